From an optimization exercise on the open Yosys and OpenROAD flow, aimed at small area and a short achievable clock period; shortcuts taken in it are not production practice.
RTL that was checked went through simulation tests only; none was proved equivalent to the original.
The runs stand in the order in which they began. Some may have run side by side, so a run need not build on the results above it, and the first need not be the original design.
Some runs may be left out. An edit can pass the tests and still lose a function that they never use.
For runs 3, 4, 11, 14, 15, 22, 23, 30, 34, 35, 38 to 42 and 44, only the layout was checked, not whether the RTL still works.
Power is estimated from default activity; no workload was simulated.

**flow/run.sh**
```bash
#!/bin/bash
# synth_recipe.tcl (not shown) runs the flow's synth.tcl, then flattens the netlist and writes it again
# the make line also repeats each setting of config.mk as NAME=value (left out here)
make -C /OpenROAD-flow-scripts/flow DESIGN_CONFIG=/design/flow/config.mk WORK_HOME=/design/flow/orfs CLKGATE_MAP_FILE= SYNTH_SCRIPT=/design/flow/synth_recipe.tcl finish
```
**flow/config.mk**
```make
export PLATFORM = sky130hd
export DESIGN_NAME = mult_top
export DESIGN_NICKNAME = mult_top
export VERILOG_FILES = /design/flow/design.v
export SDC_FILE = /design/flow/constraint.sdc
export NUM_CORES = 4
export LEC_CHECK = 0
export CAP_MARGIN = 20
export CORE_MARGIN = 2
export CORE_UTILIZATION = 40
export SLEW_MARGIN = 20
```
**flow/constraint.sdc**
```tcl
create_clock -name core_clock -period 5.0 [get_ports {clk}]
set_input_delay 1.0000 -clock core_clock [delete_from_list [all_inputs] [get_ports {clk}]]
set_output_delay 1.0000 -clock core_clock [all_outputs]
set_load 0.01 [all_outputs]
```
**flow/design.v**
```verilog
module LOBOq2_10bit_1C_v2(
    input [15:0] x,
    input [15:0] y,
    output [31:0] p
    );
wire [16:0] pp_rad4_0;
wire [16:0] pp_rad4_1;
wire [16:0] pp_rad4_2;
wire [2:0] sign_factor;
rad4_gen rad4_gen1( 
	.x1(x[15:9]), .y(y),
	.pp_rad4_0(pp_rad4_0),
	.pp_rad4_1(pp_rad4_1),
	.pp_rad4_2(pp_rad4_2),
	.sign_factor(sign_factor));
wire [12:0] PP_oa;
wire [24:0] PP_ob;
rad1024_gen_LOBO rad1024_gen_v1( 
  .x2(x[9:0]),.y(y),
  .PP_oa(PP_oa),
  .PP_ob(PP_ob));
pp_tree_red_v2 wallace_tree_quant(
	.pp_rad4_0(pp_rad4_0),
	.pp_rad4_1(pp_rad4_1),
	.pp_rad4_2(pp_rad4_2),
	.PP_oa(PP_oa),
        .PP_ob(PP_ob),
        .sign_factor(sign_factor),
	.p(p));
endmodule 
module code(one,two,sign,y2,y1,y0);  
	input y2,y1,y0;                     
	output one,two,sign;                
	wire [1:0]k;                        
	xor x1(one,y0,y1);                  
	xor x2(k[1],y2,y1);                 
	not n1(k[0],one);                   
	and a1(two,k[0],k[1]);              
	assign sign=y2;                     
endmodule        
module rad4_gen( x1,y,pp_rad4_0,pp_rad4_1,pp_rad4_2,sign_factor);
    input [15:0] y;
    input [6:0] x1;
    output [16:0] pp_rad4_0;
    output [16:0] pp_rad4_1;
    output [16:0] pp_rad4_2;
    output [2:0] sign_factor;
    wire [2:0] one,two,sign;
    code code0(one[0],two[0],sign[0],x1[2],x1[1], x1[0]);
    code code1(one[1],two[1],sign[1],x1[4],x1[3], x1[2]);
    code code2(one[2],two[2],sign[2],x1[6],x1[5], x1[4]);
    wire [16:0] tmp1_pp; 
    assign tmp1_pp = {y[15],y};  
    wire [17:0] out1;
    assign out1[0] = sign[0];
    genvar i;
    generate
        for ( i = 0; i < 17; i = i+1 )
            begin : pp_rad4_first 
            product pp_pr(tmp1_pp[i],out1[i],one[0],two[0],sign[0],pp_rad4_0[i],out1[i+1]);
            end
    endgenerate
    wire[17:0] out2;
    assign out2[0] = sign[1];
    genvar i2;
    generate
        for ( i2 = 0; i2 < 17; i2 = i2+1 )
            begin : pp_second 
            product pp_pr(tmp1_pp[i2],out2[i2],one[1],two[1],sign[1],pp_rad4_1[i2],out2[i2+1]);
            end
    endgenerate
    wire [17:0] out3;
    assign out3[0] = sign[2];
    genvar i3;
    generate
        for ( i3 = 0; i3 < 17; i3 = i3+1 )
            begin : pp_third 
            product pp_pr(tmp1_pp[i3],out3[i3],one[2],two[2],sign[2],pp_rad4_2[i3],out3[i3+1]);
            end
    endgenerate
    genvar i_sign;
    generate
        for ( i_sign = 0; i_sign < 3; i_sign = i_sign+1 )
            begin : sgn_fac
            sgn_gen sgn_genXX(one[i_sign],two[i_sign],sign[i_sign],sign_factor[i_sign]);
            end
    endgenerate
endmodule
module product(x1,x0,one,two,sign,p,i);
	input x1,x0,sign,one,two;
	output p,i;
	wire [1:0] k;
	xor xo1(i,x1,sign);
	and a1(k[1],i,one);
	and a0(k[0],x0,two);
	or o1(p,k[1],k[0]);
endmodule
module sgn_gen(one,two,sign,sign_factor);
	input sign,one,two;
	output sign_factor;
	wire k;
	or o1(k,one,two);
	and a1(sign_factor,sign,k);
endmodule
module rad1024_gen_LOBO(x2,y,PP_oa,PP_ob);
input [15:0] y;
input [9:0] x2;
output [12:0] PP_oa;
output [24:0] PP_ob;
wire [9:0] abs_x2;
wire [4:0] k_x2;
wire [2:0] k_x_enc;
wire zero_x2;
sec_complement_w10 x0_abs_gen
		(
            .data_in(x2), 
            .sign(x2[9]),
            .data_out(abs_x2) 
        );
LOD10_quant lod_x_2(abs_x2,zero_x2,k_x2);
PriorityEncoder_5 enc_kx(
            .data_i(k_x2),
            .code_o(k_x_enc));
wire [3:0] k_y;
wire [1:0] k_y_enc;
wire [15:0] y_abs;
wire zero_y;
sec_complement_w16 y_abs_gen 
		(
            .data_in(y), 
            .sign(y[15]),
            .data_out(y_abs) 
        );	
LOD16_quant lod_y(y_abs[15:12],zero_y,k_y);
PriorityEncoder_4 enc_ky(
            .data_i(k_y),
            .code_o(k_y_enc));
wire [9:0] x20;  
assign x20[9:6] =  abs_x2[9:6] & (~(k_x2[4:1]));
assign x20[5:1] =  abs_x2[5:1];
assign x20[0] =  abs_x2[0] & (~(k_x2[0]));
wire prod_sign;
wire [9:0] tmp_out0;
wire [15:0] tmp_out1;
wire [9:0] x20_signed;
wire [15:0] y_signed;
assign prod_sign = x2[9] ^ y[15];
sec_complement_w10 x20_sign_gen 
		(
            .data_in(x20), 
            .sign(prod_sign),
            .data_out(tmp_out0) 
        );
sec_complement_w16 y_sign_gen 
		(
            .data_in(y_abs), 
            .sign(prod_sign),
            .data_out(tmp_out1) 
        );
assign y_signed = (!zero_x2 ) ? tmp_out1 : 16'b0;			
assign x20_signed = (!zero_y) ? tmp_out0 : 10'b0;
Barrel27L_10_quant gen_P0b(
	     .shift_i(k_x_enc),
             .data_i(y_signed),
             .data_o(PP_ob));
Barrel13L_16 gen_P0a(
            .data_i(x20_signed),
            .shift_i(k_y_enc),
            .data_o(PP_oa));
endmodule 
module LOD16_quant(
    input [3:0] data_i,
    output zero_o,
    output [3:0] data_o
    );
	 wire zdet;
	 assign zdet = data_i[3] | data_i[2] | data_i[1] | data_i[0];
	 assign zero_o = ~zdet;
	 LOD4 lod4_1 (
		.data_i(data_i), 
		.data_o(data_o)
	 );
endmodule
module LOD10_quant(
    input [9:0] data_i,
    output zero_o,
    output [4:0] data_o
    );
     wire zdet;
     wire [4:0] tmp_in;	 
    assign tmp_in[3:1] = data_i[8:6];
    assign tmp_in[0] = |data_i[5:0];
    assign zdet = data_i[9] | tmp_in[3] | tmp_in[2] | tmp_in[1] | tmp_in[0];
    assign zero_o = ~( zdet);
    LOD4 lod4_1 (
        .data_i(tmp_in[3:0]), 
        .data_o(data_o[3:0])
    );
  assign	data_o[4] = data_i[9];
endmodule
module LOD3(
    input [2:0] data_i,
    output [2:0] data_o
    );
	 wire mux0;
	 wire mux1;
	 assign mux1 = (data_i[2]==1) ? 1'b0 : 1'b1;
	 assign mux0 = (data_i[1]==1) ? 1'b0 : mux1;
	 assign data_o[2] = data_i[2];
	 assign data_o[1] =(mux1 & data_i[1]);
	 assign data_o[0] =(mux0 & data_i[0]);
endmodule
module LOD4(
    input [3:0] data_i,
    output [3:0] data_o
    );
	 wire mux0;
	 wire mux1;
	 wire mux2;
	 assign mux2 = (data_i[3]==1) ? 1'b0 : 1'b1;
	 assign mux1 = (data_i[2]==1) ? 1'b0 : mux2;
	 assign mux0 = (data_i[1]==1) ? 1'b0 : mux1;
	 assign data_o[3] = data_i[3];
	 assign data_o[2] =(mux2 & data_i[2]);
	 assign data_o[1] =(mux1 & data_i[1]);
	 assign data_o[0] =(mux0 & data_i[0]);
endmodule
module LOD2(
    input [1:0] data_i,
    output [1:0] data_o
    );
	 assign data_o[1] =(data_i[1]);
	 assign data_o[0] =(~data_i[1] & data_i[0]);
endmodule
module Muxes2in1Array2(
    input [1:0] data_i,
    input select_i,
    output [1:0] data_o
    );
	assign data_o[1] = select_i ? data_i[1] : 1'b0;
	assign data_o[0] = select_i ? data_i[0] : 1'b0;
endmodule
module Muxes2in1Array4(
    input [3:0] data_i,
    input select_i,
    output [3:0] data_o
    );
	assign data_o[3] = select_i ? data_i[3] : 1'b0;
	assign data_o[2] = select_i ? data_i[2] : 1'b0;
	assign data_o[1] = select_i ? data_i[1] : 1'b0;
	assign data_o[0] = select_i ? data_i[0] : 1'b0;
endmodule
module PriorityEncoder_4(
    input [3:0] data_i,
    output reg [1:0] code_o
    );
	always @*
		case (data_i)
	     4'b0001 : code_o = 2'b00;
         4'b0010 : code_o = 2'b01;
         4'b0100 : code_o = 2'b10;
		 default  : code_o = 2'b11;
		endcase		
endmodule
module PriorityEncoder_5(
    input [4:0] data_i,
    output reg [2:0] code_o
    );
	always @*
	case (data_i)
	 5'b00001 : code_o = 3'b000;
         5'b00010 : code_o = 3'b001;
         5'b00100 : code_o = 3'b010;
         5'b01000 : code_o = 3'b011;
	  default  : code_o = 3'b100;
		endcase		
endmodule
module Barrel13L_16(
    input [9:0] data_i,
    input [1:0] shift_i,
    output reg [12:0] data_o
    );
	wire [12:0] tmp;
    assign tmp = {{3{data_i[9]}},data_i};
   always @*
      case (shift_i)
         2'b00: data_o = tmp;
         2'b01: data_o = tmp << 1;
         2'b10: data_o = tmp << 2;
         default: data_o = tmp << 3;
      endcase
endmodule
module Barrel27L_10_quant(
    input [15:0] data_i,
    input [2:0] shift_i,
    output reg [24:0] data_o
    );
	wire [24:0] tmp;
   assign tmp = {{9{data_i[15]}},data_i};
   always @*
      case (shift_i)
         3'b000: data_o = tmp;
         3'b001: data_o = tmp << 6;
         3'b010: data_o = tmp << 7;
         3'b011: data_o = tmp << 8;
         default: data_o = tmp << 9;
      endcase
endmodule
module pp_tree_red_v2(pp_rad4_0,pp_rad4_1,pp_rad4_2,PP_oa,PP_ob,sign_factor,p);
input [16:0] pp_rad4_0;
input [16:0] pp_rad4_1;
input [16:0] pp_rad4_2;
input [12:0] PP_oa;
input [24:0] PP_ob;
input [2:0] sign_factor;
output [31:0] p;
wire [4:0] E_MSB;
not n1(E_MSB[0],PP_ob[24]);
not n2(E_MSB[1],PP_oa[12]);
not n3(E_MSB[2],pp_rad4_0[16]);
not n4(E_MSB[3],pp_rad4_1[16]);
not n5(E_MSB[4],pp_rad4_2[16]);
wire [15:0] sum00_FA;
wire [15:0] carry00_FA;
wire [15:0] tmp001_FA;
wire [15:0] tmp002_FA;
wire [15:0] tmp003_FA;
assign tmp001_FA = {E_MSB[0],PP_ob[24:10]};
assign tmp002_FA = {E_MSB[1],PP_oa, 2'b0};
assign tmp003_FA = {pp_rad4_0[15:0]};
genvar i001;
generate
	for (i001 = 0; i001 < 16; i001 = i001 + 1)
		begin : pp_fad00
		FAd pp_fad(tmp001_FA[i001],tmp002_FA[i001], tmp003_FA[i001], carry00_FA[i001],sum00_FA[i001]);
		end
endgenerate
wire sum00_HA;
wire carry00_HA;
assign sum00_HA = ~pp_rad4_0[16];
assign carry00_HA = pp_rad4_0[16];
wire sum01_FA;
wire carry01_FA;
wire [16:0] sum01_HA;
wire [16:0] carry01_HA;
wire [16:0] tmp011_HA;
wire [16:0] tmp012_HA;
assign tmp011_HA = {1'b1,E_MSB[3],pp_rad4_1[16:3],pp_rad4_1[0]};
assign tmp012_HA = {pp_rad4_2[16:1],sign_factor[1]};
genvar i010;
generate
	for (i010 = 0; i010 < 17; i010 = i010 + 1)
		begin : pp_had01
		HAd pp_had(tmp011_HA[i010],tmp012_HA[i010],carry01_HA[i010],sum01_HA[i010]);
		end
endgenerate
FAd pp_fad010(pp_rad4_1[2],pp_rad4_2[0],sign_factor[2],carry01_FA,sum01_FA);
wire [16:0] sum10_FA;
wire [16:0] carry10_FA;
wire[16:0] tmp100;
wire[16:0] tmp101;
wire[16:0] tmp102;
assign tmp100 = {1'b1,E_MSB[2],sum00_HA,sum00_FA[15:2]};
assign tmp101 = {sum01_HA[14],carry00_HA,carry00_FA[15:1]};
assign tmp102 = {carry01_HA[13],sum01_HA[13:1],sum01_FA,pp_rad4_1[1],sum01_HA[0]};
genvar i11;
generate
	for(i11 = 0; i11 < 17; i11 = i11 +1 )
		begin : pp_fad10
		FAd pp_fad(tmp100[i11],tmp101[i11],tmp102[i11],carry10_FA[i11],sum10_FA[i11]);
		end
endgenerate
wire [2:0] tmp100_HA;
wire [2:0] tmp101_HA;
wire [2:0] sum10_HA;
wire [2:0] carry10_HA;
assign tmp100_HA = {E_MSB[4],sum01_HA[16:15]};
assign tmp101_HA = {carry01_HA[16:14]};
genvar i12;
generate
	for (i12 = 0; i12 < 3; i12 = i12 + 1)
		begin : pp_had10000
		HAd pp_had(tmp100_HA[i12],tmp101_HA[i12],carry10_HA[i12],sum10_HA[i12]);
		end
endgenerate
wire [13:0] sum20_FA;
wire [13:0] carry20_FA;
wire [4:0] sum20_HA;
wire [4:0] carry20_HA; 
wire[4:0] tmp200_HA;
wire[4:0] tmp201_HA;
assign tmp200_HA = {sum10_HA,sum10_FA[16],sum10_FA[2]};
assign tmp201_HA = {carry10_HA[1:0],carry10_FA[16:15],carry10_FA[1]};
genvar i20;
generate
	for(i20 = 0; i20 < 5; i20 = i20 +1 )
		begin : pp_had20 
		HAd pp_had(tmp200_HA[i20],tmp201_HA[i20],carry20_HA[i20],sum20_HA[i20]);
		end
endgenerate
wire[13:0] tmp200_FA;
wire[13:0] tmp201_FA;
wire[13:0] tmp202_FA;
assign tmp200_FA = {sum10_FA[15:3],sum10_FA[1]};
assign tmp201_FA = {carry10_FA[14:2],carry10_FA[0]};
assign tmp202_FA = {carry01_HA[12:1],carry01_FA,carry01_HA[0]};
genvar i21;
generate
	for(i21 = 0; i21 < 14; i21 = i21 +1 )
		begin : pp_fad20
		FAd pp_fad(tmp200_FA[i21],tmp201_FA[i21],tmp202_FA[i21],carry20_FA[i21],sum20_FA[i21]);
		end
endgenerate
wire [31:0] tmp_ADD1;
wire [31:0] tmp_ADD2;
assign tmp_ADD1 = {sum20_HA[4:1],sum20_FA[13:1],sum20_HA[0],sum20_FA[0],sum10_FA[0],sum00_FA[1:0],10'b0};
assign tmp_ADD2 = {carry20_HA[3:1],carry20_FA[13:1],carry20_HA[0],carry20_FA[0],1'b0,1'b0,carry00_FA[0],sign_factor[0],PP_ob[9:0]};
assign p = tmp_ADD1 + tmp_ADD2;
endmodule 
module HAd(a,b,c,s);
	input a,b;
	output c,s;
	xor x1(s,a,b);
	and a1(c,a,b);
endmodule
module FAd(a,b,c,cy,sm);
	input a,b,c;
	output cy,sm;
	wire x,y,z;
	xor x1(x,a,b);
	xor x2(sm,x,c);
	and a1(y,a,b);
	and a2(z,x,c);
	or o1(cy,y,z);
endmodule
module sec_complement_w10
  (
   input [9:0] data_in,
   input sign,
   output [9:0] data_out
   );
  genvar  ii;
  generate
    for (ii=0; ii<10; ii=ii+1) 
      begin: pc
	   assign data_out[ii] = data_in[ii] ^ (sign);
      end
  endgenerate
endmodule  
module sec_complement_w16
  (
   input [15:0] data_in,
   input sign,
   output [15:0] data_out
   );
  genvar  ii;
  generate
    for (ii=0; ii<16; ii=ii+1) 
      begin: pc
 	 assign data_out[ii] = data_in[ii] ^ (sign);
      end
  endgenerate
endmodule  
module mult_top(
    input clk,
    input  [15:0] x,
    input  [15:0] y,
    output reg [31:0] p_out
    );
    wire [31:0] P_vec;
    reg [15:0] X_vec;
    reg [15:0] Y_vec;
    LOBOq2_10bit_1C_v2 mult(X_vec,Y_vec,P_vec); 
    always @(posedge clk) 
    begin
        p_out <= P_vec;
        X_vec <= x;
        Y_vec <= y;
    end
endmodule 
```
==> results_dict.tcl, run 1 <==
set metrics [dict create \
    synth_edf_count 0 \
    status "timing/DRC/antenna clean" \
    yosysSeqAreaShare_pct 19.0 \
    die_area_mm2 0.0179 \
    skew_ps 7.58 \
    synth_top_area_cell "dfxtp_1" \
    root_buffer "clkbuf_16" \
    worstSetupPathType "flop to flop" \
    dieHeight_um 134 \
    drive_above_1_share_pct 18.5 \
    clk_latency_ps 350 \
    crit_required_ps 5220 \
    htree_levels 3 \
    drv_cap 0 \
    rsz0062_at_grt "true" \
    fin_ws_ps 174 \
    grt.total_usage_pct 21.1 \
    final_area_mm2 0.00876 \
    yosysWarnings 5 \
    crit_path_top_delay_cell "or4_4" \
    std_cell_rows 47 \
    ys.flop_type "dfxtp_1" \
    wirelength_um 18800 \
    worstPathMaxFanout 3 \
    period_share_pct 96.5 \
    fmax_mhz 207 \
    layout.nets 1050 \
    port_buffers 64 \
    holdCritPathClass "flop to flop" \
    r2r_cells 19 \
    async_flop_share_pct 0 \
    clockBufferDepth 2 \
    cp_num_buf_inv 4 \
    overflow 0 \
    firstDrtPassIters 6 \
    io_pins 65 \
    synth_cell_types 69 \
    r2r-start "X_vec[9]" \
    p_per_area_mw_per_mm2 575 \
    arrival_ps 5050 \
    p_total_mw 5.04 \
    grt_pass1_wl_um 29700 \
    dpl.hpwl_um 14200 \
    cts.sink_count 64 \
    relSlewSlack_pct 58.8 \
    cp_num_cells 19 \
    hold_viol 0 \
    globalplace.congestion 0.856 \
    synth_top_cell_area_share_pct 19.0 \
    drc 0 \
    worstPathCellList "or4_4 > o21ai_4 > nand2_2 > and2_4 > a211oi_2 > a21oi_2 > fa_1 > inv_1 > fa_1 > inv_1 > fa_2 > ha_4 > nand4b_1 > a2111oi_4 > buf_4 > o2111ai_4 > a21boi_1 > buf_4 > o311ai_0" \
    crit_start "X_vec[9]" \
    synthesis.nets 952 \
    finalMaxSlewViolations 0 \
    crit_path_end_kind "flop" \
    postSynthAreaPerCell_um2 8.11 \
    cts_tree "done" \
    die_w_um 134 \
    wl_per_cell_um 16.3 \
    clk_pin_slew_ps 60 \
    netlist_area_mm2 0.00673 \
    crit_end "p_out[28]" \
    slowest_delay_ps 540 \
    syn_inst 830 \
    syn2layout_area_growth_pct 30.1 \
    synth_seq_cells 64 \
    startpoint_type "flop" \
    reg2reg_to "p_out[28]" \
    core_area_mm2 0.0165 \
    place_ws_ps -220 \
    holdBufCountCts 0 \
    tightestPinTransition_ps 613 \
    tns_ps 0 \
    final_antenna_net_count 0 \
    antenna-diode-count 0 \
    r2r_slack_ps 170 \
    grt_start_max_net_pins 34 \
    leakage_nw 3.71 \
    synthTopCellsByArea "dfxtp_1, fa_1, ha_1, xor2_1, xnor2_1" \
    cp_top_family "adder cells" \
    route.vias.total 6337 \
    vias_per_cell 5.50 \
    max-vdd-ir-drop_mv 0.341 \
    antenna_found_initial 0 \
    start_util_pct 40.7 \
    cts_buffers 9 \
    first_global_vias 5706 \
    drt_iter0_drc 492 \
    finalSetupViolCount 0 \
    place_area_mm2 0.00811 \
    layout_min_cycle_time_ps 4830 \
    post-route-util_pct 53.0 \
]
[how the worst min path moves through the flow]
| stage | startpoint | end | slack, ps | depth (start not counted) |
|---|---|---|---|---|
| final | Y_vec[9] | p_out[9] | 630 | 2 |
| after global routing | Y_vec[9] | p_out[9] | 670 | 2 |
| after CTS | Y_vec[9] | p_out[9] | 630 | 2 |
| after detailed placement | Y_vec[9] | p_out[9] | 620 | 2 |
| after global placement | Y_vec[9] | p_out[9] | 620 | 2 |
| after floorplan | X_vec[10] | p_out[10] | 660 | 3 |
[worst register-to-register path, cell delays in order, from the launching register on]
cell	delay, ps
dfxtp_2	320
or4_4	540
o21ai_4	190
nand2_2	90
and2_4	170
a211oi_2	200
a21oi_2	60
fa_1	530
inv_1	50
fa_1	530
inv_1	60
fa_2	350
ha_4	280
nand4b_1	180
a2111oi_4	410
buf_4	180
o2111ai_4	130
a21boi_1	180
buf_4	130
o311ai_0	110
[cell usage after synthesis, drive strengths merged, types with 5 or more instances]
cell,count
nand2,52
a31oi,8
o22ai,12
o221ai,11
nand2b,6
a222oi,5
xor2,41
buf,22
o31ai,8
a2111oi,7
a211oi,16
nor3,8
ha,43
nand3,9
dfxtp,64
a221o,10
xnor2,38
inv,72
a22oi,31
o21ai,60
clkbuf,57
a221oi,8
a21oi,45
nor2b,9
fa,46
nor2,69
a21o,7
[layout by cell type, fill, tap and decap left out, types with 7 or more instances in the layout]
cell type	count
dfxtp_1	62
nor2_1	65
ha_1	37
nand3_1	8
a31oi_1	8
nor2b_1	9
a221oi_1	8
a211oi_1	14
o22ai_1	12
clkbuf_16	10
nand2_1	49
inv_1	71
xor2_1	40
a21oi_2	7
o31ai_1	7
buf_4	99
o21ai_0	56
clkdlybuf4s50_1	64
fa_1	43
o221ai_1	11
a21oi_1	37
xnor2_1	38
a221o_1	10
a22oi_1	31
[registers in the layout (all words and copies together) (netlist names)]
signal,count
Y_vec,16
p_out,32
X_vec,16
[cells by family (layout without fill, tap and decap cells)]
family	count (synthesis)	count (layout)	share of synthesized area [%]
and+or+nand+nor	179	179	12.2
muxes	5	5	0.762
DFF	64	64	19.0
buffers and inverters	152	255	8.79
xor gates and xnor gates	79	79	10.3
adders and majority gates	90	90	21.8
AOI/OAI and AO/OA	261	261	27.1
[where the power goes]
part	internal, mW	leakage, nW	total [mW]	switching (mW)
Combinational	1.82	3.02	3.63	1.81
Clock	0.451	0.155	0.704	0.253
Sequential	0.659	0.538	0.706	0.0466
Total	2.93	3.71	5.04	2.11
[timing repair]
action,in CTS,in global routing
cloned,0,1
gates resized for setup,7,50
buffers inserted,0,0
endpoints found under the setup margin,9,10
pin swaps,0,27
[final cells by class]
class                      instances  area (µm²)
inverter                          73         274
tap                              220         275
sequential                        64        1280
timing repair buffer             166        1450
multi-input combinational        614        5140
clock buffer                      10         239
fill                            1549        7770
clock inverter                     6        92.6
[through the flow]
stage	cells	hold WS, ps
floorplan	830	664
global placement	1136	619
detailed placement	1136	618
CTS	1152	628
global route	1153	674
finish	1153	631
[routing by layer]
| layer | part of all wire [%] | global-route usage [%] | vias to the layer above |
|---|---|---|---|
| li1 | - | - | 3129 |
| met1 | 46 | 28.7 | 3020 |
| met2 | 47 | 33.5 | 167 |
| met3 | 4.7 | 4.07 | 21 |
| met4 | 1.9 | 7.09 | 0 |
| met5 | 0 | 0 | - |
==> run 2: changes to the inputs <==
==> flow/design.v (replaced) <==
module mult_top(
    input clk,
    input  [15:0] x,
    input  [15:0] y,
    output [31:0] p_out
    );
    wire [2:0] on0, tw0, ng0;
    genvar g;
    generate for (g = 0; g < 3; g = g + 1) begin : benc
        wire b2 = x[11+2*g], b1 = x[10+2*g], b0 = x[9+2*g];
        assign on0[g] = b1 ^ b0;
        assign tw0[g] = (b2 ^ b1) & ~(b1 ^ b0);
        assign ng0[g] = b2 & ~(b1 & b0);
    end endgenerate
    wire sx0 = x[9];
    wire [9:0] ax = x[9:0] ^ {10{sx0}};
    wire t3 = ax[8], t2 = ax[7], t1 = ax[6], t0 = |ax[5:0];
    wire h80 = t3, h70 = ~t3 & t2, h60 = ~t3 & ~t2 & t1, h00 = ~t3 & ~t2 & ~t1 & t0;
    wire [8:0] x20 = {ax[8] & ~h80, ax[7] & ~h70, ax[6] & ~h60, ax[5:1], ax[0] & ~h00};
    wire ps = x[9] ^ y[15];
    wire [15:0] ya = y ^ {16{y[15]}};
    wire zy = ~(ya[14] | ya[13] | ya[12]);
    wire [9:0] xs = zy ? 10'd0 : ({1'b0, x20} ^ {10{ps}});
    wire [12:0] oa0 = ya[14] ? {xs[9], xs, 2'b0} : ya[13] ? {{2{xs[9]}}, xs, 1'b0} : {{3{xs[9]}}, xs};
    reg [15:0] y1; reg [2:0] on, tw, ng; reg sx, h8, h7, h6, h0; reg [12:0] oa1;
    always @(posedge clk) begin
        y1 <= y; on <= on0; tw <= tw0; ng <= ng0;
        sx <= sx0; h8 <= h80; h7 <= h70; h6 <= h60; h0 <= h00;
        oa1 <= oa0;
    end
    wire b0_0 = ((y1[0]^ng[0])&on[0])|(ng[0]&tw[0]);
    wire b0_1 = ((y1[1]^ng[0])&on[0])|((y1[0]^ng[0])&tw[0]);
    wire b0_2 = ((y1[2]^ng[0])&on[0])|((y1[1]^ng[0])&tw[0]);
    wire b0_3 = ((y1[3]^ng[0])&on[0])|((y1[2]^ng[0])&tw[0]);
    wire b0_4 = ((y1[4]^ng[0])&on[0])|((y1[3]^ng[0])&tw[0]);
    wire b0_5 = ((y1[5]^ng[0])&on[0])|((y1[4]^ng[0])&tw[0]);
    wire b0_6 = ((y1[6]^ng[0])&on[0])|((y1[5]^ng[0])&tw[0]);
    wire b0_7 = ((y1[7]^ng[0])&on[0])|((y1[6]^ng[0])&tw[0]);
    wire b0_8 = ((y1[8]^ng[0])&on[0])|((y1[7]^ng[0])&tw[0]);
    wire b0_9 = ((y1[9]^ng[0])&on[0])|((y1[8]^ng[0])&tw[0]);
    wire b0_10 = ((y1[10]^ng[0])&on[0])|((y1[9]^ng[0])&tw[0]);
    wire b0_11 = ((y1[11]^ng[0])&on[0])|((y1[10]^ng[0])&tw[0]);
    wire b0_12 = ((y1[12]^ng[0])&on[0])|((y1[11]^ng[0])&tw[0]);
    wire b0_13 = ((y1[13]^ng[0])&on[0])|((y1[12]^ng[0])&tw[0]);
    wire b0_14 = ((y1[14]^ng[0])&on[0])|((y1[13]^ng[0])&tw[0]);
    wire b0_15 = ((y1[15]^ng[0])&on[0])|((y1[14]^ng[0])&tw[0]);
    wire b0_16 = ~((y1[15]^ng[0])&(on[0]|tw[0]));
    wire b1_0 = ((y1[0]^ng[1])&on[1])|(ng[1]&tw[1]);
    wire b1_1 = ((y1[1]^ng[1])&on[1])|((y1[0]^ng[1])&tw[1]);
    wire b1_2 = ((y1[2]^ng[1])&on[1])|((y1[1]^ng[1])&tw[1]);
    wire b1_3 = ((y1[3]^ng[1])&on[1])|((y1[2]^ng[1])&tw[1]);
    wire b1_4 = ((y1[4]^ng[1])&on[1])|((y1[3]^ng[1])&tw[1]);
    wire b1_5 = ((y1[5]^ng[1])&on[1])|((y1[4]^ng[1])&tw[1]);
    wire b1_6 = ((y1[6]^ng[1])&on[1])|((y1[5]^ng[1])&tw[1]);
    wire b1_7 = ((y1[7]^ng[1])&on[1])|((y1[6]^ng[1])&tw[1]);
    wire b1_8 = ((y1[8]^ng[1])&on[1])|((y1[7]^ng[1])&tw[1]);
    wire b1_9 = ((y1[9]^ng[1])&on[1])|((y1[8]^ng[1])&tw[1]);
    wire b1_10 = ((y1[10]^ng[1])&on[1])|((y1[9]^ng[1])&tw[1]);
    wire b1_11 = ((y1[11]^ng[1])&on[1])|((y1[10]^ng[1])&tw[1]);
    wire b1_12 = ((y1[12]^ng[1])&on[1])|((y1[11]^ng[1])&tw[1]);
    wire b1_13 = ((y1[13]^ng[1])&on[1])|((y1[12]^ng[1])&tw[1]);
    wire b1_14 = ((y1[14]^ng[1])&on[1])|((y1[13]^ng[1])&tw[1]);
    wire b1_15 = ((y1[15]^ng[1])&on[1])|((y1[14]^ng[1])&tw[1]);
    wire b1_16 = ~((y1[15]^ng[1])&(on[1]|tw[1]));
    wire b2_0 = ((y1[0]^ng[2])&on[2])|(ng[2]&tw[2]);
    wire b2_1 = ((y1[1]^ng[2])&on[2])|((y1[0]^ng[2])&tw[2]);
    wire b2_2 = ((y1[2]^ng[2])&on[2])|((y1[1]^ng[2])&tw[2]);
    wire b2_3 = ((y1[3]^ng[2])&on[2])|((y1[2]^ng[2])&tw[2]);
    wire b2_4 = ((y1[4]^ng[2])&on[2])|((y1[3]^ng[2])&tw[2]);
    wire b2_5 = ((y1[5]^ng[2])&on[2])|((y1[4]^ng[2])&tw[2]);
    wire b2_6 = ((y1[6]^ng[2])&on[2])|((y1[5]^ng[2])&tw[2]);
    wire b2_7 = ((y1[7]^ng[2])&on[2])|((y1[6]^ng[2])&tw[2]);
    wire b2_8 = ((y1[8]^ng[2])&on[2])|((y1[7]^ng[2])&tw[2]);
    wire b2_9 = ((y1[9]^ng[2])&on[2])|((y1[8]^ng[2])&tw[2]);
    wire b2_10 = ((y1[10]^ng[2])&on[2])|((y1[9]^ng[2])&tw[2]);
    wire b2_11 = ((y1[11]^ng[2])&on[2])|((y1[10]^ng[2])&tw[2]);
    wire b2_12 = ((y1[12]^ng[2])&on[2])|((y1[11]^ng[2])&tw[2]);
    wire b2_13 = ((y1[13]^ng[2])&on[2])|((y1[12]^ng[2])&tw[2]);
    wire b2_14 = ((y1[14]^ng[2])&on[2])|((y1[13]^ng[2])&tw[2]);
    wire b2_15 = ((y1[15]^ng[2])&on[2])|((y1[14]^ng[2])&tw[2]);
    wire b2_16 = ~((y1[15]^ng[2])&(on[2]|tw[2]));
    wire [15:0] ys = y1 ^ {16{sx}};
    wire [24:0] ob = ({25{h0}} & {{9{ys[15]}},ys}) | ({25{h6}} & {{3{ys[15]}},ys,6'b0}) | ({25{h7}} & {{2{ys[15]}},ys,7'b0}) | ({25{h8}} & {ys[15],ys,8'b0});
    wire ob24n = ~ob[24];
    wire oa12n = ~oa1[12];
    wire q1 = b0_2^b1_0;
    wire q2 = b0_2&b1_0;
    wire q3 = b0_3^b1_1;
    wire q4 = b0_3&b1_1;
    wire q5 = b0_4^b1_2^b2_0;
    wire q6 = (b0_4&b1_2)|(b0_4&b2_0)|(b1_2&b2_0);
    wire q7 = ng[2]^ob[14];
    wire q8 = ng[2]&ob[14];
    wire q9 = b0_5^b1_3^b2_1;
    wire q10 = (b0_5&b1_3)|(b0_5&b2_1)|(b1_3&b2_1);
    wire q11 = ob[15]^oa1[3];
    wire q12 = ob[15]&oa1[3];
    wire q13 = b0_6^b1_4^b2_2;
    wire q14 = (b0_6&b1_4)|(b0_6&b2_2)|(b1_4&b2_2);
    wire q15 = ob[16]^oa1[4];
    wire q16 = ob[16]&oa1[4];
    wire q17 = b0_7^b1_5^b2_3;
    wire q18 = (b0_7&b1_5)|(b0_7&b2_3)|(b1_5&b2_3);
    wire q19 = ob[17]^oa1[5];
    wire q20 = ob[17]&oa1[5];
    wire q21 = b0_8^b1_6^b2_4;
    wire q22 = (b0_8&b1_6)|(b0_8&b2_4)|(b1_6&b2_4);
    wire q23 = ob[18]^oa1[6];
    wire q24 = ob[18]&oa1[6];
    wire q25 = b0_9^b1_7^b2_5;
    wire q26 = (b0_9&b1_7)|(b0_9&b2_5)|(b1_7&b2_5);
    wire q27 = ob[19]^oa1[7];
    wire q28 = ob[19]&oa1[7];
    wire q29 = b0_10^b1_8^b2_6;
    wire q30 = (b0_10&b1_8)|(b0_10&b2_6)|(b1_8&b2_6);
    wire q31 = ob[20]^oa1[8];
    wire q32 = ob[20]&oa1[8];
    wire q33 = b0_11^b1_9^b2_7;
    wire q34 = (b0_11&b1_9)|(b0_11&b2_7)|(b1_9&b2_7);
    wire q35 = ob[21]^oa1[9];
    wire q36 = ob[21]&oa1[9];
    wire q37 = b0_12^b1_10^b2_8;
    wire q38 = (b0_12&b1_10)|(b0_12&b2_8)|(b1_10&b2_8);
    wire q39 = ob[22]^oa1[10];
    wire q40 = ob[22]&oa1[10];
    wire q41 = b0_13^b1_11^b2_9;
    wire q42 = (b0_13&b1_11)|(b0_13&b2_9)|(b1_11&b2_9);
    wire q43 = ob[23]^oa1[11];
    wire q44 = ob[23]&oa1[11];
    wire q45 = b0_14^b1_12^b2_10;
    wire q46 = (b0_14&b1_12)|(b0_14&b2_10)|(b1_12&b2_10);
    wire q47 = ob24n^oa12n;
    wire q48 = ob24n&oa12n;
    wire q49 = b0_15^b1_13^b2_11;
    wire q50 = (b0_15&b1_13)|(b0_15&b2_11)|(b1_13&b2_11);
    wire q51 = q1^ng[1];
    wire q52 = q1&ng[1];
    wire q53 = q3^ob[13]^oa1[1];
    wire q54 = (q3&ob[13])|(q3&oa1[1])|(ob[13]&oa1[1]);
    wire q55 = q5^q7^oa1[2];
    wire q56 = (q5&q7)|(q5&oa1[2])|(q7&oa1[2]);
    wire q57 = q9^q11^q6;
    wire q58 = (q9&q11)|(q9&q6)|(q11&q6);
    wire q59 = q13^q15^q10;
    wire q60 = (q13&q15)|(q13&q10)|(q15&q10);
    wire q61 = q17^q19^q14;
    wire q62 = (q17&q19)|(q17&q14)|(q19&q14);
    wire q63 = q21^q23^q18;
    wire q64 = (q21&q23)|(q21&q18)|(q23&q18);
    wire q65 = q25^q27^q22;
    wire q66 = (q25&q27)|(q25&q22)|(q27&q22);
    wire q67 = q29^q31^q26;
    wire q68 = (q29&q31)|(q29&q26)|(q31&q26);
    wire q69 = q33^q35^q30;
    wire q70 = (q33&q35)|(q33&q30)|(q35&q30);
    wire q71 = q37^q39^q34;
    wire q72 = (q37&q39)|(q37&q34)|(q39&q34);
    wire q73 = q41^q43^q38;
    wire q74 = (q41&q43)|(q41&q38)|(q43&q38);
    wire q75 = q45^q47^q42;
    wire q76 = (q45&q47)|(q45&q42)|(q47&q42);
    wire q77 = q49^1'b1^q46;
    wire q78 = (q49&1'b1)|(q49&q46)|(1'b1&q46);
    wire q79 = b0_16^b1_14^b2_12;
    wire q80 = (b0_16&b1_14)|(b0_16&b2_12)|(b1_14&b2_12);
    wire q81 = b1_15^b2_13;
    wire q82 = b1_15&b2_13;
    wire q83 = b0_0^ng[0];
    wire q84 = b0_0&ng[0];
    wire q85 = b0_1^ob[11];
    wire q86 = b0_1&ob[11];
    wire q87 = q51^ob[12]^oa1[0];
    wire q88 = (q51&ob[12])|(q51&oa1[0])|(ob[12]&oa1[0]);
    wire q89 = q53^q2^q52;
    wire q90 = (q53&q2)|(q53&q52)|(q2&q52);
    wire q91 = q55^q4^q54;
    wire q92 = (q55&q4)|(q55&q54)|(q4&q54);
    wire q93 = q57^q8^q56;
    wire q94 = (q57&q8)|(q57&q56)|(q8&q56);
    wire q95 = q59^q12^q58;
    wire q96 = (q59&q12)|(q59&q58)|(q12&q58);
    wire q97 = q61^q16^q60;
    wire q98 = (q61&q16)|(q61&q60)|(q16&q60);
    wire q99 = q63^q20^q62;
    wire q100 = (q63&q20)|(q63&q62)|(q20&q62);
    wire q101 = q65^q24^q64;
    wire q102 = (q65&q24)|(q65&q64)|(q24&q64);
    wire q103 = q67^q28^q66;
    wire q104 = (q67&q28)|(q67&q66)|(q28&q66);
    wire q105 = q69^q32^q68;
    wire q106 = (q69&q32)|(q69&q68)|(q32&q68);
    wire q107 = q71^q36^q70;
    wire q108 = (q71&q36)|(q71&q70)|(q36&q70);
    wire q109 = q73^q40^q72;
    wire q110 = (q73&q40)|(q73&q72)|(q40&q72);
    wire q111 = q75^q44^q74;
    wire q112 = (q75&q44)|(q75&q74)|(q44&q74);
    wire q113 = q77^q48^q76;
    wire q114 = (q77&q48)|(q77&q76)|(q48&q76);
    wire q115 = q79^q50^q78;
    wire q116 = (q79&q50)|(q79&q78)|(q50&q78);
    wire q117 = q81^1'b1^q80;
    wire q118 = (q81&1'b1)|(q81&q80)|(1'b1&q80);
    wire q119 = b1_16^b2_14^q82;
    wire q120 = (b1_16&b2_14)|(b1_16&q82)|(b2_14&q82);
    wire q121 = b2_15^1'b1;
    wire q122 = b2_15&1'b1;
    wire [31:0] ra = {1'b1,b2_16,q121,q119,q117,q115,q113,q111,q109,q107,q105,q103,q101,q99,q97,q95,q93,q91,q89,q87,q85,q83,ob[9],ob[8],ob[7],ob[6],ob[5],ob[4],ob[3],ob[2],ob[1],ob[0]};
    wire [31:0] rb = {1'b0,q122,q120,q118,q116,q114,q112,q110,q108,q106,q104,q102,q100,q98,q96,q94,q92,q90,q88,q86,q84,ob[10],1'b0,1'b0,1'b0,1'b0,1'b0,1'b0,1'b0,1'b0,1'b0,1'b0};
    wire [12:0] lo = ra[11:0] + rb[11:0];
    wire [19:0] hi = ra[31:12] + rb[31:12];
    reg [11:0] r2lo; reg [19:0] r2hi; reg r2c;
    always @(posedge clk) begin r2lo <= lo[11:0]; r2hi <= hi; r2c <= lo[12]; end
    assign p_out = {r2hi + {19'b0, r2c}, r2lo};
endmodule
==> run 2 against run 1 <==
  * First-iteration DRC count grew 1.8%
  * Routed wire length shrank 21%
  * Critical path depth fell by 7
  * Clock skew grew 1.7 ps
  * Combinational power is 12% lower
  * Fmax rose by 8.3%
  * Sequential share of layout area up 5.2 points
  * Still clean
  * Synthesized area decreased by 4.6%
  * Worst hold slack improved by 82 ps
  * Die area shrank 4.4%
  * Synthesized cell count fell by 13%
  * Clock-buffer cell count shrank 1
==> results_dict.tcl, run 2 <==
set metrics [dict create \
    cts_buffers 9 \
    drt_iter0_drc 501 \
    final_common_cell "xor2_1" \
    cp_common_cell "fa_1" \
    drive_above_1_share_pct 4.99 \
    dieHeight_um 131 \
    hold_path_startpoint "h0" \
    port_buffers 64 \
    core_area_mm2 0.0158 \
    antenna_found_initial 0 \
    first_global_vias 4984 \
    crit_required_ps 5250 \
    skew_ps 9.28 \
    start_util_pct 40.7 \
    syn2layout_area_growth_pct 16.3 \
    rsz0062_at_grt "false" \
    layout_common_cells "xor2_1, dfxtp_1, inv_1" \
    synth_top_cell_area_share_pct 23.1 \
    cts.sink_count 74 \
    clk_latency_ps 350 \
    arrival_ps 4710 \
    ys.flop_type "dfxtp_1" \
    p_total_mw 4.74 \
    dpl.hpwl_um 12100 \
    synth.most_common_cell "xor2_1" \
    synthTopCellsByArea "dfxtp_1, fa_1, xor2_1, ha_1, a22oi_1" \
    synth_top_area_cell "dfxtp_1" \
    hold_viol 0 \
    finalSetupViolCount 0 \
    cts_tree "done" \
    hold_depth 2 \
    cts_resized 0 \
    worstSetupPathType "flop to flop" \
    route.vias.total 5311 \
    cp_num_cells 12 \
    finalMaxSlewViolations 0 \
    relSlewSlack_pct 35.0 \
    tightestPinTransition_ps 972 \
    final_antenna_net_count 0 \
    antenna-diode-count 0 \
    cp_top_family "compound AO/OA/AOI/OAI gates" \
    synth_edf_count 0 \
    r2r_slack_ps 540 \
    die_w_um 131 \
    synth_seq_cells 74 \
    synthesis.nets 845 \
    yosysWarnings 1 \
    startpoint_type "flop" \
    slowest_delay_ps 650 \
    crit_path_end_kind "flop" \
    fmax_mhz 224 \
    clockBufferDepth 2 \
    reg2reg_to "r2hi[19]" \
    period_share_pct 89.1 \
    netlist_area_mm2 0.00642 \
    syn_inst 726 \
    p_per_area_mw_per_mm2 634 \
    root_buffer "clkbuf_16" \
    grt_start_max_net_pins 29 \
    wirelength_um 15000 \
    cts_setup_buffers 0 \
    crit_path_top_delay_cell "dfxtp_1" \
    cp_num_buf_inv 2 \
    worstPathMaxFanout 12 \
    globalplace.congestion 0.903 \
    std_cell_rows 46 \
    holdWs_ps 713 \
    status "timing/DRC/antenna clean" \
    grt_pass1_wl_um 24800 \
    fill_cells 1548 \
    io_pins 65 \
    holdBufCountCts 0 \
    dp_cells 961 \
    synthTopCellsByCount "xor2_1, dfxtp_1, inv_1" \
    vias_per_cell 5.44 \
    leakage_nw 3.21 \
    min_to "r2lo[2]" \
    die_area_mm2 0.0171 \
    async_flop_share_pct 0 \
    max-vdd-ir-drop_mv 0.265 \
    wl_per_cell_um 15.3 \
    max_flop_register "r2hi" \
    clk_pin_slew_ps 60 \
    firstDrtPassIters 6 \
    holdCritPathClass "flop to flop" \
    postSynthAreaPerCell_um2 8.85 \
    htree_levels 3 \
    worstPathCellList "buf_4 > xor2_1 > a221oi_1 > fa_1 > fa_1 > inv_1 > ha_1 > a21oi_1 > o211ai_2 > a311oi_4 > o21ai_2 > a221oi_2" \
    post-route-util_pct 47.4 \
    drv_cap 0 \
    synth_cell_types 63 \
    tns_ps 0 \
    layout_min_cycle_time_ps 4460 \
    final_cells 977 \
    overflow 0 \
    r2r_cells 12 \
    largest_register_ffs 20 \
    r2r-start "sx" \
    grt.total_usage_pct 18.4 \
    yosysSeqAreaShare_pct 23.1 \
    top_regs "r2hi (20), y1 (16), r2lo (12)" \
    drc 0 \
    layout.nets 875 \
]
run 2: cell types whose count changed in the layout (fill, tap and decap cells not counted), sizes merged, moves of 8 or more:
cell    before  now
buf        101    5
nor2        69   24
o21ai       60   25
xor2        41   75
a22o         2   19
nand3        9   26
a21oi       45   29
a22oi       31   45
a211oi      16    3
dfxtp       64   74
nand2       52   43
a221o       10    2
o221ai      11    3
run 2: stage by stage:
step	setup slack [ps]	cell area, µm²
after floorplan	885	6420
after global placement	732	7160
after detailed placement	628	7160
after CTS	606	7470
after global routing	250	7470
final	543	7470
run 2: worst max path at each step:
| stage | start | end | slack [ps] |
|---|---|---|---|
| finish | sx | r2hi[19] | 540 |
| global route | sx | r2hi[19] | 250 |
| CTS | sx | r2hi[15] | 610 |
| detailed placement | sx | r2hi[15] | 630 |
| global placement | sx | r2hi[19] | 730 |
| floorplan | ng[0] | r2hi[19] | 890 |
run 2: area by class of cell:
cell class	count	area [µm²]	share of cell area [%]
well taps	216	270	3.62
multi-input cells	529	4460	59.7
clock buffers	9	225	3.02
clock inverters	7	81.3	1.09
repair buffers	69	678	9.08
inverters	73	274	3.67
flip-flops and latches	74	1480	19.8
run 2: cell families after synthesis:
family          share of synthesized area, %
simple gates                            11.5
mux                                    0.507
fa+ha+maj                               21.9
buf+inv                                 7.52
compound gates                          21.0
flops                                   23.1
xor+xnor                                14.6
run 2: tightest hold or removal path: cells and delay by family (launching register included):
kind          cells  cell delay (ps)
flops             1              330
buf+inv           1              200
simple gates      1              150
run 2: power breakdown:
group	switching (mW)	internal, mW	total, mW
registers	0.136	0.761	0.897
clock network	0.260	0.394	0.654
logic	1.77	1.42	3.19
total	2.17	2.57	4.74
run 2: per-layer routing:
layer | vias up | global-route usage, % | share of wire, %
met5 | - | 0 | 0
met4 | 0 | 8.26 | 3.0
met3 | 42 | 2.28 | 4.7
met2 | 214 | 30.3 | 47
met1 | 2477 | 24.2 | 45
li1 | 2578 | - | -
==> run 3: changes to the inputs <==
--- a/flow/design.v
+++ b/flow/design.v
@@ -10,12 +10,12 @@
         wire b2 = x[11+2*g], b1 = x[10+2*g], b0 = x[9+2*g];
         assign on0[g] = b1 ^ b0;
         assign tw0[g] = (b2 ^ b1) & ~(b1 ^ b0);
-        assign ng0[g] = b2 & ~(b1 & b0);
+        assign ng0[g] = b2 & ~(b1 & b0);           
     end endgenerate
     wire sx0 = x[9];
     wire [9:0] ax = x[9:0] ^ {10{sx0}};
-    wire t3 = ax[8], t2 = ax[7], t1 = ax[6], t0 = |ax[5:0];
-    wire h80 = t3, h70 = ~t3 & t2, h60 = ~t3 & ~t2 & t1, h00 = ~t3 & ~t2 & ~t1 & t0;
+    wire l3 = ax[8], l2 = ax[7], l1 = ax[6], l0 = |ax[5:0];
+    wire h80 = l3, h70 = ~l3 & l2, h60 = ~l3 & ~l2 & l1, h00 = ~l3 & ~l2 & ~l1 & l0;
     wire [8:0] x20 = {ax[8] & ~h80, ax[7] & ~h70, ax[6] & ~h60, ax[5:1], ax[0] & ~h00};
     wire ps = x[9] ^ y[15];
     wire [15:0] ya = y ^ {16{y[15]}};
@@ -25,59 +25,58 @@
     reg [15:0] y1; reg [2:0] on, tw, ng; reg sx, h8, h7, h6, h0; reg [12:0] oa1;
     always @(posedge clk) begin
         y1 <= y; on <= on0; tw <= tw0; ng <= ng0;
-        sx <= sx0; h8 <= h80; h7 <= h70; h6 <= h60; h0 <= h00;
-        oa1 <= oa0;
+        sx <= sx0; h8 <= h80; h7 <= h70; h6 <= h60; h0 <= h00; oa1 <= oa0;
     end
-    wire b0_0 = ((y1[0]^ng[0])&on[0])|(ng[0]&tw[0]);
-    wire b0_1 = ((y1[1]^ng[0])&on[0])|((y1[0]^ng[0])&tw[0]);
-    wire b0_2 = ((y1[2]^ng[0])&on[0])|((y1[1]^ng[0])&tw[0]);
-    wire b0_3 = ((y1[3]^ng[0])&on[0])|((y1[2]^ng[0])&tw[0]);
-    wire b0_4 = ((y1[4]^ng[0])&on[0])|((y1[3]^ng[0])&tw[0]);
-    wire b0_5 = ((y1[5]^ng[0])&on[0])|((y1[4]^ng[0])&tw[0]);
-    wire b0_6 = ((y1[6]^ng[0])&on[0])|((y1[5]^ng[0])&tw[0]);
-    wire b0_7 = ((y1[7]^ng[0])&on[0])|((y1[6]^ng[0])&tw[0]);
-    wire b0_8 = ((y1[8]^ng[0])&on[0])|((y1[7]^ng[0])&tw[0]);
-    wire b0_9 = ((y1[9]^ng[0])&on[0])|((y1[8]^ng[0])&tw[0]);
-    wire b0_10 = ((y1[10]^ng[0])&on[0])|((y1[9]^ng[0])&tw[0]);
-    wire b0_11 = ((y1[11]^ng[0])&on[0])|((y1[10]^ng[0])&tw[0]);
-    wire b0_12 = ((y1[12]^ng[0])&on[0])|((y1[11]^ng[0])&tw[0]);
-    wire b0_13 = ((y1[13]^ng[0])&on[0])|((y1[12]^ng[0])&tw[0]);
-    wire b0_14 = ((y1[14]^ng[0])&on[0])|((y1[13]^ng[0])&tw[0]);
-    wire b0_15 = ((y1[15]^ng[0])&on[0])|((y1[14]^ng[0])&tw[0]);
+    wire b0_0 = (y1[0]&on[0])^ng[0];
+    wire b0_1 = ((y1[1]&on[0])|(y1[0]&tw[0]))^ng[0];
+    wire b0_2 = ((y1[2]&on[0])|(y1[1]&tw[0]))^ng[0];
+    wire b0_3 = ((y1[3]&on[0])|(y1[2]&tw[0]))^ng[0];
+    wire b0_4 = ((y1[4]&on[0])|(y1[3]&tw[0]))^ng[0];
+    wire b0_5 = ((y1[5]&on[0])|(y1[4]&tw[0]))^ng[0];
+    wire b0_6 = ((y1[6]&on[0])|(y1[5]&tw[0]))^ng[0];
+    wire b0_7 = ((y1[7]&on[0])|(y1[6]&tw[0]))^ng[0];
+    wire b0_8 = ((y1[8]&on[0])|(y1[7]&tw[0]))^ng[0];
+    wire b0_9 = ((y1[9]&on[0])|(y1[8]&tw[0]))^ng[0];
+    wire b0_10 = ((y1[10]&on[0])|(y1[9]&tw[0]))^ng[0];
+    wire b0_11 = ((y1[11]&on[0])|(y1[10]&tw[0]))^ng[0];
+    wire b0_12 = ((y1[12]&on[0])|(y1[11]&tw[0]))^ng[0];
+    wire b0_13 = ((y1[13]&on[0])|(y1[12]&tw[0]))^ng[0];
+    wire b0_14 = ((y1[14]&on[0])|(y1[13]&tw[0]))^ng[0];
+    wire b0_15 = ((y1[15]&on[0])|(y1[14]&tw[0]))^ng[0];
     wire b0_16 = ~((y1[15]^ng[0])&(on[0]|tw[0]));
-    wire b1_0 = ((y1[0]^ng[1])&on[1])|(ng[1]&tw[1]);
-    wire b1_1 = ((y1[1]^ng[1])&on[1])|((y1[0]^ng[1])&tw[1]);
-    wire b1_2 = ((y1[2]^ng[1])&on[1])|((y1[1]^ng[1])&tw[1]);
-    wire b1_3 = ((y1[3]^ng[1])&on[1])|((y1[2]^ng[1])&tw[1]);
-    wire b1_4 = ((y1[4]^ng[1])&on[1])|((y1[3]^ng[1])&tw[1]);
-    wire b1_5 = ((y1[5]^ng[1])&on[1])|((y1[4]^ng[1])&tw[1]);
-    wire b1_6 = ((y1[6]^ng[1])&on[1])|((y1[5]^ng[1])&tw[1]);
-    wire b1_7 = ((y1[7]^ng[1])&on[1])|((y1[6]^ng[1])&tw[1]);
-    wire b1_8 = ((y1[8]^ng[1])&on[1])|((y1[7]^ng[1])&tw[1]);
-    wire b1_9 = ((y1[9]^ng[1])&on[1])|((y1[8]^ng[1])&tw[1]);
-    wire b1_10 = ((y1[10]^ng[1])&on[1])|((y1[9]^ng[1])&tw[1]);
-    wire b1_11 = ((y1[11]^ng[1])&on[1])|((y1[10]^ng[1])&tw[1]);
-    wire b1_12 = ((y1[12]^ng[1])&on[1])|((y1[11]^ng[1])&tw[1]);
-    wire b1_13 = ((y1[13]^ng[1])&on[1])|((y1[12]^ng[1])&tw[1]);
-    wire b1_14 = ((y1[14]^ng[1])&on[1])|((y1[13]^ng[1])&tw[1]);
-    wire b1_15 = ((y1[15]^ng[1])&on[1])|((y1[14]^ng[1])&tw[1]);
+    wire b1_0 = (y1[0]&on[1])^ng[1];
+    wire b1_1 = ((y1[1]&on[1])|(y1[0]&tw[1]))^ng[1];
+    wire b1_2 = ((y1[2]&on[1])|(y1[1]&tw[1]))^ng[1];
+    wire b1_3 = ((y1[3]&on[1])|(y1[2]&tw[1]))^ng[1];
+    wire b1_4 = ((y1[4]&on[1])|(y1[3]&tw[1]))^ng[1];
+    wire b1_5 = ((y1[5]&on[1])|(y1[4]&tw[1]))^ng[1];
+    wire b1_6 = ((y1[6]&on[1])|(y1[5]&tw[1]))^ng[1];
+    wire b1_7 = ((y1[7]&on[1])|(y1[6]&tw[1]))^ng[1];
+    wire b1_8 = ((y1[8]&on[1])|(y1[7]&tw[1]))^ng[1];
+    wire b1_9 = ((y1[9]&on[1])|(y1[8]&tw[1]))^ng[1];
+    wire b1_10 = ((y1[10]&on[1])|(y1[9]&tw[1]))^ng[1];
+    wire b1_11 = ((y1[11]&on[1])|(y1[10]&tw[1]))^ng[1];
+    wire b1_12 = ((y1[12]&on[1])|(y1[11]&tw[1]))^ng[1];
+    wire b1_13 = ((y1[13]&on[1])|(y1[12]&tw[1]))^ng[1];
+    wire b1_14 = ((y1[14]&on[1])|(y1[13]&tw[1]))^ng[1];
+    wire b1_15 = ((y1[15]&on[1])|(y1[14]&tw[1]))^ng[1];
     wire b1_16 = ~((y1[15]^ng[1])&(on[1]|tw[1]));
-    wire b2_0 = ((y1[0]^ng[2])&on[2])|(ng[2]&tw[2]);
-    wire b2_1 = ((y1[1]^ng[2])&on[2])|((y1[0]^ng[2])&tw[2]);
-    wire b2_2 = ((y1[2]^ng[2])&on[2])|((y1[1]^ng[2])&tw[2]);
-    wire b2_3 = ((y1[3]^ng[2])&on[2])|((y1[2]^ng[2])&tw[2]);
-    wire b2_4 = ((y1[4]^ng[2])&on[2])|((y1[3]^ng[2])&tw[2]);
-    wire b2_5 = ((y1[5]^ng[2])&on[2])|((y1[4]^ng[2])&tw[2]);
-    wire b2_6 = ((y1[6]^ng[2])&on[2])|((y1[5]^ng[2])&tw[2]);
-    wire b2_7 = ((y1[7]^ng[2])&on[2])|((y1[6]^ng[2])&tw[2]);
-    wire b2_8 = ((y1[8]^ng[2])&on[2])|((y1[7]^ng[2])&tw[2]);
-    wire b2_9 = ((y1[9]^ng[2])&on[2])|((y1[8]^ng[2])&tw[2]);
-    wire b2_10 = ((y1[10]^ng[2])&on[2])|((y1[9]^ng[2])&tw[2]);
-    wire b2_11 = ((y1[11]^ng[2])&on[2])|((y1[10]^ng[2])&tw[2]);
-    wire b2_12 = ((y1[12]^ng[2])&on[2])|((y1[11]^ng[2])&tw[2]);
-    wire b2_13 = ((y1[13]^ng[2])&on[2])|((y1[12]^ng[2])&tw[2]);
-    wire b2_14 = ((y1[14]^ng[2])&on[2])|((y1[13]^ng[2])&tw[2]);
-    wire b2_15 = ((y1[15]^ng[2])&on[2])|((y1[14]^ng[2])&tw[2]);
+    wire b2_0 = (y1[0]&on[2])^ng[2];
+    wire b2_1 = ((y1[1]&on[2])|(y1[0]&tw[2]))^ng[2];
+    wire b2_2 = ((y1[2]&on[2])|(y1[1]&tw[2]))^ng[2];
+    wire b2_3 = ((y1[3]&on[2])|(y1[2]&tw[2]))^ng[2];
+    wire b2_4 = ((y1[4]&on[2])|(y1[3]&tw[2]))^ng[2];
+    wire b2_5 = ((y1[5]&on[2])|(y1[4]&tw[2]))^ng[2];
+    wire b2_6 = ((y1[6]&on[2])|(y1[5]&tw[2]))^ng[2];
+    wire b2_7 = ((y1[7]&on[2])|(y1[6]&tw[2]))^ng[2];
+    wire b2_8 = ((y1[8]&on[2])|(y1[7]&tw[2]))^ng[2];
+    wire b2_9 = ((y1[9]&on[2])|(y1[8]&tw[2]))^ng[2];
+    wire b2_10 = ((y1[10]&on[2])|(y1[9]&tw[2]))^ng[2];
+    wire b2_11 = ((y1[11]&on[2])|(y1[10]&tw[2]))^ng[2];
+    wire b2_12 = ((y1[12]&on[2])|(y1[11]&tw[2]))^ng[2];
+    wire b2_13 = ((y1[13]&on[2])|(y1[12]&tw[2]))^ng[2];
+    wire b2_14 = ((y1[14]&on[2])|(y1[13]&tw[2]))^ng[2];
+    wire b2_15 = ((y1[15]&on[2])|(y1[14]&tw[2]))^ng[2];
     wire b2_16 = ~((y1[15]^ng[2])&(on[2]|tw[2]));
     wire [15:0] ys = y1 ^ {16{sx}};
     wire [24:0] ob = ({25{h0}} & {{9{ys[15]}},ys}) | ({25{h6}} & {{3{ys[15]}},ys,6'b0}) | ({25{h7}} & {{2{ys[15]}},ys,7'b0}) | ({25{h8}} & {ys[15],ys,8'b0});
@@ -207,9 +206,13 @@
     wire q122 = b2_15&1'b1;
     wire [31:0] ra = {1'b1,b2_16,q121,q119,q117,q115,q113,q111,q109,q107,q105,q103,q101,q99,q97,q95,q93,q91,q89,q87,q85,q83,ob[9],ob[8],ob[7],ob[6],ob[5],ob[4],ob[3],ob[2],ob[1],ob[0]};
     wire [31:0] rb = {1'b0,q122,q120,q118,q116,q114,q112,q110,q108,q106,q104,q102,q100,q98,q96,q94,q92,q90,q88,q86,q84,ob[10],1'b0,1'b0,1'b0,1'b0,1'b0,1'b0,1'b0,1'b0,1'b0,1'b0};
-    wire [12:0] lo = ra[11:0] + rb[11:0];
-    wire [19:0] hi = ra[31:12] + rb[31:12];
-    reg [11:0] r2lo; reg [19:0] r2hi; reg r2c;
-    always @(posedge clk) begin r2lo <= lo[11:0]; r2hi <= hi; r2c <= lo[12]; end
-    assign p_out = {r2hi + {19'b0, r2c}, r2lo};
+    wire [16:0] lo = ra[15:0] + rb[15:0];
+    wire [7:0] mid = ra[23:16] + rb[23:16];
+    reg [15:0] r2lo; reg [7:0] r2mid; reg r2c; reg [7:0] r2a, r2b;
+    always @(posedge clk) begin
+        r2lo <= lo[15:0]; r2mid <= mid; r2c <= lo[16]; r2a <= ra[31:24]; r2b <= rb[31:24];
+    end
+    wire [8:0] m3 = r2mid + {{7{1'b0}}, r2c};
+    wire [7:0] h3 = r2a + r2b + m3[8];
+    assign p_out = {h3, m3[7:0], r2lo};
 endmodule
==> flow/flow/run.sh (new file) <==
#!/bin/bash
# The standard layout; the only change is the port buffer cell (buf_1 instead of the default).
set -euo pipefail
export BUFFER_PORTS_ARGS="-buffer_cell sky130_fd_sc_hd__buf_1"
bash standard.sh > standard.log 2>&1
==> flow/standard.sh (new file) <==
#!/bin/bash
# synth_recipe.tcl (not shown) runs the flow's synth.tcl, then flattens the netlist and writes it again
# the make line also repeats each setting of config.mk as NAME=value (left out here)
make -C /OpenROAD-flow-scripts/flow DESIGN_CONFIG=/design/flow/config.mk WORK_HOME=/design/flow/orfs CLKGATE_MAP_FILE= SYNTH_SCRIPT=/design/flow/synth_recipe.tcl "${@:-finish}"
--- a/flow/config.mk
+++ b/flow/config.mk
@@ -8,4 +8,5 @@
 export CAP_MARGIN = 20
 export CORE_MARGIN = 2
 export CORE_UTILIZATION = 40
+export SETUP_SLACK_MARGIN = 1.5
 export SLEW_MARGIN = 20
removed: flow/run.sh
==> run 3 against run 2 <==
  * Cell area rose by 4.0%
  * Clock power rose by 2%
  * Synthesized cell count fell by 7.9%
  * Clock skew rose by 1.1 ps
  * Non-clock buffer count rose by 59
  * Routed wire length rose by 10%
  * Worst hold slack got worse by 120 ps
  * Sequential share of layout area rose by 1.9 points
  * Fmax rose by 19%
  * Utilization rose by 3.5 points
  * Flip-flop and latch count rose by 6
==> results_dict.tcl, run 3 <==
set metrics [dict create \
    status "timing/DRC/antenna clean" \
    die_w_um 129 \
    drt_iter0_drc 466 \
    cp_common_cell "inv_2" \
    max-vdd-ir-drop_mv 0.368 \
    synth_top_cell_area_share_pct 25.5 \
    period_share_pct 75.0 \
    crit_path_top_delay_cell "fa_1" \
    dp_cells 887 \
    start_util_pct 41.2 \
    cts.sink_count 80 \
    antenna-diode-count 0 \
    multi_input_area_mm2 0.00446 \
    crit_path_end_kind "flop" \
    final_common_cell "buf_1" \
    finalMaxSlewViolations 0 \
    hold_viol 0 \
    synthTopCellsByArea "dfxtp_1, fa_1, ha_1, xor2_1, a22oi_1" \
    final_antenna_net_count 0 \
    async_flop_share_pct 0 \
    cts_tree "done" \
    synth_cell_types 60 \
    synth_top_area_cell "dfxtp_1" \
    top_regs "r2lo (16), y1 (16), oa1 (11)" \
    fin_ws_ps 1250 \
    wl_per_cell_um 17.2 \
    syn2layout_area_growth_pct 23.5 \
    relSlewSlack_pct 33.5 \
    antenna_found_initial 0 \
    port_buffers 64 \
    clk_latency_ps 350 \
    drv_cap 0 \
    leakage_nw 3.24 \
    layout.nets 864 \
    p_per_area_mw_per_mm2 602 \
    htree_levels 3 \
    final_area_mm2 0.00777 \
    worstSetupPathType "flop to flop" \
    overflow 0 \
    holdWs_ps 596 \
    tns_ps 0 \
    dieHeight_um 129 \
    grt_pass1_wl_um 26100 \
    skew_ps 10.4 \
    worstPathCellList "a22oi_2 > xor2_2 > fa_1 > inv_2 > fa_1 > inv_2 > fa_2 > inv_2 > ha_4 > inv_2 > fa_2 > nor2b_2 > o21ai_2 > a21boi_2 > or4_4 > nand3_2" \
    holdCritPathClass "flop to flop" \
    startpoint_type "flop" \
    yosysWarnings 1 \
    slowest_delay_ps 570 \
    grtUsageMet2_pct 33.1 \
    wirelength_um 16500 \
    drc 0 \
    finalSetupViolCount 0 \
    synthTopCellsByCount "dfxtp_1, inv_1, a22oi_1" \
    grt_start_max_net_pins 29 \
    place_ws_ps 882 \
    synth_edf_count 0 \
    worstPathMaxFanout 6 \
    grt_use_met1_pct 26.1 \
    layout_min_cycle_time_ps 3750 \
    postSynthAreaPerCell_um2 9.40 \
    final_cells 958 \
    arrival_ps 4050 \
    core_area_mm2 0.0153 \
    fmax_mhz 267 \
    clk_pin_slew_ps 60 \
    crit_required_ps 5290 \
    io_pins 65 \
    layout_common_cells "buf_1, inv_1, buf_4" \
    first_global_vias 5136 \
    gr-usage-met3_pct 3.01 \
    ys.flop_type "dfxtp_1" \
    firstDrtPassIters 6 \
    cts_buffers 9 \
    synthesis.nets 790 \
    dpl.hpwl_um 11600 \
    tightestPinTransition_ps 997 \
    cp_top_family "adder cells" \
    cp_num_buf_inv 4 \
    globalplace.congestion 0.914 \
    vias_per_cell 5.44 \
    synth_seq_cells 80 \
    drive_above_1_share_pct 27.4 \
    clockBufferDepth 2 \
    std_cell_rows 45 \
    netlist_area_mm2 0.00629 \
    die_area_mm2 0.0167 \
    root_buffer "clkbuf_16" \
    seq_area_mm2 0.00169 \
    route.vias.total 5216 \
    synth.most_common_cell "dfxtp_1" \
    place_area_mm2 0.00658 \
    fill_cells 1436 \
    rsz0062_at_grt "true" \
    grt.busiest_layer "met2" \
    grt.total_usage_pct 20.4 \
    yosysSeqAreaShare_pct 25.5 \
    syn_inst 669 \
]
## run 3: cell types whose count changed in the layout (fill, tap and decap cells not counted), sizes merged, moves of 8 or more
cell / previous run / this run
a21oi: 29 / 16
a22oi: 45 / 53
nand2b: 11 / 3
buf: 5 / 127
clkdlybuf4s50: 64 / 0
xor2: 75 / 51
a22o: 19 / 1
o22ai: 9 / 0
o221a: 2 / 12
nand3: 26 / 13
a221oi: 9 / 18
nand2: 43 / 23
xnor2: 32 / 40
## run 3: what timing repair did
item	in CTS	in global routing
setup buffers	45	10
cloned	0	1
setup endpoints to repair	15	10
pin swaps	39	28
hold buffers	0	0
resized for setup	101	30
## run 3: layer usage
metal / part of all wire (%) / routed length (µm)
met4: 3.6 / 596
met3: 5.5 / 906
met5: 0 / 0
met2: 48 / 7930
met1: 43 / 7100
## run 3: logic make-up (layout without fill, tap and decap cells)
| group | after synthesis | in the layout | synth area share, % |
|---|---|---|---|
| flip-flops | 80 | 80 | 25.5 |
| XOR/XNOR | 91 | 91 | 12.7 |
| AND/OR/NAND/NOR | 91 | 91 | 7.42 |
| AO/OA/AOI/OAI | 176 | 176 | 21.6 |
| multiplexers | 3 | 3 | 0.497 |
| buffers and inverters | 139 | 217 | 9.29 |
| adder cells (fa/ha/maj) | 89 | 89 | 23.1 |
## run 3: cell type report
type	instances	area share [%]
clock buffer	10	3.08
clock inverter	5	0.822
inverter	74	3.61
multi-input combinational	450	57.5
sequential	80	21.7
tap	211	3.40
timing repair buffer	128	9.89
## run 3: final timing paths
| path | start | end | slack, ps | cells after the start |
|---|---|---|---|---|
| setup / recovery | y1[6] | r2mid[6] | 1250 | 16 |
| hold / removal | tw[2] | r2a[6] | 600 | 1 |
| setup reg to reg | y1[6] | r2mid[6] | 1250 | 16 |
| hold reg to reg | tw[2] | r2a[6] | 600 | 1 |
## run 3: where the power goes
part           internal [mW]  leakage [nW]  switching, mW
logic                   1.52          2.41           1.54
clock network          0.401         0.146          0.268
registers              0.820         0.682          0.125
total                   2.74          3.24           1.94
## run 3: through the flow
| step | power (mW) | util (%) |
|---|---|---|
| after global routing | 5.11 | 50.9 |
| final | 4.67 | 50.9 |
| after global placement | 3.33 | 43.1 |
| after CTS | 4.47 | 49.4 |
| after floorplan | 2.86 | - |
| after detailed placement | 3.41 | 43.1 |
==> run 4: changes to the inputs <==
==> flow/run.sh (new file) <==
#!/bin/bash
# synth_recipe.tcl (not shown) runs the flow's synth.tcl, then flattens the netlist and writes it again
# the make line also repeats each setting of config.mk as NAME=value (left out here)
make -C /OpenROAD-flow-scripts/flow DESIGN_CONFIG=/design/flow/config.mk WORK_HOME=/design/flow/orfs CLKGATE_MAP_FILE= SYNTH_SCRIPT=/design/flow/synth_recipe.tcl finish
removed: flow/flow/run.sh
removed: flow/standard.sh
==> run 4 against run 3 <==
  * Via count is essentially flat
  * Flip-flop and latch count stayed put
  * Fmax increased by 0.24%
  * First-iteration DRC count is 7.5% lower
  * Clock skew down 2.3 ps
  * Die area did not move
  * Utilization grew 2.4 points
  * Final cell count increased by 0.21%
==> results_dict.tcl, run 4 <==
set metrics [dict create \
    clk_pin_slew_ps 60 \
    hold_viol 0 \
    p_total_mw 5.03 \
    dpl.hpwl_um 11500 \
    cts.sink_count 80 \
    drt_iter0_drc 431 \
    tns_ps 0 \
    seq_area_mm2 0.00169 \
    clk_latency_ps 350 \
    die_w_um 129 \
    tightestPinTransition_ps 983 \
    slowest_delay_ps 480 \
    holdCritPathClass "flop to flop" \
    max-vdd-ir-drop_mv 0.410 \
    antenna-diode-count 0 \
    syn2layout_area_growth_pct 29.2 \
    finalSetupViolCount 0 \
    syn_inst 669 \
    final_common_cell "inv_1" \
    top_regs "r2lo (16), y1 (16), oa1 (11)" \
    std_cell_rows 45 \
    vias_per_cell 5.43 \
    crit_path_end_kind "flop" \
    period_share_pct 74.8 \
    worstSetupPathType "flop to flop" \
    root_buffer "clkbuf_16" \
    drive_above_1_share_pct 28.0 \
    skew_ps 8.06 \
    holdBufCountCts 0 \
    status "timing/DRC/antenna clean" \
    synth_edf_count 0 \
    grt_start_max_net_pins 29 \
    drc 0 \
    grt.total_usage_pct 20.2 \
    dieHeight_um 129 \
    multi_input_area_mm2 0.00445 \
    p_comb_share_pct 68.7 \
    crit_required_ps 5290 \
    antenna_found_initial 0 \
    rsz0062_at_grt "true" \
    relSlewSlack_pct 34.3 \
    grt_pass1_wl_um 26300 \
    synth_top_cell_area_share_pct 25.5 \
    intPower_mw 3.02 \
    leakage_nw 3.40 \
    switchingPower_mw 2.01 \
    fill_cells 1397 \
    wl_per_cell_um 17.0 \
    yosysWarnings 1 \
    startpoint_type "flop" \
    drv_cap 0 \
    p_clk_share_pct 12.7 \
    layout_min_cycle_time_ps 3740 \
    route.vias.total 5212 \
    synth_top_area_cell "dfxtp_1" \
    htree_levels 3 \
    netlist_area_mm2 0.00629 \
    worstPathCellList "a221o_1 > a221o_1 > ha_1 > fa_1 > inv_1 > fa_1 > inv_1 > ha_2 > inv_2 > fa_2 > nor2b_4 > o21ai_2 > a21boi_2 > or4_1 > nand3_1" \
    synthesis.nets 790 \
    ys.flop_type "dfxtp_1" \
    layout_common_cells "inv_1, clkdlybuf4s50_1, buf_4" \
    crit_path_top_delay_cell "fa_1" \
    io_pins 65 \
    async_flop_share_pct 0 \
    wirelength_um 16400 \
    core_area_mm2 0.0153 \
    globalplace.congestion 0.885 \
    synth.most_common_cell "dfxtp_1" \
    overflow 0 \
    p_per_area_mw_per_mm2 619 \
    swShare_pct 40.1 \
    clockBufferDepth 2 \
    first_global_vias 5228 \
    arrival_ps 4030 \
    die_area_mm2 0.0167 \
    synthTopCellsByCount "dfxtp_1, inv_1, a22oi_1" \
    finalMaxSlewViolations 0 \
    worstPathMaxFanout 4 \
    cts_tree "done" \
    pwr-share-seq_pct 18.7 \
    synth_seq_cells 80 \
    final_antenna_net_count 0 \
    firstDrtPassIters 5 \
    port_buffers 64 \
    yosysSeqAreaShare_pct 25.5 \
    cts_buffers 9 \
    fmax_mhz 267 \
    start_util_pct 41.2 \
    synth_cell_types 60 \
    layout.nets 865 \
    synthTopCellsByArea "dfxtp_1, fa_1, ha_1, xor2_1, a22oi_1" \
    postSynthAreaPerCell_um2 9.40 \
]
run 4: cells by family after synthesis:
group / count (synthesis) / share of synthesized area (%)
XOR/XNOR: 91 / 12.7
AND/OR/NAND/NOR: 91 / 7.42
flip-flops: 80 / 25.5
multiplexers: 3 / 0.497
buffers and inverters: 139 / 9.29
adder cells (fa/ha/maj): 89 / 23.1
AO/OA/AOI/OAI: 176 / 21.6
run 4: per-stage QoR:
stage                     cell area (µm²)  cells  worst slack, ps  hold slack (ps)  utilization (%)
final                                8130    960             1260              637             53.3
after global routing                 8130    960             1120              642             53.3
after CTS                            7860    947             1280              631             51.5
after detailed placement             6970    886              724              723             45.7
after global placement               6970    886              865              728             45.7
after floorplan                      6370    669             1260              567                -
run 4: final timing paths:
kind                            start        to  slack (ps)  depth (start not counted)
worst max-delay path               h7  r2mid[6]        1260                         15
worst min-delay path               h0   r2lo[0]         640                          1
worst max register to register     h7  r2mid[6]        1260                         15
worst min register to register     h0   r2lo[0]         640                          1
run 4: worst max-delay path: cells and delay by family, from the launching register on:
kind | cells | cell delay, ps
adder cells (fa/ha/maj) | 5 | 1650
AO/OA/AOI/OAI | 4 | 930
AND/OR/NAND/NOR | 3 | 580
flip-flops | 1 | 370
buffers and inverters | 3 | 150
run 4: repair_timing:
item / in CTS / in global routing
setup buffers: 45 / 13
pin swaps: 40 / 49
setup endpoints to repair: 18 / 11
gates resized for setup: 99 / 49
gates cloned: 0 / 0
run 4: area by class of cell:
class                      count  share of cell area (%)
clock buffer                  10                    2.94
clock inverter                 6                   0.631
inverter                      74                    3.48
multi-input combinational    450                    54.8
sequential                    80                    20.8
tap                          211                    3.25
timing repair buffer         129                    14.1
run 4: per-layer routing:
layer | share of wire [%] | track usage (%)
met1 | 42 | 25.3
met2 | 49 | 33.7
met3 | 5.8 | 3.84
met4 | 3.7 | 9.46
met5 | 0 | 0
run 4: power groups by stage:
stage	clock network (mW)	logic [mW]	registers [mW]
floorplan	0	1.96	0.900
global placement	0	2.59	0.955
detailed placement	0	2.67	0.961
CTS	0.654	3.12	0.935
global route	0.684	3.87	0.956
finish	0.636	3.45	0.938
--- run 5: outline of the changes from run 4 ---
flow/design.v: 218 -> 218 lines; modules unchanged: 0
  mult_top: edited, 218 -> 218 lines, shown in part
==> module mult_top as of run 5, first 40 of 218 lines <==
module mult_top(
    input clk,
    input  [15:0] x,
    input  [15:0] y,
    output [31:0] p_out
    );
    wire [2:0] on0, tw0, ng0;
    genvar g;
    generate for (g = 0; g < 3; g = g + 1) begin : benc
        wire b2 = x[11+2*g], b1 = x[10+2*g], b0 = x[9+2*g];
        assign on0[g] = b1 ^ b0;
        assign tw0[g] = (b2 ^ b1) & ~(b1 ^ b0);
        assign ng0[g] = b2 & ~(b1 & b0);           
    end endgenerate
    wire sx0 = x[9];
    wire [9:0] ax = x[9:0] ^ {10{sx0}};
    wire l3 = ax[8], l2 = ax[7], l1 = ax[6], l0 = |ax[5:0];
    wire h80 = l3, h70 = ~l3 & l2, h60 = ~l3 & ~l2 & l1, h00 = ~l3 & ~l2 & ~l1 & l0;
    wire [8:0] x20 = {ax[8] & ~h80, ax[7] & ~h70, ax[6] & ~h60, ax[5:1], ax[0] & ~h00};
    wire ps = x[9] ^ y[15];
    wire [15:0] ya = y ^ {16{y[15]}};
    wire zy = ~(ya[14] | ya[13] | ya[12]);
    wire [9:0] xs = zy ? 10'd0 : ({1'b0, x20} ^ {10{ps}});
    wire [12:0] oa0 = ya[14] ? {xs[9], xs, 2'b0} : ya[13] ? {{2{xs[9]}}, xs, 1'b0} : {{3{xs[9]}}, xs};
    reg [15:0] y1; reg [2:0] on, tw, ng; reg sx, h8, h7, h6, h0; reg [12:0] oa1;
    always @(posedge clk) begin
        y1 <= y; on <= on0; tw <= tw0; ng <= ng0;
        sx <= sx0; h8 <= h80; h7 <= h70; h6 <= h60; h0 <= h00; oa1 <= oa0;
    end
    wire b0_0 = (y1[0]&on[0])^ng[0];
    wire b0_1 = ((y1[1]&on[0])|(y1[0]&tw[0]))^ng[0];
    wire b0_2 = ((y1[2]&on[0])|(y1[1]&tw[0]))^ng[0];
    wire b0_3 = ((y1[3]&on[0])|(y1[2]&tw[0]))^ng[0];
    wire b0_4 = ((y1[4]&on[0])|(y1[3]&tw[0]))^ng[0];
    wire b0_5 = ((y1[5]&on[0])|(y1[4]&tw[0]))^ng[0];
    wire b0_6 = ((y1[6]&on[0])|(y1[5]&tw[0]))^ng[0];
    wire b0_7 = ((y1[7]&on[0])|(y1[6]&tw[0]))^ng[0];
    wire b0_8 = ((y1[8]&on[0])|(y1[7]&tw[0]))^ng[0];
    wire b0_9 = ((y1[9]&on[0])|(y1[8]&tw[0]))^ng[0];
    wire b0_10 = ((y1[10]&on[0])|(y1[9]&tw[0]))^ng[0];
removed: flow/run.sh
==> flow/flow/run.sh (new file) <==
#!/bin/bash
# The standard layout; the only change is the port buffer cell (buf_1 instead of the default).
set -euo pipefail
export BUFFER_PORTS_ARGS="-buffer_cell sky130_fd_sc_hd__buf_1"
bash standard.sh > standard.log 2>&1
==> flow/standard.sh (new file) <==
#!/bin/bash
# synth_recipe.tcl (not shown) runs the flow's synth.tcl, then flattens the netlist and writes it again
# the make line also repeats each setting of config.mk as NAME=value (left out here)
make -C /OpenROAD-flow-scripts/flow DESIGN_CONFIG=/design/flow/config.mk WORK_HOME=/design/flow/orfs CLKGATE_MAP_FILE= SYNTH_SCRIPT=/design/flow/synth_recipe.tcl "${@:-finish}"
--- a/flow/config.mk
+++ b/flow/config.mk
@@ -8,5 +8,5 @@
 export CAP_MARGIN = 20
 export CORE_MARGIN = 2
 export CORE_UTILIZATION = 40
-export SETUP_SLACK_MARGIN = 1.5
+export SETUP_SLACK_MARGIN = 2.0
 export SLEW_MARGIN = 20
==> run 5 against run 4 <==
  * Clock skew increased by 2.1 ps
  * Still clean
  * Power decreased by 6.5%
  * Largest cell class unchanged
  * Fmax decreased by 0.48%
  * Critical endpoint is now p_out[26]
  * Worst setup slack got worse by 18 ps
  * Die area decreased by 4.8%
  * Sequential share of layout area increased by 1.7 points
  * Routed wire length decreased by 18%
  * Combinational power decreased by 12%
  * Sequential power increased by 4.2%
  * Critical path type is now flop to primary output
==> results_dict.tcl, run 5 <==
set metrics [dict create \
    hold_path_startpoint "y1[15]" \
    holdCritPathClass "flop to flop" \
    fill_cells 1340 \
    grt.total_usage_pct 17.7 \
    layout_min_cycle_time_ps 3760 \
    post-route-util_pct 50.2 \
    final_cells 879 \
    period_share_pct 75.2 \
    clockBufferDepth 2 \
    start_util_pct 41.0 \
    arrival_ps 2760 \
    holdBufCountCts 0 \
    netlist_area_mm2 0.00598 \
    status "timing/DRC/antenna clean" \
    top_regs "r2lo (16), y1 (16), oa1 (11)" \
    globalplace.congestion 0.989 \
    route.vias.total 4632 \
    cts_tree "done" \
    overflow 0 \
    synth_edf_count 0 \
    cts_buffers 9 \
    io_pins 65 \
    syn_inst 641 \
    layout_common_cells "dfxtp_1, a22oi_1, buf_1" \
    tightestPinTransition_ps 923 \
    clk_pin_slew_ps 60 \
    firstDrtPassIters 5 \
    synth_cell_types 48 \
    fmax_mhz 266 \
    synth_seq_cells 81 \
    die_w_um 126 \
    synth.most_common_cell "dfxtp_1" \
    crit_required_ps 4000 \
    wirelength_um 13400 \
    dp_cells 838 \
    tns_ps 0 \
    clk_latency_ps 350 \
    grt_start_max_net_pins 24 \
    final_antenna_net_count 0 \
    rsz0062_at_grt "true" \
    wl_per_cell_um 15.2 \
    std_cell_rows 44 \
    r2r_cells 13 \
    root_buffer "clkbuf_16" \
    crit_path_end_kind "primary output" \
    drv_cap 0 \
    final_common_cell "dfxtp_1" \
    pwr-share-seq_pct 20.8 \
    htree_levels 3 \
    finalSetupViolCount 0 \
    synthTopCellsByArea "dfxtp_1, fa_1, ha_1, xnor2_1, a22oi_1" \
    yosysSeqAreaShare_pct 27.1 \
    postSynthAreaPerCell_um2 9.33 \
    first_global_vias 4702 \
    leakage_nw 3.01 \
    dpl.hpwl_um 10200 \
    p_clk_share_pct 14.6 \
    hold_viol 0 \
    p_per_area_mw_per_mm2 641 \
    die_area_mm2 0.0159 \
    drt_iter0_drc 235 \
    layout.nets 812 \
    r2r-start "y1[4]" \
    synth_top_area_cell "dfxtp_1" \
    switchingPower_mw 1.84 \
    worstPathMaxFanout 4 \
    core_area_mm2 0.0146 \
    max-vdd-ir-drop_mv 0.318 \
    vias_per_cell 5.27 \
    dieHeight_um 126 \
    worstSetupPathType "flop to primary output" \
    ys.flop_type "dfxtp_1" \
    port_buffers 64 \
    min_to "r2a[6]" \
    skew_ps 10.2 \
    intPower_mw 2.86 \
    reg2reg_to "r2mc" \
    relSlewSlack_pct 38.5 \
    r2r_slack_ps 1360 \
    cts.sink_count 81 \
    antenna-diode-count 0 \
    holdWs_ps 595 \
    synthTopCellsByCount "dfxtp_1, a22oi_1, inv_1" \
    synthesis.nets 762 \
    hold_depth 2 \
    antenna_found_initial 0 \
    drc 0 \
    async_flop_share_pct 0 \
    grt_pass1_wl_um 22700 \
    p_comb_share_pct 64.6 \
    finalMaxSlewViolations 0 \
    synth_top_cell_area_share_pct 27.1 \
    syn2layout_area_growth_pct 22.6 \
    yosysWarnings 1 \
    swShare_pct 39.1 \
    startpoint_type "flop" \
    drive_above_1_share_pct 21.9 \
]
[run 5: layout make-up]
cell class | instances | area [µm²] | share of cell area, %
multi-input combinational | 447 | 4380 | 59.8
sequential | 81 | 1650 | 22.5
timing repair buffer | 93 | 534 | 7.29
clock buffer | 11 | 233 | 3.17
tap | 184 | 230 | 3.14
inverter | 59 | 221 | 3.02
clock inverter | 4 | 76.3 | 1.04
[run 5: critical path: stages, from the launching register on]
cell	delay, ps
dfxtp_2	330
ha_4	170
ha_4	160
nand3_4	70
o21bai_4	70
fa_2	350
fa_2	360
buf_4	150
buf_6	100
buf_6	100
buf_6	100
buf_6	100
buf_6	100
xor2_1	120
buf_2	140
[run 5: power groups by stage]
stage / sequential (mW) / combinational [mW] / clock (mW)
finish: 0.977 / 3.04 / 0.685
global route: 0.996 / 3.43 / 0.725
CTS: 0.975 / 2.88 / 0.702
detailed placement: 0.983 / 2.45 / 0
global placement: 0.977 / 2.42 / 0
floorplan: 0.923 / 2.00 / 0
[run 5: logic make-up after synthesis]
family | share of synthesized area, %
AND/OR/NAND/NOR | 9.54
multiplexers | 0.670
buffers and inverters | 7.68
AO/OA/AOI/OAI | 16.8
flip-flops | 27.1
adder cells (fa/ha/maj) | 24.4
XOR/XNOR | 13.8
[run 5: worst max path at each step]
stage	startpoint	end	cells past startpoint	slack, ps
CTS	r2c	p_out[30]	12	1100
floorplan	sx	r2mid[6]	15	1600
detailed placement	tw[0]	r2mid[6]	13	1240
global placement	sx	r2mid[6]	16	1340
finish	r2mid[0]	p_out[26]	14	1240
global route	r2mid[0]	p_out[30]	12	1130
[run 5: repair_timing]
action / in CTS / in global routing
cloned: 0 / 0
hold endpoints to repair: 0 / 0
resized for setup: 78 / 29
setup buffers: 19 / 7
setup endpoints to repair: 19 / 19
pin swaps: 36 / 33
[run 5: routing by layer]
metal	vias to the layer above	track usage (%)	part of all wire [%]
met5	-	0	0
met3	21	3.10	4.0
li1	2261	-	-
met1	2238	22.2	44
met2	112	30.4	50
met4	0	6.40	1.7
[run 5: through the flow]
step | cell area, µm² | total power [mW] | setup WS [ps]
6_report | 7330 | 4.70 | 1240
5_1_grt | 7330 | 5.15 | 1130
4_1_cts | 7150 | 4.55 | 1100
3_5_place_dp | 6410 | 3.43 | 1240
3_3_place_gp | 6410 | 3.40 | 1340
2_1_floorplan | 6210 | 2.93 | 1600
==> run 6: changes to the inputs <==
--- a/flow/config.mk
+++ b/flow/config.mk
@@ -8,5 +8,5 @@
 export CAP_MARGIN = 20
 export CORE_MARGIN = 2
 export CORE_UTILIZATION = 40
-export SETUP_SLACK_MARGIN = 2.0
+export SETUP_SLACK_MARGIN = 1.0
 export SLEW_MARGIN = 20
==> run 6 against run 5 <==
  * Sequential power down 2%
  * Global-route usage down 0.93 points
  * Combinational power down 28%
  * Critical path depth down 2
  * Synthesized cell count unchanged
  * Still clean
==> results_dict.tcl, run 6 <==
set metrics [dict create \
    synth.most_common_cell "dfxtp_1" \
    root_buffer "clkbuf_16" \
    synthesis.nets 762 \
    reg2reg_to "r2mid[6]" \
    slowest_delay_ps 360 \
    yosysSeqAreaShare_pct 27.1 \
    synth_top_area_cell "dfxtp_1" \
    skew_ps 9.16 \
    io_pins 65 \
    final_common_cell "dfxtp_1" \
    layout_min_cycle_time_ps 3840 \
    rsz0062_at_grt "true" \
    layout.nets 789 \
    worstPathMaxFanout 4 \
    top_regs "r2lo (16), y1 (16), oa1 (11)" \
    synth_top_cell_area_share_pct 27.1 \
    leakage_nw 2.82 \
    synth_seq_cells 81 \
    crit_path_end_kind "primary output" \
    p_per_area_mw_per_mm2 576 \
    route.vias.total 4486 \
    first_global_vias 4463 \
    r2r_slack_ps 1170 \
    core_area_mm2 0.0146 \
    firstDrtPassIters 5 \
    synthTopCellsByCount "dfxtp_1, a22oi_1, inv_1" \
    status "timing/DRC/antenna clean" \
    max-vdd-ir-drop_mv 0.201 \
    hold_viol 0 \
    synthTopCellsByArea "dfxtp_1, fa_1, ha_1, xnor2_1, a22oi_1" \
    arrival_ps 2840 \
    synth_edf_count 0 \
    ys.flop_type "dfxtp_1" \
    drt_iter0_drc 223 \
    worstPathCellList "ha_1 > ha_2 > nand3_2 > o21bai_2 > fa_2 > fa_2 > a21o_1 > a21oi_2 > o21bai_1 > a21oi_2 > xnor2_1 > buf_2" \
    hold_path_startpoint "h0" \
    clk_latency_ps 350 \
    holdBufCountCts 0 \
    finalSetupViolCount 0 \
    cp_num_cells 12 \
    clk_pin_slew_ps 60 \
    tns_ps 0 \
    cts.sink_count 81 \
    startpoint_type "flop" \
    grt_start_max_net_pins 24 \
    dpl.hpwl_um 10200 \
    clockBufferDepth 2 \
    crit_end "p_out[30]" \
    crit_required_ps 4000 \
    netlist_area_mm2 0.00598 \
    wl_per_cell_um 14.9 \
    wirelength_um 12800 \
    crit_start "r2mid[0]" \
    die_area_mm2 0.0159 \
    holdCritPathClass "flop to flop" \
    async_flop_share_pct 0 \
    htree_levels 3 \
    overflow 0 \
    grt.total_usage_pct 16.7 \
    globalplace.congestion 0.847 \
    finalMaxSlewViolations 0 \
    drive_above_1_share_pct 8.17 \
    final_antenna_net_count 0 \
    antenna_found_initial 0 \
    vias_per_cell 5.23 \
    place_area_mm2 0.00625 \
    synth_cell_types 48 \
    cp_num_buf_inv 1 \
    relSlewSlack_pct 37.1 \
    cts_buffers 9 \
    cp_top_family "adder cells" \
    cts_tree "done" \
    port_buffers 64 \
    start_util_pct 41.0 \
    r2r-start "y1[10]" \
    period_share_pct 76.9 \
    crit_path_top_delay_cell "fa_2" \
    r2r_cells 14 \
    yosysWarnings 1 \
    grt_pass1_wl_um 21700 \
    tightestPinTransition_ps 943 \
    dieHeight_um 126 \
    syn_inst 641 \
    std_cell_rows 44 \
    syn2layout_area_growth_pct 10.9 \
    layout_common_cells "dfxtp_1, a22oi_1, buf_1" \
    worstSetupPathType "flop to primary output" \
    drv_cap 0 \
    final_area_mm2 0.00663 \
    postSynthAreaPerCell_um2 9.33 \
    antenna-diode-count 0 \
    die_w_um 126 \
    fmax_mhz 260 \
    drc 0 \
]
-- run 6: cell counts after synthesis --
Identical to the previous run, type by type.
-- run 6: worst min-delay path by stage --
stage,endpoint,slack (ps),depth (start not counted)
6_report,r2lo[4],610,1
4_1_cts,y1[4],730,1
3_5_place_dp,r2a[6],720,2
5_1_grt,r2lo[2],640,1
3_3_place_gp,r2lo[2],720,1
2_1_floorplan,r2lo[10],570,2
-- run 6: cell type report --
cell class	instances	area (µm²)
Fill cell	1448	7960
Multi-Input combinational cell	447	3940
Clock buffer	9	225
Sequential cell	81	1640
Inverter	59	221
Tap cell	184	230
Clock inverter	7	83.8
Timing Repair Buffer	70	287
-- run 6: kinds of logic (layout without fill, tap and decap cells) --
logic type | Yosys count | after routing | synth area share (%)
AND/OR/NAND/NOR | 119 | 119 | 9.54
buffers and inverters | 113 | 145 | 7.68
adder cells (fa/ha/maj) | 89 | 89 | 24.4
AO/OA/AOI/OAI | 141 | 141 | 16.8
multiplexers | 4 | 4 | 0.670
XOR/XNOR | 94 | 94 | 13.8
flip-flops | 81 | 81 | 27.1
-- run 6: timing repair --
action,CTS,global route
setup endpoints to repair,3,8
pin swaps,0,1
gates resized for setup,3,22
setup buffers,0,1
endpoints found under the hold margin,0,0
-- run 6: through the flow --
step,instances,power [mW],utilization [%],hold WS (ps),setup slack (ps)
final,857,3.82,45.5,612,1160
after global placement,840,3.10,42.8,718,989
after CTS,856,3.87,45.0,730,842
after detailed placement,840,3.17,42.8,723,827
after global routing,857,4.24,45.5,636,991
after floorplan,641,2.68,-,572,1320
-- run 6: metal layers --
metal / global-route usage (%) / vias up / share of wire, %
li1: - / 2211 / -
met3: 3.31 / 15 / 4.6
met1: 21.2 / 2158 / 45
met4: 4.98 / 0 / 1.5
met2: 28.8 / 102 / 48
met5: 0 / - / 0
-- run 6: power breakdown --
part	internal, mW	switching, mW
combinational	1.02	1.17
sequential	0.834	0.127
clock	0.396	0.281
==> run 7: changes to the inputs <==
--- a/flow/config.mk
+++ b/flow/config.mk
@@ -8,5 +8,5 @@
 export CAP_MARGIN = 20
 export CORE_MARGIN = 2
 export CORE_UTILIZATION = 40
-export SETUP_SLACK_MARGIN = 1.0
+export SETUP_SLACK_MARGIN = 0
 export SLEW_MARGIN = 20
==> run 7 against run 6 <==
  * Still clean on timing, DRC and antenna
  * Sequential share of layout area barely moved
  * Flip-flop and latch count did not move
  * Clock power barely moved
  * Non-clock buffer count fell by 1
  * Synthesized area did not move
  * Utilization fell by 0.51 points
  * Final cell count fell by 0.12%
  * Worst hold slack improved by 120 ps
  * First-iteration DRC count fell by 8.5%
  * Synthesized cell count did not move
  * Critical path type is now flop to flop
  * Largest cell class unchanged
  * Largest power group unchanged
==> results_dict.tcl, run 7 <==
set metrics [dict create \
    status "timing/DRC/antenna clean" \
    std_cell_rows 44 \
    finalSetupViolCount 0 \
    drv_cap 0 \
    vias_per_cell 5.24 \
    ys.flop_type "dfxtp_1" \
    synth_edf_count 0 \
    fin_ws_ps 815 \
    grt_start_max_net_pins 24 \
    synth.most_common_cell "dfxtp_1" \
    dieHeight_um 126 \
    syn2layout_area_growth_pct 9.69 \
    fmax_mhz 239 \
    place_ws_ps 827 \
    first_global_vias 4463 \
    crit_required_ps 5230 \
    max-vdd-ir-drop_mv 0.200 \
    final_common_cell "dfxtp_1" \
    overflow 0 \
    yosysWarnings 1 \
    layout_min_cycle_time_ps 4180 \
    cts_setup_buffers 0 \
    clk_latency_ps 350 \
    route.vias.total 4484 \
    drive_above_1_share_pct 4.46 \
    cts.sink_count 81 \
    root_buffer "clkbuf_16" \
    yosysSeqAreaShare_pct 27.1 \
    cts_buffers 9 \
    die_area_mm2 0.0159 \
    synthesis.nets 762 \
    tightestPinTransition_ps 938 \
    drc 0 \
    fill_cells 1453 \
    async_flop_share_pct 0 \
    period_share_pct 83.7 \
    io_pins 65 \
    switchingPower_mw 1.56 \
    holdCritPathClass "flop to flop" \
    wl_per_cell_um 14.8 \
    synthTopCellsByCount "dfxtp_1, a22oi_1, inv_1" \
    startpoint_type "flop" \
    port_buffers 64 \
    netlist_area_mm2 0.00598 \
    clockBufferDepth 2 \
    p_clk_share_pct 17.8 \
    grt.total_usage_pct 16.7 \
    hold_viol 0 \
    die_w_um 126 \
    p_per_area_mw_per_mm2 578 \
    grt_pass1_wl_um 21700 \
    synth_cell_types 48 \
    worstPathMaxFanout 13 \
    dpl.hpwl_um 10200 \
    rsz0062_at_grt "false" \
    pwr-share-seq_pct 25.2 \
    swShare_pct 41.1 \
    top_regs "r2lo (16), y1 (16), oa1 (11)" \
    final_antenna_net_count 0 \
    core_area_mm2 0.0146 \
    syn_inst 641 \
    holdBufCountCts 0 \
    postSynthAreaPerCell_um2 9.33 \
    skew_ps 8.75 \
    synth_top_cell_area_share_pct 27.1 \
    synth_seq_cells 81 \
    p_comb_share_pct 56.9 \
    htree_levels 3 \
    wirelength_um 12700 \
    firstDrtPassIters 5 \
    synth_top_area_cell "dfxtp_1" \
    drt_iter0_drc 204 \
    antenna-diode-count 0 \
    tns_ps 0 \
    crit_path_end_kind "flop" \
    relSlewSlack_pct 37.5 \
    layout_common_cells "dfxtp_1, a22oi_1, buf_1" \
    intPower_mw 2.23 \
    start_util_pct 41.0 \
    cts_tree "done" \
    worstSetupPathType "flop to flop" \
    cts_resized 0 \
    layout.nets 788 \
    finalMaxSlewViolations 0 \
    arrival_ps 4410 \
    antenna_found_initial 0 \
    clk_pin_slew_ps 60 \
    globalplace.congestion 0.847 \
    synthTopCellsByArea "dfxtp_1, fa_1, ha_1, xnor2_1, a22oi_1" \
    leakage_nw 2.81 \
]
[run 7: cell families (layout without fill, tap and decap cells)]
| group | Yosys count | count (layout) | share of synthesized area (%) |
|---|---|---|---|
| and+or+nand+nor | 119 | 119 | 9.54 |
| muxes | 4 | 4 | 0.670 |
| DFF | 81 | 81 | 27.1 |
| xor gates and xnor gates | 94 | 94 | 13.8 |
| AOI/OAI and AO/OA | 141 | 141 | 16.8 |
| buffers and inverters | 113 | 144 | 7.68 |
| adders and majority gates | 89 | 89 | 24.4 |
[run 7: routing by layer]
metal  vias to the layer above  global-route usage [%]  routed length [µm]
li1                       2212                       -                   -
met1                      2146                    21.2                5780
met2                       113                    28.8                6130
met3                        13                    3.31                 604
met4                         0                    4.98                 178
met5                         -                       0                   0
[run 7: power by group through the flow]
stage | clock, mW | combinational [mW] | sequential, mW
4_1_cts | 0.695 | 2.21 | 0.958
3_3_place_gp | 0 | 2.13 | 0.968
5_1_grt | 0.719 | 2.52 | 0.979
3_5_place_dp | 0 | 2.19 | 0.972
2_1_floorplan | 0 | 1.76 | 0.918
6_report | 0.676 | 2.16 | 0.957
[run 7: final timing paths]
| check | from | end | slack [ps] | cells past startpoint |
|---|---|---|---|---|
| worst max-delay path | sx | r2mid[6] | 820 | 16 |
| worst min-delay path | h0 | r2lo[4] | 730 | 1 |
| worst max register to register | sx | r2mid[6] | 820 | 16 |
| worst min register to register | h0 | r2lo[4] | 730 | 1 |
[run 7: area by class of cell]
| class | count | area, µm² | area share (%) |
|---|---|---|---|
| clock buffer | 9 | 225 | 3.43 |
| clock inverter | 7 | 83.8 | 1.28 |
| multi-input combinational | 447 | 3900 | 59.4 |
| tap | 184 | 230 | 3.51 |
| timing repair buffer | 69 | 278 | 4.24 |
| inverter | 59 | 221 | 3.38 |
| sequential | 81 | 1620 | 24.7 |
[run 7: through the flow]
stage	utilization, %	power (mW)	cell area (µm²)	hold WS, ps	cells
6_report	44.9	3.79	6560	730	856
5_1_grt	44.9	4.21	6560	729	856
3_3_place_gp	42.8	3.10	6250	718	840
2_1_floorplan	-	2.68	5980	572	641
3_5_place_dp	42.8	3.17	6250	723	840
4_1_cts	44.9	3.86	6560	730	856
[run 7: critical path, stage by stage (launching register included)]
cell and delay (ps):
dfxtp_1 730, xor2_1 250, a22oi_1 250, nand2_1 100, fa_1 380, inv_1 90, fa_1 440, fa_1 430
inv_1 60, ha_1 160, inv_1 50, fa_1 390, nor2b_1 170, o21ai_1 100, a21oi_1 220, a211oi_1 90
xnor2_1 140
==> run 8: changes to the inputs <==
--- a/flow/config.mk
+++ b/flow/config.mk
@@ -8,5 +8,5 @@
 export CAP_MARGIN = 20
 export CORE_MARGIN = 2
 export CORE_UTILIZATION = 40
-export SETUP_SLACK_MARGIN = 0
+export SETUP_SLACK_MARGIN = 0.5
 export SLEW_MARGIN = 20
==> run 8 against run 7 <==
  * Critical path depth unchanged
  * Flip-flop and latch count unchanged
  * Utilization unchanged
  * Via count unchanged
  * Worst hold slack unchanged
  * Clock power about the same
  * Cell area unchanged
  * Final cell count unchanged
  * First-iteration DRC count unchanged
==> results_dict.tcl, run 8 <==
set metrics [dict create \
    synth_top_family_by_area "adder cells" \
    rsz0062_at_grt "false" \
    synth_edf_count 0 \
    dpl.hpwl_um 10200 \
    startpoint_type "flop" \
    r2r_cells 16 \
    intPower_mw 2.23 \
    cts_setup_buffers 0 \
    pwr-share-seq_pct 25.2 \
    drive_above_1_share_pct 4.46 \
    final_antenna_net_count 0 \
    synth_fa_ha_area_share_pct 24.4 \
    syn_inst 641 \
    synthesis.nets 762 \
    period_share_pct 83.7 \
    layout_min_cycle_time_ps 4180 \
    port_buffers 64 \
    p_comb_share_pct 56.9 \
    synth_seq_cells 81 \
    fill_cells 1453 \
    layout_common_cells "dfxtp_1, a22oi_1, buf_1" \
    clockBufferDepth 2 \
    first_global_vias 4463 \
    vias_per_cell 5.24 \
    yosysWarnings 1 \
    antenna-diode-count 0 \
    synth-compound-area-share_pct 16.8 \
    worstPathMaxFanout 13 \
    drv_cap 0 \
    p_clk_share_pct 17.8 \
    p_total_mw 3.79 \
    io_pins 65 \
    drc 0 \
    swShare_pct 41.1 \
    start_util_pct 41.0 \
    leakage_nw 2.81 \
    cts_resized 0 \
    async_flop_share_pct 0 \
    antenna_found_initial 0 \
    cts_tree "done" \
    relSlewSlack_pct 37.5 \
    synth.most_common_cell "dfxtp_1" \
    p_per_area_mw_per_mm2 578 \
    root_buffer "clkbuf_16" \
    cts.sink_count 81 \
    finalMaxSlewViolations 0 \
    firstDrtPassIters 5 \
    final_common_cell "dfxtp_1" \
    wl_per_cell_um 14.8 \
    synthTopCellsByArea "dfxtp_1, fa_1, ha_1, xnor2_1, a22oi_1" \
    tns_ps 0 \
    wirelength_um 12700 \
    fmax_mhz 239 \
    grt_pass1_wl_um 21700 \
    worstSetupPathType "flop to flop" \
    hold_viol 0 \
    tightestPinTransition_ps 938 \
    status "timing/DRC/antenna clean" \
    synth_cell_types 48 \
    hold_depth 1 \
    grt_start_max_net_pins 24 \
    layout.nets 788 \
    die_w_um 126 \
    finalSetupViolCount 0 \
    holdCritPathClass "flop to flop" \
    holdWs_ps 730 \
    syn2layout_area_growth_pct 9.69 \
    yosysSeqAreaShare_pct 27.1 \
    yosys.area_share.simple_pct 9.54 \
    arrival_ps 4410 \
    top_regs "r2lo (16), y1 (16), oa1 (11)" \
    synth_mux_area_share_pct 0.670 \
    core_area_mm2 0.0146 \
    route.vias.total 4484 \
    synth_top_cell_area_share_pct 27.1 \
    clk_pin_slew_ps 60 \
    crit_required_ps 5230 \
    globalplace.congestion 0.847 \
    holdBufCountCts 0 \
    cts_buffers 9 \
    ys.flop_type "dfxtp_1" \
    std_cell_rows 44 \
    postSynthAreaPerCell_um2 9.33 \
    overflow 0 \
    max-vdd-ir-drop_mv 0.200 \
    drt_iter0_drc 204 \
    dieHeight_um 126 \
    grt.total_usage_pct 16.7 \
    crit_path_end_kind "flop" \
    netlist_area_mm2 0.00598 \
    die_area_mm2 0.0159 \
    synthTopCellsByCount "dfxtp_1, a22oi_1, inv_1" \
    htree_levels 3 \
    clk_latency_ps 350 \
    skew_ps 8.75 \
    synthXorXnorAreaFrac_pct 13.8 \
    switchingPower_mw 1.56 \
    synth_top_area_cell "dfxtp_1" \
]
## run 8: stage by stage
| stage | area (µm²) | util (%) | cells | setup slack [ps] |
|---|---|---|---|---|
| 2_1_floorplan | 5980 | - | 641 | 1320 |
| 3_3_place_gp | 6250 | 42.8 | 840 | 989 |
| 3_5_place_dp | 6250 | 42.8 | 840 | 827 |
| 4_1_cts | 6560 | 44.9 | 856 | 764 |
| 5_1_grt | 6560 | 44.9 | 856 | 590 |
| 6_report | 6560 | 44.9 | 856 | 815 |
## run 8: path summary, 6_finish.rpt
| kind | startpoint | endpoint | slack [ps] |
|---|---|---|---|
| worst max-delay path | sx | r2mid[6] | 820 |
| worst min-delay path | h0 | r2lo[4] | 730 |
| worst max register to register | sx | r2mid[6] | 820 |
| worst min register to register | h0 | r2lo[4] | 730 |
## run 8: final cells by class
cell class	instances	area [µm²]	area share [%]
Tap cell	184	230	3.51
Timing Repair Buffer	69	278	4.24
Inverter	59	221	3.38
Clock inverter	7	83.8	1.28
Multi-Input combinational cell	447	3900	59.4
Clock buffer	9	225	3.43
Sequential cell	81	1620	24.7
## run 8: logic make-up (layout without fill, tap and decap cells)
| logic type | Yosys count | count (layout) |
|---|---|---|
| buffers and inverters | 113 | 144 |
| and+or+nand+nor | 119 | 119 |
| DFF | 81 | 81 |
| xor gates and xnor gates | 94 | 94 |
| AOI/OAI and AO/OA | 141 | 141 |
| muxes | 4 | 4 |
| adders and majority gates | 89 | 89 |
## run 8: metal layers
layer	vias to the layer above	part of all wire (%)	wire, µm	track usage (%)
met2	113	48	6130	28.8
li1	2212	-	-	-
met1	2146	46	5780	21.2
met5	-	0	0	0
met3	13	4.8	604	3.31
met4	0	1.4	178	4.98
## run 8: power groups by stage
stage          logic [mW]  clock network (mW)  registers (mW)
5_1_grt              2.52               0.719           0.979
3_3_place_gp         2.13                   0           0.968
4_1_cts              2.21               0.695           0.958
3_5_place_dp         2.19                   0           0.972
6_report             2.16               0.676           0.957
2_1_floorplan        1.76                   0           0.918
## run 8: critical path, stage by stage (launching register included)
cell,delay (ps)
dfxtp_1,730
xor2_1,250
a22oi_1,250
nand2_1,100
fa_1,380
inv_1,90
fa_1,440
fa_1,430
inv_1,60
ha_1,160
inv_1,50
fa_1,390
nor2b_1,170
o21ai_1,100
a21oi_1,220
a211oi_1,90
xnor2_1,140
==> run 9: changes to the inputs <==
--- a/flow/config.mk
+++ b/flow/config.mk
@@ -8,5 +8,6 @@
 export CAP_MARGIN = 20
 export CORE_MARGIN = 2
 export CORE_UTILIZATION = 40
-export SETUP_SLACK_MARGIN = 0.5
+export CTS_BUF_LIST = sky130_fd_sc_hd__clkbuf_4 sky130_fd_sc_hd__clkbuf_8
+export SETUP_SLACK_MARGIN = 1.0
 export SLEW_MARGIN = 20
==> run 9 against run 8 <==
  * Worst setup slack improved by 310 ps
  * Critical path depth shrank 4
  * Clock-buffer cell count stayed put
  * Global-route usage hardly changed
  * Utilization is 0.10 points lower
  * Routed wire length grew 0.44%
  * Worst hold slack got worse by 120 ps
  * Via count unchanged
  * Combinational power hardly changed
  * Synthesized cell count did not move
  * Register-to-register slack improved by 380 ps
  * Largest cell class unchanged
  * Largest power group unchanged
==> results_dict.tcl, run 9 <==
set metrics [dict create \
    status "timing/DRC/antenna clean" \
    synth_cell_types 48 \
    syn_inst 641 \
    clk_pin_slew_ps 90 \
    cts_tree "done" \
    fmax_mhz 258 \
    final_antenna_net_count 0 \
    dpl.hpwl_um 10200 \
    skew_ps 15.0 \
    grt.total_usage_pct 16.7 \
    final_common_cell "dfxtp_1" \
    layout_common_cells "dfxtp_1, a22oi_1, buf_1" \
    drt_iter0_drc 253 \
    grt_pass1_wl_um 21500 \
    firstDrtPassIters 7 \
    grtUsageMet2_pct 28.4 \
    holdBufCountCts 0 \
    place_area_mm2 0.00625 \
    synth_top_cell_area_share_pct 27.1 \
    wl_per_cell_um 14.9 \
    core_area_mm2 0.0146 \
    tightestPinTransition_ps 950 \
    synthTopCellsByArea "dfxtp_1, fa_1, ha_1, xnor2_1, a22oi_1" \
    drv_cap 0 \
    synthTopCellsByCount "dfxtp_1, a22oi_1, inv_1" \
    port_buffers 64 \
    synth_edf_count 0 \
    layout.nets 790 \
    die_area_mm2 0.0159 \
    gr-usage-met3_pct 3.82 \
    period_share_pct 77.6 \
    htree_levels 3 \
    hold_viol 0 \
    p_total_mw 3.66 \
    grt.busiest_layer "met2" \
    root_buffer "clkbuf_8" \
    arrival_ps 2880 \
    yosysSeqAreaShare_pct 27.1 \
    final_area_mm2 0.00654 \
    cts_buffers 9 \
    netlist_area_mm2 0.00598 \
    synth.most_common_cell "dfxtp_1" \
    postSynthAreaPerCell_um2 9.33 \
    drc 0 \
    wirelength_um 12800 \
    clockBufferDepth 2 \
    hold_depth 1 \
    overflow 0 \
    async_flop_share_pct 0 \
    std_cell_rows 44 \
    finalMaxSlewViolations 0 \
    io_pins 65 \
    max-vdd-ir-drop_mv 0.218 \
    worstPathMaxFanout 4 \
    first_global_vias 4437 \
    dieHeight_um 126 \
    synth_seq_cells 81 \
    tns_ps 0 \
    antenna-diode-count 0 \
    start_util_pct 41.0 \
    synthesis.nets 762 \
    route.vias.total 4484 \
    worstSetupPathType "flop to primary output" \
    drive_above_1_share_pct 8.61 \
    leakage_nw 2.78 \
    grt_use_met1_pct 21.2 \
    synth_top_area_cell "dfxtp_1" \
    layout_min_cycle_time_ps 3880 \
    vias_per_cell 5.23 \
    ys.flop_type "dfxtp_1" \
    grt_start_max_net_pins 24 \
    final_cells 858 \
    antenna_found_initial 0 \
    holdCritPathClass "flop to flop" \
    rsz0062_at_grt "true" \
    cts.sink_count 81 \
    relSlewSlack_pct 36.7 \
    dp_cells 840 \
    clk_latency_ps 380 \
    startpoint_type "flop" \
    p_per_area_mw_per_mm2 559 \
    globalplace.congestion 0.847 \
    yosysWarnings 1 \
    r2r_cells 14 \
    finalSetupViolCount 0 \
    crit_path_end_kind "primary output" \
    crit_required_ps 4000 \
    syn2layout_area_growth_pct 9.44 \
    top_regs "r2lo (16), y1 (16), oa1 (11)" \
    die_w_um 126 \
]
run 9: cell count changes in the layout (fill, tap and decap cells not counted), moves of 2 or more:
cell	change
clkbuf_8	+9
fa_2	+2
buf_4	+2
dfxtp_2	+13
xor2_1	-3
fa_1	-2
a21oi_2	+3
dfxtp_1	-14
a21oi_1	-3
xor2_2	+3
clkbuf_16	-9
run 9: cell type report:
type,instances,area [µm²]
timing repair buffer,71,294
clock inverter,7,83.8
clock buffer,9,124
multi-input combinational,447,3950
tap,184,230
inverter,59,221
fill,1456,8050
sequential,81,1640
run 9: critical path: stages (launching register included):
cell and delay (ps):
dfxtp_1 310, ha_1 240, ha_2 220, nand3_2 90, o21bai_2 90, fa_2 360, fa_2 360, a21o_1 180
a21oi_2 170, o21bai_1 90, a21oi_2 140, xnor2_1 120, buf_2 140
run 9: cell families after synthesis:
group	after synthesis	synth area share, %
multiplexers	4	0.670
XOR/XNOR	94	13.8
AND/OR/NAND/NOR	119	9.54
adder cells (fa/ha/maj)	89	24.4
buffers and inverters	113	7.68
AO/OA/AOI/OAI	141	16.8
flip-flops	81	27.1
run 9: final timing paths:
check	startpoint	endpoint	slack, ps
worst min-delay path	h0	r2lo[4]	610
worst min register to register	h0	r2lo[4]	610
worst max register to register	sx	r2mid[6]	1200
worst max-delay path	r2mid[0]	p_out[30]	1120
run 9: layer usage:
metal  up-vias  wire length (µm)  part of all wire, %
li1       2213                 -                    -
met1      2163              5880                   46
met2        96              6200                   49
met3        12               502                  3.9
met4         0               176                  1.4
met5         -                 0                    0
run 9: per-stage QoR:
step / setup WS, ps / hold slack, ps / utilization, %
2_1_floorplan: 1320 / 572 / -
3_3_place_gp: 989 / 718 / 42.8
3_5_place_dp: 827 / 723 / 42.8
4_1_cts: 852 / 687 / 44.3
5_1_grt: 936 / 638 / 44.8
6_report: 1120 / 615 / 44.8
run 9: timing repair:
action	in CTS	in global routing
pin swaps	0	2
setup endpoints to repair	4	8
buffers inserted	0	2
gates resized for setup	4	23
run 9: power by group:
group          switching (mW)  leakage, nW  total, mW  internal [mW]
Combinational            1.17         1.99       2.19           1.02
Clock                   0.263        0.103      0.503          0.240
Sequential              0.126        0.682      0.959          0.833
Total                    1.56         2.78       3.66           2.09
==> run 10: changes to the inputs <==
--- a/flow/config.mk
+++ b/flow/config.mk
@@ -7,7 +7,6 @@
 export LEC_CHECK = 0
 export CAP_MARGIN = 20
 export CORE_MARGIN = 2
-export CORE_UTILIZATION = 40
-export CTS_BUF_LIST = sky130_fd_sc_hd__clkbuf_4 sky130_fd_sc_hd__clkbuf_8
+export CORE_UTILIZATION = 60
 export SETUP_SLACK_MARGIN = 1.0
 export SLEW_MARGIN = 20
==> run 10 against run 9 <==
  * Routed wire length is 2.2% higher
  * Cell area is 0.27% lower
  * Still clean
  * Global-route usage is 8.9 points higher
  * Die area is 32% lower
  * Fmax is 1.0% higher
==> results_dict.tcl, run 10 <==
set metrics [dict create \
    netlist_area_mm2 0.00598 \
    route.vias.total 4589 \
    hold_depth 1 \
    yosysWarnings 1 \
    yosysSeqAreaShare_pct 27.1 \
    period_share_pct 76.8 \
    layout_common_cells "dfxtp_1, a22oi_1, buf_1" \
    grt.total_usage_pct 25.6 \
    crit_start "r2mid[0]" \
    leakage_nw 2.79 \
    std_cell_rows 36 \
    cp_num_buf_inv 1 \
    layout.nets 789 \
    overflow 0 \
    layout_min_cycle_time_ps 3840 \
    core_area_mm2 0.00973 \
    antenna_found_initial 0 \
    crit_required_ps 4000 \
    grtUsageMet2_pct 43.3 \
    grt_use_met1_pct 33.4 \
    p_per_area_mw_per_mm2 583 \
    skew_ps 10.6 \
    clk_pin_slew_ps 80 \
    vias_per_cell 5.69 \
    synth_edf_count 0 \
    synthTopCellsByArea "dfxtp_1, fa_1, ha_1, xnor2_1, a22oi_1" \
    synth_top_cell_area_share_pct 27.1 \
    tns_ps 0 \
    slowest_delay_ps 390 \
    finalSetupViolCount 0 \
    first_global_vias 4522 \
    synth_cell_types 48 \
    grt_start_max_net_pins 24 \
    place_area_mm2 0.00618 \
    crit_end "p_out[30]" \
    drc 0 \
    drive_above_1_share_pct 9.21 \
    cts_buffers 9 \
    syn2layout_area_growth_pct 9.15 \
    worstPathMaxFanout 4 \
    io_pins 65 \
    arrival_ps 2840 \
    final_common_cell "dfxtp_1" \
    fill_cells 815 \
    synthTopCellsByCount "dfxtp_1, a22oi_1, inv_1" \
    die_w_um 104 \
    postSynthAreaPerCell_um2 9.33 \
    hold_viol 0 \
    fmax_mhz 261 \
    die_area_mm2 0.0108 \
    cp_top_family "adder cells" \
    firstDrtPassIters 5 \
    reg2reg_to "r2mid[6]" \
    dieHeight_um 104 \
    tightestPinTransition_ps 892 \
    worstPathCellList "ha_2 > ha_2 > nand3_2 > o21bai_2 > fa_2 > fa_2 > a21o_1 > a21oi_2 > o21bai_1 > a21oi_1 > xnor2_1 > buf_2" \
    ys.flop_type "dfxtp_1" \
    final_area_mm2 0.00653 \
    clockBufferDepth 2 \
    startpoint_type "flop" \
    max-vdd-ir-drop_mv 0.455 \
    status "timing/DRC/antenna clean" \
    synth_seq_cells 81 \
    top_regs "r2lo (16), y1 (16), oa1 (11)" \
    grt_pass1_wl_um 22200 \
    cts.sink_count 81 \
    final_antenna_net_count 0 \
    holdCritPathClass "flop to flop" \
    clk_latency_ps 370 \
    synthesis.nets 762 \
    crit_path_end_kind "primary output" \
    grt.busiest_layer "met2" \
    crit_path_top_delay_cell "fa_2" \
    r2r-start "y1[11]" \
    synth_top_area_cell "dfxtp_1" \
    finalMaxSlewViolations 0 \
    wl_per_cell_um 16.2 \
    dpl.hpwl_um 9960 \
    htree_levels 3 \
    root_buffer "clkbuf_8" \
    wirelength_um 13000 \
    syn_inst 641 \
    cp_num_cells 12 \
    rsz0062_at_grt "false" \
    gr-usage-met3_pct 4.91 \
    drv_cap 0 \
    cts_tree "done" \
    r2r_slack_ps 1210 \
    globalplace.congestion 0.878 \
    async_flop_share_pct 0 \
    start_util_pct 61.4 \
    p_total_mw 3.80 \
    antenna-diode-count 0 \
    synth.most_common_cell "dfxtp_1" \
    r2r_cells 13 \
    port_buffers 64 \
    relSlewSlack_pct 40.5 \
    worstSetupPathType "flop to primary output" \
    holdBufCountCts 0 \
    drt_iter0_drc 325 \
]
-- run 10: how the worst min path moves through the flow --
stage,from,to,slack (ps)
2_1_floorplan,ng[0],r2lo[10],570
3_3_place_gp,tw[2],r2a[6],730
3_5_place_dp,y1[15],r2a[6],720
4_1_cts,y[0],y1[0],700
5_1_grt,h0,r2lo[1],640
6_report,h0,r2lo[1],620
-- run 10: report_power, final --
group | switching [mW] | leakage [nW] | total (mW) | internal, mW
Sequential | 0.134 | 0.682 | 0.968 | 0.834
Clock | 0.248 | 0.119 | 0.595 | 0.347
Combinational | 1.19 | 1.99 | 2.24 | 1.04
Total | 1.58 | 2.79 | 3.80 | 2.22
-- run 10: cell families after synthesis --
kind of cell | count (synthesis) | share of synthesized area [%]
compound gates | 141 | 16.8
simple gates | 119 | 9.54
buf+inv | 113 | 7.68
xor+xnor | 94 | 13.8
fa+ha+maj | 89 | 24.4
flops | 81 | 27.1
mux | 4 | 0.670
-- run 10: final cells by class --
cell class,instances,area (µm²),share of cell area (%)
well taps,133,166,2.55
multi-input cells,447,3950,60.6
repair buffers,70,287,4.39
clock buffers,10,138,2.11
inverters,59,221,3.39
flip-flops and latches,81,1650,25.2
clock inverters,6,114,1.74
-- run 10: per-stage QoR --
stage / cells / setup WS, ps / utilization [%] / hold slack, ps
2_1_floorplan: 641 / 1320 / - / 572
3_3_place_gp: 788 / 1060 / 63.5 / 726
3_5_place_dp: 788 / 931 / 63.5 / 716
4_1_cts: 804 / 937 / 66.2 / 700
5_1_grt: 806 / 1010 / 67.1 / 642
6_report: 806 / 1160 / 67.1 / 616
-- run 10: what timing repair did --
item                       in CTS  in global routing
setup buffers                   0                  2
gates resized for setup         5                 28
setup endpoints to repair       3                  6
pin swaps                       0                  6
gates cloned                    0                  0
-- run 10: routing by layer --
| layer | wire [µm] | part of all wire [%] |
|---|---|---|
| met1 | 5620 | 43 |
| met2 | 6500 | 50 |
| met3 | 687 | 5.3 |
| met4 | 228 | 1.7 |
| met5 | 0 | 0 |
==> run 11: changes to the inputs <==
--- a/flow/design.v
+++ b/flow/design.v
@@ -212,7 +212,8 @@
     always @(posedge clk) begin
         r2lo <= lo[15:0]; r2mid <= mid[7:0]; r2c <= lo[16]; r2a <= ra[31:24]; r2b <= rb[31:24]; r2mc <= mid[8];
     end
-    wire [8:0] m3 = r2mid + {{7{1'b0}}, r2c};
-    wire [7:0] h3 = r2a + r2b + (m3[8] | r2mc);    
-    assign p_out = {h3, m3[7:0], r2lo};
+    wire c24 = r2mc | (r2c & (&r2mid));
+    wire [8:0] m3 = {r2mid, 1'b1} + {{8{1'b0}}, r2c};
+    wire [8:0] h3 = {r2a, 1'b1} + {r2b, c24};
+    assign p_out = {h3[8:1], m3[8:1], r2lo};
 endmodule
==> run 11 against run 10 <==
  * Non-clock buffer count increased by 10
  * Clock skew is 1.4 ps higher
  * Final cell count increased by 2.9%
  * Sequential power is essentially flat
  * Synthesized area is 1.9% higher
  * Utilization up 1.3 points
  * Combinational power grew 13%
  * Via count up 5.1%
  * Power rose by 4.9%
  * Flip-flop and latch count did not move
  * Clock power down 16%
  * Routed wire length up 9.0%
  * Largest cell class unchanged
==> results_dict.tcl, run 11 <==
set metrics [dict create \
    status "timing/DRC/antenna clean" \
    p_total_mw 3.99 \
    firstDrtPassIters 5 \
    antenna_found_initial 0 \
    cts_tree "done" \
    antenna-diode-count 0 \
    netlist_area_mm2 0.00609 \
    leakage_nw 2.87 \
    crit_start "sx" \
    drc 0 \
    hold_path_startpoint "y1[15]" \
    synth.most_common_cell "dfxtp_1" \
    die_area_mm2 0.0110 \
    layout_common_cells "dfxtp_1, buf_1, a22oi_1" \
    syn2layout_area_growth_pct 10.3 \
    finalSetupViolCount 0 \
    core_area_mm2 0.00982 \
    startpoint_type "flop" \
    synth_seq_cells 81 \
    synth_top_area_cell "dfxtp_1" \
    port_buffers 64 \
    synthesis.nets 774 \
    r2r_cells 14 \
    place_ws_ps 499 \
    dieHeight_um 105 \
    finalMaxSlewViolations 0 \
    overflow 0 \
    layout_min_cycle_time_ps 3940 \
    holdCritPathClass "flop to flop" \
    route.vias.total 4825 \
    io_pins 65 \
    skew_ps 12.0 \
    slowest_delay_ps 420 \
    min_to "r2a[6]" \
    cts.sink_count 81 \
    yosysWarnings 1 \
    clockBufferDepth 2 \
    globalplace.congestion 0.921 \
    final_antenna_net_count 0 \
    yosysSeqAreaShare_pct 26.6 \
    grt_start_max_net_pins 30 \
    first_global_vias 4687 \
    p_per_area_mw_per_mm2 594 \
    syn_inst 654 \
    vias_per_cell 5.82 \
    crit_required_ps 5250 \
    hold_depth 2 \
    max-vdd-ir-drop_mv 0.389 \
    rsz0062_at_grt "true" \
    wirelength_um 14200 \
    synth_cell_types 54 \
    tightestPinTransition_ps 777 \
    top_regs "r2lo (16), y1 (16), oa1 (11)" \
    synthTopCellsByCount "dfxtp_1, a22oi_1, inv_1" \
    htree_levels 3 \
    worstPathMaxFanout 6 \
    fin_ws_ps 1060 \
    tns_ps 0 \
    std_cell_rows 36 \
    post-route-util_pct 68.4 \
    fmax_mhz 254 \
    drive_above_1_share_pct 9.48 \
    start_util_pct 62.0 \
    synth_top_cell_area_share_pct 26.6 \
    crit_path_top_delay_cell "fa_2" \
    worstPathCellList "buf_2 > buf_4 > xor2_2 > a22oi_1 > nand2_1 > fa_2 > fa_2 > fa_1 > ha_2 > fa_2 > a21o_1 > a21oi_2 > o21ai_0 > o41a_1" \
    r2r-start "sx" \
    clk_pin_slew_ps 90 \
    layout.nets 811 \
    r2r_slack_ps 1060 \
    final_common_cell "dfxtp_1" \
    clk_latency_ps 370 \
    postSynthAreaPerCell_um2 9.31 \
    cts_buffers 9 \
    worstSetupPathType "flop to flop" \
    cp_common_cell "fa_2" \
    period_share_pct 78.7 \
    relSlewSlack_pct 48.2 \
    reg2reg_to "r2mc" \
    hold_viol 0 \
    grt.total_usage_pct 26.6 \
    dpl.hpwl_um 11200 \
    synthTopCellsByArea "dfxtp_1, fa_1, ha_1, a22oi_1, xnor2_1" \
    drt_iter0_drc 496 \
    grt_pass1_wl_um 23100 \
    crit_path_end_kind "flop" \
    synth_edf_count 0 \
    drv_cap 0 \
    arrival_ps 4190 \
    ys.flop_type "dfxtp_1" \
    wl_per_cell_um 17.1 \
    holdBufCountCts 0 \
    die_w_um 105 \
    async_flop_share_pct 0 \
    root_buffer "clkbuf_8" \
]
-- run 11: layout make-up --
| class | count | area [µm²] |
|---|---|---|
| multi-input combinational | 463 | 4140 |
| fill | 841 | 3100 |
| sequential | 81 | 1640 |
| timing repair buffer | 80 | 358 |
| inverter | 56 | 210 |
| tap | 133 | 166 |
| clock buffer | 9 | 124 |
| clock inverter | 7 | 82.6 |
-- run 11: how the worst max path moves through the flow --
| stage | end |
|---|---|
| floorplan | r2mc |
| global placement | r2mc |
| detailed placement | r2mc |
| CTS | r2mc |
| global route | r2mc |
| finish | r2mc |
-- run 11: repair_timing --
action,CTS,global route
gates resized for setup,12,15
setup endpoints to repair,4,3
setup buffers,4,4
pin swaps,0,4
-- run 11: logic make-up after synthesis --
| family | Yosys count | share of synthesized area [%] |
|---|---|---|
| simple gates | 131 | 10.8 |
| compound gates | 146 | 17.6 |
| buf+inv | 110 | 7.15 |
| xor+xnor | 96 | 13.8 |
| mux | 2 | 0.349 |
| flops | 81 | 26.6 |
| fa+ha+maj | 88 | 23.6 |
-- run 11: metrics by stage --
step / cells / hold WS (ps) / instance area (µm²)
2_1_floorplan: 654 / 564 / 6090
3_3_place_gp: 805 / 685 / 6330
3_5_place_dp: 805 / 671 / 6330
4_1_cts: 825 / 635 / 6610
5_1_grt: 829 / 619 / 6720
6_report: 829 / 583 / 6720
-- run 11: worst max-delay path, delay by kind of cell, from the launching register on --
kind / cells / cell delay [ps]
xor+xnor: 1 / 170
buf+inv: 2 / 350
flops: 1 / 390
fa+ha+maj: 5 / 1740
simple gates: 1 / 150
compound gates: 5 / 1010
-- run 11: power by group --
group	switching (mW)	leakage [nW]	internal, mW
clock network	0.259	0.0988	0.239
registers	0.136	0.682	0.834
logic	1.39	2.09	1.13
-- run 11: layer usage --
layer | global-route usage [%] | wire [µm]
met3 | 4.18 | 667
met4 | 8.67 | 239
met2 | 46.2 | 7250
met5 | 0 | 0
met1 | 33.9 | 6050
==> run 12: changes to the inputs <==
--- a/flow/design.v
+++ b/flow/design.v
@@ -212,8 +212,7 @@
     always @(posedge clk) begin
         r2lo <= lo[15:0]; r2mid <= mid[7:0]; r2c <= lo[16]; r2a <= ra[31:24]; r2b <= rb[31:24]; r2mc <= mid[8];
     end
-    wire c24 = r2mc | (r2c & (&r2mid));
-    wire [8:0] m3 = {r2mid, 1'b1} + {{8{1'b0}}, r2c};
-    wire [8:0] h3 = {r2a, 1'b1} + {r2b, c24};
-    assign p_out = {h3[8:1], m3[8:1], r2lo};
+    wire [8:0] m3 = r2mid + {{7{1'b0}}, r2c};
+    wire [7:0] h3 = r2a + r2b + (m3[8] | r2mc);    
+    assign p_out = {h3, m3[7:0], r2lo};
 endmodule
--- a/flow/config.mk
+++ b/flow/config.mk
@@ -8,5 +8,6 @@
 export CAP_MARGIN = 20
 export CORE_MARGIN = 2
 export CORE_UTILIZATION = 60
+export CTS_BUF_LIST = sky130_fd_sc_hd__clkbuf_4 sky130_fd_sc_hd__clkbuf_8
 export SETUP_SLACK_MARGIN = 1.0
 export SLEW_MARGIN = 20
==> run 12 against run 11 <==
  * Still clean
  * Clock power is 19% higher
  * Via count decreased by 4.9%
  * Utilization is 1.3 points lower
  * Die area shrank 1.8%
  * Largest power group unchanged
==> results_dict.tcl, run 12 <==
set metrics [dict create \
    p_total_mw 3.80 \
    startpoint_type "flop" \
    overflow 0 \
    io_pins 65 \
    skew_ps 10.6 \
    synth.most_common_cell "dfxtp_1" \
    layout.nets 789 \
    hold_depth 1 \
    root_buffer "clkbuf_8" \
    drv_cap 0 \
    port_buffers 64 \
    syn_inst 641 \
    worstSetupPathType "flop to primary output" \
    vias_per_cell 5.69 \
    clockBufferDepth 2 \
    slowest_delay_ps 390 \
    layout_common_cells "dfxtp_1, a22oi_1, buf_1" \
    hold_path_startpoint "h0" \
    netlist_area_mm2 0.00598 \
    status "timing/DRC/antenna clean" \
    fin_ws_ps 1160 \
    clk_pin_slew_ps 80 \
    core_area_mm2 0.00973 \
    dieHeight_um 104 \
    drc 0 \
    drt_iter0_drc 325 \
    fmax_mhz 261 \
    syn2layout_area_growth_pct 9.15 \
    wl_per_cell_um 16.2 \
    p_per_area_mw_per_mm2 583 \
    hold_viol 0 \
    dpl.hpwl_um 9960 \
    die_area_mm2 0.0108 \
    leakage_nw 2.79 \
    rsz0062_at_grt "false" \
    cts_tree "done" \
    holdCritPathClass "flop to flop" \
    synth_cell_types 48 \
    crit_path_top_delay_cell "fa_2" \
    synthTopCellsByCount "dfxtp_1, a22oi_1, inv_1" \
    arrival_ps 2840 \
    crit_path_end_kind "primary output" \
    r2r_cells 13 \
    first_global_vias 4522 \
    antenna_found_initial 0 \
    synthTopCellsByArea "dfxtp_1, fa_1, ha_1, xnor2_1, a22oi_1" \
    holdBufCountCts 0 \
    globalplace.congestion 0.878 \
    yosysSeqAreaShare_pct 27.1 \
    reg2reg_to "r2mid[6]" \
    finalMaxSlewViolations 0 \
    ys.flop_type "dfxtp_1" \
    post-route-util_pct 67.1 \
    postSynthAreaPerCell_um2 9.33 \
    synthesis.nets 762 \
    period_share_pct 76.8 \
    relSlewSlack_pct 40.5 \
    synth_top_area_cell "dfxtp_1" \
    cts_buffers 9 \
    firstDrtPassIters 5 \
    yosysWarnings 1 \
    r2r_slack_ps 1210 \
    min_to "r2lo[1]" \
    wirelength_um 13000 \
    tns_ps 0 \
    synth_edf_count 0 \
    grt_start_max_net_pins 24 \
    final_common_cell "dfxtp_1" \
    grt_pass1_wl_um 22200 \
    place_ws_ps 931 \
    synth_top_cell_area_share_pct 27.1 \
    die_w_um 104 \
    route.vias.total 4589 \
    finalSetupViolCount 0 \
    worstPathCellList "ha_2 > ha_2 > nand3_2 > o21bai_2 > fa_2 > fa_2 > a21o_1 > a21oi_2 > o21bai_1 > a21oi_1 > xnor2_1 > buf_2" \
    htree_levels 3 \
    worstPathMaxFanout 4 \
    synth_seq_cells 81 \
    grt.total_usage_pct 25.6 \
    antenna-diode-count 0 \
    std_cell_rows 36 \
    max-vdd-ir-drop_mv 0.455 \
    crit_required_ps 4000 \
    top_regs "r2lo (16), y1 (16), oa1 (11)" \
    holdWs_ps 616 \
    r2r-start "y1[11]" \
    layout_min_cycle_time_ps 3840 \
    async_flop_share_pct 0 \
    drive_above_1_share_pct 9.21 \
    clk_latency_ps 370 \
    tightestPinTransition_ps 892 \
    cts.sink_count 81 \
    final_antenna_net_count 0 \
    start_util_pct 61.4 \
]
run 12: per-stage QoR:
| stage | instance area [µm²] | instances |
|---|---|---|
| global route | 6530 | 806 |
| global placement | 6180 | 788 |
| finish | 6530 | 806 |
| detailed placement | 6180 | 788 |
| floorplan | 5980 | 641 |
| CTS | 6440 | 804 |
run 12: cell families (layout without fill, tap and decap cells):
| kind of cell | after synthesis | in the layout | synth area share (%) |
|---|---|---|---|
| adders and majority gates | 89 | 89 | 24.4 |
| AOI/OAI and AO/OA | 141 | 141 | 16.8 |
| DFF | 81 | 81 | 27.1 |
| and+or+nand+nor | 119 | 119 | 9.54 |
| buffers and inverters | 113 | 145 | 7.68 |
| muxes | 4 | 4 | 0.670 |
| xor gates and xnor gates | 94 | 94 | 13.8 |
run 12: timing repair:
item	4_1_cts	5_1_grt
gates cloned	0	0
setup buffers	0	2
resized for setup	5	28
pin swaps	0	6
hold endpoints to repair	0	0
setup endpoints to repair	3	6
run 12: layout make-up:
cell class | instances | area (µm²)
Tap cell | 133 | 166
Timing Repair Buffer | 70 | 287
Fill cell | 815 | 3200
Clock inverter | 6 | 114
Inverter | 59 | 221
Clock buffer | 10 | 138
Multi-Input combinational cell | 447 | 3950
Sequential cell | 81 | 1650
run 12: per-layer routing:
| metal | global-route usage [%] | part of all wire [%] | vias to the layer above | wire length, µm |
|---|---|---|---|---|
| li1 | - | - | 2213 | - |
| met1 | 33.4 | 43 | 2199 | 5620 |
| met2 | 43.3 | 50 | 151 | 6500 |
| met3 | 4.91 | 5.3 | 26 | 687 |
| met4 | 7.92 | 1.7 | 0 | 228 |
| met5 | 0 | 0 | - | 0 |
run 12: worst max-delay path: cells and delay by family (launching register included):
kind            cells  cell delay (ps)
xor+xnor            1              130
flops               1              310
fa+ha+maj           4             1150
buf+inv             1              140
simple gates        1               80
compound gates      5              650
run 12: worst max path at each step:
| stage | from | end | depth (start not counted) |
|---|---|---|---|
| floorplan | tw[0] | r2mid[6] | 15 |
| detailed placement | sx | r2mid[6] | 14 |
| finish | r2mid[0] | p_out[30] | 12 |
| global route | sx | r2mc | 17 |
| global placement | sx | r2mid[6] | 16 |
| CTS | r2mid[0] | p_out[30] | 12 |
run 12: power by group:
group	switching [mW]	internal, mW	total, mW
combinational	1.19	1.04	2.24
clock	0.248	0.347	0.595
sequential	0.134	0.834	0.968
==> run 13: changes to the inputs <==
--- a/flow/config.mk
+++ b/flow/config.mk
@@ -5,6 +5,7 @@
 export SDC_FILE = /design/flow/constraint.sdc
 export NUM_CORES = 4
 export LEC_CHECK = 0
+export ABC_AREA = 1
 export CAP_MARGIN = 20
 export CORE_MARGIN = 2
 export CORE_UTILIZATION = 60
==> run 13 against run 12 <==
  * Still clean on timing, DRC and antenna
  * Clock power shrank 14%
  * Sequential power is 2.8% lower
  * Flip-flop and latch count is the same
  * Clock skew is 8.2 ps higher
  * Final cell count increased by 11%
  * Global-route usage is 1.3 points higher
  * Synthesized area is 1.7% lower
  * Highest routed layer unchanged
==> results_dict.tcl, run 13 <==
set metrics [dict create \
    status "timing/DRC/antenna clean" \
    firstDrtPassIters 5 \
    holdBufCountCts 0 \
    yosys.area_share.simple_pct 12.6 \
    crit_required_ps 4000 \
    wirelength_um 13500 \
    syn_inst 690 \
    core_area_mm2 0.00964 \
    wl_per_cell_um 15.1 \
    max-vdd-ir-drop_mv 0.514 \
    skew_ps 18.7 \
    port_buffers 64 \
    clk_latency_ps 360 \
    grt_start_max_net_pins 17 \
    p_per_area_mw_per_mm2 604 \
    final_common_cell "inv_1" \
    fmax_mhz 254 \
    cts.sink_count 81 \
    syn2layout_area_growth_pct 11.4 \
    holdCritPathClass "flop to flop" \
    postSynthAreaPerCell_um2 8.52 \
    post-route-util_pct 67.9 \
    synth_top_family_by_area "adder cells" \
    overflow 0 \
    clk_pin_slew_ps 90 \
    grt.total_usage_pct 26.9 \
    tns_ps 0 \
    ys.flop_type "dfxtp_1" \
    dpl.hpwl_um 10800 \
    synth_seq_cells 81 \
    die_w_um 103 \
    synth_mux_area_share_pct 0 \
    dieHeight_um 103 \
    p_total_mw 3.95 \
    grt_pass1_wl_um 21600 \
    drt_iter0_drc 275 \
    synth-compound-area-share_pct 11.8 \
    route.vias.total 4765 \
    synth_top_cell_area_share_pct 27.6 \
    holdWs_ps 504 \
    top_regs "r2lo (16), y1 (16), oa1 (11)" \
    arrival_ps 2940 \
    clockBufferDepth 2 \
    drv_cap 0 \
    netlist_area_mm2 0.00588 \
    htree_levels 3 \
    synthTopCellsByCount "inv_1, nand2_1, dfxtp_1" \
    layout_common_cells "inv_1, nand2_1, dfxtp_1" \
    finalSetupViolCount 0 \
    leakage_nw 3.16 \
    rsz0062_at_grt "true" \
    cts_buffers 9 \
    antenna-diode-count 0 \
    worstPathMaxFanout 2 \
    synth_top_area_cell "dfxtp_1" \
    io_pins 65 \
    die_area_mm2 0.0106 \
    worstSetupPathType "flop to primary output" \
    async_flop_share_pct 0 \
    yosysWarnings 1 \
    yosysSeqAreaShare_pct 27.6 \
    final_antenna_net_count 0 \
    start_util_pct 61.0 \
    layout_min_cycle_time_ps 3940 \
    relSlewSlack_pct 30.3 \
    hold_viol 0 \
    vias_per_cell 5.34 \
    drive_above_1_share_pct 8.30 \
    synthTopCellsByArea "dfxtp_1, fa_1, xor2_1, ha_1, inv_1" \
    antenna_found_initial 0 \
    crit_path_end_kind "primary output" \
    synth_edf_count 0 \
    synthesis.nets 811 \
    synthXorXnorAreaFrac_pct 14.1 \
    tightestPinTransition_ps 1050 \
    period_share_pct 78.7 \
    layout.nets 875 \
    synth_fa_ha_area_share_pct 24.6 \
    drc 0 \
    root_buffer "clkbuf_8" \
    globalplace.congestion 0.928 \
    startpoint_type "flop" \
    first_global_vias 4540 \
    finalMaxSlewViolations 0 \
    synth.most_common_cell "inv_1" \
    std_cell_rows 36 \
    synth_cell_types 37 \
    cts_tree "done" \
]
run 13: report_power, final:
part / switching (mW) / total [mW] / internal, mW
registers: 0.0945 / 0.941 / 0.847
logic: 1.45 / 2.50 / 1.05
clock network: 0.261 / 0.512 / 0.251
run 13: cell families after synthesis:
logic type	count (synthesis)
AO/OA/AOI/OAI	112
XOR/XNOR	89
adder cells (fa/ha/maj)	88
buffers and inverters	141
flip-flops	81
AND/OR/NAND/NOR	179
run 13: through the flow:
step	worst slack [ps]	instance area, µm²	std cells
6_report	1060	6550	892
5_1_grt	865	6550	892
4_1_cts	942	6450	890
3_5_place_dp	955	6240	874
3_3_place_gp	1040	6240	874
2_1_floorplan	1350	5880	690
run 13: area by class of cell:
class                           count  area [µm²]
Clock buffer                       10         138
Inverter                          124         483
Sequential cell                    81        1630
Tap cell                          133         166
Clock inverter                      6        72.6
Timing Repair Buffer               70         287
Multi-Input combinational cell    468        3770
Fill cell                         804        3090
run 13: critical path, cell delays in order (launching register included):
cell and delay [ps]:
dfxtp_1 340, ha_4 170, ha_4 170, nand3_4 60, nor2_2 40, a41o_1 280, fa_2 390, fa_2 390
nand3_2 70, nand2_2 60, a21oi_2 140, nor2_1 60, nor2_1 120, xnor2_1 130, buf_2 150
run 13: final timing paths:
kind         cells past startpoint  slack (ps)     start         to
min                              1         500     tw[2]     r2a[6]
min reg2reg                      1         500     tw[2]     r2a[6]
max reg2reg                     15        1160     on[0]   r2mid[6]
max                             14        1060  r2mid[0]  p_out[30]
run 13: timing repair:
item                       in CTS  in global routing
cloned                          0                  0
setup endpoints to repair       2                  6
resized for setup               3                 19
pin swaps                       0                 10
setup buffers                   0                  2
run 13: per-layer routing:
layer / routed length (µm) / track usage [%] / up-vias
li1: - / - / 2343
met1: 5630 / 34.3 / 2188
met2: 6500 / 44.3 / 196
met3: 888 / 5.76 / 38
met4: 433 / 11.7 / 0
met5: 0 / 0 / -
==> run 14: changes to the inputs <==
--- a/flow/design.v
+++ b/flow/design.v
@@ -206,13 +206,12 @@
     wire q122 = 1'b1&b2_15;
     wire [31:0] ra = {1'b1,b2_16,q121,q119,q117,q115,q113,q111,q109,q107,q105,q103,q101,q99,q97,q95,q93,q91,q89,q87,q85,q83,ob[9],ob[8],ob[7],ob[6],ob[5],ob[4],ob[3],ob[2],ob[1],ob[0]};
     wire [31:0] rb = {1'b0,q122,q120,q118,q116,q114,q112,q110,q108,q106,q104,q102,q100,q98,q96,q94,q92,q90,q88,q86,q84,b0_0,1'b0,1'b0,1'b0,1'b0,1'b0,1'b0,1'b0,1'b0,1'b0,1'b0};
-    wire [16:0] lo = ra[15:0] + rb[15:0];
-    wire [8:0] mid = ra[23:16] + rb[23:16];
-    reg [15:0] r2lo; reg [7:0] r2mid; reg r2c; reg [7:0] r2a, r2b; reg r2mc;
+    wire [20:0] lo = ra[19:0] + rb[19:0];
+    wire [12:0] mid = ra[31:20] + rb[31:20];
+    reg [19:0] r2lo; reg [11:0] r2mid; reg r2c;
     always @(posedge clk) begin
-        r2lo <= lo[15:0]; r2mid <= mid[7:0]; r2c <= lo[16]; r2a <= ra[31:24]; r2b <= rb[31:24]; r2mc <= mid[8];
+        r2lo <= lo[19:0]; r2mid <= mid[11:0]; r2c <= lo[20];
     end
-    wire [8:0] m3 = r2mid + {{7{1'b0}}, r2c};
-    wire [7:0] h3 = r2a + r2b + (m3[8] | r2mc);    
-    assign p_out = {h3, m3[7:0], r2lo};
+    wire [12:0] m3 = {r2mid, 1'b1} + {{12{1'b0}}, r2c};
+    assign p_out = {m3[12:1], r2lo};
 endmodule
==> flow/config.mk (replaced) <==
export PLATFORM = sky130hd
export DESIGN_NAME = mult_top
export DESIGN_NICKNAME = mult_top
export VERILOG_FILES = /design/flow/design.v
export SDC_FILE = /design/flow/constraint.sdc
export NUM_CORES = 4
export LEC_CHECK = 0
export CAP_MARGIN = 20
export CORE_MARGIN = 2
export CORE_UTILIZATION = 60
export SETUP_SLACK_MARGIN = 1.0
export SLEW_MARGIN = 20
==> run 14 against run 13 <==
  * Power is 11% higher
  * Critical path depth is 1 lower
  * Flip-flop and latch count is 7 lower
  * Synthesized area is 4.8% higher
  * Still clean
==> results_dict.tcl, run 14 <==
set metrics [dict create \
    final_common_cell "a22oi_1" \
    layout_min_cycle_time_ps 3840 \
    final_antenna_net_count 0 \
    synth_cell_types 61 \
    status "timing/DRC/antenna clean" \
    grt_start_max_net_pins 29 \
    netlist_area_mm2 0.00616 \
    holdWs_ps 627 \
    drc 0 \
    r2r_slack_ps 1160 \
    p_clk_share_pct 13.1 \
    crit_path_end_kind "flop" \
    antenna_found_initial 0 \
    core_area_mm2 0.00986 \
    tightestPinTransition_ps 857 \
    syn2layout_area_growth_pct 9.31 \
    syn_inst 679 \
    vias_per_cell 5.74 \
    grt.total_usage_pct 24.9 \
    first_global_vias 4677 \
    p_comb_share_pct 66.3 \
    crit_required_ps 5260 \
    holdBufCountCts 0 \
    clk_latency_ps 370 \
    hold_viol 0 \
    antenna-diode-count 0 \
    drt_iter0_drc 300 \
    ys.flop_type "dfxtp_1" \
    cts_buffers 9 \
    wl_per_cell_um 15.7 \
    firstDrtPassIters 6 \
    final_area_mm2 0.00673 \
    start_util_pct 62.4 \
    max-vdd-ir-drop_mv 0.472 \
    globalplace.congestion 0.953 \
    synth_seq_cells 74 \
    route.vias.total 4854 \
    largest_register_ffs 20 \
    relSlewSlack_pct 42.8 \
    skew_ps 14.5 \
    post-route-util_pct 68.2 \
    worstSetupPathType "flop to flop" \
    max_flop_register "r2lo" \
    root_buffer "clkbuf_8" \
    top_regs "r2lo (20), y1 (16), r2mid (12)" \
    yosysWarnings 1 \
    synth_edf_count 0 \
    dpl.hpwl_um 10300 \
    port_buffers 64 \
    drv_cap 0 \
    yosysSeqAreaShare_pct 24.1 \
    overflow 0 \
    period_share_pct 76.8 \
    arrival_ps 4100 \
    synthesis.nets 798 \
    swShare_pct 44.7 \
    synthTopCellsByArea "dfxtp_1, fa_1, ha_1, a22oi_1, xnor2_1" \
    grt_pass1_wl_um 22100 \
    dieHeight_um 105 \
    io_pins 65 \
    rsz0062_at_grt "false" \
    p_total_mw 4.37 \
    layout.nets 826 \
    cts_tree "done" \
    fmax_mhz 260 \
    finalMaxSlewViolations 0 \
    synthTopCellsByCount "dfxtp_1, a22oi_1, inv_1" \
    worstPathMaxFanout 7 \
    wirelength_um 13300 \
    tns_ps 0 \
    synth_top_area_cell "dfxtp_1" \
    startpoint_type "flop" \
    htree_levels 3 \
    pwr-share-seq_pct 20.5 \
    drive_above_1_share_pct 8.43 \
    synth.most_common_cell "dfxtp_1" \
    place_area_mm2 0.00634 \
    synth_top_cell_area_share_pct 24.1 \
    clk_pin_slew_ps 80 \
    p_per_area_mw_per_mm2 650 \
    std_cell_rows 36 \
    cts.sink_count 74 \
    fill_cells 827 \
    leakage_nw 2.83 \
    die_area_mm2 0.0111 \
    holdCritPathClass "flop to flop" \
    layout_common_cells "a22oi_1, dfxtp_1, buf_1" \
    async_flop_share_pct 0 \
    finalSetupViolCount 0 \
    switchingPower_mw 1.95 \
    clockBufferDepth 2 \
    intPower_mw 2.42 \
    die_w_um 105 \
    postSynthAreaPerCell_um2 9.07 \
]
[run 14: final cells by class]
| class | count | area (µm²) | share of cell area [%] |
|---|---|---|---|
| Clock buffer | 12 | 155 | 2.30 |
| Clock inverter | 4 | 97.6 | 1.45 |
| Inverter | 59 | 221 | 3.29 |
| Multi-Input combinational cell | 489 | 4260 | 63.3 |
| Sequential cell | 74 | 1500 | 22.3 |
| Tap cell | 133 | 166 | 2.47 |
| Timing Repair Buffer | 74 | 329 | 4.89 |
[run 14: what timing repair did]
item | CTS | global route
setup endpoints to repair | 7 | 8
buffers inserted | 0 | 3
gates resized for setup | 9 | 20
pin swaps | 2 | 3
[run 14: through the flow]
step,cells,setup slack [ps]
finish,845,1160
global route,845,936
CTS,842,1010
detailed placement,826,568
global placement,826,739
floorplan,679,1110
[run 14: cells by family (layout without fill, tap and decap cells)]
| family | Yosys count | count (layout) | share of synthesized area, % |
|---|---|---|---|
| simple gates | 142 | 142 | 11.8 |
| mux | 5 | 5 | 0.813 |
| fa+ha+maj | 87 | 87 | 23.0 |
| compound gates | 157 | 157 | 18.3 |
| flops | 74 | 74 | 24.1 |
| buf+inv | 116 | 149 | 8.11 |
| xor+xnor | 98 | 98 | 13.9 |
[run 14: final timing paths]
| check | startpoint | to | cells past startpoint |
|---|---|---|---|
| worst min-delay path | h0 | r2lo[3] | 1 |
| worst max-delay path | y1[12] | r2mid[10] | 13 |
| worst max register to register | y1[12] | r2mid[10] | 13 |
| worst min register to register | h0 | r2lo[3] | 1 |
[run 14: worst max-delay path, stage by stage, from the launching register on]
cell and delay [ps]:
dfxtp_1 520, xor2_2 260, nand2_1 70, and3_1 200, fa_2 370, fa_1 450, fa_1 490, inv_1 40
ha_2 190, fa_2 420, a211oi_2 280, o211a_1 230, nor3_1 70, nand3b_1 150
[run 14: power by group through the flow]
| stage | Sequential (mW) | Combinational [mW] | Clock, mW |
|---|---|---|---|
| 2_1_floorplan | 0.868 | 2.29 | 0 |
| 6_report | 0.898 | 2.90 | 0.573 |
| 3_3_place_gp | 0.902 | 2.74 | 0 |
| 4_1_cts | 0.893 | 2.88 | 0.585 |
| 5_1_grt | 0.912 | 3.30 | 0.610 |
| 3_5_place_dp | 0.905 | 2.84 | 0 |
[run 14: routing by layer]
metal  up-vias  share of wire [%]  track usage (%)
met4         0                1.9             8.76
met3        20                4.5             4.45
met5         -                  0                0
met2       129                 48             41.2
met1      2329                 46             32.7
li1       2376                  -                -
==> run 15: changes to the inputs <==
--- a/flow/design.v
+++ b/flow/design.v
@@ -206,12 +206,14 @@
     wire q122 = 1'b1&b2_15;
     wire [31:0] ra = {1'b1,b2_16,q121,q119,q117,q115,q113,q111,q109,q107,q105,q103,q101,q99,q97,q95,q93,q91,q89,q87,q85,q83,ob[9],ob[8],ob[7],ob[6],ob[5],ob[4],ob[3],ob[2],ob[1],ob[0]};
     wire [31:0] rb = {1'b0,q122,q120,q118,q116,q114,q112,q110,q108,q106,q104,q102,q100,q98,q96,q94,q92,q90,q88,q86,q84,b0_0,1'b0,1'b0,1'b0,1'b0,1'b0,1'b0,1'b0,1'b0,1'b0,1'b0};
-    wire [20:0] lo = ra[19:0] + rb[19:0];
-    wire [12:0] mid = ra[31:20] + rb[31:20];
-    reg [19:0] r2lo; reg [11:0] r2mid; reg r2c;
+    wire [14:0] lo = ra[13:0] + rb[13:0];
+    wire [10:0] mid = ra[23:14] + rb[23:14];
+    reg [13:0] r2lo; reg [9:0] r2mid; reg r2c; reg [7:0] r2a, r2b; reg r2mc;
     always @(posedge clk) begin
-        r2lo <= lo[19:0]; r2mid <= mid[11:0]; r2c <= lo[20];
+        r2lo <= lo[13:0]; r2mid <= mid[9:0]; r2c <= lo[14]; r2a <= ra[31:24]; r2b <= rb[31:24]; r2mc <= mid[10];
     end
-    wire [12:0] m3 = {r2mid, 1'b1} + {{12{1'b0}}, r2c};
-    assign p_out = {m3[12:1], r2lo};
+    wire c24 = r2mc | (r2c & (&r2mid));
+    wire [10:0] m3 = {r2mid, 1'b1} + {{10{1'b0}}, r2c};
+    wire [8:0] h3 = {r2a, 1'b1} + {r2b, c24};
+    assign p_out = {h3[8:1], m3[10:1], r2lo};
 endmodule
==> run 15 against run 14 <==
  * Still clean
  * Final cell count shrank 3.9%
  * Sequential power rose by 8.1%
  * Global-route usage is 0.44 points lower
  * Fmax decreased by 0.37%
  * Critical endpoint is now r2mid[9]
==> results_dict.tcl, run 15 <==
set metrics [dict create \
    intPower_mw 2.32 \
    p_comb_share_pct 62.4 \
    final_common_cell "a22oi_1" \
    port_buffers 64 \
    arrival_ps 4160 \
    tightestPinTransition_ps 926 \
    antenna_found_initial 0 \
    dp_cells 789 \
    postSynthAreaPerCell_um2 9.37 \
    start_util_pct 61.6 \
    fill_cells 793 \
    layout_common_cells "a22oi_1, dfxtp_1, buf_1" \
    synth_edf_count 0 \
    switchingPower_mw 1.71 \
    overflow 0 \
    skew_ps 13.5 \
    p_clk_share_pct 13.4 \
    tns_ps 0 \
    synthesis.nets 760 \
    layout_min_cycle_time_ps 3850 \
    clockBufferDepth 2 \
    cts_buffers 9 \
    rsz0062_at_grt "false" \
    synth_top_area_cell "dfxtp_1" \
    worstPathMaxFanout 6 \
    final_antenna_net_count 0 \
    finalSetupViolCount 0 \
    firstDrtPassIters 8 \
    drv_cap 0 \
    wirelength_um 12600 \
    hold_depth 1 \
    multi_input_area_mm2 0.00416 \
    synthTopCellsByArea "dfxtp_1, fa_1, ha_1, a22oi_1, xnor2_1" \
    first_global_vias 4556 \
    clk_latency_ps 370 \
    cts.sink_count 81 \
    yosysWarnings 1 \
    fmax_mhz 260 \
    status "timing/DRC/antenna clean" \
    vias_per_cell 5.71 \
    syn_inst 640 \
    synth_cell_types 55 \
    leakage_nw 2.86 \
    io_pins 65 \
    period_share_pct 77.1 \
    grt_start_max_net_pins 26 \
    final_cells 812 \
    startpoint_type "flop" \
    dieHeight_um 104 \
    relSlewSlack_pct 38.2 \
    async_flop_share_pct 0 \
    cts_tree "done" \
    max-vdd-ir-drop_mv 0.433 \
    wl_per_cell_um 15.5 \
    min_to "r2lo[4]" \
    globalplace.congestion 0.911 \
    netlist_area_mm2 0.00600 \
    r2r_slack_ps 1150 \
    worstSetupPathType "flop to flop" \
    crit_required_ps 5300 \
    pwr-share-seq_pct 24.1 \
    reg2reg_to "r2mid[9]" \
    grt_pass1_wl_um 21200 \
    layout.nets 794 \
    fin_ws_ps 1150 \
    core_area_mm2 0.00973 \
    hold_path_startpoint "h0" \
    std_cell_rows 36 \
    syn2layout_area_growth_pct 12.7 \
    seq_area_mm2 0.00165 \
    top_regs "y1 (16), r2lo (14), oa1 (11)" \
    place_ws_ps 671 \
    p_per_area_mw_per_mm2 596 \
    route.vias.total 4640 \
    root_buffer "clkbuf_8" \
    die_area_mm2 0.0108 \
    finalMaxSlewViolations 0 \
    antenna-diode-count 0 \
    synth_seq_cells 81 \
    holdCritPathClass "flop to flop" \
    ys.flop_type "dfxtp_1" \
    drc 0 \
    htree_levels 3 \
    drt_iter0_drc 243 \
    hold_viol 0 \
    max_flop_register "y1" \
    synth_top_cell_area_share_pct 27.0 \
    swShare_pct 42.3 \
    grt.total_usage_pct 24.4 \
    r2r-start "sx" \
    die_w_um 104 \
    clk_pin_slew_ps 90 \
    crit_path_end_kind "flop" \
    largest_register_ffs 16 \
    yosysSeqAreaShare_pct 27.0 \
    synth.most_common_cell "dfxtp_1" \
    dpl.hpwl_um 9560 \
    synthTopCellsByCount "dfxtp_1, a22oi_1, inv_1" \
    drive_above_1_share_pct 11.8 \
    p_total_mw 4.03 \
    r2r_cells 14 \
]
## run 15: changes by cell type after synthesis, moves of 4 or more
cell	previous run	this run
buf_2	29	7
clkbuf_1	23	43
nand3_1	16	6
o21ai_1	10	1
nor2_1	30	22
o21ai_0	14	22
dfxtp_1	74	81
inv_1	58	52
nor2b_1	10	15
xnor2_1	56	51
nand3b_1	5	1
## run 15: repair_timing
item,CTS,global route
pin swaps,0,9
resized for setup,15,37
hold buffers,0,0
setup buffers,0,7
setup endpoints to repair,5,6
## run 15: worst max path at each step
stage | startpoint | to | slack [ps] | depth (start not counted)
finish | sx | r2mid[9] | 1150 | 14
global route | sx | r2mid[9] | 980 | 14
CTS | sx | r2mid[9] | 1020 | 15
detailed placement | sx | r2mc | 670 | 15
global placement | sx | r2mc | 760 | 15
floorplan | ng[0] | r2mc | 1120 | 17
## run 15: worst max-delay path, cell delays in order, from the launching register on
cell and delay, ps:
dfxtp_4 440, buf_12 170, xor2_4 210, nand2_1 80, and3_1 220, fa_1 380, inv_1 90, fa_1 430
fa_1 560, ha_4 220, o21a_1 210, a2111oi_4 360, o21bai_1 110, a21oi_1 170, xnor2_1 130
## run 15: layout make-up
class                           count  area share [%]
Multi-Input combinational cell    453            61.5
Timing Repair Buffer               77            5.42
Clock buffer                        9            1.83
Inverter                           52            2.89
Tap cell                          133            2.46
Sequential cell                    81            24.3
Clock inverter                      7            1.52
## run 15: logic make-up (layout without fill, tap and decap cells)
logic type / after synthesis / after routing / synth area share [%]
XOR/XNOR: 96 / 96 / 14.0
AND/OR/NAND/NOR: 119 / 119 / 9.91
buffers and inverters: 106 / 145 / 6.97
multiplexers: 4 / 4 / 0.668
AO/OA/AOI/OAI: 146 / 146 / 17.4
flip-flops: 81 / 81 / 27.0
adder cells (fa/ha/maj): 88 / 88 / 24.0
## run 15: routing by layer
layer	track usage, %	wire (µm)	up-vias
li1	-	-	2232
met1	30.4	5320	2221
met2	41.2	6250	156
met3	5.95	667	31
met4	9.36	391	0
met5	0	0	-
## run 15: power by group through the flow
| stage | clock network (mW) | registers (mW) | logic (mW) |
|---|---|---|---|
| after floorplan | 0 | 0.923 | 1.89 |
| after global placement | 0 | 0.974 | 2.29 |
| after detailed placement | 0 | 0.980 | 2.32 |
| after CTS | 0.554 | 0.966 | 2.36 |
| after global routing | 0.583 | 0.992 | 2.84 |
| final | 0.541 | 0.971 | 2.51 |
## run 15: through the flow
stage | utilization [%] | area [µm²] | hold slack (ps)
after global routing | 69.5 | 6760 | 630
final | 69.5 | 6760 | 610
after CTS | 66.9 | 6510 | 659
after floorplan | - | 6000 | 564
after detailed placement | 64.0 | 6230 | 718
after global placement | 64.0 | 6230 | 698
==> run 16: changes to the inputs <==
--- a/flow/design.v
+++ b/flow/design.v
@@ -206,14 +206,13 @@
     wire q122 = 1'b1&b2_15;
     wire [31:0] ra = {1'b1,b2_16,q121,q119,q117,q115,q113,q111,q109,q107,q105,q103,q101,q99,q97,q95,q93,q91,q89,q87,q85,q83,ob[9],ob[8],ob[7],ob[6],ob[5],ob[4],ob[3],ob[2],ob[1],ob[0]};
     wire [31:0] rb = {1'b0,q122,q120,q118,q116,q114,q112,q110,q108,q106,q104,q102,q100,q98,q96,q94,q92,q90,q88,q86,q84,b0_0,1'b0,1'b0,1'b0,1'b0,1'b0,1'b0,1'b0,1'b0,1'b0,1'b0};
-    wire [14:0] lo = ra[13:0] + rb[13:0];
-    wire [10:0] mid = ra[23:14] + rb[23:14];
-    reg [13:0] r2lo; reg [9:0] r2mid; reg r2c; reg [7:0] r2a, r2b; reg r2mc;
+    wire [16:0] lo = ra[15:0] + rb[15:0];
+    wire [8:0] mid = ra[23:16] + rb[23:16];
+    reg [15:0] r2lo; reg [7:0] r2mid; reg r2c; reg [7:0] r2a, r2b; reg r2mc;
     always @(posedge clk) begin
-        r2lo <= lo[13:0]; r2mid <= mid[9:0]; r2c <= lo[14]; r2a <= ra[31:24]; r2b <= rb[31:24]; r2mc <= mid[10];
+        r2lo <= lo[15:0]; r2mid <= mid[7:0]; r2c <= lo[16]; r2a <= ra[31:24]; r2b <= rb[31:24]; r2mc <= mid[8];
     end
-    wire c24 = r2mc | (r2c & (&r2mid));
-    wire [10:0] m3 = {r2mid, 1'b1} + {{10{1'b0}}, r2c};
-    wire [8:0] h3 = {r2a, 1'b1} + {r2b, c24};
-    assign p_out = {h3[8:1], m3[10:1], r2lo};
+    wire [8:0] m3 = r2mid + {{7{1'b0}}, r2c};
+    wire [7:0] h3 = r2a + r2b + (m3[8] | r2mc);    
+    assign p_out = {h3, m3[7:0], r2lo};
 endmodule
--- a/flow/config.mk
+++ b/flow/config.mk
@@ -8,5 +8,5 @@
 export CAP_MARGIN = 20
 export CORE_MARGIN = 2
 export CORE_UTILIZATION = 60
-export SETUP_SLACK_MARGIN = 1.0
+export SETUP_SLACK_MARGIN = 1.3
 export SLEW_MARGIN = 20
==> run 16 against run 15 <==
  * Still clean
  * Utilization grew 1.0 points
  * Routed wire length grew 4.7%
  * Synthesized cell count grew 0.16%
  * Power grew 0.63%
  * Highest routed layer unchanged
==> results_dict.tcl, run 16 <==
set metrics [dict create \
    drv_cap 0 \
    finalSetupViolCount 0 \
    final_antenna_net_count 0 \
    holdCritPathClass "flop to flop" \
    port_buffers 64 \
    postSynthAreaPerCell_um2 9.33 \
    holdBufCountCts 0 \
    period_share_pct 74.6 \
    p_per_area_mw_per_mm2 591 \
    leakage_nw 2.90 \
    hold_viol 0 \
    wl_per_cell_um 16.1 \
    synthesis.nets 762 \
    seq_area_mm2 0.00166 \
    fin_ws_ps 1270 \
    place_ws_ps 931 \
    arrival_ps 2730 \
    synth_edf_count 0 \
    synth_seq_cells 81 \
    io_pins 65 \
    yosysWarnings 1 \
    firstDrtPassIters 6 \
    synthTopCellsByCount "dfxtp_1, a22oi_1, inv_1" \
    first_global_vias 4585 \
    fmax_mhz 268 \
    yosys.area_share.simple_pct 9.54 \
    synth_top_cell_area_share_pct 27.1 \
    top_regs "r2lo (16), y1 (16), oa1 (11)" \
    grt_start_max_net_pins 24 \
    cts_buffers 9 \
    dieHeight_um 104 \
    start_util_pct 61.4 \
    synthXorXnorAreaFrac_pct 13.8 \
    grt.total_usage_pct 25.9 \
    multi_input_area_mm2 0.00414 \
    core_area_mm2 0.00973 \
    synth-compound-area-share_pct 16.8 \
    netlist_area_mm2 0.00598 \
    globalplace.congestion 0.878 \
    synth_top_family_by_area "adder cells" \
    finalMaxSlewViolations 0 \
    async_flop_share_pct 0 \
    relSlewSlack_pct 39.2 \
    worstPathMaxFanout 2 \
    die_area_mm2 0.0108 \
    startpoint_type "flop" \
    fill_cells 772 \
    r2r_slack_ps 1380 \
    overflow 0 \
    status "timing/DRC/antenna clean" \
    ys.flop_type "dfxtp_1" \
    synth_cell_types 48 \
    root_buffer "clkbuf_8" \
    skew_ps 13.4 \
    layout.nets 803 \
    clk_pin_slew_ps 80 \
    final_common_cell "a22oi_1" \
    max-vdd-ir-drop_mv 0.478 \
    drive_above_1_share_pct 15.7 \
    grt_pass1_wl_um 22400 \
    route.vias.total 4649 \
    std_cell_rows 36 \
    synth_top_area_cell "dfxtp_1" \
    yosysSeqAreaShare_pct 27.1 \
    rsz0062_at_grt "true" \
    syn2layout_area_growth_pct 14.7 \
    worstSetupPathType "flop to primary output" \
    syn_inst 641 \
    synthTopCellsByArea "dfxtp_1, fa_1, ha_1, xnor2_1, a22oi_1" \
    drt_iter0_drc 304 \
    clk_latency_ps 370 \
    wirelength_um 13200 \
    die_w_um 104 \
    layout_common_cells "a22oi_1, buf_1, dfxtp_1" \
    dpl.hpwl_um 9960 \
    htree_levels 3 \
    drc 0 \
    tns_ps 0 \
    synth_fa_ha_area_share_pct 24.4 \
    crit_path_end_kind "primary output" \
    cts_tree "done" \
    tightestPinTransition_ps 912 \
    crit_required_ps 4000 \
    layout_min_cycle_time_ps 3730 \
    clockBufferDepth 2 \
    vias_per_cell 5.67 \
    cts.sink_count 81 \
    synth_mux_area_share_pct 0.670 \
    synth.most_common_cell "dfxtp_1" \
    antenna-diode-count 0 \
    antenna_found_initial 0 \
]
## run 16: cell count changes after synthesis, moves of 5 or more
cell / previous run / this run
xnor2_1: 51 / 57
nor3_1: 4 / 9
buf_2: 7 / 12
nand3_1: 6 / 11
inv_1: 52 / 59
xor2_1: 45 / 37
clkbuf_1: 43 / 38
nor2b_1: 15 / 8
## run 16: final timing paths
check | startpoint | to | cells after the start
max | r2mid[0] | p_out[30] | 12
min | y1[15] | r2a[6] | 2
max reg2reg | sx | r2mc | 14
min reg2reg | y1[15] | r2a[6] | 2
## run 16: power by group
part | leakage [nW] | switching [mW] | internal (mW)
Combinational | 2.09 | 1.27 | 1.20
Sequential | 0.684 | 0.144 | 0.836
Clock | 0.119 | 0.248 | 0.347
## run 16: cell families after synthesis
logic type,Yosys count
AOI/OAI and AO/OA,141
xor gates and xnor gates,94
adders and majority gates,89
buffers and inverters,113
DFF,81
muxes,4
and+or+nand+nor,119
## run 16: critical path, stage by stage, from the launching register on
cell,delay (ps)
dfxtp_2,330
ha_4,170
ha_4,160
nand3_4,70
o21bai_4,70
fa_2,370
fa_2,360
a21o_1,170
a21oi_2,150
o21bai_1,80
a21oi_1,180
xnor2_1,130
buf_2,140
## run 16: metal layers
metal  part of all wire [%]  GRT usage (%)
met5                      0              0
met4                    1.3           7.92
met2                     51           44.1
met1                     42           33.5
met3                    5.8           4.91
## run 16: timing repair
action | 4_1_cts | 5_1_grt
buffers inserted | 9 | 7
endpoints found under the setup margin | 10 | 9
endpoints found under the hold margin | 0 | 0
resized for setup | 48 | 34
pin swaps | 11 | 19
## run 16: stage by stage
stage	power [mW]	utilization, %	cells	hold slack (ps)	cell area [µm²]
detailed placement	3.18	63.5	788	716	6180
global route	4.45	70.5	820	649	6860
finish	4.05	70.5	820	611	6860
floorplan	2.68	-	641	572	5980
global placement	3.09	63.5	788	726	6180
CTS	3.92	68.5	813	616	6660
## run 16: layout make-up
type                       instances  area share [%]
tap                              133            2.43
clock buffer                      10            2.01
sequential                        81            24.2
multi-input combinational        447            60.4
clock inverter                     6            1.66
timing repair buffer              84            6.10
inverter                          59            3.23
==> run 17: changes to the inputs <==
--- a/flow/config.mk
+++ b/flow/config.mk
@@ -7,6 +7,6 @@
 export LEC_CHECK = 0
 export CAP_MARGIN = 20
 export CORE_MARGIN = 2
-export CORE_UTILIZATION = 60
-export SETUP_SLACK_MARGIN = 1.3
+export CORE_UTILIZATION = 75
+export SETUP_SLACK_MARGIN = 1.0
 export SLEW_MARGIN = 20
==> run 17 against run 16 <==
  * Still clean on timing, DRC and antenna
  * Sequential power fell by 1%
  * Clock skew rose by 3.7 ps
  * Cell area fell by 6.1%
  * Clock power fell by 13%
  * Die area fell by 19%
  * Combinational power fell by 4%
  * Final cell count fell by 5.5%
  * Worst setup slack got worse by 140 ps
  * Routed wire length rose by 4.1%
  * Flip-flop and latch count did not move
  * First-iteration DRC count rose by 57%
  * Register-to-register slack got worse by 220 ps
==> results_dict.tcl, run 17 <==
set metrics [dict create \
    die_w_um 93.3 \
    p_comb_share_pct 61.6 \
    synth_seq_cells 81 \
    synthesis.nets 762 \
    synth_top_area_cell "dfxtp_1" \
    r2r-start "sx" \
    dieHeight_um 93.3 \
    hold_viol 0 \
    grt.total_usage_pct 33.8 \
    fmax_mhz 259 \
    globalplace.congestion 0.989 \
    top_regs "r2lo (16), y1 (16), oa1 (11)" \
    hold_depth 1 \
    slowest_delay_ps 370 \
    die_area_mm2 0.00870 \
    layout_min_cycle_time_ps 3870 \
    ys.flop_type "dfxtp_1" \
    worstSetupPathType "flop to primary output" \
    synth_edf_count 0 \
    swShare_pct 44.2 \
    dpl.hpwl_um 9960 \
    std_cell_rows 32 \
    cts_buffers 9 \
    leakage_nw 2.78 \
    postSynthAreaPerCell_um2 9.33 \
    p_clk_share_pct 13.3 \
    crit_required_ps 4000 \
    rsz0062_at_grt "true" \
    dp_cells 758 \
    core_area_mm2 0.00773 \
    async_flop_share_pct 0 \
    tns_ps 0 \
    synth_top_cell_area_share_pct 27.1 \
    cts_tree "done" \
    drc 0 \
    firstDrtPassIters 8 \
    antenna-diode-count 0 \
    p_per_area_mw_per_mm2 601 \
    relSlewSlack_pct 40.3 \
    drive_above_1_share_pct 8.77 \
    min_to "r2lo[3]" \
    clk_pin_slew_ps 90 \
    worstPathCellList "ha_2 > ha_2 > nand3_1 > o21bai_1 > fa_2 > fa_2 > a21o_1 > a21oi_2 > o21bai_1 > a21oi_2 > xnor2_1 > buf_2" \
    start_util_pct 77.4 \
    tightestPinTransition_ps 895 \
    vias_per_cell 6.21 \
    crit_path_end_kind "primary output" \
    holdCritPathClass "flop to flop" \
    reg2reg_to "r2mc" \
    skew_ps 17.1 \
    finalSetupViolCount 0 \
    synthTopCellsByCount "dfxtp_1, a22oi_1, inv_1" \
    intPower_mw 2.16 \
    drt_iter0_drc 476 \
    r2r_slack_ps 1160 \
    fill_cells 484 \
    final_antenna_net_count 0 \
    pwr-share-seq_pct 25.0 \
    clockBufferDepth 2 \
    layout.nets 789 \
    status "timing/DRC/antenna clean" \
    clk_latency_ps 380 \
    hold_path_startpoint "h0" \
    syn_inst 641 \
    port_buffers 64 \
    grt_start_max_net_pins 24 \
    yosysWarnings 1 \
    startpoint_type "flop" \
    final_common_cell "dfxtp_1" \
    htree_levels 3 \
    grt_pass1_wl_um 22900 \
    netlist_area_mm2 0.00598 \
    period_share_pct 77.3 \
    overflow 0 \
    wirelength_um 13800 \
    yosysSeqAreaShare_pct 27.1 \
    io_pins 65 \
    crit_path_top_delay_cell "fa_2" \
    root_buffer "clkbuf_8" \
    antenna_found_initial 0 \
    syn2layout_area_growth_pct 7.70 \
    first_global_vias 4959 \
    max-vdd-ir-drop_mv 0.462 \
    synth_cell_types 48 \
    layout_common_cells "dfxtp_1, a22oi_1, buf_1" \
    final_cells 775 \
    r2r_cells 17 \
    route.vias.total 4815 \
    cts.sink_count 81 \
    synth.most_common_cell "dfxtp_1" \
    wl_per_cell_um 17.8 \
    switchingPower_mw 1.71 \
    finalMaxSlewViolations 0 \
    arrival_ps 2870 \
    worstPathMaxFanout 4 \
    drv_cap 0 \
    synthTopCellsByArea "dfxtp_1, fa_1, ha_1, xnor2_1, a22oi_1" \
]
-- run 17: changes by cell type in the layout (fill, tap and decap cells not counted), sizes merged --
cell,before,now
buf,83,70
bufinv,3,1
clkinv,0,2
clkinvlp,2,0
inv,60,62
clkbuf,11,10
-- run 17: worst max-delay path, delay by kind of cell, from the launching register on --
kind	cells	cell delay [ps]
AO/OA/AOI/OAI	5	680
flip-flops	1	320
buffers and inverters	1	140
XOR/XNOR	1	120
adder cells (fa/ha/maj)	4	1110
AND/OR/NAND/NOR	1	100
-- run 17: per-stage QoR --
| stage | power, mW | setup WS [ps] | area [µm²] | hold slack [ps] | util, % |
|---|---|---|---|---|---|
| 2_1_floorplan | 2.68 | 1320 | 5980 | 572 | - |
| 3_3_place_gp | 3.06 | 1110 | 6150 | 707 | 79.5 |
| 3_5_place_dp | 3.20 | 924 | 6150 | 717 | 79.5 |
| 4_1_cts | 3.79 | 930 | 6360 | 703 | 82.4 |
| 5_1_grt | 4.20 | 965 | 6440 | 639 | 83.3 |
| 6_report | 3.87 | 1130 | 6440 | 610 | 83.3 |
-- run 17: routing by layer --
metal	wire length [µm]	share of wire, %	vias up	GRT usage (%)
met1	5260	38	2263	40.3
met4	589	4.3	0	18.8
met5	0	0	-	0
met3	1050	7.6	59	6.20
li1	-	-	2215	-
met2	6860	50	278	57.6
-- run 17: cells by family after synthesis --
family	Yosys count	synth area share, %
muxes	4	0.670
and+or+nand+nor	119	9.54
buffers and inverters	113	7.68
adders and majority gates	89	24.4
AOI/OAI and AO/OA	141	16.8
xor gates and xnor gates	94	13.8
DFF	81	27.1
-- run 17: how the worst max path moves through the flow --
stage | endpoint | depth (start not counted) | from | slack [ps]
detailed placement | r2mid[6] | 16 | sx | 920
global route | r2mc | 17 | sx | 960
CTS | p_out[30] | 12 | r2c | 930
finish | p_out[30] | 12 | r2c | 1130
global placement | r2mid[6] | 16 | sx | 1110
floorplan | r2mid[6] | 15 | tw[0] | 1320
-- run 17: cell type report --
class | count | area (µm²) | area share (%)
Inverter | 59 | 221 | 3.44
Multi-Input combinational cell | 447 | 3950 | 61.3
Clock buffer | 10 | 138 | 2.14
Clock inverter | 6 | 72.6 | 1.13
Timing Repair Buffer | 70 | 287 | 4.45
Tap cell | 102 | 128 | 1.98
Sequential cell | 81 | 1640 | 25.5
-- run 17: repair_timing --
item,CTS,global route
resized for setup,4,27
pin swaps,0,4
buffers inserted,0,1
hold buffers,0,0
setup endpoints to repair,5,5
-- run 17: power groups by stage --
stage	clock, mW	combinational (mW)	sequential (mW)
finish	0.516	2.39	0.968
global route	0.544	2.67	0.984
CTS	0.522	2.30	0.964
detailed placement	0	2.22	0.978
global placement	0	2.10	0.967
floorplan	0	1.76	0.918
==> run 18: changes to the inputs <==
--- a/flow/config.mk
+++ b/flow/config.mk
@@ -7,6 +7,9 @@
 export LEC_CHECK = 0
 export CAP_MARGIN = 20
 export CORE_MARGIN = 2
-export CORE_UTILIZATION = 75
+export CORE_UTILIZATION = 60
+export CTS_BUF_LIST = sky130_fd_sc_hd__clkbuf_8
+export CTS_CLUSTER_DIAMETER = 150
+export CTS_CLUSTER_SIZE = 40
 export SETUP_SLACK_MARGIN = 1.0
 export SLEW_MARGIN = 20
==> run 18 against run 17 <==
  * Critical path type unchanged
  * Die area rose by 24%
  * Clock skew fell by 6.5 ps
  * Largest power group unchanged
  * Still clean
  * Utilization fell by 16 points
==> results_dict.tcl, run 18 <==
set metrics [dict create \
    status "timing/DRC/antenna clean" \
    p_per_area_mw_per_mm2 583 \
    layout_common_cells "dfxtp_1, a22oi_1, buf_1" \
    synth_edf_count 0 \
    cts.sink_count 81 \
    clockBufferDepth 2 \
    synth_top_cell_area_share_pct 27.1 \
    leakage_nw 2.79 \
    multi_input_area_mm2 0.00395 \
    r2r-start "y1[11]" \
    globalplace.congestion 0.878 \
    antenna-diode-count 0 \
    worstPathCellList "ha_2 > ha_2 > nand3_2 > o21bai_2 > fa_2 > fa_2 > a21o_1 > a21oi_2 > o21bai_1 > a21oi_1 > xnor2_1 > buf_2" \
    die_area_mm2 0.0108 \
    cp_num_cells 12 \
    worstSetupPathType "flop to primary output" \
    layout.nets 789 \
    io_pins 65 \
    slowest_delay_ps 390 \
    skew_ps 10.6 \
    route.vias.total 4589 \
    port_buffers 64 \
    dieHeight_um 104 \
    cts_buffers 9 \
    firstDrtPassIters 5 \
    tightestPinTransition_ps 892 \
    crit_path_end_kind "primary output" \
    post-route-util_pct 67.1 \
    postSynthAreaPerCell_um2 9.33 \
    worstPathMaxFanout 4 \
    top_regs "r2lo (16), y1 (16), oa1 (11)" \
    syn2layout_area_growth_pct 9.15 \
    overflow 0 \
    synthTopCellsByArea "dfxtp_1, fa_1, ha_1, xnor2_1, a22oi_1" \
    htree_levels 3 \
    ys.flop_type "dfxtp_1" \
    cts_tree "done" \
    synth_cell_types 48 \
    vias_per_cell 5.69 \
    netlist_area_mm2 0.00598 \
    synth_top_area_cell "dfxtp_1" \
    clk_pin_slew_ps 80 \
    yosysWarnings 1 \
    core_area_mm2 0.00973 \
    tns_ps 0 \
    synthesis.nets 762 \
    antenna_found_initial 0 \
    std_cell_rows 36 \
    rsz0062_at_grt "false" \
    finalMaxSlewViolations 0 \
    p_total_mw 3.80 \
    fill_cells 815 \
    grt_start_max_net_pins 24 \
    layout_min_cycle_time_ps 3840 \
    wirelength_um 13000 \
    period_share_pct 76.8 \
    cp_top_family "adder cells" \
    root_buffer "clkbuf_8" \
    reg2reg_to "r2mid[6]" \
    grt_pass1_wl_um 22200 \
    drv_cap 0 \
    holdCritPathClass "flop to flop" \
    syn_inst 641 \
    r2r_cells 13 \
    die_w_um 104 \
    place_ws_ps 931 \
    hold_viol 0 \
    holdBufCountCts 0 \
    crit_required_ps 4000 \
    synthTopCellsByCount "dfxtp_1, a22oi_1, inv_1" \
    fmax_mhz 261 \
    crit_path_top_delay_cell "fa_2" \
    drc 0 \
    hold_path_startpoint "h0" \
    finalSetupViolCount 0 \
    synth_seq_cells 81 \
    hold_depth 1 \
    drt_iter0_drc 325 \
    wl_per_cell_um 16.2 \
    min_to "r2lo[1]" \
    relSlewSlack_pct 40.5 \
    cp_num_buf_inv 1 \
    clk_latency_ps 370 \
    seq_area_mm2 0.00165 \
    startpoint_type "flop" \
    start_util_pct 61.4 \
    arrival_ps 2840 \
    dpl.hpwl_um 9960 \
    fin_ws_ps 1160 \
    holdWs_ps 616 \
    drive_above_1_share_pct 9.21 \
    max-vdd-ir-drop_mv 0.455 \
    final_common_cell "dfxtp_1" \
    r2r_slack_ps 1210 \
    yosysSeqAreaShare_pct 27.1 \
    async_flop_share_pct 0 \
    final_antenna_net_count 0 \
    grt.total_usage_pct 25.6 \
    synth.most_common_cell "dfxtp_1" \
    first_global_vias 4522 \
]
[run 18: cells by family after synthesis]
group / Yosys count / share of synthesized area, %
buffers and inverters: 113 / 7.68
multiplexers: 4 / 0.670
AO/OA/AOI/OAI: 141 / 16.8
flip-flops: 81 / 27.1
adder cells (fa/ha/maj): 89 / 24.4
AND/OR/NAND/NOR: 119 / 9.54
XOR/XNOR: 94 / 13.8
[run 18: repair_timing]
action	4_1_cts	5_1_grt
setup buffers	0	2
endpoints found under the hold margin	0	0
setup endpoints to repair	3	6
pin swaps	0	6
resized for setup	5	28
[run 18: metrics by stage]
step,cell area (µm²),std cells
after floorplan,5980,641
after detailed placement,6180,788
final,6530,806
after CTS,6440,804
after global placement,6180,788
after global routing,6530,806
[run 18: worst max-delay path by stage]
stage / slack [ps] / start / end
after floorplan: 1320 / tw[0] / r2mid[6]
after global placement: 1060 / sx / r2mid[6]
after detailed placement: 930 / sx / r2mid[6]
after CTS: 940 / r2mid[0] / p_out[30]
after global routing: 1010 / sx / r2mc
final: 1160 / r2mid[0] / p_out[30]
[run 18: where the power goes]
group / switching (mW) / internal [mW] / total, mW
clock: 0.248 / 0.347 / 0.595
sequential: 0.134 / 0.834 / 0.968
combinational: 1.19 / 1.04 / 2.24
[run 18: worst reg2reg max path: cells and delay by family (launching register included)]
| family | cells | cell delay [ps] |
|---|---|---|
| AO/OA/AOI/OAI | 4 | 670 |
| XOR/XNOR | 2 | 540 |
| adder cells (fa/ha/maj) | 4 | 1600 |
| buffers and inverters | 1 | 80 |
| flip-flops | 1 | 450 |
| AND/OR/NAND/NOR | 2 | 390 |
[run 18: cell type report]
type | count | share of cell area [%]
multi-input cells | 447 | 60.6
repair buffers | 70 | 4.39
inverters | 59 | 3.39
clock buffers | 10 | 2.11
well taps | 133 | 2.55
flip-flops and latches | 81 | 25.2
clock inverters | 6 | 1.74
[run 18: metal layers]
metal	routed length, µm	vias to the layer above	track usage (%)	part of all wire [%]
met5	0	-	0	0
met3	687	26	4.91	5.3
met4	228	0	7.92	1.7
met1	5620	2199	33.4	43
li1	-	2213	-	-
met2	6500	151	43.3	50
==> run 19: changes to the inputs <==
--- a/flow/design.v
+++ b/flow/design.v
@@ -207,12 +207,10 @@
     wire [31:0] ra = {1'b1,b2_16,q121,q119,q117,q115,q113,q111,q109,q107,q105,q103,q101,q99,q97,q95,q93,q91,q89,q87,q85,q83,ob[9],ob[8],ob[7],ob[6],ob[5],ob[4],ob[3],ob[2],ob[1],ob[0]};
     wire [31:0] rb = {1'b0,q122,q120,q118,q116,q114,q112,q110,q108,q106,q104,q102,q100,q98,q96,q94,q92,q90,q88,q86,q84,b0_0,1'b0,1'b0,1'b0,1'b0,1'b0,1'b0,1'b0,1'b0,1'b0,1'b0};
     wire [16:0] lo = ra[15:0] + rb[15:0];
-    wire [8:0] mid = ra[23:16] + rb[23:16];
-    reg [15:0] r2lo; reg [7:0] r2mid; reg r2c; reg [7:0] r2a, r2b; reg r2mc;
+    reg [15:0] r2lo; reg r2c; reg [15:0] r2a, r2b;
     always @(posedge clk) begin
-        r2lo <= lo[15:0]; r2mid <= mid[7:0]; r2c <= lo[16]; r2a <= ra[31:24]; r2b <= rb[31:24]; r2mc <= mid[8];
+        r2lo <= lo[15:0]; r2c <= lo[16]; r2a <= ra[31:16]; r2b <= rb[31:16];
     end
-    wire [8:0] m3 = r2mid + {{7{1'b0}}, r2c};
-    wire [7:0] h3 = r2a + r2b + (m3[8] | r2mc);    
-    assign p_out = {h3, m3[7:0], r2lo};
+    wire [16:0] h3 = {r2a, 1'b1} + {r2b, r2c};
+    assign p_out = {h3[16:1], r2lo};
 endmodule
--- a/flow/config.mk
+++ b/flow/config.mk
@@ -8,8 +8,5 @@
 export CAP_MARGIN = 20
 export CORE_MARGIN = 2
 export CORE_UTILIZATION = 60
-export CTS_BUF_LIST = sky130_fd_sc_hd__clkbuf_8
-export CTS_CLUSTER_DIAMETER = 150
-export CTS_CLUSTER_SIZE = 40
-export SETUP_SLACK_MARGIN = 1.0
+export SETUP_SLACK_MARGIN = 1.3
 export SLEW_MARGIN = 20
==> run 19 against run 18 <==
  * Critical endpoint is now p_out[29]
  * Critical path type unchanged
  * Clock skew up 1.9 ps
  * Flip-flop and latch count is 7 higher
  * Largest power group unchanged
  * Combinational power decreased by 8%
==> results_dict.tcl, run 19 <==
set metrics [dict create \
    dpl.hpwl_um 10600 \
    std_cell_rows 37 \
    layout_min_cycle_time_ps 3510 \
    port_buffers 64 \
    cp_num_buf_inv 2 \
    final_cells 829 \
    firstDrtPassIters 5 \
    max-vdd-ir-drop_mv 0.464 \
    cts.sink_count 88 \
    synth_top_cell_area_share_pct 28.0 \
    io_pins 65 \
    drv_cap 0 \
    clk_latency_ps 370 \
    worstPathCellList "inv_1 > fa_1 > nor2b_1 > o21bai_1 > a21oi_1 > o221ai_1 > a21oi_1 > a31oi_1 > buf_1" \
    cts_buffers 9 \
    finalSetupViolCount 0 \
    synth_seq_cells 88 \
    cts_tree "done" \
    synth_top_area_cell "dfxtp_1" \
    worstSetupPathType "flop to primary output" \
    syn_inst 668 \
    wirelength_um 14100 \
    p_per_area_mw_per_mm2 533 \
    leakage_nw 2.78 \
    synth_cell_types 48 \
    antenna_found_initial 0 \
    root_buffer "clkbuf_8" \
    antenna-diode-count 0 \
    postSynthAreaPerCell_um2 9.43 \
    hold_viol 0 \
    period_share_pct 70.3 \
    final_antenna_net_count 0 \
    arrival_ps 2510 \
    cp_common_cell "a21oi_1" \
    layout_common_cells "dfxtp_1, buf_1, inv_1" \
    tns_ps 0 \
    synthesis.nets 786 \
    syn2layout_area_growth_pct 6.74 \
    worstPathMaxFanout 3 \
    grt.total_usage_pct 25.7 \
    relSlewSlack_pct 28.1 \
    drive_above_1_share_pct 6.06 \
    route.vias.total 4953 \
    grt_pass1_wl_um 22900 \
    clockBufferDepth 2 \
    cp_top_family "compound AO/OA/AOI/OAI gates" \
    synthTopCellsByArea "dfxtp_1, fa_1, ha_1, xnor2_1, a22oi_1" \
    startpoint_type "flop" \
    rsz0062_at_grt "false" \
    crit_path_end_kind "primary output" \
    slowest_delay_ps 460 \
    netlist_area_mm2 0.00630 \
    yosysWarnings 1 \
    async_flop_share_pct 0 \
    holdWs_ps 704 \
    vias_per_cell 5.97 \
    synth_edf_count 0 \
    holdCritPathClass "flop to flop" \
    finalMaxSlewViolations 0 \
    core_area_mm2 0.0103 \
    yosysSeqAreaShare_pct 28.0 \
    first_global_vias 4635 \
    status "timing/DRC/antenna clean" \
    fmax_mhz 285 \
    top_regs "r2lo (16), y1 (16)" \
    htree_levels 3 \
    synth.most_common_cell "dfxtp_1" \
    die_w_um 106 \
    layout.nets 806 \
    skew_ps 12.4 \
    globalplace.congestion 0.886 \
    grt_start_max_net_pins 35 \
    die_area_mm2 0.0113 \
    clk_pin_slew_ps 90 \
    tightestPinTransition_ps 1080 \
    crit_required_ps 4000 \
    dp_cells 813 \
    overflow 0 \
    drt_iter0_drc 340 \
    final_common_cell "dfxtp_1" \
    ys.flop_type "dfxtp_1" \
    drc 0 \
    dieHeight_um 106 \
    synthTopCellsByCount "dfxtp_1, inv_1, a22oi_1" \
    wl_per_cell_um 17.0 \
    crit_path_top_delay_cell "fa_1" \
    start_util_pct 61.3 \
]
## run 19: what timing repair did
item                                    CTS  global route
buffers inserted                          0             0
gates resized for setup                   0             3
endpoints found under the setup margin    0             2
hold buffers                              0             0
## run 19: where the power goes
part / leakage, nW / switching (mW) / total [mW] / internal, mW
registers: 0.740 / 0.122 / 1.02 / 0.894
logic: 1.94 / 1.15 / 2.05 / 0.902
clock network: 0.101 / 0.259 / 0.510 / 0.251
## run 19: per-stage QoR
| step | worst slack, ps | instance area (µm²) | power (mW) | utilization (%) |
|---|---|---|---|---|
| floorplan | 1880 | 6300 | 2.56 | - |
| global placement | 1500 | 6500 | 3.02 | 63.3 |
| detailed placement | 1320 | 6500 | 3.09 | 63.3 |
| CTS | 1330 | 6720 | 3.60 | 65.4 |
| global route | 1330 | 6720 | 3.93 | 65.4 |
| finish | 1490 | 6720 | 3.58 | 65.4 |
## run 19: worst paths after layout
check | cells past startpoint | startpoint | endpoint | slack, ps
hold reg to reg | 1 | h7 | r2lo[7] | 700
setup reg to reg | 11 | h6 | r2c | 1550
setup / recovery | 9 | r2c | p_out[29] | 1490
hold / removal | 1 | h7 | r2lo[7] | 700
## run 19: logic make-up after synthesis
family	share of synthesized area, %
compound gates	22.2
xor+xnor	12.8
fa+ha+maj	22.3
buf+inv	7.43
flops	28.0
mux	0.477
simple gates	6.78
## run 19: layer usage
layer | share of wire (%) | track usage, %
met1 | 44 | 32.7
met2 | 48 | 43.6
met5 | 0 | 0
met3 | 5.6 | 4.66
met4 | 2.9 | 9.55
## run 19: layout make-up
cell class / count / area [µm²]
clock buffer: 10 / 138
clock inverter: 6 / 73.8
fill: 885 / 3560
inverter: 61 / 229
multi-input combinational: 459 / 4070
sequential: 88 / 1770
tap: 136 / 170
timing repair buffer: 69 / 278
==> run 20: changes to the inputs <==
--- a/flow/config.mk
+++ b/flow/config.mk
@@ -8,5 +8,5 @@
 export CAP_MARGIN = 20
 export CORE_MARGIN = 2
 export CORE_UTILIZATION = 60
-export SETUP_SLACK_MARGIN = 1.3
+export SETUP_SLACK_MARGIN = 1.9
 export SLEW_MARGIN = 20
==> run 20 against run 19 <==
  * First-iteration DRC count decreased by 4.1%
  * Worst hold slack got worse by 100 ps
  * Still clean
  * Synthesized cell count unchanged
  * Non-clock buffer count increased by 23
  * Routed wire length increased by 7.9%
  * Power increased by 19%
  * Critical path type unchanged
  * Fmax increased by 7.6%
  * Clock skew decreased by 5.4 ps
  * Sequential power about the same
  * Final cell count increased by 2.8%
  * Flip-flop and latch count unchanged
==> results_dict.tcl, run 20 <==
set metrics [dict create \
    arrival_ps 2270 \
    r2r-start "h7" \
    worstSetupPathType "flop to primary output" \
    die_area_mm2 0.0113 \
    finalMaxSlewViolations 0 \
    crit_required_ps 4000 \
    die_w_um 106 \
    clk_pin_slew_ps 90 \
    skew_ps 6.99 \
    dieHeight_um 106 \
    yosysSeqAreaShare_pct 28.0 \
    yosysWarnings 1 \
    worstPathMaxFanout 2 \
    async_flop_share_pct 0 \
    layout_common_cells "inv_1, a22oi_1, dfxtp_1, buf_1, xnor2_1" \
    fmax_mhz 306 \
    netlist_area_mm2 0.00630 \
    max-vdd-ir-drop_mv 0.546 \
    syn2layout_area_growth_pct 14.9 \
    synth_seq_cells 88 \
    leakage_nw 2.97 \
    synth_edf_count 0 \
    layout_min_cycle_time_ps 3270 \
    synth_cell_types 48 \
    start_util_pct 61.3 \
    grt_start_max_net_pins 24 \
    clockBufferDepth 2 \
    period_share_pct 65.3 \
    vias_per_cell 5.93 \
    finalSetupViolCount 0 \
    drt_iter0_drc 326 \
    globalplace.congestion 0.867 \
    reg2reg_to "r2a[1]" \
    htree_levels 3 \
    dpl.hpwl_um 10800 \
    first_global_vias 4815 \
    wl_per_cell_um 17.9 \
    syn_inst 668 \
    tns_ps 0 \
    p_total_mw 4.24 \
    cts_tree "done" \
    synth_top_area_cell "dfxtp_1" \
    hold_path_startpoint "h0" \
    synth_top_cell_area_share_pct 28.0 \
    synthTopCellsByArea "dfxtp_1, fa_1, ha_1, xnor2_1, a22oi_1" \
    std_cell_rows 37 \
    min_to "r2lo[3]" \
    clk_latency_ps 370 \
    hold_depth 1 \
    antenna_found_initial 0 \
    layout.nets 829 \
    drive_above_1_share_pct 19.6 \
    core_area_mm2 0.0103 \
    cts_buffers 9 \
    top_regs "r2lo (16), y1 (16)" \
    cts.sink_count 88 \
    final_antenna_net_count 0 \
    route.vias.total 5053 \
    r2r_cells 8 \
    overflow 0 \
    final_common_cell "inv_1" \
    wirelength_um 15200 \
    postSynthAreaPerCell_um2 9.43 \
    rsz0062_at_grt "true" \
    drc 0 \
    port_buffers 64 \
    grt.total_usage_pct 27.0 \
    status "timing/DRC/antenna clean" \
    synthesis.nets 786 \
    antenna-diode-count 0 \
    p_per_area_mw_per_mm2 586 \
    hold_viol 0 \
    startpoint_type "flop" \
    crit_path_end_kind "primary output" \
    drv_cap 0 \
    grt_pass1_wl_um 23800 \
    r2r_slack_ps 2060 \
    synthTopCellsByCount "dfxtp_1, inv_1, a22oi_1" \
    fill_cells 774 \
    firstDrtPassIters 5 \
    relSlewSlack_pct 39.7 \
    tightestPinTransition_ps 904 \
    io_pins 65 \
    ys.flop_type "dfxtp_1" \
    synth.most_common_cell "dfxtp_1" \
    holdCritPathClass "flop to flop" \
    root_buffer "clkbuf_8" \
]
run 20: timing repair:
action                     in CTS  in global routing
setup endpoints to repair      26                 13
setup buffers                  14                  9
resized for setup              57                 50
hold buffers                    0                  0
pin swaps                      22                 22
run 20: stage by stage:
stage | hold WS [ps] | cells | setup slack, ps | util, % | area [µm²]
final | 601 | 852 | 1730 | 70.4 | 7240
after global routing | 620 | 852 | 1650 | 70.4 | 7240
after CTS | 628 | 843 | 1790 | 68.5 | 7040
after detailed placement | 707 | 813 | 1430 | 63.3 | 6500
after global placement | 702 | 813 | 1480 | 63.3 | 6500
after floorplan | 570 | 668 | 1910 | - | 6300
run 20: cell type report:
| cell class | instances | area (µm²) | area share (%) |
|---|---|---|---|
| inverter | 61 | 236 | 3.27 |
| clock buffer | 10 | 128 | 1.76 |
| sequential | 88 | 1830 | 25.3 |
| multi-input combinational | 459 | 4280 | 59.1 |
| clock inverter | 6 | 115 | 1.59 |
| tap | 136 | 170 | 2.35 |
| timing repair buffer | 92 | 483 | 6.67 |
run 20: worst max path at each step:
stage,start,end,slack (ps),cells past startpoint
floorplan,on[1],r2c,1910,14
global placement,h6,r2c,1480,11
detailed placement,h6,r2c,1430,11
CTS,r2b[1],p_out[28],1790,8
global route,r2c,p_out[19],1650,12
finish,r2c,p_out[19],1730,12
run 20: kinds of logic (layout without fill, tap and decap cells):
| logic type | after synthesis | after routing | synth area share [%] |
|---|---|---|---|
| compound gates | 190 | 190 | 22.2 |
| xor+xnor | 92 | 92 | 12.8 |
| mux | 3 | 3 | 0.477 |
| fa+ha+maj | 86 | 86 | 22.3 |
| flops | 88 | 88 | 28.0 |
| buf+inv | 121 | 169 | 7.43 |
| simple gates | 88 | 88 | 6.78 |
run 20: worst max-delay path, stage by stage (launching register included):
cell     delay [ps]
dfxtp_2         360
inv_2            40
fa_2            410
nor2b_4         170
buf_6           110
buf_6            80
buf_6            80
buf_6            90
nor2_4           30
nor2_2          110
nor2_1           60
xnor2_1         180
buf_2           160
run 20: power breakdown:
part / total (mW) / internal [mW] / switching (mW)
sequential: 1.05 / 0.906 / 0.142
combinational: 2.60 / 1.24 / 1.36
clock: 0.594 / 0.336 / 0.258
run 20: routing by layer:
| layer | track usage (%) | share of wire, % | wire length (µm) |
|---|---|---|---|
| met1 | 34.1 | 43 | 6540 |
| met4 | 11.7 | 2.7 | 418 |
| met2 | 45.7 | 49 | 7500 |
| met3 | 4.48 | 5.0 | 767 |
| met5 | 0 | 0 | 0 |
==> run 21: changes to the inputs <==
--- a/flow/config.mk
+++ b/flow/config.mk
@@ -8,5 +8,5 @@
 export CAP_MARGIN = 20
 export CORE_MARGIN = 2
 export CORE_UTILIZATION = 60
-export SETUP_SLACK_MARGIN = 1.9
+export SETUP_SLACK_MARGIN = 2.2
 export SLEW_MARGIN = 20
==> run 21 against run 20 <==
  * Critical path depth is 1 higher
  * Cell area is 6.1% higher
  * Synthesized cell count stayed put
  * First-iteration DRC count is 16% higher
  * Routed wire length is 3.8% higher
  * Clock skew is 3.7 ps higher
  * Synthesized area stayed put
  * Via count is 2.3% higher
  * Die area stayed put
  * Clock power is 16% lower
  * Sequential share of layout area is 1.1 points lower
  * Critical endpoint unchanged
  * Highest routed layer unchanged
==> results_dict.tcl, run 21 <==
set metrics [dict create \
    first_global_vias 5023 \
    synthTopCellsByArea "dfxtp_1, fa_1, ha_1, xnor2_1, a22oi_1" \
    fill_cells 745 \
    crit_path_end_kind "primary output" \
    crit_required_ps 4000 \
    dpl.hpwl_um 10700 \
    grt_pass1_wl_um 24800 \
    netlist_area_mm2 0.00630 \
    route.vias.total 5171 \
    rsz0062_at_grt "true" \
    layout_common_cells "inv_1, xnor2_1, a22oi_1, buf_1, dfxtp_1" \
    place_area_mm2 0.00654 \
    synthesis.nets 786 \
    holdCritPathClass "flop to flop" \
    yosys.area_share.simple_pct 6.78 \
    drc 0 \
    period_share_pct 68.5 \
    overflow 0 \
    synth-compound-area-share_pct 22.2 \
    final_area_mm2 0.00768 \
    clk_latency_ps 370 \
    synthTopCellsByCount "dfxtp_1, inv_1, a22oi_1" \
    async_flop_share_pct 0 \
    wl_per_cell_um 18.0 \
    synth_mux_area_share_pct 0.477 \
    seq_area_mm2 0.00185 \
    grt.total_usage_pct 27.7 \
    htree_levels 3 \
    firstDrtPassIters 6 \
    antenna-diode-count 0 \
    max-vdd-ir-drop_mv 0.523 \
    wirelength_um 15800 \
    synth_fa_ha_area_share_pct 22.3 \
    core_area_mm2 0.0103 \
    syn2layout_area_growth_pct 21.9 \
    io_pins 65 \
    synth_top_area_cell "dfxtp_1" \
    worstSetupPathType "flop to primary output" \
    top_regs "r2lo (16), y1 (16)" \
    multi_input_area_mm2 0.00451 \
    relSlewSlack_pct 41.1 \
    holdWs_ps 607 \
    vias_per_cell 5.90 \
    cts_tree "done" \
    std_cell_rows 37 \
    postSynthAreaPerCell_um2 9.43 \
    status "timing/DRC/antenna clean" \
    finalSetupViolCount 0 \
    drv_cap 0 \
    layout.nets 854 \
    tightestPinTransition_ps 883 \
    syn_inst 668 \
    cts.sink_count 88 \
    tns_ps 0 \
    layout_min_cycle_time_ps 3430 \
    synth_top_family_by_area "adder cells" \
    fmax_mhz 292 \
    die_area_mm2 0.0113 \
    hold_viol 0 \
    drt_iter0_drc 378 \
    synth_cell_types 48 \
    grt_start_max_net_pins 35 \
    cts_buffers 9 \
    synth_edf_count 0 \
    yosysSeqAreaShare_pct 28.0 \
    start_util_pct 61.3 \
    arrival_ps 2430 \
    leakage_nw 3.12 \
    synthXorXnorAreaFrac_pct 12.8 \
    dieHeight_um 106 \
    port_buffers 64 \
    worstPathMaxFanout 2 \
    die_w_um 106 \
    clk_pin_slew_ps 90 \
    skew_ps 10.7 \
    post-route-util_pct 74.7 \
    final_common_cell "inv_1" \
    final_antenna_net_count 0 \
    ys.flop_type "dfxtp_1" \
    synth_seq_cells 88 \
    synth_top_cell_area_share_pct 28.0 \
    startpoint_type "flop" \
    antenna_found_initial 0 \
    clockBufferDepth 2 \
    synth.most_common_cell "dfxtp_1" \
    globalplace.congestion 0.828 \
    drive_above_1_share_pct 27.9 \
    yosysWarnings 1 \
    finalMaxSlewViolations 0 \
    root_buffer "clkbuf_8" \
    p_per_area_mw_per_mm2 571 \
]
[run 21: cell types whose count changed in the layout (fill, tap and decap cells not counted), moves of 4 or more]
cell     delta
a21oi_1     -4
dfxtp_1     -5
a22oi_2     +5
inv_2       +4
buf_6      +10
o21ai_0     -4
buf_4      +14
dfxtp_4     +7
xor2_1      -8
a22oi_1     -5
ha_4        +6
xor2_2      +7
[run 21: final timing paths]
kind	start	endpoint	slack (ps)	cells past startpoint
hold / removal	h0	r2lo[1]	610	1
setup reg to reg	sx	r2c	2080	11
setup / recovery	r2b[0]	p_out[19]	1570	13
hold reg to reg	h0	r2lo[1]	610	1
[run 21: timing repair]
action	CTS	global route
setup buffers	26	25
gates cloned	0	0
pin swaps	36	40
hold buffers	0	0
resized for setup	98	59
setup endpoints to repair	42	23
[run 21: per-layer routing]
layer	global-route usage, %	up-vias	routed length (µm)
li1	-	2454	-
met1	35.9	2528	6840
met2	47.0	169	8080
met3	4.60	20	657
met4	9.28	0	241
met5	0	-	0
[run 21: cells by family (layout without fill, tap and decap cells)]
kind of cell | count (synthesis) | in the layout
multiplexers | 3 | 3
XOR/XNOR | 92 | 92
buffers and inverters | 121 | 194
flip-flops | 88 | 88
AO/OA/AOI/OAI | 190 | 190
AND/OR/NAND/NOR | 88 | 88
adder cells (fa/ha/maj) | 86 | 86
[run 21: worst max-delay path, cell delays in order (launching register included)]
cell and delay (ps):
dfxtp_2 380, inv_2 50, fa_2 420, nor2b_4 160
buf_6 110, buf_6 80, buf_6 80, buf_6 80
buf_6 80, nor2_2 20, nor2_1 110, nor2_1 80
xnor2_1 220, buf_2 180
[run 21: where the power goes]
part	total (mW)	switching [mW]	leakage [nW]	internal (mW)
logic	2.83	1.43	2.27	1.40
registers	1.05	0.146	0.747	0.905
clock network	0.496	0.261	0.100	0.235
total	4.38	1.84	3.12	2.54
[run 21: final cells by class]
class / count / share of cell area, %
clock buffers: 9 / 1.61
clock inverters: 7 / 1.01
inverters: 61 / 3.03
multi-input cells: 459 / 58.8
flip-flops and latches: 88 / 24.1
well taps: 136 / 2.22
repair buffers: 117 / 9.23
[run 21: through the flow]
| stage | setup slack (ps) | cells | power, mW |
|---|---|---|---|
| detailed placement | 1340 | 810 | 3.12 |
| global route | 1500 | 877 | 4.71 |
| CTS | 1780 | 852 | 3.99 |
| global placement | 1410 | 810 | 3.04 |
| floorplan | 2200 | 668 | 2.60 |
| finish | 1570 | 877 | 4.38 |
==> run 22: changes to the inputs <==
--- a/flow/design.v
+++ b/flow/design.v
@@ -206,11 +206,11 @@
     wire q122 = 1'b1&b2_15;
     wire [31:0] ra = {1'b1,b2_16,q121,q119,q117,q115,q113,q111,q109,q107,q105,q103,q101,q99,q97,q95,q93,q91,q89,q87,q85,q83,ob[9],ob[8],ob[7],ob[6],ob[5],ob[4],ob[3],ob[2],ob[1],ob[0]};
     wire [31:0] rb = {1'b0,q122,q120,q118,q116,q114,q112,q110,q108,q106,q104,q102,q100,q98,q96,q94,q92,q90,q88,q86,q84,b0_0,1'b0,1'b0,1'b0,1'b0,1'b0,1'b0,1'b0,1'b0,1'b0,1'b0};
-    wire [16:0] lo = ra[15:0] + rb[15:0];
-    reg [15:0] r2lo; reg r2c; reg [15:0] r2a, r2b;
+    wire [14:0] lo = ra[13:0] + rb[13:0];
+    reg [13:0] r2lo; reg r2c; reg [17:0] r2a, r2b;
     always @(posedge clk) begin
-        r2lo <= lo[15:0]; r2c <= lo[16]; r2a <= ra[31:16]; r2b <= rb[31:16];
+        r2lo <= lo[13:0]; r2c <= lo[14]; r2a <= ra[31:14]; r2b <= rb[31:14];
     end
-    wire [16:0] h3 = {r2a, 1'b1} + {r2b, r2c};
-    assign p_out = {h3[16:1], r2lo};
+    wire [18:0] h3 = {r2a, 1'b1} + {r2b, r2c};
+    assign p_out = {h3[18:1], r2lo};
 endmodule
--- a/flow/config.mk
+++ b/flow/config.mk
@@ -8,5 +8,5 @@
 export CAP_MARGIN = 20
 export CORE_MARGIN = 2
 export CORE_UTILIZATION = 60
-export SETUP_SLACK_MARGIN = 2.2
+export SETUP_SLACK_MARGIN = 1.9
 export SLEW_MARGIN = 20
==> run 22 against run 21 <==
  * Still clean
  * Clock skew hardly changed
  * Worst setup slack better by 140 ps
  * Clock-buffer cell count stayed put
  * Power is 1.7% lower
  * Via count is 3.8% higher
  * Routed wire length is 0.85% lower
  * Final cell count is 4.1% higher
  * Cell area is 3.1% lower
  * Worst hold slack better by 77 ps
  * Synthesized area is 5.5% higher
  * First-iteration DRC count is 25% higher
  * Flip-flop and latch count is 2 higher
  * Critical path type unchanged
==> results_dict.tcl, run 22 <==
set metrics [dict create \
    status "timing/DRC/antenna clean" \
    leakage_nw 3.08 \
    layout_min_cycle_time_ps 3290 \
    skew_ps 10.8 \
    cts_buffers 9 \
    grt_start_max_net_pins 49 \
    cts_tree "done" \
    crit_start "r2b[0]" \
    firstDrtPassIters 5 \
    crit_path_top_delay_cell "fa_2" \
    first_global_vias 4871 \
    holdBufCountCts 0 \
    io_pins 65 \
    port_buffers 64 \
    drv_cap 0 \
    crit_path_end_kind "primary output" \
    final_cells 913 \
    synth.most_common_cell "dfxtp_1" \
    fill_cells 876 \
    antenna-diode-count 0 \
    clk_pin_slew_ps 90 \
    dieHeight_um 109 \
    startpoint_type "flop" \
    ys.flop_type "dfxtp_1" \
    tightestPinTransition_ps 1040 \
    hold_path_startpoint "h6" \
    worstPathMaxFanout 2 \
    finalMaxSlewViolations 0 \
    route.vias.total 5366 \
    final_antenna_net_count 0 \
    core_area_mm2 0.0108 \
    slowest_delay_ps 380 \
    syn2layout_area_growth_pct 12.0 \
    synthTopCellsByArea "dfxtp_1, fa_1, ha_1, xnor2_1, a22oi_1" \
    std_cell_rows 38 \
    rsz0062_at_grt "true" \
    wl_per_cell_um 17.2 \
    drive_above_1_share_pct 13.8 \
    wirelength_um 15700 \
    antenna_found_initial 0 \
    drt_iter0_drc 473 \
    worstPathCellList "inv_2 > fa_2 > nand2b_4 > a211oi_4 > buf_4 > o211ai_1 > mux2i_1 > nand2_1 > buf_2" \
    synthesis.nets 853 \
    period_share_pct 65.8 \
    holdCritPathClass "flop to flop" \
    clockBufferDepth 2 \
    die_w_um 109 \
    fmax_mhz 304 \
    drc 0 \
    syn_inst 736 \
    synth_cell_types 56 \
    dp_cells 876 \
    r2r-start "h8" \
    layout_common_cells "inv_1, dfxtp_1, xnor2_1" \
    crit_required_ps 4000 \
    max-vdd-ir-drop_mv 0.519 \
    overflow 0 \
    p_per_area_mw_per_mm2 579 \
    postSynthAreaPerCell_um2 9.02 \
    arrival_ps 2290 \
    yosysWarnings 1 \
    htree_levels 3 \
    cts.sink_count 90 \
    clk_latency_ps 370 \
    yosysSeqAreaShare_pct 27.1 \
    globalplace.congestion 0.860 \
    grt.total_usage_pct 26.9 \
    final_common_cell "inv_1" \
    synth_edf_count 0 \
    synth_top_area_cell "dfxtp_1" \
    start_util_pct 61.3 \
    relSlewSlack_pct 30.7 \
    hold_depth 1 \
    die_area_mm2 0.0119 \
    tns_ps 0 \
    synth_seq_cells 90 \
    vias_per_cell 5.88 \
    hold_viol 0 \
    layout.nets 885 \
    grt_pass1_wl_um 24500 \
    top_regs "r2a (17), r2b (17), y1 (16)" \
    worstSetupPathType "flop to primary output" \
    dpl.hpwl_um 11400 \
    finalSetupViolCount 0 \
    netlist_area_mm2 0.00664 \
    r2r_cells 9 \
    async_flop_share_pct 0 \
    synthTopCellsByCount "dfxtp_1, inv_1, xnor2_1" \
    synth_top_cell_area_share_pct 27.1 \
    root_buffer "clkbuf_8" \
]
## run 22: changes by cell type in the layout (fill, tap and decap cells not counted), moves of 11 or more
cell	delta
buf_4	-16
buf_6	-15
dfxtp_1	+28
dfxtp_2	-12
dfxtp_4	-14
inv_1	+27
o21ai_0	+11
## run 22: worst max-delay path: cells and delay by family, from the launching register on
kind / cells / cell delay (ps)
buf+inv: 3 / 330
mux: 1 / 200
simple gates: 2 / 220
flops: 1 / 350
fa+ha+maj: 1 / 380
compound gates: 2 / 430
## run 22: cell families (layout without fill, tap and decap cells)
logic type	after synthesis	after routing	synth area share [%]
AO/OA/AOI/OAI	206	206	22.6
AND/OR/NAND/NOR	111	111	8.37
XOR/XNOR	91	91	12.0
multiplexers	2	2	0.302
flip-flops	90	90	27.1
adder cells (fa/ha/maj)	86	86	20.9
buffers and inverters	150	187	8.71
## run 22: what timing repair did
item                                    CTS  global route
endpoints found under the setup margin   23            23
pin swaps                                15             7
gates resized for setup                  39            21
buffers inserted                         11            10
gates cloned                              0             0
## run 22: through the flow
stage,power [mW],cell area (µm²),hold WS [ps],utilization (%),setup slack [ps]
global placement,3.21,6810,735,62.8,1740
global route,4.71,7440,696,68.6,1590
CTS,4.19,7290,693,67.3,1670
detailed placement,3.27,6810,757,62.8,1690
floorplan,2.72,6640,576,-,2160
finish,4.31,7440,685,68.6,1710
## run 22: path summary, 6_finish.rpt
path / slack, ps / endpoint
setup / recovery: 1710 / p_out[29]
hold / removal: 680 / r2lo[6]
setup reg to reg: 2020 / r2a[7]
hold reg to reg: 680 / r2lo[6]
## run 22: area by class of cell
| cell class | instances | area (µm²) | share of cell area (%) |
|---|---|---|---|
| well taps | 140 | 175 | 2.36 |
| flip-flops and latches | 90 | 1820 | 24.5 |
| clock inverters | 7 | 124 | 1.67 |
| repair buffers | 86 | 439 | 5.91 |
| multi-input cells | 496 | 4420 | 59.5 |
| inverters | 85 | 327 | 4.39 |
| clock buffers | 9 | 124 | 1.67 |
## run 22: per-layer routing
layer	global-route usage [%]	up-vias	part of all wire (%)
met3	3.95	36	4.3
met4	10.9	0	2.6
met1	34.3	2533	44
met5	0	-	0
li1	-	2614	-
met2	45.7	183	49
## run 22: where the power goes
| part | leakage (nW) | internal (mW) | total (mW) | switching (mW) |
|---|---|---|---|---|
| Sequential | 0.759 | 0.925 | 1.10 | 0.175 |
| Clock | 0.126 | 0.337 | 0.598 | 0.261 |
| Combinational | 2.20 | 1.21 | 2.61 | 1.40 |
==> run 23: changes to the inputs <==
--- a/flow/config.mk
+++ b/flow/config.mk
@@ -8,5 +8,5 @@
 export CAP_MARGIN = 20
 export CORE_MARGIN = 2
 export CORE_UTILIZATION = 60
-export SETUP_SLACK_MARGIN = 1.9
+export SETUP_SLACK_MARGIN = 1.6
 export SLEW_MARGIN = 20
==> run 23 against run 22 <==
  * Via count decreased by 1.8%
  * Clock-buffer cell count is the same
  * Sequential share of layout area up 0.88 points
  * Register-to-register slack got worse by 90 ps
  * Worst hold slack better by 23 ps
  * Combinational power down 12%
  * Final cell count decreased by 2.0%
  * Non-clock buffer count down 18
  * Synthesized cell count did not move
  * Fmax is 0.58% lower
==> results_dict.tcl, run 23 <==
set metrics [dict create \
    holdWs_ps 707 \
    arrival_ps 2310 \
    htree_levels 3 \
    synth_top_area_cell "dfxtp_1" \
    clockBufferDepth 2 \
    yosysWarnings 1 \
    dieHeight_um 109 \
    fin_ws_ps 1690 \
    antenna-diode-count 0 \
    port_buffers 64 \
    post-route-util_pct 65.8 \
    place_ws_ps 1690 \
    root_buffer "clkbuf_8" \
    fmax_mhz 302 \
    firstDrtPassIters 5 \
    layout.nets 867 \
    io_pins 65 \
    skew_ps 10.9 \
    synthTopCellsByCount "dfxtp_1, inv_1, xnor2_1" \
    syn_inst 736 \
    synth_top_cell_area_share_pct 27.1 \
    hold_viol 0 \
    ys.flop_type "dfxtp_1" \
    startpoint_type "flop" \
    p_total_mw 3.95 \
    vias_per_cell 5.89 \
    netlist_area_mm2 0.00664 \
    layout_common_cells "inv_1, dfxtp_1, buf_1" \
    r2r_cells 8 \
    period_share_pct 66.1 \
    status "timing/DRC/antenna clean" \
    std_cell_rows 38 \
    start_util_pct 61.3 \
    worstSetupPathType "flop to primary output" \
    synth_cell_types 56 \
    relSlewSlack_pct 30.7 \
    cts.sink_count 90 \
    drc 0 \
    max-vdd-ir-drop_mv 0.457 \
    final_antenna_net_count 0 \
    cts_buffers 9 \
    drive_above_1_share_pct 7.55 \
    layout_min_cycle_time_ps 3310 \
    tightestPinTransition_ps 1040 \
    tns_ps 0 \
    synth.most_common_cell "dfxtp_1" \
    crit_required_ps 4000 \
    grt_pass1_wl_um 24000 \
    worstPathMaxFanout 3 \
    clk_latency_ps 370 \
    hold_depth 1 \
    finalMaxSlewViolations 0 \
    clk_pin_slew_ps 90 \
    yosysSeqAreaShare_pct 27.1 \
    rsz0062_at_grt "true" \
    top_regs "r2a (17), r2b (17), y1 (16)" \
    overflow 0 \
    synthTopCellsByArea "dfxtp_1, fa_1, ha_1, xnor2_1, a22oi_1" \
    finalSetupViolCount 0 \
    die_w_um 109 \
    wl_per_cell_um 16.8 \
    wirelength_um 15000 \
    drt_iter0_drc 383 \
    synthesis.nets 853 \
    die_area_mm2 0.0119 \
    globalplace.congestion 0.860 \
    synth_edf_count 0 \
    cts_tree "done" \
    dpl.hpwl_um 11400 \
    first_global_vias 4822 \
    synth_seq_cells 90 \
    async_flop_share_pct 0 \
    grt.total_usage_pct 26.3 \
    leakage_nw 2.97 \
    antenna_found_initial 0 \
    route.vias.total 5270 \
    syn2layout_area_growth_pct 7.35 \
    drv_cap 0 \
    holdCritPathClass "flop to flop" \
    crit_path_end_kind "primary output" \
    core_area_mm2 0.0108 \
    postSynthAreaPerCell_um2 9.02 \
    grt_start_max_net_pins 49 \
    p_per_area_mw_per_mm2 554 \
]
run 23: through the flow:
| step | cells | instance area (µm²) |
|---|---|---|
| floorplan | 736 | 6640 |
| global placement | 876 | 6810 |
| detailed placement | 876 | 6810 |
| CTS | 894 | 7100 |
| global route | 895 | 7130 |
| finish | 895 | 7130 |
run 23: critical path, stage by stage, from the launching register on:
cell and delay, ps:
dfxtp_2 350, inv_2 40, fa_2 390, nand2b_4 170
a211oi_4 270, buf_4 160, o211ai_1 160, mux2i_1 200
nand2_1 60, buf_2 130
run 23: logic make-up (layout without fill, tap and decap cells):
logic type	Yosys count	count (layout)	synth area share, %
buf+inv	150	169	8.71
mux	2	2	0.302
compound gates	206	206	22.6
fa+ha+maj	86	86	20.9
xor+xnor	91	91	12.0
simple gates	111	111	8.37
flops	90	90	27.1
run 23: layout make-up:
type / instances / area (µm²)
multi-input combinational: 496 / 4300
clock buffer: 9 / 124
sequential: 90 / 1810
timing repair buffer: 68 / 274
tap: 140 / 175
fill: 924 / 3710
inverter: 85 / 319
clock inverter: 7 / 124
run 23: repair_timing:
item / 4_1_cts / 5_1_grt
pin swaps: 3 / 4
buffers inserted: 2 / 1
endpoints found under the setup margin: 5 / 19
gates resized for setup: 8 / 14
hold buffers: 0 / 0
run 23: metal layers:
metal | global-route usage (%) | routed length (µm) | up-vias
met5 | 0 | 0 | -
met1 | 33.4 | 6590 | 2477
li1 | - | - | 2579
met3 | 3.95 | 695 | 36
met4 | 11.1 | 406 | 0
met2 | 44.6 | 7340 | 178
run 23: path summary, 6_finish.rpt:
kind	start	end	slack [ps]
max	r2b[0]	p_out[29]	1690
min	h6	r2lo[6]	710
min reg2reg	h6	r2lo[6]	710
max reg2reg	h7	r2a[1]	1930
run 23: report_power, final:
group	switching [mW]	internal, mW	leakage [nW]
sequential	0.146	0.919	0.758
clock	0.261	0.337	0.126
combinational	1.31	0.980	2.08
total	1.72	2.24	2.97
==> run 24: changes to the inputs <==
--- a/flow/design.v
+++ b/flow/design.v
@@ -206,11 +206,11 @@
     wire q122 = 1'b1&b2_15;
     wire [31:0] ra = {1'b1,b2_16,q121,q119,q117,q115,q113,q111,q109,q107,q105,q103,q101,q99,q97,q95,q93,q91,q89,q87,q85,q83,ob[9],ob[8],ob[7],ob[6],ob[5],ob[4],ob[3],ob[2],ob[1],ob[0]};
     wire [31:0] rb = {1'b0,q122,q120,q118,q116,q114,q112,q110,q108,q106,q104,q102,q100,q98,q96,q94,q92,q90,q88,q86,q84,b0_0,1'b0,1'b0,1'b0,1'b0,1'b0,1'b0,1'b0,1'b0,1'b0,1'b0};
-    wire [14:0] lo = ra[13:0] + rb[13:0];
-    reg [13:0] r2lo; reg r2c; reg [17:0] r2a, r2b;
+    wire [16:0] lo = ra[15:0] + rb[15:0];
+    reg [15:0] r2lo; reg r2c; reg [15:0] r2a, r2b;
     always @(posedge clk) begin
-        r2lo <= lo[13:0]; r2c <= lo[14]; r2a <= ra[31:14]; r2b <= rb[31:14];
+        r2lo <= lo[15:0]; r2c <= lo[16]; r2a <= ra[31:16]; r2b <= rb[31:16];
     end
-    wire [18:0] h3 = {r2a, 1'b1} + {r2b, r2c};
-    assign p_out = {h3[18:1], r2lo};
+    wire [16:0] h3 = {r2a, 1'b1} + {r2b, r2c};
+    assign p_out = {h3[16:1], r2lo};
 endmodule
==> run 24 against run 23 <==
  * Still clean
  * Clock-buffer cell count grew 1
  * Cell area is 3.5% lower
  * Die area fell by 5.0%
  * Sequential share of layout area grew 0.42 points
  * Power down 5.5%
  * Via count down 6.0%
  * Synthesized area shrank 5.2%
  * Global-route usage fell by 0.56 points
  * Highest routed layer unchanged
==> results_dict.tcl, run 24 <==
set metrics [dict create \
    status "timing/DRC/antenna clean" \
    io_pins 65 \
    wirelength_um 14300 \
    drt_iter0_drc 334 \
    port_buffers 64 \
    synth_mux_area_share_pct 0.477 \
    yosysWarnings 1 \
    root_buffer "clkbuf_8" \
    final_area_mm2 0.00688 \
    min_to "r2lo[3]" \
    layout.nets 812 \
    grt_pass1_wl_um 22900 \
    finalSetupViolCount 0 \
    period_share_pct 66.7 \
    grt.total_usage_pct 25.7 \
    seq_area_mm2 0.00178 \
    firstDrtPassIters 5 \
    layout_common_cells "dfxtp_1, buf_1, inv_1" \
    multi_input_area_mm2 0.00416 \
    synth_top_area_cell "dfxtp_1" \
    async_flop_share_pct 0 \
    globalplace.congestion 0.886 \
    p_per_area_mw_per_mm2 543 \
    antenna-diode-count 0 \
    dp_cells 813 \
    syn_inst 668 \
    tightestPinTransition_ps 882 \
    dieHeight_um 106 \
    yosys.area_share.simple_pct 6.78 \
    crit_required_ps 4000 \
    finalMaxSlewViolations 0 \
    synth_top_cell_area_share_pct 28.0 \
    yosysSeqAreaShare_pct 28.0 \
    r2r_cells 9 \
    synth_cell_types 48 \
    std_cell_rows 37 \
    r2r_slack_ps 1760 \
    relSlewSlack_pct 41.2 \
    synth_fa_ha_area_share_pct 22.3 \
    dpl.hpwl_um 10600 \
    netlist_area_mm2 0.00630 \
    p_total_mw 3.73 \
    overflow 0 \
    grt_start_max_net_pins 35 \
    drv_cap 0 \
    synth_edf_count 0 \
    clockBufferDepth 2 \
    syn2layout_area_growth_pct 9.22 \
    synthTopCellsByCount "dfxtp_1, inv_1, a22oi_1" \
    cts_tree "done" \
    synthTopCellsByArea "dfxtp_1, fa_1, ha_1, xnor2_1, a22oi_1" \
    holdCritPathClass "flop to flop" \
    place_ws_ps 1320 \
    hold_path_startpoint "h0" \
    die_w_um 106 \
    max-vdd-ir-drop_mv 0.489 \
    crit_path_end_kind "primary output" \
    first_global_vias 4632 \
    worstSetupPathType "flop to primary output" \
    place_area_mm2 0.00650 \
    layout_min_cycle_time_ps 3330 \
    final_cells 835 \
    drive_above_1_share_pct 9.44 \
    synth.most_common_cell "dfxtp_1" \
    cts_buffers 9 \
    holdBufCountCts 0 \
    leakage_nw 2.82 \
    route.vias.total 4956 \
    core_area_mm2 0.0103 \
    cts.sink_count 88 \
    ys.flop_type "dfxtp_1" \
    rsz0062_at_grt "true" \
    die_area_mm2 0.0113 \
    r2r-start "y1[2]" \
    drc 0 \
    htree_levels 3 \
    vias_per_cell 5.94 \
    startpoint_type "flop" \
    synth_seq_cells 88 \
    tns_ps 0 \
    antenna_found_initial 0 \
    synth-compound-area-share_pct 22.2 \
    clk_pin_slew_ps 90 \
    skew_ps 12.7 \
    synth_top_family_by_area "adder cells" \
    worstPathMaxFanout 3 \
    synthXorXnorAreaFrac_pct 12.8 \
    wl_per_cell_um 17.1 \
    hold_depth 1 \
    clk_latency_ps 370 \
    reg2reg_to "r2c" \
    final_common_cell "dfxtp_1" \
    fin_ws_ps 1670 \
    fill_cells 865 \
    fmax_mhz 300 \
    start_util_pct 61.3 \
    postSynthAreaPerCell_um2 9.43 \
    synthesis.nets 786 \
    final_antenna_net_count 0 \
    top_regs "r2lo (16), y1 (16)" \
    hold_viol 0 \
    arrival_ps 2330 \
]
run 24: changes by cell type after synthesis, sizes merged, moves of 6 or more:
cell    before  now
a31oi        8    2
inv         85   61
o21ai       38   32
clkbuf      52   46
o22ai        3    9
run 24: repair_timing:
| item | CTS | global route |
|---|---|---|
| gates resized for setup | 6 | 21 |
| endpoints found under the setup margin | 5 | 7 |
| gates cloned | 0 | 0 |
| setup buffers | 0 | 6 |
| pin swaps | 1 | 4 |
run 24: worst max path at each step:
stage	slack (ps)	to	from
detailed placement	1320	r2c	h7
finish	1670	p_out[27]	r2c
CTS	1610	p_out[29]	r2c
global placement	1500	r2c	h6
floorplan	1880	r2c	ng[0]
global route	1550	p_out[27]	r2c
run 24: kinds of logic after synthesis:
group                    after synthesis
AO/OA/AOI/OAI                        190
XOR/XNOR                              92
adder cells (fa/ha/maj)               86
buffers and inverters                121
flip-flops                            88
multiplexers                           3
AND/OR/NAND/NOR                       88
run 24: final cells by class:
cell class              count  area share, %
multi-input cells         459           60.5
clock inverters             6           1.07
well taps                 136           2.47
flip-flops and latches     88           25.8
clock buffers              10           2.00
repair buffers             75           4.75
inverters                  61           3.38
run 24: metal layers:
metal | global-route usage [%] | routed length [µm] | share of wire [%]
met1 | 32.8 | 6250 | 44
met5 | 0 | 0 | 0
met2 | 43.7 | 6810 | 48
met4 | 9.55 | 386 | 2.7
met3 | 4.66 | 805 | 5.6
run 24: per-stage QoR:
stage,util (%),hold slack [ps]
final,66.9,641
after global routing,66.9,668
after CTS,65.4,699
after detailed placement,63.3,717
after global placement,63.3,703
after floorplan,-,570
run 24: where the power goes:
part / internal (mW) / total [mW] / switching [mW]
clock: 0.251 / 0.510 / 0.259
sequential: 0.894 / 1.03 / 0.135
combinational: 0.988 / 2.19 / 1.21
total: 2.13 / 3.73 / 1.60
run 24: critical path, cell delays in order, from the launching register on:
cell and delay (ps):
dfxtp_1 360, inv_1 70, fa_1 470, nor2b_2 180, o21bai_2 100, a21oi_2 240
buf_4 150, o41ai_2 70, xnor2_1 170, clkbuf_2 160
==> run 25: changes to the inputs <==
--- a/flow/config.mk
+++ b/flow/config.mk
@@ -8,5 +8,6 @@
 export CAP_MARGIN = 20
 export CORE_MARGIN = 2
 export CORE_UTILIZATION = 60
+export PLACE_DENSITY = 0.8
 export SETUP_SLACK_MARGIN = 1.6
 export SLEW_MARGIN = 20
==> run 25 against run 24 <==
  * Still clean
  * Power up 1.6%
  * Die area unchanged
  * Utilization up 0.49 points
  * Clock-buffer cell count did not move
  * Routed wire length up 1.9%
  * Critical endpoint is now p_out[28]
==> results_dict.tcl, run 25 <==
set metrics [dict create \
    route.vias.total 5036 \
    holdCritPathClass "flop to flop" \
    dpl.hpwl_um 10800 \
    synth_seq_cells 88 \
    die_w_um 106 \
    topRoutingLayerUsed "met4" \
    cts_buffers 9 \
    layout_common_cells "dfxtp_1, buf_1, inv_1" \
    leakage_nw 2.84 \
    drc 0 \
    std_cell_rows 37 \
    grt_pass1_wl_um 23800 \
    synth.most_common_cell "dfxtp_1" \
    netlist_area_mm2 0.00630 \
    htree_levels 3 \
    dr_wl_met2_um 7300 \
    synth_edf_count 0 \
    drive_above_1_share_pct 10.4 \
    antenna_found_initial 0 \
    root_buffer "clkbuf_8" \
    worstSetupPathType "flop to primary output" \
    max-vdd-ir-drop_mv 0.431 \
    r2r_slack_ps 1760 \
    skew_ps 9.55 \
    tns_ps 0 \
    dieHeight_um 106 \
    fmax_mhz 305 \
    yosysWarnings 1 \
    crit_end "p_out[28]" \
    clk_latency_ps 370 \
    fill_cells 819 \
    overflow 0 \
    wirelength_um 14500 \
    port_buffers 64 \
    die_area_mm2 0.0113 \
    crit_required_ps 4000 \
    dp_cells 812 \
    wl_met1_um 6100 \
    cts.sink_count 88 \
    start_util_pct 61.3 \
    final_area_mm2 0.00693 \
    layout.nets 815 \
    core_area_mm2 0.0103 \
    synthesis.nets 786 \
    final_cells 838 \
    tightestPinTransition_ps 868 \
    layout_min_cycle_time_ps 3280 \
    reg2reg_to "r2c" \
    cts_tree "done" \
    synth_cell_types 48 \
    yosysSeqAreaShare_pct 28.0 \
    rsz0062_at_grt "true" \
    firstDrtPassIters 6 \
    crit_path_end_kind "primary output" \
    r2r-start "sx" \
    drv_cap 0 \
    slowest_delay_ps 370 \
    postSynthAreaPerCell_um2 9.43 \
    io_pins 65 \
    final_antenna_net_count 0 \
    crit_path_top_delay_cell "ha_2" \
    synth_top_cell_area_share_pct 28.0 \
    hold_viol 0 \
    clockBufferDepth 2 \
    final_common_cell "dfxtp_1" \
    synth_top_area_cell "dfxtp_1" \
    finalMaxSlewViolations 0 \
    finalSetupViolCount 0 \
    grt.total_usage_pct 26.4 \
    worstPathCellList "ha_2 > nand3_1 > a21o_1 > a311oi_4 > nor3_1 > o21bai_1 > xor2_1 > buf_1" \
    syn_inst 668 \
    synthTopCellsByCount "dfxtp_1, inv_1, a22oi_1" \
    startpoint_type "flop" \
    arrival_ps 2280 \
    drt_iter0_drc 491 \
    place_area_mm2 0.00650 \
    synthTopCellsByArea "dfxtp_1, fa_1, ha_1, xnor2_1, a22oi_1" \
    clk_pin_slew_ps 90 \
    async_flop_share_pct 0 \
    grt_start_max_net_pins 47 \
    vias_per_cell 6.01 \
    p_per_area_mw_per_mm2 547 \
    relSlewSlack_pct 42.1 \
    r2r_cells 12 \
    antenna-diode-count 0 \
    first_global_vias 4828 \
    period_share_pct 65.6 \
    worstPathMaxFanout 3 \
    status "timing/DRC/antenna clean" \
    top_regs "r2lo (16), y1 (16)" \
    globalplace.congestion 0.889 \
    ys.flop_type "dfxtp_1" \
    wl_met3_um 877 \
    crit_start "r2b[4]" \
    wl_per_cell_um 17.3 \
    syn2layout_area_growth_pct 10.0 \
]
run 25: cell counts after synthesis:
Identical to the previous run, type by type.
run 25: worst min-delay path by stage:
stage               to    from  depth (start not counted)
3_3_place_gp   r2a[14]  y1[15]                          2
3_5_place_dp   r2a[14]  y1[15]                          2
4_1_cts        r2a[14]  y1[15]                          2
6_report       r2lo[1]      h0                          1
5_1_grt        r2lo[3]      h0                          1
2_1_floorplan  r2lo[7]   y1[1]                          2
run 25: timing repair:
action	CTS	global route
pin swaps	1	4
endpoints found under the setup margin	4	10
gates resized for setup	3	30
setup buffers	1	9
endpoints found under the hold margin	0	0
hold buffers	0	0
run 25: worst max-delay path: cells and delay by family, from the launching register on:
kind | cells | cell delay [ps]
and+or+nand+nor | 2 | 170
xor gates and xnor gates | 1 | 190
adders and majority gates | 1 | 370
DFF | 1 | 310
buffers and inverters | 1 | 170
AOI/OAI and AO/OA | 3 | 710
run 25: metal layers:
metal	up-vias	GRT usage (%)
li1	2387	-
met1	2425	33.9
met2	199	46.4
met3	25	4.54
met4	0	6.68
met5	-	0
run 25: kinds of logic after synthesis:
family	Yosys count	synth area share, %
AO/OA/AOI/OAI	190	22.2
buffers and inverters	121	7.43
XOR/XNOR	92	12.8
AND/OR/NAND/NOR	88	6.78
flip-flops	88	28.0
adder cells (fa/ha/maj)	86	22.3
multiplexers	3	0.477
run 25: layout make-up:
| class | instances | area, µm² | area share [%] |
|---|---|---|---|
| timing repair buffer | 78 | 354 | 5.11 |
| inverter | 61 | 236 | 3.41 |
| clock buffer | 10 | 138 | 1.99 |
| sequential | 88 | 1780 | 25.7 |
| clock inverter | 6 | 90.1 | 1.30 |
| multi-input combinational | 459 | 4160 | 60.0 |
| tap | 136 | 170 | 2.46 |
run 25: through the flow:
| stage | hold slack [ps] | total power [mW] | util, % | worst slack, ps |
|---|---|---|---|---|
| 6_report | 636 | 3.79 | 67.4 | 1720 |
| 5_1_grt | 656 | 4.13 | 67.4 | 1580 |
| 4_1_cts | 712 | 3.65 | 65.6 | 1620 |
| 3_5_place_dp | 688 | 3.09 | 63.2 | 1420 |
| 3_3_place_gp | 687 | 2.99 | 63.2 | 1570 |
| 2_1_floorplan | 570 | 2.56 | - | 1880 |
run 25: report_power, final:
part / internal, mW / switching [mW]
logic: 0.983 / 1.22
registers: 0.896 / 0.130
clock network: 0.298 / 0.261
==> run 26: changes to the inputs <==
--- a/flow/config.mk
+++ b/flow/config.mk
@@ -8,6 +8,5 @@
 export CAP_MARGIN = 20
 export CORE_MARGIN = 2
 export CORE_UTILIZATION = 60
-export PLACE_DENSITY = 0.8
-export SETUP_SLACK_MARGIN = 1.6
+export SETUP_SLACK_MARGIN = 1.45
 export SLEW_MARGIN = 20
==> run 26 against run 25 <==
  * Power decreased by 5.5%
  * Worst setup slack got worse by 110 ps
  * Fmax decreased by 3.4%
  * Worst hold slack improved by 8.3 ps
  * Synthesized area unchanged
  * Clock power decreased by 8.6%
  * Still clean
  * Clock-buffer cell count unchanged
  * Sequential share of layout area increased by 0.50 points
==> results_dict.tcl, run 26 <==
set metrics [dict create \
    dieHeight_um 106 \
    fill_cells 881 \
    period_share_pct 67.9 \
    crit_path_top_delay_cell "fa_1" \
    leakage_nw 2.79 \
    synth.most_common_cell "dfxtp_1" \
    finalMaxSlewViolations 0 \
    synthTopCellsByArea "dfxtp_1, fa_1, ha_1, xnor2_1, a22oi_1" \
    cts_buffers 9 \
    tightestPinTransition_ps 871 \
    fin_ws_ps 1600 \
    core_area_mm2 0.0103 \
    holdBufCountCts 0 \
    top_regs "r2lo (16), y1 (16)" \
    crit_path_end_kind "primary output" \
    arrival_ps 2400 \
    status "timing/DRC/antenna clean" \
    layout_common_cells "dfxtp_1, buf_1, inv_1" \
    syn2layout_area_growth_pct 7.45 \
    worstSetupPathType "flop to primary output" \
    worstPathCellList "inv_1 > fa_1 > nor2b_1 > o21bai_1 > a21oi_2 > o221ai_1 > a21oi_1 > a31oi_1 > buf_1" \
    die_area_mm2 0.0113 \
    wl_per_cell_um 16.9 \
    max-vdd-ir-drop_mv 0.465 \
    crit_required_ps 4000 \
    rsz0062_at_grt "false" \
    skew_ps 12.8 \
    p_per_area_mw_per_mm2 530 \
    grt_pass1_wl_um 22900 \
    drv_cap 0 \
    slowest_delay_ps 460 \
    overflow 0 \
    vias_per_cell 5.91 \
    synth_top_cell_area_share_pct 28.0 \
    post-route-util_pct 65.8 \
    place_ws_ps 1320 \
    grt.total_usage_pct 25.7 \
    drc 0 \
    first_global_vias 4633 \
    globalplace.congestion 0.886 \
    holdCritPathClass "flop to flop" \
    clk_latency_ps 370 \
    synthesis.nets 786 \
    dp_cells 813 \
    io_pins 65 \
    grt_start_max_net_pins 35 \
    firstDrtPassIters 5 \
    ys.flop_type "dfxtp_1" \
    fmax_mhz 294 \
    synth_seq_cells 88 \
    relSlewSlack_pct 41.9 \
    die_w_um 106 \
    root_buffer "clkbuf_8" \
    synth_edf_count 0 \
    dpl.hpwl_um 10600 \
    std_cell_rows 37 \
    htree_levels 3 \
    startpoint_type "flop" \
    worstPathMaxFanout 3 \
    antenna-diode-count 0 \
    yosysWarnings 1 \
    hold_viol 0 \
    final_common_cell "dfxtp_1" \
    layout.nets 810 \
    cts.sink_count 88 \
    final_cells 833 \
    p_total_mw 3.59 \
    drt_iter0_drc 344 \
    clk_pin_slew_ps 90 \
    synth_cell_types 48 \
    syn_inst 668 \
    wirelength_um 14100 \
    clockBufferDepth 2 \
    start_util_pct 61.3 \
    async_flop_share_pct 0 \
    netlist_area_mm2 0.00630 \
    tns_ps 0 \
    layout_min_cycle_time_ps 3400 \
    synth_top_area_cell "dfxtp_1" \
    finalSetupViolCount 0 \
    final_antenna_net_count 0 \
    yosysSeqAreaShare_pct 28.0 \
    drive_above_1_share_pct 7.17 \
    synthTopCellsByCount "dfxtp_1, inv_1, a22oi_1" \
    route.vias.total 4922 \
    cts_tree "done" \
    antenna_found_initial 0 \
    postSynthAreaPerCell_um2 9.43 \
    port_buffers 64 \
]
run 26: where the power goes:
part	switching [mW]	internal [mW]	leakage, nW
clock	0.260	0.251	0.101
sequential	0.121	0.894	0.741
combinational	1.15	0.904	1.95
total	1.54	2.05	2.79
run 26: path summary, 6_finish.rpt:
kind         from        end  slack [ps]  cells after the start
max           r2c  p_out[29]        1600                      9
min            h0    r2lo[3]         640                      1
max reg2reg    h7        r2c        1710                     11
min reg2reg    h0    r2lo[3]         640                      1
run 26: cell families (layout without fill, tap and decap cells):
family	count (synthesis)	after routing	share of synthesized area, %
compound gates	190	190	22.2
mux	3	3	0.477
flops	88	88	28.0
buf+inv	121	150	7.43
simple gates	88	88	6.78
xor+xnor	92	92	12.8
fa+ha+maj	86	86	22.3
run 26: what timing repair did:
item,4_1_cts,5_1_grt
pin swaps,0,1
setup buffers,0,4
resized for setup,2,7
setup endpoints to repair,2,5
run 26: metrics by stage:
step	instance area, µm²	hold WS (ps)
global route	6770	668
CTS	6720	699
detailed placement	6500	717
global placement	6500	703
finish	6770	644
floorplan	6300	570
run 26: worst max-delay path: cells and delay by family (launching register included):
family,cells,cell delay [ps]
flops,1,350
compound gates,5,830
simple gates,1,180
buf+inv,2,200
fa+ha+maj,1,460
run 26: layout make-up:
| cell class | instances | area, µm² | share of cell area, % |
|---|---|---|---|
| Tap cell | 136 | 170 | 2.52 |
| Clock inverter | 6 | 73.8 | 1.09 |
| Timing Repair Buffer | 73 | 308 | 4.55 |
| Multi-Input combinational cell | 459 | 4070 | 60.2 |
| Clock buffer | 10 | 138 | 2.03 |
| Sequential cell | 88 | 1770 | 26.2 |
| Inverter | 61 | 233 | 3.44 |
run 26: per-layer routing:
metal / track usage, % / up-vias / wire [µm]
met5: 0 / - / 0
met4: 9.55 / 0 / 424
met3: 4.66 / 33 / 767
met2: 43.7 / 184 / 6670
met1: 32.8 / 2332 / 6210
li1: - / 2373 / -
==> run 27: changes to the inputs <==
--- a/flow/config.mk
+++ b/flow/config.mk
@@ -8,5 +8,5 @@
 export CAP_MARGIN = 20
 export CORE_MARGIN = 2
 export CORE_UTILIZATION = 60
-export SETUP_SLACK_MARGIN = 1.45
+export SETUP_SLACK_MARGIN = 1.75
 export SLEW_MARGIN = 20
==> run 27 against run 26 <==
  * Via count grew 0.83%
  * First-iteration DRC count down 0.29%
  * Clock skew up 1.4 ps
  * Worst hold slack worse by 1.4 ps
  * Worst setup slack better by 170 ps
  * Synthesized cell count unchanged
  * Critical path depth fell by 1
  * Power is 10% higher
  * Critical path type unchanged
  * Largest cell class unchanged
  * Largest power group unchanged
==> results_dict.tcl, run 27 <==
set metrics [dict create \
    htree_levels 3 \
    max-vdd-ir-drop_mv 0.502 \
    wl_per_cell_um 17.5 \
    skew_ps 14.2 \
    synth_top_cell_area_share_pct 28.0 \
    synth_edf_count 0 \
    synth-compound-area-share_pct 22.2 \
    synth_top_area_cell "dfxtp_1" \
    status "timing/DRC/antenna clean" \
    final_common_cell "dfxtp_1" \
    ys.flop_type "dfxtp_1" \
    drc 0 \
    yosysWarnings 1 \
    worstSetupPathType "flop to primary output" \
    synthXorXnorAreaFrac_pct 12.8 \
    io_pins 65 \
    firstDrtPassIters 5 \
    cts.sink_count 88 \
    period_share_pct 64.5 \
    route.vias.total 4963 \
    syn2layout_area_growth_pct 11.6 \
    dieHeight_um 106 \
    syn_inst 668 \
    synth_cell_types 48 \
    rsz0062_at_grt "true" \
    die_area_mm2 0.0113 \
    dpl.hpwl_um 10600 \
    drive_above_1_share_pct 14.7 \
    p_per_area_mw_per_mm2 563 \
    finalSetupViolCount 0 \
    grt.total_usage_pct 26.2 \
    antenna-diode-count 0 \
    core_area_mm2 0.0103 \
    hold_viol 0 \
    start_util_pct 61.3 \
    p_total_mw 3.95 \
    holdCritPathClass "flop to flop" \
    die_w_um 106 \
    final_antenna_net_count 0 \
    finalMaxSlewViolations 0 \
    worstPathMaxFanout 4 \
    crit_required_ps 4000 \
    synthTopCellsByCount "dfxtp_1, inv_1, a22oi_1" \
    vias_per_cell 5.92 \
    synth_seq_cells 88 \
    drt_iter0_drc 343 \
    cts_buffers 9 \
    clk_latency_ps 380 \
    first_global_vias 4677 \
    synth_top_family_by_area "adder cells" \
    synthesis.nets 786 \
    arrival_ps 2230 \
    grt_start_max_net_pins 35 \
    cts_tree "done" \
    leakage_nw 2.86 \
    final_area_mm2 0.00702 \
    antenna_found_initial 0 \
    synth.most_common_cell "dfxtp_1" \
    synth_mux_area_share_pct 0.477 \
    tns_ps 0 \
    layout_common_cells "dfxtp_1, inv_1, buf_1" \
    relSlewSlack_pct 42.3 \
    postSynthAreaPerCell_um2 9.43 \
    async_flop_share_pct 0 \
    drv_cap 0 \
    place_area_mm2 0.00650 \
    overflow 0 \
    globalplace.congestion 0.886 \
    port_buffers 64 \
    synth_fa_ha_area_share_pct 22.3 \
    crit_path_end_kind "primary output" \
    clk_pin_slew_ps 90 \
    clockBufferDepth 2 \
    std_cell_rows 37 \
    layout.nets 816 \
    top_regs "r2lo (16), y1 (16)" \
    grt_pass1_wl_um 23200 \
    netlist_area_mm2 0.00630 \
    root_buffer "clkbuf_8" \
    tightestPinTransition_ps 866 \
    fmax_mhz 310 \
    synthTopCellsByArea "dfxtp_1, fa_1, ha_1, xnor2_1, a22oi_1" \
    layout_min_cycle_time_ps 3230 \
    yosysSeqAreaShare_pct 28.0 \
    wirelength_um 14700 \
    yosys.area_share.simple_pct 6.78 \
    startpoint_type "flop" \
]
run 27: layer usage:
metal	track usage, %	part of all wire (%)
met5	0	0
met1	33.2	44
met2	44.7	48
met4	9.65	2.9
met3	4.66	5.0
run 27: report_power, final:
part	internal (mW)	switching (mW)	leakage, nW	total, mW
clock	0.251	0.261	0.101	0.512
combinational	1.09	1.31	2.01	2.40
sequential	0.903	0.139	0.742	1.04
run 27: path summary, 6_finish.rpt:
| check | from | endpoint | slack [ps] | cells past startpoint |
|---|---|---|---|---|
| hold reg to reg | h0 | r2lo[3] | 640 | 1 |
| setup / recovery | r2a[3] | p_out[24] | 1770 | 8 |
| setup reg to reg | h6 | r2c | 1860 | 10 |
| hold / removal | h0 | r2lo[3] | 640 | 1 |
run 27: cell type report:
type                            count  area [µm²]
Clock buffer                       10         138
Tap cell                          136         170
Multi-Input combinational cell    459        4250
Clock inverter                      6        73.8
Inverter                           61         236
Sequential cell                    88        1800
Timing Repair Buffer               79         360
Fill cell                         830        3250
run 27: cells by family after synthesis:
family          Yosys count
compound gates          190
buf+inv                 121
xor+xnor                 92
flops                    88
fa+ha+maj                86
mux                       3
simple gates             88
run 27: metrics by stage:
stage / utilization [%] / cells / setup WS, ps / hold slack (ps)
5_1_grt: 68.3 / 839 / 1700 / 667
3_3_place_gp: 63.3 / 813 / 1500 / 703
2_1_floorplan: - / 668 / 1880 / 570
3_5_place_dp: 63.3 / 813 / 1320 / 717
4_1_cts: 66.4 / 832 / 1730 / 632
6_report: 68.3 / 839 / 1770 / 643
run 27: repair_timing:
action | 4_1_cts | 5_1_grt
pin swaps | 5 | 11
gates resized for setup | 20 | 48
hold buffers | 0 | 0
buffers inserted | 3 | 7
endpoints found under the setup margin | 21 | 11
run 27: worst max-delay path: stages, from the launching register on:
cell       delay [ps]
dfxtp_2           340
ha_4              260
a21o_1            190
a21oi_4           250
nand2_2           120
a2111oi_4         320
nor3_2             90
xor2_1            140
buf_2             140
==> run 28: changes to the inputs <==
--- a/flow/config.mk
+++ b/flow/config.mk
@@ -7,6 +7,7 @@
 export LEC_CHECK = 0
 export CAP_MARGIN = 20
 export CORE_MARGIN = 2
-export CORE_UTILIZATION = 60
+export CORE_UTILIZATION = 70
+export PLACE_DENSITY = 0.8
 export SETUP_SLACK_MARGIN = 1.75
 export SLEW_MARGIN = 20
==> run 28 against run 27 <==
  * Critical endpoint is now p_out[28]
  * Still clean
  * Critical path type unchanged
  * Combinational power barely moved
  * Clock-buffer cell count unchanged
  * Critical path depth is the same
  * Utilization rose by 12 points
  * Largest cell class unchanged
  * Die area fell by 14%
  * Clock power increased by 18%
  * Worst setup slack got worse by 56 ps
  * Cell area grew 0.18%
==> results_dict.tcl, run 28 <==
set metrics [dict create \
    ys.flop_type "dfxtp_1" \
    leakage_nw 2.89 \
    layout_min_cycle_time_ps 3280 \
    fin_ws_ps 1720 \
    vias_per_cell 6.36 \
    antenna-diode-count 0 \
    grt_pass1_wl_um 24100 \
    synth.most_common_cell "dfxtp_1" \
    layout.nets 819 \
    layout_common_cells "dfxtp_1, inv_1, buf_1" \
    crit_required_ps 4000 \
    r2r_cells 9 \
    std_cell_rows 34 \
    die_area_mm2 0.00977 \
    status "timing/DRC/antenna clean" \
    clk_pin_slew_ps 80 \
    clk_latency_ps 350 \
    holdCritPathClass "flop to flop" \
    rsz0062_at_grt "true" \
    crit_path_end_kind "primary output" \
    route.vias.total 5181 \
    place_area_mm2 0.00646 \
    clockBufferDepth 2 \
    drv_cap 0 \
    grt.total_usage_pct 30.8 \
    antenna_found_initial 0 \
    swShare_pct 42.8 \
    yosysWarnings 1 \
    syn2layout_area_growth_pct 11.8 \
    cts.sink_count 88 \
    synth_top_area_cell "dfxtp_1" \
    globalplace.congestion 0.959 \
    fmax_mhz 305 \
    hold_depth 1 \
    grt_start_max_net_pins 35 \
    syn_inst 668 \
    async_flop_share_pct 0 \
    final_common_cell "dfxtp_1" \
    postSynthAreaPerCell_um2 9.43 \
    worstPathMaxFanout 4 \
    cts_buffers 9 \
    yosysSeqAreaShare_pct 28.0 \
    drc 0 \
    drive_above_1_share_pct 14.2 \
    start_util_pct 72.2 \
    wl_per_cell_um 19.4 \
    hold_viol 0 \
    tns_ps 0 \
    post-route-util_pct 80.7 \
    holdBufCountCts 0 \
    synthTopCellsByArea "dfxtp_1, fa_1, ha_1, xnor2_1, a22oi_1" \
    skew_ps 16.0 \
    relSlewSlack_pct 43.8 \
    synthesis.nets 786 \
    final_antenna_net_count 0 \
    final_area_mm2 0.00704 \
    die_w_um 98.8 \
    p_per_area_mw_per_mm2 576 \
    synth_edf_count 0 \
    port_buffers 64 \
    arrival_ps 2280 \
    startpoint_type "flop" \
    core_area_mm2 0.00872 \
    io_pins 65 \
    synth_cell_types 48 \
    cts_tree "done" \
    firstDrtPassIters 5 \
    wirelength_um 15800 \
    worstSetupPathType "flop to primary output" \
    overflow 0 \
    drt_iter0_drc 371 \
    finalMaxSlewViolations 0 \
    synth_seq_cells 88 \
    top_regs "r2lo (16), y1 (16)" \
    period_share_pct 65.7 \
    p_clk_share_pct 14.8 \
    root_buffer "clkbuf_8" \
    max-vdd-ir-drop_mv 0.332 \
    finalSetupViolCount 0 \
    synthTopCellsByCount "dfxtp_1, inv_1, a22oi_1" \
    tightestPinTransition_ps 843 \
    intPower_mw 2.32 \
    place_ws_ps 1430 \
    dieHeight_um 98.8 \
    htree_levels 3 \
    first_global_vias 4933 \
    synth_top_cell_area_share_pct 28.0 \
    p_comb_share_pct 59.1 \
    dpl.hpwl_um 11100 \
    pwr-share-seq_pct 26.0 \
    switchingPower_mw 1.73 \
    netlist_area_mm2 0.00630 \
]
[run 28: cell families (layout without fill, tap and decap cells)]
logic type	after synthesis	after routing	share of synthesized area, %
compound gates	190	190	22.2
xor+xnor	92	92	12.8
fa+ha+maj	86	86	22.3
buf+inv	121	159	7.43
flops	88	88	28.0
mux	3	3	0.477
simple gates	88	88	6.78
[run 28: metrics by stage]
stage               hold WS [ps]  cells  power, mW
floorplan                    570    668       2.56
global placement             706    784       2.99
detailed placement           722    784       3.11
CTS                          721    805       3.85
global route                 654    814       4.35
finish                       640    814       4.06
[run 28: layout make-up]
class,count,area [µm²]
fill,541,1680
timing repair buffer,81,383
inverter,61,236
sequential,88,1800
multi-input combinational,459,4230
clock buffer,10,138
clock inverter,6,115
timing repair inverter,1,5.00
tap,108,135
[run 28: power by group through the flow]
| stage | Sequential (mW) | Clock (mW) | Combinational [mW] |
|---|---|---|---|
| finish | 1.06 | 0.602 | 2.40 |
| global route | 1.07 | 0.640 | 2.64 |
| CTS | 1.03 | 0.609 | 2.21 |
| detailed placement | 1.04 | 0 | 2.08 |
| global placement | 1.03 | 0 | 1.96 |
| floorplan | 0.971 | 0 | 1.58 |
[run 28: path summary, 6_finish.rpt]
path / from / end / slack [ps]
max: r2b[3] / p_out[28] / 1720
min: h0 / r2lo[1] / 640
max reg2reg: y1[2] / r2c / 1780
min reg2reg: h0 / r2lo[1] / 640
[run 28: critical path: stages (launching register included)]
cell	delay, ps
dfxtp_2	340
ha_4	290
nand3_1	100
a21o_1	220
a311oi_4	370
nor3_2	70
o21bai_1	190
xor2_1	190
buf_2	160
[run 28: repair_timing]
action | CTS | global route
endpoints found under the setup margin | 18 | 11
cloned | 0 | 1
gates resized for setup | 24 | 35
setup buffers | 5 | 8
pin swaps | 4 | 7
endpoints found under the hold margin | 0 | 0
[run 28: metal layers]
metal,share of wire [%],global-route usage [%],routed length [µm]
met3,6.0,5.04,953
met1,39,37.9,6230
met2,52,54.9,8220
met4,2.6,10.3,405
met5,0,0,0
==> run 29: changes to the inputs <==
==> flow/config.mk (replaced) <==
export PLATFORM = sky130hd
export DESIGN_NAME = mult_top
export DESIGN_NICKNAME = mult_top
export VERILOG_FILES = /design/flow/design.v
export SDC_FILE = /design/flow/constraint.sdc
export NUM_CORES = 4
export LEC_CHECK = 0
export CAP_MARGIN = 0
export CORE_MARGIN = 2
export CORE_UTILIZATION = 60
export PLACE_DENSITY = 0.8
export SETUP_SLACK_MARGIN = 1.75
export SLEW_MARGIN = 0
==> run 29 against run 28 <==
  * Synthesized cell count unchanged
  * Cell area is 0.52% lower
  * Global-route usage down 4.1 points
  * Clock power shrank 7.5%
  * Worst hold slack lost 4.0 ps
  * Highest routed layer unchanged
  * Critical endpoint unchanged
  * Critical path depth is the same
==> results_dict.tcl, run 29 <==
set metrics [dict create \
    status "timing/DRC/antenna clean" \
    vias_per_cell 5.98 \
    synth_top_cell_area_share_pct 28.0 \
    period_share_pct 65.9 \
    finalMaxSlewViolations 0 \
    grt_pass1_wl_um 24000 \
    core_area_mm2 0.0103 \
    relSlewSlack_pct 40.6 \
    top_regs "r2lo (16), y1 (16)" \
    die_area_mm2 0.0113 \
    cts_tree "done" \
    max-vdd-ir-drop_mv 0.443 \
    synthesis.nets 786 \
    synth_top_area_cell "dfxtp_1" \
    wirelength_um 14700 \
    grt_use_met1_pct 33.8 \
    syn_inst 668 \
    leakage_nw 2.86 \
    clk_latency_ps 360 \
    crit_required_ps 4000 \
    first_global_vias 4844 \
    antenna-diode-count 0 \
    yosysSeqAreaShare_pct 28.0 \
    yosysWarnings 1 \
    holdCritPathClass "flop to flop" \
    grt_start_max_net_pins 47 \
    std_cell_rows 37 \
    netlist_area_mm2 0.00630 \
    syn2layout_area_growth_pct 11.2 \
    grtUsageMet2_pct 47.9 \
    io_pins 65 \
    worstSetupPathType "flop to primary output" \
    drive_above_1_share_pct 13.4 \
    dieHeight_um 106 \
    layout_min_cycle_time_ps 3300 \
    root_buffer "clkbuf_8" \
    start_util_pct 61.3 \
    tns_ps 0 \
    fmax_mhz 303 \
    p_per_area_mw_per_mm2 558 \
    rsz0062_at_grt "true" \
    worstPathMaxFanout 4 \
    final_common_cell "dfxtp_1" \
    cts_buffers 9 \
    fill_cells 806 \
    synth_edf_count 0 \
    synth_seq_cells 88 \
    cts.sink_count 88 \
    dpl.hpwl_um 10800 \
    gr-usage-met3_pct 4.29 \
    post-route-util_pct 68.1 \
    layout.nets 812 \
    synthTopCellsByCount "dfxtp_1, inv_1, a22oi_1" \
    layout_common_cells "dfxtp_1, inv_1, buf_1" \
    dp_cells 812 \
    postSynthAreaPerCell_um2 9.43 \
    grt.total_usage_pct 26.7 \
    globalplace.congestion 0.889 \
    ys.flop_type "dfxtp_1" \
    drt_iter0_drc 438 \
    final_cells 835 \
    holdBufCountCts 0 \
    firstDrtPassIters 5 \
    drv_cap 0 \
    hold_viol 0 \
    arrival_ps 2300 \
    port_buffers 64 \
    final_antenna_net_count 0 \
    synth.most_common_cell "dfxtp_1" \
    route.vias.total 4991 \
    htree_levels 3 \
    drc 0 \
    overflow 0 \
    antenna_found_initial 0 \
    skew_ps 9.45 \
    synthTopCellsByArea "dfxtp_1, fa_1, ha_1, xnor2_1, a22oi_1" \
    wl_per_cell_um 17.6 \
    startpoint_type "flop" \
    finalSetupViolCount 0 \
    async_flop_share_pct 0 \
    tightestPinTransition_ps 891 \
    clockBufferDepth 2 \
    synth_cell_types 48 \
    grt.busiest_layer "met2" \
    die_w_um 106 \
    crit_path_end_kind "primary output" \
    clk_pin_slew_ps 90 \
]
run 29: cell counts after synthesis:
Identical to the previous run, type by type.
run 29: final timing paths:
| kind | cells after the start | end | startpoint | slack [ps] |
|---|---|---|---|---|
| worst min-delay path | 1 | r2lo[3] | h0 | 640 |
| worst max-delay path | 8 | p_out[28] | r2a[1] | 1700 |
| worst max register to register | 10 | r2c | y1[5] | 1810 |
| worst min register to register | 1 | r2lo[3] | h0 | 640 |
run 29: final cells by class:
| class | instances | area, µm² | area share [%] |
|---|---|---|---|
| multi-input cells | 459 | 4230 | 60.4 |
| flip-flops and latches | 88 | 1790 | 25.6 |
| repair buffers | 75 | 348 | 4.97 |
| inverters | 61 | 236 | 3.38 |
| well taps | 136 | 170 | 2.43 |
| clock buffers | 10 | 138 | 1.97 |
| clock inverters | 6 | 90.1 | 1.29 |
run 29: layer usage:
metal  vias to the layer above  routed length (µm)  share of wire, %
met5                         -                   0                 0
met4                         0                 221               1.5
met3                        26                 794               5.4
met2                       203                7390                50
met1                      2385                6250                43
li1                       2377                   -                 -
run 29: worst max-delay path, stage by stage, from the launching register on:
cell	delay (ps)
dfxtp_2	340
ha_4	290
nand3_2	80
a21o_1	220
a311oi_4	360
nor3_1	90
o21bai_1	220
xor2_1	180
buf_2	150
run 29: per-stage QoR:
step	power (mW)	setup slack, ps	hold slack [ps]	cell area, µm²
global route	4.24	1650	656	7000
finish	3.91	1700	636	7000
global placement	2.99	1570	687	6500
detailed placement	3.09	1420	688	6500
CTS	3.77	1710	712	6850
floorplan	2.56	1880	570	6300
run 29: timing repair:
| item | in CTS | in global routing |
|---|---|---|
| endpoints found under the hold margin | 0 | 0 |
| pin swaps | 5 | 13 |
| endpoints found under the setup margin | 10 | 11 |
| gates resized for setup | 21 | 42 |
| setup buffers | 4 | 3 |
| gates cloned | 0 | 0 |
run 29: report_power, final:
| part | internal (mW) | switching (mW) | total (mW) | leakage, nW |
|---|---|---|---|---|
| Combinational | 1.06 | 1.25 | 2.31 | 2.00 |
| Clock | 0.298 | 0.259 | 0.557 | 0.113 |
| Sequential | 0.903 | 0.143 | 1.05 | 0.742 |
| Total | 2.26 | 1.65 | 3.91 | 2.86 |
run 29: logic make-up after synthesis:
| logic type | count (synthesis) | synth area share (%) |
|---|---|---|
| xor+xnor | 92 | 12.8 |
| flops | 88 | 28.0 |
| mux | 3 | 0.477 |
| fa+ha+maj | 86 | 22.3 |
| simple gates | 88 | 6.78 |
| buf+inv | 121 | 7.43 |
| compound gates | 190 | 22.2 |
==> run 30: changes to the inputs <==
--- a/flow/design.v
+++ b/flow/design.v
@@ -206,11 +206,33 @@
     wire q122 = 1'b1&b2_15;
     wire [31:0] ra = {1'b1,b2_16,q121,q119,q117,q115,q113,q111,q109,q107,q105,q103,q101,q99,q97,q95,q93,q91,q89,q87,q85,q83,ob[9],ob[8],ob[7],ob[6],ob[5],ob[4],ob[3],ob[2],ob[1],ob[0]};
     wire [31:0] rb = {1'b0,q122,q120,q118,q116,q114,q112,q110,q108,q106,q104,q102,q100,q98,q96,q94,q92,q90,q88,q86,q84,b0_0,1'b0,1'b0,1'b0,1'b0,1'b0,1'b0,1'b0,1'b0,1'b0,1'b0};
-    wire [16:0] lo = ra[15:0] + rb[15:0];
-    reg [15:0] r2lo; reg r2c; reg [15:0] r2a, r2b;
+    wire [12:0] lo = ra[11:0] + rb[11:0];
+    wire [19:0] gg = ra[31:12] & rb[31:12];    
+    wire [19:0] pp = ra[31:12] ^ rb[31:12];    
+    reg [11:0] r2lo; reg r2c; reg [19:0] r2g, r2p;
     always @(posedge clk) begin
-        r2lo <= lo[15:0]; r2c <= lo[16]; r2a <= ra[31:16]; r2b <= rb[31:16];
+        r2lo <= lo[11:0]; r2c <= lo[12]; r2g <= gg; r2p <= pp;
     end
-    wire [16:0] h3 = {r2a, 1'b1} + {r2b, r2c};
-    assign p_out = {h3[16:1], r2lo};
+    wire [19:0] cy;
+    ks20 pfx(.g({r2g[18:0], r2c}), .p({r2p[18:0], 1'b0}), .c(cy));
+    assign p_out = {r2p ^ cy, r2lo};
 endmodule
+module ks20(input [19:0] g, input [19:0] p, output [19:0] c);
+    wire [19:0] gl [0:5];
+    wire [19:0] pl [0:5];
+    assign gl[0] = g;
+    assign pl[0] = p;
+    genvar l, i;
+    generate for (l = 0; l < 5; l = l + 1) begin : lv
+        for (i = 0; i < 20; i = i + 1) begin : bt
+            if (i >= (1 << l)) begin : op
+                assign gl[l+1][i] = gl[l][i] | (pl[l][i] & gl[l][i - (1 << l)]);
+                assign pl[l+1][i] = pl[l][i] & pl[l][i - (1 << l)];
+            end else begin : pass
+                assign gl[l+1][i] = gl[l][i];
+                assign pl[l+1][i] = pl[l][i];
+            end
+        end
+    end endgenerate
+    assign c = gl[5];
+endmodule
==> flow/config.mk (replaced) <==
export PLATFORM = sky130hd
export DESIGN_NAME = mult_top
export DESIGN_NICKNAME = mult_top
export VERILOG_FILES = /design/flow/design.v
export SDC_FILE = /design/flow/constraint.sdc
export NUM_CORES = 4
export LEC_CHECK = 0
export CAP_MARGIN = 20
export CORE_MARGIN = 2
export CORE_UTILIZATION = 60
export SETUP_SLACK_MARGIN = 1.75
export SLEW_MARGIN = 20
==> run 30 against run 29 <==
  * Fmax is 2.1% higher
  * Utilization is 1.4 points lower
  * Critical path depth stayed put
  * Critical path type unchanged
  * Critical endpoint is now p_out[30]
==> results_dict.tcl, run 30 <==
set metrics [dict create \
    dpl.hpwl_um 10800 \
    synth_top_area_cell "dfxtp_1" \
    crit_path_end_kind "primary output" \
    relSlewSlack_pct 33.0 \
    synth_top_cell_area_share_pct 28.9 \
    core_area_mm2 0.0103 \
    clk_pin_slew_ps 100 \
    drv_cap 0 \
    tns_ps 0 \
    rsz0062_at_grt "true" \
    fmax_mhz 310 \
    wl_per_cell_um 16.3 \
    holdCritPathClass "input pin to flop" \
    worstPathMaxFanout 2 \
    htree_levels 3 \
    fin_ws_ps 1770 \
    dieHeight_um 107 \
    arrival_ps 2230 \
    layout_common_cells "dfxtp_1, inv_1, a22oi_1" \
    slowest_delay_ps 350 \
    cp_num_buf_inv 2 \
    synth.most_common_cell "dfxtp_1" \
    final_common_cell "dfxtp_1" \
    status "timing/DRC/antenna clean" \
    p_total_mw 3.53 \
    grt.total_usage_pct 25.5 \
    max-vdd-ir-drop_mv 0.296 \
    place_ws_ps 1470 \
    syn_inst 695 \
    synthesis.nets 812 \
    antenna_found_initial 0 \
    io_pins 65 \
    leakage_nw 2.92 \
    start_util_pct 61.7 \
    crit_required_ps 4000 \
    cts_tree "done" \
    clockBufferDepth 2 \
    antenna-diode-count 0 \
    yosysSeqAreaShare_pct 28.9 \
    finalMaxSlewViolations 0 \
    r2r-start "y1[7]" \
    worstSetupPathType "flop to primary output" \
    synthTopCellsByCount "dfxtp_1, inv_1, a22oi_1" \
    route.vias.total 4950 \
    synth_cell_types 54 \
    vias_per_cell 5.75 \
    postSynthAreaPerCell_um2 9.16 \
    die_area_mm2 0.0115 \
    cp_num_cells 8 \
    async_flop_share_pct 0 \
    tightestPinTransition_ps 1000 \
    hold_depth 1 \
    holdWs_ps 711 \
    top_regs "r2g (19), r2p (19), y1 (16)" \
    wirelength_um 14000 \
    worstPathCellList "buf_4 > a211oi_2 > o211ai_1 > a21boi_1 > nand2b_1 > o31ai_2 > xnor2_1 > clkbuf_2" \
    startpoint_type "flop" \
    drc 0 \
    crit_path_top_delay_cell "dfxtp_2" \
    p_per_area_mw_per_mm2 513 \
    die_w_um 107 \
    synth_seq_cells 92 \
    netlist_area_mm2 0.00637 \
    synth_edf_count 0 \
    skew_ps 14.1 \
    drive_above_1_share_pct 7.59 \
    grt_pass1_wl_um 23200 \
    globalplace.congestion 0.913 \
    cts_buffers 9 \
    synthTopCellsByArea "dfxtp_1, fa_1, ha_1, a22oi_1, xnor2_1" \
    firstDrtPassIters 5 \
    period_share_pct 64.6 \
    grt_start_max_net_pins 30 \
    crit_start "r2c" \
    first_global_vias 4745 \
    r2r_cells 8 \
    layout.nets 837 \
    syn2layout_area_growth_pct 8.12 \
    yosysWarnings 2 \
    hold_path_startpoint "y[5]" \
    finalSetupViolCount 0 \
    cts.sink_count 92 \
    port_buffers 64 \
    clk_latency_ps 370 \
    final_antenna_net_count 0 \
    post-route-util_pct 66.7 \
    overflow 0 \
    std_cell_rows 37 \
    root_buffer "clkbuf_8" \
    layout_min_cycle_time_ps 3230 \
    ys.flop_type "dfxtp_1" \
    cp_top_family "compound AO/OA/AOI/OAI gates" \
    hold_viol 0 \
    drt_iter0_drc 364 \
]
run 30: path summary, 6_finish.rpt:
check,to,slack [ps]
worst max register to register,r2p[4],1900
worst max-delay path,p_out[30],1770
worst min register to register,r2lo[8],770
worst min-delay path,y1[5],710
run 30: worst reg2reg max path: stages, from the launching register on:
cell and delay, ps:
dfxtp_1 530, xor2_1 380, a22oi_1 140, and3_1 260, fa_1 410, inv_1 100
fa_1 440, fa_1 460, ha_1 290
run 30: layout make-up:
cell class	instances	area [µm²]
Clock inverter	7	83.8
Inverter	65	244
Timing Repair Buffer	73	317
Sequential cell	92	1850
Multi-Input combinational cell	479	4090
Tap cell	136	170
Clock buffer	9	124
Fill cell	875	3440
run 30: logic make-up (layout without fill, tap and decap cells):
kind of cell / Yosys count / in the layout / share of synthesized area [%]
flops: 92 / 92 / 28.9
buf+inv: 124 / 154 / 7.45
mux: 5 / 5 / 0.786
compound gates: 179 / 179 / 19.6
simple gates: 120 / 120 / 9.08
fa+ha+maj: 85 / 85 / 21.7
xor+xnor: 90 / 90 / 12.4
run 30: layer usage:
metal / GRT usage (%) / wire length (µm) / vias up
met5: 0 / 0 / -
met1: 32.8 / 6410 / 2346
met4: 9.74 / 365 / 0
li1: - / - / 2417
met3: 3.89 / 623 / 27
met2: 43.4 / 6640 / 160
run 30: power by group:
group	leakage (nW)	internal [mW]	switching [mW]
Clock	0.108	0.241	0.279
Sequential	0.772	0.942	0.271
Combinational	2.04	0.842	0.957
Total	2.92	2.03	1.51
run 30: metrics by stage:
step | instances | area, µm²
finish | 861 | 6880
global route | 861 | 6880
CTS | 859 | 6830
detailed placement | 837 | 6550
global placement | 837 | 6550
floorplan | 695 | 6370
run 30: timing repair:
| item | in CTS | in global routing |
|---|---|---|
| setup endpoints to repair | 29 | 31 |
| buffers inserted | 6 | 2 |
| hold buffers | 0 | 0 |
| gates resized for setup | 9 | 15 |
| pin swaps | 8 | 4 |
==> run 31: changes to the inputs <==
--- a/flow/design.v
+++ b/flow/design.v
@@ -206,25 +206,25 @@
     wire q122 = 1'b1&b2_15;
     wire [31:0] ra = {1'b1,b2_16,q121,q119,q117,q115,q113,q111,q109,q107,q105,q103,q101,q99,q97,q95,q93,q91,q89,q87,q85,q83,ob[9],ob[8],ob[7],ob[6],ob[5],ob[4],ob[3],ob[2],ob[1],ob[0]};
     wire [31:0] rb = {1'b0,q122,q120,q118,q116,q114,q112,q110,q108,q106,q104,q102,q100,q98,q96,q94,q92,q90,q88,q86,q84,b0_0,1'b0,1'b0,1'b0,1'b0,1'b0,1'b0,1'b0,1'b0,1'b0,1'b0};
-    wire [12:0] lo = ra[11:0] + rb[11:0];
-    wire [19:0] gg = ra[31:12] & rb[31:12];    
-    wire [19:0] pp = ra[31:12] ^ rb[31:12];    
-    reg [11:0] r2lo; reg r2c; reg [19:0] r2g, r2p;
+    wire [14:0] lo = ra[13:0] + rb[13:0];
+    wire [17:0] gg = ra[31:14] & rb[31:14];    
+    wire [17:0] pp = ra[31:14] ^ rb[31:14];    
+    reg [13:0] r2lo; reg r2c; reg [17:0] r2g, r2p;
     always @(posedge clk) begin
-        r2lo <= lo[11:0]; r2c <= lo[12]; r2g <= gg; r2p <= pp;
+        r2lo <= lo[13:0]; r2c <= lo[14]; r2g <= gg; r2p <= pp;
     end
-    wire [19:0] cy;
-    ks20 pfx(.g({r2g[18:0], r2c}), .p({r2p[18:0], 1'b0}), .c(cy));
+    wire [17:0] cy;
+    ks18 pfx(.g({r2g[16:0], r2c}), .p({r2p[16:0], 1'b0}), .c(cy));
     assign p_out = {r2p ^ cy, r2lo};
 endmodule
-module ks20(input [19:0] g, input [19:0] p, output [19:0] c);
-    wire [19:0] gl [0:5];
-    wire [19:0] pl [0:5];
+module ks18(input [17:0] g, input [17:0] p, output [17:0] c);
+    wire [17:0] gl [0:5];
+    wire [17:0] pl [0:5];
     assign gl[0] = g;
     assign pl[0] = p;
     genvar l, i;
     generate for (l = 0; l < 5; l = l + 1) begin : lv
-        for (i = 0; i < 20; i = i + 1) begin : bt
+        for (i = 0; i < 18; i = i + 1) begin : bt
             if (i >= (1 << l)) begin : op
                 assign gl[l+1][i] = gl[l][i] | (pl[l][i] & gl[l][i - (1 << l)]);
                 assign pl[l+1][i] = pl[l][i] & pl[l][i - (1 << l)];
--- a/flow/config.mk
+++ b/flow/config.mk
@@ -8,5 +8,5 @@
 export CAP_MARGIN = 20
 export CORE_MARGIN = 2
 export CORE_UTILIZATION = 60
-export SETUP_SLACK_MARGIN = 1.75
+export SETUP_SLACK_MARGIN = 1.6
 export SLEW_MARGIN = 20
==> run 31 against run 30 <==
  * Utilization down 1.0 points
  * Combinational power decreased by 9%
  * Sequential share of layout area is essentially flat
  * Synthesized area decreased by 1.3%
==> results_dict.tcl, run 31 <==
set metrics [dict create \
    status "timing/DRC/antenna clean" \
    hold_path_startpoint "y[2]" \
    synth_edf_count 0 \
    dieHeight_um 106 \
    tightestPinTransition_ps 1060 \
    wl_per_cell_um 16.9 \
    grt_start_max_net_pins 35 \
    wirelength_um 14100 \
    antenna_found_initial 0 \
    yosysSeqAreaShare_pct 28.7 \
    synth_top_cell_area_share_pct 28.7 \
    fin_ws_ps 1760 \
    die_area_mm2 0.0113 \
    layout_common_cells "dfxtp_1, buf_1, inv_1" \
    skew_ps 11.4 \
    htree_levels 3 \
    cts_tree "done" \
    place_ws_ps 1390 \
    clk_latency_ps 370 \
    firstDrtPassIters 5 \
    r2r-start "y1[8]" \
    cts_buffers 9 \
    leakage_nw 2.88 \
    p_per_area_mw_per_mm2 495 \
    tns_ps 0 \
    clk_pin_slew_ps 90 \
    finalSetupViolCount 0 \
    worstSetupPathType "flop to primary output" \
    r2r_cells 10 \
    io_pins 65 \
    std_cell_rows 37 \
    ys.flop_type "dfxtp_1" \
    grt_pass1_wl_um 23100 \
    grt.total_usage_pct 25.9 \
    synthTopCellsByCount "dfxtp_1, inv_1, a22oi_1" \
    vias_per_cell 5.78 \
    crit_path_end_kind "primary output" \
    synthesis.nets 788 \
    fmax_mhz 309 \
    overflow 0 \
    layout_min_cycle_time_ps 3240 \
    worstPathMaxFanout 3 \
    die_w_um 106 \
    dpl.hpwl_um 11000 \
    holdCritPathClass "input pin to flop" \
    layout.nets 810 \
    min_to "y1[2]" \
    final_common_cell "dfxtp_1" \
    clockBufferDepth 2 \
    finalMaxSlewViolations 0 \
    fill_cells 874 \
    drive_above_1_share_pct 5.02 \
    syn2layout_area_growth_pct 6.83 \
    startpoint_type "flop" \
    relSlewSlack_pct 29.3 \
    rsz0062_at_grt "false" \
    core_area_mm2 0.0102 \
    syn_inst 670 \
    synth_seq_cells 90 \
    yosysWarnings 2 \
    period_share_pct 64.7 \
    globalplace.congestion 0.884 \
    max-vdd-ir-drop_mv 0.273 \
    port_buffers 64 \
    hold_depth 1 \
    drv_cap 0 \
    reg2reg_to "r2p[1]" \
    cts.sink_count 90 \
    root_buffer "clkbuf_8" \
    r2r_slack_ps 1850 \
    synth_top_area_cell "dfxtp_1" \
    postSynthAreaPerCell_um2 9.38 \
    synthTopCellsByArea "dfxtp_1, fa_1, ha_1, a22oi_1, xnor2_1" \
    route.vias.total 4818 \
    crit_required_ps 4000 \
    final_antenna_net_count 0 \
    async_flop_share_pct 0 \
    netlist_area_mm2 0.00628 \
    synth.most_common_cell "dfxtp_1" \
    hold_viol 0 \
    first_global_vias 4715 \
    drt_iter0_drc 379 \
    arrival_ps 2240 \
    antenna-diode-count 0 \
    drc 0 \
    top_regs "r2g (17), r2p (17), y1 (16)" \
    start_util_pct 61.4 \
    synth_cell_types 60 \
]
run 31: cell families after synthesis:
logic type / Yosys count / share of synthesized area, %
xor gates and xnor gates: 90 / 12.5
muxes: 4 / 0.637
adders and majority gates: 86 / 22.2
AOI/OAI and AO/OA: 172 / 20.1
DFF: 90 / 28.7
and+or+nand+nor: 110 / 8.56
buffers and inverters: 118 / 7.27
run 31: timing repair:
item / CTS / global route
endpoints found under the setup margin: 20 / 3
pin swaps: 0 / 2
buffers inserted: 0 / 1
resized for setup: 2 / 3
hold buffers: 0 / 0
run 31: worst max-delay path by stage:
| stage | start | end | slack [ps] | cells after the start |
|---|---|---|---|---|
| floorplan | sx | r2p[9] | 1980 | 11 |
| global placement | sx | r2p[1] | 1460 | 10 |
| detailed placement | sx | r2p[1] | 1390 | 10 |
| CTS | ng[2] | r2p[1] | 1640 | 8 |
| global route | r2c | p_out[31] | 1600 | 7 |
| finish | r2c | p_out[31] | 1760 | 7 |
run 31: cell type report:
cell class | count | area, µm² | area share [%]
clock buffers | 10 | 138 | 2.05
clock inverters | 6 | 71.3 | 1.06
inverters | 63 | 236 | 3.52
multi-input cells | 462 | 4040 | 60.1
flip-flops and latches | 90 | 1810 | 26.9
well taps | 136 | 170 | 2.53
repair buffers | 66 | 255 | 3.80
run 31: per-stage QoR:
step                      util (%)  area, µm²  hold slack [ps]  std cells  power, mW
after floorplan                  -       6280              564        670       2.36
after global placement        63.4       6480              776        816       2.75
after detailed placement      63.4       6480              761        816       2.83
after CTS                     65.5       6700              704        832       3.35
after global routing          65.6       6710              706        833       3.65
final                         65.6       6710              713        833       3.32
run 31: report_power, final:
part	switching (mW)	leakage (nW)	total (mW)	internal, mW
combinational	0.890	2.03	1.64	0.749
clock	0.264	0.0999	0.514	0.250
sequential	0.249	0.755	1.17	0.919
run 31: metal layers:
metal,vias up,part of all wire (%),track usage [%]
li1,2350,-,-
met1,2306,44,33.1
met2,135,49,44.9
met3,27,4.3,2.64
met4,0,2.7,10.5
met5,-,0,0
run 31: worst max-delay path, stage by stage (launching register included):
cell	delay (ps)
dfxtp_1	340
ha_1	220
o211ai_1	250
a21oi_2	130
o2111ai_2	290
nand3b_1	160
a221oi_1	290
buf_1	180
==> run 32: changes to the inputs <==
--- a/flow/config.mk
+++ b/flow/config.mk
@@ -8,5 +8,5 @@
 export CAP_MARGIN = 20
 export CORE_MARGIN = 2
 export CORE_UTILIZATION = 60
-export SETUP_SLACK_MARGIN = 1.6
+export SETUP_SLACK_MARGIN = 2.0
 export SLEW_MARGIN = 20
==> run 32 against run 31 <==
  * Flip-flop and latch count unchanged
  * Clock power decreased by 5.6%
  * Utilization increased by 2.5 points
  * Synthesized area unchanged
  * Worst hold slack got worse by 52 ps
  * Still clean on timing, DRC and antenna
  * Highest routed layer unchanged
  * Fmax increased by 3.0%
  * Register-to-register slack improved by 230 ps
  * Power increased by 3.1%
  * Sequential power about the same
==> results_dict.tcl, run 32 <==
set metrics [dict create \
    yosysWarnings 2 \
    synth_seq_cells 90 \
    r2r_slack_ps 2080 \
    synth.most_common_cell "dfxtp_1" \
    leakage_nw 2.98 \
    drt_iter0_drc 381 \
    clk_latency_ps 370 \
    final_common_cell "dfxtp_1" \
    drive_above_1_share_pct 14.0 \
    tightestPinTransition_ps 896 \
    r2r_cells 8 \
    io_pins 65 \
    status "timing/DRC/antenna clean" \
    antenna-diode-count 0 \
    root_buffer "clkbuf_8" \
    synthTopCellsByCount "dfxtp_1, inv_1, a22oi_1" \
    final_antenna_net_count 0 \
    synth_top_area_cell "dfxtp_1" \
    wirelength_um 14400 \
    p_comb_share_pct 51.0 \
    holdBufCountCts 0 \
    syn_inst 670 \
    switchingPower_mw 1.46 \
    port_buffers 64 \
    p_per_area_mw_per_mm2 491 \
    final_area_mm2 0.00697 \
    crit_path_end_kind "primary output" \
    drc 0 \
    crit_required_ps 4000 \
    overflow 0 \
    drv_cap 0 \
    hold_viol 0 \
    wl_per_cell_um 17.1 \
    vias_per_cell 5.76 \
    dpl.hpwl_um 10900 \
    p_clk_share_pct 14.2 \
    finalMaxSlewViolations 0 \
    seq_area_mm2 0.00185 \
    htree_levels 3 \
    cts.sink_count 90 \
    max-vdd-ir-drop_mv 0.273 \
    worstPathMaxFanout 3 \
    intPower_mw 1.96 \
    core_area_mm2 0.0102 \
    swShare_pct 42.6 \
    std_cell_rows 37 \
    grt.total_usage_pct 26.3 \
    postSynthAreaPerCell_um2 9.38 \
    crit_start "r2p[0]" \
    clockBufferDepth 2 \
    clk_pin_slew_ps 100 \
    arrival_ps 2140 \
    hold_depth 1 \
    min_to "r2lo[3]" \
    layout.nets 818 \
    synth_cell_types 60 \
    layout_common_cells "dfxtp_1, inv_1, a22oi_1" \
    rsz0062_at_grt "true" \
    period_share_pct 62.9 \
    ys.flop_type "dfxtp_1" \
    startpoint_type "flop" \
    antenna_found_initial 0 \
    finalSetupViolCount 0 \
    r2r-start "y1[12]" \
    synthesis.nets 788 \
    synth_top_cell_area_share_pct 28.7 \
    synthTopCellsByArea "dfxtp_1, fa_1, ha_1, a22oi_1, xnor2_1" \
    layout_min_cycle_time_ps 3140 \
    fmax_mhz 318 \
    globalplace.congestion 0.907 \
    firstDrtPassIters 5 \
    die_w_um 106 \
    netlist_area_mm2 0.00628 \
    start_util_pct 61.4 \
    dieHeight_um 106 \
    fill_cells 834 \
    cts_buffers 9 \
    pwr-share-seq_pct 34.9 \
    reg2reg_to "r2p[5]" \
    multi_input_area_mm2 0.00418 \
    syn2layout_area_growth_pct 10.9 \
    first_global_vias 4751 \
    hold_path_startpoint "h0" \
    die_area_mm2 0.0113 \
    place_area_mm2 0.00648 \
    synth_edf_count 0 \
    grt_pass1_wl_um 23200 \
    grt_start_max_net_pins 35 \
    relSlewSlack_pct 40.2 \
    async_flop_share_pct 0 \
    tns_ps 0 \
    cts_tree "done" \
    skew_ps 10.0 \
    route.vias.total 4844 \
    holdCritPathClass "flop to flop" \
    worstSetupPathType "flop to primary output" \
    top_regs "r2g (17), r2p (17), y1 (16)" \
    yosysSeqAreaShare_pct 28.7 \
]
run 32: critical path: stages, from the launching register on:
cell and delay (ps):
dfxtp_2 350, ha_4 150, o211ai_1 240, a21oi_2 120, o2111ai_2 290, nand3b_1 170
buf_4 170, xor2_1 130, buf_2 150
run 32: stage by stage:
step                      utilization (%)  cells  total power [mW]  setup WS (ps)  hold slack (ps)
final                                68.1    841              3.42           1860              661
after CTS                            66.5    838              3.39           1840              695
after global routing                 68.1    841              3.77           1740              679
after global placement               63.4    816              2.76           1590              769
after detailed placement             63.4    816              2.83           1480              764
after floorplan                         -    670              2.36           2050              564
run 32: layer usage:
layer	up-vias	track usage (%)	routed length [µm]
met5	-	0	0
met4	0	8.55	320
met3	20	5.82	725
met2	156	44.9	7050
met1	2309	32.9	6280
li1	2359	-	-
run 32: repair_timing:
action | CTS | global route
endpoints found under the hold margin | 0 | 0
resized for setup | 32 | 41
setup buffers | 6 | 3
pin swaps | 7 | 8
endpoints found under the setup margin | 39 | 35
run 32: cell families after synthesis:
kind of cell / share of synthesized area, %
AOI/OAI and AO/OA: 20.1
xor gates and xnor gates: 12.5
adders and majority gates: 22.2
buffers and inverters: 7.27
DFF: 28.7
muxes: 0.637
and+or+nand+nor: 8.56
run 32: worst max-delay path by stage:
stage	endpoint	slack [ps]	cells past startpoint
finish	p_out[27]	1860	8
global route	p_out[27]	1740	8
CTS	p_out[31]	1840	7
detailed placement	r2p[1]	1480	10
global placement	r2p[2]	1590	8
floorplan	r2p[9]	2050	11
run 32: power by group through the flow:
stage | Sequential [mW] | Clock, mW | Combinational [mW]
2_1_floorplan | 1.07 | 0 | 1.29
3_3_place_gp | 1.17 | 0 | 1.59
3_5_place_dp | 1.18 | 0 | 1.65
4_1_cts | 1.17 | 0.494 | 1.73
5_1_grt | 1.22 | 0.529 | 2.02
6_report | 1.19 | 0.485 | 1.74
run 32: area by class of cell:
type	count	share of cell area, %
Multi-Input combinational cell	462	60.0
Timing Repair Buffer	74	4.86
Clock buffer	10	1.97
Inverter	63	3.45
Sequential cell	90	26.5
Tap cell	136	2.44
Clock inverter	6	0.808
==> run 33: changes to the inputs <==
--- a/flow/config.mk
+++ b/flow/config.mk
@@ -8,5 +8,5 @@
 export CAP_MARGIN = 20
 export CORE_MARGIN = 2
 export CORE_UTILIZATION = 60
-export SETUP_SLACK_MARGIN = 2.0
+export SETUP_SLACK_MARGIN = 1.75
 export SLEW_MARGIN = 20
==> run 33 against run 32 <==
  * Sequential power hardly changed
  * Clock skew is 0.90 ps lower
  * Clock-buffer cell count stayed put
  * Utilization is 2.0 points lower
  * Largest power group unchanged
  * Synthesized cell count stayed put
  * Clock power is 5.8% higher
  * Still clean
  * Register-to-register slack worse by 150 ps
  * Flip-flop and latch count stayed put
  * Highest routed layer unchanged
  * Power is 1.8% lower
==> results_dict.tcl, run 33 <==
set metrics [dict create \
    synth_seq_cells 90 \
    place_area_mm2 0.00648 \
    hold_depth 1 \
    leakage_nw 2.92 \
    worstSetupPathType "flop to primary output" \
    worstPathMaxFanout 3 \
    vias_per_cell 5.82 \
    fmax_mhz 318 \
    std_cell_rows 37 \
    wl_per_cell_um 16.9 \
    die_w_um 106 \
    rsz0062_at_grt "true" \
    final_cells 838 \
    drt_iter0_drc 461 \
    finalMaxSlewViolations 0 \
    crit_path_end_kind "primary output" \
    switchingPower_mw 1.42 \
    swShare_pct 42.1 \
    syn_inst 670 \
    yosysSeqAreaShare_pct 28.7 \
    synth_top_cell_area_share_pct 28.7 \
    relSlewSlack_pct 28.7 \
    grt_start_max_net_pins 35 \
    synth_cell_types 60 \
    htree_levels 3 \
    async_flop_share_pct 0 \
    r2r_slack_ps 1930 \
    grt.total_usage_pct 26.0 \
    synth_top_area_cell "dfxtp_1" \
    final_common_cell "dfxtp_1" \
    status "timing/DRC/antenna clean" \
    io_pins 65 \
    min_to "y1[2]" \
    top_regs "r2g (17), r2p (17), y1 (16)" \
    ys.flop_type "dfxtp_1" \
    synthTopCellsByArea "dfxtp_1, fa_1, ha_1, a22oi_1, xnor2_1" \
    grt_pass1_wl_um 23200 \
    max-vdd-ir-drop_mv 0.320 \
    startpoint_type "flop" \
    reg2reg_to "r2p[6]" \
    holdCritPathClass "input pin to flop" \
    clockBufferDepth 2 \
    p_per_area_mw_per_mm2 497 \
    hold_path_startpoint "y[2]" \
    tightestPinTransition_ps 1070 \
    antenna-diode-count 0 \
    dp_cells 816 \
    synthTopCellsByCount "dfxtp_1, inv_1, a22oi_1" \
    drc 0 \
    route.vias.total 4875 \
    holdWs_ps 714 \
    pwr-share-seq_pct 34.8 \
    wirelength_um 14200 \
    r2r-start "sx" \
    first_global_vias 4720 \
    clk_latency_ps 370 \
    yosysWarnings 2 \
    r2r_cells 8 \
    synth_edf_count 0 \
    start_util_pct 61.4 \
    final_area_mm2 0.00677 \
    post-route-util_pct 66.2 \
    clk_pin_slew_ps 90 \
    overflow 0 \
    antenna_found_initial 0 \
    holdBufCountCts 0 \
    layout_common_cells "dfxtp_1, inv_1, buf_1" \
    layout_min_cycle_time_ps 3140 \
    arrival_ps 2140 \
    dpl.hpwl_um 11000 \
    skew_ps 9.15 \
    period_share_pct 62.8 \
    crit_required_ps 4000 \
    port_buffers 64 \
    final_antenna_net_count 0 \
    layout.nets 815 \
    slowest_delay_ps 340 \
    firstDrtPassIters 6 \
    postSynthAreaPerCell_um2 9.38 \
    cts_buffers 9 \
    intPower_mw 1.95 \
    core_area_mm2 0.0102 \
    syn2layout_area_growth_pct 7.70 \
    cts.sink_count 90 \
    tns_ps 0 \
    dieHeight_um 106 \
    drive_above_1_share_pct 6.98 \
    fill_cells 869 \
    synthesis.nets 788 \
    p_comb_share_pct 50.0 \
    drv_cap 0 \
    cts_tree "done" \
    root_buffer "clkbuf_8" \
    finalSetupViolCount 0 \
    crit_path_top_delay_cell "dfxtp_2" \
    netlist_area_mm2 0.00628 \
    cp_num_buf_inv 2 \
    worstPathCellList "ha_2 > o211ai_1 > a21oi_2 > o2111ai_2 > buf_4 > a31o_2 > a31oi_1 > buf_2" \
    cp_top_family "compound AO/OA/AOI/OAI gates" \
    globalplace.congestion 0.884 \
    die_area_mm2 0.0113 \
    p_clk_share_pct 15.3 \
    synth.most_common_cell "dfxtp_1" \
    hold_viol 0 \
]
[run 33: worst max-delay path by stage]
stage | from | end | slack (ps) | cells after the start
global route | r2c | p_out[19] | 1730 | 9
global placement | sx | r2p[1] | 1460 | 10
CTS | r2c | p_out[31] | 1760 | 7
finish | r2p[0] | p_out[29] | 1860 | 8
floorplan | sx | r2p[9] | 1980 | 11
detailed placement | sx | r2p[1] | 1390 | 10
[run 33: layer usage]
layer	vias to the layer above	wire length (µm)	GRT usage, %
li1	2364	-	-
met1	2351	6210	33.1
met2	137	7020	45.1
met3	23	613	2.64
met4	0	335	10.5
met5	-	0	0
[run 33: layout make-up]
cell class                 instances  area (µm²)  area share [%]
multi-input combinational        462        4050            59.8
sequential                        90        1810            26.8
timing repair buffer              71         297            4.38
inverter                          63         236            3.49
tap                              136         170            2.51
clock buffer                      10         138            2.03
clock inverter                     6        71.3            1.05
[run 33: through the flow]
step	setup WS, ps	power (mW)
2_1_floorplan	1980	2.36
3_3_place_gp	1460	2.75
3_5_place_dp	1390	2.83
4_1_cts	1760	3.35
5_1_grt	1730	3.69
6_report	1860	3.36
[run 33: cell families after synthesis]
family | share of synthesized area, %
xor+xnor | 12.5
simple gates | 8.56
mux | 0.637
compound gates | 20.1
flops | 28.7
buf+inv | 7.27
fa+ha+maj | 22.2
[run 33: power by group through the flow]
stage / Combinational (mW) / Sequential (mW) / Clock, mW
6_report: 1.68 / 1.17 / 0.513
5_1_grt: 1.94 / 1.20 / 0.555
4_1_cts: 1.67 / 1.16 / 0.527
3_5_place_dp: 1.65 / 1.18 / 0
3_3_place_gp: 1.58 / 1.17 / 0
2_1_floorplan: 1.29 / 1.07 / 0
[run 33: repair_timing]
action / CTS / global route
setup endpoints to repair: 31 / 18
setup buffers: 1 / 5
pin swaps: 2 / 7
resized for setup: 4 / 12
==> run 34: changes to the inputs <==
--- a/flow/design.v
+++ b/flow/design.v
@@ -225,9 +225,9 @@
     genvar l, i;
     generate for (l = 0; l < 5; l = l + 1) begin : lv
         for (i = 0; i < 18; i = i + 1) begin : bt
-            if (i >= (1 << l)) begin : op
-                assign gl[l+1][i] = gl[l][i] | (pl[l][i] & gl[l][i - (1 << l)]);
-                assign pl[l+1][i] = pl[l][i] & pl[l][i - (1 << l)];
+            if ((i >> l) & 1) begin : op
+                assign gl[l+1][i] = gl[l][i] | (pl[l][i] & gl[l][((i >> l) << l) - 1]);
+                assign pl[l+1][i] = pl[l][i] & pl[l][((i >> l) << l) - 1];
             end else begin : pass
                 assign gl[l+1][i] = gl[l][i];
                 assign pl[l+1][i] = pl[l][i];
==> run 34 against run 33 <==
  * Clock skew up 8.1 ps
  * Highest routed layer unchanged
  * Still clean
  * Synthesized area shrank 2.6%
  * Utilization rose by 2.5 points
  * Final cell count decreased by 3.2%
  * Clock power fell by 2%
==> results_dict.tcl, run 34 <==
set metrics [dict create \
    status "timing/DRC/antenna clean" \
    die_w_um 105 \
    cts.sink_count 90 \
    top_regs "r2g (17), r2p (17), y1 (16)" \
    r2r_slack_ps 1910 \
    skew_ps 17.3 \
    holdCritPathClass "input pin to flop" \
    hold_viol 0 \
    htree_levels 3 \
    drv_cap 0 \
    finalMaxSlewViolations 0 \
    root_buffer "clkbuf_8" \
    firstDrtPassIters 5 \
    clk_pin_slew_ps 100 \
    grt.total_usage_pct 26.9 \
    worstPathMaxFanout 6 \
    multi_input_area_mm2 0.00400 \
    clk_latency_ps 370 \
    cts_buffers 9 \
    p_per_area_mw_per_mm2 492 \
    crit_path_end_kind "primary output" \
    start_util_pct 62.4 \
    holdBufCountCts 0 \
    cts_tree "done" \
    yosysWarnings 2 \
    layout_min_cycle_time_ps 3440 \
    syn2layout_area_growth_pct 10.1 \
    grt_start_max_net_pins 35 \
    yosysSeqAreaShare_pct 29.4 \
    fill_cells 806 \
    wl_per_cell_um 17.8 \
    std_cell_rows 36 \
    antenna-diode-count 0 \
    relSlewSlack_pct 31.4 \
    core_area_mm2 0.00982 \
    postSynthAreaPerCell_um2 9.49 \
    layout.nets 796 \
    io_pins 65 \
    syn_inst 645 \
    drc 0 \
    synthTopCellsByArea "dfxtp_1, fa_1, ha_1, a22oi_1, xnor2_1" \
    first_global_vias 4670 \
    final_antenna_net_count 0 \
    overflow 0 \
    max-vdd-ir-drop_mv 0.283 \
    die_area_mm2 0.0110 \
    port_buffers 64 \
    place_ws_ps 1500 \
    startpoint_type "flop" \
    async_flop_share_pct 0 \
    synth_top_area_cell "dfxtp_1" \
    rsz0062_at_grt "true" \
    synth_cell_types 60 \
    route.vias.total 4770 \
    fin_ws_ps 1560 \
    layout_common_cells "dfxtp_1, inv_1, a22oi_1" \
    drive_above_1_share_pct 9.00 \
    final_common_cell "dfxtp_1" \
    arrival_ps 2440 \
    ys.flop_type "dfxtp_1" \
    crit_required_ps 4000 \
    fmax_mhz 291 \
    drt_iter0_drc 388 \
    synthesis.nets 767 \
    wirelength_um 14400 \
    p_total_mw 3.32 \
    globalplace.congestion 0.880 \
    tightestPinTransition_ps 1030 \
    tns_ps 0 \
    seq_area_mm2 0.00181 \
    dpl.hpwl_um 10500 \
    synth_edf_count 0 \
    netlist_area_mm2 0.00612 \
    grt_pass1_wl_um 23300 \
    post-route-util_pct 68.7 \
    period_share_pct 68.7 \
    synth.most_common_cell "dfxtp_1" \
    leakage_nw 2.92 \
    synth_seq_cells 90 \
    holdWs_ps 712 \
    finalSetupViolCount 0 \
    clockBufferDepth 2 \
    dieHeight_um 105 \
    synth_top_cell_area_share_pct 29.4 \
    vias_per_cell 5.88 \
    antenna_found_initial 0 \
    synthTopCellsByCount "dfxtp_1, inv_1, a22oi_1" \
    worstSetupPathType "flop to primary output" \
]
run 34: cell count changes after synthesis, sizes merged, moves of 3 or more:
cell and change:
nand3 -3, nand2 -8, o21ai -7, a21o -9, ha +4, a21oi -3
xor2 -6, inv +3, nor3 +7
run 34: per-layer routing:
metal	vias up	routed length [µm]	global-route usage [%]
met1	2282	6300	34.7
li1	2263	-	-
met4	0	450	11.0
met2	190	6790	44.3
met3	35	865	4.93
met5	-	0	0
run 34: timing repair:
action                     CTS  global route
gates resized for setup     16            25
setup endpoints to repair   31            22
pin swaps                    9             5
buffers inserted             5             1
run 34: metrics by stage:
| stage | cell area, µm² | instances |
|---|---|---|
| 6_report | 6740 | 811 |
| 3_5_place_dp | 6340 | 790 |
| 3_3_place_gp | 6340 | 790 |
| 5_1_grt | 6740 | 811 |
| 4_1_cts | 6630 | 810 |
| 2_1_floorplan | 6120 | 645 |
run 34: final cells by class:
cell class,count,share of cell area [%]
clock inverter,6,1.08
sequential,90,26.9
timing repair buffer,72,4.77
inverter,66,3.67
clock buffer,9,1.84
multi-input combinational,435,59.3
tap,133,2.47
run 34: worst paths after layout:
check,from,to,cells after the start
min reg2reg,h0,r2lo[3],1
max,r2p[9],p_out[30],10
min,y[9],y1[9],1
max reg2reg,y1[8],r2p[2],8
run 34: critical path: stages, from the launching register on:
cell,delay [ps]
dfxtp_1,380
and4_1,270
a31o_1,270
nor3_1,160
a21oi_1,90
buf_4,160
or2_4,260
ha_4,160
nor2_2,90
xnor2_1,110
buf_2,140
run 34: power breakdown:
| group | internal, mW | leakage, nW | switching [mW] |
|---|---|---|---|
| clock | 0.236 | 0.102 | 0.267 |
| combinational | 0.795 | 2.06 | 0.894 |
| sequential | 0.918 | 0.754 | 0.210 |
| total | 1.95 | 2.92 | 1.37 |
run 34: cells by family (layout without fill, tap and decap cells):
kind of cell,count (synthesis),count (layout),share of synthesized area (%)
XOR/XNOR,84,84,12.0
AO/OA/AOI/OAI,151,151,18.2
multiplexers,3,3,0.511
adder cells (fa/ha/maj),90,90,23.6
flip-flops,90,90,29.4
buffers and inverters,120,153,7.46
AND/OR/NAND/NOR,107,107,8.77
==> run 35: changes to the inputs <==
--- a/flow/design.v
+++ b/flow/design.v
@@ -24,10 +24,10 @@
     wire [12:0] oa0 = ya[14] ? {xs[9], xs, 2'b0} : ya[13] ? {{2{xs[9]}}, xs, 1'b0} : {{3{xs[9]}}, xs};
     reg [15:0] y1; reg [2:0] on, tw, ng; reg sx, h8, h7, h6, h0; reg [12:0] oa1;
     always @(posedge clk) begin
-        y1 <= y; on <= on0; tw <= tw0; ng <= ng0;
+        y1 <= y ^ {16{sx0}}; on <= on0; tw <= tw0; ng <= ng0 ^ ({3{sx0}} & (on0 | tw0));
         sx <= sx0; h8 <= h80; h7 <= h70; h6 <= h60; h0 <= h00; oa1 <= oa0;
     end
-    wire b0_0 = (y1[0]&on[0])^ng[0];
+    wire b0_0 = ((y1[0]&on[0])|(sx&tw[0]))^ng[0];
     wire b0_1 = ((y1[1]&on[0])|(y1[0]&tw[0]))^ng[0];
     wire b0_2 = ((y1[2]&on[0])|(y1[1]&tw[0]))^ng[0];
     wire b0_3 = ((y1[3]&on[0])|(y1[2]&tw[0]))^ng[0];
@@ -44,7 +44,7 @@
     wire b0_14 = ((y1[14]&on[0])|(y1[13]&tw[0]))^ng[0];
     wire b0_15 = ((y1[15]&on[0])|(y1[14]&tw[0]))^ng[0];
     wire b0_16 = ~((y1[15]^ng[0])&(on[0]|tw[0]));
-    wire b1_0 = (y1[0]&on[1])^ng[1];
+    wire b1_0 = ((y1[0]&on[1])|(sx&tw[1]))^ng[1];
     wire b1_1 = ((y1[1]&on[1])|(y1[0]&tw[1]))^ng[1];
     wire b1_2 = ((y1[2]&on[1])|(y1[1]&tw[1]))^ng[1];
     wire b1_3 = ((y1[3]&on[1])|(y1[2]&tw[1]))^ng[1];
@@ -61,7 +61,7 @@
     wire b1_14 = ((y1[14]&on[1])|(y1[13]&tw[1]))^ng[1];
     wire b1_15 = ((y1[15]&on[1])|(y1[14]&tw[1]))^ng[1];
     wire b1_16 = ~((y1[15]^ng[1])&(on[1]|tw[1]));
-    wire b2_0 = (y1[0]&on[2])^ng[2];
+    wire b2_0 = ((y1[0]&on[2])|(sx&tw[2]))^ng[2];
     wire b2_1 = ((y1[1]&on[2])|(y1[0]&tw[2]))^ng[2];
     wire b2_2 = ((y1[2]&on[2])|(y1[1]&tw[2]))^ng[2];
     wire b2_3 = ((y1[3]&on[2])|(y1[2]&tw[2]))^ng[2];
@@ -78,16 +78,17 @@
     wire b2_14 = ((y1[14]&on[2])|(y1[13]&tw[2]))^ng[2];
     wire b2_15 = ((y1[15]&on[2])|(y1[14]&tw[2]))^ng[2];
     wire b2_16 = ~((y1[15]^ng[2])&(on[2]|tw[2]));
-    wire [15:0] ys = y1 ^ {16{sx}};
+    wire [2:0] sf = ng ^ ({3{sx}} & (on | tw));
+    wire [15:0] ys = y1;
     wire [24:0] ob = ({25{h0}} & {{9{ys[15]}},ys}) | ({25{h6}} & {{3{ys[15]}},ys,6'b0}) | ({25{h7}} & {{2{ys[15]}},ys,7'b0}) | ({25{h8}} & {ys[15],ys,8'b0});
     wire ob24n = ~ob[24];
     wire oa12n = ~oa1[12];
-    wire q1 = ng[1]^oa1[0];
-    wire q2 = ng[1]&oa1[0];
+    wire q1 = sf[1]^oa1[0];
+    wire q2 = sf[1]&oa1[0];
     wire q3 = oa1[1]^ob[13];
     wire q4 = oa1[1]&ob[13];
-    wire q5 = ng[2]^oa1[2]^ob[14];
-    wire q6 = (ng[2]&oa1[2])|(ng[2]&ob[14])|(oa1[2]&ob[14]);
+    wire q5 = sf[2]^oa1[2]^ob[14];
+    wire q6 = (sf[2]&oa1[2])|(sf[2]&ob[14])|(oa1[2]&ob[14]);
     wire q7 = b0_4^b1_2;
     wire q8 = b0_4&b1_2;
     wire q9 = oa1[3]^ob[15]^b0_5;
@@ -164,8 +165,8 @@
     wire q80 = (b0_16&b1_14)|(b0_16&b2_12)|(b1_14&b2_12);
     wire q81 = 1'b1^b1_15;
     wire q82 = 1'b1&b1_15;
-    wire q83 = ng[0]^ob[10];
-    wire q84 = ng[0]&ob[10];
+    wire q83 = sf[0]^ob[10];
+    wire q84 = sf[0]&ob[10];
     wire q85 = ob[11]^b0_1;
     wire q86 = ob[11]&b0_1;
     wire q87 = b0_2^b1_0^q51;
@@ -225,9 +226,9 @@
     genvar l, i;
     generate for (l = 0; l < 5; l = l + 1) begin : lv
         for (i = 0; i < 18; i = i + 1) begin : bt
-            if ((i >> l) & 1) begin : op
-                assign gl[l+1][i] = gl[l][i] | (pl[l][i] & gl[l][((i >> l) << l) - 1]);
-                assign pl[l+1][i] = pl[l][i] & pl[l][((i >> l) << l) - 1];
+            if (i >= (1 << l)) begin : op
+                assign gl[l+1][i] = gl[l][i] | (pl[l][i] & gl[l][i - (1 << l)]);
+                assign pl[l+1][i] = pl[l][i] & pl[l][i - (1 << l)];
             end else begin : pass
                 assign gl[l+1][i] = gl[l][i];
                 assign pl[l+1][i] = pl[l][i];
==> run 35 against run 34 <==
  * Sequential share of layout area down 1.1 points
  * Critical path type unchanged
  * First-iteration DRC count up 49%
  * Clock skew up 3.2 ps
  * Critical path depth down 3
  * Cell area up 3.8%
  * Utilization down 3.5 points
  * Synthesized cell count up 12%
==> results_dict.tcl, run 35 <==
set metrics [dict create \
    vias_per_cell 5.80 \
    die_w_um 109 \
    worstSetupPathType "flop to primary output" \
    antenna-diode-count 0 \
    clockBufferDepth 2 \
    yosysWarnings 2 \
    slowest_delay_ps 360 \
    antenna_found_initial 0 \
    cts_tree "done" \
    crit_path_end_kind "primary output" \
    postSynthAreaPerCell_um2 9.05 \
    cp_top_family "compound AO/OA/AOI/OAI gates" \
    period_share_pct 63.4 \
    crit_required_ps 4000 \
    dieHeight_um 109 \
    synth_top_area_cell "dfxtp_1" \
    drv_cap 0 \
    holdCritPathClass "flop to flop" \
    tightestPinTransition_ps 1070 \
    tns_ps 0 \
    cts.sink_count 90 \
    port_buffers 64 \
    startpoint_type "flop" \
    synthTopCellsByArea "dfxtp_1, fa_1, ha_1, a22oi_1, xor2_1" \
    worstPathCellList "ha_4 > o211ai_1 > a21oi_2 > o2111ai_2 > nand3b_1 > a211oi_2 > clkbuf_2" \
    synth.most_common_cell "dfxtp_1" \
    drive_above_1_share_pct 5.76 \
    netlist_area_mm2 0.00656 \
    max-vdd-ir-drop_mv 0.366 \
    synthesis.nets 843 \
    syn_inst 725 \
    clk_latency_ps 380 \
    die_area_mm2 0.0118 \
    start_util_pct 61.0 \
    final_common_cell "dfxtp_1" \
    clk_pin_slew_ps 100 \
    synth_edf_count 0 \
    place_area_mm2 0.00674 \
    yosysSeqAreaShare_pct 27.5 \
    layout_min_cycle_time_ps 3170 \
    synth_cell_types 62 \
    cts_buffers 9 \
    io_pins 65 \
    async_flop_share_pct 0 \
    cp_num_buf_inv 1 \
    firstDrtPassIters 7 \
    fmax_mhz 316 \
    std_cell_rows 38 \
    p_per_area_mw_per_mm2 545 \
    layout.nets 860 \
    globalplace.congestion 0.842 \
    root_buffer "clkbuf_8" \
    wl_per_cell_um 15.9 \
    dpl.hpwl_um 10700 \
    first_global_vias 4804 \
    skew_ps 20.4 \
    final_antenna_net_count 0 \
    wirelength_um 14100 \
    grt_pass1_wl_um 23100 \
    synthTopCellsByCount "dfxtp_1, inv_1, a22oi_1" \
    holdBufCountCts 0 \
    relSlewSlack_pct 28.2 \
    finalSetupViolCount 0 \
    arrival_ps 2170 \
    overflow 0 \
    synth_top_cell_area_share_pct 27.5 \
    syn2layout_area_growth_pct 6.73 \
    htree_levels 3 \
    crit_path_top_delay_cell "dfxtp_2" \
    finalMaxSlewViolations 0 \
    leakage_nw 3.03 \
    route.vias.total 5147 \
    status "timing/DRC/antenna clean" \
    core_area_mm2 0.0107 \
    top_regs "r2g (17), r2p (17), y1 (16)" \
    rsz0062_at_grt "true" \
    drc 0 \
    synth_seq_cells 90 \
    hold_viol 0 \
    final_area_mm2 0.00700 \
    layout_common_cells "dfxtp_1, inv_1, a22oi_1" \
    grt.total_usage_pct 25.2 \
    worstPathMaxFanout 3 \
    grt_start_max_net_pins 39 \
    drt_iter0_drc 577 \
    ys.flop_type "dfxtp_1" \
]
run 35: cell types whose count changed after synthesis, moves of 6 or more:
| cell | before | now |
|---|---|---|
| buf_2 | 5 | 19 |
| a21oi_1 | 20 | 31 |
| a22oi_1 | 58 | 69 |
| inv_1 | 65 | 76 |
| clkbuf_1 | 46 | 36 |
| xor2_1 | 37 | 47 |
| a21o_1 | 3 | 11 |
| o21ai_0 | 8 | 15 |
| nand2_1 | 29 | 35 |
| nor2_1 | 23 | 29 |
run 35: cells by family after synthesis:
family	Yosys count	share of synthesized area [%]
compound gates	187	20.3
simple gates	128	9.71
flops	90	27.5
fa+ha+maj	85	21.1
buf+inv	138	8.28
xor+xnor	92	12.3
mux	5	0.782
run 35: stage by stage:
step	total power [mW]	hold WS [ps]	worst slack, ps	instances	utilization (%)
floorplan	2.74	651	2110	725	-
global placement	3.19	641	1900	870	62.7
detailed placement	3.29	639	1870	870	62.7
finish	3.81	674	1830	887	65.1
global route	4.28	702	1710	887	65.1
CTS	3.83	659	1760	886	64.8
run 35: cell type report:
| class | count | area, µm² |
|---|---|---|
| clock buffers | 10 | 138 |
| clock inverters | 6 | 80.1 |
| fillers | 918 | 3740 |
| inverters | 77 | 289 |
| multi-input cells | 497 | 4240 |
| flip-flops and latches | 90 | 1810 |
| well taps | 140 | 175 |
| repair buffers | 67 | 269 |
run 35: worst paths after layout:
check | end | cells past startpoint | start | slack [ps]
min | r2lo[5] | 1 | y1[5] | 670
max | p_out[31] | 7 | r2p[0] | 1830
max reg2reg | r2c | 9 | ng[1] | 1880
min reg2reg | r2lo[5] | 1 | y1[5] | 670
run 35: layer usage:
metal / vias to the layer above / GRT usage, % / share of wire (%)
met3: 22 / 4.40 / 5.3
met1: 2442 / 33.9 / 45
met4: 0 / 9.89 / 2.3
met5: - / 0 / 0
met2: 167 / 40.4 / 47
li1: 2516 / - / -
run 35: repair_timing:
action,4_1_cts,5_1_grt
gates cloned,0,0
setup buffers,0,1
setup endpoints to repair,3,6
resized for setup,1,13
pin swaps,1,7
run 35: power breakdown:
part           total, mW  internal [mW]  switching [mW]
logic               2.04          0.943            1.10
clock network      0.532          0.254           0.278
registers           1.24          0.951           0.286
total               3.81           2.15            1.66
run 35: worst register-to-register path, delay by kind of cell (launching register included):
| kind | cells | cell delay [ps] |
|---|---|---|
| adders and majority gates | 4 | 1360 |
| DFF | 1 | 1040 |
| AOI/OAI and AO/OA | 2 | 350 |
| xor gates and xnor gates | 1 | 170 |
| buffers and inverters | 2 | 90 |
==> run 36: changes to the inputs <==
==> flow/design.v: back to that of run 31 <==
--- a/flow/config.mk
+++ b/flow/config.mk
@@ -8,5 +8,6 @@
 export CAP_MARGIN = 20
 export CORE_MARGIN = 2
 export CORE_UTILIZATION = 60
+export PLACE_DENSITY = 0.8
 export SETUP_SLACK_MARGIN = 1.75
 export SLEW_MARGIN = 20
==> run 36 against run 35 <==
  * Flip-flop and latch count stayed put
  * Still clean
  * Power down 9.7%
  * Register-to-register slack worse by 40 ps
  * Critical endpoint is now r2p[10]
  * Clock power up 6.0%
  * Die area decreased by 4.0%
  * Sequential share of layout area grew 0.92 points
  * Worst hold slack improved by 44 ps
  * Worst setup slack better by 9.7 ps
  * Clock skew is 14 ps lower
  * Final cell count is 6.0% lower
  * Synthesized cell count decreased by 7.6%
==> results_dict.tcl, run 36 <==
set metrics [dict create \
    syn2layout_area_growth_pct 7.68 \
    synth_cell_types 60 \
    fmax_mhz 317 \
    std_cell_rows 37 \
    cts_buffers 9 \
    root_buffer "clkbuf_8" \
    globalplace.congestion 0.957 \
    synth_edf_count 0 \
    first_global_vias 4842 \
    core_area_mm2 0.0102 \
    drc 0 \
    drt_iter0_drc 389 \
    period_share_pct 63.2 \
    final_antenna_net_count 0 \
    cts.sink_count 90 \
    holdCritPathClass "input pin to flop" \
    grt_start_max_net_pins 35 \
    hold_depth 1 \
    overflow 0 \
    slowest_delay_ps 1070 \
    clk_pin_slew_ps 90 \
    p_per_area_mw_per_mm2 509 \
    synth_top_area_cell "dfxtp_1" \
    grt_pass1_wl_um 23300 \
    async_flop_share_pct 0 \
    dpl.hpwl_um 10900 \
    worstPathCellList "xnor2_1 > ha_1 > fa_1 > inv_1 > fa_1 > inv_1 > ha_1" \
    arrival_ps 3420 \
    crit_path_end_kind "flop" \
    tns_ps 0 \
    layout_min_cycle_time_ps 3160 \
    final_common_cell "dfxtp_1" \
    r2r_cells 7 \
    synth_seq_cells 90 \
    relSlewSlack_pct 24.6 \
    synth_top_cell_area_share_pct 28.7 \
    antenna_found_initial 0 \
    cts_tree "done" \
    start_util_pct 61.4 \
    dieHeight_um 106 \
    die_area_mm2 0.0113 \
    place_area_mm2 0.00649 \
    htree_levels 3 \
    drv_cap 0 \
    hold_viol 0 \
    yosysSeqAreaShare_pct 28.7 \
    synthesis.nets 788 \
    antenna-diode-count 0 \
    firstDrtPassIters 6 \
    r2r_slack_ps 1840 \
    port_buffers 64 \
    yosysWarnings 2 \
    synthTopCellsByCount "dfxtp_1, inv_1, a22oi_1" \
    status "timing/DRC/antenna clean" \
    layout.nets 811 \
    rsz0062_at_grt "true" \
    io_pins 65 \
    grt.total_usage_pct 26.1 \
    route.vias.total 4993 \
    leakage_nw 2.91 \
    netlist_area_mm2 0.00628 \
    tightestPinTransition_ps 1130 \
    drive_above_1_share_pct 5.87 \
    vias_per_cell 5.99 \
    ys.flop_type "dfxtp_1" \
    holdBufCountCts 0 \
    wl_per_cell_um 17.3 \
    wirelength_um 14400 \
    layout_common_cells "dfxtp_1, inv_1, buf_1" \
    clockBufferDepth 2 \
    synthTopCellsByArea "dfxtp_1, fa_1, ha_1, a22oi_1, xnor2_1" \
    synth.most_common_cell "dfxtp_1" \
    skew_ps 6.60 \
    worstSetupPathType "flop to flop" \
    worstPathMaxFanout 18 \
    max-vdd-ir-drop_mv 0.275 \
    final_area_mm2 0.00677 \
    die_w_um 106 \
    finalMaxSlewViolations 0 \
    clk_latency_ps 370 \
    crit_path_top_delay_cell "dfxtp_1" \
    postSynthAreaPerCell_um2 9.38 \
    startpoint_type "flop" \
    crit_required_ps 5260 \
    syn_inst 670 \
    finalSetupViolCount 0 \
    top_regs "r2g (17), r2p (17), y1 (16)" \
]
[run 36: cell types whose count changed in the layout (fill, tap and decap cells not counted), sizes merged, moves of 4 or more]
cell    change
a221o       +4
a22oi      -11
xor2        -4
nor2        -8
o21a        -4
a21oi       -8
o221a       +4
inv        -14
clkbuf      -4
and3        -4
a221oi      +6
a211oi      -5
[run 36: worst max-delay path: cells and delay by family, from the launching register on]
| family | cells | cell delay, ps |
|---|---|---|
| DFF | 1 | 1070 |
| buffers and inverters | 2 | 100 |
| xor gates and xnor gates | 1 | 200 |
| adders and majority gates | 4 | 1660 |
[run 36: cell families after synthesis]
group	after synthesis	share of synthesized area, %
AO/OA/AOI/OAI	172	20.1
buffers and inverters	118	7.27
AND/OR/NAND/NOR	110	8.56
XOR/XNOR	90	12.5
flip-flops	90	28.7
adder cells (fa/ha/maj)	86	22.2
multiplexers	4	0.637
[run 36: repair_timing]
action / 4_1_cts / 5_1_grt
buffers inserted: 0 / 1
resized for setup: 4 / 8
setup endpoints to repair: 28 / 20
pin swaps: 1 / 6
[run 36: worst paths after layout]
| path | end | from |
|---|---|---|
| setup / recovery | r2p[10] | ng[1] |
| hold / removal | y1[3] | y[3] |
| setup reg to reg | r2p[10] | ng[1] |
| hold reg to reg | r2lo[9] | sx |
[run 36: report_power, final]
group	internal, mW	total, mW	switching [mW]
combinational	0.779	1.70	0.924
sequential	0.921	1.18	0.255
clock	0.293	0.564	0.271
[run 36: through the flow]
step           cells  hold WS [ps]  utilization, %  worst slack (ps)  total power [mW]
2_1_floorplan    670           564               -              1980              2.36
3_3_place_gp     817           764            63.4              1600              2.74
3_5_place_dp     817           750            63.4              1510              2.87
4_1_cts          833           706            65.8              1760              3.45
5_1_grt          834           705            66.1              1700              3.78
6_report         834           718            66.1              1840              3.44
[run 36: area by class of cell]
| class | count | area, µm² |
|---|---|---|
| repair buffers | 67 | 265 |
| flip-flops and latches | 90 | 1810 |
| well taps | 136 | 170 |
| clock buffers | 9 | 124 |
| inverters | 63 | 236 |
| clock inverters | 7 | 109 |
| fillers | 861 | 3460 |
| multi-input cells | 462 | 4060 |
[run 36: per-layer routing]
metal | GRT usage (%) | routed length, µm | part of all wire, % | vias up
met2 | 44.8 | 7070 | 49 | 186
met5 | 0 | 0 | 0 | -
met4 | 10.5 | 463 | 3.2 | 0
li1 | - | - | - | 2356
met3 | 4.29 | 770 | 5.3 | 31
met1 | 32.8 | 6100 | 42 | 2420
==> run 37: changes to the inputs <==
--- a/flow/config.mk
+++ b/flow/config.mk
@@ -8,6 +8,5 @@
 export CAP_MARGIN = 20
 export CORE_MARGIN = 2
 export CORE_UTILIZATION = 60
-export PLACE_DENSITY = 0.8
-export SETUP_SLACK_MARGIN = 1.75
+export SETUP_SLACK_MARGIN = 1.85
 export SLEW_MARGIN = 20
==> run 37 against run 36 <==
  * Non-clock buffer count is 4 higher
  * Worst setup slack improved by 5.5 ps
  * Die area unchanged
  * Routed wire length is 0.51% lower
  * Sequential power barely moved
  * Synthesized cell count unchanged
  * Critical endpoint is now p_out[27]
  * First-iteration DRC count is 15% higher
  * Worst hold slack got worse by 63 ps
==> results_dict.tcl, run 37 <==
set metrics [dict create \
    max-vdd-ir-drop_mv 0.281 \
    clockBufferDepth 2 \
    rsz0062_at_grt "true" \
    cts_buffers 9 \
    status "timing/DRC/antenna clean" \
    synth.most_common_cell "dfxtp_1" \
    antenna_found_initial 0 \
    yosys.area_share.simple_pct 8.56 \
    synth_cell_types 60 \
    tightestPinTransition_ps 937 \
    route.vias.total 4901 \
    netlist_area_mm2 0.00628 \
    hold_depth 1 \
    fill_cells 874 \
    top_regs "r2g (17), r2p (17), y1 (16)" \
    drt_iter0_drc 448 \
    synth_top_area_cell "dfxtp_1" \
    die_area_mm2 0.0113 \
    holdCritPathClass "flop to flop" \
    holdWs_ps 654 \
    port_buffers 64 \
    start_util_pct 61.4 \
    synth_fa_ha_area_share_pct 22.2 \
    hold_viol 0 \
    synth_seq_cells 90 \
    drive_above_1_share_pct 8.55 \
    final_cells 838 \
    layout_min_cycle_time_ps 3150 \
    worstPathMaxFanout 3 \
    period_share_pct 63.1 \
    synth-compound-area-share_pct 20.1 \
    yosysWarnings 2 \
    ys.flop_type "dfxtp_1" \
    synthesis.nets 788 \
    std_cell_rows 37 \
    synthTopCellsByArea "dfxtp_1, fa_1, ha_1, a22oi_1, xnor2_1" \
    synthXorXnorAreaFrac_pct 12.5 \
    dp_cells 816 \
    worstPathCellList "ha_4 > o211ai_1 > a21oi_2 > o2111ai_2 > nand3b_1 > buf_4 > xor2_1 > buf_2" \
    arrival_ps 2150 \
    wirelength_um 14300 \
    p_per_area_mw_per_mm2 498 \
    die_w_um 106 \
    slowest_delay_ps 350 \
    drv_cap 0 \
    overflow 0 \
    seq_area_mm2 0.00182 \
    cts.sink_count 90 \
    cts_tree "done" \
    vias_per_cell 5.85 \
    first_global_vias 4759 \
    synth_top_family_by_area "adder cells" \
    synthTopCellsByCount "dfxtp_1, inv_1, a22oi_1" \
    firstDrtPassIters 5 \
    io_pins 65 \
    final_antenna_net_count 0 \
    reg2reg_to "r2p[5]" \
    drc 0 \
    fmax_mhz 317 \
    syn_inst 670 \
    async_flop_share_pct 0 \
    globalplace.congestion 0.884 \
    r2r_slack_ps 1960 \
    synth_top_cell_area_share_pct 28.7 \
    antenna-diode-count 0 \
    layout_common_cells "dfxtp_1, inv_1, buf_1" \
    final_common_cell "dfxtp_1" \
    postSynthAreaPerCell_um2 9.38 \
    cp_num_buf_inv 2 \
    grt_start_max_net_pins 35 \
    worstSetupPathType "flop to primary output" \
    yosysSeqAreaShare_pct 28.7 \
    dpl.hpwl_um 11000 \
    layout.nets 815 \
    synth_edf_count 0 \
    cp_top_family "compound AO/OA/AOI/OAI gates" \
    crit_path_end_kind "primary output" \
    grt.total_usage_pct 26.1 \
    clk_pin_slew_ps 90 \
    r2r-start "y1[12]" \
    leakage_nw 2.93 \
    multi_input_area_mm2 0.00407 \
    skew_ps 12.1 \
    min_to "r2lo[2]" \
    grt_pass1_wl_um 23300 \
    finalSetupViolCount 0 \
    finalMaxSlewViolations 0 \
    synth_mux_area_share_pct 0.637 \
    tns_ps 0 \
    htree_levels 3 \
    hold_path_startpoint "h0" \
    wl_per_cell_um 17.1 \
    root_buffer "clkbuf_8" \
    crit_required_ps 4000 \
    r2r_cells 8 \
    startpoint_type "flop" \
    relSlewSlack_pct 37.5 \
    crit_path_top_delay_cell "dfxtp_2" \
    dieHeight_um 106 \
    syn2layout_area_growth_pct 8.32 \
    core_area_mm2 0.0102 \
    clk_latency_ps 370 \
]
[run 37: area by class of cell]
class	count	share of cell area, %
multi-input combinational	462	59.8
sequential	90	26.7
timing repair buffer	71	4.37
inverter	63	3.47
tap	136	2.50
clock buffer	10	2.02
clock inverter	6	1.05
[run 37: power breakdown]
group / total [mW] / switching [mW] / internal (mW)
Combinational: 1.69 / 0.909 / 0.784
Sequential: 1.18 / 0.254 / 0.925
Clock: 0.517 / 0.268 / 0.250
Total: 3.39 / 1.43 / 1.96
[run 37: worst max path at each step]
stage | start | endpoint | slack (ps) | cells past startpoint
final | r2p[0] | p_out[27] | 1850 | 8
after global routing | r2p[0] | p_out[27] | 1790 | 8
after CTS | r2c | p_out[31] | 1840 | 7
after detailed placement | sx | r2p[1] | 1390 | 10
after global placement | sx | r2p[1] | 1460 | 10
after floorplan | sx | r2p[9] | 1980 | 11
[run 37: timing repair]
action                                  CTS  global route
endpoints found under the setup margin   34            19
pin swaps                                 6             7
hold buffers                              0             0
endpoints found under the hold margin     0             0
cloned                                    0             0
setup buffers                             4             2
resized for setup                        13            14
[run 37: layer usage]
layer / up-vias / wire length [µm] / GRT usage (%)
met4: 0 / 369 / 10.5
met2: 161 / 7060 / 45.3
met5: - / 0 / 0
li1: 2360 / - / -
met3: 28 / 636 / 2.64
met1: 2352 / 6260 / 33.3
[run 37: stage by stage]
step / utilization [%] / power [mW] / cell area, µm² / setup WS [ps]
floorplan: - / 2.36 / 6280 / 1980
global placement: 63.4 / 2.75 / 6480 / 1460
detailed placement: 63.4 / 2.83 / 6480 / 1390
CTS: 66.1 / 3.39 / 6760 / 1840
global route: 66.5 / 3.72 / 6810 / 1790
finish: 66.5 / 3.39 / 6810 / 1850
[run 37: cells by family after synthesis]
kind of cell,after synthesis
flops,90
xor+xnor,90
mux,4
buf+inv,118
simple gates,110
compound gates,172
fa+ha+maj,86
==> run 38: changes to the inputs <==
--- a/flow/design.v
+++ b/flow/design.v
@@ -84,118 +84,118 @@
     wire oa12n = ~oa1[12];
     wire q1 = ng[1]^oa1[0];
     wire q2 = ng[1]&oa1[0];
-    wire q3 = oa1[1]^ob[13];
-    wire q4 = oa1[1]&ob[13];
-    wire q5 = ng[2]^oa1[2]^ob[14];
-    wire q6 = (ng[2]&oa1[2])|(ng[2]&ob[14])|(oa1[2]&ob[14]);
-    wire q7 = b0_4^b1_2;
-    wire q8 = b0_4&b1_2;
-    wire q9 = oa1[3]^ob[15]^b0_5;
-    wire q10 = (oa1[3]&ob[15])|(oa1[3]&b0_5)|(ob[15]&b0_5);
-    wire q11 = b1_3^b2_1;
-    wire q12 = b1_3&b2_1;
-    wire q13 = oa1[4]^ob[16]^b0_6;
-    wire q14 = (oa1[4]&ob[16])|(oa1[4]&b0_6)|(ob[16]&b0_6);
-    wire q15 = b1_4^b2_2;
-    wire q16 = b1_4&b2_2;
-    wire q17 = oa1[5]^ob[17]^b0_7;
-    wire q18 = (oa1[5]&ob[17])|(oa1[5]&b0_7)|(ob[17]&b0_7);
-    wire q19 = b1_5^b2_3;
-    wire q20 = b1_5&b2_3;
-    wire q21 = oa1[6]^ob[18]^b0_8;
-    wire q22 = (oa1[6]&ob[18])|(oa1[6]&b0_8)|(ob[18]&b0_8);
-    wire q23 = b1_6^b2_4;
-    wire q24 = b1_6&b2_4;
-    wire q25 = oa1[7]^ob[19]^b0_9;
-    wire q26 = (oa1[7]&ob[19])|(oa1[7]&b0_9)|(ob[19]&b0_9);
-    wire q27 = b1_7^b2_5;
-    wire q28 = b1_7&b2_5;
-    wire q29 = oa1[8]^ob[20]^b0_10;
-    wire q30 = (oa1[8]&ob[20])|(oa1[8]&b0_10)|(ob[20]&b0_10);
-    wire q31 = b1_8^b2_6;
-    wire q32 = b1_8&b2_6;
-    wire q33 = oa1[9]^ob[21]^b0_11;
-    wire q34 = (oa1[9]&ob[21])|(oa1[9]&b0_11)|(ob[21]&b0_11);
-    wire q35 = b1_9^b2_7;
-    wire q36 = b1_9&b2_7;
-    wire q37 = oa1[10]^ob[22]^b0_12;
-    wire q38 = (oa1[10]&ob[22])|(oa1[10]&b0_12)|(ob[22]&b0_12);
-    wire q39 = b1_10^b2_8;
-    wire q40 = b1_10&b2_8;
-    wire q41 = oa1[11]^ob[23]^b0_13;
-    wire q42 = (oa1[11]&ob[23])|(oa1[11]&b0_13)|(ob[23]&b0_13);
-    wire q43 = b1_11^b2_9;
-    wire q44 = b1_11&b2_9;
-    wire q45 = oa12n^ob24n^b0_14;
-    wire q46 = (oa12n&ob24n)|(oa12n&b0_14)|(ob24n&b0_14);
-    wire q47 = b1_12^b2_10;
-    wire q48 = b1_12&b2_10;
+    wire q3 = oa1[1]^b0_3;
+    wire q4 = oa1[1]&b0_3;
+    wire q5 = ng[2]^oa1[2]^b0_4;
+    wire q6 = (ng[2]&oa1[2])|(ng[2]&b0_4)|(oa1[2]&b0_4);
+    wire q7 = b1_2^b2_0;
+    wire q8 = b1_2&b2_0;
+    wire q9 = oa1[3]^b0_5^b1_3;
+    wire q10 = (oa1[3]&b0_5)|(oa1[3]&b1_3)|(b0_5&b1_3);
+    wire q11 = b2_1^ob[15];
+    wire q12 = b2_1&ob[15];
+    wire q13 = oa1[4]^b0_6^b1_4;
+    wire q14 = (oa1[4]&b0_6)|(oa1[4]&b1_4)|(b0_6&b1_4);
+    wire q15 = b2_2^ob[16];
+    wire q16 = b2_2&ob[16];
+    wire q17 = oa1[5]^b0_7^b1_5;
+    wire q18 = (oa1[5]&b0_7)|(oa1[5]&b1_5)|(b0_7&b1_5);
+    wire q19 = b2_3^ob[17];
+    wire q20 = b2_3&ob[17];
+    wire q21 = oa1[6]^b0_8^b1_6;
+    wire q22 = (oa1[6]&b0_8)|(oa1[6]&b1_6)|(b0_8&b1_6);
+    wire q23 = b2_4^ob[18];
+    wire q24 = b2_4&ob[18];
+    wire q25 = oa1[7]^b0_9^b1_7;
+    wire q26 = (oa1[7]&b0_9)|(oa1[7]&b1_7)|(b0_9&b1_7);
+    wire q27 = b2_5^ob[19];
+    wire q28 = b2_5&ob[19];
+    wire q29 = oa1[8]^b0_10^b1_8;
+    wire q30 = (oa1[8]&b0_10)|(oa1[8]&b1_8)|(b0_10&b1_8);
+    wire q31 = b2_6^ob[20];
+    wire q32 = b2_6&ob[20];
+    wire q33 = oa1[9]^b0_11^b1_9;
+    wire q34 = (oa1[9]&b0_11)|(oa1[9]&b1_9)|(b0_11&b1_9);
+    wire q35 = b2_7^ob[21];
+    wire q36 = b2_7&ob[21];
+    wire q37 = oa1[10]^b0_12^b1_10;
+    wire q38 = (oa1[10]&b0_12)|(oa1[10]&b1_10)|(b0_12&b1_10);
+    wire q39 = b2_8^ob[22];
+    wire q40 = b2_8&ob[22];
+    wire q41 = oa1[11]^b0_13^b1_11;
+    wire q42 = (oa1[11]&b0_13)|(oa1[11]&b1_11)|(b0_13&b1_11);
+    wire q43 = b2_9^ob[23];
+    wire q44 = b2_9&ob[23];
+    wire q45 = oa12n^b0_14^b1_12;
+    wire q46 = (oa12n&b0_14)|(oa12n&b1_12)|(b0_14&b1_12);
+    wire q47 = b2_10^ob24n;
+    wire q48 = b2_10&ob24n;
     wire q49 = 1'b1^b0_15^b1_13;
     wire q50 = (1'b1&b0_15)|(1'b1&b1_13)|(b0_15&b1_13);
-    wire q51 = q1^ob[12];
-    wire q52 = q1&ob[12];
-    wire q53 = q2^b0_3^b1_1;
-    wire q54 = (q2&b0_3)|(q2&b1_1)|(b0_3&b1_1);
-    wire q55 = b2_0^q4^q7;
-    wire q56 = (b2_0&q4)|(b2_0&q7)|(q4&q7);
-    wire q57 = q8^q11^q6;
-    wire q58 = (q8&q11)|(q8&q6)|(q11&q6);
-    wire q59 = q12^q15^q10;
-    wire q60 = (q12&q15)|(q12&q10)|(q15&q10);
-    wire q61 = q16^q19^q14;
-    wire q62 = (q16&q19)|(q16&q14)|(q19&q14);
-    wire q63 = q20^q23^q18;
-    wire q64 = (q20&q23)|(q20&q18)|(q23&q18);
-    wire q65 = q24^q27^q22;
-    wire q66 = (q24&q27)|(q24&q22)|(q27&q22);
-    wire q67 = q28^q31^q26;
-    wire q68 = (q28&q31)|(q28&q26)|(q31&q26);
-    wire q69 = q32^q35^q30;
-    wire q70 = (q32&q35)|(q32&q30)|(q35&q30);
-    wire q71 = q36^q39^q34;
-    wire q72 = (q36&q39)|(q36&q34)|(q39&q34);
-    wire q73 = q40^q43^q38;
-    wire q74 = (q40&q43)|(q40&q38)|(q43&q38);
-    wire q75 = q44^q47^q42;
-    wire q76 = (q44&q47)|(q44&q42)|(q47&q42);
-    wire q77 = b2_11^q48^q46;
-    wire q78 = (b2_11&q48)|(b2_11&q46)|(q48&q46);
+    wire q51 = q1^b0_2;
+    wire q52 = q1&b0_2;
+    wire q53 = q2^b1_1^ob[13];
+    wire q54 = (q2&b1_1)|(q2&ob[13])|(b1_1&ob[13]);
+    wire q55 = ob[14]^q4^q7;
+    wire q56 = (ob[14]&q4)|(ob[14]&q7)|(q4&q7);
+    wire q57 = q8^q6^q9;
+    wire q58 = (q8&q6)|(q8&q9)|(q6&q9);
+    wire q59 = q10^q13^q12;
+    wire q60 = (q10&q13)|(q10&q12)|(q13&q12);
+    wire q61 = q14^q17^q16;
+    wire q62 = (q14&q17)|(q14&q16)|(q17&q16);
+    wire q63 = q18^q21^q20;
+    wire q64 = (q18&q21)|(q18&q20)|(q21&q20);
+    wire q65 = q22^q25^q24;
+    wire q66 = (q22&q25)|(q22&q24)|(q25&q24);
+    wire q67 = q26^q29^q28;
+    wire q68 = (q26&q29)|(q26&q28)|(q29&q28);
+    wire q69 = q30^q33^q32;
+    wire q70 = (q30&q33)|(q30&q32)|(q33&q32);
+    wire q71 = q34^q37^q36;
+    wire q72 = (q34&q37)|(q34&q36)|(q37&q36);
+    wire q73 = q38^q41^q40;
+    wire q74 = (q38&q41)|(q38&q40)|(q41&q40);
+    wire q75 = q42^q45^q44;
+    wire q76 = (q42&q45)|(q42&q44)|(q45&q44);
+    wire q77 = b2_11^q46^q49;
+    wire q78 = (b2_11&q46)|(b2_11&q49)|(q46&q49);
     wire q79 = b0_16^b1_14^b2_12;
     wire q80 = (b0_16&b1_14)|(b0_16&b2_12)|(b1_14&b2_12);
     wire q81 = 1'b1^b1_15;
     wire q82 = 1'b1&b1_15;
-    wire q83 = ng[0]^ob[10];
-    wire q84 = ng[0]&ob[10];
-    wire q85 = ob[11]^b0_1;
-    wire q86 = ob[11]&b0_1;
-    wire q87 = b0_2^b1_0^q51;
-    wire q88 = (b0_2&b1_0)|(b0_2&q51)|(b1_0&q51);
+    wire q83 = ng[0]^b0_0;
+    wire q84 = ng[0]&b0_0;
+    wire q85 = b0_1^ob[11];
+    wire q86 = b0_1&ob[11];
+    wire q87 = b1_0^ob[12]^q51;
+    wire q88 = (b1_0&ob[12])|(b1_0&q51)|(ob[12]&q51);
     wire q89 = q52^q3^q53;
     wire q90 = (q52&q3)|(q52&q53)|(q3&q53);
     wire q91 = q5^q54^q55;
     wire q92 = (q5&q54)|(q5&q55)|(q54&q55);
-    wire q93 = q9^q56^q57;
-    wire q94 = (q9&q56)|(q9&q57)|(q56&q57);
-    wire q95 = q13^q58^q59;
-    wire q96 = (q13&q58)|(q13&q59)|(q58&q59);
-    wire q97 = q17^q60^q61;
-    wire q98 = (q17&q60)|(q17&q61)|(q60&q61);
-    wire q99 = q21^q62^q63;
-    wire q100 = (q21&q62)|(q21&q63)|(q62&q63);
-    wire q101 = q25^q64^q65;
-    wire q102 = (q25&q64)|(q25&q65)|(q64&q65);
-    wire q103 = q29^q66^q67;
-    wire q104 = (q29&q66)|(q29&q67)|(q66&q67);
-    wire q105 = q33^q68^q69;
-    wire q106 = (q33&q68)|(q33&q69)|(q68&q69);
-    wire q107 = q37^q70^q71;
-    wire q108 = (q37&q70)|(q37&q71)|(q70&q71);
-    wire q109 = q41^q72^q73;
-    wire q110 = (q41&q72)|(q41&q73)|(q72&q73);
-    wire q111 = q45^q74^q75;
-    wire q112 = (q45&q74)|(q45&q75)|(q74&q75);
-    wire q113 = q49^q76^q77;
-    wire q114 = (q49&q76)|(q49&q77)|(q76&q77);
+    wire q93 = q11^q56^q57;
+    wire q94 = (q11&q56)|(q11&q57)|(q56&q57);
+    wire q95 = q15^q58^q59;
+    wire q96 = (q15&q58)|(q15&q59)|(q58&q59);
+    wire q97 = q19^q60^q61;
+    wire q98 = (q19&q60)|(q19&q61)|(q60&q61);
+    wire q99 = q23^q62^q63;
+    wire q100 = (q23&q62)|(q23&q63)|(q62&q63);
+    wire q101 = q27^q64^q65;
+    wire q102 = (q27&q64)|(q27&q65)|(q64&q65);
+    wire q103 = q31^q66^q67;
+    wire q104 = (q31&q66)|(q31&q67)|(q66&q67);
+    wire q105 = q35^q68^q69;
+    wire q106 = (q35&q68)|(q35&q69)|(q68&q69);
+    wire q107 = q39^q70^q71;
+    wire q108 = (q39&q70)|(q39&q71)|(q70&q71);
+    wire q109 = q43^q72^q73;
+    wire q110 = (q43&q72)|(q43&q73)|(q72&q73);
+    wire q111 = q47^q74^q75;
+    wire q112 = (q47&q74)|(q47&q75)|(q74&q75);
+    wire q113 = q48^q77^q76;
+    wire q114 = (q48&q77)|(q48&q76)|(q77&q76);
     wire q115 = q50^q79^q78;
     wire q116 = (q50&q79)|(q50&q78)|(q79&q78);
     wire q117 = b2_13^q81^q80;
@@ -205,7 +205,7 @@
     wire q121 = 1'b1^b2_15;
     wire q122 = 1'b1&b2_15;
     wire [31:0] ra = {1'b1,b2_16,q121,q119,q117,q115,q113,q111,q109,q107,q105,q103,q101,q99,q97,q95,q93,q91,q89,q87,q85,q83,ob[9],ob[8],ob[7],ob[6],ob[5],ob[4],ob[3],ob[2],ob[1],ob[0]};
-    wire [31:0] rb = {1'b0,q122,q120,q118,q116,q114,q112,q110,q108,q106,q104,q102,q100,q98,q96,q94,q92,q90,q88,q86,q84,b0_0,1'b0,1'b0,1'b0,1'b0,1'b0,1'b0,1'b0,1'b0,1'b0,1'b0};
+    wire [31:0] rb = {1'b0,q122,q120,q118,q116,q114,q112,q110,q108,q106,q104,q102,q100,q98,q96,q94,q92,q90,q88,q86,q84,ob[10],1'b0,1'b0,1'b0,1'b0,1'b0,1'b0,1'b0,1'b0,1'b0,1'b0};
     wire [14:0] lo = ra[13:0] + rb[13:0];
     wire [17:0] gg = ra[31:14] & rb[31:14];    
     wire [17:0] pp = ra[31:14] ^ rb[31:14];    
--- a/flow/config.mk
+++ b/flow/config.mk
@@ -8,5 +8,5 @@
 export CAP_MARGIN = 20
 export CORE_MARGIN = 2
 export CORE_UTILIZATION = 60
-export SETUP_SLACK_MARGIN = 1.85
+export SETUP_SLACK_MARGIN = 1.75
 export SLEW_MARGIN = 20
==> run 38 against run 37 <==
  * Highest routed layer unchanged
  * Power rose by 1.3%
  * Global-route usage fell by 0.57 points
  * Die area rose by 3.7%
  * Via count rose by 6.0%
  * Synthesized area rose by 3.8%
  * Flip-flop and latch count did not move
  * Routed wire length rose by 2.7%
  * Worst setup slack got worse by 52 ps
==> results_dict.tcl, run 38 <==
set metrics [dict create \
    startpoint_type "flop" \
    drt_iter0_drc 463 \
    tightestPinTransition_ps 953 \
    period_share_pct 64.1 \
    wl_per_cell_um 17.1 \
    synth_top_cell_area_share_pct 27.6 \
    vias_per_cell 6.02 \
    p_per_area_mw_per_mm2 492 \
    p_total_mw 3.43 \
    synthTopCellsByCount "dfxtp_1, inv_1, xnor2_1" \
    synth_top_area_cell "dfxtp_1" \
    crit_path_end_kind "primary output" \
    synth_edf_count 0 \
    dieHeight_um 108 \
    die_area_mm2 0.0117 \
    wirelength_um 14700 \
    finalMaxSlewViolations 0 \
    htree_levels 3 \
    antenna_found_initial 0 \
    clk_pin_slew_ps 100 \
    status "timing/DRC/antenna clean" \
    synth_cell_types 59 \
    r2r_slack_ps 1920 \
    rsz0062_at_grt "true" \
    synthTopCellsByArea "dfxtp_1, fa_1, ha_1, xnor2_1, a22oi_1" \
    layout.nets 836 \
    async_flop_share_pct 0 \
    grt_pass1_wl_um 23200 \
    route.vias.total 5196 \
    tns_ps 0 \
    final_antenna_net_count 0 \
    grt_start_max_net_pins 35 \
    synth_seq_cells 90 \
    synth.most_common_cell "dfxtp_1" \
    seq_area_mm2 0.00182 \
    ys.flop_type "dfxtp_1" \
    drv_cap 0 \
    hold_viol 0 \
    fmax_mhz 312 \
    worstPathMaxFanout 3 \
    cts.sink_count 90 \
    cts_tree "done" \
    yosysSeqAreaShare_pct 27.6 \
    std_cell_rows 38 \
    clockBufferDepth 2 \
    yosysWarnings 2 \
    crit_required_ps 4000 \
    netlist_area_mm2 0.00652 \
    root_buffer "clkbuf_8" \
    layout_common_cells "inv_1, dfxtp_1, buf_1" \
    antenna-diode-count 0 \
    globalplace.congestion 0.907 \
    cts_buffers 9 \
    layout_min_cycle_time_ps 3210 \
    grt.total_usage_pct 25.5 \
    firstDrtPassIters 5 \
    worstSetupPathType "flop to primary output" \
    dpl.hpwl_um 11400 \
    syn2layout_area_growth_pct 6.90 \
    post-route-util_pct 64.9 \
    core_area_mm2 0.0107 \
    top_regs "r2g (17), r2p (17), y1 (16)" \
    start_util_pct 60.7 \
    clk_latency_ps 370 \
    syn_inst 700 \
    dp_cells 845 \
    first_global_vias 4679 \
    drive_above_1_share_pct 7.61 \
    max-vdd-ir-drop_mv 0.365 \
    postSynthAreaPerCell_um2 9.32 \
    die_w_um 108 \
    holdCritPathClass "input pin to flop" \
    multi_input_area_mm2 0.00418 \
    final_cells 863 \
    finalSetupViolCount 0 \
    arrival_ps 2210 \
    place_area_mm2 0.00671 \
    leakage_nw 2.97 \
    holdBufCountCts 0 \
    fill_cells 916 \
    synthesis.nets 818 \
    drc 0 \
    overflow 0 \
    relSlewSlack_pct 36.4 \
    skew_ps 15.3 \
    port_buffers 64 \
    io_pins 65 \
    final_area_mm2 0.00697 \
]
==> run 38: final cells by class <==
type                    count  share of cell area (%)
multi-input cells         466                    59.9
flip-flops and latches     90                    26.0
inverters                  82                    4.41
repair buffers             69                    4.02
well taps                 140                    2.51
clock buffers              10                    1.97
clock inverters             6                    1.09
==> run 38: through the flow <==
stage	hold WS, ps	setup slack, ps
6_report	711	1790
5_1_grt	697	1690
2_1_floorplan	562	1960
3_3_place_gp	762	1630
4_1_cts	700	1740
3_5_place_dp	777	1590
==> run 38: layer usage <==
| layer | vias to the layer above | GRT usage, % | share of wire (%) |
|---|---|---|---|
| met5 | - | 0 | 0 |
| met4 | 0 | 7.23 | 1.7 |
| met3 | 18 | 4.28 | 4.9 |
| met2 | 179 | 44.4 | 49 |
| met1 | 2522 | 32.8 | 44 |
| li1 | 2477 | - | - |
==> run 38: kinds of logic after synthesis <==
family / Yosys count / share of synthesized area (%)
flops: 90 / 27.6
buf+inv: 144 / 8.55
mux: 4 / 0.614
compound gates: 198 / 23.1
fa+ha+maj: 86 / 21.4
simple gates: 88 / 6.64
xor+xnor: 90 / 12.1
==> run 38: repair_timing <==
item                                    in CTS  in global routing
buffers inserted                             1                  1
pin swaps                                    3                  6
gates resized for setup                      6                 11
endpoints found under the setup margin      19                 15
endpoints found under the hold margin        0                  0
==> run 38: worst paths after layout <==
| kind | startpoint | end | cells after the start |
|---|---|---|---|
| max | r2c | p_out[27] | 8 |
| min | y[3] | y1[3] | 1 |
| max reg2reg | y1[9] | r2p[5] | 8 |
| min reg2reg | h6 | r2lo[9] | 2 |
==> run 38: worst max-delay path: stages (launching register included) <==
cell and delay, ps:
dfxtp_2 350, ha_1 220, o211ai_1 260, a21oi_2 120, o2111ai_2 260, nand3b_1 160, buf_4 170, xor2_1 120
buf_1 180
==> run 38: report_power, final <==
part           total, mW  switching, mW  internal (mW)
clock              0.526          0.272          0.254
sequential          1.18          0.258          0.923
combinational       1.73          0.945          0.782
total               3.43           1.47           1.96
==> run 39: changes to the inputs <==
==> flow/design.v (replaced) <==
module mult_top(
    input clk,
    input  [15:0] x,
    input  [15:0] y,
    output [31:0] p_out
    );
    wire [2:0] on0, tw0, ng0;
    genvar g;
    generate for (g = 0; g < 3; g = g + 1) begin : benc
        wire b2 = x[11+2*g], b1 = x[10+2*g], b0 = x[9+2*g];
        assign on0[g] = b1 ^ b0;
        assign tw0[g] = (b2 ^ b1) & ~(b1 ^ b0);
        assign ng0[g] = b2 & ~(b1 & b0);           
    end endgenerate
    wire sx0 = x[9];
    wire [9:0] ax = x[9:0] ^ {10{sx0}};
    wire l3 = ax[8], l2 = ax[7], l1 = ax[6], l0 = |ax[5:0];
    wire h80 = l3, h70 = ~l3 & l2, h60 = ~l3 & ~l2 & l1, h00 = ~l3 & ~l2 & ~l1 & l0;
    wire [8:0] x20 = {ax[8] & ~h80, ax[7] & ~h70, ax[6] & ~h60, ax[5:1], ax[0] & ~h00};
    wire ps = x[9] ^ y[15];
    wire [15:0] ya = y ^ {16{y[15]}};
    wire zy = ~(ya[14] | ya[13] | ya[12]);
    wire [9:0] xs = zy ? 10'd0 : ({1'b0, x20} ^ {10{ps}});
    wire [12:0] oa0 = ya[14] ? {xs[9], xs, 2'b0} : ya[13] ? {{2{xs[9]}}, xs, 1'b0} : {{3{xs[9]}}, xs};
    reg [15:0] y1; reg [2:0] on, tw, ng; reg sx, h8, h7, h6, h0; reg [12:0] oa1;
    always @(posedge clk) begin
        y1 <= y; on <= on0; tw <= tw0; ng <= ng0;
        sx <= sx0; h8 <= h80; h7 <= h70; h6 <= h60; h0 <= h00; oa1 <= oa0;
    end
    wire b0_0 = (y1[0]&on[0])^ng[0];
    wire b0_1 = ((y1[1]&on[0])|(y1[0]&tw[0]))^ng[0];
    wire b0_2 = ((y1[2]&on[0])|(y1[1]&tw[0]))^ng[0];
    wire b0_3 = ((y1[3]&on[0])|(y1[2]&tw[0]))^ng[0];
    wire b0_4 = ((y1[4]&on[0])|(y1[3]&tw[0]))^ng[0];
    wire b0_5 = ((y1[5]&on[0])|(y1[4]&tw[0]))^ng[0];
    wire b0_6 = ((y1[6]&on[0])|(y1[5]&tw[0]))^ng[0];
    wire b0_7 = ((y1[7]&on[0])|(y1[6]&tw[0]))^ng[0];
    wire b0_8 = ((y1[8]&on[0])|(y1[7]&tw[0]))^ng[0];
    wire b0_9 = ((y1[9]&on[0])|(y1[8]&tw[0]))^ng[0];
    wire b0_10 = ((y1[10]&on[0])|(y1[9]&tw[0]))^ng[0];
    wire b0_11 = ((y1[11]&on[0])|(y1[10]&tw[0]))^ng[0];
    wire b0_12 = ((y1[12]&on[0])|(y1[11]&tw[0]))^ng[0];
    wire b0_13 = ((y1[13]&on[0])|(y1[12]&tw[0]))^ng[0];
    wire b0_14 = ((y1[14]&on[0])|(y1[13]&tw[0]))^ng[0];
    wire b0_15 = ((y1[15]&on[0])|(y1[14]&tw[0]))^ng[0];
    wire b0_16 = ~((y1[15]^ng[0])&(on[0]|tw[0]));
    wire b1_0 = (y1[0]&on[1])^ng[1];
    wire b1_1 = ((y1[1]&on[1])|(y1[0]&tw[1]))^ng[1];
    wire b1_2 = ((y1[2]&on[1])|(y1[1]&tw[1]))^ng[1];
    wire b1_3 = ((y1[3]&on[1])|(y1[2]&tw[1]))^ng[1];
    wire b1_4 = ((y1[4]&on[1])|(y1[3]&tw[1]))^ng[1];
    wire b1_5 = ((y1[5]&on[1])|(y1[4]&tw[1]))^ng[1];
    wire b1_6 = ((y1[6]&on[1])|(y1[5]&tw[1]))^ng[1];
    wire b1_7 = ((y1[7]&on[1])|(y1[6]&tw[1]))^ng[1];
    wire b1_8 = ((y1[8]&on[1])|(y1[7]&tw[1]))^ng[1];
    wire b1_9 = ((y1[9]&on[1])|(y1[8]&tw[1]))^ng[1];
    wire b1_10 = ((y1[10]&on[1])|(y1[9]&tw[1]))^ng[1];
    wire b1_11 = ((y1[11]&on[1])|(y1[10]&tw[1]))^ng[1];
    wire b1_12 = ((y1[12]&on[1])|(y1[11]&tw[1]))^ng[1];
    wire b1_13 = ((y1[13]&on[1])|(y1[12]&tw[1]))^ng[1];
    wire b1_14 = ((y1[14]&on[1])|(y1[13]&tw[1]))^ng[1];
    wire b1_15 = ((y1[15]&on[1])|(y1[14]&tw[1]))^ng[1];
    wire b1_16 = ~((y1[15]^ng[1])&(on[1]|tw[1]));
    wire b2_0 = (y1[0]&on[2])^ng[2];
    wire b2_1 = ((y1[1]&on[2])|(y1[0]&tw[2]))^ng[2];
    wire b2_2 = ((y1[2]&on[2])|(y1[1]&tw[2]))^ng[2];
    wire b2_3 = ((y1[3]&on[2])|(y1[2]&tw[2]))^ng[2];
    wire b2_4 = ((y1[4]&on[2])|(y1[3]&tw[2]))^ng[2];
    wire b2_5 = ((y1[5]&on[2])|(y1[4]&tw[2]))^ng[2];
    wire b2_6 = ((y1[6]&on[2])|(y1[5]&tw[2]))^ng[2];
    wire b2_7 = ((y1[7]&on[2])|(y1[6]&tw[2]))^ng[2];
    wire b2_8 = ((y1[8]&on[2])|(y1[7]&tw[2]))^ng[2];
    wire b2_9 = ((y1[9]&on[2])|(y1[8]&tw[2]))^ng[2];
    wire b2_10 = ((y1[10]&on[2])|(y1[9]&tw[2]))^ng[2];
    wire b2_11 = ((y1[11]&on[2])|(y1[10]&tw[2]))^ng[2];
    wire b2_12 = ((y1[12]&on[2])|(y1[11]&tw[2]))^ng[2];
    wire b2_13 = ((y1[13]&on[2])|(y1[12]&tw[2]))^ng[2];
    wire b2_14 = ((y1[14]&on[2])|(y1[13]&tw[2]))^ng[2];
    wire b2_15 = ((y1[15]&on[2])|(y1[14]&tw[2]))^ng[2];
    wire b2_16 = ~((y1[15]^ng[2])&(on[2]|tw[2]));
    wire [15:0] ys = y1 ^ {16{sx}};
    wire [24:0] ob = ({25{h0}} & {{9{ys[15]}},ys}) | ({25{h6}} & {{3{ys[15]}},ys,6'b0}) | ({25{h7}} & {{2{ys[15]}},ys,7'b0}) | ({25{h8}} & {ys[15],ys,8'b0});
    wire ob24n = ~ob[24];
    wire oa12n = ~oa1[12];
    wire q1 = ng[1]^oa1[0];
    wire q2 = ng[1]&oa1[0];
    wire q3 = oa1[1]^ob[13];
    wire q4 = oa1[1]&ob[13];
    wire q5 = ng[2]^oa1[2]^ob[14];
    wire q6 = (ng[2]&oa1[2])|(ng[2]&ob[14])|(oa1[2]&ob[14]);
    wire q7 = b0_4^b1_2;
    wire q8 = b0_4&b1_2;
    wire q9 = oa1[3]^ob[15]^b0_5;
    wire q10 = (oa1[3]&ob[15])|(oa1[3]&b0_5)|(ob[15]&b0_5);
    wire q11 = b1_3^b2_1;
    wire q12 = b1_3&b2_1;
    wire q13 = oa1[4]^ob[16]^b0_6;
    wire q14 = (oa1[4]&ob[16])|(oa1[4]&b0_6)|(ob[16]&b0_6);
    wire q15 = b1_4^b2_2;
    wire q16 = b1_4&b2_2;
    wire q17 = oa1[5]^ob[17]^b0_7;
    wire q18 = (oa1[5]&ob[17])|(oa1[5]&b0_7)|(ob[17]&b0_7);
    wire q19 = b1_5^b2_3;
    wire q20 = b1_5&b2_3;
    wire q21 = oa1[6]^ob[18]^b0_8;
    wire q22 = (oa1[6]&ob[18])|(oa1[6]&b0_8)|(ob[18]&b0_8);
    wire q23 = b1_6^b2_4;
    wire q24 = b1_6&b2_4;
    wire q25 = oa1[7]^ob[19]^b0_9;
    wire q26 = (oa1[7]&ob[19])|(oa1[7]&b0_9)|(ob[19]&b0_9);
    wire q27 = b1_7^b2_5;
    wire q28 = b1_7&b2_5;
    wire q29 = oa1[8]^ob[20]^b0_10;
    wire q30 = (oa1[8]&ob[20])|(oa1[8]&b0_10)|(ob[20]&b0_10);
    wire q31 = b1_8^b2_6;
    wire q32 = b1_8&b2_6;
    wire q33 = oa1[9]^ob[21]^b0_11;
    wire q34 = (oa1[9]&ob[21])|(oa1[9]&b0_11)|(ob[21]&b0_11);
    wire q35 = b1_9^b2_7;
    wire q36 = b1_9&b2_7;
    wire q37 = oa1[10]^ob[22]^b0_12;
    wire q38 = (oa1[10]&ob[22])|(oa1[10]&b0_12)|(ob[22]&b0_12);
    wire q39 = b1_10^b2_8;
    wire q40 = b1_10&b2_8;
    wire q41 = oa1[11]^ob[23]^b0_13;
    wire q42 = (oa1[11]&ob[23])|(oa1[11]&b0_13)|(ob[23]&b0_13);
    wire q43 = b1_11^b2_9;
    wire q44 = b1_11&b2_9;
    wire q45 = oa12n^ob24n^b0_14;
    wire q46 = (oa12n&ob24n)|(oa12n&b0_14)|(ob24n&b0_14);
    wire q47 = b1_12^b2_10;
    wire q48 = b1_12&b2_10;
    wire q49 = 1'b1^b0_15^b1_13;
    wire q50 = (1'b1&b0_15)|(1'b1&b1_13)|(b0_15&b1_13);
    wire q51 = q1^ob[12];
    wire q52 = q1&ob[12];
    wire q53 = q2^b0_3^b1_1;
    wire q54 = (q2&b0_3)|(q2&b1_1)|(b0_3&b1_1);
    wire q55 = b2_0^q4^q7;
    wire q56 = (b2_0&q4)|(b2_0&q7)|(q4&q7);
    wire q57 = q8^q11^q6;
    wire q58 = (q8&q11)|(q8&q6)|(q11&q6);
    wire q59 = q12^q15^q10;
    wire q60 = (q12&q15)|(q12&q10)|(q15&q10);
    wire q61 = q16^q19^q14;
    wire q62 = (q16&q19)|(q16&q14)|(q19&q14);
    wire q63 = q20^q23^q18;
    wire q64 = (q20&q23)|(q20&q18)|(q23&q18);
    wire q65 = q24^q27^q22;
    wire q66 = (q24&q27)|(q24&q22)|(q27&q22);
    wire q67 = q28^q31^q26;
    wire q68 = (q28&q31)|(q28&q26)|(q31&q26);
    wire q69 = q32^q35^q30;
    wire q70 = (q32&q35)|(q32&q30)|(q35&q30);
    wire q71 = q36^q39^q34;
    wire q72 = (q36&q39)|(q36&q34)|(q39&q34);
    wire q73 = q40^q43^q38;
    wire q74 = (q40&q43)|(q40&q38)|(q43&q38);
    wire q75 = q44^q47^q42;
    wire q76 = (q44&q47)|(q44&q42)|(q47&q42);
    wire q77 = b2_11^q48^q46;
    wire q78 = (b2_11&q48)|(b2_11&q46)|(q48&q46);
    wire q79 = b0_16^b1_14^b2_12;
    wire q80 = (b0_16&b1_14)|(b0_16&b2_12)|(b1_14&b2_12);
    wire q81 = 1'b1^b1_15;
    wire q82 = 1'b1&b1_15;
    wire q83 = ng[0]^ob[10];
    wire q84 = ng[0]&ob[10];
    wire q85 = ob[11]^b0_1;
    wire q86 = ob[11]&b0_1;
    wire q87 = b0_2^b1_0^q51;
    wire q88 = (b0_2&b1_0)|(b0_2&q51)|(b1_0&q51);
    wire q89 = q52^q3^q53;
    wire q90 = (q52&q3)|(q52&q53)|(q3&q53);
    wire q91 = q5^q54^q55;
    wire q92 = (q5&q54)|(q5&q55)|(q54&q55);
    wire q93 = q9^q56^q57;
    wire q94 = (q9&q56)|(q9&q57)|(q56&q57);
    wire q95 = q13^q58^q59;
    wire q96 = (q13&q58)|(q13&q59)|(q58&q59);
    wire q97 = q17^q60^q61;
    wire q98 = (q17&q60)|(q17&q61)|(q60&q61);
    wire q99 = q21^q62^q63;
    wire q100 = (q21&q62)|(q21&q63)|(q62&q63);
    wire q101 = q25^q64^q65;
    wire q102 = (q25&q64)|(q25&q65)|(q64&q65);
    wire q103 = q29^q66^q67;
    wire q104 = (q29&q66)|(q29&q67)|(q66&q67);
    wire q105 = q33^q68^q69;
    wire q106 = (q33&q68)|(q33&q69)|(q68&q69);
    wire q107 = q37^q70^q71;
    wire q108 = (q37&q70)|(q37&q71)|(q70&q71);
    wire q109 = q41^q72^q73;
    wire q110 = (q41&q72)|(q41&q73)|(q72&q73);
    wire q111 = q45^q74^q75;
    wire q112 = (q45&q74)|(q45&q75)|(q74&q75);
    wire q113 = q49^q76^q77;
    wire q114 = (q49&q76)|(q49&q77)|(q76&q77);
    wire q115 = q50^q79^q78;
    wire q116 = (q50&q79)|(q50&q78)|(q79&q78);
    wire q117 = b2_13^q81^q80;
    wire q118 = (b2_13&q81)|(b2_13&q80)|(q81&q80);
    wire q119 = b1_16^b2_14^q82;
    wire q120 = (b1_16&b2_14)|(b1_16&q82)|(b2_14&q82);
    wire q121 = 1'b1^b2_15;
    wire q122 = 1'b1&b2_15;
    wire [31:0] ra = {1'b1,b2_16,q121,q119,q117,q115,q113,q111,q109,q107,q105,q103,q101,q99,q97,q95,q93,q91,q89,q87,q85,q83,ob[9],ob[8],ob[7],ob[6],ob[5],ob[4],ob[3],ob[2],ob[1],ob[0]};
    wire [31:0] rb = {1'b0,q122,q120,q118,q116,q114,q112,q110,q108,q106,q104,q102,q100,q98,q96,q94,q92,q90,q88,q86,q84,b0_0,1'b0,1'b0,1'b0,1'b0,1'b0,1'b0,1'b0,1'b0,1'b0,1'b0};
    wire [16:0] lo = ra[15:0] + rb[15:0];
    wire [15:0] gg = ra[31:16] & rb[31:16];    
    wire [15:0] pp = ra[31:16] ^ rb[31:16];    
    reg [15:0] r2lo; reg r2c; reg [15:0] r2g, r2p;
    always @(posedge clk) begin
        r2lo <= lo[15:0]; r2c <= lo[16]; r2g <= gg; r2p <= pp;
    end
    wire [15:0] cy;
    ks16 pfx(.g({r2g[14:0], r2c}), .p({r2p[14:0], 1'b0}), .c(cy));
    assign p_out = {r2p ^ cy, r2lo};
endmodule
module ks16(input [15:0] g, input [15:0] p, output [15:0] c);
    wire [15:0] gl [0:4];
    wire [15:0] pl [0:4];
    assign gl[0] = g;
    assign pl[0] = p;
    genvar l, i;
    generate for (l = 0; l < 4; l = l + 1) begin : lv
        for (i = 0; i < 16; i = i + 1) begin : bt
            if (i >= (1 << l)) begin : op
                assign gl[l+1][i] = gl[l][i] | (pl[l][i] & gl[l][i - (1 << l)]);
                assign pl[l+1][i] = pl[l][i] & pl[l][i - (1 << l)];
            end else begin : pass
                assign gl[l+1][i] = gl[l][i];
                assign pl[l+1][i] = pl[l][i];
            end
        end
    end endgenerate
    assign c = gl[4];
endmodule
==> run 39 against run 38 <==
  * Critical path type is now flop to flop
  * Synthesized cell count is 0.71% higher
  * Highest routed layer unchanged
  * Global-route usage rose by 1.6 points
  * Largest power group unchanged
  * Still clean
  * Flip-flop and latch count shrank 2
==> results_dict.tcl, run 39 <==
set metrics [dict create \
    die_area_mm2 0.0116 \
    final_cells 875 \
    finalMaxSlewViolations 0 \
    hold_viol 0 \
    r2r-start "h8" \
    ys.flop_type "dfxtp_1" \
    fmax_mhz 320 \
    globalplace.congestion 0.975 \
    yosysSeqAreaShare_pct 27.3 \
    holdBufCountCts 0 \
    crit_path_top_delay_cell "fa_1" \
    p_clk_share_pct 14.2 \
    antenna_found_initial 0 \
    post-route-util_pct 67.1 \
    netlist_area_mm2 0.00645 \
    io_pins 65 \
    worstPathCellList "buf_4 > a221o_1 > a221o_1 > fa_2 > fa_1 > inv_1 > fa_1 > inv_1 > ha_1" \
    finalSetupViolCount 0 \
    place_ws_ps 1150 \
    seq_area_mm2 0.00180 \
    std_cell_rows 37 \
    start_util_pct 62.2 \
    cp_top_family "adder cells" \
    leakage_nw 2.99 \
    layout_min_cycle_time_ps 3120 \
    synthesis.nets 823 \
    route.vias.total 5162 \
    cts.sink_count 88 \
    grt_pass1_wl_um 24500 \
    p_per_area_mw_per_mm2 471 \
    worstSetupPathType "flop to flop" \
    holdCritPathClass "flop to flop" \
    worstPathMaxFanout 14 \
    firstDrtPassIters 5 \
    p_total_mw 3.28 \
    grt.total_usage_pct 27.1 \
    status "timing/DRC/antenna clean" \
    crit_path_end_kind "flop" \
    period_share_pct 62.5 \
    synth_seq_cells 88 \
    p_comb_share_pct 51.8 \
    arrival_ps 3390 \
    top_regs "r2lo (16), y1 (16)" \
    layout.nets 852 \
    dieHeight_um 108 \
    relSlewSlack_pct 40.6 \
    layout_common_cells "inv_1, buf_1, dfxtp_1" \
    root_buffer "clkbuf_8" \
    switchingPower_mw 1.42 \
    grt_start_max_net_pins 32 \
    holdWs_ps 649 \
    synthTopCellsByCount "dfxtp_1, inv_1, a22oi_1" \
    synth_edf_count 0 \
    synth_top_area_cell "dfxtp_1" \
    clk_pin_slew_ps 100 \
    yosysWarnings 2 \
    syn2layout_area_growth_pct 7.89 \
    clk_latency_ps 380 \
    final_area_mm2 0.00696 \
    die_w_um 108 \
    overflow 0 \
    slowest_delay_ps 490 \
    multi_input_area_mm2 0.00412 \
    drive_above_1_share_pct 11.8 \
    htree_levels 3 \
    tns_ps 0 \
    antenna-diode-count 0 \
    synth_cell_types 55 \
    clockBufferDepth 2 \
    pwr-share-seq_pct 34.1 \
    vias_per_cell 5.90 \
    wirelength_um 14700 \
    syn_inst 705 \
    swShare_pct 43.5 \
    first_global_vias 5038 \
    postSynthAreaPerCell_um2 9.15 \
    synthTopCellsByArea "dfxtp_1, fa_1, ha_1, xnor2_1, a22oi_1" \
    hold_path_startpoint "h0" \
    skew_ps 15.9 \
    final_common_cell "inv_1" \
    cts_buffers 9 \
    synth.most_common_cell "dfxtp_1" \
    async_flop_share_pct 0 \
    cp_num_buf_inv 3 \
    fill_cells 890 \
    drt_iter0_drc 426 \
    synth_top_cell_area_share_pct 27.3 \
    dp_cells 844 \
    wl_per_cell_um 16.8 \
    rsz0062_at_grt "true" \
    crit_start "h8" \
    crit_required_ps 5260 \
    tightestPinTransition_ps 891 \
    final_antenna_net_count 0 \
    dpl.hpwl_um 11100 \
    max-vdd-ir-drop_mv 0.345 \
    port_buffers 64 \
    startpoint_type "flop" \
    drc 0 \
    fin_ws_ps 1880 \
    place_area_mm2 0.00661 \
    cts_tree "done" \
    intPower_mw 1.85 \
    core_area_mm2 0.0104 \
    drv_cap 0 \
]
-- run 39: cell types whose count changed in the layout (fill, tap and decap cells not counted), sizes merged, moves of 4 or more --
cell | before | now
o21ai | 28 | 46
buf | 69 | 79
xnor2 | 57 | 50
a221o | 13 | 7
a21o | 12 | 8
nand2 | 24 | 28
nor3 | 3 | 7
-- run 39: final timing paths --
path / to / slack (ps) / depth (start not counted)
worst max-delay path: r2p[2] / 1880 / 9
worst min-delay path: r2lo[2] / 650 / 2
worst max register to register: r2p[2] / 1880 / 9
worst min register to register: r2lo[2] / 650 / 2
-- run 39: cell type report --
cell class	count	share of cell area [%]
Inverter	83	4.55
Sequential cell	88	25.9
Clock buffer	9	1.78
Multi-Input combinational cell	472	59.2
Tap cell	136	2.44
Clock inverter	7	0.917
Timing Repair Buffer	80	5.19
-- run 39: cells by family after synthesis --
kind of cell	synth area share (%)
AOI/OAI and AO/OA	23.3
buffers and inverters	8.92
and+or+nand+nor	6.65
DFF	27.3
adders and majority gates	21.7
xor gates and xnor gates	11.5
muxes	0.640
-- run 39: per-layer routing --
layer | up-vias | routed length (µm) | GRT usage (%)
met2 | 168 | 7260 | 46.1
met5 | - | 0 | 0
met3 | 19 | 922 | 5.39
met1 | 2487 | 6290 | 34.5
li1 | 2488 | - | -
met4 | 0 | 245 | 8.61
-- run 39: power groups by stage --
stage          Combinational, mW  Clock (mW)  Sequential [mW]
2_1_floorplan               1.33           0             1.03
3_3_place_gp                1.62           0             1.13
3_5_place_dp                1.69           0             1.13
4_1_cts                     1.70       0.476             1.11
5_1_grt                     1.99       0.511             1.14
6_report                    1.70       0.464             1.12
-- run 39: worst register-to-register path, delay by kind of cell (launching register included) --
family	cells	cell delay, ps
buffers and inverters	3	270
adder cells (fa/ha/maj)	4	1610
AO/OA/AOI/OAI	2	740
flip-flops	1	370
-- run 39: what timing repair did --
| item | in CTS | in global routing |
|---|---|---|
| setup buffers | 4 | 11 |
| gates resized for setup | 17 | 18 |
| endpoints found under the setup margin | 27 | 10 |
==> run 40: changes to the inputs <==
--- a/flow/design.v
+++ b/flow/design.v
@@ -206,33 +206,110 @@
     wire q122 = 1'b1&b2_15;
     wire [31:0] ra = {1'b1,b2_16,q121,q119,q117,q115,q113,q111,q109,q107,q105,q103,q101,q99,q97,q95,q93,q91,q89,q87,q85,q83,ob[9],ob[8],ob[7],ob[6],ob[5],ob[4],ob[3],ob[2],ob[1],ob[0]};
     wire [31:0] rb = {1'b0,q122,q120,q118,q116,q114,q112,q110,q108,q106,q104,q102,q100,q98,q96,q94,q92,q90,q88,q86,q84,b0_0,1'b0,1'b0,1'b0,1'b0,1'b0,1'b0,1'b0,1'b0,1'b0,1'b0};
-    wire [16:0] lo = ra[15:0] + rb[15:0];
-    wire [15:0] gg = ra[31:16] & rb[31:16];    
-    wire [15:0] pp = ra[31:16] ^ rb[31:16];    
-    reg [15:0] r2lo; reg r2c; reg [15:0] r2g, r2p;
+    wire [14:0] lo = ra[13:0] + rb[13:0];
+    wire [17:0] gg = ra[31:14] & rb[31:14];    
+    wire [17:0] pp = ra[31:14] ^ rb[31:14];    
+    reg [13:0] r2lo; reg r2c; reg [17:0] r2g, r2p;
     always @(posedge clk) begin
-        r2lo <= lo[15:0]; r2c <= lo[16]; r2g <= gg; r2p <= pp;
+        r2lo <= lo[13:0]; r2c <= lo[14]; r2g <= gg; r2p <= pp;
     end
-    wire [15:0] cy;
-    ks16 pfx(.g({r2g[14:0], r2c}), .p({r2p[14:0], 1'b0}), .c(cy));
+    wire [17:0] cy;
+    ks18 pfx(.g({r2g[16:0], r2c}), .p({r2p[16:0], 1'b0}), .c(cy));
     assign p_out = {r2p ^ cy, r2lo};
 endmodule
-module ks16(input [15:0] g, input [15:0] p, output [15:0] c);
-    wire [15:0] gl [0:4];
-    wire [15:0] pl [0:4];
-    assign gl[0] = g;
-    assign pl[0] = p;
-    genvar l, i;
-    generate for (l = 0; l < 4; l = l + 1) begin : lv
-        for (i = 0; i < 16; i = i + 1) begin : bt
-            if (i >= (1 << l)) begin : op
-                assign gl[l+1][i] = gl[l][i] | (pl[l][i] & gl[l][i - (1 << l)]);
-                assign pl[l+1][i] = pl[l][i] & pl[l][i - (1 << l)];
-            end else begin : pass
-                assign gl[l+1][i] = gl[l][i];
-                assign pl[l+1][i] = pl[l][i];
-            end
-        end
-    end endgenerate
-    assign c = gl[4];
+module ks18(input [17:0] g, input [17:0] p, output [17:0] c);
+    wire hg1 = g[1] | (p[1] & g[0]);
+    wire hp1 = p[1] & p[0];
+    wire hg2 = g[3] | (p[3] & g[2]);
+    wire hp2 = p[3] & p[2];
+    wire hg3 = g[5] | (p[5] & g[4]);
+    wire hp3 = p[5] & p[4];
+    wire hg4 = g[7] | (p[7] & g[6]);
+    wire hp4 = p[7] & p[6];
+    wire hg5 = g[9] | (p[9] & g[8]);
+    wire hp5 = p[9] & p[8];
+    wire hg6 = g[11] | (p[11] & g[10]);
+    wire hp6 = p[11] & p[10];
+    wire hg7 = g[13] | (p[13] & g[12]);
+    wire hp7 = p[13] & p[12];
+    wire hg8 = g[15] | (p[15] & g[14]);
+    wire hp8 = p[15] & p[14];
+    wire hg9 = g[17] | (p[17] & g[16]);
+    wire hp9 = p[17] & p[16];
+    wire hg10 = hg2 | (hp2 & hg1);
+    wire hp10 = hp2 & hp1;
+    wire hg11 = hg3 | (hp3 & hg2);
+    wire hp11 = hp3 & hp2;
+    wire hg12 = hg4 | (hp4 & hg3);
+    wire hp12 = hp4 & hp3;
+    wire hg13 = hg5 | (hp5 & hg4);
+    wire hp13 = hp5 & hp4;
+    wire hg14 = hg6 | (hp6 & hg5);
+    wire hp14 = hp6 & hp5;
+    wire hg15 = hg7 | (hp7 & hg6);
+    wire hp15 = hp7 & hp6;
+    wire hg16 = hg8 | (hp8 & hg7);
+    wire hp16 = hp8 & hp7;
+    wire hg17 = hg9 | (hp9 & hg8);
+    wire hp17 = hp9 & hp8;
+    wire hg18 = hg11 | (hp11 & hg1);
+    wire hp18 = hp11 & hp1;
+    wire hg19 = hg12 | (hp12 & hg10);
+    wire hp19 = hp12 & hp10;
+    wire hg20 = hg13 | (hp13 & hg11);
+    wire hp20 = hp13 & hp11;
+    wire hg21 = hg14 | (hp14 & hg12);
+    wire hp21 = hp14 & hp12;
+    wire hg22 = hg15 | (hp15 & hg13);
+    wire hp22 = hp15 & hp13;
+    wire hg23 = hg16 | (hp16 & hg14);
+    wire hp23 = hp16 & hp14;
+    wire hg24 = hg17 | (hp17 & hg15);
+    wire hp24 = hp17 & hp15;
+    wire hg25 = hg20 | (hp20 & hg1);
+    wire hp25 = hp20 & hp1;
+    wire hg26 = hg21 | (hp21 & hg10);
+    wire hp26 = hp21 & hp10;
+    wire hg27 = hg22 | (hp22 & hg18);
+    wire hp27 = hp22 & hp18;
+    wire hg28 = hg23 | (hp23 & hg19);
+    wire hp28 = hp23 & hp19;
+    wire hg29 = hg24 | (hp24 & hg20);
+    wire hp29 = hp24 & hp20;
+    wire hg30 = hg29 | (hp29 & hg1);
+    wire hp30 = hp29 & hp1;
+    wire hg31 = g[2] | (p[2] & hg1);
+    wire hp31 = p[2] & hp1;
+    wire hg32 = g[4] | (p[4] & hg10);
+    wire hp32 = p[4] & hp10;
+    wire hg33 = g[6] | (p[6] & hg18);
+    wire hp33 = p[6] & hp18;
+    wire hg34 = g[8] | (p[8] & hg19);
+    wire hp34 = p[8] & hp19;
+    wire hg35 = g[10] | (p[10] & hg25);
+    wire hp35 = p[10] & hp25;
+    wire hg36 = g[12] | (p[12] & hg26);
+    wire hp36 = p[12] & hp26;
+    wire hg37 = g[14] | (p[14] & hg27);
+    wire hp37 = p[14] & hp27;
+    wire hg38 = g[16] | (p[16] & hg28);
+    wire hp38 = p[16] & hp28;
+    assign c[0] = g[0];
+    assign c[1] = hg1;
+    assign c[2] = hg31;
+    assign c[3] = hg10;
+    assign c[4] = hg32;
+    assign c[5] = hg18;
+    assign c[6] = hg33;
+    assign c[7] = hg19;
+    assign c[8] = hg34;
+    assign c[9] = hg25;
+    assign c[10] = hg35;
+    assign c[11] = hg26;
+    assign c[12] = hg36;
+    assign c[13] = hg27;
+    assign c[14] = hg37;
+    assign c[15] = hg28;
+    assign c[16] = hg38;
+    assign c[17] = hg30;
 endmodule
==> run 40 against run 39 <==
  * Critical path depth grew 1
  * Sequential share of layout area rose by 1.7 points
  * Register-to-register slack hardly changed
  * Critical endpoint is now p_out[22]
  * Routed wire length fell by 10%
==> results_dict.tcl, run 40 <==
set metrics [dict create \
    io_pins 65 \
    drc 0 \
    status "timing/DRC/antenna clean" \
    synth_mux_area_share_pct 0.185 \
    globalplace.congestion 0.887 \
    period_share_pct 65.6 \
    postSynthAreaPerCell_um2 9.55 \
    multi_input_area_mm2 0.00387 \
    async_flop_share_pct 0 \
    top_regs "r2g (17), r2p (17), y1 (16)" \
    dieHeight_um 105 \
    syn_inst 636 \
    final_common_cell "dfxtp_1" \
    clk_pin_slew_ps 90 \
    synthTopCellsByArea "dfxtp_1, fa_1, ha_1, xnor2_1, a22oi_1" \
    leakage_nw 2.84 \
    startpoint_type "flop" \
    switchingPower_mw 1.28 \
    crit_required_ps 4000 \
    synth_top_area_cell "dfxtp_1" \
    synthesis.nets 762 \
    synth.most_common_cell "dfxtp_1" \
    die_w_um 105 \
    swShare_pct 40.3 \
    final_antenna_net_count 0 \
    die_area_mm2 0.0109 \
    cts.sink_count 90 \
    antenna-diode-count 0 \
    synth_fa_ha_area_share_pct 24.6 \
    synth_seq_cells 90 \
    synth_top_family_by_area "adder cells" \
    std_cell_rows 36 \
    ys.flop_type "dfxtp_1" \
    p_clk_share_pct 15.9 \
    hold_viol 0 \
    crit_path_end_kind "primary output" \
    drive_above_1_share_pct 8.58 \
    holdCritPathClass "input pin to flop" \
    relSlewSlack_pct 40.1 \
    holdBufCountCts 0 \
    drt_iter0_drc 229 \
    layout.nets 785 \
    antenna_found_initial 0 \
    netlist_area_mm2 0.00608 \
    clk_latency_ps 370 \
    dpl.hpwl_um 10100 \
    synth_cell_types 52 \
    yosys.area_share.simple_pct 7.91 \
    r2r_cells 9 \
    synth-compound-area-share_pct 17.3 \
    synth_top_cell_area_share_pct 29.7 \
    core_area_mm2 0.00982 \
    synthXorXnorAreaFrac_pct 12.3 \
    hold_path_startpoint "y[5]" \
    pwr-share-seq_pct 34.6 \
    cts_buffers 9 \
    wirelength_um 13200 \
    reg2reg_to "r2p[9]" \
    rsz0062_at_grt "true" \
    root_buffer "clkbuf_8" \
    overflow 0 \
    min_to "y1[5]" \
    cts_tree "done" \
    fill_cells 854 \
    grt_pass1_wl_um 21600 \
    finalSetupViolCount 0 \
    seq_area_mm2 0.00182 \
    layout_min_cycle_time_ps 3280 \
    skew_ps 10.3 \
    port_buffers 64 \
    syn2layout_area_growth_pct 8.15 \
    yosysWarnings 1 \
    first_global_vias 4404 \
    clockBufferDepth 2 \
    wl_per_cell_um 16.6 \
    intPower_mw 1.90 \
    route.vias.total 4606 \
    synthTopCellsByCount "dfxtp_1, inv_1, a22oi_1" \
    max-vdd-ir-drop_mv 0.275 \
    finalMaxSlewViolations 0 \
    yosysSeqAreaShare_pct 29.7 \
    hold_depth 1 \
    r2r-start "sx" \
    final_cells 797 \
    vias_per_cell 5.78 \
    tns_ps 0 \
    worstPathMaxFanout 4 \
    drv_cap 0 \
    tightestPinTransition_ps 899 \
    r2r_slack_ps 1880 \
    firstDrtPassIters 7 \
    grt.total_usage_pct 24.8 \
    worstSetupPathType "flop to primary output" \
    post-route-util_pct 66.9 \
    fmax_mhz 305 \
    grt_start_max_net_pins 31 \
    synth_edf_count 0 \
    dp_cells 779 \
    p_per_area_mw_per_mm2 485 \
    layout_common_cells "dfxtp_1, inv_1, buf_1" \
    arrival_ps 2280 \
    p_comb_share_pct 49.5 \
    htree_levels 3 \
    start_util_pct 61.9 \
]
[run 40: changes by cell type after synthesis, moves of 5 or more]
cell and change:
buf_2 -6, o21ai_1 -8, a221oi_1 -7, inv_1 -19
o21ai_0 -22, ha_1 +8, a21oi_1 -9, nor2_1 +5
o221a_2 -12, a31oi_1 +5, o22ai_1 +5
[run 40: area by class of cell]
| type | count | area share, % |
|---|---|---|
| multi-input cells | 426 | 58.8 |
| clock buffers | 10 | 2.09 |
| well taps | 133 | 2.53 |
| flip-flops and latches | 90 | 27.6 |
| clock inverters | 6 | 1.09 |
| repair buffers | 67 | 4.11 |
| inverters | 65 | 3.71 |
[run 40: cells by family (layout without fill, tap and decap cells)]
family | count (synthesis) | after routing
xor gates and xnor gates | 85 | 85
muxes | 1 | 1
AOI/OAI and AO/OA | 146 | 146
DFF | 90 | 90
buffers and inverters | 120 | 148
adders and majority gates | 94 | 94
and+or+nand+nor | 100 | 100
[run 40: repair_timing]
item / CTS / global route
endpoints found under the setup margin: 39 / 14
setup buffers: 2 / 0
pin swaps: 9 / 12
resized for setup: 14 / 22
[run 40: routing by layer]
metal | wire, µm | global-route usage, % | part of all wire (%)
met5 | 0 | 0 | 0
met4 | 397 | 10.8 | 3.0
met3 | 735 | 4.99 | 5.6
met2 | 6370 | 41.1 | 48
met1 | 5700 | 31.6 | 43
[run 40: worst max-delay path by stage]
stage / depth (start not counted) / start / end
finish: 10 / r2p[0] / p_out[22]
global route: 10 / r2p[0] / p_out[22]
CTS: 10 / r2p[0] / p_out[22]
detailed placement: 10 / sx / r2p[1]
global placement: 10 / sx / r2p[1]
floorplan: 9 / on[0] / r2p[11]
[run 40: power groups by stage]
stage,clock network [mW],registers (mW),logic [mW]
floorplan,0,1.02,1.16
global route,0.559,1.12,1.82
CTS,0.524,1.09,1.56
global placement,0,1.09,1.44
detailed placement,0,1.10,1.51
finish,0.508,1.10,1.58
[run 40: critical path, cell delays in order, from the launching register on]
cell,delay [ps]
dfxtp_2,340
ha_4,150
o211ai_1,140
nand2_1,120
a31o_4,290
a21o_1,160
a21o_2,210
ha_4,170
nor2_4,80
xnor2_1,110
buf_2,150
[run 40: metrics by stage]
stage / setup WS (ps) / hold WS [ps] / area, µm² / power (mW)
after floorplan: 2050 / 564 / 6080 / 2.17
after global placement: 1340 / 759 / 6250 / 2.53
after detailed placement: 1210 / 756 / 6250 / 2.61
after CTS: 1690 / 700 / 6510 / 3.17
after global routing: 1620 / 684 / 6570 / 3.50
final: 1720 / 716 / 6570 / 3.19
==> run 41: changes to the inputs <==
--- a/flow/design.v
+++ b/flow/design.v
@@ -206,18 +206,18 @@
     wire q122 = 1'b1&b2_15;
     wire [31:0] ra = {1'b1,b2_16,q121,q119,q117,q115,q113,q111,q109,q107,q105,q103,q101,q99,q97,q95,q93,q91,q89,q87,q85,q83,ob[9],ob[8],ob[7],ob[6],ob[5],ob[4],ob[3],ob[2],ob[1],ob[0]};
     wire [31:0] rb = {1'b0,q122,q120,q118,q116,q114,q112,q110,q108,q106,q104,q102,q100,q98,q96,q94,q92,q90,q88,q86,q84,b0_0,1'b0,1'b0,1'b0,1'b0,1'b0,1'b0,1'b0,1'b0,1'b0,1'b0};
-    wire [14:0] lo = ra[13:0] + rb[13:0];
-    wire [17:0] gg = ra[31:14] & rb[31:14];    
-    wire [17:0] pp = ra[31:14] ^ rb[31:14];    
-    reg [13:0] r2lo; reg r2c; reg [17:0] r2g, r2p;
+    wire [16:0] lo = ra[15:0] + rb[15:0];
+    wire [15:0] gg = ra[31:16] & rb[31:16];    
+    wire [15:0] pp = ra[31:16] ^ rb[31:16];    
+    reg [15:0] r2lo; reg r2c; reg [15:0] r2g, r2p;
     always @(posedge clk) begin
-        r2lo <= lo[13:0]; r2c <= lo[14]; r2g <= gg; r2p <= pp;
+        r2lo <= lo[15:0]; r2c <= lo[16]; r2g <= gg; r2p <= pp;
     end
-    wire [17:0] cy;
-    ks18 pfx(.g({r2g[16:0], r2c}), .p({r2p[16:0], 1'b0}), .c(cy));
+    wire [15:0] cy;
+    ks16 pfx(.g({r2g[14:0], r2c}), .p({r2p[14:0], 1'b0}), .c(cy));
     assign p_out = {r2p ^ cy, r2lo};
 endmodule
-module ks18(input [17:0] g, input [17:0] p, output [17:0] c);
+module ks16(input [15:0] g, input [15:0] p, output [15:0] c);
     wire hg1 = g[1] | (p[1] & g[0]);
     wire hp1 = p[1] & p[0];
     wire hg2 = g[3] | (p[3] & g[2]);
@@ -234,82 +234,68 @@
     wire hp7 = p[13] & p[12];
     wire hg8 = g[15] | (p[15] & g[14]);
     wire hp8 = p[15] & p[14];
-    wire hg9 = g[17] | (p[17] & g[16]);
-    wire hp9 = p[17] & p[16];
-    wire hg10 = hg2 | (hp2 & hg1);
-    wire hp10 = hp2 & hp1;
-    wire hg11 = hg3 | (hp3 & hg2);
-    wire hp11 = hp3 & hp2;
-    wire hg12 = hg4 | (hp4 & hg3);
-    wire hp12 = hp4 & hp3;
-    wire hg13 = hg5 | (hp5 & hg4);
-    wire hp13 = hp5 & hp4;
-    wire hg14 = hg6 | (hp6 & hg5);
-    wire hp14 = hp6 & hp5;
-    wire hg15 = hg7 | (hp7 & hg6);
-    wire hp15 = hp7 & hp6;
-    wire hg16 = hg8 | (hp8 & hg7);
-    wire hp16 = hp8 & hp7;
-    wire hg17 = hg9 | (hp9 & hg8);
-    wire hp17 = hp9 & hp8;
-    wire hg18 = hg11 | (hp11 & hg1);
-    wire hp18 = hp11 & hp1;
-    wire hg19 = hg12 | (hp12 & hg10);
-    wire hp19 = hp12 & hp10;
-    wire hg20 = hg13 | (hp13 & hg11);
-    wire hp20 = hp13 & hp11;
-    wire hg21 = hg14 | (hp14 & hg12);
-    wire hp21 = hp14 & hp12;
-    wire hg22 = hg15 | (hp15 & hg13);
-    wire hp22 = hp15 & hp13;
-    wire hg23 = hg16 | (hp16 & hg14);
-    wire hp23 = hp16 & hp14;
-    wire hg24 = hg17 | (hp17 & hg15);
-    wire hp24 = hp17 & hp15;
-    wire hg25 = hg20 | (hp20 & hg1);
-    wire hp25 = hp20 & hp1;
-    wire hg26 = hg21 | (hp21 & hg10);
-    wire hp26 = hp21 & hp10;
-    wire hg27 = hg22 | (hp22 & hg18);
-    wire hp27 = hp22 & hp18;
-    wire hg28 = hg23 | (hp23 & hg19);
-    wire hp28 = hp23 & hp19;
-    wire hg29 = hg24 | (hp24 & hg20);
-    wire hp29 = hp24 & hp20;
-    wire hg30 = hg29 | (hp29 & hg1);
-    wire hp30 = hp29 & hp1;
-    wire hg31 = g[2] | (p[2] & hg1);
-    wire hp31 = p[2] & hp1;
-    wire hg32 = g[4] | (p[4] & hg10);
-    wire hp32 = p[4] & hp10;
-    wire hg33 = g[6] | (p[6] & hg18);
-    wire hp33 = p[6] & hp18;
-    wire hg34 = g[8] | (p[8] & hg19);
-    wire hp34 = p[8] & hp19;
-    wire hg35 = g[10] | (p[10] & hg25);
-    wire hp35 = p[10] & hp25;
-    wire hg36 = g[12] | (p[12] & hg26);
-    wire hp36 = p[12] & hp26;
-    wire hg37 = g[14] | (p[14] & hg27);
-    wire hp37 = p[14] & hp27;
-    wire hg38 = g[16] | (p[16] & hg28);
-    wire hp38 = p[16] & hp28;
+    wire hg9 = hg2 | (hp2 & hg1);
+    wire hp9 = hp2 & hp1;
+    wire hg10 = hg3 | (hp3 & hg2);
+    wire hp10 = hp3 & hp2;
+    wire hg11 = hg4 | (hp4 & hg3);
+    wire hp11 = hp4 & hp3;
+    wire hg12 = hg5 | (hp5 & hg4);
+    wire hp12 = hp5 & hp4;
+    wire hg13 = hg6 | (hp6 & hg5);
+    wire hp13 = hp6 & hp5;
+    wire hg14 = hg7 | (hp7 & hg6);
+    wire hp14 = hp7 & hp6;
+    wire hg15 = hg8 | (hp8 & hg7);
+    wire hp15 = hp8 & hp7;
+    wire hg16 = hg10 | (hp10 & hg1);
+    wire hp16 = hp10 & hp1;
+    wire hg17 = hg11 | (hp11 & hg9);
+    wire hp17 = hp11 & hp9;
+    wire hg18 = hg12 | (hp12 & hg10);
+    wire hp18 = hp12 & hp10;
+    wire hg19 = hg13 | (hp13 & hg11);
+    wire hp19 = hp13 & hp11;
+    wire hg20 = hg14 | (hp14 & hg12);
+    wire hp20 = hp14 & hp12;
+    wire hg21 = hg15 | (hp15 & hg13);
+    wire hp21 = hp15 & hp13;
+    wire hg22 = hg18 | (hp18 & hg1);
+    wire hp22 = hp18 & hp1;
+    wire hg23 = hg19 | (hp19 & hg9);
+    wire hp23 = hp19 & hp9;
+    wire hg24 = hg20 | (hp20 & hg16);
+    wire hp24 = hp20 & hp16;
+    wire hg25 = hg21 | (hp21 & hg17);
+    wire hp25 = hp21 & hp17;
+    wire hg26 = g[2] | (p[2] & hg1);
+    wire hp26 = p[2] & hp1;
+    wire hg27 = g[4] | (p[4] & hg9);
+    wire hp27 = p[4] & hp9;
+    wire hg28 = g[6] | (p[6] & hg16);
+    wire hp28 = p[6] & hp16;
+    wire hg29 = g[8] | (p[8] & hg17);
+    wire hp29 = p[8] & hp17;
+    wire hg30 = g[10] | (p[10] & hg22);
+    wire hp30 = p[10] & hp22;
+    wire hg31 = g[12] | (p[12] & hg23);
+    wire hp31 = p[12] & hp23;
+    wire hg32 = g[14] | (p[14] & hg24);
+    wire hp32 = p[14] & hp24;
     assign c[0] = g[0];
     assign c[1] = hg1;
-    assign c[2] = hg31;
-    assign c[3] = hg10;
-    assign c[4] = hg32;
-    assign c[5] = hg18;
-    assign c[6] = hg33;
-    assign c[7] = hg19;
-    assign c[8] = hg34;
-    assign c[9] = hg25;
-    assign c[10] = hg35;
-    assign c[11] = hg26;
-    assign c[12] = hg36;
-    assign c[13] = hg27;
-    assign c[14] = hg37;
-    assign c[15] = hg28;
-    assign c[16] = hg38;
-    assign c[17] = hg30;
+    assign c[2] = hg26;
+    assign c[3] = hg9;
+    assign c[4] = hg27;
+    assign c[5] = hg16;
+    assign c[6] = hg28;
+    assign c[7] = hg17;
+    assign c[8] = hg29;
+    assign c[9] = hg22;
+    assign c[10] = hg30;
+    assign c[11] = hg23;
+    assign c[12] = hg31;
+    assign c[13] = hg24;
+    assign c[14] = hg32;
+    assign c[15] = hg25;
 endmodule
==> run 41 against run 40 <==
  * Synthesized area grew 3.2%
  * Utilization grew 0.28 points
  * Clock power grew 4.7%
  * Non-clock buffer count grew 12
  * Power grew 2.3%
  * Sequential share of layout area shrank 1.4 points
  * Final cell count grew 5.1%
  * Critical endpoint is now p_out[28]
  * Highest routed layer unchanged
==> results_dict.tcl, run 41 <==
set metrics [dict create \
    synthTopCellsByArea "dfxtp_1, fa_1, ha_1, xnor2_1, a22oi_1" \
    arrival_ps 2260 \
    skew_ps 21.0 \
    postSynthAreaPerCell_um2 9.38 \
    synth_seq_cells 88 \
    synthesis.nets 793 \
    start_util_pct 61.3 \
    p_per_area_mw_per_mm2 474 \
    cts_buffers 9 \
    globalplace.congestion 0.893 \
    cts.sink_count 88 \
    worstSetupPathType "flop to primary output" \
    max-vdd-ir-drop_mv 0.323 \
    leakage_nw 2.95 \
    vias_per_cell 5.86 \
    worstPathCellList "ha_2 > o211ai_1 > a21oi_2 > o21ai_4 > a32oi_2 > ha_2 > nor2_2 > xnor2_1 > buf_2" \
    clk_latency_ps 390 \
    gr-usage-met3_pct 4.35 \
    crit_required_ps 4000 \
    grt_pass1_wl_um 22400 \
    dp_cells 809 \
    antenna-diode-count 0 \
    startpoint_type "flop" \
    synth_edf_count 0 \
    synth_top_cell_area_share_pct 28.1 \
    async_flop_share_pct 0 \
    layout.nets 822 \
    clk_pin_slew_ps 100 \
    layout_common_cells "inv_1, dfxtp_1, buf_1" \
    grtUsageMet2_pct 40.3 \
    top_regs "r2lo (16), y1 (16)" \
    rsz0062_at_grt "true" \
    overflow 0 \
    port_buffers 64 \
    hold_viol 0 \
    grt.total_usage_pct 25.4 \
    status "timing/DRC/antenna clean" \
    netlist_area_mm2 0.00627 \
    dpl.hpwl_um 10400 \
    route.vias.total 4913 \
    yosysWarnings 1 \
    grt.busiest_layer "met2" \
    tns_ps 0 \
    finalMaxSlewViolations 0 \
    cts_tree "done" \
    synthTopCellsByCount "dfxtp_1, inv_1, a22oi_1, xnor2_1, ha_1" \
    final_antenna_net_count 0 \
    slowest_delay_ps 330 \
    cp_top_family "compound AO/OA/AOI/OAI gates" \
    crit_path_end_kind "primary output" \
    antenna_found_initial 0 \
    cp_num_buf_inv 1 \
    htree_levels 3 \
    final_common_cell "inv_1" \
    wl_per_cell_um 16.7 \
    holdCritPathClass "flop to flop" \
    firstDrtPassIters 5 \
    synth_top_area_cell "dfxtp_1" \
    yosysSeqAreaShare_pct 28.1 \
    cp_common_cell "ha_2" \
    ys.flop_type "dfxtp_1" \
    drive_above_1_share_pct 12.0 \
    tightestPinTransition_ps 861 \
    drt_iter0_drc 537 \
    seq_area_mm2 0.00180 \
    multi_input_area_mm2 0.00402 \
    finalSetupViolCount 0 \
    die_w_um 106 \
    wirelength_um 14000 \
    layout_min_cycle_time_ps 3260 \
    syn2layout_area_growth_pct 9.70 \
    worstPathMaxFanout 4 \
    dieHeight_um 106 \
    drc 0 \
    final_cells 838 \
    first_global_vias 4480 \
    die_area_mm2 0.0113 \
    fill_cells 832 \
    syn_inst 668 \
    period_share_pct 65.2 \
    core_area_mm2 0.0102 \
    clockBufferDepth 2 \
    io_pins 65 \
    fmax_mhz 307 \
    crit_path_top_delay_cell "dfxtp_2" \
    synth_cell_types 49 \
    grt_start_max_net_pins 32 \
    root_buffer "clkbuf_8" \
    relSlewSlack_pct 42.6 \
    std_cell_rows 37 \
    synth.most_common_cell "dfxtp_1" \
    grt_use_met1_pct 35.4 \
    drv_cap 0 \
]
[run 41: final cells by class]
type,count,share of cell area [%]
Multi-Input combinational cell,438,58.5
Sequential cell,88,26.2
Timing Repair Buffer,79,5.24
Inverter,81,4.53
Tap cell,136,2.47
Clock buffer,9,1.80
Clock inverter,7,1.27
[run 41: per-stage QoR]
| stage | instance area, µm² | util [%] | hold slack (ps) | worst slack (ps) | total power [mW] |
|---|---|---|---|---|---|
| after global routing | 6880 | 67.2 | 618 | 1640 | 3.59 |
| after global placement | 6440 | 63.0 | 766 | 1410 | 2.60 |
| after detailed placement | 6440 | 63.0 | 765 | 1350 | 2.68 |
| after CTS | 6760 | 66.0 | 633 | 1670 | 3.24 |
| final | 6880 | 67.2 | 604 | 1740 | 3.26 |
| after floorplan | 6270 | - | 570 | 1800 | 2.26 |
[run 41: worst paths after layout]
path / startpoint / end / slack [ps] / cells after the start
min: h0 / r2lo[3] / 600 / 1
max: r2c / p_out[28] / 1740 / 9
min reg2reg: h0 / r2lo[3] / 600 / 1
max reg2reg: h6 / r2c / 1840 / 11
[run 41: repair_timing]
item | 4_1_cts | 5_1_grt
pin swaps | 8 | 14
setup buffers | 8 | 5
hold buffers | 0 | 0
resized for setup | 21 | 30
endpoints found under the setup margin | 32 | 25
[run 41: kinds of logic (layout without fill, tap and decap cells)]
kind of cell               count (synthesis)  after routing  share of synthesized area [%]
AOI/OAI and AO/OA                        174            174                           20.5
xor gates and xnor gates                  84             84                           11.7
adders and majority gates                 93             93                           23.7
buffers and inverters                    142            176                           8.84
DFF                                       88             88                           28.1
muxes                                      6              6                          0.958
and+or+nand+nor                           81             81                           6.17
[run 41: layer usage]
metal  share of wire [%]  up-vias
met2                  45      176
li1                    -     2345
met3                 5.7       24
met4                 1.9        0
met5                   0        -
met1                  47     2368
[run 41: power breakdown]
| part | total [mW] | internal (mW) | switching [mW] |
|---|---|---|---|
| Clock | 0.532 | 0.244 | 0.288 |
| Sequential | 1.07 | 0.900 | 0.172 |
| Combinational | 1.66 | 0.751 | 0.905 |
| Total | 3.26 | 1.89 | 1.37 |
[run 41: worst reg2reg max path: stages (launching register included)]
cell and delay [ps]:
dfxtp_4 480, clkinvlp_4 140, o221a_2 280, o21ai_0 220
fa_1 230, inv_1 70, fa_1 510, fa_1 540
inv_1 40, ha_1 320, a21oi_1 130, o21ai_0 90
==> run 42: changes to the inputs <==
==> flow/design.v: back to that of run 40 <==
--- a/flow/config.mk
+++ b/flow/config.mk
@@ -8,5 +8,5 @@
 export CAP_MARGIN = 20
 export CORE_MARGIN = 2
 export CORE_UTILIZATION = 60
-export SETUP_SLACK_MARGIN = 1.75
+export SETUP_SLACK_MARGIN = 2.0
 export SLEW_MARGIN = 20
==> run 42 against run 41 <==
  * Sequential share of layout area up 0.43 points
  * Worst setup slack got worse by 45 ps
  * Largest power group unchanged
  * Global-route usage decreased by 0.17 points
  * Clock skew is 11 ps lower
  * Sequential power up 4%
  * Largest cell class unchanged
  * Highest routed layer unchanged
  * Clock power down 4.3%
  * Via count decreased by 6.0%
==> results_dict.tcl, run 42 <==
set metrics [dict create \
    period_share_pct 66.1 \
    ys.flop_type "dfxtp_1" \
    tightestPinTransition_ps 909 \
    first_global_vias 4444 \
    layout.nets 793 \
    port_buffers 64 \
    synth_seq_cells 90 \
    skew_ps 10.5 \
    drv_cap 0 \
    final_common_cell "dfxtp_1" \
    synthesis.nets 762 \
    drive_above_1_share_pct 16.2 \
    dpl.hpwl_um 10100 \
    rsz0062_at_grt "true" \
    clk_latency_ps 370 \
    antenna-diode-count 0 \
    drt_iter0_drc 294 \
    crit_path_end_kind "primary output" \
    hold_viol 0 \
    r2r_cells 10 \
    postSynthAreaPerCell_um2 9.55 \
    overflow 0 \
    yosysWarnings 1 \
    layout_common_cells "dfxtp_1, inv_1, a22oi_1" \
    die_w_um 105 \
    r2r_slack_ps 2050 \
    arrival_ps 2300 \
    htree_levels 3 \
    synth_cell_types 52 \
    cts_tree "done" \
    cts_buffers 9 \
    synth_edf_count 0 \
    core_area_mm2 0.00982 \
    grt_pass1_wl_um 21900 \
    clockBufferDepth 2 \
    grt.total_usage_pct 25.2 \
    wl_per_cell_um 16.9 \
    post-route-util_pct 70.5 \
    root_buffer "clkbuf_8" \
    io_pins 65 \
    synthTopCellsByArea "dfxtp_1, fa_1, ha_1, xnor2_1, a22oi_1" \
    synth_top_cell_area_share_pct 29.7 \
    worstPathMaxFanout 4 \
    dieHeight_um 105 \
    tns_ps 0 \
    crit_start "r2p[0]" \
    cts.sink_count 90 \
    async_flop_share_pct 0 \
    drc 0 \
    max-vdd-ir-drop_mv 0.333 \
    holdBufCountCts 0 \
    vias_per_cell 5.73 \
    layout_min_cycle_time_ps 3300 \
    grt_start_max_net_pins 31 \
    start_util_pct 61.9 \
    relSlewSlack_pct 39.4 \
    crit_required_ps 4000 \
    final_antenna_net_count 0 \
    syn2layout_area_growth_pct 14.0 \
    globalplace.congestion 0.887 \
    synth_top_area_cell "dfxtp_1" \
    std_cell_rows 36 \
    synth.most_common_cell "dfxtp_1" \
    holdCritPathClass "flop to flop" \
    fmax_mhz 303 \
    wirelength_um 13600 \
    reg2reg_to "r2p[5]" \
    status "timing/DRC/antenna clean" \
    netlist_area_mm2 0.00608 \
    antenna_found_initial 0 \
    die_area_mm2 0.0109 \
    r2r-start "sx" \
    worstSetupPathType "flop to primary output" \
    clk_pin_slew_ps 90 \
    finalMaxSlewViolations 0 \
    p_per_area_mw_per_mm2 484 \
    yosysSeqAreaShare_pct 29.7 \
    route.vias.total 4616 \
    finalSetupViolCount 0 \
    synthTopCellsByCount "dfxtp_1, inv_1, a22oi_1" \
    crit_end "p_out[22]" \
    top_regs "r2g (17), r2p (17), y1 (16)" \
    firstDrtPassIters 5 \
    startpoint_type "flop" \
    leakage_nw 2.95 \
    syn_inst 636 \
]
run 42: what timing repair did:
item / in CTS / in global routing
setup buffers: 3 / 7
resized for setup: 45 / 56
endpoints found under the setup margin: 43 / 32
pin swaps: 13 / 19
run 42: logic make-up (layout without fill, tap and decap cells):
| logic type | after synthesis | count (layout) | synth area share (%) |
|---|---|---|---|
| compound gates | 146 | 146 | 17.3 |
| xor+xnor | 85 | 85 | 12.3 |
| fa+ha+maj | 94 | 94 | 24.6 |
| buf+inv | 120 | 156 | 8.01 |
| flops | 90 | 90 | 29.7 |
| mux | 1 | 1 | 0.185 |
| simple gates | 100 | 100 | 7.91 |
run 42: report_power, final:
group	leakage [nW]	switching [mW]	internal, mW
registers	0.757	0.192	0.919
logic	2.09	0.882	0.852
clock network	0.0995	0.260	0.249
run 42: metrics by stage:
step / power, mW / cells / hold WS [ps] / setup WS [ps] / instance area, µm²
after floorplan: 2.17 / 636 / 564 / 2050 / 6080
after global placement: 2.53 / 779 / 759 / 1340 / 6250
after detailed placement: 2.61 / 779 / 756 / 1210 / 6250
after CTS: 3.23 / 798 / 640 / 1700 / 6610
after global routing: 3.68 / 805 / 684 / 1570 / 6930
final: 3.35 / 805 / 679 / 1700 / 6930
run 42: cell type report:
cell class / instances / area (µm²)
fill: 814 / 2890
clock buffer: 10 / 138
inverter: 65 / 244
timing repair buffer: 75 / 389
sequential: 90 / 1840
multi-input combinational: 426 / 4070
tap: 133 / 166
clock inverter: 6 / 71.3
run 42: worst min-delay path by stage:
stage | start | to | slack, ps | cells past startpoint
finish | h0 | r2lo[3] | 680 | 1
global route | y[5] | y1[5] | 680 | 1
CTS | h0 | r2lo[5] | 640 | 1
detailed placement | h0 | r2lo[5] | 760 | 1
global placement | h0 | r2lo[4] | 760 | 1
floorplan | ng[0] | r2lo[10] | 560 | 2
run 42: worst max-delay path: stages, from the launching register on:
cell and delay, ps:
dfxtp_2 340, ha_4 150, o211ai_1 140, nand2_1 120, a31o_4 290, a21o_1 160, a21o_2 210, ha_4 170
nor2_4 100, xnor2_1 110, buf_2 150
run 42: per-layer routing:
| metal | vias to the layer above | track usage, % | routed length, µm |
|---|---|---|---|
| li1 | 2214 | - | - |
| met1 | 2190 | 31.6 | 5680 |
| met2 | 181 | 42.2 | 6670 |
| met3 | 31 | 5.18 | 842 |
| met4 | 0 | 11.2 | 384 |
| met5 | - | 0 | 0 |
==> run 43: changes to the inputs <==
==> flow/design.v: back to that of run 31 <==
--- a/flow/config.mk
+++ b/flow/config.mk
@@ -8,5 +8,5 @@
 export CAP_MARGIN = 20
 export CORE_MARGIN = 2
 export CORE_UTILIZATION = 60
-export SETUP_SLACK_MARGIN = 2.0
+export SETUP_SLACK_MARGIN = 1.7
 export SLEW_MARGIN = 20
==> run 43 against run 42 <==
  * Routed wire length is 4.6% higher
  * Critical path depth is 3 lower
  * Sequential power is 5% higher
  * Synthesized cell count is 5.3% higher
  * Fmax is 2.9% higher
  * Synthesized area is 3.4% higher
==> results_dict.tcl, run 43 <==
set metrics [dict create \
    skew_ps 12.4 \
    finalSetupViolCount 0 \
    yosysWarnings 2 \
    cts.sink_count 90 \
    holdBufCountCts 0 \
    final_common_cell "dfxtp_1" \
    clockBufferDepth 2 \
    synthTopCellsByCount "dfxtp_1, inv_1, a22oi_1" \
    synth-compound-area-share_pct 20.1 \
    vias_per_cell 5.83 \
    htree_levels 3 \
    topRoutingLayerUsed "met4" \
    hold_viol 0 \
    tightestPinTransition_ps 1070 \
    relSlewSlack_pct 28.6 \
    drive_above_1_share_pct 5.73 \
    drv_cap 0 \
    async_flop_share_pct 0 \
    std_cell_rows 37 \
    wl_per_cell_um 17.0 \
    synth_edf_count 0 \
    root_buffer "clkbuf_8" \
    io_pins 65 \
    startpoint_type "flop" \
    leakage_nw 2.89 \
    layout_common_cells "dfxtp_1, buf_1, inv_1" \
    yosysSeqAreaShare_pct 28.7 \
    max-vdd-ir-drop_mv 0.273 \
    layout_min_cycle_time_ps 3210 \
    synth.most_common_cell "dfxtp_1" \
    final_area_mm2 0.00673 \
    grt_pass1_wl_um 23100 \
    antenna-diode-count 0 \
    synthTopCellsByArea "dfxtp_1, fa_1, ha_1, a22oi_1, xnor2_1" \
    tns_ps 0 \
    fill_cells 871 \
    synthesis.nets 788 \
    p_per_area_mw_per_mm2 496 \
    globalplace.congestion 0.884 \
    port_buffers 64 \
    arrival_ps 2210 \
    die_area_mm2 0.0113 \
    cts_tree "done" \
    finalMaxSlewViolations 0 \
    holdCritPathClass "input pin to flop" \
    place_area_mm2 0.00648 \
    synth_top_family_by_area "adder cells" \
    start_util_pct 61.4 \
    overflow 0 \
    status "timing/DRC/antenna clean" \
    top_regs "r2g (17), r2p (17), y1 (16)" \
    clk_pin_slew_ps 100 \
    ys.flop_type "dfxtp_1" \
    drt_iter0_drc 473 \
    drc 0 \
    crit_required_ps 4000 \
    rsz0062_at_grt "true" \
    firstDrtPassIters 6 \
    synth_seq_cells 90 \
    netlist_area_mm2 0.00628 \
    crit_path_end_kind "primary output" \
    wl_met3_um 573 \
    synthXorXnorAreaFrac_pct 12.5 \
    final_antenna_net_count 0 \
    first_global_vias 4715 \
    route.vias.total 4862 \
    synth_top_cell_area_share_pct 28.7 \
    wirelength_um 14200 \
    synth_top_area_cell "dfxtp_1" \
    fmax_mhz 312 \
    worstPathMaxFanout 3 \
    cts_buffers 9 \
    period_share_pct 64.2 \
    synth_cell_types 60 \
    clk_latency_ps 370 \
    die_w_um 106 \
    yosys.area_share.simple_pct 8.56 \
    synth_fa_ha_area_share_pct 22.2 \
    synth_mux_area_share_pct 0.637 \
    worstSetupPathType "flop to primary output" \
    wl_met1_um 6320 \
    layout.nets 811 \
    core_area_mm2 0.0102 \
    dr_wl_met2_um 6940 \
    postSynthAreaPerCell_um2 9.38 \
    grt_start_max_net_pins 35 \
    antenna_found_initial 0 \
    syn_inst 670 \
    dieHeight_um 106 \
    dpl.hpwl_um 11000 \
    syn2layout_area_growth_pct 7.05 \
    grt.total_usage_pct 25.9 \
]
[run 43: cell count changes in the layout (fill, tap and decap cells not counted), moves of 7 or more]
cell	change
buf_1	+12
dfxtp_1	+23
a21oi_1	+9
dfxtp_2	-21
buf_2	-7
xor2_1	+15
[run 43: path summary, 6_finish.rpt]
| path | from | endpoint | slack [ps] | cells past startpoint |
|---|---|---|---|---|
| hold / removal | y[2] | y1[2] | 710 | 1 |
| setup reg to reg | y1[8] | r2p[1] | 1850 | 10 |
| setup / recovery | r2p[0] | p_out[31] | 1790 | 7 |
| hold reg to reg | sx | r2lo[9] | 760 | 2 |
[run 43: per-layer routing]
| layer | track usage (%) | vias up |
|---|---|---|
| met2 | 44.9 | 154 |
| met5 | 0 | - |
| li1 | - | 2357 |
| met3 | 2.64 | 28 |
| met4 | 10.5 | 0 |
| met1 | 33.1 | 2323 |
[run 43: what timing repair did]
action,CTS,global route
endpoints found under the setup margin,27,16
resized for setup,2,8
setup buffers,0,2
pin swaps,0,4
[run 43: cell families (layout without fill, tap and decap cells)]
kind of cell | after synthesis | count (layout)
compound gates | 172 | 172
flops | 90 | 90
simple gates | 110 | 110
buf+inv | 118 | 146
xor+xnor | 90 | 90
mux | 4 | 4
fa+ha+maj | 86 | 86
[run 43: area by class of cell]
class | count | area [µm²] | share of cell area [%]
Multi-Input combinational cell | 462 | 4040 | 60.0
Clock inverter | 6 | 71.3 | 1.06
Clock buffer | 10 | 138 | 2.05
Sequential cell | 90 | 1810 | 26.9
Timing Repair Buffer | 67 | 264 | 3.92
Tap cell | 136 | 170 | 2.53
Inverter | 63 | 236 | 3.51
[run 43: where the power goes]
group | internal [mW] | switching [mW] | total, mW
Combinational | 0.757 | 0.894 | 1.65
Clock | 0.250 | 0.266 | 0.516
Sequential | 0.921 | 0.250 | 1.17
[run 43: critical path, cell delays in order, from the launching register on]
cell and delay [ps]:
dfxtp_2 340, ha_2 180, o211ai_1 260, a21oi_2 140, o2111ai_2 290, nand3b_1 160, a221oi_1 290, buf_1 180
[run 43: stage by stage]
| stage | power (mW) | setup WS [ps] | hold slack (ps) | instances | util [%] |
|---|---|---|---|---|---|
| floorplan | 2.36 | 1980 | 564 | 670 | - |
| global placement | 2.75 | 1460 | 776 | 816 | 63.4 |
| detailed placement | 2.83 | 1390 | 761 | 816 | 63.4 |
| CTS | 3.35 | 1640 | 704 | 832 | 65.5 |
| global route | 3.66 | 1650 | 706 | 834 | 65.8 |
| finish | 3.34 | 1790 | 711 | 834 | 65.8 |
==> run 44: changes to the inputs <==
--- a/flow/design.v
+++ b/flow/design.v
@@ -24,10 +24,10 @@
     wire [12:0] oa0 = ya[14] ? {xs[9], xs, 2'b0} : ya[13] ? {{2{xs[9]}}, xs, 1'b0} : {{3{xs[9]}}, xs};
     reg [15:0] y1; reg [2:0] on, tw, ng; reg sx, h8, h7, h6, h0; reg [12:0] oa1;
     always @(posedge clk) begin
-        y1 <= y; on <= on0; tw <= tw0; ng <= ng0;
+        y1 <= y ^ {16{sx0}}; on <= on0; tw <= tw0; ng <= ng0 ^ ({3{sx0}} & (on0 | tw0));
         sx <= sx0; h8 <= h80; h7 <= h70; h6 <= h60; h0 <= h00; oa1 <= oa0;
     end
-    wire b0_0 = (y1[0]&on[0])^ng[0];
+    wire b0_0 = ((y1[0]&on[0])|(sx&tw[0]))^ng[0];
     wire b0_1 = ((y1[1]&on[0])|(y1[0]&tw[0]))^ng[0];
     wire b0_2 = ((y1[2]&on[0])|(y1[1]&tw[0]))^ng[0];
     wire b0_3 = ((y1[3]&on[0])|(y1[2]&tw[0]))^ng[0];
@@ -44,7 +44,7 @@
     wire b0_14 = ((y1[14]&on[0])|(y1[13]&tw[0]))^ng[0];
     wire b0_15 = ((y1[15]&on[0])|(y1[14]&tw[0]))^ng[0];
     wire b0_16 = ~((y1[15]^ng[0])&(on[0]|tw[0]));
-    wire b1_0 = (y1[0]&on[1])^ng[1];
+    wire b1_0 = ((y1[0]&on[1])|(sx&tw[1]))^ng[1];
     wire b1_1 = ((y1[1]&on[1])|(y1[0]&tw[1]))^ng[1];
     wire b1_2 = ((y1[2]&on[1])|(y1[1]&tw[1]))^ng[1];
     wire b1_3 = ((y1[3]&on[1])|(y1[2]&tw[1]))^ng[1];
@@ -61,7 +61,7 @@
     wire b1_14 = ((y1[14]&on[1])|(y1[13]&tw[1]))^ng[1];
     wire b1_15 = ((y1[15]&on[1])|(y1[14]&tw[1]))^ng[1];
     wire b1_16 = ~((y1[15]^ng[1])&(on[1]|tw[1]));
-    wire b2_0 = (y1[0]&on[2])^ng[2];
+    wire b2_0 = ((y1[0]&on[2])|(sx&tw[2]))^ng[2];
     wire b2_1 = ((y1[1]&on[2])|(y1[0]&tw[2]))^ng[2];
     wire b2_2 = ((y1[2]&on[2])|(y1[1]&tw[2]))^ng[2];
     wire b2_3 = ((y1[3]&on[2])|(y1[2]&tw[2]))^ng[2];
@@ -78,16 +78,17 @@
     wire b2_14 = ((y1[14]&on[2])|(y1[13]&tw[2]))^ng[2];
     wire b2_15 = ((y1[15]&on[2])|(y1[14]&tw[2]))^ng[2];
     wire b2_16 = ~((y1[15]^ng[2])&(on[2]|tw[2]));
-    wire [15:0] ys = y1 ^ {16{sx}};
+    wire [2:0] sf = ng ^ ({3{sx}} & (on | tw));
+    wire [15:0] ys = y1;
     wire [24:0] ob = ({25{h0}} & {{9{ys[15]}},ys}) | ({25{h6}} & {{3{ys[15]}},ys,6'b0}) | ({25{h7}} & {{2{ys[15]}},ys,7'b0}) | ({25{h8}} & {ys[15],ys,8'b0});
     wire ob24n = ~ob[24];
     wire oa12n = ~oa1[12];
-    wire q1 = ng[1]^oa1[0];
-    wire q2 = ng[1]&oa1[0];
+    wire q1 = sf[1]^oa1[0];
+    wire q2 = sf[1]&oa1[0];
     wire q3 = oa1[1]^ob[13];
     wire q4 = oa1[1]&ob[13];
-    wire q5 = ng[2]^oa1[2]^ob[14];
-    wire q6 = (ng[2]&oa1[2])|(ng[2]&ob[14])|(oa1[2]&ob[14]);
+    wire q5 = sf[2]^oa1[2]^ob[14];
+    wire q6 = (sf[2]&oa1[2])|(sf[2]&ob[14])|(oa1[2]&ob[14]);
     wire q7 = b0_4^b1_2;
     wire q8 = b0_4&b1_2;
     wire q9 = oa1[3]^ob[15]^b0_5;
@@ -164,8 +165,8 @@
     wire q80 = (b0_16&b1_14)|(b0_16&b2_12)|(b1_14&b2_12);
     wire q81 = 1'b1^b1_15;
     wire q82 = 1'b1&b1_15;
-    wire q83 = ng[0]^ob[10];
-    wire q84 = ng[0]&ob[10];
+    wire q83 = sf[0]^ob[10];
+    wire q84 = sf[0]&ob[10];
     wire q85 = ob[11]^b0_1;
     wire q86 = ob[11]&b0_1;
     wire q87 = b0_2^b1_0^q51;
@@ -206,25 +207,25 @@
     wire q122 = 1'b1&b2_15;
     wire [31:0] ra = {1'b1,b2_16,q121,q119,q117,q115,q113,q111,q109,q107,q105,q103,q101,q99,q97,q95,q93,q91,q89,q87,q85,q83,ob[9],ob[8],ob[7],ob[6],ob[5],ob[4],ob[3],ob[2],ob[1],ob[0]};
     wire [31:0] rb = {1'b0,q122,q120,q118,q116,q114,q112,q110,q108,q106,q104,q102,q100,q98,q96,q94,q92,q90,q88,q86,q84,b0_0,1'b0,1'b0,1'b0,1'b0,1'b0,1'b0,1'b0,1'b0,1'b0,1'b0};
-    wire [14:0] lo = ra[13:0] + rb[13:0];
-    wire [17:0] gg = ra[31:14] & rb[31:14];    
-    wire [17:0] pp = ra[31:14] ^ rb[31:14];    
-    reg [13:0] r2lo; reg r2c; reg [17:0] r2g, r2p;
+    wire [16:0] lo = ra[15:0] + rb[15:0];
+    wire [15:0] gg = ra[31:16] & rb[31:16];    
+    wire [15:0] pp = ra[31:16] ^ rb[31:16];    
+    reg [15:0] r2lo; reg r2c; reg [15:0] r2g, r2p;
     always @(posedge clk) begin
-        r2lo <= lo[13:0]; r2c <= lo[14]; r2g <= gg; r2p <= pp;
+        r2lo <= lo[15:0]; r2c <= lo[16]; r2g <= gg; r2p <= pp;
     end
-    wire [17:0] cy;
-    ks18 pfx(.g({r2g[16:0], r2c}), .p({r2p[16:0], 1'b0}), .c(cy));
+    wire [15:0] cy;
+    ks16 pfx(.g({r2g[14:0], r2c}), .p({r2p[14:0], 1'b0}), .c(cy));
     assign p_out = {r2p ^ cy, r2lo};
 endmodule
-module ks18(input [17:0] g, input [17:0] p, output [17:0] c);
-    wire [17:0] gl [0:5];
-    wire [17:0] pl [0:5];
+module ks16(input [15:0] g, input [15:0] p, output [15:0] c);
+    wire [15:0] gl [0:4];
+    wire [15:0] pl [0:4];
     assign gl[0] = g;
     assign pl[0] = p;
     genvar l, i;
-    generate for (l = 0; l < 5; l = l + 1) begin : lv
-        for (i = 0; i < 18; i = i + 1) begin : bt
+    generate for (l = 0; l < 4; l = l + 1) begin : lv
+        for (i = 0; i < 16; i = i + 1) begin : bt
             if (i >= (1 << l)) begin : op
                 assign gl[l+1][i] = gl[l][i] | (pl[l][i] & gl[l][i - (1 << l)]);
                 assign pl[l+1][i] = pl[l][i] & pl[l][i - (1 << l)];
@@ -234,5 +235,5 @@
             end
         end
     end endgenerate
-    assign c = gl[5];
+    assign c = gl[4];
 endmodule
--- a/flow/config.mk
+++ b/flow/config.mk
@@ -8,5 +8,5 @@
 export CAP_MARGIN = 20
 export CORE_MARGIN = 2
 export CORE_UTILIZATION = 60
-export SETUP_SLACK_MARGIN = 1.7
+export SETUP_SLACK_MARGIN = 1.75
 export SLEW_MARGIN = 20
==> run 44 against run 43 <==
  * Highest routed layer unchanged
  * Clock skew up 1.7 ps
  * Synthesized cell count grew 4.2%
  * Sequential share of layout area shrank 0.86 points
  * Via count rose by 0.72%
  * Global-route usage is 0.34 points lower
  * Still clean
  * Critical endpoint is now p_out[29]
  * Largest power group unchanged
  * Non-clock buffer count rose by 7
  * Utilization grew 1.1 points
  * Fmax down 0.57%
  * Cell area up 2.6%
==> results_dict.tcl, run 44 <==
set metrics [dict create \
    final_antenna_net_count 0 \
    synth_top_family_by_area "adder cells" \
    slowest_delay_ps 370 \
    gr-usage-met3_pct 2.92 \
    relSlewSlack_pct 36.9 \
    grt_use_met1_pct 34.3 \
    worstPathCellList "a21o_1 > a221o_1 > a221oi_2 > nor2_1 > a21oi_2 > xnor2_1 > buf_2" \
    cts_buffers 9 \
    period_share_pct 64.6 \
    rsz0062_at_grt "true" \
    firstDrtPassIters 8 \
    finalMaxSlewViolations 0 \
    crit_path_end_kind "primary output" \
    max-vdd-ir-drop_mv 0.345 \
    layout_min_cycle_time_ps 3230 \
    synth_top_cell_area_share_pct 27.7 \
    clockBufferDepth 2 \
    yosys.area_share.simple_pct 7.47 \
    grt_pass1_wl_um 23000 \
    crit_required_ps 4000 \
    route.vias.total 4897 \
    status "timing/DRC/antenna clean" \
    core_area_mm2 0.0103 \
    fmax_mhz 310 \
    netlist_area_mm2 0.00636 \
    synth_mux_area_share_pct 0.806 \
    layout_common_cells "inv_1, a22oi_1, dfxtp_1" \
    pwr-share-seq_pct 31.0 \
    die_w_um 107 \
    ys.flop_type "dfxtp_1" \
    grt.busiest_layer "met2" \
    cp_top_family "compound AO/OA/AOI/OAI gates" \
    dpl.hpwl_um 10300 \
    async_flop_share_pct 0 \
    drv_cap 0 \
    postSynthAreaPerCell_um2 9.12 \
    tightestPinTransition_ps 947 \
    holdWs_ps 611 \
    clk_pin_slew_ps 100 \
    root_buffer "clkbuf_8" \
    holdCritPathClass "flop to flop" \
    synth_top_area_cell "dfxtp_1" \
    htree_levels 3 \
    synthesis.nets 816 \
    p_clk_share_pct 12.4 \
    antenna_found_initial 0 \
    synth.most_common_cell "inv_1" \
    yosysWarnings 2 \
    grt.total_usage_pct 25.6 \
    wl_per_cell_um 15.8 \
    final_common_cell "inv_1" \
    cts_tree "done" \
    antenna-diode-count 0 \
    vias_per_cell 5.65 \
    final_cells 867 \
    first_global_vias 4792 \
    cp_num_buf_inv 1 \
    skew_ps 14.1 \
    worstPathMaxFanout 4 \
    switchingPower_mw 1.69 \
    synth-compound-area-share_pct 20.4 \
    wirelength_um 13700 \
    synth_edf_count 0 \
    crit_path_top_delay_cell "a221oi_2" \
    swShare_pct 43.9 \
    grtUsageMet2_pct 42.4 \
    synth_fa_ha_area_share_pct 21.8 \
    worstSetupPathType "flop to primary output" \
    std_cell_rows 37 \
    syn2layout_area_growth_pct 8.45 \
    globalplace.congestion 0.888 \
    synth_cell_types 52 \
    syn_inst 698 \
    arrival_ps 2230 \
    drt_iter0_drc 312 \
    top_regs "r2lo (16), y1 (16)" \
    post-route-util_pct 66.9 \
    clk_latency_ps 390 \
    drive_above_1_share_pct 9.85 \
    p_comb_share_pct 56.5 \
    grt_start_max_net_pins 41 \
    synth_seq_cells 88 \
    tns_ps 0 \
    holdBufCountCts 0 \
    startpoint_type "flop" \
    yosysSeqAreaShare_pct 27.7 \
    hold_viol 0 \
    p_per_area_mw_per_mm2 557 \
    cts.sink_count 88 \
    port_buffers 64 \
    drc 0 \
    leakage_nw 3.02 \
    layout.nets 844 \
    synthTopCellsByArea "dfxtp_1, fa_1, ha_1, a22oi_1, xnor2_1" \
    synthXorXnorAreaFrac_pct 12.9 \
    die_area_mm2 0.0114 \
    io_pins 65 \
    dp_cells 845 \
    overflow 0 \
    dieHeight_um 107 \
    intPower_mw 2.16 \
    start_util_pct 61.6 \
    finalSetupViolCount 0 \
    synthTopCellsByCount "inv_1, dfxtp_1, a22oi_1" \
]
==> run 44: changes by cell type after synthesis, moves of 5 or more <==
| cell | change |
|---|---|
| inv_1 | +29 |
| xnor2_1 | +12 |
| a22oi_1 | +11 |
| xor2_1 | -8 |
| nand2_1 | -7 |
| a221oi_1 | -6 |
| o22ai_1 | +6 |
| a31oi_1 | -5 |
| nor2_1 | +5 |
==> run 44: path summary, 6_finish.rpt <==
| check | cells past startpoint | from | endpoint | slack [ps] |
|---|---|---|---|---|
| worst max-delay path | 7 | r2p[4] | p_out[29] | 1770 |
| worst min-delay path | 1 | y1[1] | r2lo[1] | 610 |
| worst max register to register | 11 | h0 | r2c | 1940 |
| worst min register to register | 1 | y1[1] | r2lo[1] | 610 |
==> run 44: routing by layer <==
| layer | share of wire, % | routed length, µm |
|---|---|---|
| met1 | 46 | 6290 |
| met3 | 3.4 | 469 |
| met4 | 2.9 | 392 |
| met2 | 48 | 6540 |
| met5 | 0 | 0 |
==> run 44: stage by stage <==
step / power, mW / area [µm²] / setup WS [ps]
6_report: 3.85 / 6900 / 1770
5_1_grt: 4.32 / 6900 / 1650
4_1_cts: 3.84 / 6830 / 1750
3_5_place_dp: 3.32 / 6580 / 1680
3_3_place_gp: 3.23 / 6580 / 1800
2_1_floorplan: 2.77 / 6360 / 1780
==> run 44: power groups by stage <==
stage	Sequential, mW	Clock (mW)	Combinational (mW)
after floorplan	1.07	0	1.70
after global placement	1.17	0	2.06
after detailed placement	1.18	0	2.14
after CTS	1.17	0.491	2.18
after global routing	1.22	0.520	2.58
final	1.19	0.479	2.17
==> run 44: final cells by class <==
type / instances / area (µm²)
clock inverter: 7 / 72.6
timing repair buffer: 74 / 322
inverter: 91 / 342
tap: 136 / 170
fill: 871 / 3420
clock buffer: 9 / 124
sequential: 88 / 1800
multi-input combinational: 462 / 4080
==> run 44: what timing repair did <==
action | in CTS | in global routing
resized for setup | 10 | 30
setup buffers | 4 | 2
endpoints found under the hold margin | 0 | 0
pin swaps | 5 | 12
endpoints found under the setup margin | 8 | 8
==> run 44: cells by family (layout without fill, tap and decap cells) <==
family                     count (synthesis)  count (layout)
xor gates and xnor gates                  94              94
DFF                                       88              88
adders and majority gates                 85              85
and+or+nand+nor                          101             101
AOI/OAI and AO/OA                        177             177
muxes                                      5               5
buffers and inverters                    148             181

static timing again, ports no longer ideal:
Ports are ideal in the flow. The routed layouts listed here were re-timed in OpenROAD.
Step 1, drivers: a clkbuf_16 drives clk and a buf_2 each remaining input, both assumed.
Step 2, shift: input delay + t, output delay - t, t = (earliest + latest rising clock arrival at the registers) / 2. This alone moves slack from input paths to output paths.
Three values: ideal, step 1, step 2; two values: the first two.
run | t, ns | slack for setup (ns) | worst setup path at the end
run 1 | 0.390 | 0.174 / 0.174 / 0.174 | register to register
run 2 | 0.378 | 0.543 / 0.543 / 0.543 | register to register
run 3 | 0.391 | 1.249 / 1.249 / 1.249 | register to register
run 4 | 0.385 | 1.258 / 1.258 / 1.258 | register to register
run 5 | 0.388 | 1.240 / 1.196 / 1.358 | register to register
run 6 | 0.383 | 1.155 / 1.117 / 1.172 | register to register
run 7 | 0.383 | 0.815 / 0.800 / 0.815 | register to register
run 8 | 0.383 | 0.815 / 0.800 / 0.815 | register to register
run 9 | 0.409 | 1.122 / 1.088 / 1.200 | register to register
run 10 | 0.398 | 1.162 / 1.128 / 1.208 | register to register
run 11 | 0.394 | 1.063 / 1.063 / 1.063 | register to register
run 12 | 0.398 | 1.162 / 1.128 / 1.208 | register to register
run 13 | 0.388 | 1.063 / 1.028 / 1.159 | register to register
run 14 | 0.401 | 1.161 / 1.161 / 1.161 | register to register
run 15 | 0.399 | 1.146 / 1.146 / 1.146 | register to register
run 16 | 0.396 | 1.271 / 1.237 / 1.384 | register to register
run 17 | 0.401 | 1.134 / 1.101 / 1.155 | register to register
run 18 | 0.398 | 1.162 / 1.128 / 1.208 | register to register
run 19 | 0.398 | 1.485 / 1.450 / 1.554 | register to register
run 20 | 0.405 | 1.734 / 1.700 / 2.061 | register to register
run 21 | 0.399 | 1.574 / 1.536 / 1.935 | register to output
run 22 | 0.401 | 1.712 / 1.676 / 2.015 | register to register
run 23 | 0.404 | 1.693 / 1.657 / 1.932 | register to register
run 24 | 0.399 | 1.667 / 1.632 / 1.756 | register to register
run 25 | 0.396 | 1.719 / 1.688 / 1.761 | register to register
run 26 | 0.401 | 1.604 / 1.569 / 1.706 | register to register
run 27 | 0.403 | 1.774 / 1.738 / 1.856 | register to register
run 28 | 0.382 | 1.717 / 1.682 / 1.778 | register to register
run 29 | 0.389 | 1.704 / 1.674 / 1.807 | register to register
run 30 | 0.398 | 1.772 / 1.737 / 1.896 | register to register
run 31 | 0.399 | 1.763 / 1.728 / 1.855 | register to register
run 32 | 0.401 | 1.857 / 1.825 / 2.081 | register to register
run 33 | 0.398 | 1.858 / 1.824 / 1.927 | register to register
run 34 | 0.397 | 1.563 / 1.529 / 1.908 | register to register
run 35 | 0.400 | 1.832 / 1.796 / 1.882 | register to register
run 36 | 0.394 | 1.842 / 1.841 / 1.842 | register to register
run 37 | 0.398 | 1.847 / 1.812 / 1.958 | register to register
run 38 | 0.398 | 1.795 / 1.759 / 1.919 | register to register
run 39 | 0.409 | 1.877 / 1.877 / 1.877 | register to register
run 40 | 0.399 | 1.719 / 1.684 / 1.875 | register to register
run 41 | 0.412 | 1.741 / 1.706 / 1.838 | register to register
run 42 | 0.401 | 1.696 / 1.662 / 2.047 | register to register
run 43 | 0.400 | 1.790 / 1.756 / 1.852 | register to register
run 44 | 0.413 | 1.772 / 1.738 / 1.937 | register to register
After both steps every run listed still meets setup and hold.
